Context: an optimization exercise on an open-source flow, tuned for small area and a short achievable clock period. The choices shown serve that exercise and are no tape-out recipe. RTL that was checked went through simulation tests only; none was proved equivalent to the original. Order is by start time. A run may have started before the one above it ended, and the first run may already hold edits. Some runs may be left out. An edit can pass the tests and still lose a function that they never use. Only the layout flow was run in run 2; the RTL was not checked for function there. No driver is modelled on the clock port, so clocking that relies on it looks cheaper here than on a real chip. No activity file was given, so power comes from the tool's default toggle rates.

--- design/flow/design.v ---
`timescale 1ns / 1ps
module Converter #(parameter INPUT_WIDTH = 16,
                   parameter OUTPUT_WIDTH = 64)(
    input[INPUT_WIDTH-1:0] data,
    input sop,
    input eop,
    input rst,
    input clk,
    output[OUTPUT_WIDTH-1:0] number,
    output valid,
    output error
    );
    localparam IDLE = 0;
    localparam WORKING = 1;
    localparam RESULT = 2;
    reg[INPUT_WIDTH-1:0] decimal_st1;
    reg[INPUT_WIDTH-1:0] base;
    reg sop_st1;
    reg eop_st1;
    reg rst_sync;
    reg err;
    reg err_next;
    reg[OUTPUT_WIDTH-1:0] result;
    wire[OUTPUT_WIDTH-1:0] result_next;
    reg[1:0] state;
    reg[1:0] state_next;
    always @(posedge clk or posedge rst)
        begin
            if (rst)
                rst_sync <= 1'b1;
            else
                rst_sync <= 1'b0;
        end
    always @(posedge clk or posedge rst_sync)
        begin
            if (rst_sync)
                begin
                    state <= IDLE;
                    sop_st1 <= 'b0;
                    eop_st1 <= 1'b0;
                    result <= 'd0;
                    err <= 1'b0;
                    base <= 'd0;
                    decimal_st1 <= 'd0;
                end
            else
                begin
                    state <= state_next;
                    result <= result_next;
                    sop_st1 <= sop;
                    eop_st1 <= eop;
                    err <= err_next;
                    if (sop)
                        decimal_st1 <= data;
                    else
                        decimal_st1 <= data - 48;
                    if (sop_st1)
                        base <= decimal_st1;
                end
        end
    always @(*)
        begin
            state_next = IDLE;
            case(state)
            IDLE: state_next = sop_st1?WORKING:IDLE;
            WORKING: state_next = eop_st1?RESULT:WORKING;
            RESULT: state_next = sop_st1?WORKING:IDLE;
            default: state_next = state;
            endcase
        end
    always @(*)
        begin
            err_next = err;
            if (state != WORKING)
                err_next = 'b0;
            else if (decimal_st1 >= base)
                err_next = 'b1;
            else
                err_next = err;
        end
    assign valid = (state==RESULT)?'b1:'b0;
    assign result_next = (state==WORKING)?result*base+decimal_st1:'d0;
    assign number = result;
    assign error = err;  
endmodule
--- design/flow/run.sh ---
#!/bin/bash
# synth_recipe.tcl (not shown) runs the flow's synth.tcl, then flattens the netlist and writes it again
# the make line also repeats each setting of config.mk as NAME=value (left out here)
make -C /OpenROAD-flow-scripts/flow DESIGN_CONFIG=/design/flow/config.mk WORK_HOME=/design/flow/orfs CLKGATE_MAP_FILE= SYNTH_SCRIPT=/design/flow/synth_recipe.tcl finish
--- design/flow/config.mk ---
export PLATFORM = sky130hd
export DESIGN_NAME = Converter
export DESIGN_NICKNAME = Converter
export VERILOG_FILES = /design/flow/design.v
export SDC_FILE = /design/flow/constraint.sdc
export NUM_CORES = 8
export LEC_CHECK = 0
export CAP_MARGIN = 20
export CORE_MARGIN = 2
export CORE_UTILIZATION = 40
export SLEW_MARGIN = 20
--- design/flow/constraint.sdc ---
create_clock -name core_clock -period 8.5 [get_ports {clk}]
set_input_delay 1.7000 -clock core_clock [delete_from_list [all_inputs] [get_ports {clk}]]
set_output_delay 1.7000 -clock core_clock [all_outputs]
set_load 0.01 [all_outputs]
==> results of run 1 <==
## cell families after synthesis
| group | count (synthesis) | share of synthesized area |
|---|---|---|
| muxes | 5 | 0.001631 |
| other | 1 | 0.0001164 |
| adders and majority gates | 931 | 0.5403 |
| xor gates and xnor gates | 90 | 0.02446 |
| AOI/OAI and AO/OA | 241 | 0.04874 |
| DFF | 102 | 0.07926 |
| buffers and inverters | 1173 | 0.1372 |
| and+or+nand+nor | 1158 | 0.1684 |
## final timing paths
| path | from | to | slack [ps] | depth (start not counted) |
|---|---|---|---|---|
| hold / removal | rst_sync | eop_st1 | 290 | 1 |
| setup / recovery | base[2] | result[63] | 1220 | 21 |
| setup reg to reg | base[2] | result[63] | 1220 | 21 |
| max in group asynchronous | rst | rst_sync | 6860 | 2 |
| min in group core_clock | eop_st1 | state[1] | 490 | 1 |
| hold reg to reg | rst_sync | eop_st1 | 290 | 1 |
## synthesized netlist by cell type, types with 3 or more instances
cell / n
inv_1: 992
fa_1: 767
nand2_1: 652
and2_1: 325
clkbuf_1: 171
ha_1: 164
dfrtp_1: 101
nor2_1: 75
a21oi_1: 72
xnor2_1: 55
a21o_1: 49
o21ai_0: 41
xor2_1: 35
nand4_1: 16
nor3_1: 16
and3_1: 15
nand3_1: 14
o21bai_1: 12
nand2b_1: 11
o21a_1: 10
a31oi_1: 8
nor2b_1: 8
buf_2: 7
o211ai_1: 7
nor3b_1: 6
o21ai_1: 6
a211o_1: 5
a211oi_1: 5
and4_1: 5
nor4_1: 4
mux2i_1: 3
or3_1: 3
## worst max-delay path, cell delays in order, from the launching register on
cell,delay (ps)
dfrtp_2,710
buf_4,440
nand2_1,130
fa_1,510
fa_1,530
fa_1,520
inv_1,50
fa_1,520
fa_1,520
inv_1,50
fa_1,480
inv_1,50
ha_1,380
a21oi_1,360
o21a_1,160
o21ai_0,130
a221oi_2,540
a31oi_2,200
nor4_2,460
o31ai_2,150
xnor2_1,170
nor2_1,50
## per-layer routing
metal | up-vias | global-route usage
met1 | 12340 | 0.2984
met3 | 107 | 0.01846
met2 | 649 | 0.3840
met4 | 0 | 0.05453
met5 | - | 0
li1 | 10460 | -
## state kept, by name, indices dropped and copies added (netlist names)
register,flops
decimal_st1,16
base,16
rst_sync,1
sop_st1,1
err,1
result,64
state,2
eop_st1,1
## cell type report
| type | count | area share |
|---|---|---|
| Multi-Input combinational cell | 2426 | 0.7366 |
| Inverter | 992 | 0.1087 |
| Sequential cell | 102 | 0.07508 |
| Tap cell | 1060 | 0.03869 |
| Timing Repair Buffer | 117 | 0.03219 |
| Clock buffer | 12 | 0.007191 |
| Clock inverter | 4 | 0.001570 |
## stage by stage
step	setup slack, ps	utilization	cells	hold WS (ps)	instance area [um2]
2_1_floorplan	2191	-	3701	464.2	32220
3_3_place_gp	1345	0.4239	4697	315.2	33980
3_5_place_dp	1307	0.4239	4697	315.0	33980
4_1_cts	1250	0.4277	4713	322.5	34280
5_1_grt	896.0	0.4277	4713	359.1	34280
6_report	1217	0.4277	4713	288.9	34280
==> summary.md, run 1 <==
| Metric | Value |
|---|---|
| Placer Congestion | `0.8666` |
| Crit end category | `flip-flop` |
| Critical Path RT | `8730 ps` |
| Total setup buffers inserted after CTS | `0` |
| Num rows | `104` |
| Synth area leader | `fa_1` |
| Post-synth EDFFs | `0` |
| MaxCap Viol Count | `0` |
| Post-synth top area share | `0.4766` |
| Largest net degree at the start of global routing | `64` |
| Final setup vio count | `0` |
| RSZ-0062 raised after global routing | `no` |
| Multi-input logic area | `25250 um2` |
| Top cells by area, synth | `fa_1, inv_1, dfrtp_1, nand2_1, ha_1` |
| Share of cells above drive strength 1 | `0.02108` |
| Die Y | `287.8 um` |
| Wirelength per Cell | `18.23 um` |
| Crit-path max FO | `24` |
| Setup TNS | `0 ps` |
| Status | `finished clean` |
| First-pass GRT wire length | `143700 um` |
| Yosys cell types | `64` |
| Critical path type | `reg2reg` |
| Post-layout minimum cycle time | `7283 ps` |
| NumNets Final | `4599` |
| Clock latency (worst-skew pair) | `370 ps` |
| Area occupied by registers | `2574 um2` |
| CTS tree | `done` |
| Met2 wire length | `42700 um` |
| Syn Inst Count | `3701` |
| Synth Register Bits | `102` |
| Crit share post-route | `0.8568` |
| Commonest non-fill, non-tap cell in the layout | `inv_1` |
| Root Buffer | `clkbuf_16` |
| CTS H-tree lvls | `3` |
| Post-Route WL | `85940 um` |
| Fillers | `8069` |
| TritonRoute pass-1 iters | `6` |
| Post-route ant nets | `0` |
| FFs w/ async S/R, synth | `1.000` |
| Residual DRC count | `0` |
| Vias in the first global route | `26030` |
| Count of final hold-check violations | `0` |
| Worst Skew | `16.22 ps` |
| Hold WC Path Type | `reg2async` |
| Most frequent cells in the layout | `inv_1, fa_1, nand2_1` |
| Port-buffer cells | `85` |
| Overflow left after global routing | `0` |
| DP HPWL | `67320 um` |
| Synthesis warning total | `1` |
| Via count | `23550` |
| Startpoint Class | `flip-flop` |
| Avg Synthesized Cell Area | `8.706 um2` |
| DRT iter0 DRCs | `1215` |
| Initial antenna violation count | `0` |
| Die W | `287.8 um` |
| ANT cells | `0` |
| Via density | `4.996` |
| Sequential-to-total area share from yosys stat | `0.07926` |
| Wire length on met1 | `37120 um` |
| TritonCTS Sinks | `102` |
| Max Slew Vio Count | `0` |
| Clk buf depth | `2` |
| Syn_nets | `4652` |
| Die Area | `82830 um2` |
| CTS Buf Count | `9` |
| Area growth from synthesis to layout | `6.392%` |
| DR WL met3 | `4110 um` |
| Slew margin rel. | `0.3028` |
| Initial Utilization | `0.4020` |
| Resized cells post-CTS | `0` |
| I/O pin total | `86` |
| Tot GR Track Use | `0.2208` |
| Core area | `80160 um2` |
| Least-Margin Pin Slew | `1046 ps` |
| Achievable Freq | `0.1373 GHz` |
| Highest routed metal layer | `met4` |
| Worst EP arrival | `7510 ps` |
| Most used DFF post-synth | `dfrtp_1` |
| CTS Hold Bufs | `0` |
| Reg clk slew, reported paths | `80 ps` |
| Post-Syn Area | `32220 um2` |
Power of run 1 is not shown: default switching activity piles up to over one toggle a cycle in this logic, so the estimate is an artifact.
==> run 2: changes to the inputs <==
==> design/flow/design.v (replaced) <==
`timescale 1ns / 1ps
module Converter #(parameter INPUT_WIDTH = 16,
                   parameter OUTPUT_WIDTH = 64)(
    input[INPUT_WIDTH-1:0] data,
    input sop,
    input eop,
    input rst,
    input clk,
    output[OUTPUT_WIDTH-1:0] number,
    output valid,
    output error
    );
    localparam W = OUTPUT_WIDTH;
    reg sop_d;       
    reg eop_d;       
    reg vld;         
    reg [3:0] base;
    reg t1_1, t1_2, t1_3;        
    reg t2_0, t2_1, t2_n;        
    reg first;                   
    reg [3:0] dig;
    reg dig_ok;
    reg [W-1:0] acc;
    reg err;
    wire hi_ok = (data[INPUT_WIDTH-1:4] == 3);
    wire ch_ok = hi_ok && (data[3:0] < base);
    always @(posedge clk or posedge rst)
        if (rst) begin
            sop_d <= 1'b0;
            eop_d <= 1'b0;
            vld <= 1'b0;
        end else begin
            sop_d <= sop;
            eop_d <= eop;
            vld <= eop_d;
        end
    always @(posedge clk) begin
        if (sop)
            base <= data[3:0];
        t1_1 <= !sop_d && (base == 2 || base == 3);
        t1_2 <= !sop_d && (base == 4 || base == 5 || base == 6);
        t1_3 <= !sop_d && (base == 7 || base == 8 || base == 9 || base == 10);
        t2_0 <= !sop_d && (base == 3 || base == 5 || base == 9);
        t2_1 <= !sop_d && (base == 6 || base == 10);
        t2_n <= !sop_d && (base == 7);
        first <= sop_d;
        dig <= data[3:0];
        dig_ok <= ch_ok;
    end
    wire [W-1:0] sh1 = {acc[W-2:0], 1'b0};
    wire [W-1:0] sh2 = {acc[W-3:0], 2'b0};
    wire [W-1:0] sh3 = {acc[W-4:0], 3'b0};
    wire [W-1:0] T1 = ({W{t1_1}} & sh1) | ({W{t1_2}} & sh2) | ({W{t1_3}} & sh3);
    wire [W-1:0] T2 = ({W{t2_0}} & acc) | ({W{t2_1}} & sh1) | ({W{t2_n}} & ~acc);
    always @(posedge clk) begin
        acc <= T1 + T2 + {{(W-4){1'b0}}, dig} + {{(W-1){1'b0}}, t2_n};
        err <= (!first && err) || !dig_ok;
    end
    assign number = acc;
    assign valid = vld;
    assign error = err;
endmodule
==> summary.md, run 2 <==
| Metric | Value |
|---|---|
| Critical Path RT | `8720 ps` |
| NumNets Final | `1266` |
| Post-synth top area share | `0.1837` |
| Area occupied by registers | `1743 um2` |
| Post-synth EDFFs | `4` |
| TritonCTS Sinks | `84` |
| Top Registers | `acc: 64 flops, base: 4 flops, dig: 4 flops` |
| CTS Hold Bufs | `0` |
| Post-route ant nets | `0` |
| Reg clk slew, reported paths | `70 ps` |
| Worst path bufs/invs | `3` |
| Core area | `20890 um2` |
| Least-Margin Pin Slew | `736.3 ps` |
| Max Slew Vio Count | `0` |
| Post-Route WL | `22990 um` |
| Die W | `149.3 um` |
| FFs w/ async S/R, synth | `0.03571` |
| Wirelength per Cell | `16.46 um` |
| Top cells by area, synth | `ha_1, dfxtp_1, nand2_1, a222oi_1, o211ai_1` |
| Resized cells post-CTS | `0` |
| Yosys cell types | `71` |
| Placer Congestion | `0.8847` |
| Slew margin rel. | `0.5091` |
| Comb pwr share | `0.246` |
| Worst EP arrival | `4850 ps` |
| ANT cells | `0` |
| Critical path type | `reg2reg` |
| Die Area | `22290 um2` |
| CTS Buf Count | `9` |
| PD cells | `125.6 nW/um2` |
| Largest net degree at the start of global routing | `66` |
| Via count | `8245` |
| Initial Utilization | `0.4043` |
| DRT iter0 DRCs | `956` |
| Crit-path max cell delay | `510 ps` |
| Total Power | `1.221 mW` |
| Worst Skew | `8.873 ps` |
| Num rows | `53` |
| Setup TNS | `0 ps` |
| Share of cells above drive strength 1 | `0.04011` |
| Post-synth top cells | `nand2_1, ha_1, inv_1` |
| Area growth from synthesis to layout | `15.07%` |
| Post-Syn Area | `8444 um2` |
| RSZ-0062 raised after global routing | `no` |
| Reg power frac | `0.419` |
| Die Y | `149.3 um` |
| First-pass GRT wire length | `38580 um` |
| Port-buffer cells | `85` |
| CTS tree | `done` |
| Final setup vio count | `0` |
| Via density | `5.902` |
| Peak VDD IR | `0.1352 mV` |
| Sw power | `403.0 uW` |
| Final Util | `0.4652` |
| CTS H-tree lvls | `3` |
| Count of final hold-check violations | `0` |
| Clock network power share | `0.335` |
| Synthesis warning total | `1` |
| Root Buffer | `clkbuf_16` |
| Max FFs per register | `64` |
| Delay-heaviest family, CP | `compound AO/OA/AOI/OAI gates` |
| Hold WC Path Type | `reg2reg` |
| Startpoint Class | `flip-flop` |
| Syn Inst Count | `1082` |
| Commonest non-fill, non-tap cell in the layout | `nand2_1` |
| Vias in the first global route | `7553` |
| Critical path's slowest cell | `fa_1` |
| Total setup buffers inserted after CTS | `0` |
| Tot GR Track Use | `0.2103` |
| Post-layout minimum cycle time | `4629 ps` |
| MaxCap Viol Count | `0` |
| Clk buf depth | `2` |
| Syn_nets | `1231` |
| TritonRoute pass-1 iters | `6` |
| Crit share post-route | `0.5446` |
| Most used DFF post-synth | `dfxtp_1` |
| Synth area leader | `ha_1` |
| Status | `finished clean` |
| Critical path's most frequent cell | `a211oi_2` |
| Overflow left after global routing | `0` |
| Most frequent cells in the layout | `nand2_1, ha_1, inv_1` |
| Fillers | `2088` |
| Sequential-to-total area share from yosys stat | `0.2057` |
| Sw frac | `0.3301` |
| Avg Synthesized Cell Area | `7.804 um2` |
| Initial antenna violation count | `0` |
| Synth Register Bits | `84` |
| Most numerous cell in the Yosys netlist | `nand2_1` |
| CP cell instances | `inv_2 -> buf_4 -> nor2_1 -> a221oi_1 -> fa_1 -> inv_1 -> ha_1 -> a211oi_2 -> o211ai_1 -> a21o_1 -> a31o_2 -> a211oi_2 -> o21ai_2 -> a211oi_2 -> o41ai_1 -> xor2_1` |
| I/O pin total | `86` |
| DP HPWL | `16950 um` |
| Residual DRC count | `0` |
| P_leak | `4.807 nW` |
| Largest Register | `acc` |
| Achievable Freq | `0.2160 GHz` |
| Multi-input logic area | `6092 um2` |
| Pint | `817.9 uW` |
| Crit-path max FO | `35` |
| Clock latency (worst-skew pair) | `350 ps` |
| Crit end category | `flip-flop` |
## run 2: cell count changes after synthesis, moves of 19 or more
cell      delta
fa_1       -762
a222oi_1    +60
ha_1        -40
inv_1      -901
o211ai_1    +56
dfrtp_1     -98
xnor2_1     -19
and2_1     -319
dfxtp_1     +77
clkbuf_1   -113
nand2_1    -475
nor2_1      -37
## run 2: cells by family after synthesis
group,after synthesis,synth area share
buf+inv,159,0.07290
xor+xnor,62,0.06431
simple gates,297,0.1540
compound gates,350,0.3064
flops,84,0.2057
fa+ha+maj,129,0.1956
mux,1,0.001185
## run 2: layout make-up
| class | count | share of cell area |
|---|---|---|
| multi-input combinational | 839 | 0.6270 |
| sequential | 84 | 0.1794 |
| timing repair buffer | 91 | 0.09220 |
| inverter | 92 | 0.03554 |
| tap | 275 | 0.03541 |
| clock buffer | 13 | 0.02575 |
| clock inverter | 3 | 0.004764 |
## run 2: worst paths after layout
check	from	endpoint	slack (ps)	cells past startpoint
max	t2_n	acc[60]	3870	16
min	eop_d	vld	350	0
max reg2reg	t2_n	acc[60]	3870	16
min reg2reg	eop_d	vld	350	0
max in group asynchronous	rst	sop_d	6870	2
min in group asynchronous	rst	eop_d	1500	2
## run 2: metal layers
layer  GRT usage  vias to the layer above  wire [um]  part of all wire
met5           0                        -          0                 0
met4     0.05095                        0        292             0.013
met3     0.03731                       22       1504             0.065
met2      0.3276                      302      10150              0.44
met1      0.3008                     3824      11040              0.48
li1            -                     4097          -                 -
## run 2: per-stage QoR
step	setup slack, ps	area (um2)	hold WS [ps]	cells
3_5_place_dp	3926	9420	336.5	1381
6_report	3871	9717	349.4	1397
2_1_floorplan	4780	8444	331.2	1082
4_1_cts	3851	9717	351.4	1397
5_1_grt	3526	9717	359.3	1397
3_3_place_gp	4023	9420	334.4	1381
## run 2: worst register-to-register path: stages, from the launching register on
cell      delay [ps]
dfxtp_1          320
inv_2            390
buf_4            460
nor2_1            90
a221oi_1         260
fa_1             510
inv_1             90
ha_1             260
a211oi_2         300
o211ai_1         200
a21o_1           240
a31o_2           280
a211oi_2         350
o21ai_2          150
a211oi_2         320
o41ai_1          120
xor2_1           150
## run 2: power by group through the flow
stage	clock network (mW)	logic, mW	registers [mW]
finish	0.409	0.300	0.512
global route	0.438	0.329	0.521
CTS	0.418	0.301	0.511
detailed placement	0	0.297	0.519
global placement	0	0.296	0.520
floorplan	0	0.167	0.511
==> run 3: changes to the inputs <==
--- a/design/flow/design.v
+++ b/design/flow/design.v
@@ -12,3 +12,3 @@
     );
-    localparam W = OUTPUT_WIDTH;
+    localparam W = 64;
     reg sop_d;       
@@ -54,4 +54,231 @@
     wire [W-1:0] T2 = ({W{t2_0}} & acc) | ({W{t2_1}} & sh1) | ({W{t2_n}} & ~acc);
+    wire [4:0] lo = T1[3:0] + T2[3:0] + dig + t2_n;
+    wire [W-5:0] hi;
+    wire [59:0] u_g0, u_p0;
+    assign u_g0 = T1[63:4] & T2[63:4];
+    assign u_p0 = T1[63:4] ^ T2[63:4];
+    wire u_g1_1 = u_g0[1] | (u_p0[1] & u_g0[0]);
+    wire u_p1_1 = u_p0[1] & u_p0[0];
+    wire u_g1_3 = u_g0[3] | (u_p0[3] & u_g0[2]);
+    wire u_p1_3 = u_p0[3] & u_p0[2];
+    wire u_g1_5 = u_g0[5] | (u_p0[5] & u_g0[4]);
+    wire u_p1_5 = u_p0[5] & u_p0[4];
+    wire u_g1_7 = u_g0[7] | (u_p0[7] & u_g0[6]);
+    wire u_p1_7 = u_p0[7] & u_p0[6];
+    wire u_g1_9 = u_g0[9] | (u_p0[9] & u_g0[8]);
+    wire u_p1_9 = u_p0[9] & u_p0[8];
+    wire u_g1_11 = u_g0[11] | (u_p0[11] & u_g0[10]);
+    wire u_p1_11 = u_p0[11] & u_p0[10];
+    wire u_g1_13 = u_g0[13] | (u_p0[13] & u_g0[12]);
+    wire u_p1_13 = u_p0[13] & u_p0[12];
+    wire u_g1_15 = u_g0[15] | (u_p0[15] & u_g0[14]);
+    wire u_p1_15 = u_p0[15] & u_p0[14];
+    wire u_g1_17 = u_g0[17] | (u_p0[17] & u_g0[16]);
+    wire u_p1_17 = u_p0[17] & u_p0[16];
+    wire u_g1_19 = u_g0[19] | (u_p0[19] & u_g0[18]);
+    wire u_p1_19 = u_p0[19] & u_p0[18];
+    wire u_g1_21 = u_g0[21] | (u_p0[21] & u_g0[20]);
+    wire u_p1_21 = u_p0[21] & u_p0[20];
+    wire u_g1_23 = u_g0[23] | (u_p0[23] & u_g0[22]);
+    wire u_p1_23 = u_p0[23] & u_p0[22];
+    wire u_g1_25 = u_g0[25] | (u_p0[25] & u_g0[24]);
+    wire u_p1_25 = u_p0[25] & u_p0[24];
+    wire u_g1_27 = u_g0[27] | (u_p0[27] & u_g0[26]);
+    wire u_p1_27 = u_p0[27] & u_p0[26];
+    wire u_g1_29 = u_g0[29] | (u_p0[29] & u_g0[28]);
+    wire u_p1_29 = u_p0[29] & u_p0[28];
+    wire u_g1_31 = u_g0[31] | (u_p0[31] & u_g0[30]);
+    wire u_p1_31 = u_p0[31] & u_p0[30];
+    wire u_g1_33 = u_g0[33] | (u_p0[33] & u_g0[32]);
+    wire u_p1_33 = u_p0[33] & u_p0[32];
+    wire u_g1_35 = u_g0[35] | (u_p0[35] & u_g0[34]);
+    wire u_p1_35 = u_p0[35] & u_p0[34];
+    wire u_g1_37 = u_g0[37] | (u_p0[37] & u_g0[36]);
+    wire u_p1_37 = u_p0[37] & u_p0[36];
+    wire u_g1_39 = u_g0[39] | (u_p0[39] & u_g0[38]);
+    wire u_p1_39 = u_p0[39] & u_p0[38];
+    wire u_g1_41 = u_g0[41] | (u_p0[41] & u_g0[40]);
+    wire u_p1_41 = u_p0[41] & u_p0[40];
+    wire u_g1_43 = u_g0[43] | (u_p0[43] & u_g0[42]);
+    wire u_p1_43 = u_p0[43] & u_p0[42];
+    wire u_g1_45 = u_g0[45] | (u_p0[45] & u_g0[44]);
+    wire u_p1_45 = u_p0[45] & u_p0[44];
+    wire u_g1_47 = u_g0[47] | (u_p0[47] & u_g0[46]);
+    wire u_p1_47 = u_p0[47] & u_p0[46];
+    wire u_g1_49 = u_g0[49] | (u_p0[49] & u_g0[48]);
+    wire u_p1_49 = u_p0[49] & u_p0[48];
+    wire u_g1_51 = u_g0[51] | (u_p0[51] & u_g0[50]);
+    wire u_p1_51 = u_p0[51] & u_p0[50];
+    wire u_g1_53 = u_g0[53] | (u_p0[53] & u_g0[52]);
+    wire u_p1_53 = u_p0[53] & u_p0[52];
+    wire u_g1_55 = u_g0[55] | (u_p0[55] & u_g0[54]);
+    wire u_p1_55 = u_p0[55] & u_p0[54];
+    wire u_g1_57 = u_g0[57] | (u_p0[57] & u_g0[56]);
+    wire u_p1_57 = u_p0[57] & u_p0[56];
+    wire u_g1_59 = u_g0[59] | (u_p0[59] & u_g0[58]);
+    wire u_p1_59 = u_p0[59] & u_p0[58];
+    wire u_g2_3 = u_g1_3 | (u_p1_3 & u_g1_1);
+    wire u_p2_3 = u_p1_3 & u_p1_1;
+    wire u_g2_7 = u_g1_7 | (u_p1_7 & u_g1_5);
+    wire u_p2_7 = u_p1_7 & u_p1_5;
+    wire u_g2_11 = u_g1_11 | (u_p1_11 & u_g1_9);
+    wire u_p2_11 = u_p1_11 & u_p1_9;
+    wire u_g2_15 = u_g1_15 | (u_p1_15 & u_g1_13);
+    wire u_p2_15 = u_p1_15 & u_p1_13;
+    wire u_g2_19 = u_g1_19 | (u_p1_19 & u_g1_17);
+    wire u_p2_19 = u_p1_19 & u_p1_17;
+    wire u_g2_23 = u_g1_23 | (u_p1_23 & u_g1_21);
+    wire u_p2_23 = u_p1_23 & u_p1_21;
+    wire u_g2_27 = u_g1_27 | (u_p1_27 & u_g1_25);
+    wire u_p2_27 = u_p1_27 & u_p1_25;
+    wire u_g2_31 = u_g1_31 | (u_p1_31 & u_g1_29);
+    wire u_p2_31 = u_p1_31 & u_p1_29;
+    wire u_g2_35 = u_g1_35 | (u_p1_35 & u_g1_33);
+    wire u_p2_35 = u_p1_35 & u_p1_33;
+    wire u_g2_39 = u_g1_39 | (u_p1_39 & u_g1_37);
+    wire u_p2_39 = u_p1_39 & u_p1_37;
+    wire u_g2_43 = u_g1_43 | (u_p1_43 & u_g1_41);
+    wire u_p2_43 = u_p1_43 & u_p1_41;
+    wire u_g2_47 = u_g1_47 | (u_p1_47 & u_g1_45);
+    wire u_p2_47 = u_p1_47 & u_p1_45;
+    wire u_g2_51 = u_g1_51 | (u_p1_51 & u_g1_49);
+    wire u_p2_51 = u_p1_51 & u_p1_49;
+    wire u_g2_55 = u_g1_55 | (u_p1_55 & u_g1_53);
+    wire u_p2_55 = u_p1_55 & u_p1_53;
+    wire u_g2_59 = u_g1_59 | (u_p1_59 & u_g1_57);
+    wire u_p2_59 = u_p1_59 & u_p1_57;
+    wire u_g3_7 = u_g2_7 | (u_p2_7 & u_g2_3);
+    wire u_p3_7 = u_p2_7 & u_p2_3;
+    wire u_g3_15 = u_g2_15 | (u_p2_15 & u_g2_11);
+    wire u_p3_15 = u_p2_15 & u_p2_11;
+    wire u_g3_23 = u_g2_23 | (u_p2_23 & u_g2_19);
+    wire u_p3_23 = u_p2_23 & u_p2_19;
+    wire u_g3_31 = u_g2_31 | (u_p2_31 & u_g2_27);
+    wire u_p3_31 = u_p2_31 & u_p2_27;
+    wire u_g3_39 = u_g2_39 | (u_p2_39 & u_g2_35);
+    wire u_p3_39 = u_p2_39 & u_p2_35;
+    wire u_g3_47 = u_g2_47 | (u_p2_47 & u_g2_43);
+    wire u_p3_47 = u_p2_47 & u_p2_43;
+    wire u_g3_55 = u_g2_55 | (u_p2_55 & u_g2_51);
+    wire u_p3_55 = u_p2_55 & u_p2_51;
+    wire u_g4_15 = u_g3_15 | (u_p3_15 & u_g3_7);
+    wire u_p4_15 = u_p3_15 & u_p3_7;
+    wire u_g4_31 = u_g3_31 | (u_p3_31 & u_g3_23);
+    wire u_p4_31 = u_p3_31 & u_p3_23;
+    wire u_g4_47 = u_g3_47 | (u_p3_47 & u_g3_39);
+    wire u_p4_47 = u_p3_47 & u_p3_39;
+    wire u_g5_31 = u_g4_31 | (u_p4_31 & u_g4_15);
+    wire u_p5_31 = u_p4_31 & u_p4_15;
+    wire u_g7_47 = u_g4_47 | (u_p4_47 & u_g5_31);
+    wire u_p7_47 = u_p4_47 & u_p5_31;
+    wire u_g8_23 = u_g3_23 | (u_p3_23 & u_g4_15);
+    wire u_p8_23 = u_p3_23 & u_p4_15;
+    wire u_g8_39 = u_g3_39 | (u_p3_39 & u_g5_31);
+    wire u_p8_39 = u_p3_39 & u_p5_31;
+    wire u_g8_55 = u_g3_55 | (u_p3_55 & u_g7_47);
+    wire u_p8_55 = u_p3_55 & u_p7_47;
+    wire u_g9_11 = u_g2_11 | (u_p2_11 & u_g3_7);
+    wire u_p9_11 = u_p2_11 & u_p3_7;
+    wire u_g9_19 = u_g2_19 | (u_p2_19 & u_g4_15);
+    wire u_p9_19 = u_p2_19 & u_p4_15;
+    wire u_g9_27 = u_g2_27 | (u_p2_27 & u_g8_23);
+    wire u_p9_27 = u_p2_27 & u_p8_23;
+    wire u_g9_35 = u_g2_35 | (u_p2_35 & u_g5_31);
+    wire u_p9_35 = u_p2_35 & u_p5_31;
+    wire u_g9_43 = u_g2_43 | (u_p2_43 & u_g8_39);
+    wire u_p9_43 = u_p2_43 & u_p8_39;
+    wire u_g9_51 = u_g2_51 | (u_p2_51 & u_g7_47);
+    wire u_p9_51 = u_p2_51 & u_p7_47;
+    wire u_g9_59 = u_g2_59 | (u_p2_59 & u_g8_55);
+    wire u_p9_59 = u_p2_59 & u_p8_55;
+    wire u_g10_5 = u_g1_5 | (u_p1_5 & u_g2_3);
+    wire u_p10_5 = u_p1_5 & u_p2_3;
+    wire u_g10_9 = u_g1_9 | (u_p1_9 & u_g3_7);
+    wire u_p10_9 = u_p1_9 & u_p3_7;
+    wire u_g10_13 = u_g1_13 | (u_p1_13 & u_g9_11);
+    wire u_p10_13 = u_p1_13 & u_p9_11;
+    wire u_g10_17 = u_g1_17 | (u_p1_17 & u_g4_15);
+    wire u_p10_17 = u_p1_17 & u_p4_15;
+    wire u_g10_21 = u_g1_21 | (u_p1_21 & u_g9_19);
+    wire u_p10_21 = u_p1_21 & u_p9_19;
+    wire u_g10_25 = u_g1_25 | (u_p1_25 & u_g8_23);
+    wire u_p10_25 = u_p1_25 & u_p8_23;
+    wire u_g10_29 = u_g1_29 | (u_p1_29 & u_g9_27);
+    wire u_p10_29 = u_p1_29 & u_p9_27;
+    wire u_g10_33 = u_g1_33 | (u_p1_33 & u_g5_31);
+    wire u_p10_33 = u_p1_33 & u_p5_31;
+    wire u_g10_37 = u_g1_37 | (u_p1_37 & u_g9_35);
+    wire u_p10_37 = u_p1_37 & u_p9_35;
+    wire u_g10_41 = u_g1_41 | (u_p1_41 & u_g8_39);
+    wire u_p10_41 = u_p1_41 & u_p8_39;
+    wire u_g10_45 = u_g1_45 | (u_p1_45 & u_g9_43);
+    wire u_p10_45 = u_p1_45 & u_p9_43;
+    wire u_g10_49 = u_g1_49 | (u_p1_49 & u_g7_47);
+    wire u_p10_49 = u_p1_49 & u_p7_47;
+    wire u_g10_53 = u_g1_53 | (u_p1_53 & u_g9_51);
+    wire u_p10_53 = u_p1_53 & u_p9_51;
+    wire u_g10_57 = u_g1_57 | (u_p1_57 & u_g8_55);
+    wire u_p10_57 = u_p1_57 & u_p8_55;
+    wire u_g11_2 = u_g0[2] | (u_p0[2] & u_g1_1);
+    wire u_p11_2 = u_p0[2] & u_p1_1;
+    wire u_g11_4 = u_g0[4] | (u_p0[4] & u_g2_3);
+    wire u_p11_4 = u_p0[4] & u_p2_3;
+    wire u_g11_6 = u_g0[6] | (u_p0[6] & u_g10_5);
+    wire u_p11_6 = u_p0[6] & u_p10_5;
+    wire u_g11_8 = u_g0[8] | (u_p0[8] & u_g3_7);
+    wire u_p11_8 = u_p0[8] & u_p3_7;
+    wire u_g11_10 = u_g0[10] | (u_p0[10] & u_g10_9);
+    wire u_p11_10 = u_p0[10] & u_p10_9;
+    wire u_g11_12 = u_g0[12] | (u_p0[12] & u_g9_11);
+    wire u_p11_12 = u_p0[12] & u_p9_11;
+    wire u_g11_14 = u_g0[14] | (u_p0[14] & u_g10_13);
+    wire u_p11_14 = u_p0[14] & u_p10_13;
+    wire u_g11_16 = u_g0[16] | (u_p0[16] & u_g4_15);
+    wire u_p11_16 = u_p0[16] & u_p4_15;
+    wire u_g11_18 = u_g0[18] | (u_p0[18] & u_g10_17);
+    wire u_p11_18 = u_p0[18] & u_p10_17;
+    wire u_g11_20 = u_g0[20] | (u_p0[20] & u_g9_19);
+    wire u_p11_20 = u_p0[20] & u_p9_19;
+    wire u_g11_22 = u_g0[22] | (u_p0[22] & u_g10_21);
+    wire u_p11_22 = u_p0[22] & u_p10_21;
+    wire u_g11_24 = u_g0[24] | (u_p0[24] & u_g8_23);
+    wire u_p11_24 = u_p0[24] & u_p8_23;
+    wire u_g11_26 = u_g0[26] | (u_p0[26] & u_g10_25);
+    wire u_p11_26 = u_p0[26] & u_p10_25;
+    wire u_g11_28 = u_g0[28] | (u_p0[28] & u_g9_27);
+    wire u_p11_28 = u_p0[28] & u_p9_27;
+    wire u_g11_30 = u_g0[30] | (u_p0[30] & u_g10_29);
+    wire u_p11_30 = u_p0[30] & u_p10_29;
+    wire u_g11_32 = u_g0[32] | (u_p0[32] & u_g5_31);
+    wire u_p11_32 = u_p0[32] & u_p5_31;
+    wire u_g11_34 = u_g0[34] | (u_p0[34] & u_g10_33);
+    wire u_p11_34 = u_p0[34] & u_p10_33;
+    wire u_g11_36 = u_g0[36] | (u_p0[36] & u_g9_35);
+    wire u_p11_36 = u_p0[36] & u_p9_35;
+    wire u_g11_38 = u_g0[38] | (u_p0[38] & u_g10_37);
+    wire u_p11_38 = u_p0[38] & u_p10_37;
+    wire u_g11_40 = u_g0[40] | (u_p0[40] & u_g8_39);
+    wire u_p11_40 = u_p0[40] & u_p8_39;
+    wire u_g11_42 = u_g0[42] | (u_p0[42] & u_g10_41);
+    wire u_p11_42 = u_p0[42] & u_p10_41;
+    wire u_g11_44 = u_g0[44] | (u_p0[44] & u_g9_43);
+    wire u_p11_44 = u_p0[44] & u_p9_43;
+    wire u_g11_46 = u_g0[46] | (u_p0[46] & u_g10_45);
+    wire u_p11_46 = u_p0[46] & u_p10_45;
+    wire u_g11_48 = u_g0[48] | (u_p0[48] & u_g7_47);
+    wire u_p11_48 = u_p0[48] & u_p7_47;
+    wire u_g11_50 = u_g0[50] | (u_p0[50] & u_g10_49);
+    wire u_p11_50 = u_p0[50] & u_p10_49;
+    wire u_g11_52 = u_g0[52] | (u_p0[52] & u_g9_51);
+    wire u_p11_52 = u_p0[52] & u_p9_51;
+    wire u_g11_54 = u_g0[54] | (u_p0[54] & u_g10_53);
+    wire u_p11_54 = u_p0[54] & u_p10_53;
+    wire u_g11_56 = u_g0[56] | (u_p0[56] & u_g8_55);
+    wire u_p11_56 = u_p0[56] & u_p8_55;
+    wire u_g11_58 = u_g0[58] | (u_p0[58] & u_g10_57);
+    wire u_p11_58 = u_p0[58] & u_p10_57;
+    wire [59:0] u_c = {(u_g11_58 | (u_p11_58 & lo[4])), (u_g10_57 | (u_p10_57 & lo[4])), (u_g11_56 | (u_p11_56 & lo[4])), (u_g8_55 | (u_p8_55 & lo[4])), (u_g11_54 | (u_p11_54 & lo[4])), (u_g10_53 | (u_p10_53 & lo[4])), (u_g11_52 | (u_p11_52 & lo[4])), (u_g9_51 | (u_p9_51 & lo[4])), (u_g11_50 | (u_p11_50 & lo[4])), (u_g10_49 | (u_p10_49 & lo[4])), (u_g11_48 | (u_p11_48 & lo[4])), (u_g7_47 | (u_p7_47 & lo[4])), (u_g11_46 | (u_p11_46 & lo[4])), (u_g10_45 | (u_p10_45 & lo[4])), (u_g11_44 | (u_p11_44 & lo[4])), (u_g9_43 | (u_p9_43 & lo[4])), (u_g11_42 | (u_p11_42 & lo[4])), (u_g10_41 | (u_p10_41 & lo[4])), (u_g11_40 | (u_p11_40 & lo[4])), (u_g8_39 | (u_p8_39 & lo[4])), (u_g11_38 | (u_p11_38 & lo[4])), (u_g10_37 | (u_p10_37 & lo[4])), (u_g11_36 | (u_p11_36 & lo[4])), (u_g9_35 | (u_p9_35 & lo[4])), (u_g11_34 | (u_p11_34 & lo[4])), (u_g10_33 | (u_p10_33 & lo[4])), (u_g11_32 | (u_p11_32 & lo[4])), (u_g5_31 | (u_p5_31 & lo[4])), (u_g11_30 | (u_p11_30 & lo[4])), (u_g10_29 | (u_p10_29 & lo[4])), (u_g11_28 | (u_p11_28 & lo[4])), (u_g9_27 | (u_p9_27 & lo[4])), (u_g11_26 | (u_p11_26 & lo[4])), (u_g10_25 | (u_p10_25 & lo[4])), (u_g11_24 | (u_p11_24 & lo[4])), (u_g8_23 | (u_p8_23 & lo[4])), (u_g11_22 | (u_p11_22 & lo[4])), (u_g10_21 | (u_p10_21 & lo[4])), (u_g11_20 | (u_p11_20 & lo[4])), (u_g9_19 | (u_p9_19 & lo[4])), (u_g11_18 | (u_p11_18 & lo[4])), (u_g10_17 | (u_p10_17 & lo[4])), (u_g11_16 | (u_p11_16 & lo[4])), (u_g4_15 | (u_p4_15 & lo[4])), (u_g11_14 | (u_p11_14 & lo[4])), (u_g10_13 | (u_p10_13 & lo[4])), (u_g11_12 | (u_p11_12 & lo[4])), (u_g9_11 | (u_p9_11 & lo[4])), (u_g11_10 | (u_p11_10 & lo[4])), (u_g10_9 | (u_p10_9 & lo[4])), (u_g11_8 | (u_p11_8 & lo[4])), (u_g3_7 | (u_p3_7 & lo[4])), (u_g11_6 | (u_p11_6 & lo[4])), (u_g10_5 | (u_p10_5 & lo[4])), (u_g11_4 | (u_p11_4 & lo[4])), (u_g2_3 | (u_p2_3 & lo[4])), (u_g11_2 | (u_p11_2 & lo[4])), (u_g1_1 | (u_p1_1 & lo[4])), (u_g0[0] | (u_p0[0] & lo[4])), lo[4]};
+    assign hi = u_p0 ^ u_c;
     always @(posedge clk) begin
-        acc <= T1 + T2 + {{(W-4){1'b0}}, dig} + {{(W-1){1'b0}}, t2_n};
+        acc <= {hi, lo[3:0]};
         err <= (!first && err) || !dig_ok;
--- a/design/flow/config.mk
+++ b/design/flow/config.mk
@@ -10,2 +10,3 @@
 export CORE_UTILIZATION = 40
+export SETUP_SLACK_MARGIN = 5
 export SLEW_MARGIN = 20
==> summary.md, run 3 <==
| Metric | Value |
|---|---|
| Num rows | `47` |
| Post-Route WL | `19300 um` |
| Area growth from synthesis to layout | `28.10%` |
| TritonCTS Sinks | `84` |
| Yosys cell types | `68` |
| Port-buffer cells | `85` |
| Tot GR Track Use | `0.2154` |
| Syn_nets | `942` |
| Max FFs per register | `64` |
| Sequential-to-total area share from yosys stat | `0.2575` |
| Post-synth EDFFs | `4` |
| Synth Register Bits | `84` |
| CTS tree | `done` |
| Top Registers | `acc: 64 flops, base: 4 flops, dig: 4 flops` |
| Count of final hold-check violations | `0` |
| WHS | `362.3 ps` |
| Worst r2r dst | `acc[62]` |
| Clock latency (worst-skew pair) | `360 ps` |
| Root Buffer | `clkbuf_16` |
| Commonest non-fill, non-tap cell in the layout | `nand2_1` |
| P_leak | `3.961 nW` |
| ANT cells | `0` |
| Initial Utilization | `0.4082` |
| Most numerous cell in the Yosys netlist | `nand2_1` |
| Worst Hold Path Cells | `0` |
| Synthesis warning total | `1` |
| NumNets Final | `1025` |
| RR Startpoint | `t1_2` |
| DRT iter0 DRCs | `806` |
| I/O pin total | `86` |
| Multi-input logic area | `4664 um2` |
| Most frequent cells in the layout | `nand2_1, inv_1, clkdlybuf4s50_1` |
| Post-Syn Area | `6745 um2` |
| Setup TNS | `0 ps` |
| R2R depth | `14` |
| Post-layout minimum cycle time | `3499 ps` |
| Crit-path max cell delay | `520 ps` |
| Fillers | `1549` |
| Peak VDD IR | `0.09423 mV` |
| Most used DFF post-synth | `dfxtp_1` |
| Worst EP arrival | `3750 ps` |
| Share of cells above drive strength 1 | `0.09691` |
| Max Slew Vio Count | `0` |
| Overflow left after global routing | `0` |
| Syn Inst Count | `851` |
| Status | `finished clean` |
| Die Area | `17920 um2` |
| Hold WC Path Type | `reg2reg` |
| Synth area leader | `dfxtp_1` |
| WP depth | `14` |
| Die W | `133.9 um` |
| Largest Register | `acc` |
| Core area | `16520 um2` |
| First-pass GRT wire length | `30970 um` |
| Residual DRC count | `0` |
| Via count | `6685` |
| Reg clk slew, reported paths | `70 ps` |
| Die Y | `133.9 um` |
| Top cells by area, synth | `dfxtp_1, ha_1, a222oi_1, nand2_1, o211ai_1` |
| Post-synth top area share | `0.2285` |
| Initial antenna violation count | `0` |
| Wirelength per Cell | `16.65 um` |
| Final setup vio count | `0` |
| Area occupied by registers | `1750 um2` |
| Total Power | `1.241 mW` |
| Via density | `5.768` |
| CP endpoint | `acc[62]` |
| Worst path bufs/invs | `3` |
| CTS H-tree lvls | `3` |
| Dpl ws | `4406 ps` |
| Critical Path RT | `8760 ps` |
| Avg Synthesized Cell Area | `7.926 um2` |
| Placer Congestion | `0.8335` |
| Slew margin rel. | `0.5537` |
| Delay-heaviest family, CP | `compound AO/OA/AOI/OAI gates` |
| Post-route ant nets | `0` |
| Reg-to-reg setup timing slack | `5000 ps` |
| Crit share post-route | `0.4117` |
| FFs w/ async S/R, synth | `0.03571` |
| Post-synth top cells | `nand2_1, inv_1, dfxtp_1` |
| Final Util | `0.5229` |
| CTS Buf Count | `9` |
| Critical path's slowest cell | `or4b_1` |
| CP cell instances | `buf_12 -> bufbuf_16 -> a222oi_1 -> inv_1 -> ha_1 -> a21o_1 -> a31o_2 -> nor3_1 -> a21oi_1 -> nand4_1 -> and3_1 -> a21oi_2 -> or4b_1 -> o311ai_1` |
| Largest net degree at the start of global routing | `64` |
| MaxCap Viol Count | `0` |
| Vias in the first global route | `6000` |
| Crit end category | `flip-flop` |
| Achievable Freq | `0.2858 GHz` |
| Worst Skew | `16.24 ps` |
| PD cells | `143.7 nW/um2` |
| RSZ-0062 raised after global routing | `yes` |
| Clk buf depth | `2` |
| Setup WS post-layout | `5001 ps` |
| Crit-path max FO | `31` |
| Critical path type | `reg2reg` |
| DP HPWL | `12150 um` |
| Least-Margin Pin Slew | `664.3 ps` |
| Startpoint Class | `flip-flop` |
| TritonRoute pass-1 iters | `9` |
| Setup crit start | `t1_2` |
[run 3: cell count changes after synthesis, moves of 7 or more]
cell,change
a21o_1,-29
a21oi_1,-19
clkbuf_1,-21
ha_1,-59
nand2_1,-34
nand4_1,-16
nor2_1,+9
o21ai_0,-19
o21bai_1,-9
xnor2_1,-7
[run 3: power breakdown]
group,internal (mW),switching [mW],leakage [nW]
clock network,0.212,0.184,0.142
logic,0.170,0.149,3.11
registers,0.441,0.0853,0.707
total,0.823,0.418,3.96
[run 3: stage by stage]
| stage | instances | cell area (um2) |
|---|---|---|
| 2_1_floorplan | 851 | 6792 |
| 3_3_place_gp | 1119 | 7771 |
| 3_5_place_dp | 1119 | 7771 |
| 4_1_cts | 1152 | 8449 |
| 5_1_grt | 1159 | 8641 |
| 6_report | 1159 | 8641 |
[run 3: routing by layer]
layer	vias up	global-route usage	share of wire
li1	3332	-	-
met1	3091	0.2868	0.45
met2	245	0.3556	0.47
met3	17	0.04686	0.069
met4	0	0.05378	0.013
met5	-	0	0
[run 3: cell type report]
class	count	share of cell area
Timing Repair Buffer	114	0.1513
Sequential cell	84	0.2026
Inverter	92	0.04054
Clock buffer	10	0.02766
Clock inverter	6	0.006226
Tap cell	220	0.03186
Multi-Input combinational cell	633	0.5398
[run 3: how the worst min path moves through the flow]
stage | start | to
CTS | eop_d | vld
finish | eop_d | vld
global route | eop_d | vld
detailed placement | eop_d | vld
global placement | eop_d | vld
floorplan | eop_d | vld
[run 3: worst reg2reg max path, delay by kind of cell, from the launching register on]
family | cells | cell delay [ps]
AOI/OAI and AO/OA | 6 | 1150
and+or+nand+nor | 4 | 1070
buffers and inverters | 3 | 510
DFF | 1 | 360
adders and majority gates | 1 | 330
[run 3: kinds of logic after synthesis]
kind of cell | synth area share
AOI/OAI and AO/OA | 0.2853
buffers and inverters | 0.07568
adders and majority gates | 0.1384
and+or+nand+nor | 0.1695
DFF | 0.2575
xor gates and xnor gates | 0.06622
muxes | 0.007420
[run 3: timing repair]
item	CTS	global route
resized for setup	22	31
pin swaps	8	18
endpoints found under the hold margin	0	0
endpoints found under the setup margin	52	31
setup buffers	12	7
cloned	5	0
hold buffers	0	0
==> run 4: changes to the inputs <==
==> design/flow/design.v (replaced) <==
`timescale 1ns / 1ps
module Converter #(parameter INPUT_WIDTH = 16,
                   parameter OUTPUT_WIDTH = 64)(
    input[INPUT_WIDTH-1:0] data,
    input sop,
    input eop,
    input rst,
    input clk,
    output[OUTPUT_WIDTH-1:0] number,
    output valid,
    output error
    );
    localparam W = 64;
    localparam LO = 4;
    reg sop_d;       
    reg eop_d;       
    reg vld;         
    reg [3:0] base;
    reg t1_1, t1_2, t1_3;        
    reg t2_0, t2_1, t2_n;        
    reg first;                   
    reg [3:0] dig;
    reg dig_ok;
    reg [W-1:0] acc;
    reg err;
    wire hi_ok = (data[INPUT_WIDTH-1:4] == 3);
    wire ch_ok = hi_ok && (data[3:0] < base);
    always @(posedge clk or posedge rst)
        if (rst) begin
            sop_d <= 1'b0;
            eop_d <= 1'b0;
            vld <= 1'b0;
        end else begin
            sop_d <= sop;
            eop_d <= eop;
            vld <= eop_d;
        end
    always @(posedge clk) begin
        if (sop)
            base <= data[3:0];
        t1_1 <= !sop_d && (base == 2 || base == 3);
        t1_2 <= !sop_d && (base == 4 || base == 5 || base == 6);
        t1_3 <= !sop_d && (base == 7 || base == 8 || base == 9 || base == 10);
        t2_0 <= !sop_d && (base == 3 || base == 5 || base == 9);
        t2_1 <= !sop_d && (base == 6 || base == 10);
        t2_n <= !sop_d && (base == 7);
        first <= sop_d;
        dig <= data[3:0];
        dig_ok <= ch_ok;
    end
    wire [3:0] a4 = acc[3:0];
    wire [3:0] T1l = ({4{t1_1}} & {a4[2:0], 1'b0}) | ({4{t1_2}} & {a4[1:0], 2'b0}) |
                     ({4{t1_3}} & {a4[0], 3'b0});
    wire [3:0] T2l = ({4{t2_0}} & a4) | ({4{t2_1}} & {a4[2:0], 1'b0}) | ({4{t2_n}} & ~a4);
    wire [4:0] lo = T1l + T2l + dig + t2_n;
    wire cin = lo[4];
    wire cinn = ~cin;
    wire [W-LO-1:0] hi;
    wire n0;
    Converter_a222oi u0 (.a1(t1_1), .a2(acc[3]), .b1(t1_2), .b2(acc[2]), .c1(t1_3), .c2(acc[1]), .y(n0));
    wire n1;
    Converter_inv u1 (.a(acc[4]), .y(n1));
    wire n2;
    Converter_a222oi u2 (.a1(t2_0), .a2(acc[4]), .b1(t2_n), .b2(n1), .c1(t2_1), .c2(acc[3]), .y(n2));
    wire n3;
    Converter_nor2 u3 (.a(n0), .b(n2), .y(n3));
    wire n4;
    Converter_nand2 u4 (.a(n0), .b(n2), .y(n4));
    wire n5;
    Converter_nor2b u5 (.a(n3), .bn(n4), .y(n5));
    wire n6;
    Converter_a222oi u6 (.a1(t1_1), .a2(acc[4]), .b1(t1_2), .b2(acc[3]), .c1(t1_3), .c2(acc[2]), .y(n6));
    wire n7;
    Converter_inv u7 (.a(acc[5]), .y(n7));
    wire n8;
    Converter_a222oi u8 (.a1(t2_0), .a2(acc[5]), .b1(t2_n), .b2(n7), .c1(t2_1), .c2(acc[4]), .y(n8));
    wire n9;
    Converter_nor2 u9 (.a(n6), .b(n8), .y(n9));
    wire n10;
    Converter_nand2 u10 (.a(n6), .b(n8), .y(n10));
    wire n11;
    Converter_nor2b u11 (.a(n9), .bn(n10), .y(n11));
    wire n12;
    Converter_a222oi u12 (.a1(t1_1), .a2(acc[5]), .b1(t1_2), .b2(acc[4]), .c1(t1_3), .c2(acc[3]), .y(n12));
    wire n13;
    Converter_inv u13 (.a(acc[6]), .y(n13));
    wire n14;
    Converter_a222oi u14 (.a1(t2_0), .a2(acc[6]), .b1(t2_n), .b2(n13), .c1(t2_1), .c2(acc[5]), .y(n14));
    wire n15;
    Converter_nor2 u15 (.a(n12), .b(n14), .y(n15));
    wire n16;
    Converter_nand2 u16 (.a(n12), .b(n14), .y(n16));
    wire n17;
    Converter_nor2b u17 (.a(n15), .bn(n16), .y(n17));
    wire n18;
    Converter_a222oi u18 (.a1(t1_1), .a2(acc[6]), .b1(t1_2), .b2(acc[5]), .c1(t1_3), .c2(acc[4]), .y(n18));
    wire n19;
    Converter_inv u19 (.a(acc[7]), .y(n19));
    wire n20;
    Converter_a222oi u20 (.a1(t2_0), .a2(acc[7]), .b1(t2_n), .b2(n19), .c1(t2_1), .c2(acc[6]), .y(n20));
    wire n21;
    Converter_nor2 u21 (.a(n18), .b(n20), .y(n21));
    wire n22;
    Converter_nand2 u22 (.a(n18), .b(n20), .y(n22));
    wire n23;
    Converter_nor2b u23 (.a(n21), .bn(n22), .y(n23));
    wire n24;
    Converter_a222oi u24 (.a1(t1_1), .a2(acc[7]), .b1(t1_2), .b2(acc[6]), .c1(t1_3), .c2(acc[5]), .y(n24));
    wire n25;
    Converter_inv u25 (.a(acc[8]), .y(n25));
    wire n26;
    Converter_a222oi u26 (.a1(t2_0), .a2(acc[8]), .b1(t2_n), .b2(n25), .c1(t2_1), .c2(acc[7]), .y(n26));
    wire n27;
    Converter_nor2 u27 (.a(n24), .b(n26), .y(n27));
    wire n28;
    Converter_nand2 u28 (.a(n24), .b(n26), .y(n28));
    wire n29;
    Converter_nor2b u29 (.a(n27), .bn(n28), .y(n29));
    wire n30;
    Converter_a222oi u30 (.a1(t1_1), .a2(acc[8]), .b1(t1_2), .b2(acc[7]), .c1(t1_3), .c2(acc[6]), .y(n30));
    wire n31;
    Converter_inv u31 (.a(acc[9]), .y(n31));
    wire n32;
    Converter_a222oi u32 (.a1(t2_0), .a2(acc[9]), .b1(t2_n), .b2(n31), .c1(t2_1), .c2(acc[8]), .y(n32));
    wire n33;
    Converter_nor2 u33 (.a(n30), .b(n32), .y(n33));
    wire n34;
    Converter_nand2 u34 (.a(n30), .b(n32), .y(n34));
    wire n35;
    Converter_nor2b u35 (.a(n33), .bn(n34), .y(n35));
    wire n36;
    Converter_a222oi u36 (.a1(t1_1), .a2(acc[9]), .b1(t1_2), .b2(acc[8]), .c1(t1_3), .c2(acc[7]), .y(n36));
    wire n37;
    Converter_inv u37 (.a(acc[10]), .y(n37));
    wire n38;
    Converter_a222oi u38 (.a1(t2_0), .a2(acc[10]), .b1(t2_n), .b2(n37), .c1(t2_1), .c2(acc[9]), .y(n38));
    wire n39;
    Converter_nor2 u39 (.a(n36), .b(n38), .y(n39));
    wire n40;
    Converter_nand2 u40 (.a(n36), .b(n38), .y(n40));
    wire n41;
    Converter_nor2b u41 (.a(n39), .bn(n40), .y(n41));
    wire n42;
    Converter_a222oi u42 (.a1(t1_1), .a2(acc[10]), .b1(t1_2), .b2(acc[9]), .c1(t1_3), .c2(acc[8]), .y(n42));
    wire n43;
    Converter_inv u43 (.a(acc[11]), .y(n43));
    wire n44;
    Converter_a222oi u44 (.a1(t2_0), .a2(acc[11]), .b1(t2_n), .b2(n43), .c1(t2_1), .c2(acc[10]), .y(n44));
    wire n45;
    Converter_nor2 u45 (.a(n42), .b(n44), .y(n45));
    wire n46;
    Converter_nand2 u46 (.a(n42), .b(n44), .y(n46));
    wire n47;
    Converter_nor2b u47 (.a(n45), .bn(n46), .y(n47));
    wire n48;
    Converter_a222oi u48 (.a1(t1_1), .a2(acc[11]), .b1(t1_2), .b2(acc[10]), .c1(t1_3), .c2(acc[9]), .y(n48));
    wire n49;
    Converter_inv u49 (.a(acc[12]), .y(n49));
    wire n50;
    Converter_a222oi u50 (.a1(t2_0), .a2(acc[12]), .b1(t2_n), .b2(n49), .c1(t2_1), .c2(acc[11]), .y(n50));
    wire n51;
    Converter_nor2 u51 (.a(n48), .b(n50), .y(n51));
    wire n52;
    Converter_nand2 u52 (.a(n48), .b(n50), .y(n52));
    wire n53;
    Converter_nor2b u53 (.a(n51), .bn(n52), .y(n53));
    wire n54;
    Converter_a222oi u54 (.a1(t1_1), .a2(acc[12]), .b1(t1_2), .b2(acc[11]), .c1(t1_3), .c2(acc[10]), .y(n54));
    wire n55;
    Converter_inv u55 (.a(acc[13]), .y(n55));
    wire n56;
    Converter_a222oi u56 (.a1(t2_0), .a2(acc[13]), .b1(t2_n), .b2(n55), .c1(t2_1), .c2(acc[12]), .y(n56));
    wire n57;
    Converter_nor2 u57 (.a(n54), .b(n56), .y(n57));
    wire n58;
    Converter_nand2 u58 (.a(n54), .b(n56), .y(n58));
    wire n59;
    Converter_nor2b u59 (.a(n57), .bn(n58), .y(n59));
    wire n60;
    Converter_a222oi u60 (.a1(t1_1), .a2(acc[13]), .b1(t1_2), .b2(acc[12]), .c1(t1_3), .c2(acc[11]), .y(n60));
    wire n61;
    Converter_inv u61 (.a(acc[14]), .y(n61));
    wire n62;
    Converter_a222oi u62 (.a1(t2_0), .a2(acc[14]), .b1(t2_n), .b2(n61), .c1(t2_1), .c2(acc[13]), .y(n62));
    wire n63;
    Converter_nor2 u63 (.a(n60), .b(n62), .y(n63));
    wire n64;
    Converter_nand2 u64 (.a(n60), .b(n62), .y(n64));
    wire n65;
    Converter_nor2b u65 (.a(n63), .bn(n64), .y(n65));
    wire n66;
    Converter_a222oi u66 (.a1(t1_1), .a2(acc[14]), .b1(t1_2), .b2(acc[13]), .c1(t1_3), .c2(acc[12]), .y(n66));
    wire n67;
    Converter_inv u67 (.a(acc[15]), .y(n67));
    wire n68;
    Converter_a222oi u68 (.a1(t2_0), .a2(acc[15]), .b1(t2_n), .b2(n67), .c1(t2_1), .c2(acc[14]), .y(n68));
    wire n69;
    Converter_nor2 u69 (.a(n66), .b(n68), .y(n69));
    wire n70;
    Converter_nand2 u70 (.a(n66), .b(n68), .y(n70));
    wire n71;
    Converter_nor2b u71 (.a(n69), .bn(n70), .y(n71));
    wire n72;
    Converter_a222oi u72 (.a1(t1_1), .a2(acc[15]), .b1(t1_2), .b2(acc[14]), .c1(t1_3), .c2(acc[13]), .y(n72));
    wire n73;
    Converter_inv u73 (.a(acc[16]), .y(n73));
    wire n74;
    Converter_a222oi u74 (.a1(t2_0), .a2(acc[16]), .b1(t2_n), .b2(n73), .c1(t2_1), .c2(acc[15]), .y(n74));
    wire n75;
    Converter_nor2 u75 (.a(n72), .b(n74), .y(n75));
    wire n76;
    Converter_nand2 u76 (.a(n72), .b(n74), .y(n76));
    wire n77;
    Converter_nor2b u77 (.a(n75), .bn(n76), .y(n77));
    wire n78;
    Converter_a222oi u78 (.a1(t1_1), .a2(acc[16]), .b1(t1_2), .b2(acc[15]), .c1(t1_3), .c2(acc[14]), .y(n78));
    wire n79;
    Converter_inv u79 (.a(acc[17]), .y(n79));
    wire n80;
    Converter_a222oi u80 (.a1(t2_0), .a2(acc[17]), .b1(t2_n), .b2(n79), .c1(t2_1), .c2(acc[16]), .y(n80));
    wire n81;
    Converter_nor2 u81 (.a(n78), .b(n80), .y(n81));
    wire n82;
    Converter_nand2 u82 (.a(n78), .b(n80), .y(n82));
    wire n83;
    Converter_nor2b u83 (.a(n81), .bn(n82), .y(n83));
    wire n84;
    Converter_a222oi u84 (.a1(t1_1), .a2(acc[17]), .b1(t1_2), .b2(acc[16]), .c1(t1_3), .c2(acc[15]), .y(n84));
    wire n85;
    Converter_inv u85 (.a(acc[18]), .y(n85));
    wire n86;
    Converter_a222oi u86 (.a1(t2_0), .a2(acc[18]), .b1(t2_n), .b2(n85), .c1(t2_1), .c2(acc[17]), .y(n86));
    wire n87;
    Converter_nor2 u87 (.a(n84), .b(n86), .y(n87));
    wire n88;
    Converter_nand2 u88 (.a(n84), .b(n86), .y(n88));
    wire n89;
    Converter_nor2b u89 (.a(n87), .bn(n88), .y(n89));
    wire n90;
    Converter_a222oi u90 (.a1(t1_1), .a2(acc[18]), .b1(t1_2), .b2(acc[17]), .c1(t1_3), .c2(acc[16]), .y(n90));
    wire n91;
    Converter_inv u91 (.a(acc[19]), .y(n91));
    wire n92;
    Converter_a222oi u92 (.a1(t2_0), .a2(acc[19]), .b1(t2_n), .b2(n91), .c1(t2_1), .c2(acc[18]), .y(n92));
    wire n93;
    Converter_nor2 u93 (.a(n90), .b(n92), .y(n93));
    wire n94;
    Converter_nand2 u94 (.a(n90), .b(n92), .y(n94));
    wire n95;
    Converter_nor2b u95 (.a(n93), .bn(n94), .y(n95));
    wire n96;
    Converter_a222oi u96 (.a1(t1_1), .a2(acc[19]), .b1(t1_2), .b2(acc[18]), .c1(t1_3), .c2(acc[17]), .y(n96));
    wire n97;
    Converter_inv u97 (.a(acc[20]), .y(n97));
    wire n98;
    Converter_a222oi u98 (.a1(t2_0), .a2(acc[20]), .b1(t2_n), .b2(n97), .c1(t2_1), .c2(acc[19]), .y(n98));
    wire n99;
    Converter_nor2 u99 (.a(n96), .b(n98), .y(n99));
    wire n100;
    Converter_nand2 u100 (.a(n96), .b(n98), .y(n100));
    wire n101;
    Converter_nor2b u101 (.a(n99), .bn(n100), .y(n101));
    wire n102;
    Converter_a222oi u102 (.a1(t1_1), .a2(acc[20]), .b1(t1_2), .b2(acc[19]), .c1(t1_3), .c2(acc[18]), .y(n102));
    wire n103;
    Converter_inv u103 (.a(acc[21]), .y(n103));
    wire n104;
    Converter_a222oi u104 (.a1(t2_0), .a2(acc[21]), .b1(t2_n), .b2(n103), .c1(t2_1), .c2(acc[20]), .y(n104));
    wire n105;
    Converter_nor2 u105 (.a(n102), .b(n104), .y(n105));
    wire n106;
    Converter_nand2 u106 (.a(n102), .b(n104), .y(n106));
    wire n107;
    Converter_nor2b u107 (.a(n105), .bn(n106), .y(n107));
    wire n108;
    Converter_a222oi u108 (.a1(t1_1), .a2(acc[21]), .b1(t1_2), .b2(acc[20]), .c1(t1_3), .c2(acc[19]), .y(n108));
    wire n109;
    Converter_inv u109 (.a(acc[22]), .y(n109));
    wire n110;
    Converter_a222oi u110 (.a1(t2_0), .a2(acc[22]), .b1(t2_n), .b2(n109), .c1(t2_1), .c2(acc[21]), .y(n110));
    wire n111;
    Converter_nor2 u111 (.a(n108), .b(n110), .y(n111));
    wire n112;
    Converter_nand2 u112 (.a(n108), .b(n110), .y(n112));
    wire n113;
    Converter_nor2b u113 (.a(n111), .bn(n112), .y(n113));
    wire n114;
    Converter_a222oi u114 (.a1(t1_1), .a2(acc[22]), .b1(t1_2), .b2(acc[21]), .c1(t1_3), .c2(acc[20]), .y(n114));
    wire n115;
    Converter_inv u115 (.a(acc[23]), .y(n115));
    wire n116;
    Converter_a222oi u116 (.a1(t2_0), .a2(acc[23]), .b1(t2_n), .b2(n115), .c1(t2_1), .c2(acc[22]), .y(n116));
    wire n117;
    Converter_nor2 u117 (.a(n114), .b(n116), .y(n117));
    wire n118;
    Converter_nand2 u118 (.a(n114), .b(n116), .y(n118));
    wire n119;
    Converter_nor2b u119 (.a(n117), .bn(n118), .y(n119));
    wire n120;
    Converter_a222oi u120 (.a1(t1_1), .a2(acc[23]), .b1(t1_2), .b2(acc[22]), .c1(t1_3), .c2(acc[21]), .y(n120));
    wire n121;
    Converter_inv u121 (.a(acc[24]), .y(n121));
    wire n122;
    Converter_a222oi u122 (.a1(t2_0), .a2(acc[24]), .b1(t2_n), .b2(n121), .c1(t2_1), .c2(acc[23]), .y(n122));
    wire n123;
    Converter_nor2 u123 (.a(n120), .b(n122), .y(n123));
    wire n124;
    Converter_nand2 u124 (.a(n120), .b(n122), .y(n124));
    wire n125;
    Converter_nor2b u125 (.a(n123), .bn(n124), .y(n125));
    wire n126;
    Converter_a222oi u126 (.a1(t1_1), .a2(acc[24]), .b1(t1_2), .b2(acc[23]), .c1(t1_3), .c2(acc[22]), .y(n126));
    wire n127;
    Converter_inv u127 (.a(acc[25]), .y(n127));
    wire n128;
    Converter_a222oi u128 (.a1(t2_0), .a2(acc[25]), .b1(t2_n), .b2(n127), .c1(t2_1), .c2(acc[24]), .y(n128));
    wire n129;
    Converter_nor2 u129 (.a(n126), .b(n128), .y(n129));
    wire n130;
    Converter_nand2 u130 (.a(n126), .b(n128), .y(n130));
    wire n131;
    Converter_nor2b u131 (.a(n129), .bn(n130), .y(n131));
    wire n132;
    Converter_a222oi u132 (.a1(t1_1), .a2(acc[25]), .b1(t1_2), .b2(acc[24]), .c1(t1_3), .c2(acc[23]), .y(n132));
    wire n133;
    Converter_inv u133 (.a(acc[26]), .y(n133));
    wire n134;
    Converter_a222oi u134 (.a1(t2_0), .a2(acc[26]), .b1(t2_n), .b2(n133), .c1(t2_1), .c2(acc[25]), .y(n134));
    wire n135;
    Converter_nor2 u135 (.a(n132), .b(n134), .y(n135));
    wire n136;
    Converter_nand2 u136 (.a(n132), .b(n134), .y(n136));
    wire n137;
    Converter_nor2b u137 (.a(n135), .bn(n136), .y(n137));
    wire n138;
    Converter_a222oi u138 (.a1(t1_1), .a2(acc[26]), .b1(t1_2), .b2(acc[25]), .c1(t1_3), .c2(acc[24]), .y(n138));
    wire n139;
    Converter_inv u139 (.a(acc[27]), .y(n139));
    wire n140;
    Converter_a222oi u140 (.a1(t2_0), .a2(acc[27]), .b1(t2_n), .b2(n139), .c1(t2_1), .c2(acc[26]), .y(n140));
    wire n141;
    Converter_nor2 u141 (.a(n138), .b(n140), .y(n141));
    wire n142;
    Converter_nand2 u142 (.a(n138), .b(n140), .y(n142));
    wire n143;
    Converter_nor2b u143 (.a(n141), .bn(n142), .y(n143));
    wire n144;
    Converter_a222oi u144 (.a1(t1_1), .a2(acc[27]), .b1(t1_2), .b2(acc[26]), .c1(t1_3), .c2(acc[25]), .y(n144));
    wire n145;
    Converter_inv u145 (.a(acc[28]), .y(n145));
    wire n146;
    Converter_a222oi u146 (.a1(t2_0), .a2(acc[28]), .b1(t2_n), .b2(n145), .c1(t2_1), .c2(acc[27]), .y(n146));
    wire n147;
    Converter_nor2 u147 (.a(n144), .b(n146), .y(n147));
    wire n148;
    Converter_nand2 u148 (.a(n144), .b(n146), .y(n148));
    wire n149;
    Converter_nor2b u149 (.a(n147), .bn(n148), .y(n149));
    wire n150;
    Converter_a222oi u150 (.a1(t1_1), .a2(acc[28]), .b1(t1_2), .b2(acc[27]), .c1(t1_3), .c2(acc[26]), .y(n150));
    wire n151;
    Converter_inv u151 (.a(acc[29]), .y(n151));
    wire n152;
    Converter_a222oi u152 (.a1(t2_0), .a2(acc[29]), .b1(t2_n), .b2(n151), .c1(t2_1), .c2(acc[28]), .y(n152));
    wire n153;
    Converter_nor2 u153 (.a(n150), .b(n152), .y(n153));
    wire n154;
    Converter_nand2 u154 (.a(n150), .b(n152), .y(n154));
    wire n155;
    Converter_nor2b u155 (.a(n153), .bn(n154), .y(n155));
    wire n156;
    Converter_a222oi u156 (.a1(t1_1), .a2(acc[29]), .b1(t1_2), .b2(acc[28]), .c1(t1_3), .c2(acc[27]), .y(n156));
    wire n157;
    Converter_inv u157 (.a(acc[30]), .y(n157));
    wire n158;
    Converter_a222oi u158 (.a1(t2_0), .a2(acc[30]), .b1(t2_n), .b2(n157), .c1(t2_1), .c2(acc[29]), .y(n158));
    wire n159;
    Converter_nor2 u159 (.a(n156), .b(n158), .y(n159));
    wire n160;
    Converter_nand2 u160 (.a(n156), .b(n158), .y(n160));
    wire n161;
    Converter_nor2b u161 (.a(n159), .bn(n160), .y(n161));
    wire n162;
    Converter_a222oi u162 (.a1(t1_1), .a2(acc[30]), .b1(t1_2), .b2(acc[29]), .c1(t1_3), .c2(acc[28]), .y(n162));
    wire n163;
    Converter_inv u163 (.a(acc[31]), .y(n163));
    wire n164;
    Converter_a222oi u164 (.a1(t2_0), .a2(acc[31]), .b1(t2_n), .b2(n163), .c1(t2_1), .c2(acc[30]), .y(n164));
    wire n165;
    Converter_nor2 u165 (.a(n162), .b(n164), .y(n165));
    wire n166;
    Converter_nand2 u166 (.a(n162), .b(n164), .y(n166));
    wire n167;
    Converter_nor2b u167 (.a(n165), .bn(n166), .y(n167));
    wire n168;
    Converter_a222oi u168 (.a1(t1_1), .a2(acc[31]), .b1(t1_2), .b2(acc[30]), .c1(t1_3), .c2(acc[29]), .y(n168));
    wire n169;
    Converter_inv u169 (.a(acc[32]), .y(n169));
    wire n170;
    Converter_a222oi u170 (.a1(t2_0), .a2(acc[32]), .b1(t2_n), .b2(n169), .c1(t2_1), .c2(acc[31]), .y(n170));
    wire n171;
    Converter_nor2 u171 (.a(n168), .b(n170), .y(n171));
    wire n172;
    Converter_nand2 u172 (.a(n168), .b(n170), .y(n172));
    wire n173;
    Converter_nor2b u173 (.a(n171), .bn(n172), .y(n173));
    wire n174;
    Converter_a222oi u174 (.a1(t1_1), .a2(acc[32]), .b1(t1_2), .b2(acc[31]), .c1(t1_3), .c2(acc[30]), .y(n174));
    wire n175;
    Converter_inv u175 (.a(acc[33]), .y(n175));
    wire n176;
    Converter_a222oi u176 (.a1(t2_0), .a2(acc[33]), .b1(t2_n), .b2(n175), .c1(t2_1), .c2(acc[32]), .y(n176));
    wire n177;
    Converter_nor2 u177 (.a(n174), .b(n176), .y(n177));
    wire n178;
    Converter_nand2 u178 (.a(n174), .b(n176), .y(n178));
    wire n179;
    Converter_nor2b u179 (.a(n177), .bn(n178), .y(n179));
    wire n180;
    Converter_a222oi u180 (.a1(t1_1), .a2(acc[33]), .b1(t1_2), .b2(acc[32]), .c1(t1_3), .c2(acc[31]), .y(n180));
    wire n181;
    Converter_inv u181 (.a(acc[34]), .y(n181));
    wire n182;
    Converter_a222oi u182 (.a1(t2_0), .a2(acc[34]), .b1(t2_n), .b2(n181), .c1(t2_1), .c2(acc[33]), .y(n182));
    wire n183;
    Converter_nor2 u183 (.a(n180), .b(n182), .y(n183));
    wire n184;
    Converter_nand2 u184 (.a(n180), .b(n182), .y(n184));
    wire n185;
    Converter_nor2b u185 (.a(n183), .bn(n184), .y(n185));
    wire n186;
    Converter_a222oi u186 (.a1(t1_1), .a2(acc[34]), .b1(t1_2), .b2(acc[33]), .c1(t1_3), .c2(acc[32]), .y(n186));
    wire n187;
    Converter_inv u187 (.a(acc[35]), .y(n187));
    wire n188;
    Converter_a222oi u188 (.a1(t2_0), .a2(acc[35]), .b1(t2_n), .b2(n187), .c1(t2_1), .c2(acc[34]), .y(n188));
    wire n189;
    Converter_nor2 u189 (.a(n186), .b(n188), .y(n189));
    wire n190;
    Converter_nand2 u190 (.a(n186), .b(n188), .y(n190));
    wire n191;
    Converter_nor2b u191 (.a(n189), .bn(n190), .y(n191));
    wire n192;
    Converter_a222oi u192 (.a1(t1_1), .a2(acc[35]), .b1(t1_2), .b2(acc[34]), .c1(t1_3), .c2(acc[33]), .y(n192));
    wire n193;
    Converter_inv u193 (.a(acc[36]), .y(n193));
    wire n194;
    Converter_a222oi u194 (.a1(t2_0), .a2(acc[36]), .b1(t2_n), .b2(n193), .c1(t2_1), .c2(acc[35]), .y(n194));
    wire n195;
    Converter_nor2 u195 (.a(n192), .b(n194), .y(n195));
    wire n196;
    Converter_nand2 u196 (.a(n192), .b(n194), .y(n196));
    wire n197;
    Converter_nor2b u197 (.a(n195), .bn(n196), .y(n197));
    wire n198;
    Converter_a222oi u198 (.a1(t1_1), .a2(acc[36]), .b1(t1_2), .b2(acc[35]), .c1(t1_3), .c2(acc[34]), .y(n198));
    wire n199;
    Converter_inv u199 (.a(acc[37]), .y(n199));
    wire n200;
    Converter_a222oi u200 (.a1(t2_0), .a2(acc[37]), .b1(t2_n), .b2(n199), .c1(t2_1), .c2(acc[36]), .y(n200));
    wire n201;
    Converter_nor2 u201 (.a(n198), .b(n200), .y(n201));
    wire n202;
    Converter_nand2 u202 (.a(n198), .b(n200), .y(n202));
    wire n203;
    Converter_nor2b u203 (.a(n201), .bn(n202), .y(n203));
    wire n204;
    Converter_a222oi u204 (.a1(t1_1), .a2(acc[37]), .b1(t1_2), .b2(acc[36]), .c1(t1_3), .c2(acc[35]), .y(n204));
    wire n205;
    Converter_inv u205 (.a(acc[38]), .y(n205));
    wire n206;
    Converter_a222oi u206 (.a1(t2_0), .a2(acc[38]), .b1(t2_n), .b2(n205), .c1(t2_1), .c2(acc[37]), .y(n206));
    wire n207;
    Converter_nor2 u207 (.a(n204), .b(n206), .y(n207));
    wire n208;
    Converter_nand2 u208 (.a(n204), .b(n206), .y(n208));
    wire n209;
    Converter_nor2b u209 (.a(n207), .bn(n208), .y(n209));
    wire n210;
    Converter_a222oi u210 (.a1(t1_1), .a2(acc[38]), .b1(t1_2), .b2(acc[37]), .c1(t1_3), .c2(acc[36]), .y(n210));
    wire n211;
    Converter_inv u211 (.a(acc[39]), .y(n211));
    wire n212;
    Converter_a222oi u212 (.a1(t2_0), .a2(acc[39]), .b1(t2_n), .b2(n211), .c1(t2_1), .c2(acc[38]), .y(n212));
    wire n213;
    Converter_nor2 u213 (.a(n210), .b(n212), .y(n213));
    wire n214;
    Converter_nand2 u214 (.a(n210), .b(n212), .y(n214));
    wire n215;
    Converter_nor2b u215 (.a(n213), .bn(n214), .y(n215));
    wire n216;
    Converter_a222oi u216 (.a1(t1_1), .a2(acc[39]), .b1(t1_2), .b2(acc[38]), .c1(t1_3), .c2(acc[37]), .y(n216));
    wire n217;
    Converter_inv u217 (.a(acc[40]), .y(n217));
    wire n218;
    Converter_a222oi u218 (.a1(t2_0), .a2(acc[40]), .b1(t2_n), .b2(n217), .c1(t2_1), .c2(acc[39]), .y(n218));
    wire n219;
    Converter_nor2 u219 (.a(n216), .b(n218), .y(n219));
    wire n220;
    Converter_nand2 u220 (.a(n216), .b(n218), .y(n220));
    wire n221;
    Converter_nor2b u221 (.a(n219), .bn(n220), .y(n221));
    wire n222;
    Converter_a222oi u222 (.a1(t1_1), .a2(acc[40]), .b1(t1_2), .b2(acc[39]), .c1(t1_3), .c2(acc[38]), .y(n222));
    wire n223;
    Converter_inv u223 (.a(acc[41]), .y(n223));
    wire n224;
    Converter_a222oi u224 (.a1(t2_0), .a2(acc[41]), .b1(t2_n), .b2(n223), .c1(t2_1), .c2(acc[40]), .y(n224));
    wire n225;
    Converter_nor2 u225 (.a(n222), .b(n224), .y(n225));
    wire n226;
    Converter_nand2 u226 (.a(n222), .b(n224), .y(n226));
    wire n227;
    Converter_nor2b u227 (.a(n225), .bn(n226), .y(n227));
    wire n228;
    Converter_a222oi u228 (.a1(t1_1), .a2(acc[41]), .b1(t1_2), .b2(acc[40]), .c1(t1_3), .c2(acc[39]), .y(n228));
    wire n229;
    Converter_inv u229 (.a(acc[42]), .y(n229));
    wire n230;
    Converter_a222oi u230 (.a1(t2_0), .a2(acc[42]), .b1(t2_n), .b2(n229), .c1(t2_1), .c2(acc[41]), .y(n230));
    wire n231;
    Converter_nor2 u231 (.a(n228), .b(n230), .y(n231));
    wire n232;
    Converter_nand2 u232 (.a(n228), .b(n230), .y(n232));
    wire n233;
    Converter_nor2b u233 (.a(n231), .bn(n232), .y(n233));
    wire n234;
    Converter_a222oi u234 (.a1(t1_1), .a2(acc[42]), .b1(t1_2), .b2(acc[41]), .c1(t1_3), .c2(acc[40]), .y(n234));
    wire n235;
    Converter_inv u235 (.a(acc[43]), .y(n235));
    wire n236;
    Converter_a222oi u236 (.a1(t2_0), .a2(acc[43]), .b1(t2_n), .b2(n235), .c1(t2_1), .c2(acc[42]), .y(n236));
    wire n237;
    Converter_nor2 u237 (.a(n234), .b(n236), .y(n237));
    wire n238;
    Converter_nand2 u238 (.a(n234), .b(n236), .y(n238));
    wire n239;
    Converter_nor2b u239 (.a(n237), .bn(n238), .y(n239));
    wire n240;
    Converter_a222oi u240 (.a1(t1_1), .a2(acc[43]), .b1(t1_2), .b2(acc[42]), .c1(t1_3), .c2(acc[41]), .y(n240));
    wire n241;
    Converter_inv u241 (.a(acc[44]), .y(n241));
    wire n242;
    Converter_a222oi u242 (.a1(t2_0), .a2(acc[44]), .b1(t2_n), .b2(n241), .c1(t2_1), .c2(acc[43]), .y(n242));
    wire n243;
    Converter_nor2 u243 (.a(n240), .b(n242), .y(n243));
    wire n244;
    Converter_nand2 u244 (.a(n240), .b(n242), .y(n244));
    wire n245;
    Converter_nor2b u245 (.a(n243), .bn(n244), .y(n245));
    wire n246;
    Converter_a222oi u246 (.a1(t1_1), .a2(acc[44]), .b1(t1_2), .b2(acc[43]), .c1(t1_3), .c2(acc[42]), .y(n246));
    wire n247;
    Converter_inv u247 (.a(acc[45]), .y(n247));
    wire n248;
    Converter_a222oi u248 (.a1(t2_0), .a2(acc[45]), .b1(t2_n), .b2(n247), .c1(t2_1), .c2(acc[44]), .y(n248));
    wire n249;
    Converter_nor2 u249 (.a(n246), .b(n248), .y(n249));
    wire n250;
    Converter_nand2 u250 (.a(n246), .b(n248), .y(n250));
    wire n251;
    Converter_nor2b u251 (.a(n249), .bn(n250), .y(n251));
    wire n252;
    Converter_a222oi u252 (.a1(t1_1), .a2(acc[45]), .b1(t1_2), .b2(acc[44]), .c1(t1_3), .c2(acc[43]), .y(n252));
    wire n253;
    Converter_inv u253 (.a(acc[46]), .y(n253));
    wire n254;
    Converter_a222oi u254 (.a1(t2_0), .a2(acc[46]), .b1(t2_n), .b2(n253), .c1(t2_1), .c2(acc[45]), .y(n254));
    wire n255;
    Converter_nor2 u255 (.a(n252), .b(n254), .y(n255));
    wire n256;
    Converter_nand2 u256 (.a(n252), .b(n254), .y(n256));
    wire n257;
    Converter_nor2b u257 (.a(n255), .bn(n256), .y(n257));
    wire n258;
    Converter_a222oi u258 (.a1(t1_1), .a2(acc[46]), .b1(t1_2), .b2(acc[45]), .c1(t1_3), .c2(acc[44]), .y(n258));
    wire n259;
    Converter_inv u259 (.a(acc[47]), .y(n259));
    wire n260;
    Converter_a222oi u260 (.a1(t2_0), .a2(acc[47]), .b1(t2_n), .b2(n259), .c1(t2_1), .c2(acc[46]), .y(n260));
    wire n261;
    Converter_nor2 u261 (.a(n258), .b(n260), .y(n261));
    wire n262;
    Converter_nand2 u262 (.a(n258), .b(n260), .y(n262));
    wire n263;
    Converter_nor2b u263 (.a(n261), .bn(n262), .y(n263));
    wire n264;
    Converter_a222oi u264 (.a1(t1_1), .a2(acc[47]), .b1(t1_2), .b2(acc[46]), .c1(t1_3), .c2(acc[45]), .y(n264));
    wire n265;
    Converter_inv u265 (.a(acc[48]), .y(n265));
    wire n266;
    Converter_a222oi u266 (.a1(t2_0), .a2(acc[48]), .b1(t2_n), .b2(n265), .c1(t2_1), .c2(acc[47]), .y(n266));
    wire n267;
    Converter_nor2 u267 (.a(n264), .b(n266), .y(n267));
    wire n268;
    Converter_nand2 u268 (.a(n264), .b(n266), .y(n268));
    wire n269;
    Converter_nor2b u269 (.a(n267), .bn(n268), .y(n269));
    wire n270;
    Converter_a222oi u270 (.a1(t1_1), .a2(acc[48]), .b1(t1_2), .b2(acc[47]), .c1(t1_3), .c2(acc[46]), .y(n270));
    wire n271;
    Converter_inv u271 (.a(acc[49]), .y(n271));
    wire n272;
    Converter_a222oi u272 (.a1(t2_0), .a2(acc[49]), .b1(t2_n), .b2(n271), .c1(t2_1), .c2(acc[48]), .y(n272));
    wire n273;
    Converter_nor2 u273 (.a(n270), .b(n272), .y(n273));
    wire n274;
    Converter_nand2 u274 (.a(n270), .b(n272), .y(n274));
    wire n275;
    Converter_nor2b u275 (.a(n273), .bn(n274), .y(n275));
    wire n276;
    Converter_a222oi u276 (.a1(t1_1), .a2(acc[49]), .b1(t1_2), .b2(acc[48]), .c1(t1_3), .c2(acc[47]), .y(n276));
    wire n277;
    Converter_inv u277 (.a(acc[50]), .y(n277));
    wire n278;
    Converter_a222oi u278 (.a1(t2_0), .a2(acc[50]), .b1(t2_n), .b2(n277), .c1(t2_1), .c2(acc[49]), .y(n278));
    wire n279;
    Converter_nor2 u279 (.a(n276), .b(n278), .y(n279));
    wire n280;
    Converter_nand2 u280 (.a(n276), .b(n278), .y(n280));
    wire n281;
    Converter_nor2b u281 (.a(n279), .bn(n280), .y(n281));
    wire n282;
    Converter_a222oi u282 (.a1(t1_1), .a2(acc[50]), .b1(t1_2), .b2(acc[49]), .c1(t1_3), .c2(acc[48]), .y(n282));
    wire n283;
    Converter_inv u283 (.a(acc[51]), .y(n283));
    wire n284;
    Converter_a222oi u284 (.a1(t2_0), .a2(acc[51]), .b1(t2_n), .b2(n283), .c1(t2_1), .c2(acc[50]), .y(n284));
    wire n285;
    Converter_nor2 u285 (.a(n282), .b(n284), .y(n285));
    wire n286;
    Converter_nand2 u286 (.a(n282), .b(n284), .y(n286));
    wire n287;
    Converter_nor2b u287 (.a(n285), .bn(n286), .y(n287));
    wire n288;
    Converter_a222oi u288 (.a1(t1_1), .a2(acc[51]), .b1(t1_2), .b2(acc[50]), .c1(t1_3), .c2(acc[49]), .y(n288));
    wire n289;
    Converter_inv u289 (.a(acc[52]), .y(n289));
    wire n290;
    Converter_a222oi u290 (.a1(t2_0), .a2(acc[52]), .b1(t2_n), .b2(n289), .c1(t2_1), .c2(acc[51]), .y(n290));
    wire n291;
    Converter_nor2 u291 (.a(n288), .b(n290), .y(n291));
    wire n292;
    Converter_nand2 u292 (.a(n288), .b(n290), .y(n292));
    wire n293;
    Converter_nor2b u293 (.a(n291), .bn(n292), .y(n293));
    wire n294;
    Converter_a222oi u294 (.a1(t1_1), .a2(acc[52]), .b1(t1_2), .b2(acc[51]), .c1(t1_3), .c2(acc[50]), .y(n294));
    wire n295;
    Converter_inv u295 (.a(acc[53]), .y(n295));
    wire n296;
    Converter_a222oi u296 (.a1(t2_0), .a2(acc[53]), .b1(t2_n), .b2(n295), .c1(t2_1), .c2(acc[52]), .y(n296));
    wire n297;
    Converter_nor2 u297 (.a(n294), .b(n296), .y(n297));
    wire n298;
    Converter_nand2 u298 (.a(n294), .b(n296), .y(n298));
    wire n299;
    Converter_nor2b u299 (.a(n297), .bn(n298), .y(n299));
    wire n300;
    Converter_a222oi u300 (.a1(t1_1), .a2(acc[53]), .b1(t1_2), .b2(acc[52]), .c1(t1_3), .c2(acc[51]), .y(n300));
    wire n301;
    Converter_inv u301 (.a(acc[54]), .y(n301));
    wire n302;
    Converter_a222oi u302 (.a1(t2_0), .a2(acc[54]), .b1(t2_n), .b2(n301), .c1(t2_1), .c2(acc[53]), .y(n302));
    wire n303;
    Converter_nor2 u303 (.a(n300), .b(n302), .y(n303));
    wire n304;
    Converter_nand2 u304 (.a(n300), .b(n302), .y(n304));
    wire n305;
    Converter_nor2b u305 (.a(n303), .bn(n304), .y(n305));
    wire n306;
    Converter_a222oi u306 (.a1(t1_1), .a2(acc[54]), .b1(t1_2), .b2(acc[53]), .c1(t1_3), .c2(acc[52]), .y(n306));
    wire n307;
    Converter_inv u307 (.a(acc[55]), .y(n307));
    wire n308;
    Converter_a222oi u308 (.a1(t2_0), .a2(acc[55]), .b1(t2_n), .b2(n307), .c1(t2_1), .c2(acc[54]), .y(n308));
    wire n309;
    Converter_nor2 u309 (.a(n306), .b(n308), .y(n309));
    wire n310;
    Converter_nand2 u310 (.a(n306), .b(n308), .y(n310));
    wire n311;
    Converter_nor2b u311 (.a(n309), .bn(n310), .y(n311));
    wire n312;
    Converter_a222oi u312 (.a1(t1_1), .a2(acc[55]), .b1(t1_2), .b2(acc[54]), .c1(t1_3), .c2(acc[53]), .y(n312));
    wire n313;
    Converter_inv u313 (.a(acc[56]), .y(n313));
    wire n314;
    Converter_a222oi u314 (.a1(t2_0), .a2(acc[56]), .b1(t2_n), .b2(n313), .c1(t2_1), .c2(acc[55]), .y(n314));
    wire n315;
    Converter_nor2 u315 (.a(n312), .b(n314), .y(n315));
    wire n316;
    Converter_nand2 u316 (.a(n312), .b(n314), .y(n316));
    wire n317;
    Converter_nor2b u317 (.a(n315), .bn(n316), .y(n317));
    wire n318;
    Converter_a222oi u318 (.a1(t1_1), .a2(acc[56]), .b1(t1_2), .b2(acc[55]), .c1(t1_3), .c2(acc[54]), .y(n318));
    wire n319;
    Converter_inv u319 (.a(acc[57]), .y(n319));
    wire n320;
    Converter_a222oi u320 (.a1(t2_0), .a2(acc[57]), .b1(t2_n), .b2(n319), .c1(t2_1), .c2(acc[56]), .y(n320));
    wire n321;
    Converter_nor2 u321 (.a(n318), .b(n320), .y(n321));
    wire n322;
    Converter_nand2 u322 (.a(n318), .b(n320), .y(n322));
    wire n323;
    Converter_nor2b u323 (.a(n321), .bn(n322), .y(n323));
    wire n324;
    Converter_a222oi u324 (.a1(t1_1), .a2(acc[57]), .b1(t1_2), .b2(acc[56]), .c1(t1_3), .c2(acc[55]), .y(n324));
    wire n325;
    Converter_inv u325 (.a(acc[58]), .y(n325));
    wire n326;
    Converter_a222oi u326 (.a1(t2_0), .a2(acc[58]), .b1(t2_n), .b2(n325), .c1(t2_1), .c2(acc[57]), .y(n326));
    wire n327;
    Converter_nor2 u327 (.a(n324), .b(n326), .y(n327));
    wire n328;
    Converter_nand2 u328 (.a(n324), .b(n326), .y(n328));
    wire n329;
    Converter_nor2b u329 (.a(n327), .bn(n328), .y(n329));
    wire n330;
    Converter_a222oi u330 (.a1(t1_1), .a2(acc[58]), .b1(t1_2), .b2(acc[57]), .c1(t1_3), .c2(acc[56]), .y(n330));
    wire n331;
    Converter_inv u331 (.a(acc[59]), .y(n331));
    wire n332;
    Converter_a222oi u332 (.a1(t2_0), .a2(acc[59]), .b1(t2_n), .b2(n331), .c1(t2_1), .c2(acc[58]), .y(n332));
    wire n333;
    Converter_nor2 u333 (.a(n330), .b(n332), .y(n333));
    wire n334;
    Converter_nand2 u334 (.a(n330), .b(n332), .y(n334));
    wire n335;
    Converter_nor2b u335 (.a(n333), .bn(n334), .y(n335));
    wire n336;
    Converter_a222oi u336 (.a1(t1_1), .a2(acc[59]), .b1(t1_2), .b2(acc[58]), .c1(t1_3), .c2(acc[57]), .y(n336));
    wire n337;
    Converter_inv u337 (.a(acc[60]), .y(n337));
    wire n338;
    Converter_a222oi u338 (.a1(t2_0), .a2(acc[60]), .b1(t2_n), .b2(n337), .c1(t2_1), .c2(acc[59]), .y(n338));
    wire n339;
    Converter_nor2 u339 (.a(n336), .b(n338), .y(n339));
    wire n340;
    Converter_nand2 u340 (.a(n336), .b(n338), .y(n340));
    wire n341;
    Converter_nor2b u341 (.a(n339), .bn(n340), .y(n341));
    wire n342;
    Converter_a222oi u342 (.a1(t1_1), .a2(acc[60]), .b1(t1_2), .b2(acc[59]), .c1(t1_3), .c2(acc[58]), .y(n342));
    wire n343;
    Converter_inv u343 (.a(acc[61]), .y(n343));
    wire n344;
    Converter_a222oi u344 (.a1(t2_0), .a2(acc[61]), .b1(t2_n), .b2(n343), .c1(t2_1), .c2(acc[60]), .y(n344));
    wire n345;
    Converter_nor2 u345 (.a(n342), .b(n344), .y(n345));
    wire n346;
    Converter_nand2 u346 (.a(n342), .b(n344), .y(n346));
    wire n347;
    Converter_nor2b u347 (.a(n345), .bn(n346), .y(n347));
    wire n348;
    Converter_a222oi u348 (.a1(t1_1), .a2(acc[61]), .b1(t1_2), .b2(acc[60]), .c1(t1_3), .c2(acc[59]), .y(n348));
    wire n349;
    Converter_inv u349 (.a(acc[62]), .y(n349));
    wire n350;
    Converter_a222oi u350 (.a1(t2_0), .a2(acc[62]), .b1(t2_n), .b2(n349), .c1(t2_1), .c2(acc[61]), .y(n350));
    wire n351;
    Converter_nor2 u351 (.a(n348), .b(n350), .y(n351));
    wire n352;
    Converter_nand2 u352 (.a(n348), .b(n350), .y(n352));
    wire n353;
    Converter_nor2b u353 (.a(n351), .bn(n352), .y(n353));
    wire n354;
    Converter_a222oi u354 (.a1(t1_1), .a2(acc[62]), .b1(t1_2), .b2(acc[61]), .c1(t1_3), .c2(acc[60]), .y(n354));
    wire n355;
    Converter_inv u355 (.a(acc[63]), .y(n355));
    wire n356;
    Converter_a222oi u356 (.a1(t2_0), .a2(acc[63]), .b1(t2_n), .b2(n355), .c1(t2_1), .c2(acc[62]), .y(n356));
    wire n357;
    Converter_nor2 u357 (.a(n354), .b(n356), .y(n357));
    wire n358;
    Converter_nand2 u358 (.a(n354), .b(n356), .y(n358));
    wire n359;
    Converter_nor2b u359 (.a(n357), .bn(n358), .y(n359));
    wire n360;
    Converter_a21oi u360 (.a1(n10), .a2(n3), .b(n9), .y(n360));
    wire n361;
    Converter_nand2 u361 (.a(n10), .b(n4), .y(n361));
    wire n362;
    Converter_a21oi u362 (.a1(n22), .a2(n15), .b(n21), .y(n362));
    wire n363;
    Converter_nand2 u363 (.a(n22), .b(n16), .y(n363));
    wire n364;
    Converter_a21oi u364 (.a1(n34), .a2(n27), .b(n33), .y(n364));
    wire n365;
    Converter_nand2 u365 (.a(n34), .b(n28), .y(n365));
    wire n366;
    Converter_a21oi u366 (.a1(n46), .a2(n39), .b(n45), .y(n366));
    wire n367;
    Converter_nand2 u367 (.a(n46), .b(n40), .y(n367));
    wire n368;
    Converter_a21oi u368 (.a1(n58), .a2(n51), .b(n57), .y(n368));
    wire n369;
    Converter_nand2 u369 (.a(n58), .b(n52), .y(n369));
    wire n370;
    Converter_a21oi u370 (.a1(n70), .a2(n63), .b(n69), .y(n370));
    wire n371;
    Converter_nand2 u371 (.a(n70), .b(n64), .y(n371));
    wire n372;
    Converter_a21oi u372 (.a1(n82), .a2(n75), .b(n81), .y(n372));
    wire n373;
    Converter_nand2 u373 (.a(n82), .b(n76), .y(n373));
    wire n374;
    Converter_a21oi u374 (.a1(n94), .a2(n87), .b(n93), .y(n374));
    wire n375;
    Converter_nand2 u375 (.a(n94), .b(n88), .y(n375));
    wire n376;
    Converter_a21oi u376 (.a1(n106), .a2(n99), .b(n105), .y(n376));
    wire n377;
    Converter_nand2 u377 (.a(n106), .b(n100), .y(n377));
    wire n378;
    Converter_a21oi u378 (.a1(n118), .a2(n111), .b(n117), .y(n378));
    wire n379;
    Converter_nand2 u379 (.a(n118), .b(n112), .y(n379));
    wire n380;
    Converter_a21oi u380 (.a1(n130), .a2(n123), .b(n129), .y(n380));
    wire n381;
    Converter_nand2 u381 (.a(n130), .b(n124), .y(n381));
    wire n382;
    Converter_a21oi u382 (.a1(n142), .a2(n135), .b(n141), .y(n382));
    wire n383;
    Converter_nand2 u383 (.a(n142), .b(n136), .y(n383));
    wire n384;
    Converter_a21oi u384 (.a1(n154), .a2(n147), .b(n153), .y(n384));
    wire n385;
    Converter_nand2 u385 (.a(n154), .b(n148), .y(n385));
    wire n386;
    Converter_a21oi u386 (.a1(n166), .a2(n159), .b(n165), .y(n386));
    wire n387;
    Converter_nand2 u387 (.a(n166), .b(n160), .y(n387));
    wire n388;
    Converter_a21oi u388 (.a1(n178), .a2(n171), .b(n177), .y(n388));
    wire n389;
    Converter_nand2 u389 (.a(n178), .b(n172), .y(n389));
    wire n390;
    Converter_a21oi u390 (.a1(n190), .a2(n183), .b(n189), .y(n390));
    wire n391;
    Converter_nand2 u391 (.a(n190), .b(n184), .y(n391));
    wire n392;
    Converter_a21oi u392 (.a1(n202), .a2(n195), .b(n201), .y(n392));
    wire n393;
    Converter_nand2 u393 (.a(n202), .b(n196), .y(n393));
    wire n394;
    Converter_a21oi u394 (.a1(n214), .a2(n207), .b(n213), .y(n394));
    wire n395;
    Converter_nand2 u395 (.a(n214), .b(n208), .y(n395));
    wire n396;
    Converter_a21oi u396 (.a1(n226), .a2(n219), .b(n225), .y(n396));
    wire n397;
    Converter_nand2 u397 (.a(n226), .b(n220), .y(n397));
    wire n398;
    Converter_a21oi u398 (.a1(n238), .a2(n231), .b(n237), .y(n398));
    wire n399;
    Converter_nand2 u399 (.a(n238), .b(n232), .y(n399));
    wire n400;
    Converter_a21oi u400 (.a1(n250), .a2(n243), .b(n249), .y(n400));
    wire n401;
    Converter_nand2 u401 (.a(n250), .b(n244), .y(n401));
    wire n402;
    Converter_a21oi u402 (.a1(n262), .a2(n255), .b(n261), .y(n402));
    wire n403;
    Converter_nand2 u403 (.a(n262), .b(n256), .y(n403));
    wire n404;
    Converter_a21oi u404 (.a1(n274), .a2(n267), .b(n273), .y(n404));
    wire n405;
    Converter_nand2 u405 (.a(n274), .b(n268), .y(n405));
    wire n406;
    Converter_a21oi u406 (.a1(n286), .a2(n279), .b(n285), .y(n406));
    wire n407;
    Converter_nand2 u407 (.a(n286), .b(n280), .y(n407));
    wire n408;
    Converter_a21oi u408 (.a1(n298), .a2(n291), .b(n297), .y(n408));
    wire n409;
    Converter_nand2 u409 (.a(n298), .b(n292), .y(n409));
    wire n410;
    Converter_a21oi u410 (.a1(n310), .a2(n303), .b(n309), .y(n410));
    wire n411;
    Converter_nand2 u411 (.a(n310), .b(n304), .y(n411));
    wire n412;
    Converter_a21oi u412 (.a1(n322), .a2(n315), .b(n321), .y(n412));
    wire n413;
    Converter_nand2 u413 (.a(n322), .b(n316), .y(n413));
    wire n414;
    Converter_a21oi u414 (.a1(n334), .a2(n327), .b(n333), .y(n414));
    wire n415;
    Converter_nand2 u415 (.a(n334), .b(n328), .y(n415));
    wire n416;
    Converter_a21oi u416 (.a1(n346), .a2(n339), .b(n345), .y(n416));
    wire n417;
    Converter_nand2 u417 (.a(n346), .b(n340), .y(n417));
    wire n418;
    Converter_a21oi u418 (.a1(n358), .a2(n351), .b(n357), .y(n418));
    wire n419;
    Converter_nand2 u419 (.a(n358), .b(n352), .y(n419));
    wire n420;
    Converter_o21ai u420 (.a1(n363), .a2(n360), .b(n362), .y(n420));
    wire n421;
    Converter_nor2 u421 (.a(n363), .b(n361), .y(n421));
    wire n422;
    Converter_o21ai u422 (.a1(n367), .a2(n364), .b(n366), .y(n422));
    wire n423;
    Converter_nor2 u423 (.a(n367), .b(n365), .y(n423));
    wire n424;
    Converter_o21ai u424 (.a1(n371), .a2(n368), .b(n370), .y(n424));
    wire n425;
    Converter_nor2 u425 (.a(n371), .b(n369), .y(n425));
    wire n426;
    Converter_o21ai u426 (.a1(n375), .a2(n372), .b(n374), .y(n426));
    wire n427;
    Converter_nor2 u427 (.a(n375), .b(n373), .y(n427));
    wire n428;
    Converter_o21ai u428 (.a1(n379), .a2(n376), .b(n378), .y(n428));
    wire n429;
    Converter_nor2 u429 (.a(n379), .b(n377), .y(n429));
    wire n430;
    Converter_o21ai u430 (.a1(n383), .a2(n380), .b(n382), .y(n430));
    wire n431;
    Converter_nor2 u431 (.a(n383), .b(n381), .y(n431));
    wire n432;
    Converter_o21ai u432 (.a1(n387), .a2(n384), .b(n386), .y(n432));
    wire n433;
    Converter_nor2 u433 (.a(n387), .b(n385), .y(n433));
    wire n434;
    Converter_o21ai u434 (.a1(n391), .a2(n388), .b(n390), .y(n434));
    wire n435;
    Converter_nor2 u435 (.a(n391), .b(n389), .y(n435));
    wire n436;
    Converter_o21ai u436 (.a1(n395), .a2(n392), .b(n394), .y(n436));
    wire n437;
    Converter_nor2 u437 (.a(n395), .b(n393), .y(n437));
    wire n438;
    Converter_o21ai u438 (.a1(n399), .a2(n396), .b(n398), .y(n438));
    wire n439;
    Converter_nor2 u439 (.a(n399), .b(n397), .y(n439));
    wire n440;
    Converter_o21ai u440 (.a1(n403), .a2(n400), .b(n402), .y(n440));
    wire n441;
    Converter_nor2 u441 (.a(n403), .b(n401), .y(n441));
    wire n442;
    Converter_o21ai u442 (.a1(n407), .a2(n404), .b(n406), .y(n442));
    wire n443;
    Converter_nor2 u443 (.a(n407), .b(n405), .y(n443));
    wire n444;
    Converter_o21ai u444 (.a1(n411), .a2(n408), .b(n410), .y(n444));
    wire n445;
    Converter_nor2 u445 (.a(n411), .b(n409), .y(n445));
    wire n446;
    Converter_o21ai u446 (.a1(n415), .a2(n412), .b(n414), .y(n446));
    wire n447;
    Converter_nor2 u447 (.a(n415), .b(n413), .y(n447));
    wire n448;
    Converter_o21ai u448 (.a1(n419), .a2(n416), .b(n418), .y(n448));
    wire n449;
    Converter_nor2 u449 (.a(n419), .b(n417), .y(n449));
    wire n450;
    Converter_a21oi u450 (.a1(n423), .a2(n420), .b(n422), .y(n450));
    wire n451;
    Converter_nand2 u451 (.a(n423), .b(n421), .y(n451));
    wire n452;
    Converter_a21oi u452 (.a1(n427), .a2(n424), .b(n426), .y(n452));
    wire n453;
    Converter_nand2 u453 (.a(n427), .b(n425), .y(n453));
    wire n454;
    Converter_a21oi u454 (.a1(n431), .a2(n428), .b(n430), .y(n454));
    wire n455;
    Converter_nand2 u455 (.a(n431), .b(n429), .y(n455));
    wire n456;
    Converter_a21oi u456 (.a1(n435), .a2(n432), .b(n434), .y(n456));
    wire n457;
    Converter_nand2 u457 (.a(n435), .b(n433), .y(n457));
    wire n458;
    Converter_a21oi u458 (.a1(n439), .a2(n436), .b(n438), .y(n458));
    wire n459;
    Converter_nand2 u459 (.a(n439), .b(n437), .y(n459));
    wire n460;
    Converter_a21oi u460 (.a1(n443), .a2(n440), .b(n442), .y(n460));
    wire n461;
    Converter_nand2 u461 (.a(n443), .b(n441), .y(n461));
    wire n462;
    Converter_a21oi u462 (.a1(n447), .a2(n444), .b(n446), .y(n462));
    wire n463;
    Converter_nand2 u463 (.a(n447), .b(n445), .y(n463));
    wire n464;
    Converter_o21ai u464 (.a1(n453), .a2(n450), .b(n452), .y(n464));
    wire n465;
    Converter_nor2 u465 (.a(n453), .b(n451), .y(n465));
    wire n466;
    Converter_o21ai u466 (.a1(n457), .a2(n454), .b(n456), .y(n466));
    wire n467;
    Converter_nor2 u467 (.a(n457), .b(n455), .y(n467));
    wire n468;
    Converter_o21ai u468 (.a1(n461), .a2(n458), .b(n460), .y(n468));
    wire n469;
    Converter_nor2 u469 (.a(n461), .b(n459), .y(n469));
    wire n470;
    Converter_a21oi u470 (.a1(n467), .a2(n464), .b(n466), .y(n470));
    wire n471;
    Converter_nand2 u471 (.a(n467), .b(n465), .y(n471));
    wire n472;
    Converter_inv u472 (.a(n470), .y(n472));
    wire n473;
    Converter_inv u473 (.a(n471), .y(n473));
    wire n474;
    Converter_a21oi u474 (.a1(n469), .a2(n472), .b(n468), .y(n474));
    wire n475;
    Converter_nand2 u475 (.a(n469), .b(n473), .y(n475));
    wire n476;
    Converter_inv u476 (.a(n464), .y(n476));
    wire n477;
    Converter_inv u477 (.a(n465), .y(n477));
    wire n478;
    Converter_o21ai u478 (.a1(n455), .a2(n476), .b(n454), .y(n478));
    wire n479;
    Converter_nor2 u479 (.a(n455), .b(n477), .y(n479));
    wire n480;
    Converter_o21ai u480 (.a1(n459), .a2(n470), .b(n458), .y(n480));
    wire n481;
    Converter_nor2 u481 (.a(n459), .b(n471), .y(n481));
    wire n482;
    Converter_o21ai u482 (.a1(n463), .a2(n474), .b(n462), .y(n482));
    wire n483;
    Converter_nor2 u483 (.a(n463), .b(n475), .y(n483));
    wire n484;
    Converter_inv u484 (.a(n450), .y(n484));
    wire n485;
    Converter_inv u485 (.a(n451), .y(n485));
    wire n486;
    Converter_a21oi u486 (.a1(n425), .a2(n484), .b(n424), .y(n486));
    wire n487;
    Converter_nand2 u487 (.a(n425), .b(n485), .y(n487));
    wire n488;
    Converter_a21oi u488 (.a1(n429), .a2(n464), .b(n428), .y(n488));
    wire n489;
    Converter_nand2 u489 (.a(n429), .b(n465), .y(n489));
    wire n490;
    Converter_a21oi u490 (.a1(n433), .a2(n478), .b(n432), .y(n490));
    wire n491;
    Converter_nand2 u491 (.a(n433), .b(n479), .y(n491));
    wire n492;
    Converter_a21oi u492 (.a1(n437), .a2(n472), .b(n436), .y(n492));
    wire n493;
    Converter_nand2 u493 (.a(n437), .b(n473), .y(n493));
    wire n494;
    Converter_a21oi u494 (.a1(n441), .a2(n480), .b(n440), .y(n494));
    wire n495;
    Converter_nand2 u495 (.a(n441), .b(n481), .y(n495));
    wire n496;
    Converter_inv u496 (.a(n474), .y(n496));
    wire n497;
    Converter_inv u497 (.a(n475), .y(n497));
    wire n498;
    Converter_a21oi u498 (.a1(n445), .a2(n496), .b(n444), .y(n498));
    wire n499;
    Converter_nand2 u499 (.a(n445), .b(n497), .y(n499));
    wire n500;
    Converter_a21oi u500 (.a1(n449), .a2(n482), .b(n448), .y(n500));
    wire n501;
    Converter_nand2 u501 (.a(n449), .b(n483), .y(n501));
    wire n502;
    Converter_inv u502 (.a(n420), .y(n502));
    wire n503;
    Converter_inv u503 (.a(n421), .y(n503));
    wire n504;
    Converter_o21ai u504 (.a1(n365), .a2(n502), .b(n364), .y(n504));
    wire n505;
    Converter_nor2 u505 (.a(n365), .b(n503), .y(n505));
    wire n506;
    Converter_o21ai u506 (.a1(n369), .a2(n450), .b(n368), .y(n506));
    wire n507;
    Converter_nor2 u507 (.a(n369), .b(n451), .y(n507));
    wire n508;
    Converter_o21ai u508 (.a1(n373), .a2(n486), .b(n372), .y(n508));
    wire n509;
    Converter_nor2 u509 (.a(n373), .b(n487), .y(n509));
    wire n510;
    Converter_o21ai u510 (.a1(n377), .a2(n476), .b(n376), .y(n510));
    wire n511;
    Converter_nor2 u511 (.a(n377), .b(n477), .y(n511));
    wire n512;
    Converter_o21ai u512 (.a1(n381), .a2(n488), .b(n380), .y(n512));
    wire n513;
    Converter_nor2 u513 (.a(n381), .b(n489), .y(n513));
    wire n514;
    Converter_inv u514 (.a(n478), .y(n514));
    wire n515;
    Converter_inv u515 (.a(n479), .y(n515));
    wire n516;
    Converter_o21ai u516 (.a1(n385), .a2(n514), .b(n384), .y(n516));
    wire n517;
    Converter_nor2 u517 (.a(n385), .b(n515), .y(n517));
    wire n518;
    Converter_o21ai u518 (.a1(n389), .a2(n490), .b(n388), .y(n518));
    wire n519;
    Converter_nor2 u519 (.a(n389), .b(n491), .y(n519));
    wire n520;
    Converter_o21ai u520 (.a1(n393), .a2(n470), .b(n392), .y(n520));
    wire n521;
    Converter_nor2 u521 (.a(n393), .b(n471), .y(n521));
    wire n522;
    Converter_o21ai u522 (.a1(n397), .a2(n492), .b(n396), .y(n522));
    wire n523;
    Converter_nor2 u523 (.a(n397), .b(n493), .y(n523));
    wire n524;
    Converter_inv u524 (.a(n480), .y(n524));
    wire n525;
    Converter_inv u525 (.a(n481), .y(n525));
    wire n526;
    Converter_o21ai u526 (.a1(n401), .a2(n524), .b(n400), .y(n526));
    wire n527;
    Converter_nor2 u527 (.a(n401), .b(n525), .y(n527));
    wire n528;
    Converter_o21ai u528 (.a1(n405), .a2(n494), .b(n404), .y(n528));
    wire n529;
    Converter_nor2 u529 (.a(n405), .b(n495), .y(n529));
    wire n530;
    Converter_o21ai u530 (.a1(n409), .a2(n474), .b(n408), .y(n530));
    wire n531;
    Converter_nor2 u531 (.a(n409), .b(n475), .y(n531));
    wire n532;
    Converter_o21ai u532 (.a1(n413), .a2(n498), .b(n412), .y(n532));
    wire n533;
    Converter_nor2 u533 (.a(n413), .b(n499), .y(n533));
    wire n534;
    Converter_inv u534 (.a(n482), .y(n534));
    wire n535;
    Converter_inv u535 (.a(n483), .y(n535));
    wire n536;
    Converter_o21ai u536 (.a1(n417), .a2(n534), .b(n416), .y(n536));
    wire n537;
    Converter_nor2 u537 (.a(n417), .b(n535), .y(n537));
    wire n538;
    Converter_inv u538 (.a(n360), .y(n538));
    wire n539;
    Converter_inv u539 (.a(n361), .y(n539));
    wire n540;
    Converter_a21oi u540 (.a1(n16), .a2(n538), .b(n15), .y(n540));
    wire n541;
    Converter_nand2 u541 (.a(n16), .b(n539), .y(n541));
    wire n542;
    Converter_a21oi u542 (.a1(n28), .a2(n420), .b(n27), .y(n542));
    wire n543;
    Converter_nand2 u543 (.a(n28), .b(n421), .y(n543));
    wire n544;
    Converter_a21oi u544 (.a1(n40), .a2(n504), .b(n39), .y(n544));
    wire n545;
    Converter_nand2 u545 (.a(n40), .b(n505), .y(n545));
    wire n546;
    Converter_a21oi u546 (.a1(n52), .a2(n484), .b(n51), .y(n546));
    wire n547;
    Converter_nand2 u547 (.a(n52), .b(n485), .y(n547));
    wire n548;
    Converter_a21oi u548 (.a1(n64), .a2(n506), .b(n63), .y(n548));
    wire n549;
    Converter_nand2 u549 (.a(n64), .b(n507), .y(n549));
    wire n550;
    Converter_inv u550 (.a(n486), .y(n550));
    wire n551;
    Converter_inv u551 (.a(n487), .y(n551));
    wire n552;
    Converter_a21oi u552 (.a1(n76), .a2(n550), .b(n75), .y(n552));
    wire n553;
    Converter_nand2 u553 (.a(n76), .b(n551), .y(n553));
    wire n554;
    Converter_a21oi u554 (.a1(n88), .a2(n508), .b(n87), .y(n554));
    wire n555;
    Converter_nand2 u555 (.a(n88), .b(n509), .y(n555));
    wire n556;
    Converter_a21oi u556 (.a1(n100), .a2(n464), .b(n99), .y(n556));
    wire n557;
    Converter_nand2 u557 (.a(n100), .b(n465), .y(n557));
    wire n558;
    Converter_a21oi u558 (.a1(n112), .a2(n510), .b(n111), .y(n558));
    wire n559;
    Converter_nand2 u559 (.a(n112), .b(n511), .y(n559));
    wire n560;
    Converter_inv u560 (.a(n488), .y(n560));
    wire n561;
    Converter_inv u561 (.a(n489), .y(n561));
    wire n562;
    Converter_a21oi u562 (.a1(n124), .a2(n560), .b(n123), .y(n562));
    wire n563;
    Converter_nand2 u563 (.a(n124), .b(n561), .y(n563));
    wire n564;
    Converter_a21oi u564 (.a1(n136), .a2(n512), .b(n135), .y(n564));
    wire n565;
    Converter_nand2 u565 (.a(n136), .b(n513), .y(n565));
    wire n566;
    Converter_a21oi u566 (.a1(n148), .a2(n478), .b(n147), .y(n566));
    wire n567;
    Converter_nand2 u567 (.a(n148), .b(n479), .y(n567));
    wire n568;
    Converter_a21oi u568 (.a1(n160), .a2(n516), .b(n159), .y(n568));
    wire n569;
    Converter_nand2 u569 (.a(n160), .b(n517), .y(n569));
    wire n570;
    Converter_inv u570 (.a(n490), .y(n570));
    wire n571;
    Converter_inv u571 (.a(n491), .y(n571));
    wire n572;
    Converter_a21oi u572 (.a1(n172), .a2(n570), .b(n171), .y(n572));
    wire n573;
    Converter_nand2 u573 (.a(n172), .b(n571), .y(n573));
    wire n574;
    Converter_a21oi u574 (.a1(n184), .a2(n518), .b(n183), .y(n574));
    wire n575;
    Converter_nand2 u575 (.a(n184), .b(n519), .y(n575));
    wire n576;
    Converter_a21oi u576 (.a1(n196), .a2(n472), .b(n195), .y(n576));
    wire n577;
    Converter_nand2 u577 (.a(n196), .b(n473), .y(n577));
    wire n578;
    Converter_a21oi u578 (.a1(n208), .a2(n520), .b(n207), .y(n578));
    wire n579;
    Converter_nand2 u579 (.a(n208), .b(n521), .y(n579));
    wire n580;
    Converter_inv u580 (.a(n492), .y(n580));
    wire n581;
    Converter_inv u581 (.a(n493), .y(n581));
    wire n582;
    Converter_a21oi u582 (.a1(n220), .a2(n580), .b(n219), .y(n582));
    wire n583;
    Converter_nand2 u583 (.a(n220), .b(n581), .y(n583));
    wire n584;
    Converter_a21oi u584 (.a1(n232), .a2(n522), .b(n231), .y(n584));
    wire n585;
    Converter_nand2 u585 (.a(n232), .b(n523), .y(n585));
    wire n586;
    Converter_a21oi u586 (.a1(n244), .a2(n480), .b(n243), .y(n586));
    wire n587;
    Converter_nand2 u587 (.a(n244), .b(n481), .y(n587));
    wire n588;
    Converter_a21oi u588 (.a1(n256), .a2(n526), .b(n255), .y(n588));
    wire n589;
    Converter_nand2 u589 (.a(n256), .b(n527), .y(n589));
    wire n590;
    Converter_inv u590 (.a(n494), .y(n590));
    wire n591;
    Converter_inv u591 (.a(n495), .y(n591));
    wire n592;
    Converter_a21oi u592 (.a1(n268), .a2(n590), .b(n267), .y(n592));
    wire n593;
    Converter_nand2 u593 (.a(n268), .b(n591), .y(n593));
    wire n594;
    Converter_a21oi u594 (.a1(n280), .a2(n528), .b(n279), .y(n594));
    wire n595;
    Converter_nand2 u595 (.a(n280), .b(n529), .y(n595));
    wire n596;
    Converter_a21oi u596 (.a1(n292), .a2(n496), .b(n291), .y(n596));
    wire n597;
    Converter_nand2 u597 (.a(n292), .b(n497), .y(n597));
    wire n598;
    Converter_a21oi u598 (.a1(n304), .a2(n530), .b(n303), .y(n598));
    wire n599;
    Converter_nand2 u599 (.a(n304), .b(n531), .y(n599));
    wire n600;
    Converter_inv u600 (.a(n498), .y(n600));
    wire n601;
    Converter_inv u601 (.a(n499), .y(n601));
    wire n602;
    Converter_a21oi u602 (.a1(n316), .a2(n600), .b(n315), .y(n602));
    wire n603;
    Converter_nand2 u603 (.a(n316), .b(n601), .y(n603));
    wire n604;
    Converter_a21oi u604 (.a1(n328), .a2(n532), .b(n327), .y(n604));
    wire n605;
    Converter_nand2 u605 (.a(n328), .b(n533), .y(n605));
    wire n606;
    Converter_a21oi u606 (.a1(n340), .a2(n482), .b(n339), .y(n606));
    wire n607;
    Converter_nand2 u607 (.a(n340), .b(n483), .y(n607));
    wire n608;
    Converter_a21oi u608 (.a1(n352), .a2(n536), .b(n351), .y(n608));
    wire n609;
    Converter_nand2 u609 (.a(n352), .b(n537), .y(n609));
    wire n610;
    Converter_xor2 u610 (.a(n5), .b(cin), .y(n610));
    assign hi[0] = n610;
    wire n611;
    Converter_a21oi u611 (.a1(n4), .a2(cin), .b(n3), .y(n611));
    wire n612;
    Converter_xnor2 u612 (.a(n11), .b(n611), .y(n612));
    assign hi[1] = n612;
    wire n613;
    Converter_o21ai u613 (.a1(n361), .a2(cinn), .b(n360), .y(n613));
    wire n614;
    Converter_xor2 u614 (.a(n17), .b(n613), .y(n614));
    assign hi[2] = n614;
    wire n615;
    Converter_o21ai u615 (.a1(n541), .a2(cinn), .b(n540), .y(n615));
    wire n616;
    Converter_xor2 u616 (.a(n23), .b(n615), .y(n616));
    assign hi[3] = n616;
    wire n617;
    Converter_a21oi u617 (.a1(n421), .a2(cin), .b(n420), .y(n617));
    wire n618;
    Converter_xnor2 u618 (.a(n29), .b(n617), .y(n618));
    assign hi[4] = n618;
    wire n619;
    Converter_o21ai u619 (.a1(n543), .a2(cinn), .b(n542), .y(n619));
    wire n620;
    Converter_xor2 u620 (.a(n35), .b(n619), .y(n620));
    assign hi[5] = n620;
    wire n621;
    Converter_a21oi u621 (.a1(n505), .a2(cin), .b(n504), .y(n621));
    wire n622;
    Converter_xnor2 u622 (.a(n41), .b(n621), .y(n622));
    assign hi[6] = n622;
    wire n623;
    Converter_o21ai u623 (.a1(n545), .a2(cinn), .b(n544), .y(n623));
    wire n624;
    Converter_xor2 u624 (.a(n47), .b(n623), .y(n624));
    assign hi[7] = n624;
    wire n625;
    Converter_o21ai u625 (.a1(n451), .a2(cinn), .b(n450), .y(n625));
    wire n626;
    Converter_xor2 u626 (.a(n53), .b(n625), .y(n626));
    assign hi[8] = n626;
    wire n627;
    Converter_o21ai u627 (.a1(n547), .a2(cinn), .b(n546), .y(n627));
    wire n628;
    Converter_xor2 u628 (.a(n59), .b(n627), .y(n628));
    assign hi[9] = n628;
    wire n629;
    Converter_a21oi u629 (.a1(n507), .a2(cin), .b(n506), .y(n629));
    wire n630;
    Converter_xnor2 u630 (.a(n65), .b(n629), .y(n630));
    assign hi[10] = n630;
    wire n631;
    Converter_o21ai u631 (.a1(n549), .a2(cinn), .b(n548), .y(n631));
    wire n632;
    Converter_xor2 u632 (.a(n71), .b(n631), .y(n632));
    assign hi[11] = n632;
    wire n633;
    Converter_o21ai u633 (.a1(n487), .a2(cinn), .b(n486), .y(n633));
    wire n634;
    Converter_xor2 u634 (.a(n77), .b(n633), .y(n634));
    assign hi[12] = n634;
    wire n635;
    Converter_o21ai u635 (.a1(n553), .a2(cinn), .b(n552), .y(n635));
    wire n636;
    Converter_xor2 u636 (.a(n83), .b(n635), .y(n636));
    assign hi[13] = n636;
    wire n637;
    Converter_a21oi u637 (.a1(n509), .a2(cin), .b(n508), .y(n637));
    wire n638;
    Converter_xnor2 u638 (.a(n89), .b(n637), .y(n638));
    assign hi[14] = n638;
    wire n639;
    Converter_o21ai u639 (.a1(n555), .a2(cinn), .b(n554), .y(n639));
    wire n640;
    Converter_xor2 u640 (.a(n95), .b(n639), .y(n640));
    assign hi[15] = n640;
    wire n641;
    Converter_a21oi u641 (.a1(n465), .a2(cin), .b(n464), .y(n641));
    wire n642;
    Converter_xnor2 u642 (.a(n101), .b(n641), .y(n642));
    assign hi[16] = n642;
    wire n643;
    Converter_o21ai u643 (.a1(n557), .a2(cinn), .b(n556), .y(n643));
    wire n644;
    Converter_xor2 u644 (.a(n107), .b(n643), .y(n644));
    assign hi[17] = n644;
    wire n645;
    Converter_a21oi u645 (.a1(n511), .a2(cin), .b(n510), .y(n645));
    wire n646;
    Converter_xnor2 u646 (.a(n113), .b(n645), .y(n646));
    assign hi[18] = n646;
    wire n647;
    Converter_o21ai u647 (.a1(n559), .a2(cinn), .b(n558), .y(n647));
    wire n648;
    Converter_xor2 u648 (.a(n119), .b(n647), .y(n648));
    assign hi[19] = n648;
    wire n649;
    Converter_o21ai u649 (.a1(n489), .a2(cinn), .b(n488), .y(n649));
    wire n650;
    Converter_xor2 u650 (.a(n125), .b(n649), .y(n650));
    assign hi[20] = n650;
    wire n651;
    Converter_o21ai u651 (.a1(n563), .a2(cinn), .b(n562), .y(n651));
    wire n652;
    Converter_xor2 u652 (.a(n131), .b(n651), .y(n652));
    assign hi[21] = n652;
    wire n653;
    Converter_a21oi u653 (.a1(n513), .a2(cin), .b(n512), .y(n653));
    wire n654;
    Converter_xnor2 u654 (.a(n137), .b(n653), .y(n654));
    assign hi[22] = n654;
    wire n655;
    Converter_o21ai u655 (.a1(n565), .a2(cinn), .b(n564), .y(n655));
    wire n656;
    Converter_xor2 u656 (.a(n143), .b(n655), .y(n656));
    assign hi[23] = n656;
    wire n657;
    Converter_a21oi u657 (.a1(n479), .a2(cin), .b(n478), .y(n657));
    wire n658;
    Converter_xnor2 u658 (.a(n149), .b(n657), .y(n658));
    assign hi[24] = n658;
    wire n659;
    Converter_o21ai u659 (.a1(n567), .a2(cinn), .b(n566), .y(n659));
    wire n660;
    Converter_xor2 u660 (.a(n155), .b(n659), .y(n660));
    assign hi[25] = n660;
    wire n661;
    Converter_a21oi u661 (.a1(n517), .a2(cin), .b(n516), .y(n661));
    wire n662;
    Converter_xnor2 u662 (.a(n161), .b(n661), .y(n662));
    assign hi[26] = n662;
    wire n663;
    Converter_o21ai u663 (.a1(n569), .a2(cinn), .b(n568), .y(n663));
    wire n664;
    Converter_xor2 u664 (.a(n167), .b(n663), .y(n664));
    assign hi[27] = n664;
    wire n665;
    Converter_o21ai u665 (.a1(n491), .a2(cinn), .b(n490), .y(n665));
    wire n666;
    Converter_xor2 u666 (.a(n173), .b(n665), .y(n666));
    assign hi[28] = n666;
    wire n667;
    Converter_o21ai u667 (.a1(n573), .a2(cinn), .b(n572), .y(n667));
    wire n668;
    Converter_xor2 u668 (.a(n179), .b(n667), .y(n668));
    assign hi[29] = n668;
    wire n669;
    Converter_a21oi u669 (.a1(n519), .a2(cin), .b(n518), .y(n669));
    wire n670;
    Converter_xnor2 u670 (.a(n185), .b(n669), .y(n670));
    assign hi[30] = n670;
    wire n671;
    Converter_o21ai u671 (.a1(n575), .a2(cinn), .b(n574), .y(n671));
    wire n672;
    Converter_xor2 u672 (.a(n191), .b(n671), .y(n672));
    assign hi[31] = n672;
    wire n673;
    Converter_o21ai u673 (.a1(n471), .a2(cinn), .b(n470), .y(n673));
    wire n674;
    Converter_xor2 u674 (.a(n197), .b(n673), .y(n674));
    assign hi[32] = n674;
    wire n675;
    Converter_o21ai u675 (.a1(n577), .a2(cinn), .b(n576), .y(n675));
    wire n676;
    Converter_xor2 u676 (.a(n203), .b(n675), .y(n676));
    assign hi[33] = n676;
    wire n677;
    Converter_a21oi u677 (.a1(n521), .a2(cin), .b(n520), .y(n677));
    wire n678;
    Converter_xnor2 u678 (.a(n209), .b(n677), .y(n678));
    assign hi[34] = n678;
    wire n679;
    Converter_o21ai u679 (.a1(n579), .a2(cinn), .b(n578), .y(n679));
    wire n680;
    Converter_xor2 u680 (.a(n215), .b(n679), .y(n680));
    assign hi[35] = n680;
    wire n681;
    Converter_o21ai u681 (.a1(n493), .a2(cinn), .b(n492), .y(n681));
    wire n682;
    Converter_xor2 u682 (.a(n221), .b(n681), .y(n682));
    assign hi[36] = n682;
    wire n683;
    Converter_o21ai u683 (.a1(n583), .a2(cinn), .b(n582), .y(n683));
    wire n684;
    Converter_xor2 u684 (.a(n227), .b(n683), .y(n684));
    assign hi[37] = n684;
    wire n685;
    Converter_a21oi u685 (.a1(n523), .a2(cin), .b(n522), .y(n685));
    wire n686;
    Converter_xnor2 u686 (.a(n233), .b(n685), .y(n686));
    assign hi[38] = n686;
    wire n687;
    Converter_o21ai u687 (.a1(n585), .a2(cinn), .b(n584), .y(n687));
    wire n688;
    Converter_xor2 u688 (.a(n239), .b(n687), .y(n688));
    assign hi[39] = n688;
    wire n689;
    Converter_a21oi u689 (.a1(n481), .a2(cin), .b(n480), .y(n689));
    wire n690;
    Converter_xnor2 u690 (.a(n245), .b(n689), .y(n690));
    assign hi[40] = n690;
    wire n691;
    Converter_o21ai u691 (.a1(n587), .a2(cinn), .b(n586), .y(n691));
    wire n692;
    Converter_xor2 u692 (.a(n251), .b(n691), .y(n692));
    assign hi[41] = n692;
    wire n693;
    Converter_a21oi u693 (.a1(n527), .a2(cin), .b(n526), .y(n693));
    wire n694;
    Converter_xnor2 u694 (.a(n257), .b(n693), .y(n694));
    assign hi[42] = n694;
    wire n695;
    Converter_o21ai u695 (.a1(n589), .a2(cinn), .b(n588), .y(n695));
    wire n696;
    Converter_xor2 u696 (.a(n263), .b(n695), .y(n696));
    assign hi[43] = n696;
    wire n697;
    Converter_o21ai u697 (.a1(n495), .a2(cinn), .b(n494), .y(n697));
    wire n698;
    Converter_xor2 u698 (.a(n269), .b(n697), .y(n698));
    assign hi[44] = n698;
    wire n699;
    Converter_o21ai u699 (.a1(n593), .a2(cinn), .b(n592), .y(n699));
    wire n700;
    Converter_xor2 u700 (.a(n275), .b(n699), .y(n700));
    assign hi[45] = n700;
    wire n701;
    Converter_a21oi u701 (.a1(n529), .a2(cin), .b(n528), .y(n701));
    wire n702;
    Converter_xnor2 u702 (.a(n281), .b(n701), .y(n702));
    assign hi[46] = n702;
    wire n703;
    Converter_o21ai u703 (.a1(n595), .a2(cinn), .b(n594), .y(n703));
    wire n704;
    Converter_xor2 u704 (.a(n287), .b(n703), .y(n704));
    assign hi[47] = n704;
    wire n705;
    Converter_o21ai u705 (.a1(n475), .a2(cinn), .b(n474), .y(n705));
    wire n706;
    Converter_xor2 u706 (.a(n293), .b(n705), .y(n706));
    assign hi[48] = n706;
    wire n707;
    Converter_o21ai u707 (.a1(n597), .a2(cinn), .b(n596), .y(n707));
    wire n708;
    Converter_xor2 u708 (.a(n299), .b(n707), .y(n708));
    assign hi[49] = n708;
    wire n709;
    Converter_a21oi u709 (.a1(n531), .a2(cin), .b(n530), .y(n709));
    wire n710;
    Converter_xnor2 u710 (.a(n305), .b(n709), .y(n710));
    assign hi[50] = n710;
    wire n711;
    Converter_o21ai u711 (.a1(n599), .a2(cinn), .b(n598), .y(n711));
    wire n712;
    Converter_xor2 u712 (.a(n311), .b(n711), .y(n712));
    assign hi[51] = n712;
    wire n713;
    Converter_o21ai u713 (.a1(n499), .a2(cinn), .b(n498), .y(n713));
    wire n714;
    Converter_xor2 u714 (.a(n317), .b(n713), .y(n714));
    assign hi[52] = n714;
    wire n715;
    Converter_o21ai u715 (.a1(n603), .a2(cinn), .b(n602), .y(n715));
    wire n716;
    Converter_xor2 u716 (.a(n323), .b(n715), .y(n716));
    assign hi[53] = n716;
    wire n717;
    Converter_a21oi u717 (.a1(n533), .a2(cin), .b(n532), .y(n717));
    wire n718;
    Converter_xnor2 u718 (.a(n329), .b(n717), .y(n718));
    assign hi[54] = n718;
    wire n719;
    Converter_o21ai u719 (.a1(n605), .a2(cinn), .b(n604), .y(n719));
    wire n720;
    Converter_xor2 u720 (.a(n335), .b(n719), .y(n720));
    assign hi[55] = n720;
    wire n721;
    Converter_a21oi u721 (.a1(n483), .a2(cin), .b(n482), .y(n721));
    wire n722;
    Converter_xnor2 u722 (.a(n341), .b(n721), .y(n722));
    assign hi[56] = n722;
    wire n723;
    Converter_o21ai u723 (.a1(n607), .a2(cinn), .b(n606), .y(n723));
    wire n724;
    Converter_xor2 u724 (.a(n347), .b(n723), .y(n724));
    assign hi[57] = n724;
    wire n725;
    Converter_a21oi u725 (.a1(n537), .a2(cin), .b(n536), .y(n725));
    wire n726;
    Converter_xnor2 u726 (.a(n353), .b(n725), .y(n726));
    assign hi[58] = n726;
    wire n727;
    Converter_o21ai u727 (.a1(n609), .a2(cinn), .b(n608), .y(n727));
    wire n728;
    Converter_xor2 u728 (.a(n359), .b(n727), .y(n728));
    assign hi[59] = n728;
    always @(posedge clk) begin
        acc <= {hi, lo[3:0]};
        err <= (!first && err) || !dig_ok;
    end
    assign number = acc;
    assign valid = vld;
    assign error = err;
endmodule
module Converter_a21oi (input a1, input a2, input b, output y);
    assign y = ~((a1 & a2) | b);
endmodule
module Converter_a222oi (input a1, input a2, input b1, input b2, input c1, input c2, output y);
    assign y = ~((a1 & a2) | (b1 & b2) | (c1 & c2));
endmodule
module Converter_inv (input a, output y);
    assign y = ~a;
endmodule
module Converter_nand2 (input a, input b, output y);
    assign y = ~(a & b);
endmodule
module Converter_nor2 (input a, input b, output y);
    assign y = ~(a | b);
endmodule
module Converter_nor2b (input a, input bn, output y);
    assign y = ~(a | ~bn);
endmodule
module Converter_o21ai (input a1, input a2, input b, output y);
    assign y = ~((a1 | a2) & b);
endmodule
module Converter_xnor2 (input a, input b, output y);
    assign y = ~(a ^ b);
endmodule
module Converter_xor2 (input a, input b, output y);
    assign y = a ^ b;
endmodule
==> design/flow/flow/run.sh (new file) <==
#!/bin/bash
# Own layout flow: the standard synthesis unchanged, then the standard ORFS
# layout steps with one difference: the port buffers are buf_1 cells instead
# of the default choice. Each tool's output goes to a log file here.
set -euo pipefail
W=$(pwd)
R=$W/orfs/results/$FLOW_PLATFORM/Converter/base

bash standard.sh synth > synth.log 2>&1

# the flow settings from config.mk, passed on make's command line as standard.sh does
args=()
while read -r kw k eq v; do
  [[ "$kw" == export && "$eq" == "=" ]] || continue
  case "$k" in
    PLATFORM|DESIGN_NAME|DESIGN_NICKNAME|VERILOG_FILES|SDC_FILE|NUM_CORES|LEC_CHECK) ;;
    *) args+=("$k=$v") ;;
  esac
done < config.mk

make -C "$FLOW_HOME" DESIGN_CONFIG="$W/config.mk" WORK_HOME="$W/orfs" CLKGATE_MAP_FILE= \
  SYNTH_SCRIPT="$W/synth_recipe.tcl" "${args[@]}" \
  "BUFFER_PORTS_ARGS=-buffer_cell sky130_fd_sc_hd__buf_1" finish > layout.log 2>&1

: # left out here: write the final layout as DEF
==> design/flow/standard.sh (new file) <==
#!/bin/bash
# synth_recipe.tcl (not shown) runs the flow's synth.tcl, then flattens the netlist and writes it again
# the make line also repeats each setting of config.mk as NAME=value (left out here)
make -C /OpenROAD-flow-scripts/flow DESIGN_CONFIG=/design/flow/config.mk WORK_HOME=/design/flow/orfs CLKGATE_MAP_FILE= SYNTH_SCRIPT=/design/flow/synth_recipe.tcl "${@:-finish}"
--- a/design/flow/config.mk
+++ b/design/flow/config.mk
@@ -10,3 +10,5 @@
 export CORE_UTILIZATION = 40
+export CTS_BUF_LIST = sky130_fd_sc_hd__clkbuf_4 sky130_fd_sc_hd__clkbuf_8
 export SETUP_SLACK_MARGIN = 5
 export SLEW_MARGIN = 20
+export SYNTH_HIERARCHICAL = 1
removed: design/flow/run.sh
==> summary.md, run 4 <==
| Metric | Value |
|---|---|
| DRT iter0 DRCs | `1013` |
| Critical Path RT | `8830 ps` |
| CTS Hold Bufs | `0` |
| ANT cells | `0` |
| Top Registers | `acc: 64 flops, base: 4 flops, dig: 4 flops` |
| Post-Syn Area | `7167 um2` |
| Met3 Use GR | `0.02668` |
| Most numerous cell in the Yosys netlist | `nand2_1` |
| Area growth from synthesis to layout | `15.83%` |
| CTS tree | `done` |
| TritonRoute pass-1 iters | `11` |
| Crit share post-route | `0.3886` |
| Post-synth top cells | `nand2_1, a222oi_1, inv_1` |
| GRT Max-Usage Layer | `met2` |
| Crit-path max FO | `62` |
| MaxCap Viol Count | `0` |
| DP HPWL | `12550 um` |
| TritonCTS Sinks | `84` |
| Overflow left after global routing | `0` |
| Dpl ws | `4278 ps` |
| RSZ-0062 raised after global routing | `yes` |
| Status | `finished clean` |
| Syn Inst Count | `872` |
| Critical path type | `reg2reg` |
| First-pass GRT wire length | `31570 um` |
| Final Non-Filler Cells | `1211` |
| Via count | `6903` |
| Share of cells above drive strength 1 | `0.2089` |
| Placer Congestion | `0.7832` |
| FFs w/ async S/R, synth | `0.03571` |
| Post-Route WL | `19530 um` |
| Crit-path max cell delay | `360 ps` |
| PD cells | `135.1 nW/um2` |
| Top cells by area, synth | `dfxtp_1, a222oi_1, nor2b_4, a21oi_2, nand2_1` |
| CTS Buf Count | `9` |
| Max FFs per register | `64` |
| Sequential-to-total area share from yosys stat | `0.2423` |
| Least-Margin Pin Slew | `492.3 ps` |
| I/O pin total | `86` |
| Critical path's slowest cell | `dfxtp_2` |
| Setup TNS | `0 ps` |
| Die Y | `137.9 um` |
| Post-route ant nets | `0` |
| CTS H-tree lvls | `3` |
| Placed insts | `1187` |
| Synth area leader | `dfxtp_1` |
| Peak VDD IR | `0.07499 mV` |
| Slew margin rel. | `0.6688` |
| Met2 usage | `0.3493` |
| Post-synth top area share | `0.2151` |
| Multi-input logic area | `5149 um2` |
| Die W | `137.9 um` |
| Post-synth EDFFs | `4` |
| Reg clk slew, reported paths | `100 ps` |
| Post-layout minimum cycle time | `3303 ps` |
| P_leak | `3.033 nW` |
| NumNets Final | `1012` |
| Yosys cell types | `33` |
| Largest net degree at the start of global routing | `63` |
| Num rows | `48` |
| Critical path's most frequent cell | `a21oi_4` |
| Synth Register Bits | `84` |
| CP cell instances | `buf_8 -> a222oi_1 -> buf_4 -> nor2_2 -> a21oi_4 -> o21ai_4 -> a21oi_4 -> o21ai_4 -> a21oi_4 -> inv_2 -> a21oi_4 -> o21ai_2 -> inv_1 -> o21ai_1 -> a21oi_2 -> o21ai_1 -> xor2_1` |
| Vias in the first global route | `6465` |
| Startpoint Class | `flip-flop` |
| Via density | `5.700` |
| GR Util met1 | `0.2704` |
| Hold WC Path Type | `reg2reg` |
| Port-buffer cells | `85` |
| Residual DRC count | `0` |
| Worst Skew | `7.433 ps` |
| Worst EP arrival | `3630 ps` |
| Achievable Freq | `0.3027 GHz` |
| Fillers | `1753` |
| Syn_nets | `903` |
| Initial Utilization | `0.4115` |
| Clock latency (worst-skew pair) | `390 ps` |
| Commonest non-fill, non-tap cell in the layout | `nand2_1` |
| Die Area | `19000 um2` |
| Avg Synthesized Cell Area | `8.219 um2` |
| Initial antenna violation count | `0` |
| Final setup vio count | `0` |
| Wirelength per Cell | `16.13 um` |
| Setup WS post-layout | `5197 ps` |
| Clk buf depth | `2` |
| Max Slew Vio Count | `0` |
| Count of final hold-check violations | `0` |
| Most frequent cells in the layout | `nand2_1, a222oi_1, inv_1` |
| Root Buffer | `clkbuf_8` |
| Core area | `17420 um2` |
| Tot GR Track Use | `0.2069` |
| Crit end category | `flip-flop` |
| Synthesis warning total | `7` |
| Largest Register | `acc` |
| Area occupied by registers | `1757 um2` |
| Most used DFF post-synth | `dfxtp_1` |
run 4: cell types whose count changed after synthesis, moves of 37 or more:
cell,delta
nor2b_4,+60
o211ai_1,-57
ha_1,-59
clkbuf_1,-37
a21oi_2,+92
a222oi_1,+60
nor2_1,+49
a21oi_1,-48
o21ai_1,+71
run 4: kinds of logic (layout without fill, tap and decap cells):
group           after synthesis  count (layout)  synth area share
buf+inv                     107             221           0.05604
fa+ha+maj                    11              11           0.02444
simple gates                303             303            0.2490
mux                           1               1          0.001397
compound gates              302             302            0.3486
flops                        84              84            0.2423
xor+xnor                     64              64           0.07821
run 4: final cells by class:
| cell class | count | share of cell area |
|---|---|---|
| clock inverters | 7 | 0.008892 |
| repair buffers | 98 | 0.06209 |
| inverters | 107 | 0.04838 |
| well taps | 225 | 0.03391 |
| clock buffers | 9 | 0.01492 |
| flip-flops and latches | 84 | 0.2116 |
| multi-input cells | 681 | 0.6202 |
run 4: per-layer routing:
| layer | routed length [um] | part of all wire |
|---|---|---|
| met1 | 8910 | 0.46 |
| met2 | 9108 | 0.47 |
| met3 | 1223 | 0.063 |
| met4 | 290 | 0.015 |
| met5 | 0 | 0 |
run 4: report_power, final:
| part | internal, mW | switching (mW) |
|---|---|---|
| Combinational | 0.123 | 0.180 |
| Clock | 0.119 | 0.187 |
| Sequential | 0.436 | 0.0780 |
run 4: repair_timing:
action	CTS	global route
resized for setup	11	22
gates cloned	0	1
endpoints found under the setup margin	60	60
pin swaps	1	9
hold endpoints to repair	0	0
buffers inserted	3	4
run 4: Yosys stat by module (local to each module, per instance), a selection:
module | times used | flops+latches | cell area [um2] | cells
Converter_nand2 | 133 | 0 | 3.754 | 1
Converter_xor2 | 40 | 0 | 8.758 | 1
Converter_xnor2 | 20 | 0 | 8.758 | 1
Converter_nor2b | 60 | 0 | 13.76 | 1
Converter_o21ai | 73 | 0 | 5.005 | 1
Converter_a222oi | 120 | 0 | 10.01 | 1
Converter_nor2 | 94 | 0 | 3.754 | 1
Converter | 1 | 84 | 2245 | 149
run 4: worst paths after layout:
path | start | to | slack, ps | cells past startpoint
worst max-delay path | t1_2 | acc[63] | 5200 | 17
worst min-delay path | eop_d | vld | 380 | 0
worst max register to register | t1_2 | acc[63] | 5200 | 17
worst min register to register | eop_d | vld | 380 | 0
max in group asynchronous | rst | eop_d | 7240 | 2
min in group asynchronous | rst | vld | 1130 | 2
run 4: critical path: cells and delay by family, from the launching register on:
family                 cells  cell delay (ps)
buffers and inverters      4              690
AO/OA/AOI/OAI             11             1760
AND/OR/NAND/NOR            1              200
flip-flops                 1              360
XOR/XNOR                   1              140
run 4: per-stage QoR:
| step | hold slack [ps] | cell area, um2 | util | power (mW) |
|---|---|---|---|---|
| after floorplan | 331.2 | 7208 | - | 0.6984 |
| after global placement | 334.0 | 7858 | 0.4511 | 0.8029 |
| after detailed placement | 362.8 | 7858 | 0.4511 | 0.8056 |
| after CTS | 387.2 | 8155 | 0.4682 | 1.124 |
| after global routing | 404.8 | 8302 | 0.4767 | 1.188 |
| final | 381.9 | 8302 | 0.4767 | 1.122 |
==> run 5: changes to the inputs <==
==> design/flow/flow/run.sh (replaced) <==
#!/bin/bash
# Own layout flow. Differences from the standard layout:
#  1. synthesis reads design_gates.v, a copy of design.v in which each one-gate
#     cell module (Converter_<gate>) instantiates the matching sky130 cell
#     (flow/gatemap.py), so the adder keeps the gate structure the RTL spells
#     out; the rest goes through the standard flow's synthesis script (synth_recipe.tcl)
#     unchanged, so the registers and their names are the standard ones;
#  2. the port buffers are buf_1 cells;
set -euo pipefail
W=$(pwd)
R=$W/orfs/results/$FLOW_PLATFORM/Converter/base

python3 flow/gatemap.py design.v design_gates.v > gatemap.log 2>&1

# the flow settings from config.mk, passed on make's command line as standard.sh does
args=()
while read -r kw k eq v; do
  [[ "$kw" == export && "$eq" == "=" ]] || continue
  case "$k" in
    PLATFORM|DESIGN_NAME|DESIGN_NICKNAME|VERILOG_FILES|SDC_FILE|NUM_CORES|LEC_CHECK) ;;
    *) args+=("$k=$v") ;;
  esac
done < config.mk

make -C "$FLOW_HOME" DESIGN_CONFIG="$W/config.mk" WORK_HOME="$W/orfs" CLKGATE_MAP_FILE= \
  SYNTH_SCRIPT="$W/synth_recipe.tcl" "${args[@]}" VERILOG_FILES="$W/design_gates.v" \
  synth > synth.log 2>&1

make -C "$FLOW_HOME" DESIGN_CONFIG="$W/config.mk" WORK_HOME="$W/orfs" CLKGATE_MAP_FILE= \
  SYNTH_SCRIPT="$W/synth_recipe.tcl" "${args[@]}" VERILOG_FILES="$W/design_gates.v" \
  "BUFFER_PORTS_ARGS=-buffer_cell sky130_fd_sc_hd__buf_1" SETUP_SLACK_MARGIN=5.3 finish > layout.log 2>&1

: # left out here: write the final layout as DEF
==> design/flow/flow/gatemap.py (new file) <==
#!/usr/bin/env python3
"""Rewrite design.v for synthesis: each one-gate cell module Converter_<gate>
(assign y = <function>;) gets the matching sky130 cell instead of its assign,
so synthesis keeps exactly the gate netlist the RTL spells out.
usage: gatemap.py IN OUT"""
import re, sys

P = 'sky130_fd_sc_hd__'
MAP = {
    'inv':    ('inv_1',    {'a': 'A', 'y': 'Y'}),
    'nand2':  ('nand2_1',  {'a': 'A', 'b': 'B', 'y': 'Y'}),
    'nor2':   ('nor2_1',   {'a': 'A', 'b': 'B', 'y': 'Y'}),
    'nor2b':  ('nor2b_1',  {'a': 'A', 'bn': 'B_N', 'y': 'Y'}),
    'xor2':   ('xor2_1',   {'a': 'A', 'b': 'B', 'y': 'X'}),
    'xnor2':  ('xnor2_1',  {'a': 'A', 'b': 'B', 'y': 'Y'}),
    'a21oi':  ('a21oi_1',  {'a1': 'A1', 'a2': 'A2', 'b': 'B1', 'y': 'Y'}),
    'o21ai':  ('o21ai_1',  {'a1': 'A1', 'a2': 'A2', 'b': 'B1', 'y': 'Y'}),
    'a222oi': ('a222oi_1', {'a1': 'A1', 'a2': 'A2', 'b1': 'B1', 'b2': 'B2',
                            'c1': 'C1', 'c2': 'C2', 'y': 'Y'}),
}

src = open(sys.argv[1]).read()
n = [0]

def sub(m):
    kind, ports, body = m.group(1), m.group(2), m.group(3)
    if kind not in MAP:
        return m.group(0)
    cell, pins = MAP[kind]
    names = re.findall(r'(?:input|output)\s+(\w+)', ports)
    assert sorted(names) == sorted(pins), (kind, names)
    conns = ', '.join(f'.{pins[p]}({p})' for p in names)
    n[0] += 1
    return f'module Converter_{kind} ({ports});\n    {P}{cell} g ({conns});\nendmodule'

out = re.sub(r'module Converter_(\w+) \(([^)]*)\);\n(.*?)\nendmodule', sub, src, flags=re.S)
open(sys.argv[2], 'w').write(out)
print(f'gatemap: {n[0]} cell modules mapped')
==> summary.md, run 5 <==
| Metric | Value |
|---|---|
| Overflow left after global routing | `0` |
| Most numerous cell in the Yosys netlist | `nand2_1` |
| Startpoint Class | `flip-flop` |
| Worst Skew | `9.713 ps` |
| Largest net degree at the start of global routing | `43` |
| Post-layout minimum cycle time | `3098 ps` |
| Yosys cell types | `33` |
| Root Buffer | `clkbuf_8` |
| Num rows | `46` |
| Critical path type | `reg2reg` |
| Initial Utilization | `0.4052` |
| DRT iter0 DRCs | `1057` |
| Die Area | `16940 um2` |
| Clk buf depth | `2` |
| Die W | `130.2 um` |
| Largest Register | `acc` |
| Wirelength per Cell | `15.78 um` |
| PD cells | `142.9 nW/um2` |
| Clock latency (worst-skew pair) | `390 ps` |
| Least-Margin Pin Slew | `430.2 ps` |
| Final Util | `0.4940` |
| Post-synth top cells | `nand2_1, a222oi_1, inv_1` |
| ANT cells | `0` |
| CTS H-tree lvls | `3` |
| Syn_nets | `903` |
| Commonest non-fill, non-tap cell in the layout | `nand2_1` |
| Die Y | `130.2 um` |
| Most used DFF post-synth | `dfxtp_1` |
| Post-synth EDFFs | `4` |
| Achievable Freq | `0.3227 GHz` |
| Status | `finished clean` |
| Share of cells above drive strength 1 | `0.08847` |
| Area growth from synthesis to layout | `21.91%` |
| FFs w/ async S/R, synth | `0.03571` |
| TritonRoute pass-1 iters | `11` |
| Area occupied by registers | `1769 um2` |
| Synth area leader | `dfxtp_1` |
| Placer Congestion | `0.8184` |
| Worst EP arrival | `3380 ps` |
| Critical path's slowest cell | `fa_1` |
| Top Registers | `acc: 64 flops, base: 4 flops, dig: 4 flops` |
| Via count | `7003` |
| Delay-heaviest family, CP | `adder cells` |
| NumNets Final | `1032` |
| Avg Synthesized Cell Area | `7.302 um2` |
| Via density | `5.731` |
| Setup TNS | `0 ps` |
| Slew margin rel. | `0.7132` |
| Crit-path max cell delay | `520 ps` |
| Fillers | `1561` |
| Synthesis warning total | `7` |
| Most frequent cells in the layout | `nand2_1, a222oi_1, inv_1` |
| Count of final hold-check violations | `0` |
| Worst path bufs/invs | `4` |
| Hold WC Path Type | `reg2reg` |
| Crit share post-route | `0.3645` |
| Post-Syn Area | `6367 um2` |
| Sequential-to-total area share from yosys stat | `0.2727` |
| TritonCTS Sinks | `84` |
| Placed insts | `1176` |
| Multi-input logic area | `4367 um2` |
| CTS tree | `done` |
| Syn Inst Count | `872` |
| Synth Register Bits | `84` |
| Reg clk slew, reported paths | `100 ps` |
| Core area | `15710 um2` |
| MaxCap Viol Count | `0` |
| CP cell instances | `buf_6 -> buf_12 -> a22oi_1 -> fa_1 -> inv_1 -> ha_1 -> a21o_1 -> a21oi_4 -> xor2_4 -> clkbuf_16 -> o21ai_1 -> xor2_1` |
| First-pass GRT wire length | `30240 um` |
| Post-Route WL | `19290 um` |
| Top cells by area, synth | `dfxtp_1, a222oi_1, nand2_1, a21oi_1, inv_1` |
| CTS Buf Count | `9` |
| Post-synth top area share | `0.2421` |
| Peak VDD IR | `0.1122 mV` |
| Max Slew Vio Count | `0` |
| Vias in the first global route | `6213` |
| DP HPWL | `11420 um` |
| Port-buffer cells | `85` |
| P_leak | `3.070 nW` |
| Initial antenna violation count | `0` |
| Crit end category | `flip-flop` |
| Critical Path RT | `8780 ps` |
| Final setup vio count | `0` |
| Residual DRC count | `0` |
| I/O pin total | `86` |
| RSZ-0062 raised after global routing | `yes` |
| Final Non-Filler Cells | `1222` |
| Tot GR Track Use | `0.2192` |
| Post-route ant nets | `0` |
| Crit-path max FO | `19` |
| Max FFs per register | `64` |
## run 5: worst paths after layout
kind,startpoint,end,slack [ps],cells after the start
hold reg to reg,eop_d,vld,370,0
hold / removal,eop_d,vld,370,0
setup / recovery,t1_1,acc[11],5400,12
setup reg to reg,t1_1,acc[11],5400,12
max in group asynchronous,rst,sop_d,7250,2
min in group asynchronous,rst,eop_d,1130,2
## run 5: cell families (layout without fill, tap and decap cells)
logic type | Yosys count | in the layout | share of synthesized area
AOI/OAI and AO/OA | 302 | 302 | 0.3376
xor gates and xnor gates | 64 | 64 | 0.08803
adders and majority gates | 11 | 11 | 0.02751
buffers and inverters | 107 | 241 | 0.06308
DFF | 84 | 84 | 0.2727
muxes | 1 | 1 | 0.001572
and+or+nand+nor | 303 | 303 | 0.2095
## run 5: modules after synthesis (local to each module, per instance)
module,times used,cells
Converter_xor2,40,1
Converter_xnor2,20,1
Converter_a222oi,120,1
Converter_o21ai,73,1
Converter_a21oi,93,1
Converter_nor2,94,1
Converter_inv,90,1
Converter_nand2,133,1
Converter_nor2b,60,1
Converter,1,149
## run 5: per-stage QoR
step | power, mW | setup WS, ps | area (um2) | hold slack [ps]
after floorplan | 0.6656 | 5336 | 6421 | 331.2
after global placement | 0.7618 | 4684 | 7033 | 331.9
after detailed placement | 0.7601 | 4627 | 7033 | 347.3
after CTS | 1.083 | 5317 | 7423 | 371.4
after global routing | 1.171 | 5231 | 7762 | 392.0
final | 1.110 | 5402 | 7762 | 367.5
## run 5: area by class of cell
type                    instances  share of cell area
clock inverters                 7            0.009510
inverters                     107             0.05174
multi-input cells             681              0.5625
repair buffers                118             0.09752
well taps                     216             0.03482
flip-flops and latches         84              0.2279
clock buffers                   9             0.01596
## run 5: timing repair
action / 4_1_cts / 5_1_grt
buffers inserted: 10 / 17
pin swaps: 3 / 33
setup endpoints to repair: 59 / 52
hold buffers: 0 / 0
resized for setup: 10 / 36
gates cloned: 0 / 3
endpoints found under the hold margin: 0 / 0
## run 5: per-layer routing
| layer | vias up | global-route usage | share of wire |
|---|---|---|---|
| met5 | - | 0 | 0 |
| met4 | 0 | 0.08223 | 0.020 |
| met3 | 29 | 0.03075 | 0.068 |
| met2 | 282 | 0.3563 | 0.46 |
| met1 | 3183 | 0.2962 | 0.45 |
| li1 | 3509 | - | - |
## run 5: power by group
group / total (mW) / internal [mW] / leakage, nW / switching [mW]
logic: 0.292 / 0.116 / 2.26 / 0.176
registers: 0.513 / 0.438 / 0.710 / 0.0751
clock network: 0.305 / 0.118 / 0.104 / 0.186
total: 1.11 / 0.672 / 3.07 / 0.438
## run 5: worst register-to-register path: cells and delay by family, from the launching register on
kind	cells	cell delay, ps
flip-flops	1	420
adder cells (fa/ha/maj)	2	810
buffers and inverters	4	700
XOR/XNOR	2	430
AO/OA/AOI/OAI	4	630
==> run 6: changes to the inputs <==
--- a/design/flow/design.v
+++ b/design/flow/design.v
@@ -21,3 +21,3 @@
     reg first;                   
-    reg [3:0] dig;
+    reg [3:0] dign;      
     reg dig_ok;
@@ -47,13 +47,5 @@
         first <= sop_d;
-        dig <= data[3:0];
+        dign <= ~(data[3:0] + (!sop_d && base == 7));
         dig_ok <= ch_ok;
     end
-    wire [3:0] a4 = acc[3:0];
-    wire [3:0] T1l = ({4{t1_1}} & {a4[2:0], 1'b0}) | ({4{t1_2}} & {a4[1:0], 2'b0}) |
-                     ({4{t1_3}} & {a4[0], 3'b0});
-    wire [3:0] T2l = ({4{t2_0}} & a4) | ({4{t2_1}} & {a4[2:0], 1'b0}) | ({4{t2_n}} & ~a4);
-    wire [4:0] lo = T1l + T2l + dig + t2_n;
-    wire cin = lo[4];
-    wire cinn = ~cin;
-    wire [W-LO-1:0] hi;
     wire n0;
@@ -779,799 +771,850 @@
     wire n360;
-    Converter_a21oi u360 (.a1(n10), .a2(n3), .b(n9), .y(n360));
+    Converter_inv u360 (.a(acc[0]), .y(n360));
     wire n361;
-    Converter_nand2 u361 (.a(n10), .b(n4), .y(n361));
+    Converter_inv u361 (.a(acc[1]), .y(n361));
     wire n362;
-    Converter_a21oi u362 (.a1(n22), .a2(n15), .b(n21), .y(n362));
+    Converter_inv u362 (.a(acc[2]), .y(n362));
     wire n363;
-    Converter_nand2 u363 (.a(n22), .b(n16), .y(n363));
+    Converter_inv u363 (.a(acc[3]), .y(n363));
     wire n364;
-    Converter_a21oi u364 (.a1(n34), .a2(n27), .b(n33), .y(n364));
+    Converter_nand2 u364 (.a(t1_1), .b(acc[0]), .y(n364));
     wire n365;
-    Converter_nand2 u365 (.a(n34), .b(n28), .y(n365));
+    Converter_a22oi u365 (.a1(t1_1), .a2(acc[1]), .b1(t1_2), .b2(acc[0]), .y(n365));
     wire n366;
-    Converter_a21oi u366 (.a1(n46), .a2(n39), .b(n45), .y(n366));
+    Converter_a222oi u366 (.a1(t1_1), .a2(acc[2]), .b1(t1_2), .b2(acc[1]), .c1(t1_3), .c2(acc[0]), .y(n366));
     wire n367;
-    Converter_nand2 u367 (.a(n46), .b(n40), .y(n367));
+    Converter_a22oi u367 (.a1(t2_0), .a2(acc[0]), .b1(t2_n), .b2(n360), .y(n367));
     wire n368;
-    Converter_a21oi u368 (.a1(n58), .a2(n51), .b(n57), .y(n368));
+    Converter_a222oi u368 (.a1(t2_0), .a2(acc[1]), .b1(t2_n), .b2(n361), .c1(t2_1), .c2(acc[0]), .y(n368));
     wire n369;
-    Converter_nand2 u369 (.a(n58), .b(n52), .y(n369));
+    Converter_a222oi u369 (.a1(t2_0), .a2(acc[2]), .b1(t2_n), .b2(n362), .c1(t2_1), .c2(acc[1]), .y(n369));
     wire n370;
-    Converter_a21oi u370 (.a1(n70), .a2(n63), .b(n69), .y(n370));
+    Converter_a222oi u370 (.a1(t2_0), .a2(acc[3]), .b1(t2_n), .b2(n363), .c1(t2_1), .c2(acc[2]), .y(n370));
     wire n371;
-    Converter_nand2 u371 (.a(n70), .b(n64), .y(n371));
+    Converter_xor2 u371 (.a(n367), .b(dign[0]), .y(n371));
     wire n372;
-    Converter_a21oi u372 (.a1(n82), .a2(n75), .b(n81), .y(n372));
+    Converter_nor2 u372 (.a(n367), .b(dign[0]), .y(n372));
     wire n373;
-    Converter_nand2 u373 (.a(n82), .b(n76), .y(n373));
+    Converter_xor2 u373 (.a(n364), .b(n368), .y(n373));
     wire n374;
-    Converter_a21oi u374 (.a1(n94), .a2(n87), .b(n93), .y(n374));
+    Converter_xnor2 u374 (.a(n373), .b(dign[1]), .y(n374));
     wire n375;
-    Converter_nand2 u375 (.a(n94), .b(n88), .y(n375));
+    Converter_maj3 u375 (.a(n364), .b(n368), .c(dign[1]), .y(n375));
     wire n376;
-    Converter_a21oi u376 (.a1(n106), .a2(n99), .b(n105), .y(n376));
+    Converter_xor2 u376 (.a(n365), .b(n369), .y(n376));
     wire n377;
-    Converter_nand2 u377 (.a(n106), .b(n100), .y(n377));
+    Converter_xnor2 u377 (.a(n376), .b(dign[2]), .y(n377));
     wire n378;
-    Converter_a21oi u378 (.a1(n118), .a2(n111), .b(n117), .y(n378));
+    Converter_maj3 u378 (.a(n365), .b(n369), .c(dign[2]), .y(n378));
     wire n379;
-    Converter_nand2 u379 (.a(n118), .b(n112), .y(n379));
+    Converter_xor2 u379 (.a(n366), .b(n370), .y(n379));
     wire n380;
-    Converter_a21oi u380 (.a1(n130), .a2(n123), .b(n129), .y(n380));
+    Converter_xnor2 u380 (.a(n379), .b(dign[3]), .y(n380));
     wire n381;
-    Converter_nand2 u381 (.a(n130), .b(n124), .y(n381));
+    Converter_maj3 u381 (.a(n366), .b(n370), .c(dign[3]), .y(n381));
+    wire [3:0] ls = {n380, n377, n374, n371};
+    wire [4:1] lk = {~n381, ~n378, ~n375, n372};
+    wire [4:0] lo = ls + {lk[3:1], 1'b0};
+    wire cin = lk[4] | (ls[3] & lk[3]) | ((ls[3] | lk[3]) & ((ls[2] & lk[2]) |
+               ((ls[2] | lk[2]) & ls[1] & lk[1])));
+    wire cinn = ~cin;
+    wire [W-LO-1:0] hi;
     wire n382;
-    Converter_a21oi u382 (.a1(n142), .a2(n135), .b(n141), .y(n382));
+    Converter_a21oi u382 (.a1(n10), .a2(n3), .b(n9), .y(n382));
     wire n383;
-    Converter_nand2 u383 (.a(n142), .b(n136), .y(n383));
+    Converter_nand2 u383 (.a(n10), .b(n4), .y(n383));
     wire n384;
-    Converter_a21oi u384 (.a1(n154), .a2(n147), .b(n153), .y(n384));
+    Converter_a21oi u384 (.a1(n22), .a2(n15), .b(n21), .y(n384));
     wire n385;
-    Converter_nand2 u385 (.a(n154), .b(n148), .y(n385));
+    Converter_nand2 u385 (.a(n22), .b(n16), .y(n385));
     wire n386;
-    Converter_a21oi u386 (.a1(n166), .a2(n159), .b(n165), .y(n386));
+    Converter_a21oi u386 (.a1(n34), .a2(n27), .b(n33), .y(n386));
     wire n387;
-    Converter_nand2 u387 (.a(n166), .b(n160), .y(n387));
+    Converter_nand2 u387 (.a(n34), .b(n28), .y(n387));
     wire n388;
-    Converter_a21oi u388 (.a1(n178), .a2(n171), .b(n177), .y(n388));
+    Converter_a21oi u388 (.a1(n46), .a2(n39), .b(n45), .y(n388));
     wire n389;
-    Converter_nand2 u389 (.a(n178), .b(n172), .y(n389));
+    Converter_nand2 u389 (.a(n46), .b(n40), .y(n389));
     wire n390;
-    Converter_a21oi u390 (.a1(n190), .a2(n183), .b(n189), .y(n390));
+    Converter_a21oi u390 (.a1(n58), .a2(n51), .b(n57), .y(n390));
     wire n391;
-    Converter_nand2 u391 (.a(n190), .b(n184), .y(n391));
+    Converter_nand2 u391 (.a(n58), .b(n52), .y(n391));
     wire n392;
-    Converter_a21oi u392 (.a1(n202), .a2(n195), .b(n201), .y(n392));
+    Converter_a21oi u392 (.a1(n70), .a2(n63), .b(n69), .y(n392));
     wire n393;
-    Converter_nand2 u393 (.a(n202), .b(n196), .y(n393));
+    Converter_nand2 u393 (.a(n70), .b(n64), .y(n393));
     wire n394;
-    Converter_a21oi u394 (.a1(n214), .a2(n207), .b(n213), .y(n394));
+    Converter_a21oi u394 (.a1(n82), .a2(n75), .b(n81), .y(n394));
     wire n395;
-    Converter_nand2 u395 (.a(n214), .b(n208), .y(n395));
+    Converter_nand2 u395 (.a(n82), .b(n76), .y(n395));
     wire n396;
-    Converter_a21oi u396 (.a1(n226), .a2(n219), .b(n225), .y(n396));
+    Converter_a21oi u396 (.a1(n94), .a2(n87), .b(n93), .y(n396));
     wire n397;
-    Converter_nand2 u397 (.a(n226), .b(n220), .y(n397));
+    Converter_nand2 u397 (.a(n94), .b(n88), .y(n397));
     wire n398;
-    Converter_a21oi u398 (.a1(n238), .a2(n231), .b(n237), .y(n398));
+    Converter_a21oi u398 (.a1(n106), .a2(n99), .b(n105), .y(n398));
     wire n399;
-    Converter_nand2 u399 (.a(n238), .b(n232), .y(n399));
+    Converter_nand2 u399 (.a(n106), .b(n100), .y(n399));
     wire n400;
-    Converter_a21oi u400 (.a1(n250), .a2(n243), .b(n249), .y(n400));
+    Converter_a21oi u400 (.a1(n118), .a2(n111), .b(n117), .y(n400));
     wire n401;
-    Converter_nand2 u401 (.a(n250), .b(n244), .y(n401));
+    Converter_nand2 u401 (.a(n118), .b(n112), .y(n401));
     wire n402;
-    Converter_a21oi u402 (.a1(n262), .a2(n255), .b(n261), .y(n402));
+    Converter_a21oi u402 (.a1(n130), .a2(n123), .b(n129), .y(n402));
     wire n403;
-    Converter_nand2 u403 (.a(n262), .b(n256), .y(n403));
+    Converter_nand2 u403 (.a(n130), .b(n124), .y(n403));
     wire n404;
-    Converter_a21oi u404 (.a1(n274), .a2(n267), .b(n273), .y(n404));
+    Converter_a21oi u404 (.a1(n142), .a2(n135), .b(n141), .y(n404));
     wire n405;
-    Converter_nand2 u405 (.a(n274), .b(n268), .y(n405));
+    Converter_nand2 u405 (.a(n142), .b(n136), .y(n405));
     wire n406;
-    Converter_a21oi u406 (.a1(n286), .a2(n279), .b(n285), .y(n406));
+    Converter_a21oi u406 (.a1(n154), .a2(n147), .b(n153), .y(n406));
     wire n407;
-    Converter_nand2 u407 (.a(n286), .b(n280), .y(n407));
+    Converter_nand2 u407 (.a(n154), .b(n148), .y(n407));
     wire n408;
-    Converter_a21oi u408 (.a1(n298), .a2(n291), .b(n297), .y(n408));
+    Converter_a21oi u408 (.a1(n166), .a2(n159), .b(n165), .y(n408));
     wire n409;
-    Converter_nand2 u409 (.a(n298), .b(n292), .y(n409));
+    Converter_nand2 u409 (.a(n166), .b(n160), .y(n409));
     wire n410;
-    Converter_a21oi u410 (.a1(n310), .a2(n303), .b(n309), .y(n410));
+    Converter_a21oi u410 (.a1(n178), .a2(n171), .b(n177), .y(n410));
     wire n411;
-    Converter_nand2 u411 (.a(n310), .b(n304), .y(n411));
+    Converter_nand2 u411 (.a(n178), .b(n172), .y(n411));
     wire n412;
-    Converter_a21oi u412 (.a1(n322), .a2(n315), .b(n321), .y(n412));
+    Converter_a21oi u412 (.a1(n190), .a2(n183), .b(n189), .y(n412));
     wire n413;
-    Converter_nand2 u413 (.a(n322), .b(n316), .y(n413));
+    Converter_nand2 u413 (.a(n190), .b(n184), .y(n413));
     wire n414;
-    Converter_a21oi u414 (.a1(n334), .a2(n327), .b(n333), .y(n414));
+    Converter_a21oi u414 (.a1(n202), .a2(n195), .b(n201), .y(n414));
     wire n415;
-    Converter_nand2 u415 (.a(n334), .b(n328), .y(n415));
+    Converter_nand2 u415 (.a(n202), .b(n196), .y(n415));
     wire n416;
-    Converter_a21oi u416 (.a1(n346), .a2(n339), .b(n345), .y(n416));
+    Converter_a21oi u416 (.a1(n214), .a2(n207), .b(n213), .y(n416));
     wire n417;
-    Converter_nand2 u417 (.a(n346), .b(n340), .y(n417));
+    Converter_nand2 u417 (.a(n214), .b(n208), .y(n417));
     wire n418;
-    Converter_a21oi u418 (.a1(n358), .a2(n351), .b(n357), .y(n418));
+    Converter_a21oi u418 (.a1(n226), .a2(n219), .b(n225), .y(n418));
     wire n419;
-    Converter_nand2 u419 (.a(n358), .b(n352), .y(n419));
+    Converter_nand2 u419 (.a(n226), .b(n220), .y(n419));
     wire n420;
-    Converter_o21ai u420 (.a1(n363), .a2(n360), .b(n362), .y(n420));
+    Converter_a21oi u420 (.a1(n238), .a2(n231), .b(n237), .y(n420));
     wire n421;
-    Converter_nor2 u421 (.a(n363), .b(n361), .y(n421));
+    Converter_nand2 u421 (.a(n238), .b(n232), .y(n421));
     wire n422;
-    Converter_o21ai u422 (.a1(n367), .a2(n364), .b(n366), .y(n422));
+    Converter_a21oi u422 (.a1(n250), .a2(n243), .b(n249), .y(n422));
     wire n423;
-    Converter_nor2 u423 (.a(n367), .b(n365), .y(n423));
+    Converter_nand2 u423 (.a(n250), .b(n244), .y(n423));
     wire n424;
-    Converter_o21ai u424 (.a1(n371), .a2(n368), .b(n370), .y(n424));
+    Converter_a21oi u424 (.a1(n262), .a2(n255), .b(n261), .y(n424));
     wire n425;
-    Converter_nor2 u425 (.a(n371), .b(n369), .y(n425));
+    Converter_nand2 u425 (.a(n262), .b(n256), .y(n425));
     wire n426;
-    Converter_o21ai u426 (.a1(n375), .a2(n372), .b(n374), .y(n426));
+    Converter_a21oi u426 (.a1(n274), .a2(n267), .b(n273), .y(n426));
     wire n427;
-    Converter_nor2 u427 (.a(n375), .b(n373), .y(n427));
+    Converter_nand2 u427 (.a(n274), .b(n268), .y(n427));
     wire n428;
-    Converter_o21ai u428 (.a1(n379), .a2(n376), .b(n378), .y(n428));
+    Converter_a21oi u428 (.a1(n286), .a2(n279), .b(n285), .y(n428));
     wire n429;
-    Converter_nor2 u429 (.a(n379), .b(n377), .y(n429));
+    Converter_nand2 u429 (.a(n286), .b(n280), .y(n429));
     wire n430;
-    Converter_o21ai u430 (.a1(n383), .a2(n380), .b(n382), .y(n430));
+    Converter_a21oi u430 (.a1(n298), .a2(n291), .b(n297), .y(n430));
     wire n431;
-    Converter_nor2 u431 (.a(n383), .b(n381), .y(n431));
+    Converter_nand2 u431 (.a(n298), .b(n292), .y(n431));
     wire n432;
-    Converter_o21ai u432 (.a1(n387), .a2(n384), .b(n386), .y(n432));
+    Converter_a21oi u432 (.a1(n310), .a2(n303), .b(n309), .y(n432));
     wire n433;
-    Converter_nor2 u433 (.a(n387), .b(n385), .y(n433));
+    Converter_nand2 u433 (.a(n310), .b(n304), .y(n433));
     wire n434;
-    Converter_o21ai u434 (.a1(n391), .a2(n388), .b(n390), .y(n434));
+    Converter_a21oi u434 (.a1(n322), .a2(n315), .b(n321), .y(n434));
     wire n435;
-    Converter_nor2 u435 (.a(n391), .b(n389), .y(n435));
+    Converter_nand2 u435 (.a(n322), .b(n316), .y(n435));
     wire n436;
-    Converter_o21ai u436 (.a1(n395), .a2(n392), .b(n394), .y(n436));
+    Converter_a21oi u436 (.a1(n334), .a2(n327), .b(n333), .y(n436));
     wire n437;
-    Converter_nor2 u437 (.a(n395), .b(n393), .y(n437));
+    Converter_nand2 u437 (.a(n334), .b(n328), .y(n437));
     wire n438;
-    Converter_o21ai u438 (.a1(n399), .a2(n396), .b(n398), .y(n438));
+    Converter_a21oi u438 (.a1(n346), .a2(n339), .b(n345), .y(n438));
     wire n439;
-    Converter_nor2 u439 (.a(n399), .b(n397), .y(n439));
+    Converter_nand2 u439 (.a(n346), .b(n340), .y(n439));
     wire n440;
-    Converter_o21ai u440 (.a1(n403), .a2(n400), .b(n402), .y(n440));
+    Converter_a21oi u440 (.a1(n358), .a2(n351), .b(n357), .y(n440));
     wire n441;
-    Converter_nor2 u441 (.a(n403), .b(n401), .y(n441));
+    Converter_nand2 u441 (.a(n358), .b(n352), .y(n441));
     wire n442;
-    Converter_o21ai u442 (.a1(n407), .a2(n404), .b(n406), .y(n442));
+    Converter_o21ai u442 (.a1(n385), .a2(n382), .b(n384), .y(n442));
     wire n443;
-    Converter_nor2 u443 (.a(n407), .b(n405), .y(n443));
+    Converter_nor2 u443 (.a(n385), .b(n383), .y(n443));
     wire n444;
-    Converter_o21ai u444 (.a1(n411), .a2(n408), .b(n410), .y(n444));
+    Converter_o21ai u444 (.a1(n389), .a2(n386), .b(n388), .y(n444));
     wire n445;
-    Converter_nor2 u445 (.a(n411), .b(n409), .y(n445));
+    Converter_nor2 u445 (.a(n389), .b(n387), .y(n445));
     wire n446;
-    Converter_o21ai u446 (.a1(n415), .a2(n412), .b(n414), .y(n446));
+    Converter_o21ai u446 (.a1(n393), .a2(n390), .b(n392), .y(n446));
     wire n447;
-    Converter_nor2 u447 (.a(n415), .b(n413), .y(n447));
+    Converter_nor2 u447 (.a(n393), .b(n391), .y(n447));
     wire n448;
-    Converter_o21ai u448 (.a1(n419), .a2(n416), .b(n418), .y(n448));
+    Converter_o21ai u448 (.a1(n397), .a2(n394), .b(n396), .y(n448));
     wire n449;
-    Converter_nor2 u449 (.a(n419), .b(n417), .y(n449));
+    Converter_nor2 u449 (.a(n397), .b(n395), .y(n449));
     wire n450;
-    Converter_a21oi u450 (.a1(n423), .a2(n420), .b(n422), .y(n450));
+    Converter_o21ai u450 (.a1(n401), .a2(n398), .b(n400), .y(n450));
     wire n451;
-    Converter_nand2 u451 (.a(n423), .b(n421), .y(n451));
+    Converter_nor2 u451 (.a(n401), .b(n399), .y(n451));
     wire n452;
-    Converter_a21oi u452 (.a1(n427), .a2(n424), .b(n426), .y(n452));
+    Converter_o21ai u452 (.a1(n405), .a2(n402), .b(n404), .y(n452));
     wire n453;
-    Converter_nand2 u453 (.a(n427), .b(n425), .y(n453));
+    Converter_nor2 u453 (.a(n405), .b(n403), .y(n453));
     wire n454;
-    Converter_a21oi u454 (.a1(n431), .a2(n428), .b(n430), .y(n454));
+    Converter_o21ai u454 (.a1(n409), .a2(n406), .b(n408), .y(n454));
     wire n455;
-    Converter_nand2 u455 (.a(n431), .b(n429), .y(n455));
+    Converter_nor2 u455 (.a(n409), .b(n407), .y(n455));
     wire n456;
-    Converter_a21oi u456 (.a1(n435), .a2(n432), .b(n434), .y(n456));
+    Converter_o21ai u456 (.a1(n413), .a2(n410), .b(n412), .y(n456));
     wire n457;
-    Converter_nand2 u457 (.a(n435), .b(n433), .y(n457));
+    Converter_nor2 u457 (.a(n413), .b(n411), .y(n457));
     wire n458;
-    Converter_a21oi u458 (.a1(n439), .a2(n436), .b(n438), .y(n458));
+    Converter_o21ai u458 (.a1(n417), .a2(n414), .b(n416), .y(n458));
     wire n459;
-    Converter_nand2 u459 (.a(n439), .b(n437), .y(n459));
+    Converter_nor2 u459 (.a(n417), .b(n415), .y(n459));
     wire n460;
-    Converter_a21oi u460 (.a1(n443), .a2(n440), .b(n442), .y(n460));
+    Converter_o21ai u460 (.a1(n421), .a2(n418), .b(n420), .y(n460));
     wire n461;
-    Converter_nand2 u461 (.a(n443), .b(n441), .y(n461));
+    Converter_nor2 u461 (.a(n421), .b(n419), .y(n461));
     wire n462;
-    Converter_a21oi u462 (.a1(n447), .a2(n444), .b(n446), .y(n462));
+    Converter_o21ai u462 (.a1(n425), .a2(n422), .b(n424), .y(n462));
     wire n463;
-    Converter_nand2 u463 (.a(n447), .b(n445), .y(n463));
+    Converter_nor2 u463 (.a(n425), .b(n423), .y(n463));
     wire n464;
-    Converter_o21ai u464 (.a1(n453), .a2(n450), .b(n452), .y(n464));
+    Converter_o21ai u464 (.a1(n429), .a2(n426), .b(n428), .y(n464));
     wire n465;
-    Converter_nor2 u465 (.a(n453), .b(n451), .y(n465));
+    Converter_nor2 u465 (.a(n429), .b(n427), .y(n465));
     wire n466;
-    Converter_o21ai u466 (.a1(n457), .a2(n454), .b(n456), .y(n466));
+    Converter_o21ai u466 (.a1(n433), .a2(n430), .b(n432), .y(n466));
     wire n467;
-    Converter_nor2 u467 (.a(n457), .b(n455), .y(n467));
+    Converter_nor2 u467 (.a(n433), .b(n431), .y(n467));
     wire n468;
-    Converter_o21ai u468 (.a1(n461), .a2(n458), .b(n460), .y(n468));
+    Converter_o21ai u468 (.a1(n437), .a2(n434), .b(n436), .y(n468));
     wire n469;
-    Converter_nor2 u469 (.a(n461), .b(n459), .y(n469));
+    Converter_nor2 u469 (.a(n437), .b(n435), .y(n469));
     wire n470;
-    Converter_a21oi u470 (.a1(n467), .a2(n464), .b(n466), .y(n470));
+    Converter_o21ai u470 (.a1(n441), .a2(n438), .b(n440), .y(n470));
     wire n471;
-    Converter_nand2 u471 (.a(n467), .b(n465), .y(n471));
+    Converter_nor2 u471 (.a(n441), .b(n439), .y(n471));
     wire n472;
-    Converter_inv u472 (.a(n470), .y(n472));
+    Converter_a21oi u472 (.a1(n445), .a2(n442), .b(n444), .y(n472));
     wire n473;
-    Converter_inv u473 (.a(n471), .y(n473));
+    Converter_nand2 u473 (.a(n445), .b(n443), .y(n473));
     wire n474;
-    Converter_a21oi u474 (.a1(n469), .a2(n472), .b(n468), .y(n474));
+    Converter_a21oi u474 (.a1(n449), .a2(n446), .b(n448), .y(n474));
     wire n475;
-    Converter_nand2 u475 (.a(n469), .b(n473), .y(n475));
+    Converter_nand2 u475 (.a(n449), .b(n447), .y(n475));
     wire n476;
-    Converter_inv u476 (.a(n464), .y(n476));
+    Converter_a21oi u476 (.a1(n453), .a2(n450), .b(n452), .y(n476));
     wire n477;
-    Converter_inv u477 (.a(n465), .y(n477));
+    Converter_nand2 u477 (.a(n453), .b(n451), .y(n477));
     wire n478;
-    Converter_o21ai u478 (.a1(n455), .a2(n476), .b(n454), .y(n478));
+    Converter_a21oi u478 (.a1(n457), .a2(n454), .b(n456), .y(n478));
     wire n479;
-    Converter_nor2 u479 (.a(n455), .b(n477), .y(n479));
+    Converter_nand2 u479 (.a(n457), .b(n455), .y(n479));
     wire n480;
-    Converter_o21ai u480 (.a1(n459), .a2(n470), .b(n458), .y(n480));
+    Converter_a21oi u480 (.a1(n461), .a2(n458), .b(n460), .y(n480));
     wire n481;
-    Converter_nor2 u481 (.a(n459), .b(n471), .y(n481));
+    Converter_nand2 u481 (.a(n461), .b(n459), .y(n481));
     wire n482;
-    Converter_o21ai u482 (.a1(n463), .a2(n474), .b(n462), .y(n482));
+    Converter_a21oi u482 (.a1(n465), .a2(n462), .b(n464), .y(n482));
     wire n483;
-    Converter_nor2 u483 (.a(n463), .b(n475), .y(n483));
+    Converter_nand2 u483 (.a(n465), .b(n463), .y(n483));
     wire n484;
-    Converter_inv u484 (.a(n450), .y(n484));
+    Converter_a21oi u484 (.a1(n469), .a2(n466), .b(n468), .y(n484));
     wire n485;
-    Converter_inv u485 (.a(n451), .y(n485));
+    Converter_nand2 u485 (.a(n469), .b(n467), .y(n485));
     wire n486;
-    Converter_a21oi u486 (.a1(n425), .a2(n484), .b(n424), .y(n486));
+    Converter_o21ai u486 (.a1(n475), .a2(n472), .b(n474), .y(n486));
     wire n487;
-    Converter_nand2 u487 (.a(n425), .b(n485), .y(n487));
+    Converter_nor2 u487 (.a(n475), .b(n473), .y(n487));
     wire n488;
-    Converter_a21oi u488 (.a1(n429), .a2(n464), .b(n428), .y(n488));
+    Converter_o21ai u488 (.a1(n479), .a2(n476), .b(n478), .y(n488));
     wire n489;
-    Converter_nand2 u489 (.a(n429), .b(n465), .y(n489));
+    Converter_nor2 u489 (.a(n479), .b(n477), .y(n489));
     wire n490;
-    Converter_a21oi u490 (.a1(n433), .a2(n478), .b(n432), .y(n490));
+    Converter_o21ai u490 (.a1(n483), .a2(n480), .b(n482), .y(n490));
     wire n491;
-    Converter_nand2 u491 (.a(n433), .b(n479), .y(n491));
+    Converter_nor2 u491 (.a(n483), .b(n481), .y(n491));
     wire n492;
-    Converter_a21oi u492 (.a1(n437), .a2(n472), .b(n436), .y(n492));
+    Converter_a21oi u492 (.a1(n489), .a2(n486), .b(n488), .y(n492));
     wire n493;
-    Converter_nand2 u493 (.a(n437), .b(n473), .y(n493));
+    Converter_nand2 u493 (.a(n489), .b(n487), .y(n493));
     wire n494;
-    Converter_a21oi u494 (.a1(n441), .a2(n480), .b(n440), .y(n494));
+    Converter_inv u494 (.a(n492), .y(n494));
     wire n495;
-    Converter_nand2 u495 (.a(n441), .b(n481), .y(n495));
+    Converter_inv u495 (.a(n493), .y(n495));
     wire n496;
-    Converter_inv u496 (.a(n474), .y(n496));
+    Converter_a21oi u496 (.a1(n491), .a2(n494), .b(n490), .y(n496));
     wire n497;
-    Converter_inv u497 (.a(n475), .y(n497));
+    Converter_nand2 u497 (.a(n491), .b(n495), .y(n497));
     wire n498;
-    Converter_a21oi u498 (.a1(n445), .a2(n496), .b(n444), .y(n498));
+    Converter_inv u498 (.a(n486), .y(n498));
     wire n499;
-    Converter_nand2 u499 (.a(n445), .b(n497), .y(n499));
+    Converter_inv u499 (.a(n487), .y(n499));
     wire n500;
-    Converter_a21oi u500 (.a1(n449), .a2(n482), .b(n448), .y(n500));
+    Converter_o21ai u500 (.a1(n477), .a2(n498), .b(n476), .y(n500));
     wire n501;
-    Converter_nand2 u501 (.a(n449), .b(n483), .y(n501));
+    Converter_nor2 u501 (.a(n477), .b(n499), .y(n501));
     wire n502;
-    Converter_inv u502 (.a(n420), .y(n502));
+    Converter_o21ai u502 (.a1(n481), .a2(n492), .b(n480), .y(n502));
     wire n503;
-    Converter_inv u503 (.a(n421), .y(n503));
+    Converter_nor2 u503 (.a(n481), .b(n493), .y(n503));
     wire n504;
-    Converter_o21ai u504 (.a1(n365), .a2(n502), .b(n364), .y(n504));
+    Converter_o21ai u504 (.a1(n485), .a2(n496), .b(n484), .y(n504));
     wire n505;
-    Converter_nor2 u505 (.a(n365), .b(n503), .y(n505));
+    Converter_nor2 u505 (.a(n485), .b(n497), .y(n505));
     wire n506;
-    Converter_o21ai u506 (.a1(n369), .a2(n450), .b(n368), .y(n506));
+    Converter_inv u506 (.a(n472), .y(n506));
     wire n507;
-    Converter_nor2 u507 (.a(n369), .b(n451), .y(n507));
+    Converter_inv u507 (.a(n473), .y(n507));
     wire n508;
-    Converter_o21ai u508 (.a1(n373), .a2(n486), .b(n372), .y(n508));
+    Converter_a21oi u508 (.a1(n447), .a2(n506), .b(n446), .y(n508));
     wire n509;
-    Converter_nor2 u509 (.a(n373), .b(n487), .y(n509));
+    Converter_nand2 u509 (.a(n447), .b(n507), .y(n509));
     wire n510;
-    Converter_o21ai u510 (.a1(n377), .a2(n476), .b(n376), .y(n510));
+    Converter_a21oi u510 (.a1(n451), .a2(n486), .b(n450), .y(n510));
     wire n511;
-    Converter_nor2 u511 (.a(n377), .b(n477), .y(n511));
+    Converter_nand2 u511 (.a(n451), .b(n487), .y(n511));
     wire n512;
-    Converter_o21ai u512 (.a1(n381), .a2(n488), .b(n380), .y(n512));
+    Converter_a21oi u512 (.a1(n455), .a2(n500), .b(n454), .y(n512));
     wire n513;
-    Converter_nor2 u513 (.a(n381), .b(n489), .y(n513));
+    Converter_nand2 u513 (.a(n455), .b(n501), .y(n513));
     wire n514;
-    Converter_inv u514 (.a(n478), .y(n514));
+    Converter_a21oi u514 (.a1(n459), .a2(n494), .b(n458), .y(n514));
     wire n515;
-    Converter_inv u515 (.a(n479), .y(n515));
+    Converter_nand2 u515 (.a(n459), .b(n495), .y(n515));
     wire n516;
-    Converter_o21ai u516 (.a1(n385), .a2(n514), .b(n384), .y(n516));
+    Converter_a21oi u516 (.a1(n463), .a2(n502), .b(n462), .y(n516));
     wire n517;
-    Converter_nor2 u517 (.a(n385), .b(n515), .y(n517));
+    Converter_nand2 u517 (.a(n463), .b(n503), .y(n517));
     wire n518;
-    Converter_o21ai u518 (.a1(n389), .a2(n490), .b(n388), .y(n518));
+    Converter_inv u518 (.a(n496), .y(n518));
     wire n519;
-    Converter_nor2 u519 (.a(n389), .b(n491), .y(n519));
+    Converter_inv u519 (.a(n497), .y(n519));
     wire n520;
-    Converter_o21ai u520 (.a1(n393), .a2(n470), .b(n392), .y(n520));
+    Converter_a21oi u520 (.a1(n467), .a2(n518), .b(n466), .y(n520));
     wire n521;
-    Converter_nor2 u521 (.a(n393), .b(n471), .y(n521));
+    Converter_nand2 u521 (.a(n467), .b(n519), .y(n521));
     wire n522;
-    Converter_o21ai u522 (.a1(n397), .a2(n492), .b(n396), .y(n522));
+    Converter_a21oi u522 (.a1(n471), .a2(n504), .b(n470), .y(n522));
     wire n523;
-    Converter_nor2 u523 (.a(n397), .b(n493), .y(n523));
+    Converter_nand2 u523 (.a(n471), .b(n505), .y(n523));
     wire n524;
-    Converter_inv u524 (.a(n480), .y(n524));
+    Converter_inv u524 (.a(n442), .y(n524));
     wire n525;
-    Converter_inv u525 (.a(n481), .y(n525));
+    Converter_inv u525 (.a(n443), .y(n525));
     wire n526;
-    Converter_o21ai u526 (.a1(n401), .a2(n524), .b(n400), .y(n526));
+    Converter_o21ai u526 (.a1(n387), .a2(n524), .b(n386), .y(n526));
     wire n527;
-    Converter_nor2 u527 (.a(n401), .b(n525), .y(n527));
+    Converter_nor2 u527 (.a(n387), .b(n525), .y(n527));
     wire n528;
-    Converter_o21ai u528 (.a1(n405), .a2(n494), .b(n404), .y(n528));
+    Converter_o21ai u528 (.a1(n391), .a2(n472), .b(n390), .y(n528));
     wire n529;
-    Converter_nor2 u529 (.a(n405), .b(n495), .y(n529));
+    Converter_nor2 u529 (.a(n391), .b(n473), .y(n529));
     wire n530;
-    Converter_o21ai u530 (.a1(n409), .a2(n474), .b(n408), .y(n530));
+    Converter_o21ai u530 (.a1(n395), .a2(n508), .b(n394), .y(n530));
     wire n531;
-    Converter_nor2 u531 (.a(n409), .b(n475), .y(n531));
+    Converter_nor2 u531 (.a(n395), .b(n509), .y(n531));
     wire n532;
-    Converter_o21ai u532 (.a1(n413), .a2(n498), .b(n412), .y(n532));
+    Converter_o21ai u532 (.a1(n399), .a2(n498), .b(n398), .y(n532));
     wire n533;
-    Converter_nor2 u533 (.a(n413), .b(n499), .y(n533));
+    Converter_nor2 u533 (.a(n399), .b(n499), .y(n533));
     wire n534;
-    Converter_inv u534 (.a(n482), .y(n534));
+    Converter_o21ai u534 (.a1(n403), .a2(n510), .b(n402), .y(n534));
     wire n535;
-    Converter_inv u535 (.a(n483), .y(n535));
+    Converter_nor2 u535 (.a(n403), .b(n511), .y(n535));
     wire n536;
-    Converter_o21ai u536 (.a1(n417), .a2(n534), .b(n416), .y(n536));
+    Converter_inv u536 (.a(n500), .y(n536));
     wire n537;
-    Converter_nor2 u537 (.a(n417), .b(n535), .y(n537));
+    Converter_inv u537 (.a(n501), .y(n537));
     wire n538;
-    Converter_inv u538 (.a(n360), .y(n538));
+    Converter_o21ai u538 (.a1(n407), .a2(n536), .b(n406), .y(n538));
     wire n539;
-    Converter_inv u539 (.a(n361), .y(n539));
+    Converter_nor2 u539 (.a(n407), .b(n537), .y(n539));
     wire n540;
-    Converter_a21oi u540 (.a1(n16), .a2(n538), .b(n15), .y(n540));
+    Converter_o21ai u540 (.a1(n411), .a2(n512), .b(n410), .y(n540));
     wire n541;
-    Converter_nand2 u541 (.a(n16), .b(n539), .y(n541));
+    Converter_nor2 u541 (.a(n411), .b(n513), .y(n541));
     wire n542;
-    Converter_a21oi u542 (.a1(n28), .a2(n420), .b(n27), .y(n542));
+    Converter_o21ai u542 (.a1(n415), .a2(n492), .b(n414), .y(n542));
     wire n543;
-    Converter_nand2 u543 (.a(n28), .b(n421), .y(n543));
+    Converter_nor2 u543 (.a(n415), .b(n493), .y(n543));
     wire n544;
-    Converter_a21oi u544 (.a1(n40), .a2(n504), .b(n39), .y(n544));
+    Converter_o21ai u544 (.a1(n419), .a2(n514), .b(n418), .y(n544));
     wire n545;
-    Converter_nand2 u545 (.a(n40), .b(n505), .y(n545));
+    Converter_nor2 u545 (.a(n419), .b(n515), .y(n545));
     wire n546;
-    Converter_a21oi u546 (.a1(n52), .a2(n484), .b(n51), .y(n546));
+    Converter_inv u546 (.a(n502), .y(n546));
     wire n547;
-    Converter_nand2 u547 (.a(n52), .b(n485), .y(n547));
+    Converter_inv u547 (.a(n503), .y(n547));
     wire n548;
-    Converter_a21oi u548 (.a1(n64), .a2(n506), .b(n63), .y(n548));
+    Converter_o21ai u548 (.a1(n423), .a2(n546), .b(n422), .y(n548));
     wire n549;
-    Converter_nand2 u549 (.a(n64), .b(n507), .y(n549));
+    Converter_nor2 u549 (.a(n423), .b(n547), .y(n549));
     wire n550;
-    Converter_inv u550 (.a(n486), .y(n550));
+    Converter_o21ai u550 (.a1(n427), .a2(n516), .b(n426), .y(n550));
     wire n551;
-    Converter_inv u551 (.a(n487), .y(n551));
+    Converter_nor2 u551 (.a(n427), .b(n517), .y(n551));
     wire n552;
-    Converter_a21oi u552 (.a1(n76), .a2(n550), .b(n75), .y(n552));
+    Converter_o21ai u552 (.a1(n431), .a2(n496), .b(n430), .y(n552));
     wire n553;
-    Converter_nand2 u553 (.a(n76), .b(n551), .y(n553));
+    Converter_nor2 u553 (.a(n431), .b(n497), .y(n553));
     wire n554;
-    Converter_a21oi u554 (.a1(n88), .a2(n508), .b(n87), .y(n554));
+    Converter_o21ai u554 (.a1(n435), .a2(n520), .b(n434), .y(n554));
     wire n555;
-    Converter_nand2 u555 (.a(n88), .b(n509), .y(n555));
+    Converter_nor2 u555 (.a(n435), .b(n521), .y(n555));
     wire n556;
-    Converter_a21oi u556 (.a1(n100), .a2(n464), .b(n99), .y(n556));
+    Converter_inv u556 (.a(n504), .y(n556));
     wire n557;
-    Converter_nand2 u557 (.a(n100), .b(n465), .y(n557));
+    Converter_inv u557 (.a(n505), .y(n557));
     wire n558;
-    Converter_a21oi u558 (.a1(n112), .a2(n510), .b(n111), .y(n558));
+    Converter_o21ai u558 (.a1(n439), .a2(n556), .b(n438), .y(n558));
     wire n559;
-    Converter_nand2 u559 (.a(n112), .b(n511), .y(n559));
+    Converter_nor2 u559 (.a(n439), .b(n557), .y(n559));
     wire n560;
-    Converter_inv u560 (.a(n488), .y(n560));
+    Converter_inv u560 (.a(n382), .y(n560));
     wire n561;
-    Converter_inv u561 (.a(n489), .y(n561));
+    Converter_inv u561 (.a(n383), .y(n561));
     wire n562;
-    Converter_a21oi u562 (.a1(n124), .a2(n560), .b(n123), .y(n562));
+    Converter_a21oi u562 (.a1(n16), .a2(n560), .b(n15), .y(n562));
     wire n563;
-    Converter_nand2 u563 (.a(n124), .b(n561), .y(n563));
+    Converter_nand2 u563 (.a(n16), .b(n561), .y(n563));
     wire n564;
-    Converter_a21oi u564 (.a1(n136), .a2(n512), .b(n135), .y(n564));
+    Converter_a21oi u564 (.a1(n28), .a2(n442), .b(n27), .y(n564));
     wire n565;
-    Converter_nand2 u565 (.a(n136), .b(n513), .y(n565));
+    Converter_nand2 u565 (.a(n28), .b(n443), .y(n565));
     wire n566;
-    Converter_a21oi u566 (.a1(n148), .a2(n478), .b(n147), .y(n566));
+    Converter_a21oi u566 (.a1(n40), .a2(n526), .b(n39), .y(n566));
     wire n567;
-    Converter_nand2 u567 (.a(n148), .b(n479), .y(n567));
+    Converter_nand2 u567 (.a(n40), .b(n527), .y(n567));
     wire n568;
-    Converter_a21oi u568 (.a1(n160), .a2(n516), .b(n159), .y(n568));
+    Converter_a21oi u568 (.a1(n52), .a2(n506), .b(n51), .y(n568));
     wire n569;
-    Converter_nand2 u569 (.a(n160), .b(n517), .y(n569));
+    Converter_nand2 u569 (.a(n52), .b(n507), .y(n569));
     wire n570;
-    Converter_inv u570 (.a(n490), .y(n570));
+    Converter_a21oi u570 (.a1(n64), .a2(n528), .b(n63), .y(n570));
     wire n571;
-    Converter_inv u571 (.a(n491), .y(n571));
+    Converter_nand2 u571 (.a(n64), .b(n529), .y(n571));
     wire n572;
-    Converter_a21oi u572 (.a1(n172), .a2(n570), .b(n171), .y(n572));
+    Converter_inv u572 (.a(n508), .y(n572));
     wire n573;
-    Converter_nand2 u573 (.a(n172), .b(n571), .y(n573));
+    Converter_inv u573 (.a(n509), .y(n573));
     wire n574;
-    Converter_a21oi u574 (.a1(n184), .a2(n518), .b(n183), .y(n574));
+    Converter_a21oi u574 (.a1(n76), .a2(n572), .b(n75), .y(n574));
     wire n575;
-    Converter_nand2 u575 (.a(n184), .b(n519), .y(n575));
+    Converter_nand2 u575 (.a(n76), .b(n573), .y(n575));
     wire n576;
-    Converter_a21oi u576 (.a1(n196), .a2(n472), .b(n195), .y(n576));
+    Converter_a21oi u576 (.a1(n88), .a2(n530), .b(n87), .y(n576));
     wire n577;
-    Converter_nand2 u577 (.a(n196), .b(n473), .y(n577));
+    Converter_nand2 u577 (.a(n88), .b(n531), .y(n577));
     wire n578;
-    Converter_a21oi u578 (.a1(n208), .a2(n520), .b(n207), .y(n578));
+    Converter_a21oi u578 (.a1(n100), .a2(n486), .b(n99), .y(n578));
     wire n579;
-    Converter_nand2 u579 (.a(n208), .b(n521), .y(n579));
+    Converter_nand2 u579 (.a(n100), .b(n487), .y(n579));
     wire n580;
-    Converter_inv u580 (.a(n492), .y(n580));
+    Converter_a21oi u580 (.a1(n112), .a2(n532), .b(n111), .y(n580));
     wire n581;
-    Converter_inv u581 (.a(n493), .y(n581));
+    Converter_nand2 u581 (.a(n112), .b(n533), .y(n581));
     wire n582;
-    Converter_a21oi u582 (.a1(n220), .a2(n580), .b(n219), .y(n582));
+    Converter_inv u582 (.a(n510), .y(n582));
     wire n583;
-    Converter_nand2 u583 (.a(n220), .b(n581), .y(n583));
+    Converter_inv u583 (.a(n511), .y(n583));
     wire n584;
-    Converter_a21oi u584 (.a1(n232), .a2(n522), .b(n231), .y(n584));
+    Converter_a21oi u584 (.a1(n124), .a2(n582), .b(n123), .y(n584));
     wire n585;
-    Converter_nand2 u585 (.a(n232), .b(n523), .y(n585));
+    Converter_nand2 u585 (.a(n124), .b(n583), .y(n585));
     wire n586;
-    Converter_a21oi u586 (.a1(n244), .a2(n480), .b(n243), .y(n586));
+    Converter_a21oi u586 (.a1(n136), .a2(n534), .b(n135), .y(n586));
     wire n587;
-    Converter_nand2 u587 (.a(n244), .b(n481), .y(n587));
+    Converter_nand2 u587 (.a(n136), .b(n535), .y(n587));
     wire n588;
-    Converter_a21oi u588 (.a1(n256), .a2(n526), .b(n255), .y(n588));
+    Converter_a21oi u588 (.a1(n148), .a2(n500), .b(n147), .y(n588));
     wire n589;
-    Converter_nand2 u589 (.a(n256), .b(n527), .y(n589));
+    Converter_nand2 u589 (.a(n148), .b(n501), .y(n589));
     wire n590;
-    Converter_inv u590 (.a(n494), .y(n590));
+    Converter_a21oi u590 (.a1(n160), .a2(n538), .b(n159), .y(n590));
     wire n591;
-    Converter_inv u591 (.a(n495), .y(n591));
+    Converter_nand2 u591 (.a(n160), .b(n539), .y(n591));
     wire n592;
-    Converter_a21oi u592 (.a1(n268), .a2(n590), .b(n267), .y(n592));
+    Converter_inv u592 (.a(n512), .y(n592));
     wire n593;
-    Converter_nand2 u593 (.a(n268), .b(n591), .y(n593));
+    Converter_inv u593 (.a(n513), .y(n593));
     wire n594;
-    Converter_a21oi u594 (.a1(n280), .a2(n528), .b(n279), .y(n594));
+    Converter_a21oi u594 (.a1(n172), .a2(n592), .b(n171), .y(n594));
     wire n595;
-    Converter_nand2 u595 (.a(n280), .b(n529), .y(n595));
+    Converter_nand2 u595 (.a(n172), .b(n593), .y(n595));
     wire n596;
-    Converter_a21oi u596 (.a1(n292), .a2(n496), .b(n291), .y(n596));
+    Converter_a21oi u596 (.a1(n184), .a2(n540), .b(n183), .y(n596));
     wire n597;
-    Converter_nand2 u597 (.a(n292), .b(n497), .y(n597));
+    Converter_nand2 u597 (.a(n184), .b(n541), .y(n597));
     wire n598;
-    Converter_a21oi u598 (.a1(n304), .a2(n530), .b(n303), .y(n598));
+    Converter_a21oi u598 (.a1(n196), .a2(n494), .b(n195), .y(n598));
     wire n599;
-    Converter_nand2 u599 (.a(n304), .b(n531), .y(n599));
+    Converter_nand2 u599 (.a(n196), .b(n495), .y(n599));
     wire n600;
-    Converter_inv u600 (.a(n498), .y(n600));
+    Converter_a21oi u600 (.a1(n208), .a2(n542), .b(n207), .y(n600));
     wire n601;
-    Converter_inv u601 (.a(n499), .y(n601));
+    Converter_nand2 u601 (.a(n208), .b(n543), .y(n601));
     wire n602;
-    Converter_a21oi u602 (.a1(n316), .a2(n600), .b(n315), .y(n602));
+    Converter_inv u602 (.a(n514), .y(n602));
     wire n603;
-    Converter_nand2 u603 (.a(n316), .b(n601), .y(n603));
+    Converter_inv u603 (.a(n515), .y(n603));
     wire n604;
-    Converter_a21oi u604 (.a1(n328), .a2(n532), .b(n327), .y(n604));
+    Converter_a21oi u604 (.a1(n220), .a2(n602), .b(n219), .y(n604));
     wire n605;
-    Converter_nand2 u605 (.a(n328), .b(n533), .y(n605));
+    Converter_nand2 u605 (.a(n220), .b(n603), .y(n605));
     wire n606;
-    Converter_a21oi u606 (.a1(n340), .a2(n482), .b(n339), .y(n606));
+    Converter_a21oi u606 (.a1(n232), .a2(n544), .b(n231), .y(n606));
     wire n607;
-    Converter_nand2 u607 (.a(n340), .b(n483), .y(n607));
+    Converter_nand2 u607 (.a(n232), .b(n545), .y(n607));
     wire n608;
-    Converter_a21oi u608 (.a1(n352), .a2(n536), .b(n351), .y(n608));
+    Converter_a21oi u608 (.a1(n244), .a2(n502), .b(n243), .y(n608));
     wire n609;
-    Converter_nand2 u609 (.a(n352), .b(n537), .y(n609));
+    Converter_nand2 u609 (.a(n244), .b(n503), .y(n609));
     wire n610;
-    Converter_xor2 u610 (.a(n5), .b(cin), .y(n610));
-    assign hi[0] = n610;
+    Converter_a21oi u610 (.a1(n256), .a2(n548), .b(n255), .y(n610));
     wire n611;
-    Converter_a21oi u611 (.a1(n4), .a2(cin), .b(n3), .y(n611));
+    Converter_nand2 u611 (.a(n256), .b(n549), .y(n611));
     wire n612;
-    Converter_xnor2 u612 (.a(n11), .b(n611), .y(n612));
-    assign hi[1] = n612;
+    Converter_inv u612 (.a(n516), .y(n612));
     wire n613;
-    Converter_o21ai u613 (.a1(n361), .a2(cinn), .b(n360), .y(n613));
+    Converter_inv u613 (.a(n517), .y(n613));
     wire n614;
-    Converter_xor2 u614 (.a(n17), .b(n613), .y(n614));
-    assign hi[2] = n614;
+    Converter_a21oi u614 (.a1(n268), .a2(n612), .b(n267), .y(n614));
     wire n615;
-    Converter_o21ai u615 (.a1(n541), .a2(cinn), .b(n540), .y(n615));
+    Converter_nand2 u615 (.a(n268), .b(n613), .y(n615));
     wire n616;
-    Converter_xor2 u616 (.a(n23), .b(n615), .y(n616));
-    assign hi[3] = n616;
+    Converter_a21oi u616 (.a1(n280), .a2(n550), .b(n279), .y(n616));
     wire n617;
-    Converter_a21oi u617 (.a1(n421), .a2(cin), .b(n420), .y(n617));
+    Converter_nand2 u617 (.a(n280), .b(n551), .y(n617));
     wire n618;
-    Converter_xnor2 u618 (.a(n29), .b(n617), .y(n618));
-    assign hi[4] = n618;
+    Converter_a21oi u618 (.a1(n292), .a2(n518), .b(n291), .y(n618));
     wire n619;
-    Converter_o21ai u619 (.a1(n543), .a2(cinn), .b(n542), .y(n619));
+    Converter_nand2 u619 (.a(n292), .b(n519), .y(n619));
     wire n620;
-    Converter_xor2 u620 (.a(n35), .b(n619), .y(n620));
-    assign hi[5] = n620;
+    Converter_a21oi u620 (.a1(n304), .a2(n552), .b(n303), .y(n620));
     wire n621;
-    Converter_a21oi u621 (.a1(n505), .a2(cin), .b(n504), .y(n621));
+    Converter_nand2 u621 (.a(n304), .b(n553), .y(n621));
     wire n622;
-    Converter_xnor2 u622 (.a(n41), .b(n621), .y(n622));
-    assign hi[6] = n622;
+    Converter_inv u622 (.a(n520), .y(n622));
     wire n623;
-    Converter_o21ai u623 (.a1(n545), .a2(cinn), .b(n544), .y(n623));
+    Converter_inv u623 (.a(n521), .y(n623));
     wire n624;
-    Converter_xor2 u624 (.a(n47), .b(n623), .y(n624));
-    assign hi[7] = n624;
+    Converter_a21oi u624 (.a1(n316), .a2(n622), .b(n315), .y(n624));
     wire n625;
-    Converter_o21ai u625 (.a1(n451), .a2(cinn), .b(n450), .y(n625));
+    Converter_nand2 u625 (.a(n316), .b(n623), .y(n625));
     wire n626;
-    Converter_xor2 u626 (.a(n53), .b(n625), .y(n626));
-    assign hi[8] = n626;
+    Converter_a21oi u626 (.a1(n328), .a2(n554), .b(n327), .y(n626));
     wire n627;
-    Converter_o21ai u627 (.a1(n547), .a2(cinn), .b(n546), .y(n627));
+    Converter_nand2 u627 (.a(n328), .b(n555), .y(n627));
     wire n628;
-    Converter_xor2 u628 (.a(n59), .b(n627), .y(n628));
-    assign hi[9] = n628;
+    Converter_a21oi u628 (.a1(n340), .a2(n504), .b(n339), .y(n628));
     wire n629;
-    Converter_a21oi u629 (.a1(n507), .a2(cin), .b(n506), .y(n629));
+    Converter_nand2 u629 (.a(n340), .b(n505), .y(n629));
     wire n630;
-    Converter_xnor2 u630 (.a(n65), .b(n629), .y(n630));
-    assign hi[10] = n630;
+    Converter_a21oi u630 (.a1(n352), .a2(n558), .b(n351), .y(n630));
     wire n631;
-    Converter_o21ai u631 (.a1(n549), .a2(cinn), .b(n548), .y(n631));
+    Converter_nand2 u631 (.a(n352), .b(n559), .y(n631));
     wire n632;
-    Converter_xor2 u632 (.a(n71), .b(n631), .y(n632));
-    assign hi[11] = n632;
+    Converter_xor2 u632 (.a(n5), .b(cin), .y(n632));
+    assign hi[0] = n632;
     wire n633;
-    Converter_o21ai u633 (.a1(n487), .a2(cinn), .b(n486), .y(n633));
+    Converter_a21oi u633 (.a1(n4), .a2(cin), .b(n3), .y(n633));
     wire n634;
-    Converter_xor2 u634 (.a(n77), .b(n633), .y(n634));
-    assign hi[12] = n634;
+    Converter_xnor2 u634 (.a(n11), .b(n633), .y(n634));
+    assign hi[1] = n634;
     wire n635;
-    Converter_o21ai u635 (.a1(n553), .a2(cinn), .b(n552), .y(n635));
+    Converter_o21ai u635 (.a1(n383), .a2(cinn), .b(n382), .y(n635));
     wire n636;
-    Converter_xor2 u636 (.a(n83), .b(n635), .y(n636));
-    assign hi[13] = n636;
+    Converter_xor2 u636 (.a(n17), .b(n635), .y(n636));
+    assign hi[2] = n636;
     wire n637;
-    Converter_a21oi u637 (.a1(n509), .a2(cin), .b(n508), .y(n637));
+    Converter_o21ai u637 (.a1(n563), .a2(cinn), .b(n562), .y(n637));
     wire n638;
-    Converter_xnor2 u638 (.a(n89), .b(n637), .y(n638));
-    assign hi[14] = n638;
+    Converter_xor2 u638 (.a(n23), .b(n637), .y(n638));
+    assign hi[3] = n638;
     wire n639;
-    Converter_o21ai u639 (.a1(n555), .a2(cinn), .b(n554), .y(n639));
+    Converter_a21oi u639 (.a1(n443), .a2(cin), .b(n442), .y(n639));
     wire n640;
-    Converter_xor2 u640 (.a(n95), .b(n639), .y(n640));
-    assign hi[15] = n640;
+    Converter_xnor2 u640 (.a(n29), .b(n639), .y(n640));
+    assign hi[4] = n640;
     wire n641;
-    Converter_a21oi u641 (.a1(n465), .a2(cin), .b(n464), .y(n641));
+    Converter_o21ai u641 (.a1(n565), .a2(cinn), .b(n564), .y(n641));
     wire n642;
-    Converter_xnor2 u642 (.a(n101), .b(n641), .y(n642));
-    assign hi[16] = n642;
+    Converter_xor2 u642 (.a(n35), .b(n641), .y(n642));
+    assign hi[5] = n642;
     wire n643;
-    Converter_o21ai u643 (.a1(n557), .a2(cinn), .b(n556), .y(n643));
+    Converter_a21oi u643 (.a1(n527), .a2(cin), .b(n526), .y(n643));
     wire n644;
-    Converter_xor2 u644 (.a(n107), .b(n643), .y(n644));
-    assign hi[17] = n644;
+    Converter_xnor2 u644 (.a(n41), .b(n643), .y(n644));
+    assign hi[6] = n644;
     wire n645;
-    Converter_a21oi u645 (.a1(n511), .a2(cin), .b(n510), .y(n645));
+    Converter_o21ai u645 (.a1(n567), .a2(cinn), .b(n566), .y(n645));
     wire n646;
-    Converter_xnor2 u646 (.a(n113), .b(n645), .y(n646));
-    assign hi[18] = n646;
+    Converter_xor2 u646 (.a(n47), .b(n645), .y(n646));
+    assign hi[7] = n646;
     wire n647;
-    Converter_o21ai u647 (.a1(n559), .a2(cinn), .b(n558), .y(n647));
+    Converter_o21ai u647 (.a1(n473), .a2(cinn), .b(n472), .y(n647));
     wire n648;
-    Converter_xor2 u648 (.a(n119), .b(n647), .y(n648));
-    assign hi[19] = n648;
+    Converter_xor2 u648 (.a(n53), .b(n647), .y(n648));
+    assign hi[8] = n648;
     wire n649;
-    Converter_o21ai u649 (.a1(n489), .a2(cinn), .b(n488), .y(n649));
+    Converter_o21ai u649 (.a1(n569), .a2(cinn), .b(n568), .y(n649));
     wire n650;
-    Converter_xor2 u650 (.a(n125), .b(n649), .y(n650));
-    assign hi[20] = n650;
+    Converter_xor2 u650 (.a(n59), .b(n649), .y(n650));
+    assign hi[9] = n650;
     wire n651;
-    Converter_o21ai u651 (.a1(n563), .a2(cinn), .b(n562), .y(n651));
+    Converter_a21oi u651 (.a1(n529), .a2(cin), .b(n528), .y(n651));
     wire n652;
-    Converter_xor2 u652 (.a(n131), .b(n651), .y(n652));
-    assign hi[21] = n652;
+    Converter_xnor2 u652 (.a(n65), .b(n651), .y(n652));
+    assign hi[10] = n652;
     wire n653;
-    Converter_a21oi u653 (.a1(n513), .a2(cin), .b(n512), .y(n653));
+    Converter_o21ai u653 (.a1(n571), .a2(cinn), .b(n570), .y(n653));
     wire n654;
-    Converter_xnor2 u654 (.a(n137), .b(n653), .y(n654));
-    assign hi[22] = n654;
+    Converter_xor2 u654 (.a(n71), .b(n653), .y(n654));
+    assign hi[11] = n654;
     wire n655;
-    Converter_o21ai u655 (.a1(n565), .a2(cinn), .b(n564), .y(n655));
+    Converter_o21ai u655 (.a1(n509), .a2(cinn), .b(n508), .y(n655));
     wire n656;
-    Converter_xor2 u656 (.a(n143), .b(n655), .y(n656));
-    assign hi[23] = n656;
+    Converter_xor2 u656 (.a(n77), .b(n655), .y(n656));
+    assign hi[12] = n656;
     wire n657;
-    Converter_a21oi u657 (.a1(n479), .a2(cin), .b(n478), .y(n657));
+    Converter_o21ai u657 (.a1(n575), .a2(cinn), .b(n574), .y(n657));
     wire n658;
-    Converter_xnor2 u658 (.a(n149), .b(n657), .y(n658));
-    assign hi[24] = n658;
+    Converter_xor2 u658 (.a(n83), .b(n657), .y(n658));
+    assign hi[13] = n658;
     wire n659;
-    Converter_o21ai u659 (.a1(n567), .a2(cinn), .b(n566), .y(n659));
+    Converter_a21oi u659 (.a1(n531), .a2(cin), .b(n530), .y(n659));
     wire n660;
-    Converter_xor2 u660 (.a(n155), .b(n659), .y(n660));
-    assign hi[25] = n660;
+    Converter_xnor2 u660 (.a(n89), .b(n659), .y(n660));
+    assign hi[14] = n660;
     wire n661;
-    Converter_a21oi u661 (.a1(n517), .a2(cin), .b(n516), .y(n661));
+    Converter_o21ai u661 (.a1(n577), .a2(cinn), .b(n576), .y(n661));
     wire n662;
-    Converter_xnor2 u662 (.a(n161), .b(n661), .y(n662));
-    assign hi[26] = n662;
+    Converter_xor2 u662 (.a(n95), .b(n661), .y(n662));
+    assign hi[15] = n662;
     wire n663;
-    Converter_o21ai u663 (.a1(n569), .a2(cinn), .b(n568), .y(n663));
+    Converter_a21oi u663 (.a1(n487), .a2(cin), .b(n486), .y(n663));
     wire n664;
-    Converter_xor2 u664 (.a(n167), .b(n663), .y(n664));
-    assign hi[27] = n664;
+    Converter_xnor2 u664 (.a(n101), .b(n663), .y(n664));
+    assign hi[16] = n664;
     wire n665;
-    Converter_o21ai u665 (.a1(n491), .a2(cinn), .b(n490), .y(n665));
+    Converter_o21ai u665 (.a1(n579), .a2(cinn), .b(n578), .y(n665));
     wire n666;
-    Converter_xor2 u666 (.a(n173), .b(n665), .y(n666));
-    assign hi[28] = n666;
+    Converter_xor2 u666 (.a(n107), .b(n665), .y(n666));
+    assign hi[17] = n666;
     wire n667;
-    Converter_o21ai u667 (.a1(n573), .a2(cinn), .b(n572), .y(n667));
+    Converter_a21oi u667 (.a1(n533), .a2(cin), .b(n532), .y(n667));
     wire n668;
-    Converter_xor2 u668 (.a(n179), .b(n667), .y(n668));
-    assign hi[29] = n668;
+    Converter_xnor2 u668 (.a(n113), .b(n667), .y(n668));
+    assign hi[18] = n668;
     wire n669;
-    Converter_a21oi u669 (.a1(n519), .a2(cin), .b(n518), .y(n669));
+    Converter_o21ai u669 (.a1(n581), .a2(cinn), .b(n580), .y(n669));
     wire n670;
-    Converter_xnor2 u670 (.a(n185), .b(n669), .y(n670));
-    assign hi[30] = n670;
+    Converter_xor2 u670 (.a(n119), .b(n669), .y(n670));
+    assign hi[19] = n670;
     wire n671;
-    Converter_o21ai u671 (.a1(n575), .a2(cinn), .b(n574), .y(n671));
+    Converter_o21ai u671 (.a1(n511), .a2(cinn), .b(n510), .y(n671));
     wire n672;
-    Converter_xor2 u672 (.a(n191), .b(n671), .y(n672));
-    assign hi[31] = n672;
+    Converter_xor2 u672 (.a(n125), .b(n671), .y(n672));
+    assign hi[20] = n672;
     wire n673;
-    Converter_o21ai u673 (.a1(n471), .a2(cinn), .b(n470), .y(n673));
+    Converter_o21ai u673 (.a1(n585), .a2(cinn), .b(n584), .y(n673));
     wire n674;
-    Converter_xor2 u674 (.a(n197), .b(n673), .y(n674));
-    assign hi[32] = n674;
+    Converter_xor2 u674 (.a(n131), .b(n673), .y(n674));
+    assign hi[21] = n674;
     wire n675;
-    Converter_o21ai u675 (.a1(n577), .a2(cinn), .b(n576), .y(n675));
+    Converter_a21oi u675 (.a1(n535), .a2(cin), .b(n534), .y(n675));
     wire n676;
-    Converter_xor2 u676 (.a(n203), .b(n675), .y(n676));
-    assign hi[33] = n676;
+    Converter_xnor2 u676 (.a(n137), .b(n675), .y(n676));
+    assign hi[22] = n676;
     wire n677;
-    Converter_a21oi u677 (.a1(n521), .a2(cin), .b(n520), .y(n677));
+    Converter_o21ai u677 (.a1(n587), .a2(cinn), .b(n586), .y(n677));
     wire n678;
-    Converter_xnor2 u678 (.a(n209), .b(n677), .y(n678));
-    assign hi[34] = n678;
+    Converter_xor2 u678 (.a(n143), .b(n677), .y(n678));
+    assign hi[23] = n678;
     wire n679;
-    Converter_o21ai u679 (.a1(n579), .a2(cinn), .b(n578), .y(n679));
+    Converter_a21oi u679 (.a1(n501), .a2(cin), .b(n500), .y(n679));
     wire n680;
-    Converter_xor2 u680 (.a(n215), .b(n679), .y(n680));
-    assign hi[35] = n680;
+    Converter_xnor2 u680 (.a(n149), .b(n679), .y(n680));
+    assign hi[24] = n680;
     wire n681;
-    Converter_o21ai u681 (.a1(n493), .a2(cinn), .b(n492), .y(n681));
+    Converter_o21ai u681 (.a1(n589), .a2(cinn), .b(n588), .y(n681));
     wire n682;
-    Converter_xor2 u682 (.a(n221), .b(n681), .y(n682));
-    assign hi[36] = n682;
+    Converter_xor2 u682 (.a(n155), .b(n681), .y(n682));
+    assign hi[25] = n682;
     wire n683;
-    Converter_o21ai u683 (.a1(n583), .a2(cinn), .b(n582), .y(n683));
+    Converter_a21oi u683 (.a1(n539), .a2(cin), .b(n538), .y(n683));
     wire n684;
-    Converter_xor2 u684 (.a(n227), .b(n683), .y(n684));
-    assign hi[37] = n684;
+    Converter_xnor2 u684 (.a(n161), .b(n683), .y(n684));
+    assign hi[26] = n684;
     wire n685;
-    Converter_a21oi u685 (.a1(n523), .a2(cin), .b(n522), .y(n685));
+    Converter_o21ai u685 (.a1(n591), .a2(cinn), .b(n590), .y(n685));
     wire n686;
-    Converter_xnor2 u686 (.a(n233), .b(n685), .y(n686));
-    assign hi[38] = n686;
+    Converter_xor2 u686 (.a(n167), .b(n685), .y(n686));
+    assign hi[27] = n686;
     wire n687;
-    Converter_o21ai u687 (.a1(n585), .a2(cinn), .b(n584), .y(n687));
+    Converter_o21ai u687 (.a1(n513), .a2(cinn), .b(n512), .y(n687));
     wire n688;
-    Converter_xor2 u688 (.a(n239), .b(n687), .y(n688));
-    assign hi[39] = n688;
+    Converter_xor2 u688 (.a(n173), .b(n687), .y(n688));
+    assign hi[28] = n688;
     wire n689;
-    Converter_a21oi u689 (.a1(n481), .a2(cin), .b(n480), .y(n689));
+    Converter_o21ai u689 (.a1(n595), .a2(cinn), .b(n594), .y(n689));
     wire n690;
-    Converter_xnor2 u690 (.a(n245), .b(n689), .y(n690));
-    assign hi[40] = n690;
+    Converter_xor2 u690 (.a(n179), .b(n689), .y(n690));
+    assign hi[29] = n690;
     wire n691;
-    Converter_o21ai u691 (.a1(n587), .a2(cinn), .b(n586), .y(n691));
+    Converter_a21oi u691 (.a1(n541), .a2(cin), .b(n540), .y(n691));
     wire n692;
-    Converter_xor2 u692 (.a(n251), .b(n691), .y(n692));
-    assign hi[41] = n692;
+    Converter_xnor2 u692 (.a(n185), .b(n691), .y(n692));
+    assign hi[30] = n692;
     wire n693;
-    Converter_a21oi u693 (.a1(n527), .a2(cin), .b(n526), .y(n693));
+    Converter_o21ai u693 (.a1(n597), .a2(cinn), .b(n596), .y(n693));
     wire n694;
-    Converter_xnor2 u694 (.a(n257), .b(n693), .y(n694));
-    assign hi[42] = n694;
+    Converter_xor2 u694 (.a(n191), .b(n693), .y(n694));
+    assign hi[31] = n694;
     wire n695;
-    Converter_o21ai u695 (.a1(n589), .a2(cinn), .b(n588), .y(n695));
+    Converter_o21ai u695 (.a1(n493), .a2(cinn), .b(n492), .y(n695));
     wire n696;
-    Converter_xor2 u696 (.a(n263), .b(n695), .y(n696));
-    assign hi[43] = n696;
+    Converter_xor2 u696 (.a(n197), .b(n695), .y(n696));
+    assign hi[32] = n696;
     wire n697;
-    Converter_o21ai u697 (.a1(n495), .a2(cinn), .b(n494), .y(n697));
+    Converter_o21ai u697 (.a1(n599), .a2(cinn), .b(n598), .y(n697));
     wire n698;
-    Converter_xor2 u698 (.a(n269), .b(n697), .y(n698));
-    assign hi[44] = n698;
+    Converter_xor2 u698 (.a(n203), .b(n697), .y(n698));
+    assign hi[33] = n698;
     wire n699;
-    Converter_o21ai u699 (.a1(n593), .a2(cinn), .b(n592), .y(n699));
+    Converter_a21oi u699 (.a1(n543), .a2(cin), .b(n542), .y(n699));
     wire n700;
-    Converter_xor2 u700 (.a(n275), .b(n699), .y(n700));
-    assign hi[45] = n700;
+    Converter_xnor2 u700 (.a(n209), .b(n699), .y(n700));
+    assign hi[34] = n700;
     wire n701;
-    Converter_a21oi u701 (.a1(n529), .a2(cin), .b(n528), .y(n701));
+    Converter_o21ai u701 (.a1(n601), .a2(cinn), .b(n600), .y(n701));
     wire n702;
-    Converter_xnor2 u702 (.a(n281), .b(n701), .y(n702));
-    assign hi[46] = n702;
+    Converter_xor2 u702 (.a(n215), .b(n701), .y(n702));
+    assign hi[35] = n702;
     wire n703;
-    Converter_o21ai u703 (.a1(n595), .a2(cinn), .b(n594), .y(n703));
+    Converter_o21ai u703 (.a1(n515), .a2(cinn), .b(n514), .y(n703));
     wire n704;
-    Converter_xor2 u704 (.a(n287), .b(n703), .y(n704));
-    assign hi[47] = n704;
+    Converter_xor2 u704 (.a(n221), .b(n703), .y(n704));
+    assign hi[36] = n704;
     wire n705;
-    Converter_o21ai u705 (.a1(n475), .a2(cinn), .b(n474), .y(n705));
+    Converter_o21ai u705 (.a1(n605), .a2(cinn), .b(n604), .y(n705));
     wire n706;
-    Converter_xor2 u706 (.a(n293), .b(n705), .y(n706));
-    assign hi[48] = n706;
+    Converter_xor2 u706 (.a(n227), .b(n705), .y(n706));
+    assign hi[37] = n706;
     wire n707;
-    Converter_o21ai u707 (.a1(n597), .a2(cinn), .b(n596), .y(n707));
+    Converter_a21oi u707 (.a1(n545), .a2(cin), .b(n544), .y(n707));
     wire n708;
-    Converter_xor2 u708 (.a(n299), .b(n707), .y(n708));
-    assign hi[49] = n708;
+    Converter_xnor2 u708 (.a(n233), .b(n707), .y(n708));
+    assign hi[38] = n708;
     wire n709;
-    Converter_a21oi u709 (.a1(n531), .a2(cin), .b(n530), .y(n709));
+    Converter_o21ai u709 (.a1(n607), .a2(cinn), .b(n606), .y(n709));
     wire n710;
-    Converter_xnor2 u710 (.a(n305), .b(n709), .y(n710));
-    assign hi[50] = n710;
+    Converter_xor2 u710 (.a(n239), .b(n709), .y(n710));
+    assign hi[39] = n710;
     wire n711;
-    Converter_o21ai u711 (.a1(n599), .a2(cinn), .b(n598), .y(n711));
+    Converter_a21oi u711 (.a1(n503), .a2(cin), .b(n502), .y(n711));
     wire n712;
-    Converter_xor2 u712 (.a(n311), .b(n711), .y(n712));
-    assign hi[51] = n712;
+    Converter_xnor2 u712 (.a(n245), .b(n711), .y(n712));
+    assign hi[40] = n712;
     wire n713;
-    Converter_o21ai u713 (.a1(n499), .a2(cinn), .b(n498), .y(n713));
+    Converter_o21ai u713 (.a1(n609), .a2(cinn), .b(n608), .y(n713));
     wire n714;
-    Converter_xor2 u714 (.a(n317), .b(n713), .y(n714));
-    assign hi[52] = n714;
+    Converter_xor2 u714 (.a(n251), .b(n713), .y(n714));
+    assign hi[41] = n714;
     wire n715;
-    Converter_o21ai u715 (.a1(n603), .a2(cinn), .b(n602), .y(n715));
+    Converter_a21oi u715 (.a1(n549), .a2(cin), .b(n548), .y(n715));
     wire n716;
-    Converter_xor2 u716 (.a(n323), .b(n715), .y(n716));
-    assign hi[53] = n716;
+    Converter_xnor2 u716 (.a(n257), .b(n715), .y(n716));
+    assign hi[42] = n716;
     wire n717;
-    Converter_a21oi u717 (.a1(n533), .a2(cin), .b(n532), .y(n717));
+    Converter_o21ai u717 (.a1(n611), .a2(cinn), .b(n610), .y(n717));
     wire n718;
-    Converter_xnor2 u718 (.a(n329), .b(n717), .y(n718));
-    assign hi[54] = n718;
+    Converter_xor2 u718 (.a(n263), .b(n717), .y(n718));
+    assign hi[43] = n718;
     wire n719;
-    Converter_o21ai u719 (.a1(n605), .a2(cinn), .b(n604), .y(n719));
+    Converter_o21ai u719 (.a1(n517), .a2(cinn), .b(n516), .y(n719));
     wire n720;
-    Converter_xor2 u720 (.a(n335), .b(n719), .y(n720));
-    assign hi[55] = n720;
+    Converter_xor2 u720 (.a(n269), .b(n719), .y(n720));
+    assign hi[44] = n720;
     wire n721;
-    Converter_a21oi u721 (.a1(n483), .a2(cin), .b(n482), .y(n721));
+    Converter_o21ai u721 (.a1(n615), .a2(cinn), .b(n614), .y(n721));
     wire n722;
-    Converter_xnor2 u722 (.a(n341), .b(n721), .y(n722));
-    assign hi[56] = n722;
+    Converter_xor2 u722 (.a(n275), .b(n721), .y(n722));
+    assign hi[45] = n722;
     wire n723;
-    Converter_o21ai u723 (.a1(n607), .a2(cinn), .b(n606), .y(n723));
+    Converter_a21oi u723 (.a1(n551), .a2(cin), .b(n550), .y(n723));
     wire n724;
-    Converter_xor2 u724 (.a(n347), .b(n723), .y(n724));
-    assign hi[57] = n724;
+    Converter_xnor2 u724 (.a(n281), .b(n723), .y(n724));
+    assign hi[46] = n724;
     wire n725;
-    Converter_a21oi u725 (.a1(n537), .a2(cin), .b(n536), .y(n725));
+    Converter_o21ai u725 (.a1(n617), .a2(cinn), .b(n616), .y(n725));
     wire n726;
-    Converter_xnor2 u726 (.a(n353), .b(n725), .y(n726));
-    assign hi[58] = n726;
+    Converter_xor2 u726 (.a(n287), .b(n725), .y(n726));
+    assign hi[47] = n726;
     wire n727;
-    Converter_o21ai u727 (.a1(n609), .a2(cinn), .b(n608), .y(n727));
+    Converter_o21ai u727 (.a1(n497), .a2(cinn), .b(n496), .y(n727));
     wire n728;
-    Converter_xor2 u728 (.a(n359), .b(n727), .y(n728));
-    assign hi[59] = n728;
+    Converter_xor2 u728 (.a(n293), .b(n727), .y(n728));
+    assign hi[48] = n728;
+    wire n729;
+    Converter_o21ai u729 (.a1(n619), .a2(cinn), .b(n618), .y(n729));
+    wire n730;
+    Converter_xor2 u730 (.a(n299), .b(n729), .y(n730));
+    assign hi[49] = n730;
+    wire n731;
+    Converter_a21oi u731 (.a1(n553), .a2(cin), .b(n552), .y(n731));
+    wire n732;
+    Converter_xnor2 u732 (.a(n305), .b(n731), .y(n732));
+    assign hi[50] = n732;
+    wire n733;
+    Converter_o21ai u733 (.a1(n621), .a2(cinn), .b(n620), .y(n733));
+    wire n734;
+    Converter_xor2 u734 (.a(n311), .b(n733), .y(n734));
+    assign hi[51] = n734;
+    wire n735;
+    Converter_o21ai u735 (.a1(n521), .a2(cinn), .b(n520), .y(n735));
+    wire n736;
+    Converter_xor2 u736 (.a(n317), .b(n735), .y(n736));
+    assign hi[52] = n736;
+    wire n737;
+    Converter_o21ai u737 (.a1(n625), .a2(cinn), .b(n624), .y(n737));
+    wire n738;
+    Converter_xor2 u738 (.a(n323), .b(n737), .y(n738));
+    assign hi[53] = n738;
+    wire n739;
+    Converter_a21oi u739 (.a1(n555), .a2(cin), .b(n554), .y(n739));
+    wire n740;
+    Converter_xnor2 u740 (.a(n329), .b(n739), .y(n740));
+    assign hi[54] = n740;
+    wire n741;
+    Converter_o21ai u741 (.a1(n627), .a2(cinn), .b(n626), .y(n741));
+    wire n742;
+    Converter_xor2 u742 (.a(n335), .b(n741), .y(n742));
+    assign hi[55] = n742;
+    wire n743;
+    Converter_a21oi u743 (.a1(n505), .a2(cin), .b(n504), .y(n743));
+    wire n744;
+    Converter_xnor2 u744 (.a(n341), .b(n743), .y(n744));
+    assign hi[56] = n744;
+    wire n745;
+    Converter_o21ai u745 (.a1(n629), .a2(cinn), .b(n628), .y(n745));
+    wire n746;
+    Converter_xor2 u746 (.a(n347), .b(n745), .y(n746));
+    assign hi[57] = n746;
+    wire n747;
+    Converter_a21oi u747 (.a1(n559), .a2(cin), .b(n558), .y(n747));
+    wire n748;
+    Converter_xnor2 u748 (.a(n353), .b(n747), .y(n748));
+    assign hi[58] = n748;
+    wire n749;
+    Converter_o21ai u749 (.a1(n631), .a2(cinn), .b(n630), .y(n749));
+    wire n750;
+    Converter_xor2 u750 (.a(n359), .b(n749), .y(n750));
+    assign hi[59] = n750;
     always @(posedge clk) begin
@@ -1590,2 +1633,5 @@
 endmodule
+module Converter_a22oi (input a1, input a2, input b1, input b2, output y);
+    assign y = ~((a1 & a2) | (b1 & b2));
+endmodule
 module Converter_inv (input a, output y);
@@ -1593,2 +1639,5 @@
 endmodule
+module Converter_maj3 (input a, input b, input c, output y);
+    assign y = (a & b) | (a & c) | (b & c);
+endmodule
 module Converter_nand2 (input a, input b, output y);
--- a/design/flow/flow/gatemap.py
+++ b/design/flow/flow/gatemap.py
@@ -17,2 +17,4 @@
     'o21ai':  ('o21ai_1',  {'a1': 'A1', 'a2': 'A2', 'b': 'B1', 'y': 'Y'}),
+    'a22oi':  ('a22oi_1',  {'a1': 'A1', 'a2': 'A2', 'b1': 'B1', 'b2': 'B2', 'y': 'Y'}),
+    'maj3':   ('maj3_1',   {'a': 'A', 'b': 'B', 'c': 'C', 'y': 'X'}),
     'a222oi': ('a222oi_1', {'a1': 'A1', 'a2': 'A2', 'b1': 'B1', 'b2': 'B2',
==> summary.md, run 6 <==
| Metric | Value |
|---|---|
| Reg power frac | `0.474` |
| Placed insts | `1187` |
| Post-layout minimum cycle time | `3011 ps` |
| Hold WC Path Type | `reg2reg` |
| Largest Register | `acc` |
| Area growth from synthesis to layout | `20.25%` |
| Status | `finished clean` |
| CTS Hold Bufs | `0` |
| FFs w/ async S/R, synth | `0.03571` |
| Via count | `7087` |
| PD cells | `140.0 nW/um2` |
| Top Registers | `acc: 64 flops, base: 4 flops, dign: 4 flops` |
| DRT iter0 DRCs | `1366` |
| Syn Inst Count | `883` |
| Top cells by area, synth | `dfxtp_1, a222oi_1, nand2_1, a21oi_1, xor2_1` |
| Tot GR Track Use | `0.2096` |
| DP HPWL | `11340 um` |
| R2R depth | `13` |
| Hold Crit Start | `eop_d` |
| Wirelength per Cell | `15.46 um` |
| Most used DFF post-synth | `dfxtp_1` |
| Critical Path RT | `8800 ps` |
| TritonCTS Sinks | `84` |
| First-pass GRT wire length | `29210 um` |
| Largest net degree at the start of global routing | `64` |
| Vias in the first global route | `5937` |
| Via density | `5.771` |
| Post-synth top cells | `nand2_1, a222oi_1, inv_1` |
| Max Slew Vio Count | `0` |
| Crit-path max cell delay | `450 ps` |
| Startpoint Class | `flip-flop` |
| Design Area, Final | `7736 um2` |
| Final setup vio count | `0` |
| CTS Buf Count | `9` |
| P_leak | `3.032 nW` |
| Core area | `15830 um2` |
| Count of final hold-check violations | `0` |
| Post-route ant nets | `0` |
| Post-Route WL | `18990 um` |
| CTS tree | `done` |
| Post-synth top area share | `0.2396` |
| Synth Register Bits | `84` |
| Die Y | `130.8 um` |
| ANT cells | `0` |
| Hold Crit Endpoint | `vld` |
| Clock latency (worst-skew pair) | `390 ps` |
| Least-Margin Pin Slew | `493.2 ps` |
| Root Buffer | `clkbuf_8` |
| Critical path's most frequent cell | `inv_1` |
| Post-Syn Area | `6434 um2` |
| Share of cells above drive strength 1 | `0.07609` |
| RR Startpoint | `t2_0` |
| Worst Skew | `12.05 ps` |
| Synthesis warning total | `7` |
| Crit share post-route | `0.3542` |
| Die Area | `17120 um2` |
| Achievable Freq | `0.3321 GHz` |
| Setup TNS | `0 ps` |
| Worst Hold Path Cells | `0` |
| Reg clk slew, reported paths | `110 ps` |
| Worst r2r dst | `acc[28]` |
| CTS H-tree lvls | `3` |
| Critical path's slowest cell | `a222oi_1` |
| Commonest non-fill, non-tap cell in the layout | `nand2_1` |
| Pint | `657.7 uW` |
| Residual DRC count | `0` |
| Most numerous cell in the Yosys netlist | `nand2_1` |
| Sequential-to-total area share from yosys stat | `0.2699` |
| Most frequent cells in the layout | `nand2_1, a222oi_1, inv_1` |
| Total Power | `1.083 mW` |
| Max FFs per register | `64` |
| Clock network power share | `0.276` |
| Placer Congestion | `0.8200` |
| Initial Utilization | `0.4065` |
| Delay-heaviest family, CP | `compound AO/OA/AOI/OAI gates` |
| Crit-path max FO | `32` |
| I/O pin total | `86` |
| Final Util | `0.4888` |
| Critical path type | `reg2reg` |
| Syn_nets | `914` |
| Avg Synthesized Cell Area | `7.286 um2` |
| Yosys cell types | `31` |
| Num rows | `46` |
| CP cell instances | `buf_8 -> buf_12 -> a222oi_1 -> xor2_1 -> xnor2_2 -> inv_1 -> ha_1 -> inv_1 -> a31oi_1 -> o21ai_2 -> buf_4 -> a21oi_1 -> xnor2_1` |
| Dpl ws | `4466 ps` |
| Sw frac | `0.3928` |
| Post-synth EDFFs | `4` |
| Final Non-Filler Cells | `1228` |
| Worst EP arrival | `3310 ps` |
| Setup WS post-layout | `5489 ps` |
| Initial antenna violation count | `0` |
| NumNets Final | `1038` |
| Fillers | `1593` |
| MaxCap Viol Count | `0` |
| Die W | `130.8 um` |
| Slew margin rel. | `0.6712` |
| Comb pwr share | `0.251` |
| Placed Area | `7059 um2` |
| Reg-to-reg setup timing slack | `5490 ps` |
| Overflow left after global routing | `0` |
| Sw power | `425.5 uW` |
| TritonRoute pass-1 iters | `9` |
| Worst path bufs/invs | `5` |
| Peak VDD IR | `0.09542 mV` |
| WHS | `370.2 ps` |
| Crit end category | `flip-flop` |
| RSZ-0062 raised after global routing | `yes` |
| Synth area leader | `dfxtp_1` |
| Port-buffer cells | `85` |
| Clk buf depth | `2` |
==> run 6: cell count changes after synthesis, moves of 3 or more <==
cell,delta
fa_1,-4
ha_1,+4
nor4b_1,+3
xnor2_1,+3
a222oi_1,+3
xor2_1,+4
maj3_1,+3
==> run 6: modules after synthesis (local to each module, per instance), a selection <==
module	flops+latches	cells
Converter_nor2	0	1
Converter_a21oi	0	1
Converter_a22oi	0	1
Converter_nand2	0	1
Converter_maj3	0	1
Converter	84	138
Converter_xnor2	0	1
Converter_xor2	0	1
Converter_o21ai	0	1
Converter_a222oi	0	1
==> run 6: timing repair <==
item | CTS | global route
gates resized for setup | 9 | 29
pin swaps | 3 | 22
buffers inserted | 6 | 17
gates cloned | 0 | 2
setup endpoints to repair | 31 | 46
==> run 6: layout make-up <==
cell class	instances	area [um2]	share of cell area
tap	216	270.3	0.03493
multi-input combinational	692	4385	0.5669
clock inverter	7	71.32	0.009219
sequential	84	1762	0.2277
inverter	106	397.9	0.05143
timing repair buffer	114	725.7	0.09381
clock buffer	9	123.9	0.01601
==> run 6: cell families after synthesis <==
kind of cell | count (synthesis) | share of synthesized area
fa+ha+maj | 14 | 0.02723
buf+inv | 107 | 0.06418
compound gates | 302 | 0.3337
xor+xnor | 71 | 0.09665
flops | 84 | 0.2699
simple gates | 305 | 0.2083
==> run 6: worst max path at each step <==
stage / startpoint / to / depth (start not counted)
after floorplan: t2_1 / acc[59] / 15
after global placement: t2_0 / acc[59] / 15
after detailed placement: t1_1 / acc[59] / 15
after CTS: t1_3 / acc[59] / 16
after global routing: t2_0 / acc[59] / 16
final: t2_0 / acc[28] / 13
==> run 6: power groups by stage <==
stage	logic [mW]	registers (mW)	clock network (mW)
floorplan	0.141	0.526	0
global placement	0.234	0.529	0
detailed placement	0.234	0.530	0
CTS	0.248	0.514	0.309
global route	0.303	0.521	0.323
finish	0.272	0.513	0.299
==> run 6: layer usage <==
metal,track usage,up-vias,part of all wire
met5,0,-,0
met4,0.04881,0,0.018
met3,0.03787,21,0.078
met2,0.3477,318,0.45
met1,0.2843,3211,0.45
li1,-,3537,-
==> run 6: worst register-to-register path, cell delays in order (launching register included) <==
cell and delay (ps):
dfxtp_4 400, buf_8 170, buf_12 180, a222oi_1 460
xor2_1 280, xnor2_2 180, inv_1 80, ha_1 190
inv_1 50, a31oi_1 110, o21ai_2 130, buf_4 330
a21oi_1 140, xnor2_1 220
==> run 7: changes to the inputs <==
--- a/design/flow/flow/run.sh
+++ b/design/flow/flow/run.sh
@@ -8,2 +8,7 @@
 #  2. the port buffers are buf_1 cells;
+#  4. after clock tree synthesis, flow/skew.tcl gives the six multiplier-select
+#     registers their own clock buffer off the clock port, one buffer level
+#     earlier than the other registers (skew on register-to-register paths
+#     only: these registers neither read inputs nor drive outputs).
+# Each tool's output goes to a log file in this folder.
 set -euo pipefail
@@ -30,3 +35,4 @@
   SYNTH_SCRIPT="$W/synth_recipe.tcl" "${args[@]}" VERILOG_FILES="$W/design_gates.v" \
-  "BUFFER_PORTS_ARGS=-buffer_cell sky130_fd_sc_hd__buf_1" SETUP_SLACK_MARGIN=5.3 finish > layout.log 2>&1
+  "BUFFER_PORTS_ARGS=-buffer_cell sky130_fd_sc_hd__buf_1" SETUP_SLACK_MARGIN=5.3 \
+  POST_CTS_TCL="$W/flow/skew.tcl" finish > layout.log 2>&1
 
==> design/flow/flow/skew.tcl (new file) <==
# After clock tree synthesis: clock the six multiplier-select registers
# (t1_1 .. t2_n) from their own clock buffer, driven by the clock port, so
# that their clock arrives one buffer level earlier than the other
# registers'.  These registers are loaded only from other registers and
# drive only the accumulator datapath, so this skew acts only on paths
# between registers.
set block [ord::get_db_block]
set db [ord::get_db]
set clk_net [[$block findBTerm clk] getNet]
set master [$db findMaster sky130_fd_sc_hd__clkbuf_4]
set buf [odb::dbInst_create $block $master selck_buf]
set net [odb::dbNet_create $block selck_net]
$net setSigType CLOCK
[$buf findITerm A] connect $clk_net
[$buf findITerm X] connect $net
set xs 0
set ys 0
set n 0
foreach name {t1_1 t1_2 t1_3 t2_0 t2_1 t2_n} {
  set inst [$block findInst "${name}\$_DFF_P_"]
  set it [$inst findITerm CLK]
  $it disconnect
  $it connect $net
  lassign [$inst getLocation] x y
  incr xs $x
  incr ys $y
  incr n
}
$buf setLocation [expr {$xs / $n}] [expr {$ys / $n}]
$buf setPlacementStatus PLACED
global_connect
detailed_placement
check_placement -verbose
puts "skew.tcl: select registers moved to selck_net"
==> summary.md, run 7 <==
| Metric | Value |
|---|---|
| Largest Register | `acc` |
| Least-Margin Pin Slew | `511.9 ps` |
| Max Slew Vio Count | `0` |
| First-pass GRT wire length | `29320 um` |
| Commonest non-fill, non-tap cell in the layout | `nand2_1` |
| Area growth from synthesis to layout | `16.24%` |
| Clock network power share | `0.284` |
| Avg Synthesized Cell Area | `7.286 um2` |
| Die Area | `17120 um2` |
| Crit share post-route | `0.3482` |
| Largest net degree at the start of global routing | `64` |
| Count of final hold-check violations | `0` |
| Post-synth top cells | `nand2_1, a222oi_1, inv_1` |
| TritonCTS Sinks | `84` |
| Reg power frac | `0.484` |
| Port-buffer cells | `85` |
| Synth area leader | `dfxtp_1` |
| Share of cells above drive strength 1 | `0.06935` |
| Design Area, Final | `7478 um2` |
| WHS | `367.4 ps` |
| P_leak | `2.910 nW` |
| Max FFs per register | `64` |
| Residual DRC count | `0` |
| Synth Area in Compound Gates | `0.3337` |
| RSZ-0062 raised after global routing | `yes` |
| Tot GR Track Use | `0.2111` |
| GRT Max-Usage Layer | `met2` |
| Core area | `15830 um2` |
| GR Util met1 | `0.2843` |
| Top Registers | `acc: 64 flops, base: 4 flops, dign: 4 flops` |
| Clock latency (worst-skew pair) | `380 ps` |
| Post-synth top area share | `0.2396` |
| Overflow left after global routing | `0` |
| NumNets Final | `1021` |
| Met3 Use GR | `0.03787` |
| Post-route ant nets | `0` |
| Die W | `130.8 um` |
| Vias in the first global route | `5948` |
| Critical Path RT | `8770 ps` |
| Worst Skew | `251.0 ps` |
| Comb pwr share | `0.232` |
| Most used DFF post-synth | `dfxtp_1` |
| Most frequent cells in the layout | `nand2_1, a222oi_1, inv_1` |
| DRT iter0 DRCs | `1245` |
| CP cell instances | `inv_1 -> a222oi_1 -> nand2_1 -> a21oi_2 -> o21ai_2 -> a21oi_2 -> o21ai_4 -> a21oi_4 -> inv_2 -> a21oi_4 -> inv_1 -> a21oi_2 -> o21ai_1 -> a21oi_1 -> o21ai_1 -> xor2_1` |
| DP HPWL | `11340 um` |
| Initial antenna violation count | `0` |
| Status | `finished clean` |
| Multi-input logic area | `4350 um2` |
| Top cells by area, synth | `dfxtp_1, a222oi_1, nand2_1, a21oi_1, xor2_1` |
| Post-Syn Area | `6434 um2` |
| Syn Inst Count | `883` |
| Startpoint Class | `flip-flop` |
| Sequential-to-total area share from yosys stat | `0.2699` |
| Post-Route WL | `18060 um` |
| Via density | `5.742` |
| Yosys cell types | `31` |
| Wirelength per Cell | `14.91 um` |
| Synth Register Bits | `84` |
| Die Y | `130.8 um` |
| Achievable Freq | `0.3379 GHz` |
| Worst EP arrival | `3230 ps` |
| FFs w/ async S/R, synth | `0.03571` |
| I/O pin total | `86` |
| Sw frac | `0.3901` |
| Largest family of logic cells by synthesized area | `compound AO/OA/AOI/OAI gates` |
| Fillers | `1612` |
| Hold WC Path Type | `reg2reg` |
| Post-synthesis mux area share | `0` |
| Setup TNS | `0 ps` |
| Initial Utilization | `0.4065` |
| MaxCap Viol Count | `0` |
| Critical path type | `reg2reg` |
| Most numerous cell in the Yosys netlist | `nand2_1` |
| Simple-gate share of the synthesized area | `0.2083` |
| ANT cells | `0` |
| Synthesis warning total | `7` |
| Num rows | `46` |
| Peak VDD IR | `0.1116 mV` |
| Via count | `6954` |
| Crit-path max FO | `7` |
| Placed insts | `1187` |
| Area occupied by registers | `1783 um2` |
| Post-layout minimum cycle time | `2960 ps` |
| Reg clk slew, reported paths | `90 ps` |
| Slew margin rel. | `0.6587` |
| Placed Area | `7059 um2` |
| Sw power | `418.3 uW` |
| Xor/xnor cell area share of the yosys netlist | `0.09665` |
| Syn_nets | `914` |
| PD cells | `143.4 nW/um2` |
| Post-synth EDFFs | `4` |
| Crit end category | `flip-flop` |
| Final Non-Filler Cells | `1211` |
| Crit-path max cell delay | `410 ps` |
| Critical path's slowest cell | `dfxtp_2` |
| Placer Congestion | `0.8200` |
| TritonRoute pass-1 iters | `13` |
| Final setup vio count | `0` |
| Adder and majority gate portion of the synthesized area | `0.02723` |
| Met2 usage | `0.3493` |
| CTS tree | `done` |
| Pint | `653.9 uW` |
| Critical path's most frequent cell | `a21oi_2` |
[run 7: critical path, delay by kind of cell, from the launching register on]
family,cells,cell delay (ps)
xor+xnor,1,150
compound gates,11,1920
flops,1,410
simple gates,1,160
buf+inv,3,210
[run 7: cells by family after synthesis]
kind of cell,count (synthesis)
AOI/OAI and AO/OA,302
xor gates and xnor gates,71
adders and majority gates,14
buffers and inverters,107
DFF,84
and+or+nand+nor,305
[run 7: final cells by class, without the clock buffers]
class	count	share of cell area
multi-input cells	692	0.5817
well taps	216	0.03614
repair buffers	96	0.06341
flip-flops and latches	84	0.2384
plain buffers	1	0.001004
inverters	106	0.05320
clock inverters	7	0.009537
[run 7: through the flow]
stage | utilization | setup WS [ps] | total power, mW
after global routing | 0.4725 | 5274 | 1.139
after floorplan | - | 5323 | 0.6670
after global placement | 0.4460 | 4570 | 0.7633
after detailed placement | 0.4460 | 4466 | 0.7636
final | 0.4725 | 5540 | 1.072
[run 7: power groups by stage]
stage                     Combinational [mW]  Clock [mW]  Sequential (mW)
after floorplan                        0.141           0            0.526
after global placement                 0.234           0            0.529
after detailed placement               0.234           0            0.530
after global routing                   0.280       0.331            0.529
final                                  0.249       0.304            0.519
[run 7: path summary, 6_finish.rpt]
path	from	end	depth (start not counted)	slack (ps)
min reg2reg	eop_d	vld	0	370
max reg2reg	acc[5]	acc[59]	16	5540
min in group asynchronous	rst	eop_d	2	1140
max in group asynchronous	rst	sop_d	2	7240
max	acc[5]	acc[59]	16	5540
min	eop_d	vld	0	370
[run 7: per-module statistics from Yosys, one instance, submodules excluded]
| module | cell area [um2] | flip-flops and latches |
|---|---|---|
| Converter_nor2b | 6.256 | 0 |
| Converter_a22oi | 7.507 | 0 |
| Converter_inv | 3.754 | 0 |
| Converter_a21oi | 5.005 | 0 |
| Converter_nor2 | 3.754 | 0 |
| Converter_a222oi | 10.01 | 0 |
| Converter_nand2 | 3.754 | 0 |
| Converter_xor2 | 8.758 | 0 |
| Converter_maj3 | 10.01 | 0 |
| Converter_xnor2 | 8.758 | 0 |
| Converter | 2142 | 84 |
| Converter_o21ai | 5.005 | 0 |
[run 7: layer usage]
layer	part of all wire	vias up
met3	0.079	10
met2	0.46	301
li1	-	3513
met4	0.0099	0
met5	0	-
met1	0.45	3130
==> run 8: changes to the inputs <==
--- a/design/flow/design.v
+++ b/design/flow/design.v
@@ -20,5 +20,4 @@
     reg t2_0, t2_1, t2_n;        
-    reg first;                   
     reg [3:0] dign;      
-    reg dig_ok;
+    reg chr;         
     reg [W-1:0] acc;
@@ -27,2 +26,3 @@
     wire ch_ok = hi_ok && (data[3:0] < base);
+    wire is_char = sop_d || (chr && !eop_d);
     always @(posedge clk or posedge rst)
@@ -46,5 +46,6 @@
         t2_n <= !sop_d && (base == 7);
-        first <= sop_d;
         dign <= ~(data[3:0] + (!sop_d && base == 7));
-        dig_ok <= ch_ok;
+        chr <= is_char;
+        if (is_char)
+            err <= (!sop_d && err) || !ch_ok;
     end
@@ -795,3 +796,3 @@
     wire n372;
-    Converter_nor2 u372 (.a(n367), .b(dign[0]), .y(n372));
+    Converter_or2 u372 (.a(n367), .b(dign[0]), .y(n372));
     wire n373;
@@ -799,3 +800,3 @@
     wire n374;
-    Converter_xnor2 u374 (.a(n373), .b(dign[1]), .y(n374));
+    Converter_xor2 u374 (.a(n373), .b(dign[1]), .y(n374));
     wire n375;
@@ -805,3 +806,3 @@
     wire n377;
-    Converter_xnor2 u377 (.a(n376), .b(dign[2]), .y(n377));
+    Converter_xor2 u377 (.a(n376), .b(dign[2]), .y(n377));
     wire n378;
@@ -814,810 +815,606 @@
     Converter_maj3 u381 (.a(n366), .b(n370), .c(dign[3]), .y(n381));
-    wire [3:0] ls = {n380, n377, n374, n371};
-    wire [4:1] lk = {~n381, ~n378, ~n375, n372};
-    wire [4:0] lo = ls + {lk[3:1], 1'b0};
-    wire cin = lk[4] | (ls[3] & lk[3]) | ((ls[3] | lk[3]) & ((ls[2] & lk[2]) |
-               ((ls[2] | lk[2]) & ls[1] & lk[1])));
-    wire cinn = ~cin;
-    wire [W-LO-1:0] hi;
     wire n382;
-    Converter_a21oi u382 (.a1(n10), .a2(n3), .b(n9), .y(n382));
+    Converter_nor2 u382 (.a(n374), .b(n372), .y(n382));
     wire n383;
-    Converter_nand2 u383 (.a(n10), .b(n4), .y(n383));
+    Converter_nand2 u383 (.a(n377), .b(n375), .y(n383));
     wire n384;
-    Converter_a21oi u384 (.a1(n22), .a2(n15), .b(n21), .y(n384));
+    Converter_nor2 u384 (.a(n377), .b(n375), .y(n384));
     wire n385;
-    Converter_nand2 u385 (.a(n22), .b(n16), .y(n385));
+    Converter_a21oi u385 (.a1(n383), .a2(n382), .b(n384), .y(n385));
     wire n386;
-    Converter_a21oi u386 (.a1(n34), .a2(n27), .b(n33), .y(n386));
+    Converter_inv u386 (.a(n378), .y(n386));
     wire n387;
-    Converter_nand2 u387 (.a(n34), .b(n28), .y(n387));
+    Converter_nor2 u387 (.a(n380), .b(n386), .y(n387));
     wire n388;
-    Converter_a21oi u388 (.a1(n46), .a2(n39), .b(n45), .y(n388));
+    Converter_nand2 u388 (.a(n380), .b(n386), .y(n388));
     wire n389;
-    Converter_nand2 u389 (.a(n46), .b(n40), .y(n389));
+    Converter_o21ai u389 (.a1(n387), .a2(n385), .b(n388), .y(n389));
     wire n390;
-    Converter_a21oi u390 (.a1(n58), .a2(n51), .b(n57), .y(n390));
+    Converter_inv u390 (.a(n381), .y(n390));
     wire n391;
-    Converter_nand2 u391 (.a(n58), .b(n52), .y(n391));
+    Converter_or2 u391 (.a(n389), .b(n390), .y(n391));
     wire n392;
-    Converter_a21oi u392 (.a1(n70), .a2(n63), .b(n69), .y(n392));
+    Converter_nor2 u392 (.a(n389), .b(n390), .y(n392));
+    wire cin = n391;
+    wire cinn = n392;
+    wire [3:0] lo = {n380 ^ n386 ^ ~n385, n377 ^ n375 ^ n382, n374 ^ n372, n371};
+    wire [W-LO-1:0] hi;
     wire n393;
-    Converter_nand2 u393 (.a(n70), .b(n64), .y(n393));
+    Converter_a21oi u393 (.a1(n10), .a2(n3), .b(n9), .y(n393));
     wire n394;
-    Converter_a21oi u394 (.a1(n82), .a2(n75), .b(n81), .y(n394));
+    Converter_nand2 u394 (.a(n10), .b(n4), .y(n394));
     wire n395;
-    Converter_nand2 u395 (.a(n82), .b(n76), .y(n395));
+    Converter_a21oi u395 (.a1(n22), .a2(n15), .b(n21), .y(n395));
     wire n396;
-    Converter_a21oi u396 (.a1(n94), .a2(n87), .b(n93), .y(n396));
+    Converter_nand2 u396 (.a(n22), .b(n16), .y(n396));
     wire n397;
-    Converter_nand2 u397 (.a(n94), .b(n88), .y(n397));
+    Converter_a21oi u397 (.a1(n34), .a2(n27), .b(n33), .y(n397));
     wire n398;
-    Converter_a21oi u398 (.a1(n106), .a2(n99), .b(n105), .y(n398));
+    Converter_nand2 u398 (.a(n34), .b(n28), .y(n398));
     wire n399;
-    Converter_nand2 u399 (.a(n106), .b(n100), .y(n399));
+    Converter_a21oi u399 (.a1(n46), .a2(n39), .b(n45), .y(n399));
     wire n400;
-    Converter_a21oi u400 (.a1(n118), .a2(n111), .b(n117), .y(n400));
+    Converter_nand2 u400 (.a(n46), .b(n40), .y(n400));
     wire n401;
-    Converter_nand2 u401 (.a(n118), .b(n112), .y(n401));
+    Converter_a21oi u401 (.a1(n58), .a2(n51), .b(n57), .y(n401));
     wire n402;
-    Converter_a21oi u402 (.a1(n130), .a2(n123), .b(n129), .y(n402));
+    Converter_nand2 u402 (.a(n58), .b(n52), .y(n402));
     wire n403;
-    Converter_nand2 u403 (.a(n130), .b(n124), .y(n403));
+    Converter_a21oi u403 (.a1(n70), .a2(n63), .b(n69), .y(n403));
     wire n404;
-    Converter_a21oi u404 (.a1(n142), .a2(n135), .b(n141), .y(n404));
+    Converter_nand2 u404 (.a(n70), .b(n64), .y(n404));
     wire n405;
-    Converter_nand2 u405 (.a(n142), .b(n136), .y(n405));
+    Converter_a21oi u405 (.a1(n82), .a2(n75), .b(n81), .y(n405));
     wire n406;
-    Converter_a21oi u406 (.a1(n154), .a2(n147), .b(n153), .y(n406));
+    Converter_nand2 u406 (.a(n82), .b(n76), .y(n406));
     wire n407;
-    Converter_nand2 u407 (.a(n154), .b(n148), .y(n407));
+    Converter_a21oi u407 (.a1(n94), .a2(n87), .b(n93), .y(n407));
     wire n408;
-    Converter_a21oi u408 (.a1(n166), .a2(n159), .b(n165), .y(n408));
+    Converter_nand2 u408 (.a(n94), .b(n88), .y(n408));
     wire n409;
-    Converter_nand2 u409 (.a(n166), .b(n160), .y(n409));
+    Converter_a21oi u409 (.a1(n106), .a2(n99), .b(n105), .y(n409));
     wire n410;
-    Converter_a21oi u410 (.a1(n178), .a2(n171), .b(n177), .y(n410));
+    Converter_nand2 u410 (.a(n106), .b(n100), .y(n410));
     wire n411;
-    Converter_nand2 u411 (.a(n178), .b(n172), .y(n411));
+    Converter_a21oi u411 (.a1(n118), .a2(n111), .b(n117), .y(n411));
     wire n412;
-    Converter_a21oi u412 (.a1(n190), .a2(n183), .b(n189), .y(n412));
+    Converter_nand2 u412 (.a(n118), .b(n112), .y(n412));
     wire n413;
-    Converter_nand2 u413 (.a(n190), .b(n184), .y(n413));
+    Converter_a21oi u413 (.a1(n130), .a2(n123), .b(n129), .y(n413));
     wire n414;
-    Converter_a21oi u414 (.a1(n202), .a2(n195), .b(n201), .y(n414));
+    Converter_nand2 u414 (.a(n130), .b(n124), .y(n414));
     wire n415;
-    Converter_nand2 u415 (.a(n202), .b(n196), .y(n415));
+    Converter_a21oi u415 (.a1(n142), .a2(n135), .b(n141), .y(n415));
     wire n416;
-    Converter_a21oi u416 (.a1(n214), .a2(n207), .b(n213), .y(n416));
+    Converter_nand2 u416 (.a(n142), .b(n136), .y(n416));
     wire n417;
-    Converter_nand2 u417 (.a(n214), .b(n208), .y(n417));
+    Converter_a21oi u417 (.a1(n154), .a2(n147), .b(n153), .y(n417));
     wire n418;
-    Converter_a21oi u418 (.a1(n226), .a2(n219), .b(n225), .y(n418));
+    Converter_nand2 u418 (.a(n154), .b(n148), .y(n418));
     wire n419;
-    Converter_nand2 u419 (.a(n226), .b(n220), .y(n419));
+    Converter_a21oi u419 (.a1(n166), .a2(n159), .b(n165), .y(n419));
     wire n420;
-    Converter_a21oi u420 (.a1(n238), .a2(n231), .b(n237), .y(n420));
+    Converter_nand2 u420 (.a(n166), .b(n160), .y(n420));
     wire n421;
-    Converter_nand2 u421 (.a(n238), .b(n232), .y(n421));
+    Converter_a21oi u421 (.a1(n178), .a2(n171), .b(n177), .y(n421));
     wire n422;
-    Converter_a21oi u422 (.a1(n250), .a2(n243), .b(n249), .y(n422));
+    Converter_nand2 u422 (.a(n178), .b(n172), .y(n422));
     wire n423;
-    Converter_nand2 u423 (.a(n250), .b(n244), .y(n423));
+    Converter_a21oi u423 (.a1(n190), .a2(n183), .b(n189), .y(n423));
     wire n424;
-    Converter_a21oi u424 (.a1(n262), .a2(n255), .b(n261), .y(n424));
+    Converter_nand2 u424 (.a(n190), .b(n184), .y(n424));
     wire n425;
-    Converter_nand2 u425 (.a(n262), .b(n256), .y(n425));
+    Converter_a21oi u425 (.a1(n202), .a2(n195), .b(n201), .y(n425));
     wire n426;
-    Converter_a21oi u426 (.a1(n274), .a2(n267), .b(n273), .y(n426));
+    Converter_nand2 u426 (.a(n202), .b(n196), .y(n426));
     wire n427;
-    Converter_nand2 u427 (.a(n274), .b(n268), .y(n427));
+    Converter_a21oi u427 (.a1(n214), .a2(n207), .b(n213), .y(n427));
     wire n428;
-    Converter_a21oi u428 (.a1(n286), .a2(n279), .b(n285), .y(n428));
+    Converter_nand2 u428 (.a(n214), .b(n208), .y(n428));
     wire n429;
-    Converter_nand2 u429 (.a(n286), .b(n280), .y(n429));
+    Converter_a21oi u429 (.a1(n226), .a2(n219), .b(n225), .y(n429));
     wire n430;
-    Converter_a21oi u430 (.a1(n298), .a2(n291), .b(n297), .y(n430));
+    Converter_nand2 u430 (.a(n226), .b(n220), .y(n430));
     wire n431;
-    Converter_nand2 u431 (.a(n298), .b(n292), .y(n431));
+    Converter_a21oi u431 (.a1(n238), .a2(n231), .b(n237), .y(n431));
     wire n432;
-    Converter_a21oi u432 (.a1(n310), .a2(n303), .b(n309), .y(n432));
+    Converter_nand2 u432 (.a(n238), .b(n232), .y(n432));
     wire n433;
-    Converter_nand2 u433 (.a(n310), .b(n304), .y(n433));
+    Converter_a21oi u433 (.a1(n250), .a2(n243), .b(n249), .y(n433));
     wire n434;
-    Converter_a21oi u434 (.a1(n322), .a2(n315), .b(n321), .y(n434));
+    Converter_nand2 u434 (.a(n250), .b(n244), .y(n434));
     wire n435;
-    Converter_nand2 u435 (.a(n322), .b(n316), .y(n435));
+    Converter_a21oi u435 (.a1(n262), .a2(n255), .b(n261), .y(n435));
     wire n436;
-    Converter_a21oi u436 (.a1(n334), .a2(n327), .b(n333), .y(n436));
+    Converter_nand2 u436 (.a(n262), .b(n256), .y(n436));
     wire n437;
-    Converter_nand2 u437 (.a(n334), .b(n328), .y(n437));
+    Converter_a21oi u437 (.a1(n274), .a2(n267), .b(n273), .y(n437));
     wire n438;
-    Converter_a21oi u438 (.a1(n346), .a2(n339), .b(n345), .y(n438));
+    Converter_nand2 u438 (.a(n274), .b(n268), .y(n438));
     wire n439;
-    Converter_nand2 u439 (.a(n346), .b(n340), .y(n439));
+    Converter_a21oi u439 (.a1(n286), .a2(n279), .b(n285), .y(n439));
     wire n440;
-    Converter_a21oi u440 (.a1(n358), .a2(n351), .b(n357), .y(n440));
+    Converter_nand2 u440 (.a(n286), .b(n280), .y(n440));
     wire n441;
-    Converter_nand2 u441 (.a(n358), .b(n352), .y(n441));
+    Converter_a21oi u441 (.a1(n298), .a2(n291), .b(n297), .y(n441));
     wire n442;
-    Converter_o21ai u442 (.a1(n385), .a2(n382), .b(n384), .y(n442));
+    Converter_nand2 u442 (.a(n298), .b(n292), .y(n442));
     wire n443;
-    Converter_nor2 u443 (.a(n385), .b(n383), .y(n443));
+    Converter_a21oi u443 (.a1(n310), .a2(n303), .b(n309), .y(n443));
     wire n444;
-    Converter_o21ai u444 (.a1(n389), .a2(n386), .b(n388), .y(n444));
+    Converter_nand2 u444 (.a(n310), .b(n304), .y(n444));
     wire n445;
-    Converter_nor2 u445 (.a(n389), .b(n387), .y(n445));
+    Converter_a21oi u445 (.a1(n322), .a2(n315), .b(n321), .y(n445));
     wire n446;
-    Converter_o21ai u446 (.a1(n393), .a2(n390), .b(n392), .y(n446));
+    Converter_nand2 u446 (.a(n322), .b(n316), .y(n446));
     wire n447;
-    Converter_nor2 u447 (.a(n393), .b(n391), .y(n447));
+    Converter_a21oi u447 (.a1(n334), .a2(n327), .b(n333), .y(n447));
     wire n448;
-    Converter_o21ai u448 (.a1(n397), .a2(n394), .b(n396), .y(n448));
+    Converter_nand2 u448 (.a(n334), .b(n328), .y(n448));
     wire n449;
-    Converter_nor2 u449 (.a(n397), .b(n395), .y(n449));
+    Converter_a21oi u449 (.a1(n346), .a2(n339), .b(n345), .y(n449));
     wire n450;
-    Converter_o21ai u450 (.a1(n401), .a2(n398), .b(n400), .y(n450));
+    Converter_nand2 u450 (.a(n346), .b(n340), .y(n450));
     wire n451;
-    Converter_nor2 u451 (.a(n401), .b(n399), .y(n451));
+    Converter_a21oi u451 (.a1(n358), .a2(n351), .b(n357), .y(n451));
     wire n452;
-    Converter_o21ai u452 (.a1(n405), .a2(n402), .b(n404), .y(n452));
+    Converter_nand2 u452 (.a(n358), .b(n352), .y(n452));
     wire n453;
-    Converter_nor2 u453 (.a(n405), .b(n403), .y(n453));
+    Converter_o21ai u453 (.a1(n396), .a2(n393), .b(n395), .y(n453));
     wire n454;
-    Converter_o21ai u454 (.a1(n409), .a2(n406), .b(n408), .y(n454));
+    Converter_nor2 u454 (.a(n396), .b(n394), .y(n454));
     wire n455;
-    Converter_nor2 u455 (.a(n409), .b(n407), .y(n455));
+    Converter_o21ai u455 (.a1(n400), .a2(n397), .b(n399), .y(n455));
     wire n456;
-    Converter_o21ai u456 (.a1(n413), .a2(n410), .b(n412), .y(n456));
+    Converter_nor2 u456 (.a(n400), .b(n398), .y(n456));
     wire n457;
-    Converter_nor2 u457 (.a(n413), .b(n411), .y(n457));
+    Converter_o21ai u457 (.a1(n404), .a2(n401), .b(n403), .y(n457));
     wire n458;
-    Converter_o21ai u458 (.a1(n417), .a2(n414), .b(n416), .y(n458));
+    Converter_nor2 u458 (.a(n404), .b(n402), .y(n458));
     wire n459;
-    Converter_nor2 u459 (.a(n417), .b(n415), .y(n459));
+    Converter_o21ai u459 (.a1(n408), .a2(n405), .b(n407), .y(n459));
     wire n460;
-    Converter_o21ai u460 (.a1(n421), .a2(n418), .b(n420), .y(n460));
+    Converter_nor2 u460 (.a(n408), .b(n406), .y(n460));
     wire n461;
-    Converter_nor2 u461 (.a(n421), .b(n419), .y(n461));
+    Converter_o21ai u461 (.a1(n412), .a2(n409), .b(n411), .y(n461));
     wire n462;
-    Converter_o21ai u462 (.a1(n425), .a2(n422), .b(n424), .y(n462));
+    Converter_nor2 u462 (.a(n412), .b(n410), .y(n462));
     wire n463;
-    Converter_nor2 u463 (.a(n425), .b(n423), .y(n463));
+    Converter_o21ai u463 (.a1(n416), .a2(n413), .b(n415), .y(n463));
     wire n464;
-    Converter_o21ai u464 (.a1(n429), .a2(n426), .b(n428), .y(n464));
+    Converter_nor2 u464 (.a(n416), .b(n414), .y(n464));
     wire n465;
-    Converter_nor2 u465 (.a(n429), .b(n427), .y(n465));
+    Converter_o21ai u465 (.a1(n420), .a2(n417), .b(n419), .y(n465));
     wire n466;
-    Converter_o21ai u466 (.a1(n433), .a2(n430), .b(n432), .y(n466));
+    Converter_nor2 u466 (.a(n420), .b(n418), .y(n466));
     wire n467;
-    Converter_nor2 u467 (.a(n433), .b(n431), .y(n467));
+    Converter_o21ai u467 (.a1(n424), .a2(n421), .b(n423), .y(n467));
     wire n468;
-    Converter_o21ai u468 (.a1(n437), .a2(n434), .b(n436), .y(n468));
+    Converter_nor2 u468 (.a(n424), .b(n422), .y(n468));
     wire n469;
-    Converter_nor2 u469 (.a(n437), .b(n435), .y(n469));
+    Converter_o21ai u469 (.a1(n428), .a2(n425), .b(n427), .y(n469));
     wire n470;
-    Converter_o21ai u470 (.a1(n441), .a2(n438), .b(n440), .y(n470));
+    Converter_nor2 u470 (.a(n428), .b(n426), .y(n470));
     wire n471;
-    Converter_nor2 u471 (.a(n441), .b(n439), .y(n471));
+    Converter_o21ai u471 (.a1(n432), .a2(n429), .b(n431), .y(n471));
     wire n472;
-    Converter_a21oi u472 (.a1(n445), .a2(n442), .b(n444), .y(n472));
+    Converter_nor2 u472 (.a(n432), .b(n430), .y(n472));
     wire n473;
-    Converter_nand2 u473 (.a(n445), .b(n443), .y(n473));
+    Converter_o21ai u473 (.a1(n436), .a2(n433), .b(n435), .y(n473));
     wire n474;
-    Converter_a21oi u474 (.a1(n449), .a2(n446), .b(n448), .y(n474));
+    Converter_nor2 u474 (.a(n436), .b(n434), .y(n474));
     wire n475;
-    Converter_nand2 u475 (.a(n449), .b(n447), .y(n475));
+    Converter_o21ai u475 (.a1(n440), .a2(n437), .b(n439), .y(n475));
     wire n476;
-    Converter_a21oi u476 (.a1(n453), .a2(n450), .b(n452), .y(n476));
+    Converter_nor2 u476 (.a(n440), .b(n438), .y(n476));
     wire n477;
-    Converter_nand2 u477 (.a(n453), .b(n451), .y(n477));
+    Converter_o21ai u477 (.a1(n444), .a2(n441), .b(n443), .y(n477));
     wire n478;
-    Converter_a21oi u478 (.a1(n457), .a2(n454), .b(n456), .y(n478));
+    Converter_nor2 u478 (.a(n444), .b(n442), .y(n478));
     wire n479;
-    Converter_nand2 u479 (.a(n457), .b(n455), .y(n479));
+    Converter_o21ai u479 (.a1(n448), .a2(n445), .b(n447), .y(n479));
     wire n480;
-    Converter_a21oi u480 (.a1(n461), .a2(n458), .b(n460), .y(n480));
+    Converter_nor2 u480 (.a(n448), .b(n446), .y(n480));
     wire n481;
-    Converter_nand2 u481 (.a(n461), .b(n459), .y(n481));
+    Converter_o21ai u481 (.a1(n452), .a2(n449), .b(n451), .y(n481));
     wire n482;
-    Converter_a21oi u482 (.a1(n465), .a2(n462), .b(n464), .y(n482));
+    Converter_nor2 u482 (.a(n452), .b(n450), .y(n482));
     wire n483;
-    Converter_nand2 u483 (.a(n465), .b(n463), .y(n483));
+    Converter_a21oi u483 (.a1(n456), .a2(n453), .b(n455), .y(n483));
     wire n484;
-    Converter_a21oi u484 (.a1(n469), .a2(n466), .b(n468), .y(n484));
+    Converter_nand2 u484 (.a(n456), .b(n454), .y(n484));
     wire n485;
-    Converter_nand2 u485 (.a(n469), .b(n467), .y(n485));
+    Converter_a21oi u485 (.a1(n460), .a2(n457), .b(n459), .y(n485));
     wire n486;
-    Converter_o21ai u486 (.a1(n475), .a2(n472), .b(n474), .y(n486));
+    Converter_nand2 u486 (.a(n460), .b(n458), .y(n486));
     wire n487;
-    Converter_nor2 u487 (.a(n475), .b(n473), .y(n487));
+    Converter_a21oi u487 (.a1(n464), .a2(n461), .b(n463), .y(n487));
     wire n488;
-    Converter_o21ai u488 (.a1(n479), .a2(n476), .b(n478), .y(n488));
+    Converter_nand2 u488 (.a(n464), .b(n462), .y(n488));
     wire n489;
-    Converter_nor2 u489 (.a(n479), .b(n477), .y(n489));
+    Converter_a21oi u489 (.a1(n468), .a2(n465), .b(n467), .y(n489));
     wire n490;
-    Converter_o21ai u490 (.a1(n483), .a2(n480), .b(n482), .y(n490));
+    Converter_nand2 u490 (.a(n468), .b(n466), .y(n490));
     wire n491;
-    Converter_nor2 u491 (.a(n483), .b(n481), .y(n491));
+    Converter_a21oi u491 (.a1(n472), .a2(n469), .b(n471), .y(n491));
     wire n492;
-    Converter_a21oi u492 (.a1(n489), .a2(n486), .b(n488), .y(n492));
+    Converter_nand2 u492 (.a(n472), .b(n470), .y(n492));
     wire n493;
-    Converter_nand2 u493 (.a(n489), .b(n487), .y(n493));
+    Converter_a21oi u493 (.a1(n476), .a2(n473), .b(n475), .y(n493));
     wire n494;
-    Converter_inv u494 (.a(n492), .y(n494));
+    Converter_nand2 u494 (.a(n476), .b(n474), .y(n494));
     wire n495;
-    Converter_inv u495 (.a(n493), .y(n495));
+    Converter_a21oi u495 (.a1(n480), .a2(n477), .b(n479), .y(n495));
     wire n496;
-    Converter_a21oi u496 (.a1(n491), .a2(n494), .b(n490), .y(n496));
+    Converter_nand2 u496 (.a(n480), .b(n478), .y(n496));
     wire n497;
-    Converter_nand2 u497 (.a(n491), .b(n495), .y(n497));
+    Converter_o21ai u497 (.a1(n486), .a2(n483), .b(n485), .y(n497));
     wire n498;
-    Converter_inv u498 (.a(n486), .y(n498));
+    Converter_nor2 u498 (.a(n486), .b(n484), .y(n498));
     wire n499;
-    Converter_inv u499 (.a(n487), .y(n499));
+    Converter_o21ai u499 (.a1(n490), .a2(n487), .b(n489), .y(n499));
     wire n500;
-    Converter_o21ai u500 (.a1(n477), .a2(n498), .b(n476), .y(n500));
+    Converter_nor2 u500 (.a(n490), .b(n488), .y(n500));
     wire n501;
-    Converter_nor2 u501 (.a(n477), .b(n499), .y(n501));
+    Converter_o21ai u501 (.a1(n494), .a2(n491), .b(n493), .y(n501));
     wire n502;
-    Converter_o21ai u502 (.a1(n481), .a2(n492), .b(n480), .y(n502));
+    Converter_nor2 u502 (.a(n494), .b(n492), .y(n502));
     wire n503;
-    Converter_nor2 u503 (.a(n481), .b(n493), .y(n503));
+    Converter_a21oi u503 (.a1(n500), .a2(n497), .b(n499), .y(n503));
     wire n504;
-    Converter_o21ai u504 (.a1(n485), .a2(n496), .b(n484), .y(n504));
+    Converter_nand2 u504 (.a(n500), .b(n498), .y(n504));
     wire n505;
-    Converter_nor2 u505 (.a(n485), .b(n497), .y(n505));
+    Converter_inv u505 (.a(n503), .y(n505));
     wire n506;
-    Converter_inv u506 (.a(n472), .y(n506));
+    Converter_inv u506 (.a(n504), .y(n506));
     wire n507;
-    Converter_inv u507 (.a(n473), .y(n507));
+    Converter_a21oi u507 (.a1(n502), .a2(n505), .b(n501), .y(n507));
     wire n508;
-    Converter_a21oi u508 (.a1(n447), .a2(n506), .b(n446), .y(n508));
+    Converter_nand2 u508 (.a(n502), .b(n506), .y(n508));
     wire n509;
-    Converter_nand2 u509 (.a(n447), .b(n507), .y(n509));
+    Converter_inv u509 (.a(n497), .y(n509));
     wire n510;
-    Converter_a21oi u510 (.a1(n451), .a2(n486), .b(n450), .y(n510));
+    Converter_inv u510 (.a(n498), .y(n510));
     wire n511;
-    Converter_nand2 u511 (.a(n451), .b(n487), .y(n511));
+    Converter_o21ai u511 (.a1(n488), .a2(n509), .b(n487), .y(n511));
     wire n512;
-    Converter_a21oi u512 (.a1(n455), .a2(n500), .b(n454), .y(n512));
+    Converter_nor2 u512 (.a(n488), .b(n510), .y(n512));
     wire n513;
-    Converter_nand2 u513 (.a(n455), .b(n501), .y(n513));
+    Converter_o21ai u513 (.a1(n492), .a2(n503), .b(n491), .y(n513));
     wire n514;
-    Converter_a21oi u514 (.a1(n459), .a2(n494), .b(n458), .y(n514));
+    Converter_nor2 u514 (.a(n492), .b(n504), .y(n514));
     wire n515;
-    Converter_nand2 u515 (.a(n459), .b(n495), .y(n515));
+    Converter_o21ai u515 (.a1(n496), .a2(n507), .b(n495), .y(n515));
     wire n516;
-    Converter_a21oi u516 (.a1(n463), .a2(n502), .b(n462), .y(n516));
+    Converter_nor2 u516 (.a(n496), .b(n508), .y(n516));
     wire n517;
-    Converter_nand2 u517 (.a(n463), .b(n503), .y(n517));
+    Converter_a21oi u517 (.a1(n4), .a2(cin), .b(n3), .y(n517));
     wire n518;
-    Converter_inv u518 (.a(n496), .y(n518));
+    Converter_o21ai u518 (.a1(n394), .a2(cinn), .b(n393), .y(n518));
     wire n519;
-    Converter_inv u519 (.a(n497), .y(n519));
+    Converter_a21oi u519 (.a1(n454), .a2(cin), .b(n453), .y(n519));
     wire n520;
-    Converter_a21oi u520 (.a1(n467), .a2(n518), .b(n466), .y(n520));
+    Converter_o21ai u520 (.a1(n484), .a2(cinn), .b(n483), .y(n520));
     wire n521;
-    Converter_nand2 u521 (.a(n467), .b(n519), .y(n521));
+    Converter_a21oi u521 (.a1(n498), .a2(cin), .b(n497), .y(n521));
     wire n522;
-    Converter_a21oi u522 (.a1(n471), .a2(n504), .b(n470), .y(n522));
+    Converter_a21oi u522 (.a1(n512), .a2(cin), .b(n511), .y(n522));
     wire n523;
-    Converter_nand2 u523 (.a(n471), .b(n505), .y(n523));
+    Converter_o21ai u523 (.a1(n504), .a2(cinn), .b(n503), .y(n523));
     wire n524;
-    Converter_inv u524 (.a(n442), .y(n524));
+    Converter_a21oi u524 (.a1(n514), .a2(cin), .b(n513), .y(n524));
     wire n525;
-    Converter_inv u525 (.a(n443), .y(n525));
+    Converter_o21ai u525 (.a1(n508), .a2(cinn), .b(n507), .y(n525));
     wire n526;
-    Converter_o21ai u526 (.a1(n387), .a2(n524), .b(n386), .y(n526));
+    Converter_a21oi u526 (.a1(n516), .a2(cin), .b(n515), .y(n526));
     wire n527;
-    Converter_nor2 u527 (.a(n387), .b(n525), .y(n527));
+    Converter_a21oi u527 (.a1(n458), .a2(n520), .b(n457), .y(n527));
     wire n528;
-    Converter_o21ai u528 (.a1(n391), .a2(n472), .b(n390), .y(n528));
+    Converter_inv u528 (.a(n521), .y(n528));
     wire n529;
-    Converter_nor2 u529 (.a(n391), .b(n473), .y(n529));
+    Converter_a21oi u529 (.a1(n462), .a2(n528), .b(n461), .y(n529));
     wire n530;
-    Converter_o21ai u530 (.a1(n395), .a2(n508), .b(n394), .y(n530));
+    Converter_inv u530 (.a(n522), .y(n530));
     wire n531;
-    Converter_nor2 u531 (.a(n395), .b(n509), .y(n531));
+    Converter_a21oi u531 (.a1(n466), .a2(n530), .b(n465), .y(n531));
     wire n532;
-    Converter_o21ai u532 (.a1(n399), .a2(n498), .b(n398), .y(n532));
+    Converter_a21oi u532 (.a1(n470), .a2(n523), .b(n469), .y(n532));
     wire n533;
-    Converter_nor2 u533 (.a(n399), .b(n499), .y(n533));
+    Converter_inv u533 (.a(n524), .y(n533));
     wire n534;
-    Converter_o21ai u534 (.a1(n403), .a2(n510), .b(n402), .y(n534));
+    Converter_a21oi u534 (.a1(n474), .a2(n533), .b(n473), .y(n534));
     wire n535;
-    Converter_nor2 u535 (.a(n403), .b(n511), .y(n535));
+    Converter_a21oi u535 (.a1(n478), .a2(n525), .b(n477), .y(n535));
     wire n536;
-    Converter_inv u536 (.a(n500), .y(n536));
+    Converter_inv u536 (.a(n526), .y(n536));
     wire n537;
-    Converter_inv u537 (.a(n501), .y(n537));
+    Converter_a21oi u537 (.a1(n482), .a2(n536), .b(n481), .y(n537));
     wire n538;
-    Converter_o21ai u538 (.a1(n407), .a2(n536), .b(n406), .y(n538));
+    Converter_o21ai u538 (.a1(n398), .a2(n519), .b(n397), .y(n538));
     wire n539;
-    Converter_nor2 u539 (.a(n407), .b(n537), .y(n539));
+    Converter_inv u539 (.a(n520), .y(n539));
     wire n540;
-    Converter_o21ai u540 (.a1(n411), .a2(n512), .b(n410), .y(n540));
+    Converter_o21ai u540 (.a1(n402), .a2(n539), .b(n401), .y(n540));
     wire n541;
-    Converter_nor2 u541 (.a(n411), .b(n513), .y(n541));
+    Converter_o21ai u541 (.a1(n406), .a2(n527), .b(n405), .y(n541));
     wire n542;
-    Converter_o21ai u542 (.a1(n415), .a2(n492), .b(n414), .y(n542));
+    Converter_o21ai u542 (.a1(n410), .a2(n521), .b(n409), .y(n542));
     wire n543;
-    Converter_nor2 u543 (.a(n415), .b(n493), .y(n543));
+    Converter_o21ai u543 (.a1(n414), .a2(n529), .b(n413), .y(n543));
     wire n544;
-    Converter_o21ai u544 (.a1(n419), .a2(n514), .b(n418), .y(n544));
+    Converter_o21ai u544 (.a1(n418), .a2(n522), .b(n417), .y(n544));
     wire n545;
-    Converter_nor2 u545 (.a(n419), .b(n515), .y(n545));
+    Converter_o21ai u545 (.a1(n422), .a2(n531), .b(n421), .y(n545));
     wire n546;
-    Converter_inv u546 (.a(n502), .y(n546));
+    Converter_inv u546 (.a(n523), .y(n546));
     wire n547;
-    Converter_inv u547 (.a(n503), .y(n547));
+    Converter_o21ai u547 (.a1(n426), .a2(n546), .b(n425), .y(n547));
     wire n548;
-    Converter_o21ai u548 (.a1(n423), .a2(n546), .b(n422), .y(n548));
+    Converter_o21ai u548 (.a1(n430), .a2(n532), .b(n429), .y(n548));
     wire n549;
-    Converter_nor2 u549 (.a(n423), .b(n547), .y(n549));
+    Converter_o21ai u549 (.a1(n434), .a2(n524), .b(n433), .y(n549));
     wire n550;
-    Converter_o21ai u550 (.a1(n427), .a2(n516), .b(n426), .y(n550));
+    Converter_o21ai u550 (.a1(n438), .a2(n534), .b(n437), .y(n550));
     wire n551;
-    Converter_nor2 u551 (.a(n427), .b(n517), .y(n551));
+    Converter_inv u551 (.a(n525), .y(n551));
     wire n552;
-    Converter_o21ai u552 (.a1(n431), .a2(n496), .b(n430), .y(n552));
+    Converter_o21ai u552 (.a1(n442), .a2(n551), .b(n441), .y(n552));
     wire n553;
-    Converter_nor2 u553 (.a(n431), .b(n497), .y(n553));
+    Converter_o21ai u553 (.a1(n446), .a2(n535), .b(n445), .y(n553));
     wire n554;
-    Converter_o21ai u554 (.a1(n435), .a2(n520), .b(n434), .y(n554));
+    Converter_o21ai u554 (.a1(n450), .a2(n526), .b(n449), .y(n554));
     wire n555;
-    Converter_nor2 u555 (.a(n435), .b(n521), .y(n555));
+    Converter_a21oi u555 (.a1(n16), .a2(n518), .b(n15), .y(n555));
     wire n556;
-    Converter_inv u556 (.a(n504), .y(n556));
+    Converter_inv u556 (.a(n519), .y(n556));
     wire n557;
-    Converter_inv u557 (.a(n505), .y(n557));
+    Converter_a21oi u557 (.a1(n28), .a2(n556), .b(n27), .y(n557));
     wire n558;
-    Converter_o21ai u558 (.a1(n439), .a2(n556), .b(n438), .y(n558));
+    Converter_a21oi u558 (.a1(n40), .a2(n538), .b(n39), .y(n558));
     wire n559;
-    Converter_nor2 u559 (.a(n439), .b(n557), .y(n559));
+    Converter_a21oi u559 (.a1(n52), .a2(n520), .b(n51), .y(n559));
     wire n560;
-    Converter_inv u560 (.a(n382), .y(n560));
+    Converter_a21oi u560 (.a1(n64), .a2(n540), .b(n63), .y(n560));
     wire n561;
-    Converter_inv u561 (.a(n383), .y(n561));
+    Converter_inv u561 (.a(n527), .y(n561));
     wire n562;
-    Converter_a21oi u562 (.a1(n16), .a2(n560), .b(n15), .y(n562));
+    Converter_a21oi u562 (.a1(n76), .a2(n561), .b(n75), .y(n562));
     wire n563;
-    Converter_nand2 u563 (.a(n16), .b(n561), .y(n563));
+    Converter_a21oi u563 (.a1(n88), .a2(n541), .b(n87), .y(n563));
     wire n564;
-    Converter_a21oi u564 (.a1(n28), .a2(n442), .b(n27), .y(n564));
+    Converter_a21oi u564 (.a1(n100), .a2(n528), .b(n99), .y(n564));
     wire n565;
-    Converter_nand2 u565 (.a(n28), .b(n443), .y(n565));
+    Converter_a21oi u565 (.a1(n112), .a2(n542), .b(n111), .y(n565));
     wire n566;
-    Converter_a21oi u566 (.a1(n40), .a2(n526), .b(n39), .y(n566));
+    Converter_inv u566 (.a(n529), .y(n566));
     wire n567;
-    Converter_nand2 u567 (.a(n40), .b(n527), .y(n567));
+    Converter_a21oi u567 (.a1(n124), .a2(n566), .b(n123), .y(n567));
     wire n568;
-    Converter_a21oi u568 (.a1(n52), .a2(n506), .b(n51), .y(n568));
+    Converter_a21oi u568 (.a1(n136), .a2(n543), .b(n135), .y(n568));
     wire n569;
-    Converter_nand2 u569 (.a(n52), .b(n507), .y(n569));
+    Converter_a21oi u569 (.a1(n148), .a2(n530), .b(n147), .y(n569));
     wire n570;
-    Converter_a21oi u570 (.a1(n64), .a2(n528), .b(n63), .y(n570));
+    Converter_a21oi u570 (.a1(n160), .a2(n544), .b(n159), .y(n570));
     wire n571;
-    Converter_nand2 u571 (.a(n64), .b(n529), .y(n571));
+    Converter_inv u571 (.a(n531), .y(n571));
     wire n572;
-    Converter_inv u572 (.a(n508), .y(n572));
+    Converter_a21oi u572 (.a1(n172), .a2(n571), .b(n171), .y(n572));
     wire n573;
-    Converter_inv u573 (.a(n509), .y(n573));
+    Converter_a21oi u573 (.a1(n184), .a2(n545), .b(n183), .y(n573));
     wire n574;
-    Converter_a21oi u574 (.a1(n76), .a2(n572), .b(n75), .y(n574));
+    Converter_a21oi u574 (.a1(n196), .a2(n523), .b(n195), .y(n574));
     wire n575;
-    Converter_nand2 u575 (.a(n76), .b(n573), .y(n575));
+    Converter_a21oi u575 (.a1(n208), .a2(n547), .b(n207), .y(n575));
     wire n576;
-    Converter_a21oi u576 (.a1(n88), .a2(n530), .b(n87), .y(n576));
+    Converter_inv u576 (.a(n532), .y(n576));
     wire n577;
-    Converter_nand2 u577 (.a(n88), .b(n531), .y(n577));
+    Converter_a21oi u577 (.a1(n220), .a2(n576), .b(n219), .y(n577));
     wire n578;
-    Converter_a21oi u578 (.a1(n100), .a2(n486), .b(n99), .y(n578));
+    Converter_a21oi u578 (.a1(n232), .a2(n548), .b(n231), .y(n578));
     wire n579;
-    Converter_nand2 u579 (.a(n100), .b(n487), .y(n579));
+    Converter_a21oi u579 (.a1(n244), .a2(n533), .b(n243), .y(n579));
     wire n580;
-    Converter_a21oi u580 (.a1(n112), .a2(n532), .b(n111), .y(n580));
+    Converter_a21oi u580 (.a1(n256), .a2(n549), .b(n255), .y(n580));
     wire n581;
-    Converter_nand2 u581 (.a(n112), .b(n533), .y(n581));
+    Converter_inv u581 (.a(n534), .y(n581));
     wire n582;
-    Converter_inv u582 (.a(n510), .y(n582));
+    Converter_a21oi u582 (.a1(n268), .a2(n581), .b(n267), .y(n582));
     wire n583;
-    Converter_inv u583 (.a(n511), .y(n583));
+    Converter_a21oi u583 (.a1(n280), .a2(n550), .b(n279), .y(n583));
     wire n584;
-    Converter_a21oi u584 (.a1(n124), .a2(n582), .b(n123), .y(n584));
+    Converter_a21oi u584 (.a1(n292), .a2(n525), .b(n291), .y(n584));
     wire n585;
-    Converter_nand2 u585 (.a(n124), .b(n583), .y(n585));
+    Converter_a21oi u585 (.a1(n304), .a2(n552), .b(n303), .y(n585));
     wire n586;
-    Converter_a21oi u586 (.a1(n136), .a2(n534), .b(n135), .y(n586));
+    Converter_inv u586 (.a(n535), .y(n586));
     wire n587;
-    Converter_nand2 u587 (.a(n136), .b(n535), .y(n587));
+    Converter_a21oi u587 (.a1(n316), .a2(n586), .b(n315), .y(n587));
     wire n588;
-    Converter_a21oi u588 (.a1(n148), .a2(n500), .b(n147), .y(n588));
+    Converter_a21oi u588 (.a1(n328), .a2(n553), .b(n327), .y(n588));
     wire n589;
-    Converter_nand2 u589 (.a(n148), .b(n501), .y(n589));
+    Converter_a21oi u589 (.a1(n340), .a2(n536), .b(n339), .y(n589));
     wire n590;
-    Converter_a21oi u590 (.a1(n160), .a2(n538), .b(n159), .y(n590));
+    Converter_a21oi u590 (.a1(n352), .a2(n554), .b(n351), .y(n590));
     wire n591;
-    Converter_nand2 u591 (.a(n160), .b(n539), .y(n591));
+    Converter_xor2 u591 (.a(n5), .b(cin), .y(n591));
+    assign hi[0] = n591;
     wire n592;
-    Converter_inv u592 (.a(n512), .y(n592));
+    Converter_xnor2 u592 (.a(n11), .b(n517), .y(n592));
+    assign hi[1] = n592;
     wire n593;
-    Converter_inv u593 (.a(n513), .y(n593));
+    Converter_xor2 u593 (.a(n17), .b(n518), .y(n593));
+    assign hi[2] = n593;
     wire n594;
-    Converter_a21oi u594 (.a1(n172), .a2(n592), .b(n171), .y(n594));
+    Converter_xnor2 u594 (.a(n23), .b(n555), .y(n594));
+    assign hi[3] = n594;
     wire n595;
-    Converter_nand2 u595 (.a(n172), .b(n593), .y(n595));
+    Converter_xnor2 u595 (.a(n29), .b(n519), .y(n595));
+    assign hi[4] = n595;
     wire n596;
-    Converter_a21oi u596 (.a1(n184), .a2(n540), .b(n183), .y(n596));
+    Converter_xnor2 u596 (.a(n35), .b(n557), .y(n596));
+    assign hi[5] = n596;
     wire n597;
-    Converter_nand2 u597 (.a(n184), .b(n541), .y(n597));
+    Converter_xor2 u597 (.a(n41), .b(n538), .y(n597));
+    assign hi[6] = n597;
     wire n598;
-    Converter_a21oi u598 (.a1(n196), .a2(n494), .b(n195), .y(n598));
+    Converter_xnor2 u598 (.a(n47), .b(n558), .y(n598));
+    assign hi[7] = n598;
     wire n599;
-    Converter_nand2 u599 (.a(n196), .b(n495), .y(n599));
+    Converter_xor2 u599 (.a(n53), .b(n520), .y(n599));
+    assign hi[8] = n599;
     wire n600;
-    Converter_a21oi u600 (.a1(n208), .a2(n542), .b(n207), .y(n600));
+    Converter_xnor2 u600 (.a(n59), .b(n559), .y(n600));
+    assign hi[9] = n600;
     wire n601;
-    Converter_nand2 u601 (.a(n208), .b(n543), .y(n601));
+    Converter_xor2 u601 (.a(n65), .b(n540), .y(n601));
+    assign hi[10] = n601;
     wire n602;
-    Converter_inv u602 (.a(n514), .y(n602));
+    Converter_xnor2 u602 (.a(n71), .b(n560), .y(n602));
+    assign hi[11] = n602;
     wire n603;
-    Converter_inv u603 (.a(n515), .y(n603));
+    Converter_xnor2 u603 (.a(n77), .b(n527), .y(n603));
+    assign hi[12] = n603;
     wire n604;
-    Converter_a21oi u604 (.a1(n220), .a2(n602), .b(n219), .y(n604));
+    Converter_xnor2 u604 (.a(n83), .b(n562), .y(n604));
+    assign hi[13] = n604;
     wire n605;
-    Converter_nand2 u605 (.a(n220), .b(n603), .y(n605));
+    Converter_xor2 u605 (.a(n89), .b(n541), .y(n605));
+    assign hi[14] = n605;
     wire n606;
-    Converter_a21oi u606 (.a1(n232), .a2(n544), .b(n231), .y(n606));
+    Converter_xnor2 u606 (.a(n95), .b(n563), .y(n606));
+    assign hi[15] = n606;
     wire n607;
-    Converter_nand2 u607 (.a(n232), .b(n545), .y(n607));
+    Converter_xnor2 u607 (.a(n101), .b(n521), .y(n607));
+    assign hi[16] = n607;
     wire n608;
-    Converter_a21oi u608 (.a1(n244), .a2(n502), .b(n243), .y(n608));
+    Converter_xnor2 u608 (.a(n107), .b(n564), .y(n608));
+    assign hi[17] = n608;
     wire n609;
-    Converter_nand2 u609 (.a(n244), .b(n503), .y(n609));
+    Converter_xor2 u609 (.a(n113), .b(n542), .y(n609));
+    assign hi[18] = n609;
     wire n610;
-    Converter_a21oi u610 (.a1(n256), .a2(n548), .b(n255), .y(n610));
+    Converter_xnor2 u610 (.a(n119), .b(n565), .y(n610));
+    assign hi[19] = n610;
     wire n611;
-    Converter_nand2 u611 (.a(n256), .b(n549), .y(n611));
+    Converter_xnor2 u611 (.a(n125), .b(n529), .y(n611));
+    assign hi[20] = n611;
     wire n612;
-    Converter_inv u612 (.a(n516), .y(n612));
+    Converter_xnor2 u612 (.a(n131), .b(n567), .y(n612));
+    assign hi[21] = n612;
     wire n613;
-    Converter_inv u613 (.a(n517), .y(n613));
+    Converter_xor2 u613 (.a(n137), .b(n543), .y(n613));
+    assign hi[22] = n613;
     wire n614;
-    Converter_a21oi u614 (.a1(n268), .a2(n612), .b(n267), .y(n614));
+    Converter_xnor2 u614 (.a(n143), .b(n568), .y(n614));
+    assign hi[23] = n614;
     wire n615;
-    Converter_nand2 u615 (.a(n268), .b(n613), .y(n615));
+    Converter_xnor2 u615 (.a(n149), .b(n522), .y(n615));
+    assign hi[24] = n615;
     wire n616;
-    Converter_a21oi u616 (.a1(n280), .a2(n550), .b(n279), .y(n616));
+    Converter_xnor2 u616 (.a(n155), .b(n569), .y(n616));
+    assign hi[25] = n616;
     wire n617;
-    Converter_nand2 u617 (.a(n280), .b(n551), .y(n617));
+    Converter_xor2 u617 (.a(n161), .b(n544), .y(n617));
+    assign hi[26] = n617;
     wire n618;
-    Converter_a21oi u618 (.a1(n292), .a2(n518), .b(n291), .y(n618));
+    Converter_xnor2 u618 (.a(n167), .b(n570), .y(n618));
+    assign hi[27] = n618;
     wire n619;
-    Converter_nand2 u619 (.a(n292), .b(n519), .y(n619));
+    Converter_xnor2 u619 (.a(n173), .b(n531), .y(n619));
+    assign hi[28] = n619;
     wire n620;
-    Converter_a21oi u620 (.a1(n304), .a2(n552), .b(n303), .y(n620));
+    Converter_xnor2 u620 (.a(n179), .b(n572), .y(n620));
+    assign hi[29] = n620;
     wire n621;
-    Converter_nand2 u621 (.a(n304), .b(n553), .y(n621));
+    Converter_xor2 u621 (.a(n185), .b(n545), .y(n621));
+    assign hi[30] = n621;
     wire n622;
-    Converter_inv u622 (.a(n520), .y(n622));
+    Converter_xnor2 u622 (.a(n191), .b(n573), .y(n622));
+    assign hi[31] = n622;
     wire n623;
-    Converter_inv u623 (.a(n521), .y(n623));
+    Converter_xor2 u623 (.a(n197), .b(n523), .y(n623));
+    assign hi[32] = n623;
     wire n624;
-    Converter_a21oi u624 (.a1(n316), .a2(n622), .b(n315), .y(n624));
+    Converter_xnor2 u624 (.a(n203), .b(n574), .y(n624));
+    assign hi[33] = n624;
     wire n625;
-    Converter_nand2 u625 (.a(n316), .b(n623), .y(n625));
+    Converter_xor2 u625 (.a(n209), .b(n547), .y(n625));
+    assign hi[34] = n625;
     wire n626;
-    Converter_a21oi u626 (.a1(n328), .a2(n554), .b(n327), .y(n626));
+    Converter_xnor2 u626 (.a(n215), .b(n575), .y(n626));
+    assign hi[35] = n626;
     wire n627;
-    Converter_nand2 u627 (.a(n328), .b(n555), .y(n627));
+    Converter_xnor2 u627 (.a(n221), .b(n532), .y(n627));
+    assign hi[36] = n627;
     wire n628;
-    Converter_a21oi u628 (.a1(n340), .a2(n504), .b(n339), .y(n628));
+    Converter_xnor2 u628 (.a(n227), .b(n577), .y(n628));
+    assign hi[37] = n628;
     wire n629;
-    Converter_nand2 u629 (.a(n340), .b(n505), .y(n629));
+    Converter_xor2 u629 (.a(n233), .b(n548), .y(n629));
+    assign hi[38] = n629;
     wire n630;
-    Converter_a21oi u630 (.a1(n352), .a2(n558), .b(n351), .y(n630));
+    Converter_xnor2 u630 (.a(n239), .b(n578), .y(n630));
+    assign hi[39] = n630;
     wire n631;
-    Converter_nand2 u631 (.a(n352), .b(n559), .y(n631));
+    Converter_xnor2 u631 (.a(n245), .b(n524), .y(n631));
+    assign hi[40] = n631;
     wire n632;
-    Converter_xor2 u632 (.a(n5), .b(cin), .y(n632));
-    assign hi[0] = n632;
+    Converter_xnor2 u632 (.a(n251), .b(n579), .y(n632));
+    assign hi[41] = n632;
     wire n633;
-    Converter_a21oi u633 (.a1(n4), .a2(cin), .b(n3), .y(n633));
+    Converter_xor2 u633 (.a(n257), .b(n549), .y(n633));
+    assign hi[42] = n633;
     wire n634;
-    Converter_xnor2 u634 (.a(n11), .b(n633), .y(n634));
-    assign hi[1] = n634;
+    Converter_xnor2 u634 (.a(n263), .b(n580), .y(n634));
+    assign hi[43] = n634;
     wire n635;
-    Converter_o21ai u635 (.a1(n383), .a2(cinn), .b(n382), .y(n635));
+    Converter_xnor2 u635 (.a(n269), .b(n534), .y(n635));
+    assign hi[44] = n635;
     wire n636;
-    Converter_xor2 u636 (.a(n17), .b(n635), .y(n636));
-    assign hi[2] = n636;
+    Converter_xnor2 u636 (.a(n275), .b(n582), .y(n636));
+    assign hi[45] = n636;
     wire n637;
-    Converter_o21ai u637 (.a1(n563), .a2(cinn), .b(n562), .y(n637));
+    Converter_xor2 u637 (.a(n281), .b(n550), .y(n637));
+    assign hi[46] = n637;
     wire n638;
-    Converter_xor2 u638 (.a(n23), .b(n637), .y(n638));
-    assign hi[3] = n638;
+    Converter_xnor2 u638 (.a(n287), .b(n583), .y(n638));
+    assign hi[47] = n638;
     wire n639;
-    Converter_a21oi u639 (.a1(n443), .a2(cin), .b(n442), .y(n639));
+    Converter_xor2 u639 (.a(n293), .b(n525), .y(n639));
+    assign hi[48] = n639;
     wire n640;
-    Converter_xnor2 u640 (.a(n29), .b(n639), .y(n640));
-    assign hi[4] = n640;
+    Converter_xnor2 u640 (.a(n299), .b(n584), .y(n640));
+    assign hi[49] = n640;
     wire n641;
-    Converter_o21ai u641 (.a1(n565), .a2(cinn), .b(n564), .y(n641));
+    Converter_xor2 u641 (.a(n305), .b(n552), .y(n641));
+    assign hi[50] = n641;
     wire n642;
-    Converter_xor2 u642 (.a(n35), .b(n641), .y(n642));
-    assign hi[5] = n642;
+    Converter_xnor2 u642 (.a(n311), .b(n585), .y(n642));
+    assign hi[51] = n642;
     wire n643;
-    Converter_a21oi u643 (.a1(n527), .a2(cin), .b(n526), .y(n643));
+    Converter_xnor2 u643 (.a(n317), .b(n535), .y(n643));
+    assign hi[52] = n643;
     wire n644;
-    Converter_xnor2 u644 (.a(n41), .b(n643), .y(n644));
-    assign hi[6] = n644;
+    Converter_xnor2 u644 (.a(n323), .b(n587), .y(n644));
+    assign hi[53] = n644;
     wire n645;
-    Converter_o21ai u645 (.a1(n567), .a2(cinn), .b(n566), .y(n645));
+    Converter_xor2 u645 (.a(n329), .b(n553), .y(n645));
+    assign hi[54] = n645;
     wire n646;
-    Converter_xor2 u646 (.a(n47), .b(n645), .y(n646));
-    assign hi[7] = n646;
+    Converter_xnor2 u646 (.a(n335), .b(n588), .y(n646));
+    assign hi[55] = n646;
     wire n647;
-    Converter_o21ai u647 (.a1(n473), .a2(cinn), .b(n472), .y(n647));
+    Converter_xnor2 u647 (.a(n341), .b(n526), .y(n647));
+    assign hi[56] = n647;
     wire n648;
-    Converter_xor2 u648 (.a(n53), .b(n647), .y(n648));
-    assign hi[8] = n648;
+    Converter_xnor2 u648 (.a(n347), .b(n589), .y(n648));
+    assign hi[57] = n648;
     wire n649;
-    Converter_o21ai u649 (.a1(n569), .a2(cinn), .b(n568), .y(n649));
+    Converter_xor2 u649 (.a(n353), .b(n554), .y(n649));
+    assign hi[58] = n649;
     wire n650;
-    Converter_xor2 u650 (.a(n59), .b(n649), .y(n650));
-    assign hi[9] = n650;
-    wire n651;
-    Converter_a21oi u651 (.a1(n529), .a2(cin), .b(n528), .y(n651));
-    wire n652;
-    Converter_xnor2 u652 (.a(n65), .b(n651), .y(n652));
-    assign hi[10] = n652;
-    wire n653;
-    Converter_o21ai u653 (.a1(n571), .a2(cinn), .b(n570), .y(n653));
-    wire n654;
-    Converter_xor2 u654 (.a(n71), .b(n653), .y(n654));
-    assign hi[11] = n654;
-    wire n655;
-    Converter_o21ai u655 (.a1(n509), .a2(cinn), .b(n508), .y(n655));
-    wire n656;
-    Converter_xor2 u656 (.a(n77), .b(n655), .y(n656));
-    assign hi[12] = n656;
-    wire n657;
-    Converter_o21ai u657 (.a1(n575), .a2(cinn), .b(n574), .y(n657));
-    wire n658;
-    Converter_xor2 u658 (.a(n83), .b(n657), .y(n658));
-    assign hi[13] = n658;
-    wire n659;
-    Converter_a21oi u659 (.a1(n531), .a2(cin), .b(n530), .y(n659));
-    wire n660;
-    Converter_xnor2 u660 (.a(n89), .b(n659), .y(n660));
-    assign hi[14] = n660;
-    wire n661;
-    Converter_o21ai u661 (.a1(n577), .a2(cinn), .b(n576), .y(n661));
-    wire n662;
-    Converter_xor2 u662 (.a(n95), .b(n661), .y(n662));
-    assign hi[15] = n662;
-    wire n663;
-    Converter_a21oi u663 (.a1(n487), .a2(cin), .b(n486), .y(n663));
-    wire n664;
-    Converter_xnor2 u664 (.a(n101), .b(n663), .y(n664));
-    assign hi[16] = n664;
-    wire n665;
-    Converter_o21ai u665 (.a1(n579), .a2(cinn), .b(n578), .y(n665));
-    wire n666;
-    Converter_xor2 u666 (.a(n107), .b(n665), .y(n666));
-    assign hi[17] = n666;
-    wire n667;
-    Converter_a21oi u667 (.a1(n533), .a2(cin), .b(n532), .y(n667));
-    wire n668;
-    Converter_xnor2 u668 (.a(n113), .b(n667), .y(n668));
-    assign hi[18] = n668;
-    wire n669;
-    Converter_o21ai u669 (.a1(n581), .a2(cinn), .b(n580), .y(n669));
-    wire n670;
-    Converter_xor2 u670 (.a(n119), .b(n669), .y(n670));
-    assign hi[19] = n670;
-    wire n671;
-    Converter_o21ai u671 (.a1(n511), .a2(cinn), .b(n510), .y(n671));
-    wire n672;
-    Converter_xor2 u672 (.a(n125), .b(n671), .y(n672));
-    assign hi[20] = n672;
-    wire n673;
-    Converter_o21ai u673 (.a1(n585), .a2(cinn), .b(n584), .y(n673));
-    wire n674;
-    Converter_xor2 u674 (.a(n131), .b(n673), .y(n674));
-    assign hi[21] = n674;
-    wire n675;
-    Converter_a21oi u675 (.a1(n535), .a2(cin), .b(n534), .y(n675));
-    wire n676;
-    Converter_xnor2 u676 (.a(n137), .b(n675), .y(n676));
-    assign hi[22] = n676;
-    wire n677;
-    Converter_o21ai u677 (.a1(n587), .a2(cinn), .b(n586), .y(n677));
-    wire n678;
-    Converter_xor2 u678 (.a(n143), .b(n677), .y(n678));
-    assign hi[23] = n678;
-    wire n679;
-    Converter_a21oi u679 (.a1(n501), .a2(cin), .b(n500), .y(n679));
-    wire n680;
-    Converter_xnor2 u680 (.a(n149), .b(n679), .y(n680));
-    assign hi[24] = n680;
-    wire n681;
-    Converter_o21ai u681 (.a1(n589), .a2(cinn), .b(n588), .y(n681));
-    wire n682;
-    Converter_xor2 u682 (.a(n155), .b(n681), .y(n682));
-    assign hi[25] = n682;
-    wire n683;
-    Converter_a21oi u683 (.a1(n539), .a2(cin), .b(n538), .y(n683));
-    wire n684;
-    Converter_xnor2 u684 (.a(n161), .b(n683), .y(n684));
-    assign hi[26] = n684;
-    wire n685;
-    Converter_o21ai u685 (.a1(n591), .a2(cinn), .b(n590), .y(n685));
-    wire n686;
-    Converter_xor2 u686 (.a(n167), .b(n685), .y(n686));
-    assign hi[27] = n686;
-    wire n687;
-    Converter_o21ai u687 (.a1(n513), .a2(cinn), .b(n512), .y(n687));
-    wire n688;
-    Converter_xor2 u688 (.a(n173), .b(n687), .y(n688));
-    assign hi[28] = n688;
-    wire n689;
-    Converter_o21ai u689 (.a1(n595), .a2(cinn), .b(n594), .y(n689));
-    wire n690;
-    Converter_xor2 u690 (.a(n179), .b(n689), .y(n690));
-    assign hi[29] = n690;
-    wire n691;
-    Converter_a21oi u691 (.a1(n541), .a2(cin), .b(n540), .y(n691));
-    wire n692;
-    Converter_xnor2 u692 (.a(n185), .b(n691), .y(n692));
-    assign hi[30] = n692;
-    wire n693;
-    Converter_o21ai u693 (.a1(n597), .a2(cinn), .b(n596), .y(n693));
-    wire n694;
-    Converter_xor2 u694 (.a(n191), .b(n693), .y(n694));
-    assign hi[31] = n694;
-    wire n695;
-    Converter_o21ai u695 (.a1(n493), .a2(cinn), .b(n492), .y(n695));
-    wire n696;
-    Converter_xor2 u696 (.a(n197), .b(n695), .y(n696));
-    assign hi[32] = n696;
-    wire n697;
-    Converter_o21ai u697 (.a1(n599), .a2(cinn), .b(n598), .y(n697));
-    wire n698;
-    Converter_xor2 u698 (.a(n203), .b(n697), .y(n698));
-    assign hi[33] = n698;
-    wire n699;
-    Converter_a21oi u699 (.a1(n543), .a2(cin), .b(n542), .y(n699));
-    wire n700;
-    Converter_xnor2 u700 (.a(n209), .b(n699), .y(n700));
-    assign hi[34] = n700;
-    wire n701;
-    Converter_o21ai u701 (.a1(n601), .a2(cinn), .b(n600), .y(n701));
-    wire n702;
-    Converter_xor2 u702 (.a(n215), .b(n701), .y(n702));
-    assign hi[35] = n702;
-    wire n703;
-    Converter_o21ai u703 (.a1(n515), .a2(cinn), .b(n514), .y(n703));
-    wire n704;
-    Converter_xor2 u704 (.a(n221), .b(n703), .y(n704));
-    assign hi[36] = n704;
-    wire n705;
-    Converter_o21ai u705 (.a1(n605), .a2(cinn), .b(n604), .y(n705));
-    wire n706;
-    Converter_xor2 u706 (.a(n227), .b(n705), .y(n706));
-    assign hi[37] = n706;
-    wire n707;
-    Converter_a21oi u707 (.a1(n545), .a2(cin), .b(n544), .y(n707));
-    wire n708;
-    Converter_xnor2 u708 (.a(n233), .b(n707), .y(n708));
-    assign hi[38] = n708;
-    wire n709;
-    Converter_o21ai u709 (.a1(n607), .a2(cinn), .b(n606), .y(n709));
-    wire n710;
-    Converter_xor2 u710 (.a(n239), .b(n709), .y(n710));
-    assign hi[39] = n710;
-    wire n711;
-    Converter_a21oi u711 (.a1(n503), .a2(cin), .b(n502), .y(n711));
-    wire n712;
-    Converter_xnor2 u712 (.a(n245), .b(n711), .y(n712));
-    assign hi[40] = n712;
-    wire n713;
-    Converter_o21ai u713 (.a1(n609), .a2(cinn), .b(n608), .y(n713));
-    wire n714;
-    Converter_xor2 u714 (.a(n251), .b(n713), .y(n714));
-    assign hi[41] = n714;
-    wire n715;
-    Converter_a21oi u715 (.a1(n549), .a2(cin), .b(n548), .y(n715));
-    wire n716;
-    Converter_xnor2 u716 (.a(n257), .b(n715), .y(n716));
-    assign hi[42] = n716;
-    wire n717;
-    Converter_o21ai u717 (.a1(n611), .a2(cinn), .b(n610), .y(n717));
-    wire n718;
-    Converter_xor2 u718 (.a(n263), .b(n717), .y(n718));
-    assign hi[43] = n718;
-    wire n719;
-    Converter_o21ai u719 (.a1(n517), .a2(cinn), .b(n516), .y(n719));
-    wire n720;
-    Converter_xor2 u720 (.a(n269), .b(n719), .y(n720));
-    assign hi[44] = n720;
-    wire n721;
-    Converter_o21ai u721 (.a1(n615), .a2(cinn), .b(n614), .y(n721));
-    wire n722;
-    Converter_xor2 u722 (.a(n275), .b(n721), .y(n722));
-    assign hi[45] = n722;
-    wire n723;
-    Converter_a21oi u723 (.a1(n551), .a2(cin), .b(n550), .y(n723));
-    wire n724;
-    Converter_xnor2 u724 (.a(n281), .b(n723), .y(n724));
-    assign hi[46] = n724;
-    wire n725;
-    Converter_o21ai u725 (.a1(n617), .a2(cinn), .b(n616), .y(n725));
-    wire n726;
-    Converter_xor2 u726 (.a(n287), .b(n725), .y(n726));
-    assign hi[47] = n726;
-    wire n727;
-    Converter_o21ai u727 (.a1(n497), .a2(cinn), .b(n496), .y(n727));
-    wire n728;
-    Converter_xor2 u728 (.a(n293), .b(n727), .y(n728));
-    assign hi[48] = n728;
-    wire n729;
-    Converter_o21ai u729 (.a1(n619), .a2(cinn), .b(n618), .y(n729));
-    wire n730;
-    Converter_xor2 u730 (.a(n299), .b(n729), .y(n730));
-    assign hi[49] = n730;
-    wire n731;
-    Converter_a21oi u731 (.a1(n553), .a2(cin), .b(n552), .y(n731));
-    wire n732;
-    Converter_xnor2 u732 (.a(n305), .b(n731), .y(n732));
-    assign hi[50] = n732;
-    wire n733;
-    Converter_o21ai u733 (.a1(n621), .a2(cinn), .b(n620), .y(n733));
-    wire n734;
-    Converter_xor2 u734 (.a(n311), .b(n733), .y(n734));
-    assign hi[51] = n734;
-    wire n735;
-    Converter_o21ai u735 (.a1(n521), .a2(cinn), .b(n520), .y(n735));
-    wire n736;
-    Converter_xor2 u736 (.a(n317), .b(n735), .y(n736));
-    assign hi[52] = n736;
-    wire n737;
-    Converter_o21ai u737 (.a1(n625), .a2(cinn), .b(n624), .y(n737));
-    wire n738;
-    Converter_xor2 u738 (.a(n323), .b(n737), .y(n738));
-    assign hi[53] = n738;
-    wire n739;
-    Converter_a21oi u739 (.a1(n555), .a2(cin), .b(n554), .y(n739));
-    wire n740;
-    Converter_xnor2 u740 (.a(n329), .b(n739), .y(n740));
-    assign hi[54] = n740;
-    wire n741;
-    Converter_o21ai u741 (.a1(n627), .a2(cinn), .b(n626), .y(n741));
-    wire n742;
-    Converter_xor2 u742 (.a(n335), .b(n741), .y(n742));
-    assign hi[55] = n742;
-    wire n743;
-    Converter_a21oi u743 (.a1(n505), .a2(cin), .b(n504), .y(n743));
-    wire n744;
-    Converter_xnor2 u744 (.a(n341), .b(n743), .y(n744));
-    assign hi[56] = n744;
-    wire n745;
-    Converter_o21ai u745 (.a1(n629), .a2(cinn), .b(n628), .y(n745));
-    wire n746;
-    Converter_xor2 u746 (.a(n347), .b(n745), .y(n746));
-    assign hi[57] = n746;
-    wire n747;
-    Converter_a21oi u747 (.a1(n559), .a2(cin), .b(n558), .y(n747));
-    wire n748;
-    Converter_xnor2 u748 (.a(n353), .b(n747), .y(n748));
-    assign hi[58] = n748;
-    wire n749;
-    Converter_o21ai u749 (.a1(n631), .a2(cinn), .b(n630), .y(n749));
-    wire n750;
-    Converter_xor2 u750 (.a(n359), .b(n749), .y(n750));
-    assign hi[59] = n750;
+    Converter_xnor2 u650 (.a(n359), .b(n590), .y(n650));
+    assign hi[59] = n650;
     always @(posedge clk) begin
-        acc <= {hi, lo[3:0]};
-        err <= (!first && err) || !dig_ok;
+        acc <= {hi, lo};
     end
@@ -1654,2 +1451,5 @@
 endmodule
+module Converter_or2 (input a, input b, output y);
+    assign y = a | b;
+endmodule
 module Converter_xnor2 (input a, input b, output y);
--- a/design/flow/flow/gatemap.py
+++ b/design/flow/flow/gatemap.py
@@ -18,2 +18,4 @@
     'a22oi':  ('a22oi_1',  {'a1': 'A1', 'a2': 'A2', 'b1': 'B1', 'b2': 'B2', 'y': 'Y'}),
+    'or2':    ('or2_1',    {'a': 'A', 'b': 'B', 'y': 'X'}),
+    'and2':   ('and2_1',   {'a': 'A', 'b': 'B', 'y': 'X'}),
     'maj3':   ('maj3_1',   {'a': 'A', 'b': 'B', 'c': 'C', 'y': 'X'}),
==> summary.md, run 8 <==
| Metric | Value |
|---|---|
| Status | `finished clean` |
| Wirelength per Cell | `15.13 um` |
| DRT iter0 DRCs | `972` |
| Area growth from synthesis to layout | `17.00%` |
| Count of final hold-check violations | `0` |
| Post-synth EDFFs | `5` |
| Largest Register | `acc` |
| Setup TNS | `0 ps` |
| First-pass GRT wire length | `26420 um` |
| TritonCTS Sinks | `83` |
| Setup WS post-layout | `5502 ps` |
| Sequential-to-total area share from yosys stat | `0.2914` |
| Delay-heaviest family, CP | `compound AO/OA/AOI/OAI gates` |
| Overflow left after global routing | `0` |
| TritonRoute pass-1 iters | `12` |
| Critical path's most frequent cell | `a21oi_2` |
| CP cell instances | `inv_1 -> a222oi_1 -> xor2_1 -> xor2_1 -> nor2_1 -> a21oi_2 -> o21ai_1 -> or2_4 -> a21oi_2 -> inv_1 -> a21oi_2 -> o21ai_1 -> a21oi_2 -> xnor2_1` |
| Crit share post-route | `0.3527` |
| Fillers | `1466` |
| Crit-path max FO | `7` |
| Post-synth top area share | `0.2534` |
| Post-synth top cells | `a222oi_1, nand2_1, inv_1` |
| Final setup vio count | `0` |
| Max FFs per register | `64` |
| Placer Congestion | `0.8024` |
| Dpl ws | `4940 ps` |
| Avg Synthesized Cell Area | `7.644 um2` |
| Critical path's slowest cell | `dfxtp_2` |
| Critical path type | `reg2reg` |
| Via density | `5.864` |
| Crit-path max cell delay | `410 ps` |
| MaxCap Viol Count | `0` |
| Startpoint Class | `flip-flop` |
| Post-Route WL | `16200 um` |
| I/O pin total | `86` |
| FFs w/ async S/R, synth | `0.03614` |
| Most frequent cells in the layout | `a222oi_1, nand2_1, inv_1` |
| Port-buffer cells | `85` |
| Initial antenna violation count | `0` |
| P_leak | `2.585 nW` |
| Vias in the first global route | `5460` |
| Clock latency (worst-skew pair) | `370 ps` |
| Slew margin rel. | `0.6532` |
| Synth Register Bits | `83` |
| Syn_nets | `800` |
| CTS tree | `done` |
| Hold WC Path Type | `reg2reg` |
| Post-Syn Area | `5924 um2` |
| Via count | `6280` |
| GR Util met1 | `0.2544` |
| RSZ-0062 raised after global routing | `yes` |
| Post-route ant nets | `0` |
| Top cells by area, synth | `dfxtp_1, a222oi_1, xnor2_1, a21oi_1, nand2_1` |
| NumNets Final | `907` |
| Core area | `14480 um2` |
| Reg clk slew, reported paths | `90 ps` |
| Worst path bufs/invs | `2` |
| PD cells | `149.5 nW/um2` |
| Most numerous cell in the Yosys netlist | `a222oi_1` |
| Most used DFF post-synth | `dfxtp_1` |
| Die W | `125.7 um` |
| Peak VDD IR | `0.09039 mV` |
| Die Area | `15800 um2` |
| DP HPWL | `10200 um` |
| Initial Utilization | `0.4092` |
| Critical Path RT | `8800 ps` |
| GRT Max-Usage Layer | `met2` |
| Die Y | `125.7 um` |
| Residual DRC count | `0` |
| Yosys cell types | `30` |
| ANT cells | `0` |
| Commonest non-fill, non-tap cell in the layout | `a222oi_1` |
| Synth area leader | `dfxtp_1` |
| Achievable Freq | `0.3336 GHz` |
| Share of cells above drive strength 1 | `0.08117` |
| Max Slew Vio Count | `0` |
| Syn Inst Count | `775` |
| Least-Margin Pin Slew | `520.1 ps` |
| Worst Skew | `234.8 ps` |
| Post-layout minimum cycle time | `2998 ps` |
| Worst EP arrival | `3300 ps` |
| Synthesis warning total | `7` |
| Num rows | `44` |
| Largest net degree at the start of global routing | `64` |
| Tot GR Track Use | `0.1992` |
| Top Registers | `acc: 64 flops, base: 4 flops, dign: 4 flops` |
| Met2 usage | `0.3348` |
| Crit end category | `flip-flop` |
| Met3 Use GR | `0.03441` |
## run 8: cell types whose count changed in the layout (fill, tap and decap cells not counted), sizes merged, moves of 5 or more
cell | before | now
a21oi | 94 | 81
ha | 10 | 5
nand2 | 135 | 103
o21ai | 77 | 41
xnor2 | 24 | 47
xor2 | 47 | 29
inv | 112 | 93
nor2 | 95 | 85
## run 8: Yosys stat by module (local to each module, per instance)
| module | cell area (um2) | copies in the design | flops+latches |
|---|---|---|---|
| Converter_inv | 3.754 | 84 | 0 |
| Converter_maj3 | 10.01 | 3 | 0 |
| Converter_nor2 | 3.754 | 84 | 0 |
| Converter_o21ai | 5.005 | 39 | 0 |
| Converter_xor2 | 8.758 | 25 | 0 |
| Converter | 2058 | 1 | 83 |
| Converter_xnor2 | 8.758 | 42 | 0 |
| Converter_a22oi | 7.507 | 2 | 0 |
| Converter_or2 | 6.256 | 2 | 0 |
| Converter_nor2b | 6.256 | 60 | 0 |
| Converter_nand2 | 3.754 | 101 | 0 |
| Converter_a21oi | 5.005 | 80 | 0 |
| Converter_a222oi | 10.01 | 124 | 0 |
## run 8: cell type report, without the clock buffers
class                           instances  area [um2]  area share
Multi-Input combinational cell        599        3939      0.5682
Tap cell                              184       230.2     0.03321
Inverter                               92       345.3     0.04982
Clock inverter                          7       67.56    0.009747
Sequential cell                        83        1764      0.2545
Timing Repair Buffer                   96       454.2     0.06552
Buffer                                  1       7.507    0.001083
## run 8: stage by stage
step / util / total power, mW / hold WS [ps] / cells / instance area [um2]
floorplan: - / 0.6504 / 353.7 / 775 / 5939
global placement: 0.4494 / 0.7288 / 371.0 / 1046 / 6506
detailed placement: 0.4494 / 0.7306 / 362.9 / 1046 / 6506
global route: 0.4787 / 1.100 / 410.0 / 1071 / 6932
finish: 0.4787 / 1.036 / 387.5 / 1071 / 6932
## run 8: logic make-up (layout without fill, tap and decap cells)
family / Yosys count / after routing / share of synthesized area
simple gates: 263 / 263 / 0.2011
compound gates: 252 / 252 / 0.3204
buf+inv: 93 / 205 / 0.05913
flops: 83 / 83 / 0.2914
xor+xnor: 76 / 76 / 0.1124
fa+ha+maj: 8 / 8 / 0.01563
## run 8: worst reg2reg max path: stages (launching register included)
cell and delay [ps]:
dfxtp_2 410, inv_1 60, a222oi_1 380, xor2_1 210, xor2_1 220, nor2_1 110, a21oi_2 180, o21ai_1 100
or2_4 340, a21oi_2 220, inv_1 90, a21oi_2 210, o21ai_1 130, a21oi_2 170, xnor2_1 120
## run 8: worst paths after layout
check,start,to,slack (ps),depth (start not counted)
setup / recovery,acc[1],acc[27],5500,14
hold / removal,eop_d,vld,390,0
min in group asynchronous,rst,eop_d,1160,2
setup reg to reg,acc[1],acc[27],5500,14
max in group asynchronous,rst,vld,7220,2
hold reg to reg,eop_d,vld,390,0
## run 8: power by group
part / switching, mW / leakage, nW / total, mW / internal (mW)
Sequential: 0.0751 / 0.704 / 0.511 / 0.436
Combinational: 0.135 / 1.78 / 0.228 / 0.0926
Clock: 0.156 / 0.0977 / 0.297 / 0.140
## run 8: per-layer routing
| layer | up-vias | share of wire |
|---|---|---|
| met4 | 0 | 0.017 |
| met5 | - | 0 |
| met2 | 256 | 0.47 |
| li1 | 3136 | - |
| met1 | 2866 | 0.44 |
| met3 | 22 | 0.072 |
==> run 9: changes to the inputs <==
--- a/design/flow/flow/run.sh
+++ b/design/flow/flow/run.sh
@@ -11,3 +11,5 @@
 #     earlier than the other registers (skew on register-to-register paths
-#     only: these registers neither read inputs nor drive outputs).
+#     only: these registers neither read inputs nor drive outputs);
+#  5. clock tree synthesis inserts no dummy loads (CTS_ARGS below is ORFS's
+#     default argument list plus -dont_use_dummy_load).
 # Each tool's output goes to a log file in this folder.
@@ -36,3 +38,5 @@
   "BUFFER_PORTS_ARGS=-buffer_cell sky130_fd_sc_hd__buf_1" SETUP_SLACK_MARGIN=5.3 \
-  POST_CTS_TCL="$W/flow/skew.tcl" finish > layout.log 2>&1
+  POST_CTS_TCL="$W/flow/skew.tcl" \
+  "CTS_ARGS=-sink_clustering_enable -repair_clock_nets -buf_list {sky130_fd_sc_hd__clkbuf_4 sky130_fd_sc_hd__clkbuf_8} -dont_use_dummy_load" \
+  finish > layout.log 2>&1
 
==> summary.md, run 9 <==
| Metric | Value |
|---|---|
| Status | `finished clean` |
| Vias in the first global route | `5437` |
| CTS tree | `done` |
| Die W | `125.7 um` |
| Placed insts | `1046` |
| Yosys cell types | `30` |
| Syn Inst Count | `775` |
| Final setup vio count | `0` |
| Via density | `5.855` |
| Count of final hold-check violations | `0` |
| Peak VDD IR | `0.08518 mV` |
| CP endpoint | `acc[11]` |
| Critical Path RT | `8780 ps` |
| ANT cells | `0` |
| Initial Utilization | `0.4092` |
| PD cells | `142.5 nW/um2` |
| Hold WC Path Type | `reg2reg` |
| Worst r2r dst | `acc[11]` |
| Worst Skew | `233.3 ps` |
| First-pass GRT wire length | `26250 um` |
| Top Registers | `acc: 64 flops, base: 4 flops, dign: 4 flops` |
| Post-Syn Area | `5924 um2` |
| MaxCap Viol Count | `0` |
| Post-synth top cells | `a222oi_1, nand2_1, inv_1` |
| Tot GR Track Use | `0.1980` |
| Wirelength per Cell | `15.10 um` |
| Post-synth EDFFs | `5` |
| I/O pin total | `86` |
| Setup crit start | `acc[1]` |
| Top cells by area, synth | `dfxtp_1, a222oi_1, xnor2_1, a21oi_1, nand2_1` |
| Num rows | `44` |
| Area growth from synthesis to layout | `15.76%` |
| Least-Margin Pin Slew | `513.5 ps` |
| Die Y | `125.7 um` |
| Sequential-to-total area share from yosys stat | `0.2914` |
| Startpoint Class | `flip-flop` |
| Placer Congestion | `0.8024` |
| R2R depth | `13` |
| Setup TNS | `0 ps` |
| Overflow left after global routing | `0` |
| TritonCTS Sinks | `83` |
| Slew margin rel. | `0.6577` |
| Residual DRC count | `0` |
| Post-synth top area share | `0.2534` |
| Crit-path max FO | `7` |
| Synth Register Bits | `83` |
| Most numerous cell in the Yosys netlist | `a222oi_1` |
| Clock latency (worst-skew pair) | `370 ps` |
| Synth area leader | `dfxtp_1` |
| Crit share post-route | `0.3521` |
| Share of cells above drive strength 1 | `0.07053` |
| Reg clk slew, reported paths | `80 ps` |
| Largest net degree at the start of global routing | `64` |
| WHS | `383.3 ps` |
| DP HPWL | `10200 um` |
| RSZ-0062 raised after global routing | `yes` |
| Synthesis warning total | `7` |
| Most frequent cells in the layout | `a222oi_1, nand2_1, inv_1` |
| Worst EP arrival | `3270 ps` |
| DRT iter0 DRCs | `889` |
| Avg Synthesized Cell Area | `7.644 um2` |
| Largest Register | `acc` |
| Max FFs per register | `64` |
| Initial antenna violation count | `0` |
| TritonRoute pass-1 iters | `13` |
| Commonest non-fill, non-tap cell in the layout | `a222oi_1` |
| Syn_nets | `800` |
| P_leak | `2.553 nW` |
| Port-buffer cells | `85` |
| Design Area, Final | `6858 um2` |
| Crit end category | `flip-flop` |
| Final Non-Filler Cells | `1063` |
| Placed Area | `6506 um2` |
| Critical path type | `reg2reg` |
| Post-route ant nets | `0` |
| Achievable Freq | `0.3342 GHz` |
| Core area | `14480 um2` |
| Post-layout minimum cycle time | `2993 ps` |
| Most used DFF post-synth | `dfxtp_1` |
| Post-Route WL | `16050 um` |
| FFs w/ async S/R, synth | `0.03614` |
| Via count | `6224` |
| Max Slew Vio Count | `0` |
| NumNets Final | `906` |
| Die Area | `15800 um2` |
| Reg-to-reg setup timing slack | `5510 ps` |
| RR Startpoint | `acc[1]` |
==> run 9: cell families (layout without fill, tap and decap cells) <==
family                   Yosys count  count (layout)  share of synthesized area
AO/OA/AOI/OAI                    252             252                     0.3204
XOR/XNOR                          76              76                     0.1124
adder cells (fa/ha/maj)            8               8                    0.01563
buffers and inverters             93             197                    0.05913
flip-flops                        83              83                     0.2914
AND/OR/NAND/NOR                  263             263                     0.2011
==> run 9: how the worst min path moves through the flow <==
stage               cells after the start   to  slack [ps]   from
detailed placement                      0  vld         360  eop_d
floorplan                               0  vld         350  eop_d
finish                                  0  vld         380  eop_d
global route                            0  vld         410  eop_d
global placement                        0  vld         370  eop_d
==> run 9: area by class of cell, without the clock buffers <==
type	instances	area [um2]
inverter	92	345.3
multi-input combinational	599	3943
sequential	83	1762
timing repair buffer	95	446.7
tap	184	230.2
buffer	1	7.507
fill	1478	7621
==> run 9: power breakdown <==
group	switching, mW	internal [mW]
logic	0.134	0.0935
clock network	0.137	0.100
registers	0.0762	0.436
total	0.347	0.630
==> run 9: Yosys stat by module (local to each module, per instance) <==
| module | times used | flip-flops and latches | cell area [um2] | cells inside |
|---|---|---|---|---|
| Converter | 1 | 83 | 2058 | 129 |
| Converter_a21oi | 80 | 0 | 5.005 | 1 |
| Converter_a222oi | 124 | 0 | 10.01 | 1 |
| Converter_a22oi | 2 | 0 | 7.507 | 1 |
| Converter_inv | 84 | 0 | 3.754 | 1 |
| Converter_maj3 | 3 | 0 | 10.01 | 1 |
| Converter_nand2 | 101 | 0 | 3.754 | 1 |
| Converter_nor2 | 84 | 0 | 3.754 | 1 |
| Converter_nor2b | 60 | 0 | 6.256 | 1 |
| Converter_o21ai | 39 | 0 | 5.005 | 1 |
| Converter_or2 | 2 | 0 | 6.256 | 1 |
| Converter_xnor2 | 42 | 0 | 8.758 | 1 |
| Converter_xor2 | 25 | 0 | 8.758 | 1 |
==> run 9: per-stage QoR <==
step                      power, mW  utilization  setup WS (ps)
after floorplan              0.6504            -           5311
after global placement       0.7288       0.4494           4976
after detailed placement     0.7306       0.4494           4940
after global routing          1.039       0.4736           5289
final                        0.9773       0.4736           5507
==> run 9: worst max-delay path: stages (launching register included) <==
cell and delay [ps]:
dfxtp_2 400, inv_1 60, a222oi_1 380, xor2_1 210
xor2_1 220, nor2_1 120, a21oi_2 180, o21ai_1 100
or2_4 320, buf_4 160, a21oi_1 270, o21ai_1 160
a21oi_1 210, xnor2_1 130
==> run 9: routing by layer <==
| metal | part of all wire | GRT usage |
|---|---|---|
| met3 | 0.069 | 0.03483 |
| met1 | 0.45 | 0.2528 |
| met4 | 0.016 | 0.08301 |
| met5 | 0 | 0 |
| met2 | 0.47 | 0.3300 |

re-timing with driven ports:
Ports are ideal in the flow. The routed layouts listed here were re-timed in OpenROAD. Step 1: set_driving_cell puts a clkbuf_16 on clk and a buf_2 on each other input, an assumption about the parent block. Step 2 also shifts input and output timing later by t, the mid clock arrival at the registers, as if the neighbouring blocks saw the same clock. Three values: ideal, step 1, step 2; two values: the first two.
| run | t, ns | setup WS [ns] | clock arrival spread, ns | worst data-port slew with drivers (ns) |
|---|---|---|---|---|
| run 1 | 0.415 | 1.217 / 1.217 / 1.217 | 0.017 / 0.017 | 0.03 |
| run 2 | 0.393 | 3.871 / 3.871 / 3.871 | 0.009 / 0.009 | 0.03 |
| run 3 | 0.395 | 5.001 / 5.001 / 5.001 | 0.016 / 0.016 | 0.03 |
| run 4 | 0.421 | 5.197 / 5.197 / 5.197 | 0.007 / 0.007 | 0.03 |
| run 5 | 0.424 | 5.402 / 5.402 / 5.402 | 0.009 / 0.010 | 0.03 |
| run 6 | 0.419 | 5.489 / 5.489 / 5.489 | 0.013 / 0.012 | 0.03 |
| run 7 | 0.306 | 5.540 / 5.540 / 5.540 | 0.251 / 0.251 | 0.03 |
| run 8 | 0.292 | 5.502 / 5.502 / 5.295 | 0.234 / 0.235 | 0.03 |
| run 9 | 0.290 | 5.507 / 5.507 / 5.303 | 0.234 / 0.233 | 0.03 |
After both steps every run listed still meets setup and hold. For run 8, which loses most, drivers alone change the setup slack by 0.000 ns; drivers and shift together by -0.207 ns.
